From an optimization exercise on the open Yosys and OpenROAD flow, aimed at small area, a short achievable clock period and few clock cycles per item; shortcuts taken in it are not production practice.
RTL that was checked went through simulation tests only; none was proved equivalent to the original.
The runs stand in the order in which they began. Some may have run side by side, so a run need not build on the results above it, and the first need not be the original design.
Not every run is shown, and edits may drop behaviour that the tests do not exercise.
No functional check of the RTL was part of runs 2 to 6, 15 to 17, 19, 21, 22 and 26.
Power is estimated from default activity; no workload was simulated.

## constraint.sdc

```tcl
create_clock -name core_clock -period 55.0 [get_ports {clk}]
set_input_delay 11.0000 -clock core_clock [delete_from_list [all_inputs] [get_ports {clk}]]
set_output_delay 11.0000 -clock core_clock [all_outputs]
set_load 0.01 [all_outputs]
```

## run.sh

```bash
#!/bin/bash
# synth_recipe.tcl (not shown) runs the flow's synth.tcl, then flattens the netlist and writes it again
# the make line also repeats each setting of config.mk as NAME=value (left out here)
make -C /OpenROAD-flow-scripts/flow DESIGN_CONFIG=/design/flow/config.mk WORK_HOME=/design/flow/orfs CLKGATE_MAP_FILE= SYNTH_SCRIPT=/design/flow/synth_recipe.tcl finish
```

## config.mk

```make
export PLATFORM = sky130hd
export DESIGN_NAME = dsp_block_mapping
export DESIGN_NICKNAME = dsp_block_mapping
export VERILOG_FILES = /design/flow/design.v
export SDC_FILE = /design/flow/constraint.sdc
export NUM_CORES = 4
export LEC_CHECK = 0
export CAP_MARGIN = 20
export CORE_MARGIN = 2
export CORE_UTILIZATION = 40
export SLEW_MARGIN = 20
```

## design.v

```verilog
`timescale 1ns/1ps
package dsp_mapping_pkg;
    typedef enum logic [1:0] {
        INTERLEAVED_MAP = 2'b00,
        BLOCKED_MAP     = 2'b01,
        BANK_CONS_MAP   = 2'b10,
        ADAPTIVE_MAP    = 2'b11
    } mapping_mode_t;
    typedef struct packed {
        logic [15:0] block_id;
        logic [7:0]  memory_bank;
        logic [7:0]  cache_line;
        logic [31:0] base_address;
        logic        valid;
    } block_mapping_t;
    typedef struct packed {
        logic [7:0]  num_memory_banks;
        logic [7:0]  cache_lines_per_bank;
        logic [15:0] block_size_bytes;
        logic [15:0] max_blocks;
    } system_config_t;
endpackage
module dsp_block_mapping #(
    parameter NUM_BANKS         = 8,
    parameter CACHE_LINES       = 16,
    parameter BLOCK_SIZE_BYTES  = 64,
    parameter ADDR_WIDTH        = 32,
    parameter BLOCK_ID_WIDTH    = 16
)(
    input  logic                         clk,
    input  logic                         rst_n,
    input  logic [1:0]                   map_mode,
    input  logic [47:0]                  sys_config,
    input  logic                         map_req_valid,
    input  logic [BLOCK_ID_WIDTH-1:0]    block_id,
    input  logic [ADDR_WIDTH-1:0]        base_addr,
    output logic                         map_ready,
    output logic [64:0]                  mapping_result,
    output logic                         map_result_valid,
    input  logic                         map_result_ready,
    output logic [31:0]                  bank_conflict_count,
    output logic [31:0]                  cache_miss_count
);
    dsp_mapping_pkg::system_config_t cfg;
    dsp_mapping_pkg::block_mapping_t result_q;
    assign cfg = sys_config;
    assign mapping_result = result_q;
    logic [7:0] calculated_bank;
    logic [7:0] calculated_cache_line;
    logic [ADDR_WIDTH-1:0] calculated_addr;
    logic mapping_valid;
    logic [NUM_BANKS-1:0] bank_access_history;
    logic bank_conflict_detected;
    logic [CACHE_LINES-1:0] cache_line_history;
    logic cache_miss_detected;
    function automatic logic [7:0] interleaved_mapping(
        input logic [BLOCK_ID_WIDTH-1:0] block_id,
        input logic [7:0] num_banks
    );
        interleaved_mapping = block_id % num_banks;
    endfunction
    function automatic logic [7:0] blocked_mapping(
        input logic [BLOCK_ID_WIDTH-1:0] block_id,
        input logic [7:0] num_banks,
        input logic [15:0] block_stride
    );
        logic [15:0] block_group;
        block_group = block_id / block_stride;
        blocked_mapping = block_group % num_banks;
    endfunction
    function automatic logic [7:0] calculate_cache_line(
        input logic [BLOCK_ID_WIDTH-1:0] block_id,
        input logic [ADDR_WIDTH-1:0] base_addr,
        input logic [15:0] block_size
    );
        logic [ADDR_WIDTH-1:0] block_addr;
        block_addr = base_addr + (block_id * block_size);
        calculate_cache_line = block_addr[7:0] % CACHE_LINES;  
    endfunction
    function automatic logic [ADDR_WIDTH-1:0] calculate_base_address(
        input logic [BLOCK_ID_WIDTH-1:0] block_id,
        input logic [ADDR_WIDTH-1:0] system_base,
        input logic [15:0] block_size
    );
        calculate_base_address = system_base + (block_id * block_size);
    endfunction
    typedef enum logic [2:0] {
        IDLE        = 3'b000,
        CALC_BANK   = 3'b001,
        CALC_CACHE  = 3'b010,
        CHECK_CONF  = 3'b011,
        OUTPUT_MAP  = 3'b100,
        WAIT_READY  = 3'b101
    } mapping_state_t;
    mapping_state_t current_state, next_state;
    always_ff @(posedge clk or negedge rst_n) begin
        if (!rst_n) begin
            current_state <= IDLE;
        end else begin
            current_state <= next_state;
        end
    end
    always_comb begin
        next_state = current_state;
        case (current_state)
            IDLE: begin
                if (map_req_valid && map_ready) begin
                    next_state = CALC_BANK;
                end
            end
            CALC_BANK: begin
                next_state = CALC_CACHE;
            end
            CALC_CACHE: begin
                next_state = CHECK_CONF;
            end
            CHECK_CONF: begin
                next_state = OUTPUT_MAP;
            end
            OUTPUT_MAP: begin
                next_state = WAIT_READY;
            end
            WAIT_READY: begin
                if (map_result_ready) begin
                    next_state = IDLE;
                end
            end
            default: next_state = IDLE;
        endcase
    end
    assign map_ready = (current_state == IDLE);
    always_ff @(posedge clk or negedge rst_n) begin
        if (!rst_n) begin
            calculated_bank      <= '0;
            calculated_cache_line <= '0;
            calculated_addr      <= '0;
            mapping_valid        <= '0;
            result_q             <= '0;
        end else begin
            case (current_state)
                CALC_BANK: begin
                    case (map_mode)
                        dsp_mapping_pkg::INTERLEAVED_MAP: begin
                            calculated_bank <= interleaved_mapping(
                                block_id, cfg.num_memory_banks
                            );
                        end
                        dsp_mapping_pkg::BLOCKED_MAP: begin
                            calculated_bank <= blocked_mapping(
                                block_id, 
                                cfg.num_memory_banks,
                                cfg.block_size_bytes
                            );
                        end
                        default: begin
                            calculated_bank <= interleaved_mapping(
                                block_id, cfg.num_memory_banks
                            );
                        end
                    endcase
                    calculated_addr <= calculate_base_address(
                        block_id, base_addr, cfg.block_size_bytes
                    );
                end
                CALC_CACHE: begin
                    calculated_cache_line <= calculate_cache_line(
                        block_id, calculated_addr, cfg.block_size_bytes
                    );
                end
                OUTPUT_MAP: begin
                    result_q.block_id      <= block_id;
                    result_q.memory_bank   <= calculated_bank;
                    result_q.cache_line    <= calculated_cache_line;
                    result_q.base_address  <= calculated_addr;
                    result_q.valid         <= 1'b1;
                    mapping_valid <= 1'b1;
                end
                WAIT_READY: begin
                    if (map_result_ready) begin
                        mapping_valid <= 1'b0;
                        result_q.valid <= 1'b0;
                    end
                end
                default: begin
                    mapping_valid <= 1'b0;
                    result_q.valid <= 1'b0;
                end
            endcase
        end
    end
    assign map_result_valid = mapping_valid;
    always_ff @(posedge clk or negedge rst_n) begin
        if (!rst_n) begin
            bank_access_history <= '0;
            bank_conflict_count <= '0;
        end else if (map_result_valid && map_result_ready) begin
            bank_conflict_detected = bank_access_history[calculated_bank];
            bank_access_history <= (1 << calculated_bank);
            if (bank_conflict_detected) begin
                bank_conflict_count <= bank_conflict_count + 1;
            end
        end
    end
    always_ff @(posedge clk or negedge rst_n) begin
        if (!rst_n) begin
            cache_line_history <= '0;
            cache_miss_count   <= '0;
        end else if (map_result_valid && map_result_ready) begin
            cache_miss_detected = ~cache_line_history[calculated_cache_line];
            cache_line_history[calculated_cache_line] <= 1'b1;
            if (cache_miss_detected) begin
                cache_miss_count <= cache_miss_count + 1;
            end
        end
    end
endmodule
```

==> results of run 1 <==
[worst min path at each step]
stage	depth (start not counted)	slack (ps)	endpoint	from
after detailed placement	1	440	cache_line_history[15]	cache_line_history[15]
after CTS	1	460	cache_line_history[15]	cache_line_history[15]
after floorplan	1	420	cache_line_history[10]	cache_line_history[10]
after global placement	1	440	cache_line_history[3]	cache_line_history[3]
after global routing	1	470	cache_line_history[8]	cache_line_history[8]
final	1	450	cache_line_history[15]	cache_line_history[15]
[registers in the layout, indices dropped and copies added, names as in the netlist]
| signal | count |
|---|---|
| bank_access_history | 8 |
| bank_conflict_count | 32 |
| cache_line_history | 16 |
| cache_miss_count | 32 |
| calculated_addr | 32 |
| calculated_bank | 8 |
| calculated_cache_line | 4 |
| current_state | 3 |
| result_q | 61 |
[what timing repair did]
action,in CTS,in global routing
buffers inserted,0,10
resized for setup,0,54
hold buffers,0,0
endpoints found under the setup margin,0,8
[cells by family (layout without fill, tap and decap cells)]
family,Yosys count,in the layout,share of synthesized area
compound gates,709,709,0.167
xor+xnor,198,198,0.0597
buf+inv,429,658,0.0567
other cells,1,4,0.000129
mux,169,169,0.0672
simple gates,1098,1098,0.179
fa+ha+maj,582,582,0.302
flops,196,196,0.169
[critical path, delay by kind of cell]
| kind | cells | cell delay [ps] |
|---|---|---|
| adder cells (fa/ha/maj) | 20 | 5970 |
| AND/OR/NAND/NOR | 42 | 6890 |
| AO/OA/AOI/OAI | 128 | 23170 |
| XOR/XNOR | 1 | 140 |
| buffers and inverters | 15 | 2770 |
| multiplexers | 9 | 2510 |
[metal layers]
layer / track usage / share of wire
met2: 0.342 / 0.47
met1: 0.274 / 0.48
met5: 0 / 0.00048
met4: 0.0378 / 0.014
met3: 0.0175 / 0.034
[per-stage QoR]
step,utilization,TNS (ps)
floorplan,-,0
detailed placement,0.455,0
finish,0.468,0
global placement,0.455,0
global route,0.468,-731
CTS,0.464,0
[layout make-up]
class | instances | area [um2] | share of cell area
Multi-Input combinational cell | 2760 | 22700 | 0.678
Sequential cell | 196 | 4900 | 0.146
Timing Repair Buffer | 319 | 2950 | 0.0879
Tap cell | 950 | 1190 | 0.0355
Inverter | 307 | 1150 | 0.0344
Clock buffer | 17 | 425 | 0.0127
Clock inverter | 15 | 188 | 0.00560
[cell usage in the layout, fill, tap and decap left out, types with 72 or more instances in the layout]
| cell type | n |
|---|---|
| nand2_1 | 398 |
| ha_1 | 385 |
| inv_1 | 306 |
| nor2_1 | 243 |
| clkdlybuf4s50_1 | 202 |
| fa_1 | 197 |
| dfrtp_1 | 196 |
| mux2_2 | 135 |
| o21ai_0 | 133 |
| xnor2_1 | 126 |
| a21oi_1 | 125 |
| nor3_1 | 121 |
| o21a_1 | 113 |
| buf_4 | 111 |
| and2_1 | 83 |
| a21o_1 | 75 |
| xor2_1 | 72 |
==> run summary, run 1 <==
Syn. warnings=1; layout cells sized above 1=0.107; ys async rst share=1.00; site row count=98; Synth Area per Inst=8.58 um2; DP Worst Slack=157 ps; Filler cells=7090; required time of the critical path=55310 ps; DRC Markers=0; initial core utilization=0.405; I/O Buffers=204; initial antenna violation count=3; CP max-delay cell=or4_4; top cells by count, synth=398 x nand2_1, 385 x ha_1, 306 x inv_1; Synth Cell Area=29000 um2; GRT Total Usage=0.199; clock slew at reported path FFs=80 ps; startpoint types=input port; Via Count=24482; I/O pin cnt=233; Sink Count=196; Worst Hold Class=reg2reg; worst skew pair latency=450 ps; worst-margin pin slew=985 ps; grt total ovfl=0; Finished Cell Area=33500 um2; Diodes inserted=0; Setup CP Type=in2reg; nets=4285; Post-synth EDFFs=0; dpl cell area=32600 um2; Cell variety after synth=102; setup slack after layout=2710 ps; outcome=complete, no violations; Syn Inst Count=3382; full die area=74700 um2; CP peak stage delay=600 ps; RD Place Congestion=0.854; max-slew violations=0; first-pass GRT wire length=122000 um; post-synth top area cell=dfrtp_1; CTS Buf Count=17; final period utilization=0.951; vias in the first global route=23673; Core ar.=71600 um2; hold_ws=454 ps; Synth area leaders=dfrtp_1 17%, ha_1 17%, fa_1 14%; R2R Path End=cache_miss_count[31]; CTS tree=done; Routed wire per std cell=16.4 um; clk buf depth=2; dpl cells=4522; Yosys reg bits=196; reg-to-reg slack, setup=51240 ps; die width=273 um; Most used DFF post-synth=dfrtp_1; most frequent cell after synthesis=nand2_1; Seq/Total Area, Yosys=0.169; Final Non-Filler Cells=4564; crit end category=register; clock skew=16.4 ps; starting DRC count in detailed routing=1295; htree depth=4; worst r2r src=calculated_cache_line[0]; Critical Path Fanout Max=25; fmax=19.1 MHz; crit path from=sys_config[31]; worst setup path end=calculated_bank[3]; Root Buffer=clkbuf_16; post-DP HPWL=60100 um; final setup violation count=0; most used cell, CP=o21a_1; Yosys top cell area share=0.169; Initial DRT Pass Iterations=5; Final ANT Viol Nets=0; r2r worst-path depth=12; max_cap viols=0; Chip Height=273 um; overall routed net length=74800 um; post-route minimum period=52290 ps; arrival time at the worst endpoint=52600 ps; slew margin rel.=0.343; final hold viol count=0; largest net degree at the start of global routing=98; Layout Area Growth over Synthesis=15.5%; DR vias/cell=5.36
Testbench counts, summed over its fixed seeds: cycles 72,000, items 12,000.
Power of run 1 is left out: the tool's default activity adds up to more than one toggle a clock period on the data nets, which glitch-free logic cannot reach.
==> inputs of run 2 (changes only) <==
==> design.v (replaced) <==
`timescale 1ns/1ps
module dsp_block_mapping #(
    parameter NUM_BANKS         = 8,
    parameter CACHE_LINES       = 16,
    parameter BLOCK_SIZE_BYTES  = 64,
    parameter ADDR_WIDTH        = 32,
    parameter BLOCK_ID_WIDTH    = 16
)(
    input  logic                         clk,
    input  logic                         rst_n,
    input  logic [1:0]                   map_mode,
    input  logic [47:0]                  sys_config,
    input  logic                         map_req_valid,
    input  logic [BLOCK_ID_WIDTH-1:0]    block_id,
    input  logic [ADDR_WIDTH-1:0]        base_addr,
    output logic                         map_ready,
    output logic [64:0]                  mapping_result,
    output logic                         map_result_valid,
    input  logic                         map_result_ready,
    output logic [31:0]                  bank_conflict_count,
    output logic [31:0]                  cache_miss_count
);
    localparam int SPLIT = 10;   
    logic [15:0] bs;
    logic [2:0]  bank_mask;
    logic        blocked;
    assign bs        = sys_config[31:16];
    assign bank_mask = {sys_config[43], sys_config[43] | sys_config[42],
                        sys_config[43] | sys_config[42] | sys_config[41]};
    assign blocked   = (map_mode == 2'b01);
    logic vld_q, busy_q;
    logic req_hs, res_hs;
    assign map_ready = ~(vld_q | busy_q);
    assign req_hs    = map_req_valid & map_ready;
    assign res_hs    = vld_q & map_result_ready;
    logic [15:0] id_q;
    logic [2:0]  bank_q;
    logic [3:0]  line_q;
    logic [31:0] addr_q;
    assign mapping_result   = {id_q, 5'd0, bank_q, 4'd0, line_q, addr_q, vld_q};
    assign map_result_valid = vld_q;
    logic [31:0] prod, addr_d;
    logic [3:0]  line_d;
    assign prod   = block_id * bs;
    assign addr_d = base_addr + prod;
    assign line_d = addr_d[3:0] + prod[3:0];
    logic [15:0] r0 [16:0];    
    assign r0[16] = '0;
    genvar j;
    generate
        for (j = 15; j >= SPLIT; j--) begin : g_hi
            localparam int W = 16 - j;
            logic [W-1:0] t;
            logic [W:0]   d;
            logic         ge;
            if (W == 1) begin : g_w1
                assign t = block_id[j];
            end else begin : g_wn
                assign t = {r0[j+1][W-2:0], block_id[j]};
            end
            assign d  = {1'b0, t} - {1'b0, bs[W-1:0]};
            if (W < 16) begin : g_hz
                assign ge = ~d[W] & ~|bs[15:W];
            end else begin : g_nhz
                assign ge = ~d[W];
            end
            assign r0[j] = {{(16-W){1'b0}}, ge ? d[W-1:0] : t};
        end
    endgenerate
    logic [15:0] bs_q;
    logic [16-SPLIT-1:0] rem_q;
    logic [15:0] r1 [SPLIT:0];
    logic [2:0]  q1;
    assign r1[SPLIT] = {{SPLIT{1'b0}}, rem_q};
    generate
        for (j = SPLIT-1; j >= 0; j--) begin : g_lo
            localparam int W = 16 - j;
            logic [W-1:0] t;
            logic [W:0]   d;
            logic         ge;
            assign t = {r1[j+1][W-2:0], id_q[j]};
            assign d = {1'b0, t} - {1'b0, bs_q[W-1:0]};
            if (W < 16) begin : g_hz
                assign ge = ~d[W] & ~|bs_q[15:W];
            end else begin : g_nhz
                assign ge = ~d[W];
            end
            assign r1[j] = {{(16-W){1'b0}}, ge ? d[W-1:0] : t};
            if (j < 3) begin : g_q
                assign q1[j] = ge;
            end
        end
    endgenerate
    always_ff @(posedge clk or negedge rst_n) begin
        if (!rst_n) begin
            vld_q  <= 1'b0;
            busy_q <= 1'b0;
        end else begin
            if (req_hs) begin
                busy_q <= blocked;
                vld_q  <= ~blocked;
            end else if (busy_q) begin
                busy_q <= 1'b0;
                vld_q  <= 1'b1;
            end else if (res_hs) begin
                vld_q  <= 1'b0;
            end
        end
    end
    always_ff @(posedge clk) begin
        id_q   <= block_id;
        addr_q <= addr_d;
        line_q <= line_d;
        bs_q   <= bs;
        rem_q  <= r0[SPLIT][16-SPLIT-1:0];
        bank_q <= blocked ? (q1 & bank_mask) : (block_id[2:0] & bank_mask);
    end
    logic [2:0]  last_bank_q;
    logic        have_last_q;
    logic [15:0] seen_q;
    logic [4:0]  miss_q;
    logic [31:0] conf_q;
    always_ff @(posedge clk or negedge rst_n) begin
        if (!rst_n) begin
            last_bank_q <= '0;
            have_last_q <= 1'b0;
            seen_q      <= '0;
            miss_q      <= '0;
            conf_q      <= '0;
        end else if (res_hs) begin
            last_bank_q <= bank_q;
            have_last_q <= 1'b1;
            if (have_last_q && last_bank_q == bank_q)
                conf_q <= conf_q + 32'd1;
            if (!seen_q[line_q])
                miss_q <= miss_q + 5'd1;
            seen_q[line_q] <= 1'b1;
        end
    end
    assign bank_conflict_count = conf_q;
    assign cache_miss_count    = {27'd0, miss_q};
endmodule
==> run 2 against run 1 <==
Global-route usage up 1.3 points. Still clean on timing, DRC and antenna. Synthesized cell count down 26%. Register-to-register slack worse by 19000 ps. Clock-buffer cell count unchanged. Non-clock buffer count down 118.
==> run summary, run 2 <==
outcome=complete, no violations; clock slew at reported path FFs=70 ps; CP max-delay cell=a31oi_1; DRC Markers=0; simple-gate portion of the synthesized area=0.164; post-DP HPWL=45400 um; die width=235 um; post-route minimum period=22650 ps; Worst Hold Class=reg2reg; CTS tree=done; site row count=84; post-layout util=0.463; most frequent cells in the layout=320 x inv_1, 284 x ha_1, 282 x nand2_1; CP peak stage delay=700 ps; final period utilization=0.412; htree depth=4; CTS Buf Count=17; XOR/XNOR share of the synthesized area=0.0720; Seq/Total Area, Yosys=0.142; hold_ws=455 ps; final hold viol count=0; # hold bufs at CTS=0; Post-synth EDFFs=0; biggest regs=addr_q (32), conf_q (32); commonest non-fill, non-tap cell in the layout=inv_1; Yosys reg bits=136; top cells by count, synth=320 x inv_1, 284 x ha_1, 282 x nand2_1; grt total ovfl=0; Buffers & Inverters on Critical Path=7; setup_tns=0 ps; Syn Inst Count=2495; GRT Total Usage=0.212; Routed wire per std cell=17.2 um; fmax=44.2 MHz; Yosys top cell area share=0.197; Synth area leaders=fa_1 20%, ha_1 17%, dfxtp_1 7.2%; Cell variety after synth=75; layout cells sized above 1=0.0492; Setup CP Type=reg2reg; Layout Area Growth over Synthesis=14.2%; largest net degree at the start of global routing=60; kind of cell adding the most delay to the critical path=compound AO/OA/AOI/OAI gates; arrival time at the worst endpoint=23000 ps; max_cap viols=0; max-slew violations=0; Synth Area in Adders=0.364; Chip Height=235 um; Final ANT Viol Nets=0; post-CTS resize count=0; initial antenna violation count=5; crit end category=register; overall routed net length=57500 um; ys async rst share=0.434; Synth Area per Inst=8.54 um2; worst-margin pin slew=1150 ps; most used cell, CP=ha_1; RSZ-0062 raised after global routing=no; Sink Count=136; slew margin rel.=0.228; first-pass GRT wire length=94700 um; startpoint types=register; compound-gate portion of the synthesized area=0.149; DR vias/cell=5.32; Syn. warnings=3; final setup violation count=0; RD Place Congestion=0.927; Core ar.=52600 um2; total setup buffers inserted after CTS=0; full die area=55100 um2; clock skew=16.4 ps; Initial DRT Pass Iterations=5; Most used DFF post-synth=dfxtp_1; nets=3243; vias in the first global route=18338; starting DRC count in detailed routing=905; worst skew pair latency=490 ps; Root Buffer=clkbuf_16; Critical Path Fanout Max=17; Synth Cell Area=21300 um2; I/O pin cnt=233; most frequent cell after synthesis=inv_1; post-synthesis mux area share=0.0274; post-synth top area cell=fa_1; required time of the critical path=55350 ps; initial core utilization=0.405; Via Count=17835; clk buf depth=2; main combinational cell family by area after synthesis=adder cells; I/O Buffers=167
[run 2: layer usage]
layer / vias to the layer above / wire (um) / GRT usage / share of wire
met5: - / 0 / 0 / 0
met4: 0 / 1510 / 0.0736 / 0.026
met3: 86 / 2540 / 0.0350 / 0.044
met2: 393 / 28300 / 0.363 / 0.49
met1: 8750 / 25100 / 0.269 / 0.44
li1: 8606 / - / - / -
[run 2: cells by family after synthesis]
kind of cell	count (synthesis)
mux	48
simple gates	739
fa+ha+maj	494
buf+inv	423
compound gates	479
xor+xnor	175
flops	136
other cells	1
[run 2: per-stage QoR]
step / area, um2 / std cells / setup WS (ps)
2_1_floorplan: 21400 / 2530 / 35740
3_3_place_gp: 23700 / 3316 / 33060
3_5_place_dp: 23700 / 3316 / 32770
4_1_cts: 24300 / 3348 / 32640
5_1_grt: 24300 / 3352 / 30690
6_report: 24300 / 3352 / 32350
[run 2: worst paths after layout]
check | to | from | cells past startpoint | slack [ps]
min in group asynchronous | conf_q[26] | rst_n | 2 | 10650
setup reg to reg | bank_q[0] | bs_q[2] | 85 | 32350
hold / removal | seen_q[14] | seen_q[14] | 1 | 450
setup / recovery | bank_q[0] | bs_q[2] | 85 | 32350
hold reg to reg | seen_q[14] | seen_q[14] | 1 | 450
max in group asynchronous | seen_q[4] | rst_n | 2 | 43810
[run 2: layout make-up]
class | instances | area (um2)
clock buffers | 17 | 425
flip-flops and latches | 136 | 3020
multi-input cells | 1971 | 16700
diodes | 4 | 10.0
clock inverters | 15 | 194
inverters | 320 | 1200
fillers | 5175 | 28200
well taps | 688 | 861
repair buffers | 201 | 1920
[run 2: worst register-to-register path: cells and delay by family (launching register included)]
family	cells	cell delay (ps)
simple gates	17	3020
mux	2	650
fa+ha+maj	10	3430
buf+inv	7	1480
flops	1	300
compound gates	49	13600
Power of run 2 is not shown: the default activity estimate is doubtful for this run.
==> inputs of run 3 (changes only) <==
--- a/design.v
+++ b/design.v
@@ -22,3 +22,5 @@
 );
-    localparam int SPLIT = 10;   
+    localparam int DIV_ROWS = 4;               
+    localparam int NGRP     = 16 / DIV_ROWS;   
+    localparam int GW       = $clog2(NGRP);
     logic [15:0] bs;
@@ -35,58 +37,58 @@
     assign res_hs    = vld_q & map_result_ready;
+    logic [31:0] l0 [0:16];
+    logic [31:0] l1 [0:11];
+    logic [31:0] l2 [0:7];
+    logic [31:0] l3 [0:5];
+    logic [31:0] l4 [0:3];
+    logic [31:0] l5 [0:2];
+    logic [31:0] l6 [0:1];
+    always_comb begin
+        for (int i = 0; i < 16; i++) l0[i] = bs[i] ? ({16'd0, block_id} << i) : 32'd0;
+        l0[16] = base_addr;
+        for (int i = 0; i < 5; i++) begin l1[2*i] = l0[3*i] ^ l0[3*i+1] ^ l0[3*i+2]; l1[2*i+1] = ((l0[3*i] & l0[3*i+1]) | (l0[3*i] & l0[3*i+2]) | (l0[3*i+1] & l0[3*i+2])) << 1; end
+        l1[10] = l0[15]; l1[11] = l0[16];
+        for (int i = 0; i < 4; i++) begin l2[2*i] = l1[3*i] ^ l1[3*i+1] ^ l1[3*i+2]; l2[2*i+1] = ((l1[3*i] & l1[3*i+1]) | (l1[3*i] & l1[3*i+2]) | (l1[3*i+1] & l1[3*i+2])) << 1; end
+        for (int i = 0; i < 2; i++) begin l3[2*i] = l2[3*i] ^ l2[3*i+1] ^ l2[3*i+2]; l3[2*i+1] = ((l2[3*i] & l2[3*i+1]) | (l2[3*i] & l2[3*i+2]) | (l2[3*i+1] & l2[3*i+2])) << 1; end
+        l3[4] = l2[6]; l3[5] = l2[7];
+        for (int i = 0; i < 2; i++) begin l4[2*i] = l3[3*i] ^ l3[3*i+1] ^ l3[3*i+2]; l4[2*i+1] = ((l3[3*i] & l3[3*i+1]) | (l3[3*i] & l3[3*i+2]) | (l3[3*i+1] & l3[3*i+2])) << 1; end
+        l5[0] = l4[0] ^ l4[1] ^ l4[2]; l5[0+1] = ((l4[0] & l4[1]) | (l4[0] & l4[2]) | (l4[1] & l4[2])) << 1; l5[2] = l4[3];
+        l6[0] = l5[0] ^ l5[1] ^ l5[2]; l6[0+1] = ((l5[0] & l5[1]) | (l5[0] & l5[2]) | (l5[1] & l5[2])) << 1;
+    end
+    logic [2:0] prod_lo;
+    logic [3:0] line_d;
+    assign prod_lo = block_id[2:0] * bs[2:0];
+    assign line_d  = base_addr[3:0] + {prod_lo, 1'b0};
+    logic [31:0] sum_q;
+    logic [30:0] car_q;
     logic [15:0] id_q;
+    logic [3:0]  line_q;
     logic [2:0]  bank_q;
-    logic [3:0]  line_q;
-    logic [31:0] addr_q;
-    assign mapping_result   = {id_q, 5'd0, bank_q, 4'd0, line_q, addr_q, vld_q};
-    assign map_result_valid = vld_q;
-    logic [31:0] prod, addr_d;
-    logic [3:0]  line_d;
-    assign prod   = block_id * bs;
-    assign addr_d = base_addr + prod;
-    assign line_d = addr_d[3:0] + prod[3:0];
-    logic [15:0] r0 [16:0];    
-    assign r0[16] = '0;
-    genvar j;
+    logic [GW-1:0] g0;
+    logic [15:0]   r_init;
+    always_comb begin
+        g0     = '0;
+        r_init = {4'd0, block_id[15:4]};
+        for (int g = 1; g < NGRP; g++) begin
+            if ((bs >> (16 - DIV_ROWS*g)) == 16'd0) begin
+                g0     = GW'(g);
+                r_init = block_id >> (DIV_ROWS*g + DIV_ROWS);
+            end
+        end
+    end
+    logic [15:0]   r_q;
+    logic [GW-1:0] g_q;
+    logic [15:0]   bs_q;
+    logic [15:0]   r_row [0:DIV_ROWS];
+    logic [DIV_ROWS-1:0] id_bits;
+    logic [DIV_ROWS-1:0] q_bits;
+    assign id_bits = id_q[DIV_ROWS*g_q +: DIV_ROWS];
+    assign r_row[0] = r_q;
+    genvar k;
     generate
-        for (j = 15; j >= SPLIT; j--) begin : g_hi
-            localparam int W = 16 - j;
-            logic [W-1:0] t;
-            logic [W:0]   d;
-            logic         ge;
-            if (W == 1) begin : g_w1
-                assign t = block_id[j];
-            end else begin : g_wn
-                assign t = {r0[j+1][W-2:0], block_id[j]};
-            end
-            assign d  = {1'b0, t} - {1'b0, bs[W-1:0]};
-            if (W < 16) begin : g_hz
-                assign ge = ~d[W] & ~|bs[15:W];
-            end else begin : g_nhz
-                assign ge = ~d[W];
-            end
-            assign r0[j] = {{(16-W){1'b0}}, ge ? d[W-1:0] : t};
-        end
-    endgenerate
-    logic [15:0] bs_q;
-    logic [16-SPLIT-1:0] rem_q;
-    logic [15:0] r1 [SPLIT:0];
-    logic [2:0]  q1;
-    assign r1[SPLIT] = {{SPLIT{1'b0}}, rem_q};
-    generate
-        for (j = SPLIT-1; j >= 0; j--) begin : g_lo
-            localparam int W = 16 - j;
-            logic [W-1:0] t;
-            logic [W:0]   d;
-            logic         ge;
-            assign t = {r1[j+1][W-2:0], id_q[j]};
-            assign d = {1'b0, t} - {1'b0, bs_q[W-1:0]};
-            if (W < 16) begin : g_hz
-                assign ge = ~d[W] & ~|bs_q[15:W];
-            end else begin : g_nhz
-                assign ge = ~d[W];
-            end
-            assign r1[j] = {{(16-W){1'b0}}, ge ? d[W-1:0] : t};
-            if (j < 3) begin : g_q
-                assign q1[j] = ge;
-            end
+        for (k = 0; k < DIV_ROWS; k++) begin : g_row
+            logic [16:0] t, d;
+            assign t = {r_row[k], id_bits[DIV_ROWS-1-k]};
+            assign d = t - {1'b0, bs_q};
+            assign q_bits[DIV_ROWS-1-k] = ~d[16];
+            assign r_row[k+1] = d[16] ? t[15:0] : d[15:0];
         end
@@ -102,4 +104,6 @@
             end else if (busy_q) begin
-                busy_q <= 1'b0;
-                vld_q  <= 1'b1;
+                if (g_q == '0) begin
+                    busy_q <= 1'b0;
+                    vld_q  <= 1'b1;
+                end
             end else if (res_hs) begin
@@ -110,9 +114,18 @@
     always_ff @(posedge clk) begin
+        sum_q  <= l6[0];
+        car_q  <= l6[1][31:1];
         id_q   <= block_id;
-        addr_q <= addr_d;
         line_q <= line_d;
         bs_q   <= bs;
-        rem_q  <= r0[SPLIT][16-SPLIT-1:0];
-        bank_q <= blocked ? (q1 & bank_mask) : (block_id[2:0] & bank_mask);
+        r_q    <= busy_q ? r_row[DIV_ROWS] : r_init;
+        g_q    <= busy_q ? g_q - GW'(1) : g0;
+        if (!blocked)
+            bank_q <= block_id[2:0] & bank_mask;
+        else if (busy_q && g_q == '0)
+            bank_q <= q_bits[2:0] & bank_mask;
     end
+    logic [31:0] addr;
+    assign addr = sum_q + {car_q, 1'b0};
+    assign mapping_result   = {id_q, 5'd0, bank_q, 4'd0, line_q, addr, vld_q};
+    assign map_result_valid = vld_q;
     logic [2:0]  last_bank_q;
==> run 3 against run 2 <==
Setup slack gained 7200 ps. Still clean on timing, DRC and antenna. Routed wire length down 19%. Global-route usage is 1.3 points lower. Sequential cell count grew 42. Clock-buffer cell count did not move. Hold slack improved by 2.1 ps. Clock skew shrank 1.6 ps. Final area shrank 11%. Largest cell class unchanged. Critical path depth decreased by 69. Maximum frequency increased by 46%.
==> run summary, run 3 <==
# hold bufs at CTS=0; Setup CP Type=reg2out; CTS Buf Count=17; hold_ws=457 ps; outcome=complete, no violations; Core ar.=46700 um2; worst r2r src=g_q[1]; arrival time at the worst endpoint=4480 ps; startpoint types=register; Syn Inst Count=2029; clock skew=14.8 ps; Chip Height=222 um; DP Worst Slack=39110 ps; Yosys reg bits=178; total setup buffers inserted after CTS=0; post-route minimum period=15480 ps; max_cap viols=0; starting DRC count in detailed routing=678; ys async rst share=0.331; Post-synth EDFFs=3; I/O pin cnt=233; slew margin rel.=0.317; Hold Path Origin=seen_q[10]; Yosys top cell area share=0.243; GRT Total Usage=0.199; RSZ-0062 raised after global routing=no; site row count=79; fmax=64.6 MHz; nets=2662; post-synth top area cell=fa_1; setup_tns=0 ps; grt total ovfl=0; Cells on Worst Hold Path=1; RD Place Congestion=0.896; CTS tree=done; layout cells sized above 1=0.0477; I/O Buffers=167; Root Buffer=clkbuf_16; crit end category=output port; most frequent cell after synthesis=inv_1; Synth area leaders=fa_1 24%, dfxtp_1 12%, ha_1 11%; full die area=49100 um2; Syn. warnings=9; Layout Area Growth over Synthesis=14.5%; overall routed net length=46500 um; die width=222 um; top cells by count, synth=318 x inv_1, 230 x fa_1, 212 x and2_1; initial antenna violation count=0; largest net degree at the start of global routing=60; Filler cells=4484; final period utilization=0.281; most frequent cells in the layout=318 x inv_1, 230 x fa_1, 212 x and2_1; Most used DFF post-synth=dfxtp_1; setup slack after layout=39520 ps; Synth Area per Inst=9.33 um2; Cell variety after synth=76; r2r worst-path depth=47; Routed wire per std cell=16.7 um; required time of the critical path=44000 ps; DRC Markers=0; Synth Cell Area=18900 um2; clock slew at reported path FFs=70 ps; worst skew pair latency=490 ps; post-CTS resize count=0; Via Count=14203; vias in the first global route=14835; commonest non-fill, non-tap cell in the layout=inv_1; first-pass GRT wire length=77200 um; Sink Count=178; DR vias/cell=5.09; max-slew violations=0; Final ANT Viol Nets=0; crit path from=sum_q[2]; biggest regs=conf_q (32), sum_q (32), car_q (30); worst-margin pin slew=1020 ps; Critical Path Fanout Max=3; initial core utilization=0.406; Initial DRT Pass Iterations=25; Seq/Total Area, Yosys=0.205; final setup violation count=0; Worst Hold Class=reg2reg; post-DP HPWL=36400 um; htree depth=4; final hold viol count=0; clk buf depth=2
==> run 3: final timing paths <==
| path | endpoint | slack [ps] |
|---|---|---|
| min reg2reg | seen_q[10] | 460 |
| max in group asynchronous | conf_q[17] | 43850 |
| min | seen_q[10] | 460 |
| min in group asynchronous | miss_q[0] | 10650 |
| max | mapping_result[29] | 39520 |
| max reg2reg | r_q[0] | 40880 |
==> run 3: metal layers <==
metal | global-route usage | vias up | routed length [um]
met4 | 0.0617 | 0 | 935
li1 | - | 6756 | -
met2 | 0.332 | 309 | 22400
met3 | 0.0378 | 49 | 2390
met5 | 0 | - | 0
met1 | 0.261 | 7089 | 20700
==> run 3: kinds of logic (layout without fill, tap and decap cells) <==
family / count (synthesis) / after routing / share of synthesized area
AO/OA/AOI/OAI: 304 / 304 / 0.106
XOR/XNOR: 120 / 120 / 0.0559
adder cells (fa/ha/maj): 392 / 392 / 0.350
buffers and inverters: 413 / 530 / 0.0902
flip-flops: 178 / 178 / 0.205
multiplexers: 55 / 55 / 0.0356
other: 1 / 37 / 0.000198
AND/OR/NAND/NOR: 566 / 566 / 0.156
==> run 3: final cells by class <==
class,count,area (um2),share of cell area
well taps,607,759,0.0350
diodes,1,2.50,0.000115
inverters,319,1200,0.0553
clock inverters,15,164,0.00756
multi-input cells,1473,13500,0.622
repair buffers,179,1760,0.0811
clock buffers,17,425,0.0196
flip-flops and latches,178,3890,0.179
==> run 3: metrics by stage <==
| stage | utilization | std cells | area [um2] |
|---|---|---|---|
| 2_1_floorplan | - | 2064 | 19100 |
| 3_3_place_gp | 0.452 | 2756 | 21100 |
| 3_5_place_dp | 0.452 | 2756 | 21100 |
| 4_1_cts | 0.464 | 2788 | 21700 |
| 5_1_grt | 0.464 | 2788 | 21700 |
| 6_report | 0.464 | 2789 | 21700 |
==> run 3: critical path, cell delays in order, from the launching register on <==
cell	delay [ps]
dfxtp_1	320
ha_1	170
inv_1	60
fa_1	400
nor2b_1	120
o21ai_0	100
a21boi_0	340
o21ai_0	160
a21oi_1	290
a21o_1	220
a21o_1	330
a21oi_1	160
a21oi_1	300
a21o_1	160
a21oi_1	70
xnor2_1	190
clkdlybuf4s50_1	590
Power of run 3 is not shown: default switching activity piles up to over one toggle a cycle in this logic, so the estimate is an artifact.
==> inputs of run 4 (changes only) <==
--- a/design.v
+++ b/design.v
@@ -22,3 +22,3 @@
 );
-    localparam int DIV_ROWS = 4;               
+    localparam int DIV_ROWS = 8;               
     localparam int NGRP     = 16 / DIV_ROWS;   
@@ -69,3 +69,3 @@
         g0     = '0;
-        r_init = {4'd0, block_id[15:4]};
+        r_init = block_id >> DIV_ROWS;
         for (int g = 1; g < NGRP; g++) begin
==> run 4 against run 3 <==
Still clean on timing, DRC and antenna. Critical path depth up 89. Routed wire length up 23%. First-iteration DRC count up 33%. Clock skew down 5.3 ps. Final area up 16%. Critical endpoint is now r_q[0].
==> run summary, run 4 <==
starting DRC count in detailed routing=905; post-CTS resize count=0; initial core utilization=0.405; clock skew=9.53 ps; CTS tree=done; largest net degree at the start of global routing=60; commonest non-fill, non-tap cell in the layout=inv_1; max-slew violations=0; first-pass GRT wire length=94800 um; Worst Hold Class=reg2reg; final hold viol count=0; top cells by count, synth=347 x inv_1, 234 x fa_1, 225 x ha_1; most frequent cells in the layout=347 x inv_1, 234 x fa_1, 225 x ha_1; outcome=complete, no violations; initial antenna violation count=2; startpoint types=register; DR vias/cell=5.15; RSZ-0062 raised after global routing=no; post-DP HPWL=45900 um; # hold bufs at CTS=0; Critical Path Fanout Max=21; layout cells sized above 1=0.0559; I/O pin cnt=233; Synth area leaders=fa_1 21%, ha_1 13%, dfxtp_1 10%; Cells on Worst Hold Path=1; Initial DRT Pass Iterations=6; ys async rst share=0.333; Yosys reg bits=177; vias in the first global route=18182; I/O Buffers=167; GRT Total Usage=0.208; Chip Height=240 um; htree depth=4; nets=3197; Synth Area per Inst=8.92 um2; clock slew at reported path FFs=80 ps; CP peak stage delay=710 ps; worst skew pair latency=490 ps; grt total ovfl=0; worst-margin pin slew=956 ps; most frequent cell after synthesis=inv_1; Core ar.=55100 um2; Via Count=17501; DRC Markers=0; site row count=86; CTS Buf Count=17; clk buf depth=2; max_cap viols=0; biggest regs=conf_q (32), sum_q (32), car_q (30); RD Place Congestion=0.877; most used cell, CP=o21ai_0; post-synth top area cell=fa_1; r2r worst-path depth=105; crit end category=register; post-route minimum period=28510 ps; Most used DFF post-synth=dfxtp_1; total setup buffers inserted after CTS=0; full die area=57700 um2; CP max-delay cell=a21oi_2; Final ANT Viol Nets=0; die width=240 um; required time of the critical path=55370 ps; slew margin rel.=0.361; overall routed net length=57000 um; Cell variety after synth=93; final period utilization=0.518; final setup violation count=0; setup_tns=0 ps; Seq/Total Area, Yosys=0.173; Syn. warnings=9; Sink Count=177; Diodes inserted=0; Post-synth EDFFs=3; arrival time at the worst endpoint=28880 ps; Synth Cell Area=22300 um2; Filler cells=5375; Routed wire per std cell=16.8 um; Syn Inst Count=2499; Layout Area Growth over Synthesis=12.8%; fmax=35.1 MHz; Root Buffer=clkbuf_16; Yosys top cell area share=0.210; Setup CP Type=reg2reg
==> run 4: cell count changes after synthesis, moves of 10 or more <==
cell	before	now
ha_1	162	225
xnor2_1	80	102
inv_1	318	347
mux2_2	29	60
nand2_1	131	188
a21oi_1	84	101
nor2_1	95	125
nor3b_1	0	10
o21ai_0	59	112
nor3_1	17	34
a21boi_0	5	28
nand3_1	26	42
==> run 4: kinds of logic after synthesis <==
| logic type | after synthesis | synth area share |
|---|---|---|
| and+or+nand+nor | 742 | 0.172 |
| xor gates and xnor gates | 139 | 0.0552 |
| buffers and inverters | 445 | 0.0826 |
| AOI/OAI and AO/OA | 451 | 0.136 |
| other | 1 | 0.000168 |
| adders and majority gates | 459 | 0.336 |
| DFF | 177 | 0.173 |
| muxes | 85 | 0.0450 |
==> run 4: cell type report <==
type / instances / area, um2 / share of cell area
Sequential cell: 177 / 3870 / 0.154
Tap cell: 748 / 936 / 0.0372
Inverter: 348 / 1310 / 0.0519
Clock inverter: 15 / 144 / 0.00572
Clock buffer: 17 / 425 / 0.0169
Multi-Input combinational cell: 1912 / 16700 / 0.664
Timing Repair Buffer: 180 / 1760 / 0.0701
==> run 4: path summary, 6_finish.rpt <==
| kind | start | end | slack (ps) |
|---|---|---|---|
| hold / removal | seen_q[10] | seen_q[10] | 460 |
| setup reg to reg | bs_q[1] | r_q[0] | 26490 |
| setup / recovery | bs_q[1] | r_q[0] | 26490 |
| max in group asynchronous | rst_n | busy_q | 43840 |
| min in group asynchronous | rst_n | conf_q[31] | 10630 |
| hold reg to reg | seen_q[10] | seen_q[10] | 460 |
==> run 4: routing by layer <==
layer | wire [um] | track usage | up-vias
li1 | - | - | 8508
met3 | 1990 | 0.0310 | 80
met1 | 25500 | 0.268 | 8584
met4 | 1260 | 0.0627 | 4
met5 | 27 | 0 | -
met2 | 28200 | 0.360 | 325
==> run 4: stage by stage <==
step / cell area (um2) / std cells / worst slack, ps / utilization / hold slack (ps)
floorplan: 22400 / 2534 / 31470 / - / 423
global placement: 24600 / 3365 / 27380 / 0.446 / 433
detailed placement: 24600 / 3365 / 26990 / 0.446 / 441
CTS: 25200 / 3397 / 26770 / 0.457 / 458
global route: 25200 / 3397 / 24190 / 0.457 / 464
finish: 25200 / 3397 / 26490 / 0.457 / 457
==> run 4: critical path, delay by kind of cell (launching register included) <==
family / cells / cell delay [ps]
AO/OA/AOI/OAI: 67 / 16740
adder cells (fa/ha/maj): 8 / 3330
buffers and inverters: 6 / 1590
flip-flops: 1 / 680
multiplexers: 5 / 1740
AND/OR/NAND/NOR: 19 / 4200
Power of run 4 is left out for the same reason.
==> inputs of run 5 (changes only) <==
--- a/design.v
+++ b/design.v
@@ -22,3 +22,3 @@
 );
-    localparam int DIV_ROWS = 8;               
+    localparam int DIV_ROWS = 4;               
     localparam int NGRP     = 16 / DIV_ROWS;   
==> flow/run.sh (new file) <==
#!/bin/bash
# Own layout flow: the standard ORFS flow (standard synthesis unchanged),
# with timing repair asked for extra setup slack at the design's clock period
# and plain buffers on the ports. Each tool's output goes to a log in this folder.
set -euo pipefail
export SETUP_SLACK_MARGIN=40
export BUFFER_PORTS_ARGS="-buffer_cell sky130_fd_sc_hd__buf_2"
bash standard.sh > standard_flow.log 2>&1
==> standard.sh (new file) <==
#!/bin/bash
# synth_recipe.tcl (not shown) runs the flow's synth.tcl, then flattens the netlist and writes it again
# the make line also repeats each setting of config.mk as NAME=value (left out here)
make -C /OpenROAD-flow-scripts/flow DESIGN_CONFIG=/design/flow/config.mk WORK_HOME=/design/flow/orfs CLKGATE_MAP_FILE= SYNTH_SCRIPT=/design/flow/synth_recipe.tcl "${@:-finish}"
removed: run.sh
==> run 5 against run 4 <==
Sequential share of layout area rose by 3.2 points. First-iteration DRC count is 0.77% higher. Die area shrank 15%. Final area shrank 17%. Still clean. Non-clock buffer count rose by 1. Synthesized cell count shrank 19%.
==> run summary, run 5 <==
most frequent cells in the layout=312 x inv_1, 229 x fa_1, 213 x and2_1; initial core utilization=0.406; outcome=complete, no violations; clock skew=14.4 ps; Yosys top cell area share=0.243; M3 GR Usage=0.0296; Seq/Total Area, Yosys=0.205; post-DP HPWL=37100 um; GRT met2 Usage=0.334; ys async rst share=0.331; layout cells sized above 1=0.136; Syn. warnings=9; RSZ-0062 raised after global routing=yes; fmax=67.3 MHz; post-synth top area cell=fa_1; setup_tns=0 ps; initial antenna violation count=2; nets=2645; Routed wire per std cell=17.1 um; worst r2r src=g_q[0]; Syn Inst Count=2012; final setup violation count=0; I/O Buffers=167; largest net degree at the start of global routing=60; CTS tree=done; die width=222 um; Chip Height=222 um; max_cap viols=0; worst-margin pin slew=916 ps; Critical Path Fanout Max=4; most frequent cell after synthesis=inv_1; Initial DRT Pass Iterations=18; R2R Path End=r_q[8]; DR vias/cell=5.17; setup slack after layout=40140 ps; required time of the critical path=44000 ps; Worst Hold Class=reg2reg; overall routed net length=47500 um; Final ANT Viol Nets=0; crit path from=car_q[1]; starting DRC count in detailed routing=912; commonest non-fill, non-tap cell in the layout=inv_1; Yosys reg bits=178; grt met1 use=0.270; post-route minimum period=14860 ps; CTS Buf Count=17; Core ar.=46700 um2; crit end category=output port; Synth Area per Inst=9.42 um2; max-slew violations=0; grt total ovfl=0; r2r worst-path depth=46; full die area=49100 um2; site row count=79; startpoint types=register; DRC Markers=0; top cells by count, synth=312 x inv_1, 230 x fa_1, 213 x and2_1; GR peak layer=met2; first-pass GRT wire length=77600 um; Layout Area Growth over Synthesis=10.7%; Most used DFF post-synth=dfxtp_1; reg-to-reg slack, setup=41840 ps; worst skew pair latency=450 ps; worst setup path end=mapping_result[29]; arrival time at the worst endpoint=3860 ps; final period utilization=0.270; vias in the first global route=14733; Root Buffer=clkbuf_16; slew margin rel.=0.372; Setup CP Type=reg2out; final hold viol count=0; post-layout util=0.450; Via Count=14322; RD Place Congestion=0.863; Cell variety after synth=76; GRT Total Usage=0.198; clock slew at reported path FFs=70 ps; DP Worst Slack=39900 ps; htree depth=4; Synth Cell Area=19000 um2; Diodes inserted=0; Sink Count=178; Post-synth EDFFs=3; biggest regs=conf_q (32), sum_q (32), car_q (30); clk buf depth=2; I/O pin cnt=233; Synth area leaders=fa_1 24%, dfxtp_1 12%, ha_1 11%
run 5: area by class of cell:
class	count	area [um2]
Clock buffer	18	429
Multi-Input combinational cell	1461	13600
Timing Repair Buffer	181	941
Tap cell	607	759
Inverter	312	1170
Clock inverter	14	149
Sequential cell	178	3890
Fill cell	4522	25700
run 5: logic make-up (layout without fill, tap and decap cells):
group,Yosys count,count (layout),share of synthesized area
other cells,1,36,0.000198
xor+xnor,117,117,0.0545
fa+ha+maj,392,392,0.350
flops,178,178,0.205
simple gates,567,567,0.160
mux,56,56,0.0366
compound gates,293,293,0.104
buf+inv,408,525,0.0893
run 5: worst min path at each step:
stage	start	end	slack [ps]	cells past startpoint
2_1_floorplan	seen_q[10]	seen_q[10]	420	1
3_3_place_gp	seen_q[14]	seen_q[14]	430	1
3_5_place_dp	seen_q[2]	seen_q[2]	440	1
4_1_cts	seen_q[2]	seen_q[2]	460	1
5_1_grt	seen_q[13]	seen_q[13]	470	1
6_report	seen_q[2]	seen_q[2]	460	1
run 5: metal layers:
layer | vias up | share of wire
met5 | - | 0.00023
met4 | 2 | 0.015
met3 | 43 | 0.057
met2 | 355 | 0.49
met1 | 7191 | 0.44
li1 | 6731 | -
run 5: metrics by stage:
stage / instances / hold slack (ps) / area, um2
finish: 2771 / 456 / 21000
global route: 2771 / 473 / 21000
CTS: 2767 / 458 / 20900
detailed placement: 2729 / 442 / 20200
global placement: 2729 / 435 / 20200
floorplan: 2047 / 423 / 19100
run 5: critical path, stage by stage (launching register included):
cell	delay, ps
dfxtp_1	330
ha_2	170
inv_1	50
fa_2	360
nor2b_2	130
o21ai_2	70
a21boi_2	160
o21ai_2	90
a21boi_2	230
o21ai_4	110
a211oi_4	330
o2111ai_2	170
a31oi_1	240
buf_4	180
nor2_2	70
o41ai_2	370
xnor2_1	190
buf_2	170
run 5: timing repair:
action,4_1_cts,5_1_grt
pin swaps,4,11
hold buffers,0,0
hold endpoints to repair,0,0
endpoints found under the setup margin,10,10
resized for setup,14,16
buffers inserted,6,4
Power of run 5 is left out for the same reason.
==> inputs of run 6 (changes only) <==
--- a/design.v
+++ b/design.v
@@ -65,2 +65,25 @@
     logic [2:0]  bank_q;
+    logic [15:0] bs_onehot_any, bs_onehot_many;
+    logic        bs_pow2;
+    logic [2:0]  q_pow2;
+    logic        q_small_ok, q_small;
+    logic        fast_ok;
+    logic [2:0]  fast_q;
+    always_comb begin
+        bs_onehot_any[0]  = bs[0];
+        bs_onehot_many[0] = 1'b0;
+        for (int i = 1; i < 16; i++) begin
+            bs_onehot_many[i] = bs_onehot_many[i-1] | (bs_onehot_any[i-1] & bs[i]);
+            bs_onehot_any[i]  = bs_onehot_any[i-1] | bs[i];
+        end
+        bs_pow2 = bs_onehot_any[15] & ~bs_onehot_many[15];
+        q_pow2 = '0;
+        for (int s = 0; s < 16; s++) begin
+            if (bs[s]) q_pow2 = q_pow2 | 3'((block_id >> s) & 16'd7);
+        end
+    end
+    assign q_small_ok = {1'b0, block_id[15:1]} < bs;    
+    assign q_small    = block_id >= bs;
+    assign fast_ok    = bs_pow2 | q_small_ok;
+    assign fast_q     = bs_pow2 ? q_pow2 : {2'b00, q_small};
     logic [GW-1:0] g0;
@@ -101,4 +124,4 @@
             if (req_hs) begin
-                busy_q <= blocked;
-                vld_q  <= ~blocked;
+                busy_q <= blocked & ~fast_ok;
+                vld_q  <= ~blocked | fast_ok;
             end else if (busy_q) begin
@@ -123,2 +146,4 @@
             bank_q <= block_id[2:0] & bank_mask;
+        else if (!busy_q && fast_ok)
+            bank_q <= fast_q & bank_mask;
         else if (busy_q && g_q == '0)
==> run 6 against run 5 <==
Still clean. Via count grew 7.9%. Global-route usage grew 1.2 points. Register-to-register slack lost 40 ps. Final area grew 6.2%. Critical path type unchanged. Critical endpoint is now mapping_result[7]. Highest routed layer is now met4.
==> run summary, run 6 <==
outcome=complete, no violations; required time of the critical path=44000 ps; Yosys reg bits=178; arrival time at the worst endpoint=3920 ps; Post-synth EDFFs=3; largest net degree at the start of global routing=60; most frequent cells in the layout=333 x inv_1, 229 x fa_1, 220 x ha_1; starting DRC count in detailed routing=1081; Synth Area per Inst=9.31 um2; Synth Cell Area=20200 um2; biggest regs=conf_q (32), sum_q (32), car_q (30); max-slew violations=0; Core ar.=50000 um2; maximum vdd ir drop=0.0394 mV; Yosys top cell area share=0.228; DRC Markers=0; PD cells=40.6 nW/um2; slew margin rel.=0.386; clock skew=5.84 ps; clock slew at reported path FFs=80 ps; Initial DRT Pass Iterations=6; post-route minimum period=14920 ps; hold_ws=455 ps; Layout Area Growth over Synthesis=10.5%; initial antenna violation count=1; overall routed net length=53100 um; grt total ovfl=0; vias in the first global route=16216; site row count=82; die width=228 um; GRT Total Usage=0.210; first-pass GRT wire length=86200 um; post-DP HPWL=40000 um; CTS tree=done; Cell variety after synth=87; final setup violation count=0; nets=2854; startpoint types=register; Syn. warnings=9; Routed wire per std cell=17.8 um; Worst Hold Class=reg2reg; clk buf depth=2; crit end category=output port; Most used DFF post-synth=dfxtp_1; most frequent cell after synthesis=inv_1; Synth area leaders=fa_1 23%, ha_1 14%, dfxtp_1 12%; Setup CP Type=reg2out; CTS Buf Count=17; ys async rst share=0.331; RSZ-0062 raised after global routing=yes; full die area=52200 um2; Root Buffer=clkbuf_16; worst skew pair latency=490 ps; max_cap viols=0; Cells on Worst Hold Path=1; final period utilization=0.271; top cells by count, synth=334 x inv_1, 230 x fa_1, 222 x ha_1; r2r worst-path depth=48; DR vias/cell=5.17; fmax=67.0 MHz; worst-margin pin slew=914 ps; initial core utilization=0.403; layout cells sized above 1=0.132; htree depth=4; Sink Count=178; Seq/Total Area, Yosys=0.193; final hold viol count=0; Chip Height=228 um; setup_tns=0 ps; Critical Path Fanout Max=2; Via Count=15455; Syn Inst Count=2165; Pleak=11.0 nW; post-synth top area cell=fa_1; commonest non-fill, non-tap cell in the layout=inv_1; Final ANT Viol Nets=0; I/O pin cnt=233; I/O Buffers=167; RD Place Congestion=0.847
==> run 6: cell families (layout without fill, tap and decap cells) <==
kind of cell,after synthesis,in the layout,share of synthesized area
simple gates,576,576,0.146
buf+inv,448,561,0.0928
compound gates,335,335,0.114
mux,51,51,0.0330
other cells,1,38,0.000186
flops,178,178,0.193
fa+ha+maj,452,452,0.366
xor+xnor,124,124,0.0552
==> run 6: power by group <==
part	switching, mW	total (mW)	internal [mW]
Clock	0.0639	0.130	0.0661
Sequential	0.0167	0.185	0.168
Combinational	0.332	0.589	0.257
==> run 6: layout make-up <==
type / instances / area, um2
sequential: 178 / 3890
clock inverter: 14 / 166
tap: 672 / 841
antenna: 2 / 5.00
multi-input combinational: 1574 / 14600
inverter: 334 / 1250
clock buffer: 18 / 439
fill: 4858 / 27700
timing repair buffer: 195 / 1050
==> run 6: stage by stage <==
step	std cells	power [mW]	util	instance area, um2	setup slack, ps
floorplan	2200	0.610	-	20300	40140
global placement	2932	0.751	0.428	21400	39830
detailed placement	2932	0.765	0.428	21400	39810
CTS	2984	0.912	0.444	22200	39980
global route	2986	1.00	0.446	22300	39930
finish	2987	0.904	0.446	22300	40080
==> run 6: critical path, stage by stage (launching register included) <==
cell and delay, ps:
dfxtp_2 330, ha_4 160, inv_2 50, fa_2 210
nor2b_2 50, o21ai_2 170, a21boi_2 80, buf_4 130
buf_4 120, buf_4 120, buf_4 130, buf_4 130
buf_4 120, buf_4 120, buf_4 120, buf_4 120
buf_4 120, buf_4 120, buf_4 120, buf_4 120
buf_4 120, buf_4 120, buf_4 120, buf_4 120
buf_4 120, nor2_2 60, buf_2 120
==> run 6: repair_timing <==
action,CTS,global route
hold buffers,0,0
pin swaps,7,7
setup endpoints to repair,4,4
buffers inserted,20,1
resized for setup,10,16
==> run 6: routing by layer <==
metal,track usage,up-vias,part of all wire
met4,0.0625,0,0.020
met3,0.0430,65,0.058
li1,-,7240,-
met5,0,-,0
met1,0.282,7709,0.45
met2,0.343,441,0.47
==> run 6: worst paths after layout <==
check / start / end / slack (ps)
hold / removal: seen_q[10] / seen_q[10] / 450
setup reg to reg: g_q[0] / r_q[4] / 41800
max in group asynchronous: rst_n / seen_q[3] / 43830
min in group asynchronous: rst_n / conf_q[26] / 10660
setup / recovery: car_q[1] / mapping_result[7] / 40080
hold reg to reg: seen_q[10] / seen_q[10] / 450
==> inputs of run 7 (changes only) <==
--- a/design.v
+++ b/design.v
@@ -24,3 +24,3 @@
     localparam int NGRP     = 16 / DIV_ROWS;   
-    localparam int GW       = $clog2(NGRP);
+    localparam int GW       = (NGRP <= 2) ? 1 : (NGRP <= 4) ? 2 : (NGRP <= 8) ? 3 : 4;
     logic [15:0] bs;
==> run 7 against run 6 <==
First-iteration DRC count unchanged. Final cell count unchanged. Non-clock buffer count unchanged. Global-route usage unchanged. Sequential share of layout area unchanged. Die area unchanged. Register-to-register slack about the same. Clock power about the same. Critical path type unchanged.
==> run summary, run 7 <==
Syn Inst Count=2165; Most used DFF post-synth=dfxtp_1; nets=2854; crit path from=car_q[1]; Buffers & Inverters on Critical Path=20; Filler cells=4858; outcome=complete, no violations; final period utilization=0.271; initial antenna violation count=1; post-route minimum period=14920 ps; Yosys top cell area share=0.228; grt total ovfl=0; overall routed net length=53100 um; Root Buffer=clkbuf_16; arrival time at the worst endpoint=3920 ps; CP peak stage delay=330 ps; Via Count=15455; max_cap viols=0; Hold Path Origin=seen_q[10]; Core ar.=50000 um2; post-DP HPWL=40000 um; clk buf depth=2; PD cells=40.6 nW/um2; Final ANT Viol Nets=0; Pleak=11.0 nW; first-pass GRT wire length=86200 um; most frequent cell after synthesis=inv_1; setup_tns=0 ps; Final Non-Filler Cells=2987; required time of the critical path=44000 ps; layout cells sized above 1=0.132; RD Place Congestion=0.847; # hold bufs at CTS=0; DRC Markers=0; vias in the first global route=16216; slew margin rel.=0.386; Routed wire per std cell=17.8 um; CTS Buf Count=17; site row count=82; final setup violation count=0; largest net degree at the start of global routing=60; ys async rst share=0.331; full die area=52200 um2; fmax=67.0 MHz; Worst Hold Class=reg2reg; Sink Count=178; initial core utilization=0.403; Synth Cell Area=20200 um2; max-slew violations=0; Cell variety after synth=87; RSZ-0062 raised after global routing=yes; Critical Path Fanout Max=2; Chip Height=228 um; worst skew pair latency=490 ps; maximum vdd ir drop=0.0394 mV; Yosys reg bits=178; biggest regs=conf_q (32), sum_q (32), car_q (30); Setup CP Type=reg2out; Seq/Total Area, Yosys=0.193; top cells by count, synth=334 x inv_1, 230 x fa_1, 222 x ha_1; worst-margin pin slew=914 ps; Syn. warnings=9; dpl cells=2932; die width=228 um; most used cell, CP=buf_4; Synth Area per Inst=9.31 um2; htree depth=4; final hold viol count=0; DR vias/cell=5.17; clock slew at reported path FFs=80 ps; clock skew=5.84 ps; worst r2r src=g_q[0]; Total Power=0.904 mW; Layout Area Growth over Synthesis=10.5%; CTS tree=done; kind of cell adding the most delay to the critical path=buffers and inverters; I/O pin cnt=233; most frequent cells in the layout=333 x inv_1, 229 x fa_1, 220 x ha_1; CP max-delay cell=dfxtp_2; commonest non-fill, non-tap cell in the layout=inv_1; Initial DRT Pass Iterations=6; starting DRC count in detailed routing=1081; GRT Total Usage=0.210; post-synth top area cell=fa_1; startpoint types=register; I/O Buffers=167; Post-synth EDFFs=3; crit end category=output port; Synth area leaders=fa_1 23%, ha_1 14%, dfxtp_1 12%
==> run 7: cell counts in the layout (fill, tap and decap cells not counted) <==
No cell type changed its count.
==> run 7: path summary, 6_finish.rpt <==
path,slack (ps),depth (start not counted),to
worst max-delay path,40080,26,mapping_result[7]
worst min-delay path,450,1,seen_q[10]
worst max register to register,41800,48,r_q[4]
worst min register to register,450,1,seen_q[10]
max in group asynchronous,43830,2,seen_q[3]
min in group asynchronous,10660,2,conf_q[26]
==> run 7: final cells by class <==
cell class / count / area, um2 / share of cell area
multi-input combinational: 1574 / 14600 / 0.657
sequential: 178 / 3890 / 0.175
inverter: 334 / 1250 / 0.0563
timing repair buffer: 195 / 1050 / 0.0472
tap: 672 / 841 / 0.0378
clock buffer: 18 / 439 / 0.0197
clock inverter: 14 / 166 / 0.00747
antenna: 2 / 5.00 / 0.000225
==> run 7: cells by family after synthesis <==
group | share of synthesized area
AND/OR/NAND/NOR | 0.146
adder cells (fa/ha/maj) | 0.366
buffers and inverters | 0.0928
AO/OA/AOI/OAI | 0.114
flip-flops | 0.193
XOR/XNOR | 0.0552
multiplexers | 0.0330
other | 0.000186
==> run 7: through the flow <==
| step | utilization | worst slack (ps) | hold WS (ps) | instance area, um2 |
|---|---|---|---|---|
| floorplan | - | 40140 | 423 | 20300 |
| global placement | 0.428 | 39830 | 434 | 21400 |
| detailed placement | 0.428 | 39810 | 439 | 21400 |
| CTS | 0.444 | 39980 | 457 | 22200 |
| global route | 0.446 | 39930 | 476 | 22300 |
| finish | 0.446 | 40080 | 455 | 22300 |
==> run 7: layer usage <==
metal,GRT usage,vias to the layer above,share of wire
met4,0.0625,0,0.020
li1,-,7240,-
met3,0.0430,65,0.058
met2,0.343,441,0.47
met1,0.282,7709,0.45
met5,0,-,0
==> run 7: worst register-to-register path: cells and delay by family (launching register included) <==
family / cells / cell delay (ps)
mux: 3 / 1190
simple gates: 7 / 1050
fa+ha+maj: 5 / 1670
buf+inv: 5 / 1000
flops: 1 / 490
compound gates: 26 / 7340
xor+xnor: 2 / 360
==> run 7: power breakdown <==
part / internal [mW] / leakage, nW / switching (mW)
Sequential: 0.168 / 1.76 / 0.0167
Clock: 0.0661 / 0.298 / 0.0639
Combinational: 0.257 / 8.90 / 0.332
==> run 7: timing repair <==
item / CTS / global route
resized for setup: 10 / 16
endpoints found under the setup margin: 4 / 4
buffers inserted: 20 / 1
cloned: 0 / 0
pin swaps: 7 / 7
Testbench counts for the RTL of run 7, summed over its fixed seeds: cycles 25,619, items 12,000.
==> inputs of run 8 (changes only) <==
--- a/flow/run.sh
+++ b/flow/run.sh
@@ -5,3 +5,3 @@
 set -euo pipefail
-export SETUP_SLACK_MARGIN=40
+export SETUP_SLACK_MARGIN=42
 export BUFFER_PORTS_ARGS="-buffer_cell sky130_fd_sc_hd__buf_2"
==> run 8 against run 7 <==
Largest cell class unchanged. Critical path type unchanged. Setup slack better by 300 ps. Clock-buffer cell count unchanged. Total power increased by 13%. Sequential power barely moved. Area after synthesis did not move. Maximum frequency rose by 2.1%.
==> run summary, run 8 <==
ys async rst share=0.331; dpl cell area=21900 um2; Synth Area per Inst=9.31 um2; nets=2952; Syn Inst Count=2165; CP max-delay cell=dfxtp_2; initial antenna violation count=3; commonest non-fill, non-tap cell in the layout=inv_1; # hold bufs at CTS=0; Yosys top cell area share=0.228; crit end category=output port; worst-margin pin slew=863 ps; clock share of power=0.127; startpoint types=register; CP peak stage delay=340 ps; clock skew=15.4 ps; top cells by count, synth=334 x inv_1, 230 x fa_1, 222 x ha_1; Buffers & Inverters on Critical Path=2; final hold viol count=0; Finished Cell Area=26000 um2; first-pass GRT wire length=92800 um; overall routed net length=59900 um; setup slack after layout=40380 ps; Via Count=16315; multi-input logic area=16100 um2; starting DRC count in detailed routing=1139; die width=228 um; CTS Buf Count=17; critical path cell sequence=ha_4, inv_2, fa_2, nor2b_2, o21ai_2, a21boi_2, o21a_1, o21ai_2, a211oi_4, o221ai_4, a21oi_4, a211oi_4, o31ai_4, a21oi_2, xnor2_1, buf_2; Sequential Area=3900 um2; Total Power=1.03 mW; slew margin rel.=0.424; RSZ-0062 raised after global routing=yes; Setup CP Type=reg2out; I/O pin cnt=233; DR vias/cell=5.29; clk buf depth=2; full die area=52200 um2; Post-synth EDFFs=3; Worst Hold Class=reg2reg; Yosys reg bits=178; worst skew pair latency=500 ps; Seq/Total Area, Yosys=0.193; DP Worst Slack=40010 ps; arrival time at the worst endpoint=3620 ps; vias in the first global route=16704; kind of cell adding the most delay to the critical path=compound AO/OA/AOI/OAI gates; Chip Height=228 um; Routed wire per std cell=19.4 um; combinational share of power=0.690; final period utilization=0.266; Switch Pwr=0.457 mW; outcome=complete, no violations; Initial DRT Pass Iterations=6; Switching Fraction=0.446; required time of the critical path=44000 ps; Syn. warnings=9; Layout Area Growth over Synthesis=29.0%; Final ANT Viol Nets=0; fmax=68.4 MHz; initial core utilization=0.403; CTS tree=done; max-slew violations=0; post-DP HPWL=39600 um; biggest regs=conf_q (32), sum_q (32), car_q (30); RD Place Congestion=0.871; Diodes inserted=0; Critical Path Fanout Max=2; most frequent cells in the layout=262 x inv_1, 168 x fa_1, 168 x ha_1; setup_tns=0 ps; Cell variety after synth=87; Root Buffer=clkbuf_16; Seq pwr share=0.182; Core ar.=50000 um2; Filler cells=4449; max_cap viols=0; most frequent cell after synthesis=inv_1; grt total ovfl=0; clock slew at reported path FFs=80 ps; post-synth top area cell=fa_1; Sink Count=178; PD cells=39.4 nW/um2; htree depth=4; GRT Total Usage=0.229; Most used DFF post-synth=dfxtp_1; layout cells sized above 1=0.312; post-layout util=0.520; Pleak=12.2 nW; post-route minimum period=14620 ps; Synth area leaders=fa_1 23%, ha_1 14%, dfxtp_1 12%; Synth Cell Area=20200 um2; largest net degree at the start of global routing=60; final setup violation count=0; DRC Markers=0; site row count=82; maximum vdd ir drop=0.0366 mV; Cell Int Power=0.569 mW; I/O Buffers=167
[run 8: layer usage]
layer  part of all wire  vias up  GRT usage
li1                   -     7494          -
met1               0.42     8203      0.304
met2               0.49      536      0.382
met3              0.076       78     0.0513
met4              0.014        4     0.0502
met5            0.00038        -          0
[run 8: worst reg2reg max path: cells and delay by family, from the launching register on]
family	cells	cell delay, ps
compound gates	24	5640
simple gates	9	1920
fa+ha+maj	5	1700
mux	3	1190
buf+inv	5	850
xor+xnor	2	420
flops	1	410
[run 8: cells by family after synthesis]
logic type / Yosys count / share of synthesized area
flops: 178 / 0.193
simple gates: 576 / 0.146
compound gates: 335 / 0.114
buf+inv: 448 / 0.0928
xor+xnor: 124 / 0.0552
mux: 51 / 0.0330
other cells: 1 / 0.000186
fa+ha+maj: 452 / 0.366
[run 8: power by group through the flow]
stage	clock network, mW	registers, mW	logic, mW
2_1_floorplan	0	0.184	0.454
3_3_place_gp	0	0.186	0.587
3_5_place_dp	0	0.187	0.602
4_1_cts	0.135	0.186	0.668
5_1_grt	0.139	0.191	0.794
6_report	0.131	0.187	0.708
[run 8: what timing repair did]
action	CTS	global route
gates cloned	29	5
pin swaps	181	144
endpoints found under the setup margin	89	109
resized for setup	343	163
setup buffers	45	41
[run 8: path summary, 6_finish.rpt]
| kind | cells past startpoint | end | slack, ps | start |
|---|---|---|---|---|
| worst max-delay path | 16 | mapping_result[31] | 40380 | car_q[1] |
| min in group asynchronous | 2 | miss_q[2] | 10650 | rst_n |
| worst min-delay path | 1 | seen_q[6] | 460 | seen_q[6] |
| worst min register to register | 1 | seen_q[6] | 460 | seen_q[6] |
| worst max register to register | 48 | bank_q[0] | 42710 | g_q[0] |
| max in group asynchronous | 2 | seen_q[8] | 43850 | rst_n |
[run 8: metrics by stage]
step,cells,hold slack [ps]
2_1_floorplan,2200,423
3_3_place_gp,2931,434
3_5_place_dp,2931,438
4_1_cts,3037,458
5_1_grt,3083,485
6_report,3083,457
[run 8: layout make-up]
type	instances	area share
Clock inverter	14	0.00712
Tap cell	672	0.0323
Sequential cell	178	0.150
Inverter	334	0.0485
Clock buffer	18	0.0165
Timing Repair Buffer	293	0.127
Multi-Input combinational cell	1574	0.619
==> inputs of run 9 (changes only) <==
--- a/flow/run.sh
+++ b/flow/run.sh
@@ -5,3 +5,3 @@
 set -euo pipefail
-export SETUP_SLACK_MARGIN=42
+export SETUP_SLACK_MARGIN=40
 export BUFFER_PORTS_ARGS="-buffer_cell sky130_fd_sc_hd__buf_2"
--- a/config.mk
+++ b/config.mk
@@ -9,3 +9,3 @@
 export CORE_MARGIN = 2
-export CORE_UTILIZATION = 40
+export CORE_UTILIZATION = 65
 export SLEW_MARGIN = 20
==> run 9 against run 8 <==
Global-route usage is 8.1 points higher. Via count is 5.9% lower. Die area is 38% lower. Routed wire length is 20% lower. Setup slack worse by 83 ps. Sequential cell count stayed put.
==> run summary, run 9 <==
RSZ-0062 raised after global routing=no; Via Count=15346; dpl cell area=21000 um2; Most used DFF post-synth=dfxtp_1; post-route minimum period=14700 ps; Buffers & Inverters on Critical Path=1; htree depth=4; Layout Area Growth over Synthesis=8.11%; Final ANT Viol Nets=0; Routed wire per std cell=17.8 um; Seq/Total Area, Yosys=0.193; max_cap viols=0; DR vias/cell=5.70; CTS Buf Count=17; Pleak=10.9 nW; CP peak stage delay=420 ps; max-slew violations=0; Synth Cell Area=20200 um2; Yosys top cell area share=0.228; largest net degree at the start of global routing=60; top cells by count, synth=334 x inv_1, 230 x fa_1, 222 x ha_1; Core ar.=30600 um2; overall routed net length=47900 um; clock slew at reported path FFs=80 ps; Cell variety after synth=87; crit end category=output port; kind of cell adding the most delay to the critical path=compound AO/OA/AOI/OAI gates; DRC Markers=0; critical path cell sequence=ha_1, a21o_1, a21oi_1, o21ai_1, a21oi_2, o21bai_1, a31o_2, o41a_1, nor2_1, a211o_1, o311a_4, a21oi_1, xnor2_1, buf_2; Sink Count=178; DP Worst Slack=39910 ps; maximum vdd ir drop=0.0486 mV; vias in the first global route=15860; Chip Height=180 um; Critical Path Fanout Max=3; worst-margin pin slew=1040 ps; Total Power=0.908 mW; most frequent cell after synthesis=inv_1; setup slack after layout=40300 ps; worst skew pair latency=460 ps; final setup violation count=0; grt total ovfl=0; Initial DRT Pass Iterations=7; I/O pin cnt=233; RD Place Congestion=0.866; clock skew=10.9 ps; final hold viol count=0; Worst Hold Class=reg2reg; most used cell, CP=a21oi_1; initial antenna violation count=1; initial core utilization=0.659; post-DP HPWL=36800 um; startpoint types=register; ys async rst share=0.331; CTS tree=done; most frequent cells in the layout=334 x inv_1, 230 x fa_1, 222 x ha_1; clk buf depth=2; post-synth top area cell=fa_1; fmax=68.0 MHz; Synth Area per Inst=9.31 um2; Setup CP Type=reg2out; first-pass GRT wire length=81000 um; biggest regs=conf_q (32), sum_q (32), car_q (30); PD cells=41.7 nW/um2; starting DRC count in detailed routing=853; site row count=64; Syn. warnings=9; I/O Buffers=167; nets=2838; setup_tns=0 ps; Finished Cell Area=21800 um2; layout cells sized above 1=0.121; outcome=complete, no violations; full die area=32400 um2; final period utilization=0.267; required time of the critical path=44000 ps; Syn Inst Count=2165; arrival time at the worst endpoint=3700 ps; GRT Total Usage=0.310; Synth area leaders=fa_1 23%, ha_1 14%, dfxtp_1 12%; Root Buffer=clkbuf_16; die width=180 um; Yosys reg bits=178; commonest non-fill, non-tap cell in the layout=inv_1; Post-synth EDFFs=3; CP max-delay cell=o311a_4; slew margin rel.=0.300
==> run 9: cell counts after synthesis <==
Identical to the previous run, type by type.
==> run 9: final cells by class <==
type	count	area, um2
Antenna cell	1	2.50
Clock buffer	17	425
Clock inverter	15	190
Fill cell	2400	8800
Inverter	334	1250
Multi-Input combinational cell	1574	14600
Sequential cell	178	3890
Tap cell	396	495
Timing Repair Buffer	179	926
==> run 9: path summary, 6_finish.rpt <==
| path | from | to | slack (ps) | cells after the start |
|---|---|---|---|---|
| hold / removal | seen_q[15] | seen_q[15] | 460 | 1 |
| hold reg to reg | seen_q[15] | seen_q[15] | 460 | 1 |
| min in group asynchronous | rst_n | conf_q[27] | 10670 | 2 |
| setup / recovery | sum_q[3] | mapping_result[32] | 40300 | 14 |
| setup reg to reg | g_q[0] | r_q[5] | 41870 | 48 |
| max in group asynchronous | rst_n | seen_q[10] | 43830 | 2 |
==> run 9: kinds of logic after synthesis <==
family                   after synthesis  synth area share
adder cells (fa/ha/maj)              452             0.366
buffers and inverters                448            0.0928
flip-flops                           178             0.193
XOR/XNOR                             124            0.0552
multiplexers                          51            0.0330
other                                  1          0.000186
AND/OR/NAND/NOR                      576             0.146
AO/OA/AOI/OAI                        335             0.114
==> run 9: what timing repair did <==
| action | 4_1_cts | 5_1_grt |
|---|---|---|
| setup buffers | 1 | 5 |
| hold buffers | 0 | 0 |
| endpoints found under the setup margin | 4 | 6 |
| resized for setup | 5 | 12 |
| pin swaps | 2 | 8 |
==> run 9: worst register-to-register path, delay by kind of cell (launching register included) <==
kind            cells  cell delay (ps)
simple gates        7             1110
buf+inv             5             1010
flops               1              480
xor+xnor            2              370
mux                 3             1110
fa+ha+maj           5             1640
compound gates     26             7320
==> run 9: per-layer routing <==
metal | part of all wire | global-route usage
met5 | 0 | 0
met3 | 0.049 | 0.0439
met2 | 0.49 | 0.527
met1 | 0.44 | 0.422
met4 | 0.020 | 0.0777
==> run 9: power by group <==
part | total (mW) | switching (mW) | internal, mW
registers | 0.185 | 0.0169 | 0.168
logic | 0.597 | 0.336 | 0.261
clock network | 0.127 | 0.0651 | 0.0616
==> run 9: metrics by stage <==
stage,std cells,hold slack [ps],util
4_1_cts,2688,457,0.709
5_1_grt,2694,469,0.712
2_1_floorplan,2200,423,-
3_3_place_gp,2655,433,0.688
6_report,2694,457,0.712
3_5_place_dp,2655,439,0.688
==> inputs of run 10 (changes only) <==
==> flow/run.sh (replaced) <==
#!/bin/bash
# Own layout flow: the standard ORFS flow with three changes:
#  - synthesis runs without the generic ABC pass inside Yosys's synth command
#    (SYNTH_ARGS=-noabc), so full adders are extracted from the design's own
#    XOR/majority structure; the registers are the standard synthesis's;
#  - timing repair aims for extra setup slack at the design's clock period;
#  - the ports get plain buffers.
# Each tool's output goes to a log in this folder (ORFS's per-step logs stay
# under orfs/logs).
set -euo pipefail
export SYNTH_ARGS=-noabc
export SETUP_SLACK_MARGIN=40
export BUFFER_PORTS_ARGS="-buffer_cell sky130_fd_sc_hd__buf_2"
bash standard.sh > standard_flow.log 2>&1
==> run 10 against run 9 <==
Still clean on timing, DRC and antenna. Hold slack improved by 1.3 ps. Setup slack got worse by 190 ps. Sequential power barely moved. First-iteration DRC count rose by 25%. Utilization rose by 1.1 points. Sequential cell count did not move. Area after synthesis fell by 4.7%. Total power rose by 1.4%. Global-route usage rose by 1.4 points. Final cell count fell by 8.5%.
==> run summary, run 10 <==
M3 GR Usage=0.0394; RSZ-0062 raised after global routing=yes; htree depth=4; GRT Total Usage=0.324; Seq/Total Area, Yosys=0.203; nets=2596; Initial DRT Pass Iterations=5; post-DP HPWL=37000 um; most frequent cell after synthesis=fa_1; clock skew=14.0 ps; PD cells=44.1 nW/um2; I/O pin cnt=233; reg-to-reg slack, setup=41330 ps; Total Power=0.921 mW; DP Worst Slack=39970 ps; Buffers & Inverters on Critical Path=1; Pleak=9.88 nW; Core ar.=28900 um2; vias in the first global route=15356; CP max-delay cell=o31a_1; Layout Area Growth over Synthesis=8.79%; crit path from=sum_q[2]; final setup violation count=0; Final ANT Viol Nets=0; Syn. warnings=9; setup slack after layout=40110 ps; Synth area leaders=fa_1 24%, ha_1 13%, dfxtp_1 12%; Critical Path Fanout Max=3; first-pass GRT wire length=79200 um; # hold bufs at CTS=0; R2R Path End=r_q[1]; Worst Hold End=seen_q[6]; RD Place Congestion=0.909; top cells by count, synth=230 x fa_1, 227 x and2_1, 199 x ha_1; Root Buffer=clkbuf_16; commonest non-fill, non-tap cell in the layout=fa_1; max-slew violations=0; Filler cells=2169; CTS tree=done; worst skew pair latency=440 ps; Routed wire per std cell=19.4 um; fmax=67.1 MHz; biggest regs=conf_q (32), sum_q (32), car_q (30); Yosys reg bits=178; Synth Area per Inst=9.91 um2; overall routed net length=47700 um; required time of the critical path=44000 ps; layout cells sized above 1=0.133; r2r worst-path depth=42; Yosys top cell area share=0.240; Setup CP Type=reg2out; kind of cell adding the most delay to the critical path=compound AO/OA/AOI/OAI gates; CP peak stage delay=390 ps; outcome=complete, no violations; grt total ovfl=0; worst r2r src=g_q[0]; Cells on Worst Hold Path=1; Most used DFF post-synth=dfxtp_1; Synth Cell Area=19200 um2; I/O Buffers=167; GR peak layer=met2; clk buf depth=2; crit end category=output port; DR vias/cell=5.97; ys async rst share=0.331; GRT met2 Usage=0.557; CTS Buf Count=17; max_cap viols=0; Post-synth EDFFs=3; die width=176 um; Chip Height=176 um; Cell variety after synth=87; startpoint types=register; Hold Path Origin=seen_q[6]; post-route minimum period=14890 ps; most used cell, CP=a21o_1; slew margin rel.=0.362; grt met1 use=0.424; Worst Hold Class=reg2reg; full die area=30900 um2; initial antenna violation count=1; worst-margin pin slew=949 ps; clock slew at reported path FFs=70 ps; DRC Markers=0; critical path cell sequence=ha_4, fa_2, a21o_1, a21oi_2, o21bai_1, a21o_1, a2111oi_4, nor2_2, o31a_1, a31o_2, o21a_4, a41o_4, a31oi_4, xnor2_1, buf_2; arrival time at the worst endpoint=3890 ps; Via Count=14710; Syn Inst Count=1937; final hold viol count=0; Sink Count=178; setup_tns=0 ps; site row count=62; final period utilization=0.271; initial core utilization=0.665; most frequent cells in the layout=229 x fa_1, 227 x and2_1, 198 x ha_1; largest net degree at the start of global routing=60; maximum vdd ir drop=0.0508 mV; post-synth top area cell=fa_1; starting DRC count in detailed routing=1065
==> run 10: changes by cell type after synthesis, moves of 11 or more <==
| cell | delta |
|---|---|
| inv_1 | -268 |
| and2_1 | +59 |
| nor2_1 | +44 |
| nand2_1 | -37 |
| ha_1 | -23 |
| nand3_1 | -15 |
| o21a_1 | +13 |
| clkbuf_1 | -12 |
| or4_1 | +11 |
==> run 10: cell families (layout without fill, tap and decap cells) <==
family,Yosys count,count (layout),synth area share
compound gates,352,352,0.124
xor+xnor,127,127,0.0579
flops,178,178,0.203
other cells,1,38,0.000195
fa+ha+maj,430,430,0.370
mux,37,37,0.0259
buf+inv,171,277,0.0428
simple gates,641,641,0.176
==> run 10: where the power goes <==
group | switching [mW] | total [mW] | internal, mW
Sequential | 0.0175 | 0.186 | 0.168
Clock | 0.0629 | 0.129 | 0.0664
Combinational | 0.331 | 0.606 | 0.275
==> run 10: per-stage QoR <==
step                utilization  hold WS, ps  cell area (um2)  cells
CTS                       0.720          457            20800   2458
finish                    0.724          458            20900   2464
global route              0.724          462            20900   2463
detailed placement        0.697          442            20100   2425
global placement          0.697          434            20100   2425
floorplan                     -          423            19300   1972
==> run 10: final cells by class <==
type	instances	area (um2)	share of cell area
antenna	2	5.00	0.000240
sequential	178	3890	0.186
clock inverter	15	213	0.0102
multi-input combinational	1623	14700	0.704
timing repair buffer	175	896	0.0429
inverter	70	263	0.0126
tap	384	480	0.0230
clock buffer	17	425	0.0204
==> run 10: worst max path at each step <==
stage / to / depth (start not counted)
2_1_floorplan: sum_q[14] / 9
4_1_cts: mapping_result[32] / 15
5_1_grt: mapping_result[32] / 15
6_report: mapping_result[29] / 15
3_5_place_dp: sum_q[14] / 9
3_3_place_gp: sum_q[12] / 9
==> run 10: per-layer routing <==
layer / routed length [um] / share of wire
met5: 0 / 0
met4: 1690 / 0.035
met3: 2230 / 0.047
met2: 23800 / 0.50
met1: 20000 / 0.42
==> run 10: repair_timing <==
| item | CTS | global route |
|---|---|---|
| resized for setup | 5 | 13 |
| endpoints found under the setup margin | 4 | 5 |
| pin swaps | 8 | 4 |
| buffers inserted | 1 | 4 |
==> inputs of run 11 (changes only) <==
--- a/config.mk
+++ b/config.mk
@@ -10,2 +10,3 @@
 export CORE_UTILIZATION = 65
+export CTS_BUF_LIST = sky130_fd_sc_hd__clkbuf_8
 export SLEW_MARGIN = 20
==> run 11 against run 10 <==
Via count grew 0.24%. Area after synthesis is the same. Sequential power is essentially flat. Critical path depth is the same. Global-route usage shrank 0.075 points.
==> run summary, run 11 <==
final period utilization=0.272; Setup CP Type=reg2out; max_cap viols=0; simple-gate portion of the synthesized area=0.176; initial antenna violation count=0; PD cells=43.1 nW/um2; kind of cell adding the most delay to the critical path=compound AO/OA/AOI/OAI gates; final hold viol count=0; main combinational cell family by area after synthesis=adder cells; Syn Inst Count=1937; vias in the first global route=15352; XOR/XNOR share of the synthesized area=0.0579; Pleak=9.79 nW; Buffers & Inverters on Critical Path=1; Synth Cell Area=19200 um2; dpl cells=2425; CP max-delay cell=o31a_1; required time of the critical path=44000 ps; DR vias/cell=5.99; Filler cells=2199; Chip Height=176 um; RD Place Congestion=0.909; Synth Area in Adders=0.370; startpoint types=register; ys async rst share=0.331; layout cells sized above 1=0.133; # hold bufs at CTS=0; grt total ovfl=0; initial core utilization=0.665; top cells by count, synth=230 x fa_1, 227 x and2_1, 199 x ha_1; Via Count=14745; post-route minimum period=14970 ps; CP peak stage delay=390 ps; max-slew violations=0; RSZ-0062 raised after global routing=yes; fmax=66.8 MHz; die width=176 um; most frequent cell after synthesis=fa_1; Synth area leaders=fa_1 24%, ha_1 13%, dfxtp_1 12%; I/O pin cnt=233; htree depth=4; worst-margin pin slew=970 ps; slew margin rel.=0.348; biggest regs=conf_q (32), sum_q (32), car_q (30); Worst Hold Class=reg2reg; Yosys reg bits=178; Initial DRT Pass Iterations=6; Layout Area Growth over Synthesis=7.76%; site row count=62; maximum vdd ir drop=0.0517 mV; setup_tns=0 ps; first-pass GRT wire length=79000 um; nets=2596; clock skew=23.1 ps; crit end category=output port; hold_ws=464 ps; starting DRC count in detailed routing=1145; Final Non-Filler Cells=2463; Most used DFF post-synth=dfxtp_1; clk buf depth=2; I/O Buffers=167; post-synth top area cell=fa_1; most frequent cells in the layout=229 x fa_1, 227 x and2_1, 198 x ha_1; Final ANT Viol Nets=0; arrival time at the worst endpoint=3970 ps; post-DP HPWL=37000 um; CTS tree=done; compound-gate portion of the synthesized area=0.124; CTS Buf Count=17; GRT Total Usage=0.324; Root Buffer=clkbuf_8; Core ar.=28900 um2; commonest non-fill, non-tap cell in the layout=fa_1; DRC Markers=0; outcome=complete, no violations; Routed wire per std cell=19.3 um; Post-synth EDFFs=3; final setup violation count=0; Total Power=0.891 mW; Sink Count=178; critical path cell sequence=ha_2, fa_2, a21o_1, a21oi_2, o21bai_1, a21o_1, a2111oi_4, nor2_2, o31a_1, a31o_2, o21a_4, a41o_4, a31oi_4, xnor2_1, buf_2; Seq/Total Area, Yosys=0.203; full die area=30900 um2; Synth Area per Inst=9.91 um2; Cell variety after synth=87; post-synthesis mux area share=0.0259; largest net degree at the start of global routing=60; Syn. warnings=9; Yosys top cell area share=0.240; most used cell, CP=a21o_1; Critical Path Fanout Max=3; clock slew at reported path FFs=100 ps; overall routed net length=47500 um; worst skew pair latency=490 ps
-- run 11: cell type report --
| cell class | instances | area (um2) | share of cell area |
|---|---|---|---|
| antenna | 1 | 2.50 | 0.000121 |
| clock buffer | 17 | 234 | 0.0113 |
| clock inverter | 15 | 213 | 0.0103 |
| inverter | 70 | 263 | 0.0127 |
| multi-input combinational | 1623 | 14700 | 0.711 |
| sequential | 178 | 3890 | 0.188 |
| tap | 384 | 480 | 0.0232 |
| timing repair buffer | 175 | 896 | 0.0433 |
-- run 11: cell families after synthesis --
family,after synthesis
buffers and inverters,171
AO/OA/AOI/OAI,352
adder cells (fa/ha/maj),430
flip-flops,178
AND/OR/NAND/NOR,641
other,1
multiplexers,37
XOR/XNOR,127
-- run 11: where the power goes --
| group | total [mW] | switching, mW | internal (mW) | leakage (nW) |
|---|---|---|---|---|
| Combinational | 0.606 | 0.331 | 0.276 | 7.81 |
| Clock | 0.0988 | 0.0592 | 0.0396 | 0.217 |
| Sequential | 0.185 | 0.0173 | 0.168 | 1.77 |
-- run 11: worst paths after layout --
kind / cells past startpoint / startpoint / slack, ps / to
max reg2reg: 42 / g_q[0] / 41330 / r_q[1]
max: 15 / sum_q[2] / 40030 / mapping_result[29]
min in group asynchronous: 2 / rst_n / 10650 / conf_q[5]
max in group asynchronous: 2 / rst_n / 43870 / seen_q[6]
min: 1 / seen_q[6] / 460 / seen_q[6]
min reg2reg: 1 / seen_q[6] / 460 / seen_q[6]
-- run 11: layer usage --
metal  wire (um)  part of all wire  track usage  vias to the layer above
met1       19700              0.42        0.421                     7279
met5           0                 0            0                        -
met3        2660             0.056       0.0476                      104
met4        1510             0.032        0.106                        0
met2       23600              0.50        0.558                      525
li1            -                 -            -                     6837
-- run 11: repair_timing --
action,CTS,global route
setup buffers,1,4
resized for setup,7,10
pin swaps,9,5
setup endpoints to repair,5,7
-- run 11: worst register-to-register path: cells and delay by family (launching register included) --
family	cells	cell delay [ps]
AO/OA/AOI/OAI	23	6660
adder cells (fa/ha/maj)	5	1550
buffers and inverters	1	110
flip-flops	1	500
multiplexers	3	1430
AND/OR/NAND/NOR	10	3330
-- run 11: through the flow --
step                cell area [um2]  setup slack (ps)   util
floorplan                     19300             40340      -
global placement              20100             39970  0.697
detailed placement            20100             39970  0.697
CTS                           20600             40000  0.713
global route                  20700             39870  0.717
finish                        20700             40030  0.717
==> inputs of run 12 (changes only) <==
--- a/config.mk
+++ b/config.mk
@@ -11,2 +11,4 @@
 export CTS_BUF_LIST = sky130_fd_sc_hd__clkbuf_8
+export CTS_CLUSTER_DIAMETER = 100
+export CTS_CLUSTER_SIZE = 40
 export SLEW_MARGIN = 20
==> run 12 against run 11 <==
Largest power group unchanged. Synthesized cell count did not move. Setup slack stayed put. Still clean. Critical path depth unchanged. Via count unchanged. Critical endpoint unchanged. Sequential power about the same. Critical path type unchanged. Final cell count stayed put. Clock-buffer cell count did not move. Register-to-register slack hardly changed. Sequential share of layout area unchanged.
==> run summary, run 12 <==
Yosys top cell area share=0.240; Seq pwr share=0.208; Final Non-Filler Cells=2463; CP peak stage delay=390 ps; Root Buffer=clkbuf_8; Cell Int Power=0.483 mW; Cell variety after synth=87; clock slew at reported path FFs=100 ps; initial core utilization=0.665; Chip Height=176 um; vias in the first global route=15352; required time of the critical path=44000 ps; Routed wire per std cell=19.3 um; commonest non-fill, non-tap cell in the layout=fa_1; Seq/Total Area, Yosys=0.203; outcome=complete, no violations; starting DRC count in detailed routing=1145; DRC Markers=0; Switching Fraction=0.457; Syn. warnings=9; most frequent cells in the layout=229 x fa_1, 227 x and2_1, 198 x ha_1; Layout Area Growth over Synthesis=7.76%; arrival time at the worst endpoint=3970 ps; slew margin rel.=0.348; Synth area leaders=fa_1 24%, ha_1 13%, dfxtp_1 12%; Yosys reg bits=178; top cells by count, synth=230 x fa_1, 227 x and2_1, 199 x ha_1; Synth Cell Area=19200 um2; clk buf depth=2; wire length on met1=19700 um; # hold bufs at CTS=0; initial antenna violation count=0; grt total ovfl=0; Synth Area per Inst=9.91 um2; max-slew violations=0; Setup CP Type=reg2out; overall routed net length=47500 um; Pleak=9.79 nW; Finished Cell Area=20700 um2; most frequent cell after synthesis=fa_1; final period utilization=0.272; final setup violation count=0; dpl cells=2425; biggest regs=conf_q (32), sum_q (32), car_q (30); GRT Total Usage=0.324; Syn Inst Count=1937; Core ar.=28900 um2; post-layout util=0.717; Filler cells=2199; die width=176 um; worst-margin pin slew=970 ps; I/O Buffers=167; most used cell, CP=a21o_1; nets=2596; crit end category=output port; Post-synth EDFFs=3; Met2 Wirelength=23600 um; Critical Path Fanout Max=3; post-synth top area cell=fa_1; CTS tree=done; CTS Buf Count=17; maximum vdd ir drop=0.0517 mV; Worst Hold Class=reg2reg; PD cells=43.1 nW/um2; clock skew=23.1 ps; Final ANT Viol Nets=0; RD Place Congestion=0.909; setup_tns=0 ps; RSZ-0062 raised after global routing=yes; DR vias/cell=5.99; Routed met3 length=2660 um; I/O pin cnt=233; combinational share of power=0.681; post-DP HPWL=37000 um; startpoint types=register; layout cells sized above 1=0.133; critical path cell sequence=ha_2, fa_2, a21o_1, a21oi_2, o21bai_1, a21o_1, a2111oi_4, nor2_2, o31a_1, a31o_2, o21a_4, a41o_4, a31oi_4, xnor2_1, buf_2; Initial DRT Pass Iterations=6; CP max-delay cell=o31a_1; site row count=62; worst skew pair latency=490 ps; Switch Pwr=0.407 mW; clock share of power=0.111; final hold viol count=0; max_cap viols=0; Most used DFF post-synth=dfxtp_1; fmax=66.8 MHz; Via Count=14745; ys async rst share=0.331; full die area=30900 um2; Sink Count=178; largest net degree at the start of global routing=60; dpl cell area=20100 um2; Top Metal Used=met4; first-pass GRT wire length=79000 um; post-route minimum period=14970 ps; htree depth=4
-- run 12: path summary, 6_finish.rpt --
| path | start | to | slack (ps) | depth (start not counted) |
|---|---|---|---|---|
| setup reg to reg | g_q[0] | r_q[1] | 41330 | 42 |
| max in group asynchronous | rst_n | seen_q[6] | 43870 | 2 |
| hold reg to reg | seen_q[6] | seen_q[6] | 460 | 1 |
| hold / removal | seen_q[6] | seen_q[6] | 460 | 1 |
| setup / recovery | sum_q[2] | mapping_result[29] | 40030 | 15 |
| min in group asynchronous | rst_n | conf_q[5] | 10650 | 2 |
-- run 12: cell families after synthesis --
logic type               share of synthesized area
AND/OR/NAND/NOR                              0.176
flip-flops                                   0.203
buffers and inverters                       0.0428
XOR/XNOR                                    0.0579
other                                     0.000195
multiplexers                                0.0259
adder cells (fa/ha/maj)                      0.370
AO/OA/AOI/OAI                                0.124
-- run 12: worst max-delay path, delay by kind of cell (launching register included) --
family / cells / cell delay (ps)
adder cells (fa/ha/maj): 2 / 550
XOR/XNOR: 1 / 130
AO/OA/AOI/OAI: 10 / 2240
flip-flops: 1 / 320
AND/OR/NAND/NOR: 1 / 90
buffers and inverters: 1 / 150
-- run 12: power groups by stage --
stage	clock, mW	combinational (mW)	sequential [mW]
4_1_cts	0.101	0.604	0.185
2_1_floorplan	0	0.442	0.185
6_report	0.0988	0.606	0.185
3_3_place_gp	0	0.578	0.187
5_1_grt	0.106	0.690	0.189
3_5_place_dp	0	0.592	0.188
-- run 12: stage by stage --
step | hold slack (ps) | total power, mW | worst slack (ps)
final | 464 | 0.891 | 40030
after global routing | 469 | 0.985 | 39870
after CTS | 464 | 0.891 | 40000
after detailed placement | 442 | 0.780 | 39970
after global placement | 434 | 0.765 | 39970
after floorplan | 423 | 0.626 | 40340
-- run 12: routing by layer --
layer / vias to the layer above / global-route usage
li1: 6837 / -
met1: 7279 / 0.421
met2: 525 / 0.558
met3: 104 / 0.0476
met4: 0 / 0.106
met5: - / 0
-- run 12: area by class of cell --
| class | instances | area, um2 | area share |
|---|---|---|---|
| tap | 384 | 480 | 0.0232 |
| clock buffer | 17 | 234 | 0.0113 |
| clock inverter | 15 | 213 | 0.0103 |
| sequential | 178 | 3890 | 0.188 |
| timing repair buffer | 175 | 896 | 0.0433 |
| antenna | 1 | 2.50 | 0.000121 |
| inverter | 70 | 263 | 0.0127 |
| multi-input combinational | 1623 | 14700 | 0.711 |
-- run 12: repair_timing --
item,4_1_cts,5_1_grt
resized for setup,7,10
pin swaps,9,5
endpoints found under the setup margin,5,7
buffers inserted,1,4
==> inputs of run 13 (changes only) <==
--- a/design.v
+++ b/design.v
@@ -160,2 +160,7 @@
     logic [31:0] conf_q;
+    logic [15:0] line_hot;
+    logic        conf_inc, miss_inc;
+    assign line_hot = res_hs ? (16'd1 << line_q) : 16'd0;
+    assign conf_inc = res_hs & have_last_q & (last_bank_q == bank_q);
+    assign miss_inc = |(line_hot & ~seen_q);
     always_ff @(posedge clk or negedge rst_n) begin
@@ -167,10 +172,10 @@
             conf_q      <= '0;
-        end else if (res_hs) begin
-            last_bank_q <= bank_q;
-            have_last_q <= 1'b1;
-            if (have_last_q && last_bank_q == bank_q)
-                conf_q <= conf_q + 32'd1;
-            if (!seen_q[line_q])
-                miss_q <= miss_q + 5'd1;
-            seen_q[line_q] <= 1'b1;
+        end else begin
+            if (res_hs) begin
+                last_bank_q <= bank_q;
+                have_last_q <= 1'b1;
+            end
+            conf_q <= conf_q + {31'd0, conf_inc};
+            miss_q <= miss_q + {4'd0, miss_inc};
+            seen_q <= seen_q | line_hot;
         end
--- a/config.mk
+++ b/config.mk
@@ -10,5 +10,2 @@
 export CORE_UTILIZATION = 65
-export CTS_BUF_LIST = sky130_fd_sc_hd__clkbuf_8
-export CTS_CLUSTER_DIAMETER = 100
-export CTS_CLUSTER_SIZE = 40
 export SLEW_MARGIN = 20
==> run 13 against run 12 <==
Maximum frequency grew 1.6%. Routed wire length grew 2.0%. Clock skew fell by 7.6 ps. Largest cell class unchanged.
==> run summary, run 13 <==
r2r worst-path depth=45; Yosys top cell area share=0.240; vias in the first global route=15464; required time of the critical path=44000 ps; final period utilization=0.268; CTS Buf Count=17; full die area=30900 um2; Critical Path Fanout Max=4; clk buf depth=2; Seq pwr share=0.212; RD Place Congestion=0.918; arrival time at the worst endpoint=3740 ps; Syn. warnings=9; worst r2r src=g_q[0]; Hold Path Origin=miss_q[4]; Cell variety after synth=81; dpl cells=2434; Synth area leaders=fa_1 24%, ha_1 13%, dfxtp_1 12%; Pleak=9.76 nW; post-DP HPWL=37700 um; ys async rst share=0.331; Via Count=14893; multi-input logic area=14600 um2; R2R Path End=r_q[5]; CTS tree=done; reg-to-reg slack, setup=42610 ps; commonest non-fill, non-tap cell in the layout=and2_1; nets=2603; Cell Int Power=0.476 mW; starting DRC count in detailed routing=1216; Most used DFF post-synth=dfxtp_1; max_cap viols=0; Syn Inst Count=1949; most frequent cells in the layout=231 x and2_1, 230 x fa_1, 200 x ha_1; initial antenna violation count=2; GRT Total Usage=0.329; clock slew at reported path FFs=80 ps; # hold bufs at CTS=0; largest net degree at the start of global routing=60; outcome=complete, no violations; slew margin rel.=0.307; Seq/Total Area, Yosys=0.203; I/O Buffers=167; htree depth=4; Yosys reg bits=178; Initial DRT Pass Iterations=5; Worst Hold Class=reg2reg; worst skew pair latency=450 ps; DRC Markers=0; crit end category=output port; Filler cells=2214; Final ANT Viol Nets=0; Routed wire per std cell=19.6 um; first-pass GRT wire length=79800 um; site row count=62; fmax=67.8 MHz; post-route minimum period=14740 ps; Switch Pwr=0.386 mW; Cells on Worst Hold Path=1; layout cells sized above 1=0.126; Post-synth EDFFs=3; combinational share of power=0.641; grt total ovfl=0; max-slew violations=0; RSZ-0062 raised after global routing=yes; Root Buffer=clkbuf_16; Synth Area per Inst=9.83 um2; maximum vdd ir drop=0.0525 mV; post-synth top area cell=fa_1; PD cells=41.5 nW/um2; Sink Count=178; clock skew=15.5 ps; most frequent cell after synthesis=and2_1; Worst Hold End=miss_q[4]; overall routed net length=48400 um; biggest regs=conf_q (32), sum_q (32), car_q (30); die width=176 um; dpl cell area=20100 um2; DR vias/cell=6.03; final setup violation count=0; Switching Fraction=0.448; Setup CP Type=reg2out; Core ar.=28900 um2; final hold viol count=0; Final Non-Filler Cells=2470; setup_tns=0 ps; clock share of power=0.147; Total Power=0.862 mW; initial core utilization=0.664; I/O pin cnt=233; Sequential Area=3890 um2; startpoint types=register; worst-margin pin slew=1030 ps; Chip Height=176 um; top cells by count, synth=231 x and2_1, 230 x fa_1, 200 x ha_1; Layout Area Growth over Synthesis=8.47%; Synth Cell Area=19200 um2; Finished Cell Area=20800 um2
[run 13: cell types whose count changed in the layout (fill, tap and decap cells not counted), moves of 8 or more]
cell,delta
a221oi_1,+8
clkbuf_16,+17
clkbuf_8,-17
xnor2_1,-8
o21bai_1,+11
a21o_1,-13
or3_1,+8
nand4_1,-8
inv_1,+9
nand2_1,-26
[run 13: repair_timing]
| item | CTS | global route |
|---|---|---|
| hold endpoints to repair | 0 | 0 |
| setup endpoints to repair | 7 | 7 |
| setup buffers | 0 | 2 |
| pin swaps | 1 | 4 |
| resized for setup | 6 | 9 |
[run 13: cell families (layout without fill, tap and decap cells)]
group,count (synthesis),after routing,synth area share
AO/OA/AOI/OAI,359,359,0.123
XOR/XNOR,117,117,0.0549
adder cells (fa/ha/maj),432,432,0.372
buffers and inverters,184,284,0.0443
flip-flops,178,178,0.203
multiplexers,34,34,0.0223
other,1,38,0.000196
AND/OR/NAND/NOR,644,644,0.180
[run 13: per-stage QoR]
stage / hold slack (ps) / worst slack [ps] / util
final: 470 / 40260 / 0.720
after floorplan: 423 / 40320 / -
after global routing: 482 / 40010 / 0.720
after global placement: 443 / 39960 / 0.696
after detailed placement: 456 / 39900 / 0.696
after CTS: 473 / 40020 / 0.718
[run 13: final cells by class]
cell class / instances / area share
Multi-Input combinational cell: 1622 / 0.703
Sequential cell: 178 / 0.187
Timing Repair Buffer: 175 / 0.0431
Tap cell: 384 / 0.0231
Clock buffer: 17 / 0.0205
Inverter: 77 / 0.0139
Clock inverter: 15 / 0.00873
Antenna cell: 2 / 0.000241
[run 13: how the worst max path moves through the flow]
stage                    from                 end  slack, ps  cells after the start
2_1_floorplan  sys_config[17]           sum_q[11]      40320                      9
3_3_place_gp         sum_q[2]  mapping_result[29]      39960                     15
3_5_place_dp         sum_q[2]  mapping_result[29]      39900                     15
4_1_cts              sum_q[2]  mapping_result[29]      40020                     15
5_1_grt              sum_q[8]  mapping_result[32]      40010                     15
6_report             sum_q[8]  mapping_result[32]      40260                     15
[run 13: routing by layer]
metal  wire length [um]  track usage  up-vias
met2              24000        0.561      520
met4               1390        0.112        2
met5                 13            0        -
li1                   -            -     6876
met3               2790       0.0450      100
met1              20200        0.434     7395
[run 13: power by group through the flow]
stage / sequential, mW / combinational, mW / clock, mW
after CTS: 0.183 / 0.552 / 0.128
after global routing: 0.186 / 0.627 / 0.133
after detailed placement: 0.185 / 0.545 / 0
after floorplan: 0.182 / 0.395 / 0
after global placement: 0.184 / 0.531 / 0
final: 0.183 / 0.552 / 0.127
[run 13: worst max-delay path: stages (launching register included)]
cell and delay, ps:
dfxtp_1 310, ha_1 330, o21a_1 210, o21ai_0 390, inv_1 90, nand4_1 160, nor4_2 100, o311ai_1 290
buf_4 190, a21oi_1 140, a21o_1 250, o311ai_2 270, nand2b_1 90, a21oi_1 200, xnor2_1 130, buf_2 140
Testbench counts for the RTL of run 13, summed over its fixed seeds: cycles 25,619, items 12,000.
==> inputs of run 14 (changes only) <==
--- a/config.mk
+++ b/config.mk
@@ -9,3 +9,3 @@
 export CORE_MARGIN = 2
-export CORE_UTILIZATION = 65
+export CORE_UTILIZATION = 75
 export SLEW_MARGIN = 20
==> run 14 against run 13 <==
Setup slack worse by 130 ps. First-iteration DRC count grew 9.5%. Sequential cell count did not move. Register-to-register slack lost 270 ps. Routed wire length is 3.7% higher. Total power grew 1.9%. Critical path depth unchanged. Final area down 0.23%. Sequential power barely moved. Final cell count is 2.2% lower. Critical endpoint is now mapping_result[29]. Highest routed layer unchanged.
==> run summary, run 14 <==
first-pass GRT wire length=81000 um; Seq/Total Area, Yosys=0.203; arrival time at the worst endpoint=3880 ps; clk buf depth=2; Yosys reg bits=178; Via Count=15391; Root Buffer=clkbuf_16; vias in the first global route=15870; Synth Cell Area=19200 um2; crit end category=output port; site row count=58; setup slack after layout=40120 ps; commonest non-fill, non-tap cell in the layout=and2_1; max-slew violations=0; maximum vdd ir drop=0.0604 mV; GRT Total Usage=0.388; Post-synth EDFFs=3; ys async rst share=0.331; final setup violation count=0; I/O pin cnt=233; Most used DFF post-synth=dfxtp_1; Syn Inst Count=1949; RD Place Congestion=0.960; die width=164 um; Critical Path Fanout Max=4; Routed wire per std cell=20.8 um; most frequent cells in the layout=231 x and2_1, 230 x fa_1, 200 x ha_1; Worst Hold Class=reg2reg; Synth area leaders=fa_1 24%, ha_1 13%, dfxtp_1 12%; GRT met2 Usage=0.640; top cells by count, synth=231 x and2_1, 230 x fa_1, 200 x ha_1; Cells on Worst Hold Path=1; Yosys top cell area share=0.240; grt met1 use=0.504; I/O Buffers=167; Setup CP Type=reg2out; fmax=67.2 MHz; M3 GR Usage=0.0634; clock slew at reported path FFs=80 ps; worst skew pair latency=440 ps; startpoint types=register; DRC Markers=0; layout cells sized above 1=0.126; CTS Buf Count=17; DP Worst Slack=39910 ps; post-synth top area cell=fa_1; clock skew=15.8 ps; Final ANT Viol Nets=0; outcome=complete, no violations; full die area=26800 um2; Pleak=9.76 nW; Synth Area per Inst=9.83 um2; Cell variety after synth=81; CTS tree=done; nets=2601; post-DP HPWL=37600 um; max_cap viols=0; required time of the critical path=44000 ps; # hold bufs at CTS=0; Chip Height=164 um; worst-margin pin slew=979 ps; Initial DRT Pass Iterations=5; starting DRC count in detailed routing=1332; Layout Area Growth over Synthesis=8.22%; Syn. warnings=9; most frequent cell after synthesis=and2_1; biggest regs=conf_q (32), sum_q (32), car_q (30); initial core utilization=0.763; PD cells=42.4 nW/um2; Core ar.=25100 um2; RSZ-0062 raised after global routing=no; htree depth=4; r2r worst-path depth=46; grt total ovfl=0; GR peak layer=met2; initial antenna violation count=4; post-route minimum period=14880 ps; final period utilization=0.270; DR vias/cell=6.37; Sink Count=178; largest net degree at the start of global routing=60; final hold viol count=0; setup_tns=0 ps; overall routed net length=50200 um; slew margin rel.=0.341
## run 14: changes by cell type in the layout (fill, tap and decap cells not counted), moves of 2 or more
cell and change:
a21oi_1 -2, a21oi_2 +3, buf_4 -2, clkinv_8 +2, diode_2 +2, inv_12 +2
inv_8 -2
## run 14: cell families after synthesis
kind of cell | synth area share
AND/OR/NAND/NOR | 0.180
AO/OA/AOI/OAI | 0.123
other | 0.000196
buffers and inverters | 0.0443
flip-flops | 0.203
XOR/XNOR | 0.0549
multiplexers | 0.0223
adder cells (fa/ha/maj) | 0.372
## run 14: per-layer routing
metal / up-vias / part of all wire
li1: 6870 / -
met1: 7521 / 0.38
met2: 832 / 0.49
met3: 166 / 0.087
met4: 2 / 0.045
met5: - / 0.00026
## run 14: power by group
part           internal [mW]  switching [mW]
Sequential             0.167          0.0165
Clock                 0.0638          0.0679
Combinational          0.248           0.315
Total                  0.479           0.400
## run 14: through the flow
step	power, mW	utilization	instance area, um2	hold slack (ps)	std cells
6_report	0.878	0.825	20700	480	2416
5_1_grt	0.955	0.825	20700	496	2415
4_1_cts	0.872	0.823	20700	484	2412
3_5_place_dp	0.732	0.797	20000	461	2379
3_3_place_gp	0.707	0.797	20000	439	2379
2_1_floorplan	0.577	-	19300	423	1984
## run 14: area by class of cell
type | count | area (um2)
clock inverter | 15 | 211
antenna | 4 | 10.0
sequential | 178 | 3890
inverter | 77 | 289
multi-input combinational | 1622 | 14600
tap | 330 | 413
timing repair buffer | 173 | 881
fill | 1533 | 4380
clock buffer | 17 | 425
## run 14: worst paths after layout
kind                        startpoint            endpoint  slack, ps
max in group asynchronous        rst_n          seen_q[15]      43820
max                           car_q[1]  mapping_result[29]      40120
min                        have_last_q         have_last_q        480
min reg2reg                have_last_q         have_last_q        480
min in group asynchronous        rst_n          conf_q[24]      10690
max reg2reg                     g_q[0]              r_q[6]      42340
## run 14: worst max-delay path: stages (launching register included)
cell,delay [ps]
dfxtp_1,330
ha_1,210
fa_1,430
a21o_1,190
a21oi_2,180
o21bai_1,120
a21oi_2,240
o21ai_1,180
a31oi_2,300
a21oi_2,100
o21ai_2,270
a21oi_2,160
a21oi_2,220
nor2b_1,200
xnor2_1,140
buf_2,150
## run 14: timing repair
item                       in CTS  in global routing
setup buffers                   1                  0
pin swaps                       1                  4
setup endpoints to repair       7                  5
gates resized for setup         5                 11
==> inputs of run 15 (changes only) <==
--- a/design.v
+++ b/design.v
@@ -22,4 +22,4 @@
 );
-    localparam int DIV_ROWS = 4;               
-    localparam int NGRP     = 16 / DIV_ROWS;   
+    localparam int DIV_ROWS = 3;                              
+    localparam int NGRP     = (16 + DIV_ROWS - 1) / DIV_ROWS;     
     localparam int GW       = (NGRP <= 2) ? 1 : (NGRP <= 4) ? 2 : (NGRP <= 8) ? 3 : 4;
@@ -96,3 +96,3 @@
                 g0     = GW'(g);
-                r_init = block_id >> (DIV_ROWS*g + DIV_ROWS);
+                r_init = 16'((32'(block_id)) >> (DIV_ROWS*g + DIV_ROWS));
             end
@@ -100,2 +100,18 @@
     end
+    function automatic [16:0] sub17(input [16:0] t, input [15:0] b);
+        logic [16:0] x, g, p, gg, pp;
+        x  = {1'b1, ~b};
+        g  = t & x;
+        p  = t ^ x;
+        gg = g;
+        pp = p;
+        gg[0] = g[0] | p[0];    
+        for (int d = 1; d < 17; d = d * 2)
+            for (int i = 0; i < 17; i++)
+                if ((i / d) % 2 == 1) begin
+                    gg[i] = gg[i] | (pp[i] & gg[(i / d) * d - 1]);
+                    pp[i] = pp[i] & pp[(i / d) * d - 1];
+                end
+        sub17 = {gg[16], p[15:0] ^ {gg[14:0], 1'b1}};
+    endfunction
     logic [15:0]   r_q;
@@ -106,3 +122,15 @@
     logic [DIV_ROWS-1:0] q_bits;
-    assign id_bits = id_q[DIV_ROWS*g_q +: DIV_ROWS];
+    logic [2:0]          q_low;     
+    generate
+        if (DIV_ROWS >= 3) begin : g_qlow
+            assign q_low = q_bits[2:0];
+        end else begin : g_qacc
+            logic [2:0] q_acc_q;
+            always_ff @(posedge clk) q_acc_q <= busy_q ? 3'({q_acc_q, q_bits}) : 3'd0;
+            assign q_low = 3'({q_acc_q, q_bits});
+        end
+    endgenerate
+    logic [DIV_ROWS*NGRP-1:0] id_ext;
+    assign id_ext  = (DIV_ROWS*NGRP)'(id_q);
+    assign id_bits = id_ext[DIV_ROWS*g_q +: DIV_ROWS];
     assign r_row[0] = r_q;
@@ -111,7 +139,7 @@
         for (k = 0; k < DIV_ROWS; k++) begin : g_row
-            logic [16:0] t, d;
-            assign t = {r_row[k], id_bits[DIV_ROWS-1-k]};
-            assign d = t - {1'b0, bs_q};
-            assign q_bits[DIV_ROWS-1-k] = ~d[16];
-            assign r_row[k+1] = d[16] ? t[15:0] : d[15:0];
+            logic [16:0] t, sd;
+            assign t  = {r_row[k], id_bits[DIV_ROWS-1-k]};
+            assign sd = sub17(t, bs_q);
+            assign q_bits[DIV_ROWS-1-k] = sd[16];
+            assign r_row[k+1] = sd[16] ? sd[15:0] : t[15:0];
         end
@@ -149,3 +177,3 @@
         else if (busy_q && g_q == '0)
-            bank_q <= q_bits[2:0] & bank_mask;
+            bank_q <= q_low & bank_mask;
     end
--- a/config.mk
+++ b/config.mk
@@ -9,3 +9,3 @@
 export CORE_MARGIN = 2
-export CORE_UTILIZATION = 75
+export CORE_UTILIZATION = 65
 export SLEW_MARGIN = 20
==> run 15 against run 14 <==
Setup slack gained 110 ps. Routed wire length fell by 11%. Largest power group unchanged. Still clean on timing, DRC and antenna. Via count down 13%.
==> run summary, run 15 <==
htree depth=4; setup_tns=0 ps; GRT Total Usage=0.325; RD Place Congestion=0.931; Worst Hold Class=reg2reg; Seq/Total Area, Yosys=0.218; CTS Buf Count=17; first-pass GRT wire length=72700 um; Final ANT Viol Nets=0; DR vias/cell=6.06; initial antenna violation count=1; critical path cell sequence=ha_1, fa_1, a21o_1, a21oi_1, o21a_1, o31ai_1, a221oi_2, buf_4, nor4_1, or4_1, a211o_1, nand3_1, buf_2; Via Count=13354; outcome=complete, no violations; commonest non-fill, non-tap cell in the layout=fa_1; layout cells sized above 1=0.130; dpl cell area=18800 um2; required time of the critical path=44000 ps; Most used DFF post-synth=dfxtp_1; most frequent cell after synthesis=fa_1; Synth area leaders=fa_1 27%, dfxtp_1 13%, ha_1 13%; site row count=60; Yosys reg bits=179; post-synth top area cell=fa_1; worst skew pair latency=450 ps; maximum vdd ir drop=0.0505 mV; final hold viol count=0; Finished Cell Area=19400 um2; # hold bufs at CTS=0; vias in the first global route=13747; Critical Path Fanout Max=4; Cell variety after synth=84; arrival time at the worst endpoint=3770 ps; Yosys top cell area share=0.265; biggest regs=conf_q (32), sum_q (32), car_q (30); Root Buffer=clkbuf_16; grt total ovfl=0; die width=170 um; Sink Count=179; Syn. warnings=9; I/O Buffers=167; overall routed net length=44700 um; Initial DRT Pass Iterations=5; Post-synth EDFFs=3; Filler cells=2047; Synth Area per Inst=10.4 um2; most frequent cells in the layout=238 x fa_1, 212 x and2_1, 180 x ha_1; clock slew at reported path FFs=70 ps; CTS tree=done; clock skew=15.4 ps; Total Power=0.778 mW; starting DRC count in detailed routing=1035; largest net degree at the start of global routing=60; startpoint types=register; final setup violation count=0; full die area=29000 um2; initial core utilization=0.664; clk buf depth=2; RSZ-0062 raised after global routing=no; CP peak stage delay=530 ps; Setup CP Type=reg2out; nets=2369; post-DP HPWL=34800 um; I/O pin cnt=233; Layout Area Growth over Synthesis=8.20%; PD cells=40.0 nW/um2; CP max-delay cell=or4_1; top cells by count, synth=238 x fa_1, 212 x and2_1, 180 x ha_1; Synth Cell Area=18000 um2; worst-margin pin slew=985 ps; crit end category=output port; slew margin rel.=0.344; Chip Height=170 um; post-route minimum period=14770 ps; Pleak=9.21 nW; max-slew violations=0; max_cap viols=0; DRC Markers=0; ys async rst share=0.330; fmax=67.7 MHz; Core ar.=27000 um2; Syn Inst Count=1732; Routed wire per std cell=20.3 um; final period utilization=0.269
## run 15: changes by cell type after synthesis, moves of 8 or more
cell     before  now
and2_1      231  212
nand2_1      94   53
o21ai_1       9    1
o21ai_0      65   37
nand4_1       6   15
fa_1        230  238
nor2_1      131  112
ha_1        200  180
mux2i_1       9   22
a21oi_1     100   68
xnor2_1      78   64
## run 15: cell type report
type / count / area [um2] / share of cell area
clock buffers: 18 / 439 / 0.0226
inverters: 76 / 285 / 0.0147
well taps: 341 / 427 / 0.0220
diodes: 2 / 5.00 / 0.000258
flip-flops and latches: 179 / 3910 / 0.201
clock inverters: 14 / 174 / 0.00895
repair buffers: 170 / 858 / 0.0442
multi-input cells: 1405 / 13300 / 0.686
## run 15: path summary, 6_finish.rpt
| path | startpoint | slack [ps] | cells after the start | to |
|---|---|---|---|---|
| worst max-delay path | sum_q[2] | 40230 | 13 | mapping_result[31] |
| worst min-delay path | seen_q[10] | 450 | 1 | seen_q[10] |
| worst max register to register | g_q[0] | 45500 | 31 | r_q[3] |
| worst min register to register | seen_q[10] | 450 | 1 | seen_q[10] |
| max in group asynchronous | rst_n | 43800 | 2 | seen_q[10] |
| min in group asynchronous | rst_n | 10690 | 2 | conf_q[8] |
## run 15: per-stage QoR
stage | std cells | utilization | hold slack [ps] | setup slack [ps]
floorplan | 1767 | - | 424 | 40330
global placement | 2170 | 0.695 | 439 | 39920
detailed placement | 2170 | 0.695 | 440 | 39860
CTS | 2202 | 0.718 | 457 | 40060
global route | 2203 | 0.719 | 485 | 40050
finish | 2205 | 0.719 | 452 | 40230
## run 15: cell families (layout without fill, tap and decap cells)
logic type | after synthesis | after routing | synth area share
AND/OR/NAND/NOR | 545 | 545 | 0.166
AO/OA/AOI/OAI | 268 | 268 | 0.105
buffers and inverters | 183 | 278 | 0.0476
other | 1 | 38 | 0.000209
XOR/XNOR | 94 | 94 | 0.0459
multiplexers | 41 | 41 | 0.0254
adder cells (fa/ha/maj) | 421 | 421 | 0.393
flip-flops | 179 | 179 | 0.218
## run 15: layer usage
metal  share of wire  global-route usage  up-vias
met5               0                   0        -
met4           0.022              0.0944        0
met3           0.073              0.0677       70
met2            0.50               0.552      486
met1            0.41               0.423     6714
li1                -                   -     6084
## run 15: timing repair
item,4_1_cts,5_1_grt
pin swaps,0,1
setup endpoints to repair,2,1
setup buffers,0,1
resized for setup,1,0
## run 15: where the power goes
group          total, mW  switching, mW  internal (mW)
combinational      0.467          0.254          0.213
sequential         0.184         0.0158          0.168
clock              0.127         0.0637         0.0630
## run 15: critical path: cells and delay by family, from the launching register on
kind                     cells  cell delay [ps]
AO/OA/AOI/OAI                6             1420
AND/OR/NAND/NOR              3              680
adder cells (fa/ha/maj)      2              620
flip-flops                   1              310
buffers and inverters        2              310
==> inputs of run 16 (changes only) <==
--- a/design.v
+++ b/design.v
@@ -22,3 +22,3 @@
 );
-    localparam int DIV_ROWS = 3;                              
+    localparam int DIV_ROWS = 2;                              
     localparam int NGRP     = (16 + DIV_ROWS - 1) / DIV_ROWS;     
==> run 16 against run 15 <==
Sequential cell count increased by 1. Via count decreased by 2.0%. Total power decreased by 1.9%. Die area decreased by 2.5%. Synthesized cell count decreased by 2.2%. Largest power group unchanged. Clock power about the same. Maximum frequency increased by 0.83%. Global-route usage decreased by 0.54 points. Combinational power decreased by 4%. Largest cell class unchanged.
==> run summary, run 16 <==
Chip Height=168 um; PD cells=40.2 nW/um2; DRC Markers=0; Sink Count=180; largest net degree at the start of global routing=60; Critical Path Fanout Max=5; # hold bufs at CTS=0; layout cells sized above 1=0.136; Pleak=8.90 nW; Routed wire per std cell=20.0 um; Initial DRT Pass Iterations=8; post-DP HPWL=33000 um; starting DRC count in detailed routing=945; first-pass GRT wire length=70800 um; Seq pwr share=0.244; Synth Area in Adders=0.385; initial antenna violation count=0; Switch Pwr=0.328 mW; slew margin rel.=0.304; Diodes inserted=0; Via Count=13088; max-slew violations=0; GRT Total Usage=0.320; full die area=28200 um2; Cell variety after synth=72; post-layout util=0.712; crit end category=output port; Root Buffer=clkbuf_16; I/O pin cnt=233; worst skew pair latency=450 ps; Layout Area Growth over Synthesis=8.46%; initial core utilization=0.656; Yosys top cell area share=0.268; worst-margin pin slew=1040 ps; setup_tns=0 ps; site row count=60; Setup CP Type=reg2out; post-route minimum period=14650 ps; combinational share of power=0.589; post-synthesis mux area share=0.0208; Cell Int Power=0.435 mW; Seq/Total Area, Yosys=0.225; DR vias/cell=6.05; nets=2308; Synth Area per Inst=10.3 um2; clock share of power=0.167; vias in the first global route=13700; clk buf depth=2; final hold viol count=0; htree depth=4; worst r2r src=g_q[0]; most frequent cell after synthesis=fa_1; Syn Inst Count=1694; outcome=complete, no violations; Total Power=0.763 mW; post-synth top area cell=fa_1; RSZ-0062 raised after global routing=no; I/O Buffers=167; required time of the critical path=44000 ps; reg-to-reg slack, setup=47820 ps; clock skew=16.4 ps; fmax=68.3 MHz; top cells by count, synth=234 x fa_1, 224 x and2_1, 164 x ha_1; max_cap viols=0; main combinational cell family by area after synthesis=adder cells; R2R Path End=r_q[5]; simple-gate portion of the synthesized area=0.174; compound-gate portion of the synthesized area=0.106; die width=168 um; Final ANT Viol Nets=0; commonest non-fill, non-tap cell in the layout=fa_1; maximum vdd ir drop=0.0478 mV; CTS tree=done; startpoint types=register; grt total ovfl=0; Syn. warnings=9; Hold Path Origin=seen_q[0]; Yosys reg bits=180; biggest regs=conf_q (32), sum_q (32), car_q (30); RD Place Congestion=0.887; DP Worst Slack=39910 ps; most frequent cells in the layout=234 x fa_1, 224 x and2_1, 167 x buf_2; Worst Hold End=seen_q[0]; final setup violation count=0; Cells on Worst Hold Path=1; CTS Buf Count=17; final period utilization=0.266; Core ar.=26700 um2; Most used DFF post-synth=dfxtp_1; XOR/XNOR share of the synthesized area=0.0411; arrival time at the worst endpoint=3650 ps; Worst Hold Class=reg2reg; Switching Fraction=0.430; Synth Cell Area=17500 um2; Synth area leaders=fa_1 27%, dfxtp_1 14%, ha_1 12%; r2r worst-path depth=19; ys async rst share=0.328; Post-synth EDFFs=3; setup slack after layout=40350 ps; clock slew at reported path FFs=70 ps; overall routed net length=43300 um
run 16: logic make-up after synthesis:
group | Yosys count
XOR/XNOR | 82
AND/OR/NAND/NOR | 551
buffers and inverters | 180
multiplexers | 30
AO/OA/AOI/OAI | 272
other | 1
flip-flops | 180
adder cells (fa/ha/maj) | 398
run 16: layout make-up:
class | count | area [um2]
well taps | 341 | 427
repair buffers | 173 | 881
clock inverters | 15 | 181
multi-input cells | 1369 | 12900
flip-flops and latches | 180 | 3930
clock buffers | 17 | 425
inverters | 67 | 251
fillers | 2052 | 7680
run 16: worst max path at each step:
stage	from	endpoint	slack [ps]	cells past startpoint
after global routing	sum_q[2]	mapping_result[29]	40050	11
after detailed placement	block_id[1]	sum_q[12]	39910	9
after CTS	sum_q[2]	mapping_result[29]	40110	11
after floorplan	block_id[14]	sum_q[15]	40310	9
after global placement	block_id[1]	sum_q[14]	40010	9
final	sum_q[2]	mapping_result[29]	40350	11
run 16: layer usage:
layer,vias up,global-route usage,part of all wire
met3,95,0.0454,0.059
li1,5974,-,-
met1,6561,0.433,0.43
met4,0,0.117,0.031
met2,458,0.531,0.49
met5,-,0,0
run 16: power groups by stage:
stage          combinational, mW  clock (mW)  sequential (mW)
5_1_grt                    0.514       0.134            0.189
6_report                   0.450       0.127            0.186
2_1_floorplan              0.328           0            0.186
4_1_cts                    0.454       0.130            0.186
3_3_place_gp               0.435           0            0.188
3_5_place_dp               0.451           0            0.189
run 16: timing repair:
item / 4_1_cts / 5_1_grt
endpoints found under the setup margin: 2 / 4
setup buffers: 0 / 0
gates resized for setup: 1 / 3
run 16: metrics by stage:
stage | cells | hold WS (ps) | instance area (um2)
global route | 2162 | 481 | 19000
floorplan | 1729 | 420 | 17600
detailed placement | 2130 | 441 | 18300
global placement | 2130 | 434 | 18300
CTS | 2162 | 461 | 18900
finish | 2162 | 457 | 19000
run 16: worst max-delay path, cell delays in order, from the launching register on:
cell	delay (ps)
dfxtp_1	310
ha_1	230
fa_1	430
a211oi_1	310
o21ai_0	170
a31oi_1	460
o21ai_2	260
a311oi_2	400
o31ai_1	140
a21oi_1	210
xnor2_1	140
buf_2	150
==> inputs of run 17 (changes only) <==
--- a/design.v
+++ b/design.v
@@ -37,21 +37,525 @@
     assign res_hs    = vld_q & map_result_ready;
-    logic [31:0] l0 [0:16];
-    logic [31:0] l1 [0:11];
-    logic [31:0] l2 [0:7];
-    logic [31:0] l3 [0:5];
-    logic [31:0] l4 [0:3];
-    logic [31:0] l5 [0:2];
-    logic [31:0] l6 [0:1];
-    always_comb begin
-        for (int i = 0; i < 16; i++) l0[i] = bs[i] ? ({16'd0, block_id} << i) : 32'd0;
-        l0[16] = base_addr;
-        for (int i = 0; i < 5; i++) begin l1[2*i] = l0[3*i] ^ l0[3*i+1] ^ l0[3*i+2]; l1[2*i+1] = ((l0[3*i] & l0[3*i+1]) | (l0[3*i] & l0[3*i+2]) | (l0[3*i+1] & l0[3*i+2])) << 1; end
-        l1[10] = l0[15]; l1[11] = l0[16];
-        for (int i = 0; i < 4; i++) begin l2[2*i] = l1[3*i] ^ l1[3*i+1] ^ l1[3*i+2]; l2[2*i+1] = ((l1[3*i] & l1[3*i+1]) | (l1[3*i] & l1[3*i+2]) | (l1[3*i+1] & l1[3*i+2])) << 1; end
-        for (int i = 0; i < 2; i++) begin l3[2*i] = l2[3*i] ^ l2[3*i+1] ^ l2[3*i+2]; l3[2*i+1] = ((l2[3*i] & l2[3*i+1]) | (l2[3*i] & l2[3*i+2]) | (l2[3*i+1] & l2[3*i+2])) << 1; end
-        l3[4] = l2[6]; l3[5] = l2[7];
-        for (int i = 0; i < 2; i++) begin l4[2*i] = l3[3*i] ^ l3[3*i+1] ^ l3[3*i+2]; l4[2*i+1] = ((l3[3*i] & l3[3*i+1]) | (l3[3*i] & l3[3*i+2]) | (l3[3*i+1] & l3[3*i+2])) << 1; end
-        l5[0] = l4[0] ^ l4[1] ^ l4[2]; l5[0+1] = ((l4[0] & l4[1]) | (l4[0] & l4[2]) | (l4[1] & l4[2])) << 1; l5[2] = l4[3];
-        l6[0] = l5[0] ^ l5[1] ^ l5[2]; l6[0+1] = ((l5[0] & l5[1]) | (l5[0] & l5[2]) | (l5[1] & l5[2])) << 1;
-    end
+    logic [31:0] tree_a, tree_b;
+    logic ts1, tc2, ts3, tc4, ts5, tc6, ts7, tc8, ts9, tc10, ts11, tc12;
+    logic ts13, tc14, ts15, tc16, ts17, tc18, ts19, tc20, ts21, tc22, ts23, tc24;
+    logic ts25, tc26, ts27, tc28, ts29, tc30, ts31, tc32, ts33, tc34, ts35, tc36;
+    logic ts37, tc38, ts39, tc40, ts41, tc42, ts43, tc44, ts45, tc46, ts47, tc48;
+    logic ts49, tc50, ts51, tc52, ts53, tc54, ts55, tc56, ts57, tc58, ts59, tc60;
+    logic ts61, tc62, ts63, tc64, ts65, tc66, ts67, tc68, ts69, tc70, ts71, tc72;
+    logic ts73, tc74, ts75, tc76, ts77, tc78, ts79, tc80, ts81, tc82, ts83, tc84;
+    logic ts85, tc86, ts87, tc88, ts89, tc90, ts91, tc92, ts93, tc94, ts95, tc96;
+    logic ts97, tc98, ts99, tc100, ts101, tc102, ts103, tc104, ts105, tc106, ts107, tc108;
+    logic ts109, tc110, ts111, tc112, ts113, tc114, ts115, tc116, ts117, tc118, ts119, tc120;
+    logic ts121, tc122, ts123, tc124, ts125, tc126, ts127, tc128, ts129, tc130, ts131, tc132;
+    logic ts133, tc134, ts135, tc136, ts137, tc138, ts139, tc140, ts141, tc142, ts143, tc144;
+    logic ts145, tc146, ts147, tc148, ts149, tc150, ts151, tc152, ts153, tc154, ts155, tc156;
+    logic ts157, tc158, ts159, tc160, ts161, tc162, ts163, tc164, ts165, tc166, ts167, tc168;
+    logic ts169, tc170, ts171, tc172, ts173, tc174, ts175, tc176, ts177, tc178, ts179, tc180;
+    logic ts181, tc182, ts183, tc184, ts185, tc186, ts187, tc188, ts189, tc190, ts191, tc192;
+    logic ts193, tc194, ts195, tc196, ts197, tc198, ts199, tc200, ts201, tc202, ts203, tc204;
+    logic ts205, tc206, ts207, tc208, ts209, tc210, ts211, tc212, ts213, tc214, ts215, tc216;
+    logic ts217, tc218, ts219, tc220, ts221, tc222, ts223, tc224, ts225, tc226, ts227, tc228;
+    logic ts229, tc230, ts231, tc232, ts233, tc234, ts235, tc236, ts237, tc238, ts239, tc240;
+    logic ts241, tc242, ts243, tc244, ts245, tc246, ts247, tc248, ts249, tc250, ts251, tc252;
+    logic ts253, tc254, ts255, tc256, ts257, tc258, ts259, tc260, ts261, tc262, ts263, tc264;
+    logic ts265, tc266, ts267, tc268, ts269, tc270, ts271, tc272, ts273, tc274, ts275, tc276;
+    logic ts277, tc278, ts279, tc280, ts281, tc282, ts283, tc284, ts285, tc286, ts287, tc288;
+    logic ts289, tc290, ts291, tc292, ts293, tc294, ts295, tc296, ts297, tc298, ts299, tc300;
+    logic ts301, tc302, ts303, tc304, ts305, tc306, ts307, tc308, ts309, tc310, ts311, tc312;
+    logic ts313, tc314, ts315, tc316, ts317, tc318, ts319, tc320, ts321, tc322, ts323, tc324;
+    logic ts325, tc326, ts327, tc328, ts329, tc330, ts331, tc332, ts333, tc334, ts335, tc336;
+    logic ts337, tc338, ts339, tc340, ts341, tc342, ts343, tc344, ts345, tc346, ts347, tc348;
+    logic ts349, tc350, ts351, tc352, ts353, tc354, ts355, tc356, ts357, tc358, ts359, tc360;
+    logic ts361, tc362, ts363, tc364, ts365, tc366, ts367, tc368, ts369, tc370, ts371, tc372;
+    logic ts373, tc374, ts375, tc376, ts377, tc378, ts379, tc380, ts381, tc382, ts383, tc384;
+    logic ts385, tc386, ts387, tc388, ts389, tc390, ts391, tc392, ts393, tc394, ts395, tc396;
+    logic ts397, tc398, ts399, tc400, ts401, tc402, ts403, tc404, ts405, tc406, ts407, tc408;
+    logic ts409, tc410, ts411, tc412, ts413, tc414, ts415, tc416, ts417, tc418, ts419, tc420;
+    logic ts421, tc422, ts423, tc424, ts425, tc426, ts427, tc428, ts429, tc430, ts431, tc432;
+    logic ts433, tc434, ts435, tc436, ts437, tc438, ts439, tc440, ts441, tc442, ts443, tc444;
+    logic ts445, tc446, ts447, tc448, ts449, tc450, ts451, tc452, ts453, tc454, ts455, tc456;
+    logic ts457, tc458, ts459, tc460, ts461, tc462, ts463, tc464, ts465, tc466, ts467, tc468;
+    logic ts469, tc470, ts471, tc472, ts473, tc474, ts475, tc476, ts477, tc478, ts479, tc480;
+    assign ts1 = (block_id[12] & bs[0]) ^ (block_id[11] & bs[1]);
+    assign tc2 = (block_id[12] & bs[0]) & (block_id[11] & bs[1]);
+    assign ts3 = (block_id[13] & bs[0]) ^ (block_id[12] & bs[1]) ^ (block_id[11] & bs[2]);
+    assign tc4 = ((block_id[13] & bs[0]) & (block_id[12] & bs[1])) | ((block_id[13] & bs[0]) & (block_id[11] & bs[2])) | ((block_id[12] & bs[1]) & (block_id[11] & bs[2]));
+    assign ts5 = (block_id[10] & bs[3]) ^ (block_id[9] & bs[4]);
+    assign tc6 = (block_id[10] & bs[3]) & (block_id[9] & bs[4]);
+    assign ts7 = (block_id[14] & bs[0]) ^ (block_id[13] & bs[1]) ^ (block_id[12] & bs[2]);
+    assign tc8 = ((block_id[14] & bs[0]) & (block_id[13] & bs[1])) | ((block_id[14] & bs[0]) & (block_id[12] & bs[2])) | ((block_id[13] & bs[1]) & (block_id[12] & bs[2]));
+    assign ts9 = (block_id[11] & bs[3]) ^ (block_id[10] & bs[4]) ^ (block_id[9] & bs[5]);
+    assign tc10 = ((block_id[11] & bs[3]) & (block_id[10] & bs[4])) | ((block_id[11] & bs[3]) & (block_id[9] & bs[5])) | ((block_id[10] & bs[4]) & (block_id[9] & bs[5]));
+    assign ts11 = (block_id[8] & bs[6]) ^ (block_id[7] & bs[7]);
+    assign tc12 = (block_id[8] & bs[6]) & (block_id[7] & bs[7]);
+    assign ts13 = (block_id[15] & bs[0]) ^ (block_id[14] & bs[1]) ^ (block_id[13] & bs[2]);
+    assign tc14 = ((block_id[15] & bs[0]) & (block_id[14] & bs[1])) | ((block_id[15] & bs[0]) & (block_id[13] & bs[2])) | ((block_id[14] & bs[1]) & (block_id[13] & bs[2]));
+    assign ts15 = (block_id[12] & bs[3]) ^ (block_id[11] & bs[4]) ^ (block_id[10] & bs[5]);
+    assign tc16 = ((block_id[12] & bs[3]) & (block_id[11] & bs[4])) | ((block_id[12] & bs[3]) & (block_id[10] & bs[5])) | ((block_id[11] & bs[4]) & (block_id[10] & bs[5]));
+    assign ts17 = (block_id[9] & bs[6]) ^ (block_id[8] & bs[7]) ^ (block_id[7] & bs[8]);
+    assign tc18 = ((block_id[9] & bs[6]) & (block_id[8] & bs[7])) | ((block_id[9] & bs[6]) & (block_id[7] & bs[8])) | ((block_id[8] & bs[7]) & (block_id[7] & bs[8]));
+    assign ts19 = (block_id[6] & bs[9]) ^ (block_id[5] & bs[10]);
+    assign tc20 = (block_id[6] & bs[9]) & (block_id[5] & bs[10]);
+    assign ts21 = (block_id[15] & bs[1]) ^ (block_id[14] & bs[2]) ^ (block_id[13] & bs[3]);
+    assign tc22 = ((block_id[15] & bs[1]) & (block_id[14] & bs[2])) | ((block_id[15] & bs[1]) & (block_id[13] & bs[3])) | ((block_id[14] & bs[2]) & (block_id[13] & bs[3]));
+    assign ts23 = (block_id[12] & bs[4]) ^ (block_id[11] & bs[5]) ^ (block_id[10] & bs[6]);
+    assign tc24 = ((block_id[12] & bs[4]) & (block_id[11] & bs[5])) | ((block_id[12] & bs[4]) & (block_id[10] & bs[6])) | ((block_id[11] & bs[5]) & (block_id[10] & bs[6]));
+    assign ts25 = (block_id[9] & bs[7]) ^ (block_id[8] & bs[8]) ^ (block_id[7] & bs[9]);
+    assign tc26 = ((block_id[9] & bs[7]) & (block_id[8] & bs[8])) | ((block_id[9] & bs[7]) & (block_id[7] & bs[9])) | ((block_id[8] & bs[8]) & (block_id[7] & bs[9]));
+    assign ts27 = (block_id[6] & bs[10]) ^ (block_id[5] & bs[11]);
+    assign tc28 = (block_id[6] & bs[10]) & (block_id[5] & bs[11]);
+    assign ts29 = (block_id[15] & bs[2]) ^ (block_id[14] & bs[3]) ^ (block_id[13] & bs[4]);
+    assign tc30 = ((block_id[15] & bs[2]) & (block_id[14] & bs[3])) | ((block_id[15] & bs[2]) & (block_id[13] & bs[4])) | ((block_id[14] & bs[3]) & (block_id[13] & bs[4]));
+    assign ts31 = (block_id[12] & bs[5]) ^ (block_id[11] & bs[6]) ^ (block_id[10] & bs[7]);
+    assign tc32 = ((block_id[12] & bs[5]) & (block_id[11] & bs[6])) | ((block_id[12] & bs[5]) & (block_id[10] & bs[7])) | ((block_id[11] & bs[6]) & (block_id[10] & bs[7]));
+    assign ts33 = (block_id[9] & bs[8]) ^ (block_id[8] & bs[9]) ^ (block_id[7] & bs[10]);
+    assign tc34 = ((block_id[9] & bs[8]) & (block_id[8] & bs[9])) | ((block_id[9] & bs[8]) & (block_id[7] & bs[10])) | ((block_id[8] & bs[9]) & (block_id[7] & bs[10]));
+    assign ts35 = (block_id[15] & bs[3]) ^ (block_id[14] & bs[4]) ^ (block_id[13] & bs[5]);
+    assign tc36 = ((block_id[15] & bs[3]) & (block_id[14] & bs[4])) | ((block_id[15] & bs[3]) & (block_id[13] & bs[5])) | ((block_id[14] & bs[4]) & (block_id[13] & bs[5]));
+    assign ts37 = (block_id[12] & bs[6]) ^ (block_id[11] & bs[7]) ^ (block_id[10] & bs[8]);
+    assign tc38 = ((block_id[12] & bs[6]) & (block_id[11] & bs[7])) | ((block_id[12] & bs[6]) & (block_id[10] & bs[8])) | ((block_id[11] & bs[7]) & (block_id[10] & bs[8]));
+    assign ts39 = (block_id[15] & bs[4]) ^ (block_id[14] & bs[5]) ^ (block_id[13] & bs[6]);
+    assign tc40 = ((block_id[15] & bs[4]) & (block_id[14] & bs[5])) | ((block_id[15] & bs[4]) & (block_id[13] & bs[6])) | ((block_id[14] & bs[5]) & (block_id[13] & bs[6]));
+    assign ts41 = (block_id[8] & bs[0]) ^ (block_id[7] & bs[1]);
+    assign tc42 = (block_id[8] & bs[0]) & (block_id[7] & bs[1]);
+    assign ts43 = (block_id[9] & bs[0]) ^ (block_id[8] & bs[1]) ^ (block_id[7] & bs[2]);
+    assign tc44 = ((block_id[9] & bs[0]) & (block_id[8] & bs[1])) | ((block_id[9] & bs[0]) & (block_id[7] & bs[2])) | ((block_id[8] & bs[1]) & (block_id[7] & bs[2]));
+    assign ts45 = (block_id[6] & bs[3]) ^ (block_id[5] & bs[4]);
+    assign tc46 = (block_id[6] & bs[3]) & (block_id[5] & bs[4]);
+    assign ts47 = (block_id[10] & bs[0]) ^ (block_id[9] & bs[1]) ^ (block_id[8] & bs[2]);
+    assign tc48 = ((block_id[10] & bs[0]) & (block_id[9] & bs[1])) | ((block_id[10] & bs[0]) & (block_id[8] & bs[2])) | ((block_id[9] & bs[1]) & (block_id[8] & bs[2]));
+    assign ts49 = (block_id[7] & bs[3]) ^ (block_id[6] & bs[4]) ^ (block_id[5] & bs[5]);
+    assign tc50 = ((block_id[7] & bs[3]) & (block_id[6] & bs[4])) | ((block_id[7] & bs[3]) & (block_id[5] & bs[5])) | ((block_id[6] & bs[4]) & (block_id[5] & bs[5]));
+    assign ts51 = (block_id[4] & bs[6]) ^ (block_id[3] & bs[7]);
+    assign tc52 = (block_id[4] & bs[6]) & (block_id[3] & bs[7]);
+    assign ts53 = (block_id[11] & bs[0]) ^ (block_id[10] & bs[1]) ^ (block_id[9] & bs[2]);
+    assign tc54 = ((block_id[11] & bs[0]) & (block_id[10] & bs[1])) | ((block_id[11] & bs[0]) & (block_id[9] & bs[2])) | ((block_id[10] & bs[1]) & (block_id[9] & bs[2]));
+    assign ts55 = (block_id[8] & bs[3]) ^ (block_id[7] & bs[4]) ^ (block_id[6] & bs[5]);
+    assign tc56 = ((block_id[8] & bs[3]) & (block_id[7] & bs[4])) | ((block_id[8] & bs[3]) & (block_id[6] & bs[5])) | ((block_id[7] & bs[4]) & (block_id[6] & bs[5]));
+    assign ts57 = (block_id[5] & bs[6]) ^ (block_id[4] & bs[7]) ^ (block_id[3] & bs[8]);
+    assign tc58 = ((block_id[5] & bs[6]) & (block_id[4] & bs[7])) | ((block_id[5] & bs[6]) & (block_id[3] & bs[8])) | ((block_id[4] & bs[7]) & (block_id[3] & bs[8]));
+    assign ts59 = (block_id[2] & bs[9]) ^ (block_id[1] & bs[10]);
+    assign tc60 = (block_id[2] & bs[9]) & (block_id[1] & bs[10]);
+    assign ts61 = (block_id[10] & bs[2]) ^ (block_id[9] & bs[3]) ^ (block_id[8] & bs[4]);
+    assign tc62 = ((block_id[10] & bs[2]) & (block_id[9] & bs[3])) | ((block_id[10] & bs[2]) & (block_id[8] & bs[4])) | ((block_id[9] & bs[3]) & (block_id[8] & bs[4]));
+    assign ts63 = (block_id[7] & bs[5]) ^ (block_id[6] & bs[6]) ^ (block_id[5] & bs[7]);
+    assign tc64 = ((block_id[7] & bs[5]) & (block_id[6] & bs[6])) | ((block_id[7] & bs[5]) & (block_id[5] & bs[7])) | ((block_id[6] & bs[6]) & (block_id[5] & bs[7]));
+    assign ts65 = (block_id[4] & bs[8]) ^ (block_id[3] & bs[9]) ^ (block_id[2] & bs[10]);
+    assign tc66 = ((block_id[4] & bs[8]) & (block_id[3] & bs[9])) | ((block_id[4] & bs[8]) & (block_id[2] & bs[10])) | ((block_id[3] & bs[9]) & (block_id[2] & bs[10]));
+    assign ts67 = (block_id[1] & bs[11]) ^ (block_id[0] & bs[12]) ^ base_addr[12];
+    assign tc68 = ((block_id[1] & bs[11]) & (block_id[0] & bs[12])) | ((block_id[1] & bs[11]) & base_addr[12]) | ((block_id[0] & bs[12]) & base_addr[12]);
+    assign ts69 = (block_id[8] & bs[5]) ^ (block_id[7] & bs[6]) ^ (block_id[6] & bs[7]);
+    assign tc70 = ((block_id[8] & bs[5]) & (block_id[7] & bs[6])) | ((block_id[8] & bs[5]) & (block_id[6] & bs[7])) | ((block_id[7] & bs[6]) & (block_id[6] & bs[7]));
+    assign ts71 = (block_id[5] & bs[8]) ^ (block_id[4] & bs[9]) ^ (block_id[3] & bs[10]);
+    assign tc72 = ((block_id[5] & bs[8]) & (block_id[4] & bs[9])) | ((block_id[5] & bs[8]) & (block_id[3] & bs[10])) | ((block_id[4] & bs[9]) & (block_id[3] & bs[10]));
+    assign ts73 = (block_id[2] & bs[11]) ^ (block_id[1] & bs[12]) ^ (block_id[0] & bs[13]);
+    assign tc74 = ((block_id[2] & bs[11]) & (block_id[1] & bs[12])) | ((block_id[2] & bs[11]) & (block_id[0] & bs[13])) | ((block_id[1] & bs[12]) & (block_id[0] & bs[13]));
+    assign ts75 = base_addr[13] ^ ts3 ^ ts5;
+    assign tc76 = (base_addr[13] & ts3) | (base_addr[13] & ts5) | (ts3 & ts5);
+    assign ts77 = (block_id[6] & bs[8]) ^ (block_id[5] & bs[9]) ^ (block_id[4] & bs[10]);
+    assign tc78 = ((block_id[6] & bs[8]) & (block_id[5] & bs[9])) | ((block_id[6] & bs[8]) & (block_id[4] & bs[10])) | ((block_id[5] & bs[9]) & (block_id[4] & bs[10]));
+    assign ts79 = (block_id[3] & bs[11]) ^ (block_id[2] & bs[12]) ^ (block_id[1] & bs[13]);
+    assign tc80 = ((block_id[3] & bs[11]) & (block_id[2] & bs[12])) | ((block_id[3] & bs[11]) & (block_id[1] & bs[13])) | ((block_id[2] & bs[12]) & (block_id[1] & bs[13]));
+    assign ts81 = (block_id[0] & bs[14]) ^ base_addr[14] ^ ts7;
+    assign tc82 = ((block_id[0] & bs[14]) & base_addr[14]) | ((block_id[0] & bs[14]) & ts7) | (base_addr[14] & ts7);
+    assign ts83 = ts9 ^ ts11 ^ tc4;
+    assign tc84 = (ts9 & ts11) | (ts9 & tc4) | (ts11 & tc4);
+    assign ts85 = (block_id[4] & bs[11]) ^ (block_id[3] & bs[12]) ^ (block_id[2] & bs[13]);
+    assign tc86 = ((block_id[4] & bs[11]) & (block_id[3] & bs[12])) | ((block_id[4] & bs[11]) & (block_id[2] & bs[13])) | ((block_id[3] & bs[12]) & (block_id[2] & bs[13]));
+    assign ts87 = (block_id[1] & bs[14]) ^ (block_id[0] & bs[15]) ^ base_addr[15];
+    assign tc88 = ((block_id[1] & bs[14]) & (block_id[0] & bs[15])) | ((block_id[1] & bs[14]) & base_addr[15]) | ((block_id[0] & bs[15]) & base_addr[15]);
+    assign ts89 = ts13 ^ ts15 ^ ts17;
+    assign tc90 = (ts13 & ts15) | (ts13 & ts17) | (ts15 & ts17);
+    assign ts91 = ts19 ^ tc8 ^ tc10;
+    assign tc92 = (ts19 & tc8) | (ts19 & tc10) | (tc8 & tc10);
+    assign ts93 = (block_id[4] & bs[12]) ^ (block_id[3] & bs[13]) ^ (block_id[2] & bs[14]);
+    assign tc94 = ((block_id[4] & bs[12]) & (block_id[3] & bs[13])) | ((block_id[4] & bs[12]) & (block_id[2] & bs[14])) | ((block_id[3] & bs[13]) & (block_id[2] & bs[14]));
+    assign ts95 = (block_id[1] & bs[15]) ^ base_addr[16] ^ ts21;
+    assign tc96 = ((block_id[1] & bs[15]) & base_addr[16]) | ((block_id[1] & bs[15]) & ts21) | (base_addr[16] & ts21);
+    assign ts97 = ts23 ^ ts25 ^ ts27;
+    assign tc98 = (ts23 & ts25) | (ts23 & ts27) | (ts25 & ts27);
+    assign ts99 = tc14 ^ tc16 ^ tc18;
+    assign tc100 = (tc14 & tc16) | (tc14 & tc18) | (tc16 & tc18);
+    assign ts101 = (block_id[6] & bs[11]) ^ (block_id[5] & bs[12]) ^ (block_id[4] & bs[13]);
+    assign tc102 = ((block_id[6] & bs[11]) & (block_id[5] & bs[12])) | ((block_id[6] & bs[11]) & (block_id[4] & bs[13])) | ((block_id[5] & bs[12]) & (block_id[4] & bs[13]));
+    assign ts103 = (block_id[3] & bs[14]) ^ (block_id[2] & bs[15]) ^ base_addr[17];
+    assign tc104 = ((block_id[3] & bs[14]) & (block_id[2] & bs[15])) | ((block_id[3] & bs[14]) & base_addr[17]) | ((block_id[2] & bs[15]) & base_addr[17]);
+    assign ts105 = ts29 ^ ts31 ^ ts33;
+    assign tc106 = (ts29 & ts31) | (ts29 & ts33) | (ts31 & ts33);
+    assign ts107 = tc22 ^ tc24 ^ tc26;
+    assign tc108 = (tc22 & tc24) | (tc22 & tc26) | (tc24 & tc26);
+    assign ts109 = (block_id[9] & bs[9]) ^ (block_id[8] & bs[10]) ^ (block_id[7] & bs[11]);
+    assign tc110 = ((block_id[9] & bs[9]) & (block_id[8] & bs[10])) | ((block_id[9] & bs[9]) & (block_id[7] & bs[11])) | ((block_id[8] & bs[10]) & (block_id[7] & bs[11]));
+    assign ts111 = (block_id[6] & bs[12]) ^ (block_id[5] & bs[13]) ^ (block_id[4] & bs[14]);
+    assign tc112 = ((block_id[6] & bs[12]) & (block_id[5] & bs[13])) | ((block_id[6] & bs[12]) & (block_id[4] & bs[14])) | ((block_id[5] & bs[13]) & (block_id[4] & bs[14]));
+    assign ts113 = (block_id[3] & bs[15]) ^ base_addr[18] ^ ts35;
+    assign tc114 = ((block_id[3] & bs[15]) & base_addr[18]) | ((block_id[3] & bs[15]) & ts35) | (base_addr[18] & ts35);
+    assign ts115 = ts37 ^ tc30 ^ tc32;
+    assign tc116 = (ts37 & tc30) | (ts37 & tc32) | (tc30 & tc32);
+    assign ts117 = (block_id[12] & bs[7]) ^ (block_id[11] & bs[8]) ^ (block_id[10] & bs[9]);
+    assign tc118 = ((block_id[12] & bs[7]) & (block_id[11] & bs[8])) | ((block_id[12] & bs[7]) & (block_id[10] & bs[9])) | ((block_id[11] & bs[8]) & (block_id[10] & bs[9]));
+    assign ts119 = (block_id[9] & bs[10]) ^ (block_id[8] & bs[11]) ^ (block_id[7] & bs[12]);
+    assign tc120 = ((block_id[9] & bs[10]) & (block_id[8] & bs[11])) | ((block_id[9] & bs[10]) & (block_id[7] & bs[12])) | ((block_id[8] & bs[11]) & (block_id[7] & bs[12]));
+    assign ts121 = (block_id[6] & bs[13]) ^ (block_id[5] & bs[14]) ^ (block_id[4] & bs[15]);
+    assign tc122 = ((block_id[6] & bs[13]) & (block_id[5] & bs[14])) | ((block_id[6] & bs[13]) & (block_id[4] & bs[15])) | ((block_id[5] & bs[14]) & (block_id[4] & bs[15]));
+    assign ts123 = base_addr[19] ^ ts39 ^ tc36;
+    assign tc124 = (base_addr[19] & ts39) | (base_addr[19] & tc36) | (ts39 & tc36);
+    assign ts125 = (block_id[15] & bs[5]) ^ (block_id[14] & bs[6]) ^ (block_id[13] & bs[7]);
+    assign tc126 = ((block_id[15] & bs[5]) & (block_id[14] & bs[6])) | ((block_id[15] & bs[5]) & (block_id[13] & bs[7])) | ((block_id[14] & bs[6]) & (block_id[13] & bs[7]));
+    assign ts127 = (block_id[12] & bs[8]) ^ (block_id[11] & bs[9]) ^ (block_id[10] & bs[10]);
+    assign tc128 = ((block_id[12] & bs[8]) & (block_id[11] & bs[9])) | ((block_id[12] & bs[8]) & (block_id[10] & bs[10])) | ((block_id[11] & bs[9]) & (block_id[10] & bs[10]));
+    assign ts129 = (block_id[9] & bs[11]) ^ (block_id[8] & bs[12]) ^ (block_id[7] & bs[13]);
+    assign tc130 = ((block_id[9] & bs[11]) & (block_id[8] & bs[12])) | ((block_id[9] & bs[11]) & (block_id[7] & bs[13])) | ((block_id[8] & bs[12]) & (block_id[7] & bs[13]));
+    assign ts131 = (block_id[6] & bs[14]) ^ (block_id[5] & bs[15]) ^ base_addr[20];
+    assign tc132 = ((block_id[6] & bs[14]) & (block_id[5] & bs[15])) | ((block_id[6] & bs[14]) & base_addr[20]) | ((block_id[5] & bs[15]) & base_addr[20]);
+    assign ts133 = (block_id[15] & bs[6]) ^ (block_id[14] & bs[7]) ^ (block_id[13] & bs[8]);
+    assign tc134 = ((block_id[15] & bs[6]) & (block_id[14] & bs[7])) | ((block_id[15] & bs[6]) & (block_id[13] & bs[8])) | ((block_id[14] & bs[7]) & (block_id[13] & bs[8]));
+    assign ts135 = (block_id[12] & bs[9]) ^ (block_id[11] & bs[10]) ^ (block_id[10] & bs[11]);
+    assign tc136 = ((block_id[12] & bs[9]) & (block_id[11] & bs[10])) | ((block_id[12] & bs[9]) & (block_id[10] & bs[11])) | ((block_id[11] & bs[10]) & (block_id[10] & bs[11]));
+    assign ts137 = (block_id[9] & bs[12]) ^ (block_id[8] & bs[13]) ^ (block_id[7] & bs[14]);
+    assign tc138 = ((block_id[9] & bs[12]) & (block_id[8] & bs[13])) | ((block_id[9] & bs[12]) & (block_id[7] & bs[14])) | ((block_id[8] & bs[13]) & (block_id[7] & bs[14]));
+    assign ts139 = (block_id[15] & bs[7]) ^ (block_id[14] & bs[8]) ^ (block_id[13] & bs[9]);
+    assign tc140 = ((block_id[15] & bs[7]) & (block_id[14] & bs[8])) | ((block_id[15] & bs[7]) & (block_id[13] & bs[9])) | ((block_id[14] & bs[8]) & (block_id[13] & bs[9]));
+    assign ts141 = (block_id[12] & bs[10]) ^ (block_id[11] & bs[11]) ^ (block_id[10] & bs[12]);
+    assign tc142 = ((block_id[12] & bs[10]) & (block_id[11] & bs[11])) | ((block_id[12] & bs[10]) & (block_id[10] & bs[12])) | ((block_id[11] & bs[11]) & (block_id[10] & bs[12]));
+    assign ts143 = (block_id[15] & bs[8]) ^ (block_id[14] & bs[9]) ^ (block_id[13] & bs[10]);
+    assign tc144 = ((block_id[15] & bs[8]) & (block_id[14] & bs[9])) | ((block_id[15] & bs[8]) & (block_id[13] & bs[10])) | ((block_id[14] & bs[9]) & (block_id[13] & bs[10]));
+    assign ts145 = (block_id[5] & bs[0]) ^ (block_id[4] & bs[1]);
+    assign tc146 = (block_id[5] & bs[0]) & (block_id[4] & bs[1]);
+    assign ts147 = (block_id[6] & bs[0]) ^ (block_id[5] & bs[1]) ^ (block_id[4] & bs[2]);
+    assign tc148 = ((block_id[6] & bs[0]) & (block_id[5] & bs[1])) | ((block_id[6] & bs[0]) & (block_id[4] & bs[2])) | ((block_id[5] & bs[1]) & (block_id[4] & bs[2]));
+    assign ts149 = (block_id[3] & bs[3]) ^ (block_id[2] & bs[4]);
+    assign tc150 = (block_id[3] & bs[3]) & (block_id[2] & bs[4]);
+    assign ts151 = (block_id[7] & bs[0]) ^ (block_id[6] & bs[1]) ^ (block_id[5] & bs[2]);
+    assign tc152 = ((block_id[7] & bs[0]) & (block_id[6] & bs[1])) | ((block_id[7] & bs[0]) & (block_id[5] & bs[2])) | ((block_id[6] & bs[1]) & (block_id[5] & bs[2]));
+    assign ts153 = (block_id[4] & bs[3]) ^ (block_id[3] & bs[4]) ^ (block_id[2] & bs[5]);
+    assign tc154 = ((block_id[4] & bs[3]) & (block_id[3] & bs[4])) | ((block_id[4] & bs[3]) & (block_id[2] & bs[5])) | ((block_id[3] & bs[4]) & (block_id[2] & bs[5]));
+    assign ts155 = (block_id[1] & bs[6]) ^ (block_id[0] & bs[7]);
+    assign tc156 = (block_id[1] & bs[6]) & (block_id[0] & bs[7]);
+    assign ts157 = (block_id[6] & bs[2]) ^ (block_id[5] & bs[3]) ^ (block_id[4] & bs[4]);
+    assign tc158 = ((block_id[6] & bs[2]) & (block_id[5] & bs[3])) | ((block_id[6] & bs[2]) & (block_id[4] & bs[4])) | ((block_id[5] & bs[3]) & (block_id[4] & bs[4]));
+    assign ts159 = (block_id[3] & bs[5]) ^ (block_id[2] & bs[6]) ^ (block_id[1] & bs[7]);
+    assign tc160 = ((block_id[3] & bs[5]) & (block_id[2] & bs[6])) | ((block_id[3] & bs[5]) & (block_id[1] & bs[7])) | ((block_id[2] & bs[6]) & (block_id[1] & bs[7]));
+    assign ts161 = (block_id[0] & bs[8]) ^ base_addr[8] ^ ts41;
+    assign tc162 = ((block_id[0] & bs[8]) & base_addr[8]) | ((block_id[0] & bs[8]) & ts41) | (base_addr[8] & ts41);
+    assign ts163 = (block_id[4] & bs[5]) ^ (block_id[3] & bs[6]) ^ (block_id[2] & bs[7]);
+    assign tc164 = ((block_id[4] & bs[5]) & (block_id[3] & bs[6])) | ((block_id[4] & bs[5]) & (block_id[2] & bs[7])) | ((block_id[3] & bs[6]) & (block_id[2] & bs[7]));
+    assign ts165 = (block_id[1] & bs[8]) ^ (block_id[0] & bs[9]) ^ base_addr[9];
+    assign tc166 = ((block_id[1] & bs[8]) & (block_id[0] & bs[9])) | ((block_id[1] & bs[8]) & base_addr[9]) | ((block_id[0] & bs[9]) & base_addr[9]);
+    assign ts167 = ts43 ^ ts45 ^ tc42;
+    assign tc168 = (ts43 & ts45) | (ts43 & tc42) | (ts45 & tc42);
+    assign ts169 = (block_id[2] & bs[8]) ^ (block_id[1] & bs[9]) ^ (block_id[0] & bs[10]);
+    assign tc170 = ((block_id[2] & bs[8]) & (block_id[1] & bs[9])) | ((block_id[2] & bs[8]) & (block_id[0] & bs[10])) | ((block_id[1] & bs[9]) & (block_id[0] & bs[10]));
+    assign ts171 = base_addr[10] ^ ts47 ^ ts49;
+    assign tc172 = (base_addr[10] & ts47) | (base_addr[10] & ts49) | (ts47 & ts49);
+    assign ts173 = ts51 ^ tc44 ^ tc46;
+    assign tc174 = (ts51 & tc44) | (ts51 & tc46) | (tc44 & tc46);
+    assign ts175 = (block_id[0] & bs[11]) ^ base_addr[11] ^ ts53;
+    assign tc176 = ((block_id[0] & bs[11]) & base_addr[11]) | ((block_id[0] & bs[11]) & ts53) | (base_addr[11] & ts53);
+    assign ts177 = ts55 ^ ts57 ^ ts59;
+    assign tc178 = (ts55 & ts57) | (ts55 & ts59) | (ts57 & ts59);
+    assign ts179 = tc48 ^ tc50 ^ tc52;
+    assign tc180 = (tc48 & tc50) | (tc48 & tc52) | (tc50 & tc52);
+    assign ts181 = ts1 ^ ts61 ^ ts63;
+    assign tc182 = (ts1 & ts61) | (ts1 & ts63) | (ts61 & ts63);
+    assign ts183 = ts65 ^ ts67 ^ tc54;
+    assign tc184 = (ts65 & ts67) | (ts65 & tc54) | (ts67 & tc54);
+    assign ts185 = tc56 ^ tc58 ^ tc60;
+    assign tc186 = (tc56 & tc58) | (tc56 & tc60) | (tc58 & tc60);
+    assign ts187 = tc2 ^ ts69 ^ ts71;
+    assign tc188 = (tc2 & ts69) | (tc2 & ts71) | (ts69 & ts71);
+    assign ts189 = ts73 ^ ts75 ^ tc62;
+    assign tc190 = (ts73 & ts75) | (ts73 & tc62) | (ts75 & tc62);
+    assign ts191 = tc64 ^ tc66 ^ tc68;
+    assign tc192 = (tc64 & tc66) | (tc64 & tc68) | (tc66 & tc68);
+    assign ts193 = tc6 ^ ts77 ^ ts79;
+    assign tc194 = (tc6 & ts77) | (tc6 & ts79) | (ts77 & ts79);
+    assign ts195 = ts81 ^ ts83 ^ tc70;
+    assign tc196 = (ts81 & ts83) | (ts81 & tc70) | (ts83 & tc70);
+    assign ts197 = tc72 ^ tc74 ^ tc76;
+    assign tc198 = (tc72 & tc74) | (tc72 & tc76) | (tc74 & tc76);
+    assign ts199 = tc12 ^ ts85 ^ ts87;
+    assign tc200 = (tc12 & ts85) | (tc12 & ts87) | (ts85 & ts87);
+    assign ts201 = ts89 ^ ts91 ^ tc78;
+    assign tc202 = (ts89 & ts91) | (ts89 & tc78) | (ts91 & tc78);
+    assign ts203 = tc80 ^ tc82 ^ tc84;
+    assign tc204 = (tc80 & tc82) | (tc80 & tc84) | (tc82 & tc84);
+    assign ts205 = tc20 ^ ts93 ^ ts95;
+    assign tc206 = (tc20 & ts93) | (tc20 & ts95) | (ts93 & ts95);
+    assign ts207 = ts97 ^ ts99 ^ tc86;
+    assign tc208 = (ts97 & ts99) | (ts97 & tc86) | (ts99 & tc86);
+    assign ts209 = tc88 ^ tc90 ^ tc92;
+    assign tc210 = (tc88 & tc90) | (tc88 & tc92) | (tc90 & tc92);
+    assign ts211 = tc28 ^ ts101 ^ ts103;
+    assign tc212 = (tc28 & ts101) | (tc28 & ts103) | (ts101 & ts103);
+    assign ts213 = ts105 ^ ts107 ^ tc94;
+    assign tc214 = (ts105 & ts107) | (ts105 & tc94) | (ts107 & tc94);
+    assign ts215 = tc96 ^ tc98 ^ tc100;
+    assign tc216 = (tc96 & tc98) | (tc96 & tc100) | (tc98 & tc100);
+    assign ts217 = tc34 ^ ts109 ^ ts111;
+    assign tc218 = (tc34 & ts109) | (tc34 & ts111) | (ts109 & ts111);
+    assign ts219 = ts113 ^ ts115 ^ tc102;
+    assign tc220 = (ts113 & ts115) | (ts113 & tc102) | (ts115 & tc102);
+    assign ts221 = tc104 ^ tc106 ^ tc108;
+    assign tc222 = (tc104 & tc106) | (tc104 & tc108) | (tc106 & tc108);
+    assign ts223 = tc38 ^ ts117 ^ ts119;
+    assign tc224 = (tc38 & ts117) | (tc38 & ts119) | (ts117 & ts119);
+    assign ts225 = ts121 ^ ts123 ^ tc110;
+    assign tc226 = (ts121 & ts123) | (ts121 & tc110) | (ts123 & tc110);
+    assign ts227 = tc112 ^ tc114 ^ tc116;
+    assign tc228 = (tc112 & tc114) | (tc112 & tc116) | (tc114 & tc116);
+    assign ts229 = tc40 ^ ts125 ^ ts127;
+    assign tc230 = (tc40 & ts125) | (tc40 & ts127) | (ts125 & ts127);
+    assign ts231 = ts129 ^ ts131 ^ tc118;
+    assign tc232 = (ts129 & ts131) | (ts129 & tc118) | (ts131 & tc118);
+    assign ts233 = tc120 ^ tc122 ^ tc124;
+    assign tc234 = (tc120 & tc122) | (tc120 & tc124) | (tc122 & tc124);
+    assign ts235 = (block_id[6] & bs[15]) ^ base_addr[21] ^ ts133;
+    assign tc236 = ((block_id[6] & bs[15]) & base_addr[21]) | ((block_id[6] & bs[15]) & ts133) | (base_addr[21] & ts133);
+    assign ts237 = ts135 ^ ts137 ^ tc126;
+    assign tc238 = (ts135 & ts137) | (ts135 & tc126) | (ts137 & tc126);
+    assign ts239 = tc128 ^ tc130 ^ tc132;
+    assign tc240 = (tc128 & tc130) | (tc128 & tc132) | (tc130 & tc132);
+    assign ts241 = (block_id[9] & bs[13]) ^ (block_id[8] & bs[14]) ^ (block_id[7] & bs[15]);
+    assign tc242 = ((block_id[9] & bs[13]) & (block_id[8] & bs[14])) | ((block_id[9] & bs[13]) & (block_id[7] & bs[15])) | ((block_id[8] & bs[14]) & (block_id[7] & bs[15]));
+    assign ts243 = base_addr[22] ^ ts139 ^ ts141;
+    assign tc244 = (base_addr[22] & ts139) | (base_addr[22] & ts141) | (ts139 & ts141);
+    assign ts245 = tc134 ^ tc136 ^ tc138;
+    assign tc246 = (tc134 & tc136) | (tc134 & tc138) | (tc136 & tc138);
+    assign ts247 = (block_id[12] & bs[11]) ^ (block_id[11] & bs[12]) ^ (block_id[10] & bs[13]);
+    assign tc248 = ((block_id[12] & bs[11]) & (block_id[11] & bs[12])) | ((block_id[12] & bs[11]) & (block_id[10] & bs[13])) | ((block_id[11] & bs[12]) & (block_id[10] & bs[13]));
+    assign ts249 = (block_id[9] & bs[14]) ^ (block_id[8] & bs[15]) ^ base_addr[23];
+    assign tc250 = ((block_id[9] & bs[14]) & (block_id[8] & bs[15])) | ((block_id[9] & bs[14]) & base_addr[23]) | ((block_id[8] & bs[15]) & base_addr[23]);
+    assign ts251 = ts143 ^ tc140 ^ tc142;
+    assign tc252 = (ts143 & tc140) | (ts143 & tc142) | (tc140 & tc142);
+    assign ts253 = (block_id[15] & bs[9]) ^ (block_id[14] & bs[10]) ^ (block_id[13] & bs[11]);
+    assign tc254 = ((block_id[15] & bs[9]) & (block_id[14] & bs[10])) | ((block_id[15] & bs[9]) & (block_id[13] & bs[11])) | ((block_id[14] & bs[10]) & (block_id[13] & bs[11]));
+    assign ts255 = (block_id[12] & bs[12]) ^ (block_id[11] & bs[13]) ^ (block_id[10] & bs[14]);
+    assign tc256 = ((block_id[12] & bs[12]) & (block_id[11] & bs[13])) | ((block_id[12] & bs[12]) & (block_id[10] & bs[14])) | ((block_id[11] & bs[13]) & (block_id[10] & bs[14]));
+    assign ts257 = (block_id[9] & bs[15]) ^ base_addr[24] ^ tc144;
+    assign tc258 = ((block_id[9] & bs[15]) & base_addr[24]) | ((block_id[9] & bs[15]) & tc144) | (base_addr[24] & tc144);
+    assign ts259 = (block_id[15] & bs[10]) ^ (block_id[14] & bs[11]) ^ (block_id[13] & bs[12]);
+    assign tc260 = ((block_id[15] & bs[10]) & (block_id[14] & bs[11])) | ((block_id[15] & bs[10]) & (block_id[13] & bs[12])) | ((block_id[14] & bs[11]) & (block_id[13] & bs[12]));
+    assign ts261 = (block_id[12] & bs[13]) ^ (block_id[11] & bs[14]) ^ (block_id[10] & bs[15]);
+    assign tc262 = ((block_id[12] & bs[13]) & (block_id[11] & bs[14])) | ((block_id[12] & bs[13]) & (block_id[10] & bs[15])) | ((block_id[11] & bs[14]) & (block_id[10] & bs[15]));
+    assign ts263 = (block_id[15] & bs[11]) ^ (block_id[14] & bs[12]) ^ (block_id[13] & bs[13]);
+    assign tc264 = ((block_id[15] & bs[11]) & (block_id[14] & bs[12])) | ((block_id[15] & bs[11]) & (block_id[13] & bs[13])) | ((block_id[14] & bs[12]) & (block_id[13] & bs[13]));
+    assign ts265 = (block_id[3] & bs[0]) ^ (block_id[2] & bs[1]);
+    assign tc266 = (block_id[3] & bs[0]) & (block_id[2] & bs[1]);
+    assign ts267 = (block_id[4] & bs[0]) ^ (block_id[3] & bs[1]) ^ (block_id[2] & bs[2]);
+    assign tc268 = ((block_id[4] & bs[0]) & (block_id[3] & bs[1])) | ((block_id[4] & bs[0]) & (block_id[2] & bs[2])) | ((block_id[3] & bs[1]) & (block_id[2] & bs[2]));
+    assign ts269 = (block_id[1] & bs[3]) ^ (block_id[0] & bs[4]);
+    assign tc270 = (block_id[1] & bs[3]) & (block_id[0] & bs[4]);
+    assign ts271 = (block_id[3] & bs[2]) ^ (block_id[2] & bs[3]) ^ (block_id[1] & bs[4]);
+    assign tc272 = ((block_id[3] & bs[2]) & (block_id[2] & bs[3])) | ((block_id[3] & bs[2]) & (block_id[1] & bs[4])) | ((block_id[2] & bs[3]) & (block_id[1] & bs[4]));
+    assign ts273 = (block_id[0] & bs[5]) ^ base_addr[5] ^ ts145;
+    assign tc274 = ((block_id[0] & bs[5]) & base_addr[5]) | ((block_id[0] & bs[5]) & ts145) | (base_addr[5] & ts145);
+    assign ts275 = (block_id[1] & bs[5]) ^ (block_id[0] & bs[6]) ^ base_addr[6];
+    assign tc276 = ((block_id[1] & bs[5]) & (block_id[0] & bs[6])) | ((block_id[1] & bs[5]) & base_addr[6]) | ((block_id[0] & bs[6]) & base_addr[6]);
+    assign ts277 = ts147 ^ ts149 ^ tc146;
+    assign tc278 = (ts147 & ts149) | (ts147 & tc146) | (ts149 & tc146);
+    assign ts279 = base_addr[7] ^ ts151 ^ ts153;
+    assign tc280 = (base_addr[7] & ts151) | (base_addr[7] & ts153) | (ts151 & ts153);
+    assign ts281 = ts155 ^ tc148 ^ tc150;
+    assign tc282 = (ts155 & tc148) | (ts155 & tc150) | (tc148 & tc150);
+    assign ts283 = ts157 ^ ts159 ^ ts161;
+    assign tc284 = (ts157 & ts159) | (ts157 & ts161) | (ts159 & ts161);
+    assign ts285 = tc152 ^ tc154 ^ tc156;
+    assign tc286 = (tc152 & tc154) | (tc152 & tc156) | (tc154 & tc156);
+    assign ts287 = ts163 ^ ts165 ^ ts167;
+    assign tc288 = (ts163 & ts165) | (ts163 & ts167) | (ts165 & ts167);
+    assign ts289 = tc158 ^ tc160 ^ tc162;
+    assign tc290 = (tc158 & tc160) | (tc158 & tc162) | (tc160 & tc162);
+    assign ts291 = ts169 ^ ts171 ^ ts173;
+    assign tc292 = (ts169 & ts171) | (ts169 & ts173) | (ts171 & ts173);
+    assign ts293 = tc164 ^ tc166 ^ tc168;
+    assign tc294 = (tc164 & tc166) | (tc164 & tc168) | (tc166 & tc168);
+    assign ts295 = ts175 ^ ts177 ^ ts179;
+    assign tc296 = (ts175 & ts177) | (ts175 & ts179) | (ts177 & ts179);
+    assign ts297 = tc170 ^ tc172 ^ tc174;
+    assign tc298 = (tc170 & tc172) | (tc170 & tc174) | (tc172 & tc174);
+    assign ts299 = ts181 ^ ts183 ^ ts185;
+    assign tc300 = (ts181 & ts183) | (ts181 & ts185) | (ts183 & ts185);
+    assign ts301 = tc176 ^ tc178 ^ tc180;
+    assign tc302 = (tc176 & tc178) | (tc176 & tc180) | (tc178 & tc180);
+    assign ts303 = ts187 ^ ts189 ^ ts191;
+    assign tc304 = (ts187 & ts189) | (ts187 & ts191) | (ts189 & ts191);
+    assign ts305 = tc182 ^ tc184 ^ tc186;
+    assign tc306 = (tc182 & tc184) | (tc182 & tc186) | (tc184 & tc186);
+    assign ts307 = ts193 ^ ts195 ^ ts197;
+    assign tc308 = (ts193 & ts195) | (ts193 & ts197) | (ts195 & ts197);
+    assign ts309 = tc188 ^ tc190 ^ tc192;
+    assign tc310 = (tc188 & tc190) | (tc188 & tc192) | (tc190 & tc192);
+    assign ts311 = ts199 ^ ts201 ^ ts203;
+    assign tc312 = (ts199 & ts201) | (ts199 & ts203) | (ts201 & ts203);
+    assign ts313 = tc194 ^ tc196 ^ tc198;
+    assign tc314 = (tc194 & tc196) | (tc194 & tc198) | (tc196 & tc198);
+    assign ts315 = ts205 ^ ts207 ^ ts209;
+    assign tc316 = (ts205 & ts207) | (ts205 & ts209) | (ts207 & ts209);
+    assign ts317 = tc200 ^ tc202 ^ tc204;
+    assign tc318 = (tc200 & tc202) | (tc200 & tc204) | (tc202 & tc204);
+    assign ts319 = ts211 ^ ts213 ^ ts215;
+    assign tc320 = (ts211 & ts213) | (ts211 & ts215) | (ts213 & ts215);
+    assign ts321 = tc206 ^ tc208 ^ tc210;
+    assign tc322 = (tc206 & tc208) | (tc206 & tc210) | (tc208 & tc210);
+    assign ts323 = ts217 ^ ts219 ^ ts221;
+    assign tc324 = (ts217 & ts219) | (ts217 & ts221) | (ts219 & ts221);
+    assign ts325 = tc212 ^ tc214 ^ tc216;
+    assign tc326 = (tc212 & tc214) | (tc212 & tc216) | (tc214 & tc216);
+    assign ts327 = ts223 ^ ts225 ^ ts227;
+    assign tc328 = (ts223 & ts225) | (ts223 & ts227) | (ts225 & ts227);
+    assign ts329 = tc218 ^ tc220 ^ tc222;
+    assign tc330 = (tc218 & tc220) | (tc218 & tc222) | (tc220 & tc222);
+    assign ts331 = ts229 ^ ts231 ^ ts233;
+    assign tc332 = (ts229 & ts231) | (ts229 & ts233) | (ts231 & ts233);
+    assign ts333 = tc224 ^ tc226 ^ tc228;
+    assign tc334 = (tc224 & tc226) | (tc224 & tc228) | (tc226 & tc228);
+    assign ts335 = ts235 ^ ts237 ^ ts239;
+    assign tc336 = (ts235 & ts237) | (ts235 & ts239) | (ts237 & ts239);
+    assign ts337 = tc230 ^ tc232 ^ tc234;
+    assign tc338 = (tc230 & tc232) | (tc230 & tc234) | (tc232 & tc234);
+    assign ts339 = ts241 ^ ts243 ^ ts245;
+    assign tc340 = (ts241 & ts243) | (ts241 & ts245) | (ts243 & ts245);
+    assign ts341 = tc236 ^ tc238 ^ tc240;
+    assign tc342 = (tc236 & tc238) | (tc236 & tc240) | (tc238 & tc240);
+    assign ts343 = ts247 ^ ts249 ^ ts251;
+    assign tc344 = (ts247 & ts249) | (ts247 & ts251) | (ts249 & ts251);
+    assign ts345 = tc242 ^ tc244 ^ tc246;
+    assign tc346 = (tc242 & tc244) | (tc242 & tc246) | (tc244 & tc246);
+    assign ts347 = ts253 ^ ts255 ^ ts257;
+    assign tc348 = (ts253 & ts255) | (ts253 & ts257) | (ts255 & ts257);
+    assign ts349 = tc248 ^ tc250 ^ tc252;
+    assign tc350 = (tc248 & tc250) | (tc248 & tc252) | (tc250 & tc252);
+    assign ts351 = base_addr[25] ^ ts259 ^ ts261;
+    assign tc352 = (base_addr[25] & ts259) | (base_addr[25] & ts261) | (ts259 & ts261);
+    assign ts353 = tc254 ^ tc256 ^ tc258;
+    assign tc354 = (tc254 & tc256) | (tc254 & tc258) | (tc256 & tc258);
+    assign ts355 = (block_id[12] & bs[14]) ^ (block_id[11] & bs[15]) ^ base_addr[26];
+    assign tc356 = ((block_id[12] & bs[14]) & (block_id[11] & bs[15])) | ((block_id[12] & bs[14]) & base_addr[26]) | ((block_id[11] & bs[15]) & base_addr[26]);
+    assign ts357 = ts263 ^ tc260 ^ tc262;
+    assign tc358 = (ts263 & tc260) | (ts263 & tc262) | (tc260 & tc262);
+    assign ts359 = (block_id[15] & bs[12]) ^ (block_id[14] & bs[13]) ^ (block_id[13] & bs[14]);
+    assign tc360 = ((block_id[15] & bs[12]) & (block_id[14] & bs[13])) | ((block_id[15] & bs[12]) & (block_id[13] & bs[14])) | ((block_id[14] & bs[13]) & (block_id[13] & bs[14]));
+    assign ts361 = (block_id[12] & bs[15]) ^ base_addr[27] ^ tc264;
+    assign tc362 = ((block_id[12] & bs[15]) & base_addr[27]) | ((block_id[12] & bs[15]) & tc264) | (base_addr[27] & tc264);
+    assign ts363 = (block_id[15] & bs[13]) ^ (block_id[14] & bs[14]) ^ (block_id[13] & bs[15]);
+    assign tc364 = ((block_id[15] & bs[13]) & (block_id[14] & bs[14])) | ((block_id[15] & bs[13]) & (block_id[13] & bs[15])) | ((block_id[14] & bs[14]) & (block_id[13] & bs[15]));
+    assign ts365 = (block_id[2] & bs[0]) ^ (block_id[1] & bs[1]);
+    assign tc366 = (block_id[2] & bs[0]) & (block_id[1] & bs[1]);
+    assign ts367 = (block_id[1] & bs[2]) ^ (block_id[0] & bs[3]) ^ base_addr[3];
+    assign tc368 = ((block_id[1] & bs[2]) & (block_id[0] & bs[3])) | ((block_id[1] & bs[2]) & base_addr[3]) | ((block_id[0] & bs[3]) & base_addr[3]);
+    assign ts369 = base_addr[4] ^ ts267 ^ ts269;
+    assign tc370 = (base_addr[4] & ts267) | (base_addr[4] & ts269) | (ts267 & ts269);
+    assign ts371 = ts271 ^ ts273 ^ tc268;
+    assign tc372 = (ts271 & ts273) | (ts271 & tc268) | (ts273 & tc268);
+    assign ts373 = ts275 ^ ts277 ^ tc272;
+    assign tc374 = (ts275 & ts277) | (ts275 & tc272) | (ts277 & tc272);
+    assign ts375 = ts279 ^ ts281 ^ tc276;
+    assign tc376 = (ts279 & ts281) | (ts279 & tc276) | (ts281 & tc276);
+    assign ts377 = ts283 ^ ts285 ^ tc280;
+    assign tc378 = (ts283 & ts285) | (ts283 & tc280) | (ts285 & tc280);
+    assign ts379 = ts287 ^ ts289 ^ tc284;
+    assign tc380 = (ts287 & ts289) | (ts287 & tc284) | (ts289 & tc284);
+    assign ts381 = ts291 ^ ts293 ^ tc288;
+    assign tc382 = (ts291 & ts293) | (ts291 & tc288) | (ts293 & tc288);
+    assign ts383 = ts295 ^ ts297 ^ tc292;
+    assign tc384 = (ts295 & ts297) | (ts295 & tc292) | (ts297 & tc292);
+    assign ts385 = ts299 ^ ts301 ^ tc296;
+    assign tc386 = (ts299 & ts301) | (ts299 & tc296) | (ts301 & tc296);
+    assign ts387 = ts303 ^ ts305 ^ tc300;
+    assign tc388 = (ts303 & ts305) | (ts303 & tc300) | (ts305 & tc300);
+    assign ts389 = ts307 ^ ts309 ^ tc304;
+    assign tc390 = (ts307 & ts309) | (ts307 & tc304) | (ts309 & tc304);
+    assign ts391 = ts311 ^ ts313 ^ tc308;
+    assign tc392 = (ts311 & ts313) | (ts311 & tc308) | (ts313 & tc308);
+    assign ts393 = ts315 ^ ts317 ^ tc312;
+    assign tc394 = (ts315 & ts317) | (ts315 & tc312) | (ts317 & tc312);
+    assign ts395 = ts319 ^ ts321 ^ tc316;
+    assign tc396 = (ts319 & ts321) | (ts319 & tc316) | (ts321 & tc316);
+    assign ts397 = ts323 ^ ts325 ^ tc320;
+    assign tc398 = (ts323 & ts325) | (ts323 & tc320) | (ts325 & tc320);
+    assign ts399 = ts327 ^ ts329 ^ tc324;
+    assign tc400 = (ts327 & ts329) | (ts327 & tc324) | (ts329 & tc324);
+    assign ts401 = ts331 ^ ts333 ^ tc328;
+    assign tc402 = (ts331 & ts333) | (ts331 & tc328) | (ts333 & tc328);
+    assign ts403 = ts335 ^ ts337 ^ tc332;
+    assign tc404 = (ts335 & ts337) | (ts335 & tc332) | (ts337 & tc332);
+    assign ts405 = ts339 ^ ts341 ^ tc336;
+    assign tc406 = (ts339 & ts341) | (ts339 & tc336) | (ts341 & tc336);
+    assign ts407 = ts343 ^ ts345 ^ tc340;
+    assign tc408 = (ts343 & ts345) | (ts343 & tc340) | (ts345 & tc340);
+    assign ts409 = ts347 ^ ts349 ^ tc344;
+    assign tc410 = (ts347 & ts349) | (ts347 & tc344) | (ts349 & tc344);
+    assign ts411 = ts351 ^ ts353 ^ tc348;
+    assign tc412 = (ts351 & ts353) | (ts351 & tc348) | (ts353 & tc348);
+    assign ts413 = ts355 ^ ts357 ^ tc352;
+    assign tc414 = (ts355 & ts357) | (ts355 & tc352) | (ts357 & tc352);
+    assign ts415 = ts359 ^ ts361 ^ tc356;
+    assign tc416 = (ts359 & ts361) | (ts359 & tc356) | (ts361 & tc356);
+    assign ts417 = base_addr[28] ^ ts363 ^ tc360;
+    assign tc418 = (base_addr[28] & ts363) | (base_addr[28] & tc360) | (ts363 & tc360);
+    assign ts419 = (block_id[15] & bs[14]) ^ (block_id[14] & bs[15]) ^ base_addr[29];
+    assign tc420 = ((block_id[15] & bs[14]) & (block_id[14] & bs[15])) | ((block_id[15] & bs[14]) & base_addr[29]) | ((block_id[14] & bs[15]) & base_addr[29]);
+    assign ts421 = (block_id[1] & bs[0]) ^ (block_id[0] & bs[1]);
+    assign tc422 = (block_id[1] & bs[0]) & (block_id[0] & bs[1]);
+    assign ts423 = (block_id[0] & bs[2]) ^ base_addr[2] ^ ts365;
+    assign tc424 = ((block_id[0] & bs[2]) & base_addr[2]) | ((block_id[0] & bs[2]) & ts365) | (base_addr[2] & ts365);
+    assign ts425 = ts265 ^ ts367 ^ tc366;
+    assign tc426 = (ts265 & ts367) | (ts265 & tc366) | (ts367 & tc366);
+    assign ts427 = tc266 ^ ts369 ^ tc368;
+    assign tc428 = (tc266 & ts369) | (tc266 & tc368) | (ts369 & tc368);
+    assign ts429 = tc270 ^ ts371 ^ tc370;
+    assign tc430 = (tc270 & ts371) | (tc270 & tc370) | (ts371 & tc370);
+    assign ts431 = tc274 ^ ts373 ^ tc372;
+    assign tc432 = (tc274 & ts373) | (tc274 & tc372) | (ts373 & tc372);
+    assign ts433 = tc278 ^ ts375 ^ tc374;
+    assign tc434 = (tc278 & ts375) | (tc278 & tc374) | (ts375 & tc374);
+    assign ts435 = tc282 ^ ts377 ^ tc376;
+    assign tc436 = (tc282 & ts377) | (tc282 & tc376) | (ts377 & tc376);
+    assign ts437 = tc286 ^ ts379 ^ tc378;
+    assign tc438 = (tc286 & ts379) | (tc286 & tc378) | (ts379 & tc378);
+    assign ts439 = tc290 ^ ts381 ^ tc380;
+    assign tc440 = (tc290 & ts381) | (tc290 & tc380) | (ts381 & tc380);
+    assign ts441 = tc294 ^ ts383 ^ tc382;
+    assign tc442 = (tc294 & ts383) | (tc294 & tc382) | (ts383 & tc382);
+    assign ts443 = tc298 ^ ts385 ^ tc384;
+    assign tc444 = (tc298 & ts385) | (tc298 & tc384) | (ts385 & tc384);
+    assign ts445 = tc302 ^ ts387 ^ tc386;
+    assign tc446 = (tc302 & ts387) | (tc302 & tc386) | (ts387 & tc386);
+    assign ts447 = tc306 ^ ts389 ^ tc388;
+    assign tc448 = (tc306 & ts389) | (tc306 & tc388) | (ts389 & tc388);
+    assign ts449 = tc310 ^ ts391 ^ tc390;
+    assign tc450 = (tc310 & ts391) | (tc310 & tc390) | (ts391 & tc390);
+    assign ts451 = tc314 ^ ts393 ^ tc392;
+    assign tc452 = (tc314 & ts393) | (tc314 & tc392) | (ts393 & tc392);
+    assign ts453 = tc318 ^ ts395 ^ tc394;
+    assign tc454 = (tc318 & ts395) | (tc318 & tc394) | (ts395 & tc394);
+    assign ts455 = tc322 ^ ts397 ^ tc396;
+    assign tc456 = (tc322 & ts397) | (tc322 & tc396) | (ts397 & tc396);
+    assign ts457 = tc326 ^ ts399 ^ tc398;
+    assign tc458 = (tc326 & ts399) | (tc326 & tc398) | (ts399 & tc398);
+    assign ts459 = tc330 ^ ts401 ^ tc400;
+    assign tc460 = (tc330 & ts401) | (tc330 & tc400) | (ts401 & tc400);
+    assign ts461 = tc334 ^ ts403 ^ tc402;
+    assign tc462 = (tc334 & ts403) | (tc334 & tc402) | (ts403 & tc402);
+    assign ts463 = tc338 ^ ts405 ^ tc404;
+    assign tc464 = (tc338 & ts405) | (tc338 & tc404) | (ts405 & tc404);
+    assign ts465 = tc342 ^ ts407 ^ tc406;
+    assign tc466 = (tc342 & ts407) | (tc342 & tc406) | (ts407 & tc406);
+    assign ts467 = tc346 ^ ts409 ^ tc408;
+    assign tc468 = (tc346 & ts409) | (tc346 & tc408) | (ts409 & tc408);
+    assign ts469 = tc350 ^ ts411 ^ tc410;
+    assign tc470 = (tc350 & ts411) | (tc350 & tc410) | (ts411 & tc410);
+    assign ts471 = tc354 ^ ts413 ^ tc412;
+    assign tc472 = (tc354 & ts413) | (tc354 & tc412) | (ts413 & tc412);
+    assign ts473 = tc358 ^ ts415 ^ tc414;
+    assign tc474 = (tc358 & ts415) | (tc358 & tc414) | (ts415 & tc414);
+    assign ts475 = tc362 ^ ts417 ^ tc416;
+    assign tc476 = (tc362 & ts417) | (tc362 & tc416) | (ts417 & tc416);
+    assign ts477 = tc364 ^ ts419 ^ tc418;
+    assign tc478 = (tc364 & ts419) | (tc364 & tc418) | (ts419 & tc418);
+    assign ts479 = (block_id[15] & bs[15]) ^ base_addr[30] ^ tc420;
+    assign tc480 = ((block_id[15] & bs[15]) & base_addr[30]) | ((block_id[15] & bs[15]) & tc420) | (base_addr[30] & tc420);
+    assign tree_a = {base_addr[31], ts479, ts477, ts475, ts473, ts471, ts469, ts467, ts465, ts463, ts461, ts459, ts457, ts455, ts453, ts451, ts449, ts447, ts445, ts443, ts441, ts439, ts437, ts435, ts433, ts431, ts429, ts427, ts425, ts423, base_addr[1], (block_id[0] & bs[0])};
+    assign tree_b = {tc480, tc478, tc476, tc474, tc472, tc470, tc468, tc466, tc464, tc462, tc460, tc458, tc456, tc454, tc452, tc450, tc448, tc446, tc444, tc442, tc440, tc438, tc436, tc434, tc432, tc430, tc428, tc426, tc424, tc422, ts421, base_addr[0]};
     logic [2:0] prod_lo;
@@ -61,3 +565,3 @@
     logic [31:0] sum_q;
-    logic [30:0] car_q;
+    logic [31:0] car_q;
     logic [15:0] id_q;
@@ -165,4 +669,4 @@
     always_ff @(posedge clk) begin
-        sum_q  <= l6[0];
-        car_q  <= l6[1][31:1];
+        sum_q  <= tree_a;
+        car_q  <= tree_b;
         id_q   <= block_id;
@@ -179,4 +683,18 @@
     end
+    function automatic [31:0] add32(input [31:0] a, input [31:0] b);
+        logic [31:0] g, p, gg, pp;
+        g  = a & b;
+        p  = a ^ b;
+        gg = g;
+        pp = p;
+        for (int d = 1; d < 32; d = d * 2)
+            for (int i = 0; i < 32; i++)
+                if ((i / d) % 2 == 1) begin
+                    gg[i] = gg[i] | (pp[i] & gg[(i / d) * d - 1]);
+                    pp[i] = pp[i] & pp[(i / d) * d - 1];
+                end
+        add32 = p ^ {gg[30:0], 1'b0};
+    endfunction
     logic [31:0] addr;
-    assign addr = sum_q + {car_q, 1'b0};
+    assign addr = add32(sum_q, car_q);
     assign mapping_result   = {id_q, 5'd0, bank_q, 4'd0, line_q, addr, vld_q};
@@ -191,2 +709,16 @@
     assign line_hot = res_hs ? (16'd1 << line_q) : 16'd0;
+    logic [31:0] conf_next;
+    logic [32:0] conf_c;
+    logic [3:0]  conf_blk_ones;
+    always_comb begin
+        for (int k = 0; k < 4; k++) conf_blk_ones[k] = &conf_q[8*k +: 8];
+        for (int k = 0; k < 4; k++) begin
+            conf_c[8*k] = conf_inc;
+            for (int m = 0; m < k; m++) conf_c[8*k] = conf_c[8*k] & conf_blk_ones[m];
+            for (int i = 8*k; i < 8*k + 8; i++) begin
+                conf_next[i] = conf_q[i] ^ conf_c[i];
+                conf_c[i+1]  = conf_q[i] & conf_c[i];
+            end
+        end
+    end
     assign conf_inc = res_hs & have_last_q & (last_bank_q == bank_q);
@@ -205,3 +737,3 @@
             end
-            conf_q <= conf_q + {31'd0, conf_inc};
+            conf_q <= conf_next;
             miss_q <= miss_q + {4'd0, miss_inc};
==> run 17 against run 16 <==
Clock-buffer cell count unchanged. Still clean on timing, DRC and antenna. Hold slack better by 8.9 ps. Largest cell class unchanged. Via count is 6.0% lower. Utilization up 1.4 points. Die area is 3.4% lower. Highest routed layer unchanged.
==> run summary, run 17 <==
GRT Total Usage=0.321; CTS Buf Count=17; vias in the first global route=12789; max-slew violations=0; Via Count=12303; Worst Hold Class=reg2reg; Final ANT Viol Nets=0; slew margin rel.=0.444; Syn. warnings=2; RSZ-0062 raised after global routing=no; CTS tree=done; startpoint types=register; commonest non-fill, non-tap cell in the layout=fa_1; htree depth=4; Cell Int Power=0.410 mW; first-pass GRT wire length=66500 um; DP Worst Slack=39910 ps; required time of the critical path=44000 ps; Routed wire per std cell=21.0 um; Synth area leaders=fa_1 28%, dfxtp_1 14%, ha_1 13%; setup_tns=0 ps; RD Place Congestion=0.898; starting DRC count in detailed routing=1063; Hold Path Origin=seen_q[0]; ys async rst share=0.326; clk buf depth=2; outcome=complete, no violations; crit path from=line_q[0]; initial core utilization=0.666; clock skew=25.5 ps; clock share of power=0.186; overall routed net length=42200 um; initial antenna violation count=0; Synth Area per Inst=10.9 um2; max_cap viols=0; post-DP HPWL=29800 um; GR peak layer=met2; Chip Height=165 um; crit end category=output port; Yosys reg bits=181; full die area=27300 um2; Syn Inst Count=1550; Post-synth EDFFs=3; Sink Count=181; Critical Path Fanout Max=11; I/O pin cnt=233; worst-margin pin slew=834 ps; PD cells=38.3 nW/um2; Layout Area Growth over Synthesis=8.85%; Core ar.=25300 um2; largest net degree at the start of global routing=60; die width=165 um; arrival time at the worst endpoint=3770 ps; layout cells sized above 1=0.146; Synth Cell Area=16900 um2; most frequent cells in the layout=238 x fa_1, 198 x and2_1, 173 x ha_1; CP max-delay cell=or4b_1; DRC Markers=0; Seq pwr share=0.262; Buffers & Inverters on Critical Path=1; # hold bufs at CTS=0; M3 GR Usage=0.0632; Yosys top cell area share=0.282; Seq/Total Area, Yosys=0.234; Setup CP Type=reg2out; Pleak=8.77 nW; final setup violation count=0; top cells by count, synth=238 x fa_1, 198 x and2_1, 173 x ha_1; site row count=58; Cell variety after synth=89; Switching Fraction=0.416; hold_ws=466 ps; DR vias/cell=6.11; Diodes inserted=0; Most used DFF post-synth=dfxtp_1; fmax=67.7 MHz; kind of cell adding the most delay to the critical path=compound AO/OA/AOI/OAI gates; combinational share of power=0.552; most used cell, CP=o21a_1; post-route minimum period=14770 ps; Initial DRT Pass Iterations=10; post-synth top area cell=fa_1; Root Buffer=clkbuf_16; nets=2182; worst skew pair latency=450 ps; post-layout util=0.725; final hold viol count=0; biggest regs=conf_q (32), sum_q (32), car_q (31); I/O Buffers=167; CP peak stage delay=480 ps; most frequent cell after synthesis=fa_1; Total Power=0.703 mW; worst r2r src=g_q[0]; grt total ovfl=0; critical path cell sequence=ha_1, fa_1, a211oi_2, o21a_1, nor3b_1, o21a_2, o21a_1, o41a_1, or4b_1, nand3_1, buf_2; GRT met2 Usage=0.541; Switch Pwr=0.293 mW; final period utilization=0.269; setup slack after layout=40230 ps; grt met1 use=0.420; maximum vdd ir drop=0.0383 mV; clock slew at reported path FFs=80 ps
-- run 17: cell count changes after synthesis, moves of 14 or more --
cell,previous run,this run
and2_1,224,198
xnor2_1,53,28
o21ai_0,47,24
a21oi_1,65,46
nand3_1,31,13
nand2_1,64,50
or4_1,16,2
-- run 17: layout make-up --
class	instances	area [um2]
clock inverters	15	214
well taps	330	413
multi-input cells	1229	12200
fillers	1873	6960
clock buffers	17	425
inverters	67	251
repair buffers	173	881
flip-flops and latches	181	3950
-- run 17: power groups by stage --
stage | Sequential, mW | Combinational [mW] | Clock [mW]
2_1_floorplan | 0.184 | 0.282 | 0
3_3_place_gp | 0.186 | 0.373 | 0
3_5_place_dp | 0.186 | 0.388 | 0
4_1_cts | 0.184 | 0.391 | 0.133
5_1_grt | 0.187 | 0.443 | 0.138
6_report | 0.184 | 0.388 | 0.131
-- run 17: repair_timing --
action | CTS | global route
gates resized for setup | 1 | 1
buffers inserted | 2 | 0
pin swaps | 1 | 0
endpoints found under the setup margin | 10 | 2
-- run 17: final timing paths --
path / end / depth (start not counted) / slack [ps]
hold reg to reg: seen_q[0] / 1 / 470
max in group asynchronous: seen_q[15] / 2 / 43800
min in group asynchronous: conf_q[26] / 2 / 10700
hold / removal: seen_q[0] / 1 / 470
setup / recovery: mapping_result[19] / 11 / 40230
setup reg to reg: r_q[11] / 21 / 48470
-- run 17: metal layers --
| metal | part of all wire | routed length [um] | up-vias |
|---|---|---|---|
| li1 | - | - | 5457 |
| met1 | 0.41 | 17400 | 6192 |
| met4 | 0.027 | 1150 | 0 |
| met2 | 0.48 | 20300 | 555 |
| met5 | 0 | 0 | - |
| met3 | 0.077 | 3240 | 99 |
-- run 17: kinds of logic after synthesis --
family / synth area share
xor gates and xnor gates: 0.0265
other: 0.000222
and+or+nand+nor: 0.152
muxes: 0.0296
buffers and inverters: 0.0493
AOI/OAI and AO/OA: 0.0979
DFF: 0.234
adders and majority gates: 0.411
-- run 17: per-stage QoR --
stage | area [um2] | cells
final | 18400 | 2012
after global routing | 18400 | 2012
after CTS | 18400 | 2012
after detailed placement | 17700 | 1978
after global placement | 17700 | 1978
after floorplan | 17000 | 1585
==> inputs of run 18 (changes only) <==
--- a/design.v
+++ b/design.v
@@ -22,3 +22,3 @@
 );
-    localparam int DIV_ROWS = 2;                              
+    localparam int DIV_ROWS = 3;                              
     localparam int NGRP     = (16 + DIV_ROWS - 1) / DIV_ROWS;     
==> run 18 against run 17 <==
Still clean on timing, DRC and antenna. Global-route usage is 0.17 points higher. Hold slack worse by 3.9 ps. First-iteration DRC count is 22% lower. Register-to-register slack worse by 2000 ps. Sequential share of layout area is 0.59 points lower. Via count is 1.0% higher. Clock skew is 12 ps lower. Final area is 2.3% higher. Sequential cell count is 1 lower. Maximum frequency is 0.65% higher. Final cell count is 2.6% higher. Critical path type unchanged. Largest cell class unchanged. Highest routed layer is now met5.
==> run summary, run 18 <==
CTS tree=done; max_cap viols=0; initial core utilization=0.662; largest net degree at the start of global routing=60; final hold viol count=0; worst-margin pin slew=810 ps; commonest non-fill, non-tap cell in the layout=fa_1; Final ANT Viol Nets=0; Cell variety after synth=84; post-synth top area cell=fa_1; htree depth=4; DR vias/cell=6.02; first-pass GRT wire length=70200 um; Most used DFF post-synth=dfxtp_1; critical path cell sequence=ha_1, fa_1, a21o_1, a21o_1, a211oi_1, o21a_1, o31a_2, o22ai_2, a21o_1, a21oi_1, xnor2_1, buf_2; Via Count=12429; Synth Area per Inst=10.9 um2; Filler cells=1948; Worst Hold Class=reg2reg; Post-synth EDFFs=3; I/O pin cnt=233; ys async rst share=0.328; grt total ovfl=0; GRT Total Usage=0.322; Routed wire per std cell=20.9 um; Chip Height=167 um; I/O Buffers=167; worst skew pair latency=450 ps; maximum vdd ir drop=0.0454 mV; CTS Buf Count=17; Sink Count=180; arrival time at the worst endpoint=3670 ps; # hold bufs at CTS=0; die width=167 um; Finished Cell Area=18800 um2; Syn. warnings=2; Setup CP Type=reg2out; final setup violation count=0; setup_tns=0 ps; vias in the first global route=13390; clock skew=13.3 ps; PD cells=38.0 nW/um2; outcome=complete, no violations; Core ar.=26100 um2; site row count=59; Pleak=9.15 nW; post-DP HPWL=31500 um; Synth Cell Area=17200 um2; dpl cell area=18100 um2; nets=2248; Layout Area Growth over Synthesis=8.97%; CP max-delay cell=dfxtp_2; fmax=68.2 MHz; post-route minimum period=14670 ps; final period utilization=0.267; clock slew at reported path FFs=80 ps; RD Place Congestion=0.874; required time of the critical path=44000 ps; CP peak stage delay=420 ps; most frequent cell after synthesis=fa_1; Initial DRT Pass Iterations=6; DRC Markers=0; Critical Path Fanout Max=17; Seq/Total Area, Yosys=0.228; most frequent cells in the layout=242 x fa_1, 189 x ha_1, 184 x and2_1; Yosys top cell area share=0.281; top cells by count, synth=242 x fa_1, 189 x ha_1, 184 x and2_1; crit end category=output port; startpoint types=register; slew margin rel.=0.459; Yosys reg bits=180; full die area=27900 um2; most used cell, CP=a21o_1; starting DRC count in detailed routing=832; clk buf depth=2; layout cells sized above 1=0.147; overall routed net length=43200 um; Root Buffer=clkbuf_16; Syn Inst Count=1585; total setup buffers inserted after CTS=0; initial antenna violation count=4; biggest regs=conf_q (32), sum_q (32), car_q (31); max-slew violations=0; Synth area leaders=fa_1 28%, ha_1 14%, dfxtp_1 14%; RSZ-0062 raised after global routing=no
run 18: cell count changes after synthesis, sizes merged, moves of 5 or more:
| cell | previous run | this run |
|---|---|---|
| a21o | 11 | 29 |
| clkbuf | 61 | 51 |
| mux2 | 13 | 19 |
| a22oi | 7 | 12 |
| nor3 | 27 | 21 |
| ha | 173 | 189 |
| a21oi | 47 | 59 |
| and2 | 198 | 184 |
| xor2 | 23 | 32 |
| mux4 | 9 | 3 |
| inv | 66 | 72 |
| xnor2 | 28 | 36 |
| o22ai | 6 | 12 |
run 18: power breakdown:
| part | switching (mW) | leakage (nW) | internal (mW) | total, mW |
|---|---|---|---|---|
| logic | 0.218 | 7.06 | 0.181 | 0.398 |
| clock network | 0.0693 | 0.308 | 0.0641 | 0.133 |
| registers | 0.0162 | 1.78 | 0.167 | 0.183 |
run 18: routing by layer:
| metal | global-route usage | up-vias | part of all wire |
|---|---|---|---|
| li1 | - | 5586 | - |
| met1 | 0.422 | 6186 | 0.41 |
| met2 | 0.545 | 562 | 0.49 |
| met3 | 0.0568 | 91 | 0.076 |
| met4 | 0.112 | 4 | 0.026 |
| met5 | 0 | - | 0.00053 |
run 18: critical path: cells and delay by family (launching register included):
family	cells	cell delay, ps
AOI/OAI and AO/OA	8	1840
xor gates and xnor gates	1	130
adders and majority gates	2	670
buffers and inverters	1	150
DFF	1	420
run 18: what timing repair did:
action | CTS | global route
gates cloned | 0 | 0
pin swaps | 0 | 1
endpoints found under the setup margin | 4 | 5
gates resized for setup | 1 | 2
run 18: worst paths after layout:
| check | from | to | slack [ps] | depth (start not counted) |
|---|---|---|---|---|
| max | line_q[0] | mapping_result[29] | 40330 | 12 |
| max in group asynchronous | rst_n | conf_q[20] | 43790 | 2 |
| max reg2reg | g_q[0] | r_q[1] | 46460 | 30 |
| min | seen_q[15] | seen_q[15] | 460 | 2 |
| min in group asynchronous | rst_n | miss_q[4] | 10690 | 2 |
| min reg2reg | seen_q[15] | seen_q[15] | 460 | 2 |
run 18: metrics by stage:
step / power [mW] / utilization / hold WS, ps / instances / setup WS, ps
2_1_floorplan: 0.469 / - / 424 / 1620 / 40390
3_3_place_gp: 0.569 / 0.696 / 437 / 2031 / 40020
3_5_place_dp: 0.583 / 0.696 / 451 / 2031 / 39980
4_1_cts: 0.720 / 0.721 / 470 / 2063 / 40040
5_1_grt: 0.776 / 0.721 / 489 / 2065 / 40160
6_report: 0.714 / 0.721 / 462 / 2065 / 40330
run 18: final cells by class:
| class | count | area (um2) | area share |
|---|---|---|---|
| repair buffers | 171 | 866 | 0.0461 |
| multi-input cells | 1272 | 12700 | 0.674 |
| clock buffers | 17 | 425 | 0.0226 |
| well taps | 335 | 419 | 0.0223 |
| inverters | 73 | 274 | 0.0146 |
| clock inverters | 15 | 215 | 0.0114 |
| diodes | 2 | 5.00 | 0.000266 |
| flip-flops and latches | 180 | 3930 | 0.209 |
run 18: cells by family (layout without fill, tap and decap cells):
| group | count (synthesis) | in the layout | synth area share |
|---|---|---|---|
| buffers and inverters | 168 | 276 | 0.0462 |
| adders and majority gates | 433 | 433 | 0.419 |
| xor gates and xnor gates | 68 | 68 | 0.0345 |
| and+or+nand+nor | 434 | 434 | 0.135 |
| muxes | 41 | 41 | 0.0281 |
| DFF | 180 | 180 | 0.228 |
| AOI/OAI and AO/OA | 260 | 260 | 0.109 |
| other | 1 | 38 | 0.000217 |
Testbench counts for the RTL of run 18, summed over its fixed seeds: cycles 25,902, items 12,000.
==> inputs of run 19 (changes only) <==
==> design.v (replaced) <==
`timescale 1ns/1ps
module dsp_block_mapping #(
    parameter NUM_BANKS         = 8,
    parameter CACHE_LINES       = 16,
    parameter BLOCK_SIZE_BYTES  = 64,
    parameter ADDR_WIDTH        = 32,
    parameter BLOCK_ID_WIDTH    = 16
)(
    input  logic                         clk,
    input  logic                         rst_n,
    input  logic [1:0]                   map_mode,
    input  logic [47:0]                  sys_config,
    input  logic                         map_req_valid,
    input  logic [BLOCK_ID_WIDTH-1:0]    block_id,
    input  logic [ADDR_WIDTH-1:0]        base_addr,
    output logic                         map_ready,
    output logic [64:0]                  mapping_result,
    output logic                         map_result_valid,
    input  logic                         map_result_ready,
    output logic [31:0]                  bank_conflict_count,
    output logic [31:0]                  cache_miss_count
);
    localparam int DIV_ROWS = 3;                              
    localparam int NGRP     = (16 + DIV_ROWS - 1) / DIV_ROWS;     
    localparam int GW       = (NGRP <= 2) ? 1 : (NGRP <= 4) ? 2 : (NGRP <= 8) ? 3 : 4;
    logic [15:0] bs;
    logic [2:0]  bank_mask;
    logic        blocked;
    assign bs        = sys_config[31:16];
    assign bank_mask = {sys_config[43], sys_config[43] | sys_config[42],
                        sys_config[43] | sys_config[42] | sys_config[41]};
    assign blocked   = (map_mode == 2'b01);
    logic vld_q, busy_q;
    logic req_hs, res_hs;
    assign map_ready = ~(vld_q | busy_q);
    assign req_hs    = map_req_valid & map_ready;
    assign res_hs    = vld_q & map_result_ready;
    logic [31:0] tree_a, tree_b;
    logic bneg0, bone0, btwo0, bp0_0, bp0_1, bp0_2, bp0_3, bp0_4, bp0_5, bp0_6, bp0_7, bp0_8;
    logic bp0_9, bp0_10, bp0_11, bp0_12, bp0_13, bp0_14, bp0_15, bp0_16, bneg1, bone1, btwo1, bp1_0;
    logic bp1_1, bp1_2, bp1_3, bp1_4, bp1_5, bp1_6, bp1_7, bp1_8, bp1_9, bp1_10, bp1_11, bp1_12;
    logic bp1_13, bp1_14, bp1_15, bp1_16, bneg2, bone2, btwo2, bp2_0, bp2_1, bp2_2, bp2_3, bp2_4;
    logic bp2_5, bp2_6, bp2_7, bp2_8, bp2_9, bp2_10, bp2_11, bp2_12, bp2_13, bp2_14, bp2_15, bp2_16;
    logic bneg3, bone3, btwo3, bp3_0, bp3_1, bp3_2, bp3_3, bp3_4, bp3_5, bp3_6, bp3_7, bp3_8;
    logic bp3_9, bp3_10, bp3_11, bp3_12, bp3_13, bp3_14, bp3_15, bp3_16, bneg4, bone4, btwo4, bp4_0;
    logic bp4_1, bp4_2, bp4_3, bp4_4, bp4_5, bp4_6, bp4_7, bp4_8, bp4_9, bp4_10, bp4_11, bp4_12;
    logic bp4_13, bp4_14, bp4_15, bp4_16, bneg5, bone5, btwo5, bp5_0, bp5_1, bp5_2, bp5_3, bp5_4;
    logic bp5_5, bp5_6, bp5_7, bp5_8, bp5_9, bp5_10, bp5_11, bp5_12, bp5_13, bp5_14, bp5_15, bp5_16;
    logic bneg6, bone6, btwo6, bp6_0, bp6_1, bp6_2, bp6_3, bp6_4, bp6_5, bp6_6, bp6_7, bp6_8;
    logic bp6_9, bp6_10, bp6_11, bp6_12, bp6_13, bp6_14, bp6_15, bp6_16, bneg7, bone7, btwo7, bp7_0;
    logic bp7_1, bp7_2, bp7_3, bp7_4, bp7_5, bp7_6, bp7_7, bp7_8, bp7_9, bp7_10, bp7_11, bp7_12;
    logic bp7_13, bp7_14, bp7_15, bp7_16, ts1, tc2, ts3, tc4, ts5, tc6, ts7, tc8;
    logic ts9, tc10, ts11, tc12, ts13, tc14, ts15, tc16, ts17, tc18, ts19, tc20;
    logic ts21, tc22, ts23, tc24, ts25, tc26, ts27, tc28, ts29, tc30, ts31, tc32;
    logic ts33, tc34, ts35, tc36, ts37, tc38, ts39, tc40, ts41, tc42, ts43, tc44;
    logic ts45, tc46, ts47, tc48, ts49, tc50, ts51, tc52, ts53, tc54, ts55, tc56;
    logic ts57, tc58, ts59, tc60, ts61, tc62, ts63, tc64, ts65, tc66, ts67, tc68;
    logic ts69, tc70, ts71, tc72, ts73, tc74, ts75, tc76, ts77, tc78, ts79, tc80;
    logic ts81, tc82, ts83, tc84, ts85, tc86, ts87, tc88, ts89, tc90, ts91, tc92;
    logic ts93, tc94, ts95, tc96, ts97, tc98, ts99, tc100, ts101, tc102, ts103, tc104;
    logic ts105, tc106, ts107, tc108, ts109, tc110, ts111, tc112, ts113, tc114, ts115, tc116;
    logic ts117, tc118, ts119, tc120, ts121, tc122, ts123, tc124, ts125, tc126, ts127, tc128;
    logic ts129, tc130, ts131, tc132, ts133, tc134, ts135, tc136, ts137, tc138, ts139, tc140;
    logic ts141, tc142, ts143, tc144, ts145, tc146, ts147, tc148, ts149, tc150, ts151, tc152;
    logic ts153, tc154, ts155, tc156, ts157, tc158, ts159, tc160, ts161, tc162, ts163, tc164;
    logic ts165, tc166, ts167, tc168, ts169, tc170, ts171, tc172, ts173, tc174, ts175, tc176;
    logic ts177, tc178, ts179, tc180, ts181, tc182, ts183, tc184, ts185, tc186, ts187, tc188;
    logic ts189, tc190, ts191, tc192, ts193, tc194, ts195, tc196, ts197, tc198, ts199, tc200;
    logic ts201, tc202, ts203, tc204, ts205, tc206, ts207, tc208, ts209, tc210, ts211, tc212;
    logic ts213, tc214, ts215, tc216, ts217, tc218, ts219, tc220, ts221, tc222, ts223, tc224;
    logic ts225, tc226, ts227, tc228, ts229, tc230, ts231, tc232, ts233, tc234, ts235, tc236;
    logic ts237, tc238, ts239, tc240, ts241, tc242, ts243, tc244, ts245, tc246, ts247, tc248;
    logic ts249, tc250, ts251, tc252, ts253, tc254, ts255, tc256, ts257, tc258, ts259, tc260;
    logic ts261, tc262, ts263, tc264, ts265, tc266, ts267, ts268, tc269, ts270, tc271, ts272;
    logic tc273, ts274, tc275, ts276, tc277, ts278, tc279, ts280, tc281, ts282, tc283, ts284;
    logic tc285, ts286, tc287, ts288, tc289, ts290, tc291, ts292, tc293, ts294, tc295, ts296;
    logic tc297, ts298, tc299, ts300, tc301, ts302, tc303, ts304, tc305, ts306, tc307, ts308;
    logic tc309, ts310, tc311, ts312, tc313, ts314, tc315, ts316, tc317, ts318, tc319, ts320;
    logic tc321, ts322, tc323, ts324, tc325, ts326, tc327, ts328, tc329, ts330;
    assign bneg0 = bs[1];
    assign bone0 = bs[0] ^ 1'b0;
    assign btwo0 = (bs[1] & ~bs[0] & ~1'b0) | (~bs[1] & bs[0] & 1'b0);
    assign bp0_0 = ((bone0 & block_id[0]) | (btwo0 & 1'b0)) ^ bneg0;
    assign bp0_1 = ((bone0 & block_id[1]) | (btwo0 & block_id[0])) ^ bneg0;
    assign bp0_2 = ((bone0 & block_id[2]) | (btwo0 & block_id[1])) ^ bneg0;
    assign bp0_3 = ((bone0 & block_id[3]) | (btwo0 & block_id[2])) ^ bneg0;
    assign bp0_4 = ((bone0 & block_id[4]) | (btwo0 & block_id[3])) ^ bneg0;
    assign bp0_5 = ((bone0 & block_id[5]) | (btwo0 & block_id[4])) ^ bneg0;
    assign bp0_6 = ((bone0 & block_id[6]) | (btwo0 & block_id[5])) ^ bneg0;
    assign bp0_7 = ((bone0 & block_id[7]) | (btwo0 & block_id[6])) ^ bneg0;
    assign bp0_8 = ((bone0 & block_id[8]) | (btwo0 & block_id[7])) ^ bneg0;
    assign bp0_9 = ((bone0 & block_id[9]) | (btwo0 & block_id[8])) ^ bneg0;
    assign bp0_10 = ((bone0 & block_id[10]) | (btwo0 & block_id[9])) ^ bneg0;
    assign bp0_11 = ((bone0 & block_id[11]) | (btwo0 & block_id[10])) ^ bneg0;
    assign bp0_12 = ((bone0 & block_id[12]) | (btwo0 & block_id[11])) ^ bneg0;
    assign bp0_13 = ((bone0 & block_id[13]) | (btwo0 & block_id[12])) ^ bneg0;
    assign bp0_14 = ((bone0 & block_id[14]) | (btwo0 & block_id[13])) ^ bneg0;
    assign bp0_15 = ((bone0 & block_id[15]) | (btwo0 & block_id[14])) ^ bneg0;
    assign bp0_16 = ((bone0 & 1'b0) | (btwo0 & block_id[15])) ^ bneg0;
    assign bneg1 = bs[3];
    assign bone1 = bs[2] ^ bs[1];
    assign btwo1 = (bs[3] & ~bs[2] & ~bs[1]) | (~bs[3] & bs[2] & bs[1]);
    assign bp1_0 = ((bone1 & block_id[0]) | (btwo1 & 1'b0)) ^ bneg1;
    assign bp1_1 = ((bone1 & block_id[1]) | (btwo1 & block_id[0])) ^ bneg1;
    assign bp1_2 = ((bone1 & block_id[2]) | (btwo1 & block_id[1])) ^ bneg1;
    assign bp1_3 = ((bone1 & block_id[3]) | (btwo1 & block_id[2])) ^ bneg1;
    assign bp1_4 = ((bone1 & block_id[4]) | (btwo1 & block_id[3])) ^ bneg1;
    assign bp1_5 = ((bone1 & block_id[5]) | (btwo1 & block_id[4])) ^ bneg1;
    assign bp1_6 = ((bone1 & block_id[6]) | (btwo1 & block_id[5])) ^ bneg1;
    assign bp1_7 = ((bone1 & block_id[7]) | (btwo1 & block_id[6])) ^ bneg1;
    assign bp1_8 = ((bone1 & block_id[8]) | (btwo1 & block_id[7])) ^ bneg1;
    assign bp1_9 = ((bone1 & block_id[9]) | (btwo1 & block_id[8])) ^ bneg1;
    assign bp1_10 = ((bone1 & block_id[10]) | (btwo1 & block_id[9])) ^ bneg1;
    assign bp1_11 = ((bone1 & block_id[11]) | (btwo1 & block_id[10])) ^ bneg1;
    assign bp1_12 = ((bone1 & block_id[12]) | (btwo1 & block_id[11])) ^ bneg1;
    assign bp1_13 = ((bone1 & block_id[13]) | (btwo1 & block_id[12])) ^ bneg1;
    assign bp1_14 = ((bone1 & block_id[14]) | (btwo1 & block_id[13])) ^ bneg1;
    assign bp1_15 = ((bone1 & block_id[15]) | (btwo1 & block_id[14])) ^ bneg1;
    assign bp1_16 = ((bone1 & 1'b0) | (btwo1 & block_id[15])) ^ bneg1;
    assign bneg2 = bs[5];
    assign bone2 = bs[4] ^ bs[3];
    assign btwo2 = (bs[5] & ~bs[4] & ~bs[3]) | (~bs[5] & bs[4] & bs[3]);
    assign bp2_0 = ((bone2 & block_id[0]) | (btwo2 & 1'b0)) ^ bneg2;
    assign bp2_1 = ((bone2 & block_id[1]) | (btwo2 & block_id[0])) ^ bneg2;
    assign bp2_2 = ((bone2 & block_id[2]) | (btwo2 & block_id[1])) ^ bneg2;
    assign bp2_3 = ((bone2 & block_id[3]) | (btwo2 & block_id[2])) ^ bneg2;
    assign bp2_4 = ((bone2 & block_id[4]) | (btwo2 & block_id[3])) ^ bneg2;
    assign bp2_5 = ((bone2 & block_id[5]) | (btwo2 & block_id[4])) ^ bneg2;
    assign bp2_6 = ((bone2 & block_id[6]) | (btwo2 & block_id[5])) ^ bneg2;
    assign bp2_7 = ((bone2 & block_id[7]) | (btwo2 & block_id[6])) ^ bneg2;
    assign bp2_8 = ((bone2 & block_id[8]) | (btwo2 & block_id[7])) ^ bneg2;
    assign bp2_9 = ((bone2 & block_id[9]) | (btwo2 & block_id[8])) ^ bneg2;
    assign bp2_10 = ((bone2 & block_id[10]) | (btwo2 & block_id[9])) ^ bneg2;
    assign bp2_11 = ((bone2 & block_id[11]) | (btwo2 & block_id[10])) ^ bneg2;
    assign bp2_12 = ((bone2 & block_id[12]) | (btwo2 & block_id[11])) ^ bneg2;
    assign bp2_13 = ((bone2 & block_id[13]) | (btwo2 & block_id[12])) ^ bneg2;
    assign bp2_14 = ((bone2 & block_id[14]) | (btwo2 & block_id[13])) ^ bneg2;
    assign bp2_15 = ((bone2 & block_id[15]) | (btwo2 & block_id[14])) ^ bneg2;
    assign bp2_16 = ((bone2 & 1'b0) | (btwo2 & block_id[15])) ^ bneg2;
    assign bneg3 = bs[7];
    assign bone3 = bs[6] ^ bs[5];
    assign btwo3 = (bs[7] & ~bs[6] & ~bs[5]) | (~bs[7] & bs[6] & bs[5]);
    assign bp3_0 = ((bone3 & block_id[0]) | (btwo3 & 1'b0)) ^ bneg3;
    assign bp3_1 = ((bone3 & block_id[1]) | (btwo3 & block_id[0])) ^ bneg3;
    assign bp3_2 = ((bone3 & block_id[2]) | (btwo3 & block_id[1])) ^ bneg3;
    assign bp3_3 = ((bone3 & block_id[3]) | (btwo3 & block_id[2])) ^ bneg3;
    assign bp3_4 = ((bone3 & block_id[4]) | (btwo3 & block_id[3])) ^ bneg3;
    assign bp3_5 = ((bone3 & block_id[5]) | (btwo3 & block_id[4])) ^ bneg3;
    assign bp3_6 = ((bone3 & block_id[6]) | (btwo3 & block_id[5])) ^ bneg3;
    assign bp3_7 = ((bone3 & block_id[7]) | (btwo3 & block_id[6])) ^ bneg3;
    assign bp3_8 = ((bone3 & block_id[8]) | (btwo3 & block_id[7])) ^ bneg3;
    assign bp3_9 = ((bone3 & block_id[9]) | (btwo3 & block_id[8])) ^ bneg3;
    assign bp3_10 = ((bone3 & block_id[10]) | (btwo3 & block_id[9])) ^ bneg3;
    assign bp3_11 = ((bone3 & block_id[11]) | (btwo3 & block_id[10])) ^ bneg3;
    assign bp3_12 = ((bone3 & block_id[12]) | (btwo3 & block_id[11])) ^ bneg3;
    assign bp3_13 = ((bone3 & block_id[13]) | (btwo3 & block_id[12])) ^ bneg3;
    assign bp3_14 = ((bone3 & block_id[14]) | (btwo3 & block_id[13])) ^ bneg3;
    assign bp3_15 = ((bone3 & block_id[15]) | (btwo3 & block_id[14])) ^ bneg3;
    assign bp3_16 = ((bone3 & 1'b0) | (btwo3 & block_id[15])) ^ bneg3;
    assign bneg4 = bs[9];
    assign bone4 = bs[8] ^ bs[7];
    assign btwo4 = (bs[9] & ~bs[8] & ~bs[7]) | (~bs[9] & bs[8] & bs[7]);
    assign bp4_0 = ((bone4 & block_id[0]) | (btwo4 & 1'b0)) ^ bneg4;
    assign bp4_1 = ((bone4 & block_id[1]) | (btwo4 & block_id[0])) ^ bneg4;
    assign bp4_2 = ((bone4 & block_id[2]) | (btwo4 & block_id[1])) ^ bneg4;
    assign bp4_3 = ((bone4 & block_id[3]) | (btwo4 & block_id[2])) ^ bneg4;
    assign bp4_4 = ((bone4 & block_id[4]) | (btwo4 & block_id[3])) ^ bneg4;
    assign bp4_5 = ((bone4 & block_id[5]) | (btwo4 & block_id[4])) ^ bneg4;
    assign bp4_6 = ((bone4 & block_id[6]) | (btwo4 & block_id[5])) ^ bneg4;
    assign bp4_7 = ((bone4 & block_id[7]) | (btwo4 & block_id[6])) ^ bneg4;
    assign bp4_8 = ((bone4 & block_id[8]) | (btwo4 & block_id[7])) ^ bneg4;
    assign bp4_9 = ((bone4 & block_id[9]) | (btwo4 & block_id[8])) ^ bneg4;
    assign bp4_10 = ((bone4 & block_id[10]) | (btwo4 & block_id[9])) ^ bneg4;
    assign bp4_11 = ((bone4 & block_id[11]) | (btwo4 & block_id[10])) ^ bneg4;
    assign bp4_12 = ((bone4 & block_id[12]) | (btwo4 & block_id[11])) ^ bneg4;
    assign bp4_13 = ((bone4 & block_id[13]) | (btwo4 & block_id[12])) ^ bneg4;
    assign bp4_14 = ((bone4 & block_id[14]) | (btwo4 & block_id[13])) ^ bneg4;
    assign bp4_15 = ((bone4 & block_id[15]) | (btwo4 & block_id[14])) ^ bneg4;
    assign bp4_16 = ((bone4 & 1'b0) | (btwo4 & block_id[15])) ^ bneg4;
    assign bneg5 = bs[11];
    assign bone5 = bs[10] ^ bs[9];
    assign btwo5 = (bs[11] & ~bs[10] & ~bs[9]) | (~bs[11] & bs[10] & bs[9]);
    assign bp5_0 = ((bone5 & block_id[0]) | (btwo5 & 1'b0)) ^ bneg5;
    assign bp5_1 = ((bone5 & block_id[1]) | (btwo5 & block_id[0])) ^ bneg5;
    assign bp5_2 = ((bone5 & block_id[2]) | (btwo5 & block_id[1])) ^ bneg5;
    assign bp5_3 = ((bone5 & block_id[3]) | (btwo5 & block_id[2])) ^ bneg5;
    assign bp5_4 = ((bone5 & block_id[4]) | (btwo5 & block_id[3])) ^ bneg5;
    assign bp5_5 = ((bone5 & block_id[5]) | (btwo5 & block_id[4])) ^ bneg5;
    assign bp5_6 = ((bone5 & block_id[6]) | (btwo5 & block_id[5])) ^ bneg5;
    assign bp5_7 = ((bone5 & block_id[7]) | (btwo5 & block_id[6])) ^ bneg5;
    assign bp5_8 = ((bone5 & block_id[8]) | (btwo5 & block_id[7])) ^ bneg5;
    assign bp5_9 = ((bone5 & block_id[9]) | (btwo5 & block_id[8])) ^ bneg5;
    assign bp5_10 = ((bone5 & block_id[10]) | (btwo5 & block_id[9])) ^ bneg5;
    assign bp5_11 = ((bone5 & block_id[11]) | (btwo5 & block_id[10])) ^ bneg5;
    assign bp5_12 = ((bone5 & block_id[12]) | (btwo5 & block_id[11])) ^ bneg5;
    assign bp5_13 = ((bone5 & block_id[13]) | (btwo5 & block_id[12])) ^ bneg5;
    assign bp5_14 = ((bone5 & block_id[14]) | (btwo5 & block_id[13])) ^ bneg5;
    assign bp5_15 = ((bone5 & block_id[15]) | (btwo5 & block_id[14])) ^ bneg5;
    assign bp5_16 = ((bone5 & 1'b0) | (btwo5 & block_id[15])) ^ bneg5;
    assign bneg6 = bs[13];
    assign bone6 = bs[12] ^ bs[11];
    assign btwo6 = (bs[13] & ~bs[12] & ~bs[11]) | (~bs[13] & bs[12] & bs[11]);
    assign bp6_0 = ((bone6 & block_id[0]) | (btwo6 & 1'b0)) ^ bneg6;
    assign bp6_1 = ((bone6 & block_id[1]) | (btwo6 & block_id[0])) ^ bneg6;
    assign bp6_2 = ((bone6 & block_id[2]) | (btwo6 & block_id[1])) ^ bneg6;
    assign bp6_3 = ((bone6 & block_id[3]) | (btwo6 & block_id[2])) ^ bneg6;
    assign bp6_4 = ((bone6 & block_id[4]) | (btwo6 & block_id[3])) ^ bneg6;
    assign bp6_5 = ((bone6 & block_id[5]) | (btwo6 & block_id[4])) ^ bneg6;
    assign bp6_6 = ((bone6 & block_id[6]) | (btwo6 & block_id[5])) ^ bneg6;
    assign bp6_7 = ((bone6 & block_id[7]) | (btwo6 & block_id[6])) ^ bneg6;
    assign bp6_8 = ((bone6 & block_id[8]) | (btwo6 & block_id[7])) ^ bneg6;
    assign bp6_9 = ((bone6 & block_id[9]) | (btwo6 & block_id[8])) ^ bneg6;
    assign bp6_10 = ((bone6 & block_id[10]) | (btwo6 & block_id[9])) ^ bneg6;
    assign bp6_11 = ((bone6 & block_id[11]) | (btwo6 & block_id[10])) ^ bneg6;
    assign bp6_12 = ((bone6 & block_id[12]) | (btwo6 & block_id[11])) ^ bneg6;
    assign bp6_13 = ((bone6 & block_id[13]) | (btwo6 & block_id[12])) ^ bneg6;
    assign bp6_14 = ((bone6 & block_id[14]) | (btwo6 & block_id[13])) ^ bneg6;
    assign bp6_15 = ((bone6 & block_id[15]) | (btwo6 & block_id[14])) ^ bneg6;
    assign bp6_16 = ((bone6 & 1'b0) | (btwo6 & block_id[15])) ^ bneg6;
    assign bneg7 = bs[15];
    assign bone7 = bs[14] ^ bs[13];
    assign btwo7 = (bs[15] & ~bs[14] & ~bs[13]) | (~bs[15] & bs[14] & bs[13]);
    assign bp7_0 = ((bone7 & block_id[0]) | (btwo7 & 1'b0)) ^ bneg7;
    assign bp7_1 = ((bone7 & block_id[1]) | (btwo7 & block_id[0])) ^ bneg7;
    assign bp7_2 = ((bone7 & block_id[2]) | (btwo7 & block_id[1])) ^ bneg7;
    assign bp7_3 = ((bone7 & block_id[3]) | (btwo7 & block_id[2])) ^ bneg7;
    assign bp7_4 = ((bone7 & block_id[4]) | (btwo7 & block_id[3])) ^ bneg7;
    assign bp7_5 = ((bone7 & block_id[5]) | (btwo7 & block_id[4])) ^ bneg7;
    assign bp7_6 = ((bone7 & block_id[6]) | (btwo7 & block_id[5])) ^ bneg7;
    assign bp7_7 = ((bone7 & block_id[7]) | (btwo7 & block_id[6])) ^ bneg7;
    assign bp7_8 = ((bone7 & block_id[8]) | (btwo7 & block_id[7])) ^ bneg7;
    assign bp7_9 = ((bone7 & block_id[9]) | (btwo7 & block_id[8])) ^ bneg7;
    assign bp7_10 = ((bone7 & block_id[10]) | (btwo7 & block_id[9])) ^ bneg7;
    assign bp7_11 = ((bone7 & block_id[11]) | (btwo7 & block_id[10])) ^ bneg7;
    assign bp7_12 = ((bone7 & block_id[12]) | (btwo7 & block_id[11])) ^ bneg7;
    assign bp7_13 = ((bone7 & block_id[13]) | (btwo7 & block_id[12])) ^ bneg7;
    assign bp7_14 = ((bone7 & block_id[14]) | (btwo7 & block_id[13])) ^ bneg7;
    assign bp7_15 = ((bone7 & block_id[15]) | (btwo7 & block_id[14])) ^ bneg7;
    assign bp7_16 = ((bone7 & 1'b0) | (btwo7 & block_id[15])) ^ bneg7;
    assign ts1 = bp0_14 ^ bp1_12;
    assign tc2 = bp0_14 & bp1_12;
    assign ts3 = bp0_15 ^ bp1_13;
    assign tc4 = bp0_15 & bp1_13;
    assign ts5 = bp0_16 ^ bp1_14 ^ bp2_12;
    assign tc6 = (bp0_16 & bp1_14) | (bp0_16 & bp2_12) | (bp1_14 & bp2_12);
    assign ts7 = ~bneg0 ^ bp1_15 ^ bp2_13;
    assign tc8 = (~bneg0 & bp1_15) | (~bneg0 & bp2_13) | (bp1_15 & bp2_13);
    assign ts9 = bp3_11 ^ bp4_9;
    assign tc10 = bp3_11 & bp4_9;
    assign ts11 = bp1_16 ^ bp2_14 ^ bp3_12;
    assign tc12 = (bp1_16 & bp2_14) | (bp1_16 & bp3_12) | (bp2_14 & bp3_12);
    assign ts13 = bp4_10 ^ bp5_8;
    assign tc14 = bp4_10 & bp5_8;
    assign ts15 = ~bneg1 ^ bp2_15 ^ bp3_13;
    assign tc16 = (~bneg1 & bp2_15) | (~bneg1 & bp3_13) | (bp2_15 & bp3_13);
    assign ts17 = bp2_16 ^ bp3_14;
    assign tc18 = bp2_16 & bp3_14;
    assign ts19 = bp0_8 ^ bp1_6;
    assign tc20 = bp0_8 & bp1_6;
    assign ts21 = bp0_9 ^ bp1_7;
    assign tc22 = bp0_9 & bp1_7;
    assign ts23 = bp0_10 ^ bp1_8 ^ bp2_6;
    assign tc24 = (bp0_10 & bp1_8) | (bp0_10 & bp2_6) | (bp1_8 & bp2_6);
    assign ts25 = bp3_4 ^ bp4_2;
    assign tc26 = bp3_4 & bp4_2;
    assign ts27 = bp0_11 ^ bp1_9 ^ bp2_7;
    assign tc28 = (bp0_11 & bp1_9) | (bp0_11 & bp2_7) | (bp1_9 & bp2_7);
    assign ts29 = bp3_5 ^ bp4_3;
    assign tc30 = bp3_5 & bp4_3;
    assign ts31 = bp0_12 ^ bp1_10 ^ bp2_8;
    assign tc32 = (bp0_12 & bp1_10) | (bp0_12 & bp2_8) | (bp1_10 & bp2_8);
    assign ts33 = bp3_6 ^ bp4_4 ^ bp5_2;
    assign tc34 = (bp3_6 & bp4_4) | (bp3_6 & bp5_2) | (bp4_4 & bp5_2);
    assign ts35 = bp6_0 ^ bneg6;
    assign tc36 = bp6_0 & bneg6;
    assign ts37 = bp0_13 ^ bp1_11 ^ bp2_9;
    assign tc38 = (bp0_13 & bp1_11) | (bp0_13 & bp2_9) | (bp1_11 & bp2_9);
    assign ts39 = bp3_7 ^ bp4_5 ^ bp5_3;
    assign tc40 = (bp3_7 & bp4_5) | (bp3_7 & bp5_3) | (bp4_5 & bp5_3);
    assign ts41 = bp6_1 ^ base_addr[13];
    assign tc42 = bp6_1 & base_addr[13];
    assign ts43 = bp2_10 ^ bp3_8 ^ bp4_6;
    assign tc44 = (bp2_10 & bp3_8) | (bp2_10 & bp4_6) | (bp3_8 & bp4_6);
    assign ts45 = bp5_4 ^ bp6_2 ^ bp7_0;
    assign tc46 = (bp5_4 & bp6_2) | (bp5_4 & bp7_0) | (bp6_2 & bp7_0);
    assign ts47 = bneg7 ^ base_addr[14] ^ ts1;
    assign tc48 = (bneg7 & base_addr[14]) | (bneg7 & ts1) | (base_addr[14] & ts1);
    assign ts49 = bp2_11 ^ bp3_9 ^ bp4_7;
    assign tc50 = (bp2_11 & bp3_9) | (bp2_11 & bp4_7) | (bp3_9 & bp4_7);
    assign ts51 = bp5_5 ^ bp6_3 ^ bp7_1;
    assign tc52 = (bp5_5 & bp6_3) | (bp5_5 & bp7_1) | (bp6_3 & bp7_1);
    assign ts53 = base_addr[15] ^ ts3 ^ tc2;
    assign tc54 = (base_addr[15] & ts3) | (base_addr[15] & tc2) | (ts3 & tc2);
    assign ts55 = bp3_10 ^ bp4_8 ^ bp5_6;
    assign tc56 = (bp3_10 & bp4_8) | (bp3_10 & bp5_6) | (bp4_8 & bp5_6);
    assign ts57 = bp6_4 ^ bp7_2 ^ (bs[15] & block_id[0]);
    assign tc58 = (bp6_4 & bp7_2) | (bp6_4 & (bs[15] & block_id[0])) | (bp7_2 & (bs[15] & block_id[0]));
    assign ts59 = base_addr[16] ^ ts5 ^ tc4;
    assign tc60 = (base_addr[16] & ts5) | (base_addr[16] & tc4) | (ts5 & tc4);
    assign ts61 = bp5_7 ^ bp6_5 ^ bp7_3;
    assign tc62 = (bp5_7 & bp6_5) | (bp5_7 & bp7_3) | (bp6_5 & bp7_3);
    assign ts63 = (bs[15] & block_id[1]) ^ 1'b1 ^ base_addr[17];
    assign tc64 = ((bs[15] & block_id[1]) & 1'b1) | ((bs[15] & block_id[1]) & base_addr[17]) | (1'b1 & base_addr[17]);
    assign ts65 = ts7 ^ ts9 ^ tc6;
    assign tc66 = (ts7 & ts9) | (ts7 & tc6) | (ts9 & tc6);
    assign ts67 = bp6_6 ^ bp7_4 ^ (bs[15] & block_id[2]);
    assign tc68 = (bp6_6 & bp7_4) | (bp6_6 & (bs[15] & block_id[2])) | (bp7_4 & (bs[15] & block_id[2]));
    assign ts69 = 1'b1 ^ base_addr[18] ^ ts11;
    assign tc70 = (1'b1 & base_addr[18]) | (1'b1 & ts11) | (base_addr[18] & ts11);
    assign ts71 = ts13 ^ tc8 ^ tc10;
    assign tc72 = (ts13 & tc8) | (ts13 & tc10) | (tc8 & tc10);
    assign ts73 = bp4_11 ^ bp5_9 ^ bp6_7;
    assign tc74 = (bp4_11 & bp5_9) | (bp4_11 & bp6_7) | (bp5_9 & bp6_7);
    assign ts75 = bp7_5 ^ (bs[15] & block_id[3]) ^ base_addr[19];
    assign tc76 = (bp7_5 & (bs[15] & block_id[3])) | (bp7_5 & base_addr[19]) | ((bs[15] & block_id[3]) & base_addr[19]);
    assign ts77 = ts15 ^ tc12 ^ tc14;
    assign tc78 = (ts15 & tc12) | (ts15 & tc14) | (tc12 & tc14);
    assign ts79 = bp4_12 ^ bp5_10 ^ bp6_8;
    assign tc80 = (bp4_12 & bp5_10) | (bp4_12 & bp6_8) | (bp5_10 & bp6_8);
    assign ts81 = bp7_6 ^ (bs[15] & block_id[4]) ^ 1'b1;
    assign tc82 = (bp7_6 & (bs[15] & block_id[4])) | (bp7_6 & 1'b1) | ((bs[15] & block_id[4]) & 1'b1);
    assign ts83 = base_addr[20] ^ ts17 ^ tc16;
    assign tc84 = (base_addr[20] & ts17) | (base_addr[20] & tc16) | (ts17 & tc16);
    assign ts85 = ~bneg2 ^ bp3_15 ^ bp4_13;
    assign tc86 = (~bneg2 & bp3_15) | (~bneg2 & bp4_13) | (bp3_15 & bp4_13);
    assign ts87 = bp5_11 ^ bp6_9 ^ bp7_7;
    assign tc88 = (bp5_11 & bp6_9) | (bp5_11 & bp7_7) | (bp6_9 & bp7_7);
    assign ts89 = (bs[15] & block_id[5]) ^ base_addr[21] ^ tc18;
    assign tc90 = ((bs[15] & block_id[5]) & base_addr[21]) | ((bs[15] & block_id[5]) & tc18) | (base_addr[21] & tc18);
    assign ts91 = bp3_16 ^ bp4_14 ^ bp5_12;
    assign tc92 = (bp3_16 & bp4_14) | (bp3_16 & bp5_12) | (bp4_14 & bp5_12);
    assign ts93 = bp6_10 ^ bp7_8 ^ (bs[15] & block_id[6]);
    assign tc94 = (bp6_10 & bp7_8) | (bp6_10 & (bs[15] & block_id[6])) | (bp7_8 & (bs[15] & block_id[6]));
    assign ts95 = 1'b1 ^ base_addr[22];
    assign tc96 = 1'b1 & base_addr[22];
    assign ts97 = ~bneg3 ^ bp4_15 ^ bp5_13;
    assign tc98 = (~bneg3 & bp4_15) | (~bneg3 & bp5_13) | (bp4_15 & bp5_13);
    assign ts99 = bp6_11 ^ bp7_9 ^ (bs[15] & block_id[7]);
    assign tc100 = (bp6_11 & bp7_9) | (bp6_11 & (bs[15] & block_id[7])) | (bp7_9 & (bs[15] & block_id[7]));
    assign ts101 = bp4_16 ^ bp5_14 ^ bp6_12;
    assign tc102 = (bp4_16 & bp5_14) | (bp4_16 & bp6_12) | (bp5_14 & bp6_12);
    assign ts103 = bp7_10 ^ (bs[15] & block_id[8]);
    assign tc104 = bp7_10 & (bs[15] & block_id[8]);
    assign ts105 = ~bneg4 ^ bp5_15 ^ bp6_13;
    assign tc106 = (~bneg4 & bp5_15) | (~bneg4 & bp6_13) | (bp5_15 & bp6_13);
    assign ts107 = bp5_16 ^ bp6_14;
    assign tc108 = bp5_16 & bp6_14;
    assign ts109 = bp0_4 ^ bp1_2;
    assign tc110 = bp0_4 & bp1_2;
    assign ts111 = bp0_5 ^ bp1_3;
    assign tc112 = bp0_5 & bp1_3;
    assign ts113 = bp0_6 ^ bp1_4 ^ bp2_2;
    assign tc114 = (bp0_6 & bp1_4) | (bp0_6 & bp2_2) | (bp1_4 & bp2_2);
    assign ts115 = bp3_0 ^ bneg3;
    assign tc116 = bp3_0 & bneg3;
    assign ts117 = bp0_7 ^ bp1_5 ^ bp2_3;
    assign tc118 = (bp0_7 & bp1_5) | (bp0_7 & bp2_3) | (bp1_5 & bp2_3);
    assign ts119 = bp3_1 ^ base_addr[7];
    assign tc120 = bp3_1 & base_addr[7];
    assign ts121 = bp2_4 ^ bp3_2 ^ bp4_0;
    assign tc122 = (bp2_4 & bp3_2) | (bp2_4 & bp4_0) | (bp3_2 & bp4_0);
    assign ts123 = bneg4 ^ base_addr[8] ^ ts19;
    assign tc124 = (bneg4 & base_addr[8]) | (bneg4 & ts19) | (base_addr[8] & ts19);
    assign ts125 = bp2_5 ^ bp3_3 ^ bp4_1;
    assign tc126 = (bp2_5 & bp3_3) | (bp2_5 & bp4_1) | (bp3_3 & bp4_1);
    assign ts127 = base_addr[9] ^ ts21 ^ tc20;
    assign tc128 = (base_addr[9] & ts21) | (base_addr[9] & tc20) | (ts21 & tc20);
    assign ts129 = bp5_0 ^ bneg5 ^ base_addr[10];
    assign tc130 = (bp5_0 & bneg5) | (bp5_0 & base_addr[10]) | (bneg5 & base_addr[10]);
    assign ts131 = ts23 ^ ts25 ^ tc22;
    assign tc132 = (ts23 & ts25) | (ts23 & tc22) | (ts25 & tc22);
    assign ts133 = bp5_1 ^ base_addr[11] ^ ts27;
    assign tc134 = (bp5_1 & base_addr[11]) | (bp5_1 & ts27) | (base_addr[11] & ts27);
    assign ts135 = ts29 ^ tc24 ^ tc26;
    assign tc136 = (ts29 & tc24) | (ts29 & tc26) | (tc24 & tc26);
    assign ts137 = base_addr[12] ^ ts31 ^ ts33;
    assign tc138 = (base_addr[12] & ts31) | (base_addr[12] & ts33) | (ts31 & ts33);
    assign ts139 = ts35 ^ tc28 ^ tc30;
    assign tc140 = (ts35 & tc28) | (ts35 & tc30) | (tc28 & tc30);
    assign ts141 = ts37 ^ ts39 ^ ts41;
    assign tc142 = (ts37 & ts39) | (ts37 & ts41) | (ts39 & ts41);
    assign ts143 = tc32 ^ tc34 ^ tc36;
    assign tc144 = (tc32 & tc34) | (tc32 & tc36) | (tc34 & tc36);
    assign ts145 = ts43 ^ ts45 ^ ts47;
    assign tc146 = (ts43 & ts45) | (ts43 & ts47) | (ts45 & ts47);
    assign ts147 = tc38 ^ tc40 ^ tc42;
    assign tc148 = (tc38 & tc40) | (tc38 & tc42) | (tc40 & tc42);
    assign ts149 = ts49 ^ ts51 ^ ts53;
    assign tc150 = (ts49 & ts51) | (ts49 & ts53) | (ts51 & ts53);
    assign ts151 = tc44 ^ tc46 ^ tc48;
    assign tc152 = (tc44 & tc46) | (tc44 & tc48) | (tc46 & tc48);
    assign ts153 = ts55 ^ ts57 ^ ts59;
    assign tc154 = (ts55 & ts57) | (ts55 & ts59) | (ts57 & ts59);
    assign ts155 = tc50 ^ tc52 ^ tc54;
    assign tc156 = (tc50 & tc52) | (tc50 & tc54) | (tc52 & tc54);
    assign ts157 = ts61 ^ ts63 ^ ts65;
    assign tc158 = (ts61 & ts63) | (ts61 & ts65) | (ts63 & ts65);
    assign ts159 = tc56 ^ tc58 ^ tc60;
    assign tc160 = (tc56 & tc58) | (tc56 & tc60) | (tc58 & tc60);
    assign ts161 = ts67 ^ ts69 ^ ts71;
    assign tc162 = (ts67 & ts69) | (ts67 & ts71) | (ts69 & ts71);
    assign ts163 = tc62 ^ tc64 ^ tc66;
    assign tc164 = (tc62 & tc64) | (tc62 & tc66) | (tc64 & tc66);
    assign ts165 = ts73 ^ ts75 ^ ts77;
    assign tc166 = (ts73 & ts75) | (ts73 & ts77) | (ts75 & ts77);
    assign ts167 = tc68 ^ tc70 ^ tc72;
    assign tc168 = (tc68 & tc70) | (tc68 & tc72) | (tc70 & tc72);
    assign ts169 = ts79 ^ ts81 ^ ts83;
    assign tc170 = (ts79 & ts81) | (ts79 & ts83) | (ts81 & ts83);
    assign ts171 = tc74 ^ tc76 ^ tc78;
    assign tc172 = (tc74 & tc76) | (tc74 & tc78) | (tc76 & tc78);
    assign ts173 = ts85 ^ ts87 ^ ts89;
    assign tc174 = (ts85 & ts87) | (ts85 & ts89) | (ts87 & ts89);
    assign ts175 = tc80 ^ tc82 ^ tc84;
    assign tc176 = (tc80 & tc82) | (tc80 & tc84) | (tc82 & tc84);
    assign ts177 = ts91 ^ ts93 ^ ts95;
    assign tc178 = (ts91 & ts93) | (ts91 & ts95) | (ts93 & ts95);
    assign ts179 = tc86 ^ tc88 ^ tc90;
    assign tc180 = (tc86 & tc88) | (tc86 & tc90) | (tc88 & tc90);
    assign ts181 = base_addr[23] ^ ts97 ^ ts99;
    assign tc182 = (base_addr[23] & ts97) | (base_addr[23] & ts99) | (ts97 & ts99);
    assign ts183 = tc92 ^ tc94 ^ tc96;
    assign tc184 = (tc92 & tc94) | (tc92 & tc96) | (tc94 & tc96);
    assign ts185 = 1'b1 ^ base_addr[24] ^ ts101;
    assign tc186 = (1'b1 & base_addr[24]) | (1'b1 & ts101) | (base_addr[24] & ts101);
    assign ts187 = ts103 ^ tc98 ^ tc100;
    assign tc188 = (ts103 & tc98) | (ts103 & tc100) | (tc98 & tc100);
    assign ts189 = bp7_11 ^ (bs[15] & block_id[9]) ^ base_addr[25];
    assign tc190 = (bp7_11 & (bs[15] & block_id[9])) | (bp7_11 & base_addr[25]) | ((bs[15] & block_id[9]) & base_addr[25]);
    assign ts191 = ts105 ^ tc102 ^ tc104;
    assign tc192 = (ts105 & tc102) | (ts105 & tc104) | (tc102 & tc104);
    assign ts193 = bp7_12 ^ (bs[15] & block_id[10]) ^ 1'b1;
    assign tc194 = (bp7_12 & (bs[15] & block_id[10])) | (bp7_12 & 1'b1) | ((bs[15] & block_id[10]) & 1'b1);
    assign ts195 = base_addr[26] ^ ts107 ^ tc106;
    assign tc196 = (base_addr[26] & ts107) | (base_addr[26] & tc106) | (ts107 & tc106);
    assign ts197 = ~bneg5 ^ bp6_15 ^ bp7_13;
    assign tc198 = (~bneg5 & bp6_15) | (~bneg5 & bp7_13) | (bp6_15 & bp7_13);
    assign ts199 = (bs[15] & block_id[11]) ^ base_addr[27] ^ tc108;
    assign tc200 = ((bs[15] & block_id[11]) & base_addr[27]) | ((bs[15] & block_id[11]) & tc108) | (base_addr[27] & tc108);
    assign ts201 = bp6_16 ^ bp7_14 ^ (bs[15] & block_id[12]);
    assign tc202 = (bp6_16 & bp7_14) | (bp6_16 & (bs[15] & block_id[12])) | (bp7_14 & (bs[15] & block_id[12]));
    assign ts203 = 1'b1 ^ base_addr[28];
    assign tc204 = 1'b1 & base_addr[28];
    assign ts205 = ~bneg6 ^ bp7_15 ^ (bs[15] & block_id[13]);
    assign tc206 = (~bneg6 & bp7_15) | (~bneg6 & (bs[15] & block_id[13])) | (bp7_15 & (bs[15] & block_id[13]));
    assign ts207 = bp7_16 ^ (bs[15] & block_id[14]);
    assign tc208 = bp7_16 & (bs[15] & block_id[14]);
    assign ts209 = bp0_2 ^ bp1_0;
    assign tc210 = bp0_2 & bp1_0;
    assign ts211 = bp0_3 ^ bp1_1;
    assign tc212 = bp0_3 & bp1_1;
    assign ts213 = bp2_0 ^ bneg2 ^ base_addr[4];
    assign tc214 = (bp2_0 & bneg2) | (bp2_0 & base_addr[4]) | (bneg2 & base_addr[4]);
    assign ts215 = bp2_1 ^ base_addr[5] ^ ts111;
    assign tc216 = (bp2_1 & base_addr[5]) | (bp2_1 & ts111) | (base_addr[5] & ts111);
    assign ts217 = base_addr[6] ^ ts113 ^ ts115;
    assign tc218 = (base_addr[6] & ts113) | (base_addr[6] & ts115) | (ts113 & ts115);
    assign ts219 = ts117 ^ ts119 ^ tc114;
    assign tc220 = (ts117 & ts119) | (ts117 & tc114) | (ts119 & tc114);
    assign ts221 = ts121 ^ ts123 ^ tc118;
    assign tc222 = (ts121 & ts123) | (ts121 & tc118) | (ts123 & tc118);
    assign ts223 = ts125 ^ ts127 ^ tc122;
    assign tc224 = (ts125 & ts127) | (ts125 & tc122) | (ts127 & tc122);
    assign ts225 = ts129 ^ ts131 ^ tc126;
    assign tc226 = (ts129 & ts131) | (ts129 & tc126) | (ts131 & tc126);
    assign ts227 = ts133 ^ ts135 ^ tc130;
    assign tc228 = (ts133 & ts135) | (ts133 & tc130) | (ts135 & tc130);
    assign ts229 = ts137 ^ ts139 ^ tc134;
    assign tc230 = (ts137 & ts139) | (ts137 & tc134) | (ts139 & tc134);
    assign ts231 = ts141 ^ ts143 ^ tc138;
    assign tc232 = (ts141 & ts143) | (ts141 & tc138) | (ts143 & tc138);
    assign ts233 = ts145 ^ ts147 ^ tc142;
    assign tc234 = (ts145 & ts147) | (ts145 & tc142) | (ts147 & tc142);
    assign ts235 = ts149 ^ ts151 ^ tc146;
    assign tc236 = (ts149 & ts151) | (ts149 & tc146) | (ts151 & tc146);
    assign ts237 = ts153 ^ ts155 ^ tc150;
    assign tc238 = (ts153 & ts155) | (ts153 & tc150) | (ts155 & tc150);
    assign ts239 = ts157 ^ ts159 ^ tc154;
    assign tc240 = (ts157 & ts159) | (ts157 & tc154) | (ts159 & tc154);
    assign ts241 = ts161 ^ ts163 ^ tc158;
    assign tc242 = (ts161 & ts163) | (ts161 & tc158) | (ts163 & tc158);
    assign ts243 = ts165 ^ ts167 ^ tc162;
    assign tc244 = (ts165 & ts167) | (ts165 & tc162) | (ts167 & tc162);
    assign ts245 = ts169 ^ ts171 ^ tc166;
    assign tc246 = (ts169 & ts171) | (ts169 & tc166) | (ts171 & tc166);
    assign ts247 = ts173 ^ ts175 ^ tc170;
    assign tc248 = (ts173 & ts175) | (ts173 & tc170) | (ts175 & tc170);
    assign ts249 = ts177 ^ ts179 ^ tc174;
    assign tc250 = (ts177 & ts179) | (ts177 & tc174) | (ts179 & tc174);
    assign ts251 = ts181 ^ ts183 ^ tc178;
    assign tc252 = (ts181 & ts183) | (ts181 & tc178) | (ts183 & tc178);
    assign ts253 = ts185 ^ ts187 ^ tc182;
    assign tc254 = (ts185 & ts187) | (ts185 & tc182) | (ts187 & tc182);
    assign ts255 = ts189 ^ ts191 ^ tc186;
    assign tc256 = (ts189 & ts191) | (ts189 & tc186) | (ts191 & tc186);
    assign ts257 = ts193 ^ ts195 ^ tc190;
    assign tc258 = (ts193 & ts195) | (ts193 & tc190) | (ts195 & tc190);
    assign ts259 = ts197 ^ ts199 ^ tc194;
    assign tc260 = (ts197 & ts199) | (ts197 & tc194) | (ts199 & tc194);
    assign ts261 = ts201 ^ ts203 ^ tc198;
    assign tc262 = (ts201 & ts203) | (ts201 & tc198) | (ts203 & tc198);
    assign ts263 = base_addr[29] ^ ts205 ^ tc202;
    assign tc264 = (base_addr[29] & ts205) | (base_addr[29] & tc202) | (ts205 & tc202);
    assign ts265 = 1'b1 ^ base_addr[30] ^ ts207;
    assign tc266 = (1'b1 & base_addr[30]) | (1'b1 & ts207) | (base_addr[30] & ts207);
    assign ts267 = ~bneg7 ^ (bs[15] & block_id[15]) ^ base_addr[31];
    assign ts268 = bp0_0 ^ bneg0;
    assign tc269 = bp0_0 & bneg0;
    assign ts270 = bp0_1 ^ base_addr[1];
    assign tc271 = bp0_1 & base_addr[1];
    assign ts272 = bneg1 ^ base_addr[2] ^ ts209;
    assign tc273 = (bneg1 & base_addr[2]) | (bneg1 & ts209) | (base_addr[2] & ts209);
    assign ts274 = base_addr[3] ^ ts211 ^ tc210;
    assign tc275 = (base_addr[3] & ts211) | (base_addr[3] & tc210) | (ts211 & tc210);
    assign ts276 = ts109 ^ ts213 ^ tc212;
    assign tc277 = (ts109 & ts213) | (ts109 & tc212) | (ts213 & tc212);
    assign ts278 = tc110 ^ ts215 ^ tc214;
    assign tc279 = (tc110 & ts215) | (tc110 & tc214) | (ts215 & tc214);
    assign ts280 = tc112 ^ ts217 ^ tc216;
    assign tc281 = (tc112 & ts217) | (tc112 & tc216) | (ts217 & tc216);
    assign ts282 = tc116 ^ ts219 ^ tc218;
    assign tc283 = (tc116 & ts219) | (tc116 & tc218) | (ts219 & tc218);
    assign ts284 = tc120 ^ ts221 ^ tc220;
    assign tc285 = (tc120 & ts221) | (tc120 & tc220) | (ts221 & tc220);
    assign ts286 = tc124 ^ ts223 ^ tc222;
    assign tc287 = (tc124 & ts223) | (tc124 & tc222) | (ts223 & tc222);
    assign ts288 = tc128 ^ ts225 ^ tc224;
    assign tc289 = (tc128 & ts225) | (tc128 & tc224) | (ts225 & tc224);
    assign ts290 = tc132 ^ ts227 ^ tc226;
    assign tc291 = (tc132 & ts227) | (tc132 & tc226) | (ts227 & tc226);
    assign ts292 = tc136 ^ ts229 ^ tc228;
    assign tc293 = (tc136 & ts229) | (tc136 & tc228) | (ts229 & tc228);
    assign ts294 = tc140 ^ ts231 ^ tc230;
    assign tc295 = (tc140 & ts231) | (tc140 & tc230) | (ts231 & tc230);
    assign ts296 = tc144 ^ ts233 ^ tc232;
    assign tc297 = (tc144 & ts233) | (tc144 & tc232) | (ts233 & tc232);
    assign ts298 = tc148 ^ ts235 ^ tc234;
    assign tc299 = (tc148 & ts235) | (tc148 & tc234) | (ts235 & tc234);
    assign ts300 = tc152 ^ ts237 ^ tc236;
    assign tc301 = (tc152 & ts237) | (tc152 & tc236) | (ts237 & tc236);
    assign ts302 = tc156 ^ ts239 ^ tc238;
    assign tc303 = (tc156 & ts239) | (tc156 & tc238) | (ts239 & tc238);
    assign ts304 = tc160 ^ ts241 ^ tc240;
    assign tc305 = (tc160 & ts241) | (tc160 & tc240) | (ts241 & tc240);
    assign ts306 = tc164 ^ ts243 ^ tc242;
    assign tc307 = (tc164 & ts243) | (tc164 & tc242) | (ts243 & tc242);
    assign ts308 = tc168 ^ ts245 ^ tc244;
    assign tc309 = (tc168 & ts245) | (tc168 & tc244) | (ts245 & tc244);
    assign ts310 = tc172 ^ ts247 ^ tc246;
    assign tc311 = (tc172 & ts247) | (tc172 & tc246) | (ts247 & tc246);
    assign ts312 = tc176 ^ ts249 ^ tc248;
    assign tc313 = (tc176 & ts249) | (tc176 & tc248) | (ts249 & tc248);
    assign ts314 = tc180 ^ ts251 ^ tc250;
    assign tc315 = (tc180 & ts251) | (tc180 & tc250) | (ts251 & tc250);
    assign ts316 = tc184 ^ ts253 ^ tc252;
    assign tc317 = (tc184 & ts253) | (tc184 & tc252) | (ts253 & tc252);
    assign ts318 = tc188 ^ ts255 ^ tc254;
    assign tc319 = (tc188 & ts255) | (tc188 & tc254) | (ts255 & tc254);
    assign ts320 = tc192 ^ ts257 ^ tc256;
    assign tc321 = (tc192 & ts257) | (tc192 & tc256) | (ts257 & tc256);
    assign ts322 = tc196 ^ ts259 ^ tc258;
    assign tc323 = (tc196 & ts259) | (tc196 & tc258) | (ts259 & tc258);
    assign ts324 = tc200 ^ ts261 ^ tc260;
    assign tc325 = (tc200 & ts261) | (tc200 & tc260) | (ts261 & tc260);
    assign ts326 = tc204 ^ ts263 ^ tc262;
    assign tc327 = (tc204 & ts263) | (tc204 & tc262) | (ts263 & tc262);
    assign ts328 = tc206 ^ ts265 ^ tc264;
    assign tc329 = (tc206 & ts265) | (tc206 & tc264) | (ts265 & tc264);
    assign ts330 = tc208 ^ ts267 ^ tc266;
    assign tree_a = {ts330, ts328, ts326, ts324, ts322, ts320, ts318, ts316, ts314, ts312, ts310, ts308, ts306, ts304, ts302, ts300, ts298, ts296, ts294, ts292, ts290, ts288, ts286, ts284, ts282, ts280, ts278, ts276, ts274, ts272, ts270, base_addr[0]};
    assign tree_b = {tc329, tc327, tc325, tc323, tc321, tc319, tc317, tc315, tc313, tc311, tc309, tc307, tc305, tc303, tc301, tc299, tc297, tc295, tc293, tc291, tc289, tc287, tc285, tc283, tc281, tc279, tc277, tc275, tc273, tc271, tc269, ts268};
    logic [2:0] prod_lo;
    logic [3:0] line_d;
    assign prod_lo = block_id[2:0] * bs[2:0];
    assign line_d  = base_addr[3:0] + {prod_lo, 1'b0};
    logic [31:0] sum_q;
    logic [31:0] car_q;
    logic [15:0] id_q;
    logic [3:0]  line_q;
    logic [2:0]  bank_q;
    logic [15:0] bs_onehot_any, bs_onehot_many;
    logic        bs_pow2;
    logic [2:0]  q_pow2;
    logic        q_small_ok, q_small;
    logic        fast_ok;
    logic [2:0]  fast_q;
    always_comb begin
        bs_onehot_any[0]  = bs[0];
        bs_onehot_many[0] = 1'b0;
        for (int i = 1; i < 16; i++) begin
            bs_onehot_many[i] = bs_onehot_many[i-1] | (bs_onehot_any[i-1] & bs[i]);
            bs_onehot_any[i]  = bs_onehot_any[i-1] | bs[i];
        end
        bs_pow2 = bs_onehot_any[15] & ~bs_onehot_many[15];
        q_pow2 = '0;
        for (int s = 0; s < 16; s++) begin
            if (bs[s]) q_pow2 = q_pow2 | 3'((block_id >> s) & 16'd7);
        end
    end
    assign q_small_ok = {1'b0, block_id[15:1]} < bs;    
    assign q_small    = block_id >= bs;
    assign fast_ok    = bs_pow2 | q_small_ok;
    assign fast_q     = bs_pow2 ? q_pow2 : {2'b00, q_small};
    logic [GW-1:0] g0;
    logic [15:0]   r_init;
    always_comb begin
        g0     = '0;
        r_init = block_id >> DIV_ROWS;
        for (int g = 1; g < NGRP; g++) begin
            if ((bs >> (16 - DIV_ROWS*g)) == 16'd0) begin
                g0     = GW'(g);
                r_init = 16'((32'(block_id)) >> (DIV_ROWS*g + DIV_ROWS));
            end
        end
    end
    function automatic [16:0] sub17(input [16:0] t, input [15:0] b);
        logic [16:0] x, g, p, gg, pp;
        x  = {1'b1, ~b};
        g  = t & x;
        p  = t ^ x;
        gg = g;
        pp = p;
        gg[0] = g[0] | p[0];    
        for (int d = 1; d < 17; d = d * 2)
            for (int i = 0; i < 17; i++)
                if ((i / d) % 2 == 1) begin
                    gg[i] = gg[i] | (pp[i] & gg[(i / d) * d - 1]);
                    pp[i] = pp[i] & pp[(i / d) * d - 1];
                end
        sub17 = {gg[16], p[15:0] ^ {gg[14:0], 1'b1}};
    endfunction
    logic [15:0]   r_q;
    logic [GW-1:0] g_q;
    logic [15:0]   bs_q;
    logic [15:0]   r_row [0:DIV_ROWS];
    logic [DIV_ROWS-1:0] id_bits;
    logic [DIV_ROWS-1:0] q_bits;
    logic [2:0]          q_low;     
    generate
        if (DIV_ROWS >= 3) begin : g_qlow
            assign q_low = q_bits[2:0];
        end else begin : g_qacc
            logic [2:0] q_acc_q;
            always_ff @(posedge clk) q_acc_q <= busy_q ? 3'({q_acc_q, q_bits}) : 3'd0;
            assign q_low = 3'({q_acc_q, q_bits});
        end
    endgenerate
    logic [DIV_ROWS*NGRP-1:0] id_ext;
    assign id_ext  = (DIV_ROWS*NGRP)'(id_q);
    assign id_bits = id_ext[DIV_ROWS*g_q +: DIV_ROWS];
    assign r_row[0] = r_q;
    genvar k;
    generate
        for (k = 0; k < DIV_ROWS; k++) begin : g_row
            logic [16:0] t, sd;
            assign t  = {r_row[k], id_bits[DIV_ROWS-1-k]};
            assign sd = sub17(t, bs_q);
            assign q_bits[DIV_ROWS-1-k] = sd[16];
            assign r_row[k+1] = sd[16] ? sd[15:0] : t[15:0];
        end
    endgenerate
    always_ff @(posedge clk or negedge rst_n) begin
        if (!rst_n) begin
            vld_q  <= 1'b0;
            busy_q <= 1'b0;
        end else begin
            if (req_hs) begin
                busy_q <= blocked & ~fast_ok;
                vld_q  <= ~blocked | fast_ok;
            end else if (busy_q) begin
                if (g_q == '0) begin
                    busy_q <= 1'b0;
                    vld_q  <= 1'b1;
                end
            end else if (res_hs) begin
                vld_q  <= 1'b0;
            end
        end
    end
    always_ff @(posedge clk) begin
        sum_q  <= tree_a;
        car_q  <= tree_b;
        id_q   <= block_id;
        line_q <= line_d;
        bs_q   <= bs;
        r_q    <= busy_q ? r_row[DIV_ROWS] : r_init;
        g_q    <= busy_q ? g_q - GW'(1) : g0;
        if (!blocked)
            bank_q <= block_id[2:0] & bank_mask;
        else if (!busy_q && fast_ok)
            bank_q <= fast_q & bank_mask;
        else if (busy_q && g_q == '0)
            bank_q <= q_low & bank_mask;
    end
    function automatic [31:0] add32(input [31:0] a, input [31:0] b);
        logic [31:0] g, p, gg, pp;
        g  = a & b;
        p  = a ^ b;
        gg = g;
        pp = p;
        for (int d = 1; d < 32; d = d * 2)
            for (int i = 0; i < 32; i++)
                if ((i / d) % 2 == 1) begin
                    gg[i] = gg[i] | (pp[i] & gg[(i / d) * d - 1]);
                    pp[i] = pp[i] & pp[(i / d) * d - 1];
                end
        add32 = p ^ {gg[30:0], 1'b0};
    endfunction
    logic [31:0] addr;
    assign addr = add32(sum_q, car_q);
    assign mapping_result   = {id_q, 5'd0, bank_q, 4'd0, line_q, addr, vld_q};
    assign map_result_valid = vld_q;
    logic [2:0]  last_bank_q;
    logic        have_last_q;
    logic [15:0] seen_q;
    logic [4:0]  miss_q;
    logic [31:0] conf_q;
    logic [15:0] line_hot;
    logic        conf_inc, miss_inc;
    assign line_hot = res_hs ? (16'd1 << line_q) : 16'd0;
    logic [31:0] conf_next;
    logic [32:0] conf_c;
    logic [3:0]  conf_blk_ones;
    always_comb begin
        for (int k = 0; k < 4; k++) conf_blk_ones[k] = &conf_q[8*k +: 8];
        for (int k = 0; k < 4; k++) begin
            conf_c[8*k] = conf_inc;
            for (int m = 0; m < k; m++) conf_c[8*k] = conf_c[8*k] & conf_blk_ones[m];
            for (int i = 8*k; i < 8*k + 8; i++) begin
                conf_next[i] = conf_q[i] ^ conf_c[i];
                conf_c[i+1]  = conf_q[i] & conf_c[i];
            end
        end
    end
    assign conf_inc = res_hs & have_last_q & (last_bank_q == bank_q);
    assign miss_inc = |(line_hot & ~seen_q);
    always_ff @(posedge clk or negedge rst_n) begin
        if (!rst_n) begin
            last_bank_q <= '0;
            have_last_q <= 1'b0;
            seen_q      <= '0;
            miss_q      <= '0;
            conf_q      <= '0;
        end else begin
            if (res_hs) begin
                last_bank_q <= bank_q;
                have_last_q <= 1'b1;
            end
            conf_q <= conf_next;
            miss_q <= miss_q + {4'd0, miss_inc};
            seen_q <= seen_q | line_hot;
        end
    end
    assign bank_conflict_count = conf_q;
    assign cache_miss_count    = {27'd0, miss_q};
endmodule
==> run 19 against run 18 <==
Via count up 8.1%. Final cell count increased by 5.1%. Utilization shrank 0.59 points. First-iteration DRC count up 42%. Clock-buffer cell count is the same. Register-to-register slack worse by 1500 ps. Sequential share of layout area is 0.29 points higher. Critical path depth is 1 higher. Non-clock buffer count grew 16. Clock skew down 3.3 ps. Total power is 16% higher.
==> run summary, run 19 <==
outcome=complete, no violations; post-route minimum period=14820 ps; htree depth=4; Synth area leaders=fa_1 18%, dfxtp_1 14%, ha_1 14%; XOR/XNOR share of the synthesized area=0.0944; Syn Inst Count=1726; combinational share of power=0.611; CP max-delay cell=dfxtp_2; max-slew violations=0; DR vias/cell=6.19; Switch Pwr=0.363 mW; Seq/Total Area, Yosys=0.230; DP Worst Slack=39320 ps; CP peak stage delay=420 ps; slew margin rel.=0.304; CTS tree=done; Sink Count=180; Root Buffer=clkbuf_16; clk buf depth=2; RD Place Congestion=0.896; post-synth top area cell=fa_1; PD cells=44.7 nW/um2; fmax=67.5 MHz; GRT Total Usage=0.324; biggest regs=car_q (32), conf_q (32), sum_q (31); crit end category=output port; final period utilization=0.269; Cell Int Power=0.466 mW; Pleak=8.65 nW; Routed wire per std cell=20.1 um; post-DP HPWL=31200 um; RSZ-0062 raised after global routing=no; Layout Area Growth over Synthesis=8.64%; compound-gate portion of the synthesized area=0.168; site row count=59; commonest non-fill, non-tap cell in the layout=ha_1; Most used DFF post-synth=dfxtp_1; grt total ovfl=0; Final ANT Viol Nets=0; Setup CP Type=reg2out; required time of the critical path=44000 ps; post-synthesis mux area share=0.0328; critical path cell sequence=ha_1, fa_1, a21o_1, a21o_1, a2111oi_4, nor3_2, o211ai_1, buf_4, a21oi_1, or3_1, a21oi_1, xnor2_1, buf_2; DRC Markers=0; Yosys reg bits=180; first-pass GRT wire length=72000 um; clock skew=10.0 ps; startpoint types=register; setup slack after layout=40180 ps; Initial DRT Pass Iterations=6; largest net degree at the start of global routing=60; die width=166 um; full die area=27600 um2; reg-to-reg slack, setup=44990 ps; final hold viol count=0; arrival time at the worst endpoint=3820 ps; simple-gate portion of the synthesized area=0.0871; starting DRC count in detailed routing=1178; CTS Buf Count=17; Worst Hold Class=reg2reg; ys async rst share=0.328; worst skew pair latency=450 ps; Diodes inserted=0; Switching Fraction=0.438; Syn. warnings=2; worst-margin pin slew=1020 ps; nets=2264; I/O pin cnt=233; initial antenna violation count=0; Synth Cell Area=17100 um2; Core ar.=25900 um2; Post-synth EDFFs=3; most frequent cells in the layout=180 x ha_1, 165 x buf_2, 152 x fa_1; top cells by count, synth=187 x ha_1, 152 x fa_1, 151 x xnor2_1; main combinational cell family by area after synthesis=adder cells; setup_tns=0 ps; Filler cells=1999; max_cap viols=0; Via Count=13432; Seq pwr share=0.229; clock slew at reported path FFs=80 ps; Critical Path Fanout Max=16; overall routed net length=43600 um; Yosys top cell area share=0.178; maximum vdd ir drop=0.0568 mV; Chip Height=166 um; vias in the first global route=13809; layout cells sized above 1=0.144; Synth Area per Inst=9.89 um2; clock share of power=0.160; Cell variety after synth=84; initial core utilization=0.659; final setup violation count=0; I/O Buffers=167; Synth Area in Adders=0.316; most frequent cell after synthesis=ha_1
-- run 19: cells by family after synthesis --
logic type | count (synthesis)
AO/OA/AOI/OAI | 403
XOR/XNOR | 184
adder cells (fa/ha/maj) | 340
buffers and inverters | 263
flip-flops | 180
multiplexers | 49
other | 1
AND/OR/NAND/NOR | 306
-- run 19: worst max-delay path, delay by kind of cell (launching register included) --
kind / cells / cell delay [ps]
simple gates: 2 / 570
flops: 1 / 420
compound gates: 6 / 1280
fa+ha+maj: 2 / 640
xor+xnor: 1 / 130
buf+inv: 2 / 310
-- run 19: through the flow --
| stage | power [mW] | area (um2) | util | cells | hold slack [ps] |
|---|---|---|---|---|---|
| after floorplan | 0.543 | 17200 | - | 1761 | 419 |
| after global placement | 0.677 | 17800 | 0.688 | 2138 | 435 |
| after detailed placement | 0.686 | 17800 | 0.688 | 2138 | 448 |
| after CTS | 0.832 | 18500 | 0.714 | 2171 | 469 |
| after global routing | 0.908 | 18500 | 0.715 | 2171 | 490 |
| final | 0.829 | 18500 | 0.715 | 2171 | 462 |
-- run 19: area by class of cell --
| cell class | instances | area (um2) | share of cell area |
|---|---|---|---|
| multi-input cells | 1318 | 12100 | 0.654 |
| flip-flops and latches | 180 | 3930 | 0.212 |
| repair buffers | 187 | 995 | 0.0537 |
| inverters | 119 | 447 | 0.0241 |
| clock buffers | 17 | 425 | 0.0229 |
| well taps | 335 | 419 | 0.0226 |
| clock inverters | 15 | 206 | 0.0111 |
-- run 19: timing repair --
| item | CTS | global route |
|---|---|---|
| endpoints found under the hold margin | 0 | 0 |
| gates resized for setup | 9 | 8 |
| hold buffers | 0 | 0 |
| setup buffers | 1 | 0 |
| setup endpoints to repair | 27 | 23 |
| pin swaps | 1 | 0 |
-- run 19: path summary, 6_finish.rpt --
check                      cells past startpoint      start            endpoint
max in group asynchronous                      2      rst_n           conf_q[7]
max reg2reg                                   31     g_q[0]              r_q[3]
min in group asynchronous                      2      rst_n          conf_q[31]
min                                            2  seen_q[2]           seen_q[2]
max                                           13  line_q[0]  mapping_result[30]
min reg2reg                                    2  seen_q[2]           seen_q[2]
-- run 19: per-layer routing --
| layer | track usage | routed length [um] | vias up |
|---|---|---|---|
| li1 | - | - | 6169 |
| met1 | 0.436 | 18400 | 6621 |
| met2 | 0.554 | 21400 | 548 |
| met3 | 0.0410 | 2760 | 94 |
| met4 | 0.0926 | 1040 | 0 |
| met5 | 0 | 0 | - |
-- run 19: power by group through the flow --
stage,Sequential (mW),Combinational [mW],Clock (mW)
2_1_floorplan,0.189,0.355,0
3_3_place_gp,0.191,0.486,0
3_5_place_dp,0.193,0.493,0
4_1_cts,0.190,0.507,0.135
5_1_grt,0.194,0.575,0.139
6_report,0.190,0.506,0.133
==> inputs of run 20 (changes only) <==
==> design.v: back to that of run 18 <==
--- a/flow/run.sh
+++ b/flow/run.sh
@@ -11,3 +11,3 @@
 export SYNTH_ARGS=-noabc
-export SETUP_SLACK_MARGIN=40
+export SETUP_SLACK_MARGIN=41
 export BUFFER_PORTS_ARGS="-buffer_cell sky130_fd_sc_hd__buf_2"
==> run 20 against run 19 <==
Setup slack better by 590 ps. Final area grew 5.8%. Critical path depth is 1 higher. Utilization up 3.7 points. Register-to-register slack gained 1600 ps. Final cell count down 3.4%. Die area grew 1.1%. Maximum frequency increased by 4.2%.
==> run summary, run 20 <==
PD cells=38.9 nW/um2; Layout Area Growth over Synthesis=13.7%; initial core utilization=0.662; arrival time at the worst endpoint=3230 ps; Yosys top cell area share=0.281; multi-input logic area=13000 um2; die width=167 um; htree depth=4; outcome=complete, no violations; clk buf depth=2; top cells by count, synth=242 x fa_1, 189 x ha_1, 184 x and2_1; Synth Cell Area=17200 um2; crit end category=output port; max-slew violations=0; post-synth top area cell=fa_1; Sequential Area=3930 um2; grt total ovfl=0; most frequent cells in the layout=211 x fa_1, 185 x ha_1, 176 x and2_1; Final ANT Viol Nets=0; hold_ws=460 ps; post-DP HPWL=31000 um; Routed wire per std cell=20.8 um; initial antenna violation count=1; Syn. warnings=2; Sink Count=180; maximum vdd ir drop=0.0597 mV; final hold viol count=0; Syn Inst Count=1585; Core ar.=26100 um2; CTS tree=done; overall routed net length=43600 um; DR vias/cell=5.98; clock skew=12.3 ps; worst r2r src=g_q[0]; Total Power=0.764 mW; Critical Path Fanout Max=5; Yosys reg bits=180; vias in the first global route=13425; worst skew pair latency=450 ps; startpoint types=register; DRC Markers=0; full die area=27900 um2; Setup CP Type=reg2out; RSZ-0062 raised after global routing=yes; Most used DFF post-synth=dfxtp_1; main combinational cell family by area after synthesis=adder cells; setup_tns=0 ps; first-pass GRT wire length=70400 um; crit path from=line_q[0]; slew margin rel.=0.462; layout cells sized above 1=0.208; Synth area leaders=fa_1 28%, ha_1 14%, dfxtp_1 14%; Pleak=9.36 nW; required time of the critical path=44000 ps; Post-synth EDFFs=3; fmax=70.3 MHz; I/O pin cnt=233; worst setup path end=mapping_result[31]; Synth Area per Inst=10.9 um2; Filler cells=1833; simple-gate portion of the synthesized area=0.135; post-synthesis mux area share=0.0281; site row count=59; Initial DRT Pass Iterations=5; Synth Area in Adders=0.419; I/O Buffers=167; CTS Buf Count=17; ys async rst share=0.328; compound-gate portion of the synthesized area=0.109; Cell variety after synth=84; biggest regs=conf_q (32), sum_q (32), car_q (31); XOR/XNOR share of the synthesized area=0.0345; Seq/Total Area, Yosys=0.228; RD Place Congestion=0.867; Worst Hold Class=reg2reg; GRT Total Usage=0.323; most frequent cell after synthesis=fa_1; Root Buffer=clkbuf_16; Diodes inserted=0; largest net degree at the start of global routing=60; commonest non-fill, non-tap cell in the layout=fa_1; starting DRC count in detailed routing=940; reg-to-reg slack, setup=46550 ps; worst-margin pin slew=806 ps; Via Count=12549; final period utilization=0.259; Chip Height=167 um; post-route minimum period=14230 ps; R2R Path End=r_q[6]; clock slew at reported path FFs=90 ps; nets=2283; max_cap viols=0; r2r worst-path depth=30; final setup violation count=0
-- run 20: cell count changes in the layout (fill, tap and decap cells not counted), sizes merged, moves of 22 or more --
cell	before	now
and2	18	184
xnor2	151	36
a22oi	120	12
fa	152	242
inv	129	72
nand2	100	53
nor2	61	94
o21ai	67	37
nand3	39	17
-- run 20: metal layers --
metal | up-vias | GRT usage | wire length, um
li1 | 5645 | - | -
met3 | 95 | 0.0501 | 3320
met5 | - | 0 | 13
met1 | 6253 | 0.435 | 18000
met2 | 554 | 0.542 | 21100
met4 | 2 | 0.102 | 1160
-- run 20: how the worst min path moves through the flow --
stage | depth (start not counted) | endpoint | from
detailed placement | 2 | seen_q[10] | seen_q[10]
global placement | 2 | seen_q[10] | seen_q[10]
CTS | 2 | seen_q[10] | seen_q[10]
global route | 2 | seen_q[10] | seen_q[10]
floorplan | 2 | seen_q[10] | seen_q[10]
finish | 2 | seen_q[10] | seen_q[10]
-- run 20: what timing repair did --
item,4_1_cts,5_1_grt
buffers inserted,27,8
gates resized for setup,107,32
endpoints found under the setup margin,46,45
pin swaps,47,20
hold buffers,0,0
-- run 20: critical path: stages, from the launching register on --
cell,delay (ps)
dfxtp_4,350
ha_4,150
fa_2,360
a21o_1,190
a21o_1,190
a211oi_4,260
o21a_2,190
o31a_1,180
buf_12,140
o22ai_4,90
nand4_1,130
buf_4,150
a31oi_4,70
xor2_1,160
buf_2,160
-- run 20: cells by family after synthesis --
| logic type | count (synthesis) |
|---|---|
| DFF | 180 |
| muxes | 41 |
| xor gates and xnor gates | 68 |
| other | 1 |
| buffers and inverters | 168 |
| adders and majority gates | 433 |
| AOI/OAI and AO/OA | 260 |
| and+or+nand+nor | 434 |
-- run 20: area by class of cell --
type / instances / share of cell area
clock inverter: 15 / 0.0111
inverter: 73 / 0.0156
tap: 335 / 0.0214
multi-input combinational: 1272 / 0.661
clock buffer: 17 / 0.0217
timing repair buffer: 206 / 0.0690
sequential: 180 / 0.201
-- run 20: power by group --
group          internal [mW]  leakage [nW]  switching (mW)
Combinational          0.213          7.27           0.232
Sequential             0.167          1.78          0.0180
Clock                 0.0640         0.309          0.0693
Total                  0.444          9.36           0.319
-- run 20: metrics by stage --
step / utilization / std cells / area (um2) / worst slack [ps]
2_1_floorplan: - / 1620 / 17600 / 40610
6_report: 0.753 / 2098 / 19600 / 40770
3_3_place_gp: 0.698 / 2031 / 18200 / 40010
3_5_place_dp: 0.698 / 2031 / 18200 / 40020
5_1_grt: 0.753 / 2098 / 19600 / 40660
4_1_cts: 0.745 / 2090 / 19400 / 40780
Testbench counts for the RTL of run 20, summed over its fixed seeds: cycles 25,902, items 12,000.
==> inputs of run 21 (changes only) <==
--- a/design.v
+++ b/design.v
@@ -590,4 +590,4 @@
     assign q_small    = block_id >= bs;
-    assign fast_ok    = bs_pow2 | q_small_ok;
-    assign fast_q     = bs_pow2 ? q_pow2 : {2'b00, q_small};
+    assign fast_ok    = bs_pow2;
+    assign fast_q     = q_pow2;
     logic [GW-1:0] g0;
--- a/flow/run.sh
+++ b/flow/run.sh
@@ -11,3 +11,3 @@
 export SYNTH_ARGS=-noabc
-export SETUP_SLACK_MARGIN=41
+export SETUP_SLACK_MARGIN=40
 export BUFFER_PORTS_ARGS="-buffer_cell sky130_fd_sc_hd__buf_2"
==> run 21 against run 20 <==
Routed wire length fell by 3.6%. Final area fell by 7.5%. Clock-buffer cell count did not move. Sequential cell count did not move. Setup slack got worse by 600 ps. Clock power barely moved. Die area fell by 3.4%. Clock skew rose by 4.6 ps. Area after synthesis fell by 3.5%. Largest cell class unchanged. Highest routed layer unchanged.
==> run summary, run 21 <==
DRC Markers=0; CTS tree=done; Total Power=1.10 mW; maximum vdd ir drop=0.0534 mV; post-layout util=0.721; full die area=26900 um2; htree depth=4; Final ANT Viol Nets=0; critical path cell sequence=ha_1, fa_1, a21o_1, a21o_1, a2111oi_4, o21a_2, o41a_1, o21ai_2, o31a_1, nor4_1, a311oi_1, buf_2; RSZ-0062 raised after global routing=no; worst-margin pin slew=783 ps; Pleak=8.58 nW; I/O pin cnt=233; clock skew=16.9 ps; post-synth top area cell=fa_1; Syn Inst Count=1552; grt total ovfl=0; final period utilization=0.270; final hold viol count=0; CP max-delay cell=dfxtp_2; crit end category=output port; starting DRC count in detailed routing=803; dpl cell area=17500 um2; most used cell, CP=a21o_1; vias in the first global route=12519; DR vias/cell=6.10; worst skew pair latency=450 ps; CP peak stage delay=410 ps; clk buf depth=2; arrival time at the worst endpoint=3830 ps; most frequent cells in the layout=260 x and2_1, 242 x fa_1, 167 x buf_2; Yosys reg bits=180; Layout Area Growth over Synthesis=9.04%; most frequent cell after synthesis=and2_1; Seq/Total Area, Yosys=0.236; commonest non-fill, non-tap cell in the layout=and2_1; final setup violation count=0; Routed wire per std cell=20.9 um; initial core utilization=0.661; layout cells sized above 1=0.144; Critical Path Fanout Max=12; dpl cells=1973; CTS Buf Count=17; max_cap viols=0; # hold bufs at CTS=0; post-route minimum period=14830 ps; Chip Height=164 um; I/O Buffers=167; Synth area leaders=fa_1 29%, dfxtp_1 14%, and2_1 9.8%; ys async rst share=0.328; Finished Cell Area=18100 um2; post-DP HPWL=31500 um; Sink Count=180; Filler cells=1866; first-pass GRT wire length=67100 um; top cells by count, synth=260 x and2_1, 242 x fa_1, 126 x ha_1; required time of the critical path=44000 ps; largest net degree at the start of global routing=60; die width=164 um; clock slew at reported path FFs=90 ps; Initial DRT Pass Iterations=7; overall routed net length=42000 um; Setup CP Type=reg2out; Worst Hold Class=reg2reg; initial antenna violation count=1; Core ar.=25200 um2; Yosys top cell area share=0.291; biggest regs=conf_q (32), sum_q (32), car_q (31); setup_tns=0 ps; RD Place Congestion=0.893; Root Buffer=clkbuf_16; Syn. warnings=2; GRT Total Usage=0.329; Cell variety after synth=78; Synth Area per Inst=10.7 um2; fmax=67.4 MHz; startpoint types=register; slew margin rel.=0.478; Most used DFF post-synth=dfxtp_1; PD cells=60.6 nW/um2; site row count=58; outcome=complete, no violations; Post-synth EDFFs=3; Via Count=12250; Synth Cell Area=16600 um2; nets=2134; max-slew violations=0; Final Non-Filler Cells=2008
-- run 21: area by class of cell --
cell class	count	area [um2]	share of cell area
inverter	45	169	0.00931
tap	330	413	0.0227
timing repair buffer	174	888	0.0489
clock buffer	17	425	0.0234
sequential	180	3930	0.217
clock inverter	15	213	0.0117
multi-input combinational	1246	12100	0.667
antenna	1	2.50	0.000138
-- run 21: path summary, 6_finish.rpt --
kind / startpoint / to / slack (ps) / cells after the start
max: line_q[0] / mapping_result[32] / 40170 / 12
min: conf_q[31] / conf_q[31] / 460 / 1
min in group asynchronous: rst_n / conf_q[27] / 10690 / 2
max reg2reg: g_q[0] / r_q[15] / 46310 / 30
min reg2reg: conf_q[31] / conf_q[31] / 460 / 1
max in group asynchronous: rst_n / seen_q[14] / 43800 / 2
-- run 21: cells by family (layout without fill, tap and decap cells) --
group | Yosys count | after routing | share of synthesized area
flip-flops | 180 | 180 | 0.236
adder cells (fa/ha/maj) | 369 | 369 | 0.386
buffers and inverters | 161 | 251 | 0.0458
AO/OA/AOI/OAI | 235 | 235 | 0.0979
XOR/XNOR | 64 | 64 | 0.0337
AND/OR/NAND/NOR | 503 | 503 | 0.175
other | 1 | 37 | 0.000225
multiplexers | 39 | 39 | 0.0253
-- run 21: repair_timing --
item | 4_1_cts | 5_1_grt
endpoints found under the hold margin | 0 | 0
cloned | 0 | 0
resized for setup | 5 | 2
pin swaps | 1 | 2
setup endpoints to repair | 14 | 3
setup buffers | 1 | 1
-- run 21: power breakdown --
part	total (mW)	leakage [nW]	internal [mW]	switching, mW
Sequential	0.195	1.77	0.172	0.0224
Clock	0.132	0.308	0.0639	0.0678
Combinational	0.773	6.51	0.337	0.435
-- run 21: per-stage QoR --
step / hold slack, ps / setup WS [ps]
floorplan: 435 / 40430
global placement: 449 / 40040
detailed placement: 452 / 39980
CTS: 469 / 40060
global route: 476 / 40010
finish: 465 / 40170
-- run 21: layer usage --
| metal | vias up | track usage | wire length, um |
|---|---|---|---|
| met5 | - | 0 | 13 |
| met4 | 2 | 0.124 | 1360 |
| met3 | 91 | 0.0487 | 2890 |
| met2 | 524 | 0.536 | 20200 |
| met1 | 6197 | 0.451 | 17600 |
| li1 | 5436 | - | - |
-- run 21: worst max-delay path, delay by kind of cell, from the launching register on --
kind,cells,cell delay (ps)
AO/OA/AOI/OAI,8,1900
flip-flops,1,410
buffers and inverters,1,160
adder cells (fa/ha/maj),2,650
AND/OR/NAND/NOR,1,260
==> inputs of run 22 (changes only) <==
--- a/design.v
+++ b/design.v
@@ -590,4 +590,4 @@
     assign q_small    = block_id >= bs;
-    assign fast_ok    = bs_pow2;
-    assign fast_q     = q_pow2;
+    assign fast_ok    = bs_pow2 | ~q_small;
+    assign fast_q     = bs_pow2 ? q_pow2 : 3'd0;
     logic [GW-1:0] g0;
==> run 22 against run 21 <==
Still clean on timing, DRC and antenna. Non-clock buffer count down 3. Clock power is essentially flat. Utilization decreased by 0.51 points. Final cell count is 2.3% higher. Clock skew shrank 5.5 ps. Global-route usage fell by 0.21 points. Hold slack improved by 2.1 ps. Critical path type unchanged. Largest power group unchanged.
==> run summary, run 22 <==
site row count=59; Filler cells=2004; clk buf depth=2; CP max-delay cell=dfxtp_2; slew margin rel.=0.395; largest net degree at the start of global routing=60; Initial DRT Pass Iterations=5; post-route minimum period=14720 ps; Most used DFF post-synth=dfxtp_1; nets=2207; Worst Hold Class=reg2reg; crit path from=line_q[0]; initial core utilization=0.657; arrival time at the worst endpoint=3720 ps; biggest regs=conf_q (32), sum_q (32), car_q (31); starting DRC count in detailed routing=1082; Yosys top cell area share=0.285; Final Non-Filler Cells=2054; final setup violation count=0; combinational share of power=0.577; clock skew=11.4 ps; full die area=27500 um2; layout cells sized above 1=0.143; overall routed net length=43400 um; dpl cells=2020; Synth area leaders=fa_1 28%, dfxtp_1 14%, ha_1 12%; Root Buffer=clkbuf_16; first-pass GRT wire length=70400 um; Yosys reg bits=180; Syn Inst Count=1582; hold_ws=467 ps; top cells by count, synth=242 x fa_1, 230 x and2_1, 159 x ha_1; clock slew at reported path FFs=80 ps; CTS tree=done; vias in the first global route=13104; max_cap viols=0; DP Worst Slack=40180 ps; fmax=67.9 MHz; CTS Buf Count=17; setup_tns=0 ps; initial antenna violation count=1; Setup CP Type=reg2out; RSZ-0062 raised after global routing=no; htree depth=4; Seq pwr share=0.249; Total Power=0.746 mW; required time of the critical path=44000 ps; clock share of power=0.173; final period utilization=0.268; I/O pin cnt=233; worst skew pair latency=440 ps; Core ar.=25900 um2; final hold viol count=0; Seq/Total Area, Yosys=0.231; Synth Area per Inst=10.8 um2; most frequent cell after synthesis=fa_1; startpoint types=register; DR vias/cell=6.10; WP depth=12; I/O Buffers=167; most frequent cells in the layout=242 x fa_1, 230 x and2_1, 167 x buf_2; Cell variety after synth=82; maximum vdd ir drop=0.0408 mV; worst-margin pin slew=908 ps; Sink Count=180; post-DP HPWL=32500 um; worst r2r src=g_q[0]; total setup buffers inserted after CTS=0; DRC Markers=0; Final ANT Viol Nets=0; die width=166 um; Switch Pwr=0.320 mW; GRT Total Usage=0.327; Buffers & Inverters on Critical Path=1; critical path cell sequence=ha_1, fa_1, a21o_1, a311o_1, o22a_2, and3_1, nor2_4, o21a_2, a211o_1, nand2_1, a311oi_1, buf_2; Routed wire per std cell=21.1 um; CP peak stage delay=430 ps; max-slew violations=0; Layout Area Growth over Synthesis=8.92%; Chip Height=166 um; crit end category=output port; Critical Path Fanout Max=17; Post-synth EDFFs=3; commonest non-fill, non-tap cell in the layout=fa_1; Via Count=12527; Cell Int Power=0.426 mW; r2r worst-path depth=31; setup slack after layout=40280 ps; Syn. warnings=2; PD cells=40.2 nW/um2; Cells on Worst Hold Path=1; kind of cell adding the most delay to the critical path=compound AO/OA/AOI/OAI gates; Hold Path Origin=miss_q[4]; RD Place Congestion=0.944; ys async rst share=0.328; post-synth top area cell=fa_1; Pleak=8.86 nW; Synth Cell Area=17000 um2; grt total ovfl=0; Switching Fraction=0.429; outcome=complete, no violations
## run 22: power groups by stage
| stage | Clock [mW] | Sequential [mW] | Combinational (mW) |
|---|---|---|---|
| after global placement | 0 | 0.187 | 0.419 |
| after detailed placement | 0 | 0.189 | 0.431 |
| after floorplan | 0 | 0.185 | 0.310 |
| after CTS | 0.132 | 0.186 | 0.435 |
| final | 0.129 | 0.186 | 0.431 |
| after global routing | 0.137 | 0.189 | 0.489 |
## run 22: what timing repair did
| action | 4_1_cts | 5_1_grt |
|---|---|---|
| hold buffers | 0 | 0 |
| setup endpoints to repair | 7 | 2 |
| resized for setup | 2 | 3 |
## run 22: worst paths after layout
| kind | slack (ps) | to |
|---|---|---|
| worst max-delay path | 40280 | mapping_result[32] |
| worst min-delay path | 470 | miss_q[4] |
| worst max register to register | 45980 | bank_q[0] |
| worst min register to register | 470 | miss_q[4] |
| max in group asynchronous | 43820 | conf_q[5] |
| min in group asynchronous | 10690 | conf_q[22] |
## run 22: cell type report
class | count | area [um2] | area share
Multi-Input combinational cell | 1259 | 12400 | 0.670
Inverter | 75 | 282 | 0.0152
Clock buffer | 17 | 425 | 0.0229
Antenna cell | 2 | 5.00 | 0.000270
Tap cell | 335 | 419 | 0.0226
Timing Repair Buffer | 171 | 866 | 0.0467
Sequential cell | 180 | 3930 | 0.212
Clock inverter | 15 | 196 | 0.0106
## run 22: through the flow
stage	utilization	cell area, um2
global route	0.716	18500
CTS	0.715	18500
detailed placement	0.691	17900
finish	0.716	18500
global placement	0.691	17900
floorplan	-	17200
## run 22: cell families (layout without fill, tap and decap cells)
logic type,after synthesis,after routing,synth area share
and+or+nand+nor,484,484,0.160
adders and majority gates,403,403,0.403
AOI/OAI and AO/OA,236,236,0.0997
DFF,180,180,0.231
buffers and inverters,178,278,0.0480
xor gates and xnor gates,59,59,0.0304
muxes,41,41,0.0287
other,1,38,0.000220
## run 22: worst reg2reg max path: cells and delay by family (launching register included)
family / cells / cell delay (ps)
flops: 1 / 560
simple gates: 7 / 1550
compound gates: 15 / 4070
buf+inv: 2 / 320
fa+ha+maj: 4 / 1260
mux: 3 / 1050
## run 22: routing by layer
layer / vias up / global-route usage / share of wire
li1: 5579 / - / -
met1: 6280 / 0.438 / 0.41
met2: 556 / 0.534 / 0.48
met3: 112 / 0.0658 / 0.077
met4: 0 / 0.116 / 0.035
met5: - / 0 / 0
==> inputs of run 23 (changes only) <==
--- a/design.v
+++ b/design.v
@@ -590,4 +590,4 @@
     assign q_small    = block_id >= bs;
-    assign fast_ok    = bs_pow2 | ~q_small;
-    assign fast_q     = bs_pow2 ? q_pow2 : 3'd0;
+    assign fast_ok    = bs_pow2 | q_small_ok;
+    assign fast_q     = bs_pow2 ? q_pow2 : {2'b00, q_small};
     logic [GW-1:0] g0;
==> run.sh (new file) <==
#!/bin/bash
# synth_recipe.tcl (not shown) runs the flow's synth.tcl, then flattens the netlist and writes it again
# the make line also repeats each setting of config.mk as NAME=value (left out here)
make -C /OpenROAD-flow-scripts/flow DESIGN_CONFIG=/design/flow/config.mk WORK_HOME=/design/flow/orfs CLKGATE_MAP_FILE= SYNTH_SCRIPT=/design/flow/synth_recipe.tcl finish
removed: flow/run.sh
removed: standard.sh
==> run 23 against run 22 <==
Still clean on timing, DRC and antenna. Combinational power up 8.8%. Hold slack worse by 9.3 ps. Clock-buffer cell count unchanged. Non-clock buffer count up 29. Synthesized cell count up 15%. Global-route usage down 0.49 points. Sequential share of layout area down 2.1 points. Maximum frequency down 7.9%. Critical endpoint unchanged. Largest power group unchanged.
==> run summary, run 23 <==
Syn. warnings=2; final period utilization=0.291; GRT Total Usage=0.322; fmax=62.6 MHz; Switch Pwr=0.323 mW; ys async rst share=0.328; Seq/Total Area, Yosys=0.218; CP max-delay cell=a41oi_1; clock slew at reported path FFs=80 ps; Worst Hold Class=reg2reg; largest net degree at the start of global routing=60; nets=2497; clk buf depth=2; grt total ovfl=0; Setup CP Type=reg2out; starting DRC count in detailed routing=951; dpl cell area=20000 um2; max-slew violations=0; Cells on Worst Hold Path=2; worst-margin pin slew=1120 ps; Cell variety after synth=76; Synth Cell Area=18000 um2; critical path cell sequence=ha_1, inv_1, fa_1, nor2b_1, o31a_1, o41a_1, a41oi_1, o31ai_1, a41o_1, o41ai_1, o21bai_1, xnor2_1, clkdlybuf4s50_1; post-route minimum period=15980 ps; Sequential Area=3930 um2; CTS tree=done; Diodes inserted=0; I/O pin cnt=233; most frequent cells in the layout=297 x inv_1, 242 x fa_1, 184 x ha_1; Layout Area Growth over Synthesis=14.1%; Total Power=0.777 mW; setup_tns=0 ps; outcome=complete, no violations; Yosys top cell area share=0.268; WP depth=13; Synth Area per Inst=9.89 um2; worst skew pair latency=450 ps; Syn Inst Count=1825; initial core utilization=0.666; # hold bufs at CTS=0; arrival time at the worst endpoint=4980 ps; post-DP HPWL=32700 um; first-pass GRT wire length=72300 um; htree depth=4; RSZ-0062 raised after global routing=no; r2r worst-path depth=33; Finished Cell Area=20600 um2; Synth area leaders=fa_1 27%, dfxtp_1 13%, ha_1 13%; RD Place Congestion=0.877; multi-input logic area=12600 um2; die width=171 um; PD cells=37.7 nW/um2; Switching Fraction=0.415; total setup buffers inserted after CTS=0; Sink Count=180; max_cap viols=0; DR vias/cell=5.69; maximum vdd ir drop=0.0578 mV; I/O Buffers=167; Critical Path Fanout Max=15; full die area=29100 um2; Filler cells=1965; Pleak=9.79 nW; final hold viol count=0; vias in the first global route=13997; startpoint types=register; Yosys reg bits=180; post-CTS resize count=0; final setup violation count=0; Buffers & Inverters on Critical Path=2; Routed wire per std cell=18.8 um; initial antenna violation count=0; most frequent cell after synthesis=inv_1; DRC Markers=0; CTS Buf Count=17; Initial DRT Pass Iterations=8; Seq pwr share=0.235; clock share of power=0.162; top cells by count, synth=297 x inv_1, 242 x fa_1, 184 x ha_1; CP peak stage delay=670 ps; biggest regs=conf_q (32), sum_q (32), car_q (31); Post-synth EDFFs=3; post-synth top area cell=fa_1; kind of cell adding the most delay to the critical path=compound AO/OA/AOI/OAI gates; Most used DFF post-synth=dfxtp_1; Root Buffer=clkbuf_16; slew margin rel.=0.248; Chip Height=171 um; crit end category=output port; clock skew=11.5 ps; Final ANT Viol Nets=0; overall routed net length=44300 um; site row count=60; layout cells sized above 1=0.0550; Core ar.=27100 um2; Cell Int Power=0.455 mW; required time of the critical path=44000 ps; Via Count=13402; combinational share of power=0.603; commonest non-fill, non-tap cell in the layout=inv_1
## run 23: cell types whose count changed in the layout (fill, tap and decap cells not counted), moves of 7 or more
| cell | delta |
|---|---|
| a211oi_1 | -7 |
| and2_1 | -61 |
| buf_2 | -166 |
| buf_4 | +29 |
| clkdlybuf4s50_1 | +166 |
| ha_1 | +25 |
| inv_1 | +223 |
| mux2_2 | +9 |
| mux2i_1 | +9 |
| nand2_1 | +46 |
| nor3_1 | -9 |
| o21ai_0 | +7 |
| xnor2_1 | +7 |
## run 23: power groups by stage
stage | sequential, mW | clock [mW] | combinational (mW)
floorplan | 0.182 | 0 | 0.299
global placement | 0.184 | 0 | 0.456
detailed placement | 0.185 | 0 | 0.469
CTS | 0.183 | 0.127 | 0.474
global route | 0.186 | 0.133 | 0.528
finish | 0.182 | 0.126 | 0.469
## run 23: layout make-up
| cell class | count | area share |
|---|---|---|
| Multi-Input combinational cell | 1271 | 0.610 |
| Sequential cell | 180 | 0.191 |
| Timing Repair Buffer | 200 | 0.0930 |
| Inverter | 299 | 0.0545 |
| Tap cell | 372 | 0.0226 |
| Clock buffer | 17 | 0.0207 |
| Clock inverter | 15 | 0.00845 |
## run 23: per-layer routing
| metal | wire [um] | share of wire | GRT usage | up-vias |
|---|---|---|---|---|
| met5 | 0 | 0 | 0 | - |
| met2 | 21600 | 0.49 | 0.542 | 574 |
| met3 | 3490 | 0.079 | 0.0502 | 82 |
| met4 | 979 | 0.022 | 0.0896 | 0 |
| met1 | 18200 | 0.41 | 0.436 | 6642 |
| li1 | - | - | - | 6104 |
## run 23: cells by family after synthesis
group,share of synthesized area
other cells,0.000208
flops,0.218
fa+ha+maj,0.398
mux,0.0342
simple gates,0.129
buf+inv,0.0936
xor+xnor,0.0311
compound gates,0.0957
## run 23: worst paths after layout
| check | from | endpoint | slack [ps] |
|---|---|---|---|
| worst max-delay path | line_q[0] | mapping_result[32] | 39020 |
| worst min register to register | seen_q[0] | seen_q[0] | 460 |
| worst max register to register | g_q[0] | r_q[0] | 45260 |
| max in group asynchronous | rst_n | vld_q | 43820 |
| min in group asynchronous | rst_n | conf_q[22] | 10680 |
| worst min-delay path | seen_q[0] | seen_q[0] | 460 |
## run 23: per-stage QoR
step	instances	setup WS [ps]	utilization	hold WS, ps
2_1_floorplan	1860	40200	-	421
3_3_place_gp	2322	39240	0.738	435
3_5_place_dp	2322	39230	0.738	437
4_1_cts	2354	39060	0.760	453
5_1_grt	2354	38860	0.760	491
6_report	2354	39020	0.760	458
## run 23: worst reg2reg max path, delay by kind of cell (launching register included)
kind / cells / cell delay [ps]
AOI/OAI and AO/OA: 18 / 4640
muxes: 4 / 1820
adders and majority gates: 4 / 1210
buffers and inverters: 5 / 880
and+or+nand+nor: 2 / 600
DFF: 1 / 530
Testbench counts for the RTL of run 23, summed over its fixed seeds: cycles 25,902, items 12,000.
==> inputs of run 24 (changes only) <==
--- a/design.v
+++ b/design.v
@@ -22,3 +22,3 @@
 );
-    localparam int DIV_ROWS = 3;                              
+    localparam int DIV_ROWS = 2;                              
     localparam int NGRP     = (16 + DIV_ROWS - 1) / DIV_ROWS;     
@@ -605,16 +605,11 @@
     function automatic [16:0] sub17(input [16:0] t, input [15:0] b);
-        logic [16:0] x, g, p, gg, pp;
-        x  = {1'b1, ~b};
-        g  = t & x;
-        p  = t ^ x;
-        gg = g;
-        pp = p;
-        gg[0] = g[0] | p[0];    
-        for (int d = 1; d < 17; d = d * 2)
-            for (int i = 0; i < 17; i++)
-                if ((i / d) % 2 == 1) begin
-                    gg[i] = gg[i] | (pp[i] & gg[(i / d) * d - 1]);
-                    pp[i] = pp[i] & pp[(i / d) * d - 1];
-                end
-        sub17 = {gg[16], p[15:0] ^ {gg[14:0], 1'b1}};
+        logic [16:0] x, d;
+        logic [17:0] c;
+        x    = {1'b1, ~b};
+        c[0] = 1'b1;
+        for (int i = 0; i < 17; i++) begin
+            d[i]   = t[i] ^ x[i] ^ c[i];
+            c[i+1] = (t[i] & x[i]) | (t[i] & c[i]) | (x[i] & c[i]);
+        end
+        sub17 = {c[17], d[15:0]};
     endfunction
==> flow/run.sh (new file) <==
#!/bin/bash
# Own layout flow: the standard ORFS flow with three changes:
#  - synthesis runs without the generic ABC pass inside Yosys's synth command
#    (SYNTH_ARGS=-noabc), so full adders are extracted from the design's own
#    XOR/majority structure; the registers are the standard synthesis's;
#  - timing repair aims for extra setup slack at the design's clock period;
#  - the ports get plain buffers.
# Each tool's output goes to a log in this folder (ORFS's per-step logs stay
# under orfs/logs).
set -euo pipefail
export SYNTH_ARGS=-noabc
export SETUP_SLACK_MARGIN=40
export BUFFER_PORTS_ARGS="-buffer_cell sky130_fd_sc_hd__buf_2"
bash standard.sh > standard_flow.log 2>&1
==> standard.sh (new file) <==
#!/bin/bash
# synth_recipe.tcl (not shown) runs the flow's synth.tcl, then flattens the netlist and writes it again
# the make line also repeats each setting of config.mk as NAME=value (left out here)
make -C /OpenROAD-flow-scripts/flow DESIGN_CONFIG=/design/flow/config.mk WORK_HOME=/design/flow/orfs CLKGATE_MAP_FILE= SYNTH_SCRIPT=/design/flow/synth_recipe.tcl "${@:-finish}"
removed: run.sh
==> run 24 against run 23 <==
Setup slack better by 1200 ps. Die area down 9.8%. Global-route usage fell by 1.2 points.
==> run summary, run 24 <==
layout cells sized above 1=0.149; Yosys reg bits=181; startpoint types=register; Worst Hold Class=reg2reg; Synth Cell Area=16200 um2; r2r worst-path depth=39; I/O pin cnt=233; top cells by count, synth=260 x fa_1, 196 x and2_1, 145 x ha_1; critical path cell sequence=ha_1, fa_1, a211oi_1, o21ai_0, and2_1, a21oi_2, o21ai_0, buf_4, a31o_2, a21oi_1, xnor2_1, buf_2; first-pass GRT wire length=62800 um; post-synth top area cell=fa_1; grt total ovfl=0; ys async rst share=0.326; outcome=complete, no violations; site row count=57; initial antenna violation count=0; RD Place Congestion=0.871; Worst Hold End=seen_q[4]; Post-synth EDFFs=3; arrival time at the worst endpoint=3750 ps; Sink Count=181; CP max-delay cell=dfxtp_1; DRC Markers=0; Final Non-Filler Cells=1901; most frequent cells in the layout=260 x fa_1, 196 x and2_1, 167 x buf_2; htree depth=4; worst skew pair latency=440 ps; fmax=67.8 MHz; max_cap viols=0; Critical Path Fanout Max=17; CTS tree=done; Setup CP Type=reg2out; maximum vdd ir drop=0.0515 mV; Root Buffer=clkbuf_16; Diodes inserted=0; starting DRC count in detailed routing=944; R2R Path End=r_q[9]; max-slew violations=0; Cell variety after synth=66; clock skew=12.2 ps; post-DP HPWL=27900 um; final period utilization=0.268; initial core utilization=0.666; Cells on Worst Hold Path=2; Seq/Total Area, Yosys=0.243; full die area=26300 um2; commonest non-fill, non-tap cell in the layout=fa_1; reg-to-reg slack, setup=40500 ps; dpl cells=1869; DR vias/cell=5.91; vias in the first global route=11775; nets=2071; RSZ-0062 raised after global routing=no; Core ar.=24400 um2; slew margin rel.=0.356; worst r2r src=g_q[0]; clock slew at reported path FFs=80 ps; GRT Total Usage=0.310; Layout Area Growth over Synthesis=8.54%; required time of the critical path=44000 ps; CP peak stage delay=490 ps; Initial DRT Pass Iterations=9; clk buf depth=2; Chip Height=162 um; final hold viol count=0; Synth area leaders=fa_1 32%, dfxtp_1 15%, ha_1 11%; worst-margin pin slew=963 ps; most used cell, CP=o21ai_0; Synth Area per Inst=11.2 um2; Total Power=0.681 mW; most frequent cell after synthesis=fa_1; Routed wire per std cell=20.2 um; Pleak=8.42 nW; Yosys top cell area share=0.321; Syn. warnings=2; # hold bufs at CTS=0; I/O Buffers=167; Final ANT Viol Nets=0; overall routed net length=38300 um; PD cells=38.6 nW/um2; Hold Path Origin=seen_q[4]; Via Count=11235; post-route minimum period=14750 ps; die width=162 um; total setup buffers inserted after CTS=0; final setup violation count=0; biggest regs=conf_q (32), sum_q (32), car_q (31); Most used DFF post-synth=dfxtp_1; crit end category=output port; largest net degree at the start of global routing=60; Syn Inst Count=1454; CTS Buf Count=17; setup_tns=0 ps
run 24: changes by cell type after synthesis, moves of 14 or more:
cell / change
inv_1: -245
ha_1: -39
nand2_1: -39
and2_1: +27
o21ai_0: +21
fa_1: +18
xnor2_1: -17
mux2i_1: -14
nor2_1: +14
run 24: area by class of cell:
| class | instances | area, um2 |
|---|---|---|
| Clock buffer | 17 | 425 |
| Inverter | 52 | 195 |
| Tap cell | 324 | 405 |
| Clock inverter | 15 | 209 |
| Timing Repair Buffer | 170 | 858 |
| Multi-Input combinational cell | 1142 | 11600 |
| Fill cell | 1814 | 6770 |
| Sequential cell | 181 | 3950 |
run 24: power by group:
part           internal (mW)  switching (mW)  leakage, nW
Combinational          0.169           0.198         6.33
Clock                 0.0637          0.0671        0.304
Sequential             0.167          0.0161         1.78
run 24: per-stage QoR:
stage	worst slack [ps]	cell area (um2)	utilization	hold WS [ps]
after floorplan	40400	16400	-	421
after global placement	40150	17000	0.696	435
after detailed placement	40120	17000	0.696	436
after CTS	40070	17600	0.722	461
after global routing	40050	17600	0.723	483
final	40250	17600	0.723	461
run 24: worst max-delay path by stage:
stage / startpoint / to / slack [ps] / depth (start not counted)
2_1_floorplan: sys_config[19] / sum_q[17] / 40400 / 9
3_3_place_gp: block_id[14] / sum_q[17] / 40150 / 8
3_5_place_dp: block_id[14] / sum_q[15] / 40120 / 8
4_1_cts: line_q[0] / mapping_result[29] / 40070 / 12
5_1_grt: line_q[0] / mapping_result[29] / 40050 / 12
6_report: line_q[0] / mapping_result[29] / 40250 / 12
run 24: worst max-delay path: cells and delay by family (launching register included):
| kind | cells | cell delay (ps) |
|---|---|---|
| flip-flops | 1 | 490 |
| buffers and inverters | 2 | 330 |
| XOR/XNOR | 1 | 140 |
| adder cells (fa/ha/maj) | 2 | 730 |
| AO/OA/AOI/OAI | 6 | 1380 |
| AND/OR/NAND/NOR | 1 | 230 |
run 24: repair_timing:
item                                    in CTS  in global routing
resized for setup                            1                  3
endpoints found under the hold margin        0                  0
endpoints found under the setup margin       4                 18
run 24: logic make-up (layout without fill, tap and decap cells):
group | after synthesis | count (layout) | share of synthesized area
multiplexers | 30 | 30 | 0.0224
buffers and inverters | 166 | 254 | 0.0527
flip-flops | 181 | 181 | 0.243
other | 1 | 36 | 0.000231
AO/OA/AOI/OAI | 210 | 210 | 0.0846
AND/OR/NAND/NOR | 418 | 418 | 0.141
adder cells (fa/ha/maj) | 407 | 407 | 0.434
XOR/XNOR | 41 | 41 | 0.0221
run 24: per-layer routing:
metal	part of all wire	vias to the layer above	track usage
met5	0	-	0
met3	0.073	61	0.0572
li1	-	5007	-
met2	0.49	435	0.515
met4	0.017	0	0.0700
met1	0.42	5732	0.430
Testbench counts for the RTL of run 24, summed over its fixed seeds: cycles 26,769, items 12,000.
==> inputs of run 25 (changes only) <==
==> run.sh (new file) <==
#!/bin/bash
# synth_recipe.tcl (not shown) runs the flow's synth.tcl, then flattens the netlist and writes it again
# the make line also repeats each setting of config.mk as NAME=value (left out here)
make -C /OpenROAD-flow-scripts/flow DESIGN_CONFIG=/design/flow/config.mk WORK_HOME=/design/flow/orfs CLKGATE_MAP_FILE= SYNTH_SCRIPT=/design/flow/synth_recipe.tcl finish
removed: flow/run.sh
removed: standard.sh
==> run 25 against run 24 <==
Clock skew grew 1.7 ps. Total power up 7.4%. Synthesized cell count increased by 15%. Largest power group unchanged. Hold slack about the same. Area after synthesis grew 4.3%. Die area up 4.2%. Global-route usage about the same. Sequential power hardly changed. Final cell count is 14% higher. Highest routed layer unchanged. Sequential cell count unchanged.
==> run summary, run 25 <==
Most used DFF post-synth=dfxtp_1; Pleak=9.19 nW; Yosys reg bits=181; Finished Cell Area=19400 um2; worst-margin pin slew=1010 ps; starting DRC count in detailed routing=858; biggest regs=conf_q (32), sum_q (32), car_q (31); post-synth top area cell=fa_1; most frequent cell after synthesis=inv_1; wire length on met1=16300 um; Via Count=12072; crit end category=output port; arrival time at the worst endpoint=4690 ps; initial core utilization=0.655; CTS Buf Count=17; largest net degree at the start of global routing=60; Yosys top cell area share=0.306; Synth Area per Inst=10.1 um2; Chip Height=165 um; nets=2314; clk buf depth=2; Final ANT Viol Nets=0; fmax=63.7 MHz; r2r worst-path depth=43; Filler cells=1822; most frequent cells in the layout=287 x inv_1, 259 x fa_1, 166 x clkdlybuf4s50_1; overall routed net length=39900 um; outcome=complete, no violations; worst skew pair latency=440 ps; commonest non-fill, non-tap cell in the layout=inv_1; RSZ-0062 raised after global routing=no; DRC Markers=0; final period utilization=0.285; Worst Hold End=seen_q[0]; maximum vdd ir drop=0.0611 mV; startpoint types=register; Root Buffer=clkbuf_16; I/O Buffers=167; vias in the first global route=12732; Cell variety after synth=70; top cells by count, synth=287 x inv_1, 259 x fa_1, 162 x and2_1; Post-synth EDFFs=3; GRT Total Usage=0.310; Layout Area Growth over Synthesis=14.9%; Initial DRT Pass Iterations=9; Core ar.=25800 um2; post-CTS resize count=0; Syn Inst Count=1672; setup_tns=0 ps; Seq/Total Area, Yosys=0.233; post-route minimum period=15690 ps; Syn. warnings=2; layout cells sized above 1=0.0543; required time of the critical path=44000 ps; Diodes inserted=0; final hold viol count=0; full die area=27400 um2; post-DP HPWL=28800 um; Setup CP Type=reg2out; dpl cell area=18800 um2; Top Metal Used=met4; die width=165 um; Worst Hold Class=reg2reg; R2R Path End=bank_q[0]; initial antenna violation count=0; first-pass GRT wire length=64500 um; grt total ovfl=0; Critical Path Fanout Max=17; worst r2r src=g_q[0]; PD cells=37.6 nW/um2; ys async rst share=0.326; Synth area leaders=fa_1 31%, dfxtp_1 14%, ha_1 10%; site row count=59; I/O pin cnt=233; Routed wire per std cell=18.5 um; clock skew=13.9 ps; DR vias/cell=5.59; reg-to-reg slack, setup=39490 ps; Synth Cell Area=16900 um2; # hold bufs at CTS=0; total setup buffers inserted after CTS=0; htree depth=4; max_cap viols=0; final setup violation count=0; Hold Path Origin=seen_q[0]; slew margin rel.=0.322; max-slew violations=0; CTS tree=done; RD Place Congestion=0.872; clock slew at reported path FFs=70 ps; Sink Count=181; Met2 Wirelength=19800 um; Routed met3 length=2650 um; Cells on Worst Hold Path=2
run 25: area by class of cell:
class / count / area (um2) / area share
flip-flops and latches: 181 / 3950 / 0.203
well taps: 335 / 419 / 0.0216
repair buffers: 201 / 1920 / 0.0988
clock inverters: 15 / 203 / 0.0104
inverters: 288 / 1080 / 0.0556
clock buffers: 17 / 425 / 0.0219
multi-input cells: 1122 / 11400 / 0.589
run 25: worst max-delay path by stage:
stage	end	slack, ps	cells after the start	from
2_1_floorplan	r_q[12]	39300	45	g_q[0]
3_3_place_gp	bank_q[0]	39490	43	g_q[0]
3_5_place_dp	bank_q[0]	39420	43	g_q[0]
4_1_cts	mapping_result[32]	39290	13	line_q[0]
5_1_grt	r_q[0]	38800	44	g_q[0]
6_report	mapping_result[32]	39310	13	line_q[0]
run 25: metrics by stage:
step	hold slack (ps)	std cells	power, mW	utilization	setup slack, ps
global placement	435	2127	0.589	0.728	39490
finish	461	2159	0.731	0.753	39310
detailed placement	446	2127	0.606	0.728	39420
global route	481	2159	0.800	0.753	38800
floorplan	421	1707	0.450	-	39300
CTS	464	2159	0.740	0.753	39290
run 25: power by group:
part	internal, mW	total, mW	switching (mW)	leakage, nW
registers	0.167	0.183	0.0164	1.78
logic	0.204	0.417	0.213	7.11
clock network	0.0667	0.131	0.0647	0.306
total	0.437	0.731	0.294	9.19
run 25: per-layer routing:
metal	up-vias	global-route usage
met5	-	0.00568
met4	0	0.105
met3	93	0.0392
met2	473	0.532
met1	6044	0.410
li1	5462	-
run 25: cell families (layout without fill, tap and decap cells):
kind of cell,after synthesis,count (layout),synth area share
XOR/XNOR,42,42,0.0217
buffers and inverters,404,521,0.0987
flip-flops,181,181,0.233
multiplexers,50,50,0.0343
AND/OR/NAND/NOR,401,401,0.126
other,1,36,0.000222
adder cells (fa/ha/maj),402,402,0.412
AO/OA/AOI/OAI,191,191,0.0741
run 25: critical path: stages, from the launching register on:
cell and delay, ps:
dfxtp_1 480, ha_1 280, inv_1 60, fa_1 200, nor2b_1 70, o31a_1 280
o2111ai_1 360, and4b_1 430, nor3_1 150, o41ai_2 660, o221ai_1 330, a21oi_1 250
xnor2_1 140, clkdlybuf4s50_1 560
==> inputs of run 26 (changes only) <==
--- a/design.v
+++ b/design.v
@@ -594,9 +594,10 @@
     logic [15:0]   r_init;
+    localparam logic [NGRP-1:0] START_GROUPS = 8'b1011_0011;
     always_comb begin
-        g0     = '0;
-        r_init = block_id >> DIV_ROWS;
-        for (int g = 1; g < NGRP; g++) begin
-            if ((bs >> (16 - DIV_ROWS*g)) == 16'd0) begin
+        g0     = GW'(NGRP - 1);
+        r_init = '0;
+        for (int g = NGRP - 2; g >= 0; g--) begin
+            if (START_GROUPS[g] && (bs >> (16 - DIV_ROWS*g - DIV_ROWS)) != 16'd0) begin
                 g0     = GW'(g);
-                r_init = 16'((32'(block_id)) >> (DIV_ROWS*g + DIV_ROWS));
+                r_init = block_id >> (DIV_ROWS*g + DIV_ROWS);
             end
==> flow/run.sh (new file) <==
#!/bin/bash
# Own layout flow: the standard ORFS flow with three changes:
#  - synthesis runs without the generic ABC pass inside Yosys's synth command
#    (SYNTH_ARGS=-noabc), so full adders are extracted from the design's own
#    XOR/majority structure; the registers are the standard synthesis's;
#  - timing repair aims for extra setup slack at the design's clock period;
#  - the ports get plain buffers.
# Each tool's output goes to a log in this folder (ORFS's per-step logs stay
# under orfs/logs).
set -euo pipefail
export SYNTH_ARGS=-noabc
export SETUP_SLACK_MARGIN=40
export BUFFER_PORTS_ARGS="-buffer_cell sky130_fd_sc_hd__buf_2"
bash standard.sh > standard_flow.log 2>&1
==> standard.sh (new file) <==
#!/bin/bash
# synth_recipe.tcl (not shown) runs the flow's synth.tcl, then flattens the netlist and writes it again
# the make line also repeats each setting of config.mk as NAME=value (left out here)
make -C /OpenROAD-flow-scripts/flow DESIGN_CONFIG=/design/flow/config.mk WORK_HOME=/design/flow/orfs CLKGATE_MAP_FILE= SYNTH_SCRIPT=/design/flow/synth_recipe.tcl "${@:-finish}"
removed: run.sh
==> run 26 against run 25 <==
Routed wire length is 4.5% lower. Critical path depth is 2 lower. Global-route usage is 0.39 points higher. Sequential power hardly changed. Combinational power is 12% lower. Setup slack better by 910 ps. Sequential cell count stayed put. Maximum frequency is 6.2% higher. Register-to-register slack better by 980 ps. Clock power hardly changed. Synthesized cell count is 15% lower. Via count is 9.2% lower. Largest power group unchanged.
==> run summary, run 26 <==
Core ar.=24200 um2; die width=161 um; most frequent cell after synthesis=fa_1; Syn. warnings=2; post-synth top area cell=fa_1; critical path cell sequence=ha_1, fa_1, a211oi_1, o21ai_1, nand4_1, a41oi_2, a41o_1, o41ai_2, o21ba_2, xnor2_1, buf_2; Filler cells=1811; full die area=25900 um2; Syn Inst Count=1415; M3 GR Usage=0.0522; required time of the critical path=44000 ps; GRT Total Usage=0.314; Sink Count=181; Initial DRT Pass Iterations=5; I/O Buffers=167; CTS tree=done; crit end category=output port; commonest non-fill, non-tap cell in the layout=fa_1; DR vias/cell=5.88; RSZ-0062 raised after global routing=yes; site row count=57; layout cells sized above 1=0.148; vias in the first global route=11716; max-slew violations=0; Most used DFF post-synth=dfxtp_1; Yosys top cell area share=0.325; # hold bufs at CTS=0; biggest regs=conf_q (32), sum_q (32), car_q (31); Buffers & Inverters on Critical Path=1; Cell variety after synth=69; Synth area leaders=fa_1 33%, dfxtp_1 15%, ha_1 11%; setup slack after layout=40220 ps; overall routed net length=38100 um; Final ANT Viol Nets=0; first-pass GRT wire length=62600 um; CP peak stage delay=430 ps; total setup buffers inserted after CTS=0; Post-synth EDFFs=3; Routed wire per std cell=20.4 um; top cells by count, synth=260 x fa_1, 198 x and2_1, 145 x ha_1; most frequent cells in the layout=260 x fa_1, 198 x and2_1, 167 x buf_2; Chip Height=161 um; DRC Markers=0; largest net degree at the start of global routing=60; CP max-delay cell=dfxtp_1; Diodes inserted=0; grt total ovfl=0; RD Place Congestion=0.876; Synth Area per Inst=11.3 um2; post-route minimum period=14780 ps; maximum vdd ir drop=0.0376 mV; Synth Cell Area=16000 um2; clk buf depth=2; htree depth=4; GR peak layer=met2; Sequential Area=3950 um2; DP Worst Slack=40020 ps; CTS Buf Count=17; initial antenna violation count=0; max_cap viols=0; Yosys reg bits=181; PD cells=39.0 nW/um2; worst-margin pin slew=800 ps; arrival time at the worst endpoint=3780 ps; nets=2035; post-layout util=0.720; fmax=67.6 MHz; worst skew pair latency=450 ps; Layout Area Growth over Synthesis=9.24%; clock skew=12.5 ps; clock slew at reported path FFs=80 ps; starting DRC count in detailed routing=762; Worst Hold Class=reg2reg; slew margin rel.=0.461; I/O pin cnt=233; ys async rst share=0.326; Pleak=8.31 nW; kind of cell adding the most delay to the critical path=compound AO/OA/AOI/OAI gates; startpoint types=register; post-DP HPWL=27700 um; final setup violation count=0; setup_tns=0 ps; grt met1 use=0.425; final period utilization=0.269; Critical Path Fanout Max=12; Seq/Total Area, Yosys=0.247; Root Buffer=clkbuf_16; initial core utilization=0.659; Setup CP Type=reg2out; final hold viol count=0; Via Count=10962; GRT met2 Usage=0.523; multi-input logic area=11500 um2; outcome=complete, no violations
run 26: final cells by class:
class                   count  area share
clock buffers              17      0.0244
well taps                 324      0.0232
flip-flops and latches    181       0.226
clock inverters            15      0.0112
repair buffers            170      0.0491
multi-input cells        1111       0.656
inverters                  47      0.0101
run 26: where the power goes:
part	internal [mW]	switching, mW	leakage (nW)
registers	0.168	0.0172	1.79
clock network	0.0626	0.0667	0.299
logic	0.167	0.200	6.22
run 26: worst paths after layout:
check	startpoint	end	slack, ps	cells past startpoint
worst min-delay path	miss_q[4]	miss_q[4]	470	1
worst max-delay path	line_q[0]	mapping_result[32]	40220	11
worst min register to register	miss_q[4]	miss_q[4]	470	1
max in group asynchronous	rst_n	conf_q[11]	43800	2
min in group asynchronous	rst_n	miss_q[0]	10680	2
worst max register to register	g_q[1]	r_q[7]	40470	39
run 26: routing by layer:
metal / share of wire / up-vias
met5: 0 / -
met4: 0.024 / 0
met3: 0.070 / 72
met2: 0.50 / 426
met1: 0.41 / 5593
li1: - / 4871
run 26: timing repair:
item,in CTS,in global routing
setup endpoints to repair,7,19
resized for setup,2,5
endpoints found under the hold margin,0,0
run 26: kinds of logic after synthesis:
kind of cell | after synthesis | synth area share
and+or+nand+nor | 403 | 0.141
adders and majority gates | 407 | 0.440
xor gates and xnor gates | 40 | 0.0219
other | 1 | 0.000234
muxes | 28 | 0.0212
buffers and inverters | 158 | 0.0468
DFF | 181 | 0.247
AOI/OAI and AO/OA | 197 | 0.0822
run 26: through the flow:
| step | hold WS, ps | instances | area, um2 | power, mW |
|---|---|---|---|---|
| floorplan | 435 | 1450 | 16100 | 0.444 |
| global placement | 453 | 1833 | 16800 | 0.548 |
| detailed placement | 454 | 1833 | 16800 | 0.559 |
| CTS | 473 | 1865 | 17400 | 0.691 |
| global route | 490 | 1865 | 17500 | 0.745 |
| finish | 472 | 1865 | 17500 | 0.682 |
run 26: worst register-to-register path: cells and delay by family (launching register included):
family	cells	cell delay [ps]
multiplexers	3	850
buffers and inverters	1	40
flip-flops	1	510
adder cells (fa/ha/maj)	31	12400
AO/OA/AOI/OAI	2	330
AND/OR/NAND/NOR	2	310

[port drivers added, routing unchanged]
In the flow no input, the clock included, has a driving cell. The finished layouts below were timed again as built, in two steps. Step 1 (the two cells are an assumption about what drives the block):
set clk [get_ports {clk}]
set_driving_cell -lib_cell sky130_fd_sc_hd__clkbuf_16 $clk
set_driving_cell -lib_cell sky130_fd_sc_hd__buf_2 [delete_from_list [all_inputs] $clk]
Step 2, shift: input delay + t, output delay - t, t = (earliest + latest rising clock arrival at the registers) / 2. This alone moves slack from input paths to output paths. a / b / c = no drivers / after step 1 / after step 2; a / b = the first two.
run | t (ns) | slack for setup (ns) | worst setup path after step 2 | latest minus earliest clock arrival (ns)
run 1 | 0.498 | 2.707 / 2.731 / 2.233 | input to register | 0.022 / 0.022
run 2 | 0.532 | 32.352 / 32.352 / 32.352 | register to register | 0.018 / 0.019
run 3 | 0.546 | 39.521 / 39.463 / 39.058 | input to register | 0.015 / 0.015
run 4 | 0.540 | 26.489 / 26.489 / 26.489 | register to register | 0.013 / 0.013
run 5 | 0.499 | 40.138 / 40.085 / 39.938 | input to register | 0.015 / 0.014
run 6 | 0.544 | 40.083 / 40.028 / 39.837 | input to register | 0.011 / 0.011
run 7 | 0.544 | 40.083 / 40.028 / 39.837 | input to register | 0.011 / 0.011
run 8 | 0.546 | 40.383 / 40.328 / 40.147 | input to register | 0.021 / 0.021
run 9 | 0.512 | 40.300 / 40.246 / 39.885 | input to register | 0.013 / 0.014
run 10 | 0.493 | 40.106 / 40.051 / 39.937 | input to register | 0.018 / 0.019
run 11 | 0.524 | 40.026 / 39.976 / 39.965 | input to register | 0.025 / 0.025
run 12 | 0.524 | 40.026 / 39.976 / 39.965 | input to register | 0.025 / 0.025
run 13 | 0.490 | 40.255 / 40.205 / 39.925 | input to register | 0.018 / 0.018
run 14 | 0.490 | 40.123 / 40.069 / 39.844 | input to register | 0.023 / 0.023
run 15 | 0.493 | 40.228 / 40.176 / 39.833 | input to register | 0.016 / 0.016
run 16 | 0.489 | 40.350 / 40.299 / 39.926 | input to register | 0.023 / 0.023
run 17 | 0.491 | 40.232 / 40.179 / 40.101 | input to register | 0.028 / 0.027
run 18 | 0.494 | 40.328 / 40.275 / 39.901 | input to register | 0.015 / 0.015
run 19 | 0.500 | 40.179 / 40.123 / 39.701 | input to register | 0.016 / 0.017
run 20 | 0.498 | 40.769 / 40.714 / 40.347 | input to register | 0.014 / 0.015
run 21 | 0.492 | 40.167 / 40.117 / 40.159 | input to register | 0.021 / 0.021
run 22 | 0.494 | 40.279 / 40.227 / 40.101 | input to register | 0.016 / 0.016
run 23 | 0.499 | 39.018 / 38.963 / 39.131 | input to register | 0.013 / 0.013
run 24 | 0.485 | 40.246 / 40.194 / 40.063 | input to register | 0.017 / 0.017
run 25 | 0.483 | 39.305 / 39.258 / 39.487 | register to register | 0.015 / 0.016
run 26 | 0.490 | 40.217 / 40.168 / 40.208 | input to register | 0.013 / 0.013
After both steps setup and hold are still met in every run listed. The setup slack of run 19, which loses most, moves by -0.056 ns with the drivers and by -0.478 ns with both steps.
